Source: an optimization exercise on an open RTL-to-GDS flow (aim: small area, a short achievable clock period and few clock cycles per item). Production flows keep margins and buffers that such runs may drop. RTL that was checked went through simulation tests only; none was proved equivalent to the original. The runs stand in the order in which they began. Some may have run side by side, so a run need not build on the results above it, and the first need not be the original design. Some runs may be left out. An edit can pass the tests and still lose a function that they never use. The RTL of runs 3, 4, 11, 13, 18 and 19 was laid out without a check of its function. Power is estimated from default activity; no workload was simulated.

## flow/run.sh

```bash
#!/bin/bash
# synth_recipe.tcl (not shown) runs the flow's synth.tcl, then flattens the netlist and writes it again
# the make line also repeats each setting of config.mk as NAME=value (left out here)
make -C /OpenROAD-flow-scripts/flow DESIGN_CONFIG=/design/flow/config.mk WORK_HOME=/design/flow/orfs CLKGATE_MAP_FILE= SYNTH_SCRIPT=/design/flow/synth_recipe.tcl finish
```

## flow/config.mk

```make
export PLATFORM = sky130hd
export DESIGN_NAME = product_gen
export DESIGN_NICKNAME = product_gen
export VERILOG_FILES = /design/flow/design.v
export SDC_FILE = /design/flow/constraint.sdc
export NUM_CORES = 4
export LEC_CHECK = 0
export CAP_MARGIN = 20
export CORE_MARGIN = 2
export CORE_UTILIZATION = 40
export SLEW_MARGIN = 20
```

## flow/constraint.sdc

```tcl
create_clock -name core_clock -period 5.0 [get_ports {clk}]
set_input_delay 1.0000 -clock core_clock [delete_from_list [all_inputs] [get_ports {clk}]]
set_output_delay 1.0000 -clock core_clock [all_outputs]
set_load 0.01 [all_outputs]
```

## flow/design.v

```verilog
module product_gen
#(
parameter WORD_SIZE=29
)
(
  input wire clk,
  output reg[2*WORD_SIZE-1:0] sum1,
  input wire[WORD_SIZE-1:0] min,
  input wire[WORD_SIZE-1:0]q
);
  wire[2*WORD_SIZE-1:0] sum;
  wire [WORD_SIZE-1:0] temp[WORD_SIZE:1];
  wire [WORD_SIZE-1:0] ptemp[WORD_SIZE-1:1];
  row_gen #(.WORD_SIZE(WORD_SIZE)) r_first (clk,ptemp[1], temp[1], sum[0], min, {WORD_SIZE{1'b0}}, q[0]);
  genvar c;
  generate 
    for(c=2;c<=WORD_SIZE-1;c++) begin:row_inst
      row_gen #(.WORD_SIZE(WORD_SIZE)) r_intermediate (clk, ptemp[c], temp[c], sum[c-1], temp[c-1], ptemp[c-1], q[c-1]);
    end
  endgenerate
  row_gen #(.WORD_SIZE(WORD_SIZE)) r_last (clk,sum[2*WORD_SIZE-1:WORD_SIZE], temp[WORD_SIZE], sum[WORD_SIZE-1], temp[WORD_SIZE-1], ptemp[WORD_SIZE-1], q[WORD_SIZE-1]);
always@(posedge clk)
begin
  sum1<=sum;
end
endmodule
module row_gen
#(
parameter WORD_SIZE = 29
)
(
input wire clk,
output reg[WORD_SIZE-1:0] ppo1,
output reg[WORD_SIZE-1:0] mout1,
output reg sum1,
input wire[WORD_SIZE-1:0] min,
input wire[WORD_SIZE-1:0] ppi,
input wire q
);
wire[28:0] ppo;
wire[28:0] mout;
wire sum;
wire c[WORD_SIZE-1:1];
block b_first (clk,sum,c[1],mout[0],min[0],ppi[0],q,1'b0);
genvar d;
  generate 
    for(d=2;d<=WORD_SIZE-1;d++) begin:block_inst
      block  b_intermediate (clk, ppo[d-2], c[d], mout[d-1], min[d-1], ppi[d-1], q, c[d-1]);
    end
endgenerate
block b_last (clk,ppo[WORD_SIZE-2], ppo[WORD_SIZE-1], mout[WORD_SIZE-1], min[WORD_SIZE-1], ppi[WORD_SIZE-1], q, c[WORD_SIZE-1]);
always@(posedge clk)
begin
  ppo1<=ppo;
  mout1<=mout;
  sum1<=sum;
end
endmodule
module block(
input wire clk,
output reg ppo1,  
output reg cout1,  
output reg mout1,  
input wire min,  
input wire ppi,  
input wire q,  
input wire cin  
);
wire ppo;
wire cout;
wire mout;
wire temp;
and(temp,min,q);
full_adder FA(clk,ppo,cout,ppi,temp,cin);
or(mout,min,1'b0);
always@(posedge clk)
begin
  ppo1<=ppo;
  cout1<=cout;
  mout1<=mout; 
end
endmodule
module full_adder(
input wire clk,
output reg sum1,
output reg cout1,
input wire in1,
input wire in2,
input wire cin
);
wire sum;
wire cout;
wire temp1;
wire temp2;
wire temp3;
xor(sum,in1,in2,cin);
and(temp1,in1,in2);
and(temp2,in1,cin);
and(temp3,in2,cin);
or(cout,temp1,temp2,temp3);
always@(posedge clk)
begin
  sum1<=sum;
  cout1<=cout;
end
endmodule
```

==> results of run 1 <==
cells by family after synthesis:
| family | Yosys count |
|---|---|
| adders and majority gates | 812 |
| DFF | 5857 |
| and+or+nand+nor | 841 |
| buffers and inverters | 3219 |
synthesized netlist by cell type:
cell	count	area share, %
sky130_fd_sc_hd__inv_1	3132	7.9
sky130_fd_sc_hd__and2_4	7	0.041
sky130_fd_sc_hd__dfxtp_1	5857	79
sky130_fd_sc_hd__buf_8	1	0.010
sky130_fd_sc_hd__clkbuf_2	1	0.0034
sky130_fd_sc_hd__ha_1	29	0.24
sky130_fd_sc_hd__fa_1	783	11
sky130_fd_sc_hd__buf_4	28	0.14
sky130_fd_sc_hd__and2_1	42	0.18
sky130_fd_sc_hd__and2_2	9	0.045
sky130_fd_sc_hd__nand2_1	783	2.0
sky130_fd_sc_hd__buf_6	29	0.22
sky130_fd_sc_hd__buf_2	28	0.094
layout make-up:
cell class / count / area [sq um]
antenna: 2 / 5.00
clock buffer: 783 / 15700
clock inverter: 157 / 1830
fill: 33000 / 198000
inverter: 3132 / 11800
multi-input combinational: 1653 / 19400
sequential: 5857 / 117000
tap: 4972 / 6220
timing repair buffer: 138 / 1300
flip-flops by register name, summed over array words and instances (netlist names), 28 cells and up:
name / flops
row_inst.r_intermediate.block_inst.b_intermediate.mout1: 729
row_inst.r_intermediate.block_inst.b_intermediate.FA.sum1: 729
r_last.ppo1: 29
r_first.ppo1: 28
sum1: 58
row_inst.r_intermediate.ppo1: 783
row_inst.r_intermediate.block_inst.b_intermediate.FA.cout1: 729
r_first.mout1: 29
row_inst.r_intermediate.mout1: 783
row_inst.r_intermediate.block_inst.b_intermediate.cout1: 729
row_inst.r_intermediate.block_inst.b_intermediate.ppo1: 729
metal layers:
metal / global-route usage (%) / vias to the layer above
li1: - / 30800
met1: 8.44 / 28600
met2: 15.7 / 729
met3: 2.55 / 449
met4: 3.47 / 18
met5: 0 / -
power by group:
part	internal (mW)	switching (mW)	leakage, nW
Clock	23.2	16.3	8.63
Sequential	59.1	2.61	49.0
Combinational	3.53	5.32	22.9
worst max path at each step:
stage,start,end,slack (ns)
detailed placement,q[27],register,2.02
CTS,sum1[22],sum1[22],2.03
finish,sum1[22],sum1[22],2.19
global placement,q[27],register,2.04
global route,sum1[2],sum1[2],2.04
floorplan,q[25],row_inst[26].r_intermediate.b_last.FA.sum1,3.02
metrics by stage:
stage	hold WS (ns)	total power [mW]	instance area (sq um)	setup WS, ns	instances
after floorplan	0.310	69.1	149000	3.02	10700
final	0.296	110	173000	2.19	16700
after global routing	0.285	117	173000	2.04	16700
after detailed placement	0.312	72.3	156000	2.02	15800
after global placement	0.310	71.6	156000	2.04	15800
after CTS	0.287	112	173000	2.03	16700
==> impl_metrics.xml, run 1 <==
<?xml version="1.0" encoding="UTF-8"?>
<metrics>
  <group name="timing">
    <metric name="time_the_final_worst_path_needs_with_i_o_delays_and_setup" unit="ns">2.81</metric>
    <metric name="report.final.slew_viol_count" unit="">0</metric>
    <metric name="worst_slew_pin_slew" unit="ns">0.874</metric>
    <metric name="grt_setup_unrepaired" unit="">no</metric>
    <metric name="finalSetupTns" unit="ns">0</metric>
    <metric name="max_freq" unit="MHz">356</metric>
    <metric name="setup_violations" unit="">0</metric>
    <metric name="report.final.hold_viol_count" unit="">0</metric>
    <metric name="fin_skew" unit="ns">0.0342</metric>
    <metric name="worst_slew_margin_rel" unit="%">41.5</metric>
    <metric name="finalCritPeriodShare" unit="%">56.2</metric>
  </group>
  <group name="clocking">
    <metric name="numCtsBuffers" unit="">542</metric>
    <metric name="clock_tree_from_tritoncts" unit="">done</metric>
    <metric name="post_cts.resized_instances" unit="">0</metric>
    <metric name="count_of_hold_buffers_inserted_by_post_cts_repair" unit="">0</metric>
    <metric name="path_clk_slew" unit="ns">0.06</metric>
    <metric name="ctsRootBufferMaster" unit="">sky130_fd_sc_hd__clkbuf_16</metric>
    <metric name="insertion_delay" unit="ns">0.95</metric>
    <metric name="ctsLongestPathBuffers" unit="">4</metric>
    <metric name="ctsHtreeMaxLevel" unit="">6</metric>
    <metric name="postCtsSetupBuffers" unit="">0</metric>
    <metric name="cts.sink_count" unit="">5857</metric>
  </group>
  <group name="drt">
    <metric name="route.antenna.remaining_nets" unit="">0</metric>
    <metric name="drt_first_pass_iters" unit="">4</metric>
    <metric name="wirelength_met1" unit="um">57800</metric>
    <metric name="met2RoutedLength" unit="um">79500</metric>
    <metric name="dr.max_layer_used" unit="">met5</metric>
    <metric name="drt_iter0_markers" unit="">1791</metric>
    <metric name="final_wirelength" unit="um">151000</metric>
    <metric name="met3RoutedLength" unit="um">8840</metric>
    <metric name="routedWlPerCell" unit="um">9.06</metric>
    <metric name="routed_via_density" unit="">3.63</metric>
    <metric name="route.detailed.drc" unit="">0</metric>
    <metric name="vias_post_dr" unit="">60600</metric>
  </group>
  <group name="worst_setup_path">
    <metric name="crit_path_cell_trace" unit="">clkdlybuf4s50_1</metric>
    <metric name="worst_setup_path_end_kind" unit="">primary output</metric>
    <metric name="cp.buffers_inverters" unit="">1</metric>
    <metric name="worstSetupStartpointType" unit="">register</metric>
    <metric name="critical_path_cell_count" unit="">1</metric>
    <metric name="cpLargestDelayFamily" unit="">buffers and inverters</metric>
    <metric name="required_arrival_time_at_the_worst_endpoint" unit="ns">4.00</metric>
    <metric name="worstSetupPathType" unit="">reg -&gt; out</metric>
    <metric name="critical_path.slowest_cell" unit="">sky130_fd_sc_hd__clkdlybuf4s50_1</metric>
    <metric name="critPathMaxFanout" unit="">1</metric>
    <metric name="rr_startpoint" unit="">row_inst[25].r_intermediate.mout1[9]</metric>
    <metric name="critPathMaxStageDelay" unit="ns">0.57</metric>
    <metric name="r2r_slack" unit="ns">3.85</metric>
    <metric name="arrival" unit="ns">1.81</metric>
    <metric name="worst_r2r_path_depth" unit="">3</metric>
  </group>
  <group name="floorplanning">
    <metric name="fp.dieArea" unit="sq um">378000</metric>
    <metric name="die_x" unit="um">614</metric>
    <metric name="floorplan.die.height" unit="um">614</metric>
    <metric name="io_pins" unit="">117</metric>
    <metric name="effective_utilization_at_floorplan" unit="%">40.1</metric>
    <metric name="core.rowCount" unit="">224</metric>
    <metric name="placeableCoreArea" unit="sq um">372000</metric>
  </group>
  <group name="logic_synthesis">
    <metric name="syn_avg_cell_area" unit="sq um">13.9</metric>
    <metric name="synth_simple_gate_area_share" unit="%">2.23</metric>
    <metric name="synthCells" unit="">10700</metric>
    <metric name="synthXorXnorAreaFrac" unit="%">0</metric>
    <metric name="share_of_the_synthesized_area_in_compound_gates_ao_oa_aoi_oai" unit="%">0</metric>
    <metric name="netlist_area" unit="sq um">149000</metric>
    <metric name="synth_top_family_by_area" unit="">adder cells</metric>
    <metric name="synth.mux.area_fraction" unit="%">0</metric>
    <metric name="synthDistinctLibCells" unit="">13</metric>
    <metric name="register_bit_count_reported_by_yosys" unit="">5857</metric>
    <metric name="yosysSeqAreaShare" unit="%">78.7</metric>
    <metric name="synthesis.yosys.warnings" unit="">4</metric>
    <metric name="arithmetic_cell_share_of_the_synthesized_area_counting_full_adders_half_adders_and_majority_gates" unit="%">10.8</metric>
  </group>
  <group name="power_and_ir_drop">
    <metric name="peakVddDrop" unit="uV">378</metric>
    <metric name="power_per_unit_of_standard_cell_area" unit="nW/um^2">635</metric>
    <metric name="leakage" unit="nW">80.6</metric>
  </group>
  <group name="hold_path">
    <metric name="hold_depth" unit="">0</metric>
    <metric name="timing.hold.worst_endpoint" unit="">row_inst[28].r_intermediate.mout1[25]</metric>
    <metric name="worstHoldPathType" unit="">reg -&gt; reg</metric>
  </group>
  <group name="placed_design">
    <metric name="port_buffers" unit="">116</metric>
    <metric name="place_hpwl" unit="um">92600</metric>
    <metric name="final_weighted_congestion_of_routability_driven_global_placement" unit="">0.671</metric>
  </group>
  <group name="final_layout">
    <metric name="area_growth_syn_to_layout" unit="%">16.3</metric>
    <metric name="finish.utilization" unit="%">46.7</metric>
    <metric name="design.final.nets" unit="">12200</metric>
    <metric name="final_cell_mix" unit="">5,857 x sky130_fd_sc_hd__dfxtp_1, 3,132 x sky130_fd_sc_hd__inv_1, 783 x sky130_fd_sc_hd__nand2_1, 783 x sky130_fd_sc_hd__fa_1, 551 x sky130_fd_sc_hd__clkbuf_16</metric>
    <metric name="drive_gt1_share" unit="%">7.31</metric>
    <metric name="final_common_cell" unit="">sky130_fd_sc_hd__dfxtp_1</metric>
  </group>
  <group name="global_route">
    <metric name="number_of_global_route_vias_before_repair" unit="">62600</metric>
    <metric name="largest_net_degree_at_the_start_of_global_routing" unit="">30</metric>
    <metric name="grt_overflow_total" unit="">0</metric>
    <metric name="aggregate_global_route_resource_usage" unit="%">8.35</metric>
    <metric name="wire_length_of_the_first_global_routing_pass" unit="um">272000</metric>
    <metric name="antenna_violations_before_repair" unit="">13</metric>
  </group>
  <group name="run">
    <metric name="maxCapViolations" unit="">0</metric>
  </group>
  <group name="status">
    <metric name="outcome" unit="">no timing/DRC/antenna violations</metric>
  </group>
</metrics>
Testbench counts, summed over its fixed seeds: cycles 49,955, items 512.
==> inputs of run 2 (changes only) <==
==> flow/design.v (replaced) <==
module product_gen
#(
parameter WORD_SIZE=29
)
(
  input wire clk,
  output wire[2*WORD_SIZE-1:0] sum1,
  input wire[WORD_SIZE-1:0] min,
  input wire[WORD_SIZE-1:0] q
);
  reg r1130;
  reg r1131;
  reg r1132;
  reg r1133;
  reg r1134;
  reg r1135;
  reg r1136;
  reg r1137;
  reg r1138;
  reg r1139;
  reg r1140;
  reg r1141;
  reg r1142;
  reg r1143;
  reg r1144;
  reg r1145;
  reg r1146;
  reg r1147;
  reg r1148;
  reg r1149;
  reg r1150;
  reg r1151;
  reg r1152;
  reg r1153;
  reg r1154;
  reg r1155;
  reg r1156;
  reg r1157;
  reg r1158;
  reg r1159;
  reg r1160;
  reg r1161;
  reg r1162;
  reg r1163;
  reg r1164;
  reg r1165;
  reg r1166;
  reg r1167;
  reg r1168;
  reg r1169;
  reg r1170;
  reg r1171;
  reg r1172;
  reg r1173;
  reg r1174;
  reg r1175;
  reg r1176;
  reg r1177;
  reg r1178;
  reg r1179;
  reg r1180;
  reg r1181;
  reg r1182;
  reg r1183;
  reg r1184;
  reg r1185;
  reg r1186;
  reg r1187;
  reg r1188;
  reg r1189;
  reg r1190;
  reg r1191;
  reg r1192;
  reg r1193;
  reg r1194;
  reg r1195;
  reg r1196;
  reg r1197;
  reg r1198;
  reg r1199;
  reg r1200;
  reg r1201;
  reg r1202;
  reg r1203;
  reg r1204;
  reg r1205;
  reg r1206;
  reg r1207;
  reg r1208;
  reg r1209;
  reg r1210;
  reg r1211;
  reg r1212;
  reg r1213;
  reg r1214;
  reg r1215;
  reg r1216;
  reg r1217;
  reg r1218;
  reg r1219;
  reg r1220;
  reg r1221;
  reg r1222;
  reg r1223;
  reg r1224;
  reg r1225;
  reg r1226;
  reg r1227;
  reg r1228;
  reg r1229;
  reg r1230;
  reg r1231;
  reg r1232;
  reg r1233;
  reg r1234;
  reg r1235;
  reg r1236;
  reg r1237;
  reg r1238;
  reg r1239;
  reg r1240;
  reg r1241;
  reg r1242;
  reg r1243;
  reg r1244;
  reg r1245;
  reg r1246;
  reg r1247;
  reg r1248;
  reg r1249;
  reg r1250;
  reg r1251;
  reg r1252;
  reg r1253;
  reg r1254;
  reg r1255;
  reg r1256;
  reg r1257;
  reg r1258;
  reg r1259;
  reg r1260;
  reg r1261;
  reg r1262;
  reg r1263;
  reg r1264;
  reg r1265;
  reg r1266;
  reg r1267;
  reg r1268;
  reg r1269;
  reg r1270;
  reg r1271;
  reg r1272;
  reg r1273;
  reg r1274;
  reg r1275;
  reg r1276;
  reg r1277;
  reg r1278;
  reg r1279;
  reg r1280;
  reg r1281;
  reg r1282;
  reg r1283;
  reg r1284;
  reg r1285;
  reg r1286;
  reg r1287;
  reg r1288;
  reg r1289;
  reg r1290;
  reg r1291;
  reg r1292;
  reg r1293;
  reg r1294;
  reg r1295;
  reg r1296;
  reg r1297;
  reg r1298;
  reg r1299;
  reg r1300;
  reg r1301;
  reg r1302;
  reg r1303;
  reg r1304;
  reg r1305;
  reg r1306;
  reg r1307;
  reg r1308;
  reg r1309;
  reg r1310;
  reg r1311;
  reg r1312;
  reg r1313;
  reg r1314;
  reg r1315;
  reg r1316;
  reg r1317;
  reg r1318;
  reg r1319;
  reg r1320;
  reg r1321;
  reg r1322;
  reg r1323;
  reg r1324;
  reg r1325;
  reg r1326;
  reg r1327;
  reg r1328;
  reg r1329;
  reg r1330;
  reg r1331;
  reg r1332;
  reg r1333;
  reg r1334;
  reg r1335;
  reg r1336;
  reg r1337;
  reg r1338;
  reg r1339;
  reg r1340;
  reg r1341;
  reg r1342;
  reg r1343;
  reg r1344;
  reg r1345;
  wire bo1 = q[0] ^ 1'b0;
  wire bt2 = (q[1] & ~q[0] & ~1'b0) | (~q[1] & q[0] & 1'b0);
  wire bn3 = q[1] & ~(q[0] & 1'b0);
  wire pp4 = ((bo1 & min[0]) | (bt2 & 1'b0)) ^ bn3;
  wire pp5 = ((bo1 & min[1]) | (bt2 & min[0])) ^ bn3;
  wire pp6 = ((bo1 & min[2]) | (bt2 & min[1])) ^ bn3;
  wire pp7 = ((bo1 & min[3]) | (bt2 & min[2])) ^ bn3;
  wire pp8 = ((bo1 & min[4]) | (bt2 & min[3])) ^ bn3;
  wire pp9 = ((bo1 & min[5]) | (bt2 & min[4])) ^ bn3;
  wire pp10 = ((bo1 & min[6]) | (bt2 & min[5])) ^ bn3;
  wire pp11 = ((bo1 & min[7]) | (bt2 & min[6])) ^ bn3;
  wire pp12 = ((bo1 & min[8]) | (bt2 & min[7])) ^ bn3;
  wire pp13 = ((bo1 & min[9]) | (bt2 & min[8])) ^ bn3;
  wire pp14 = ((bo1 & min[10]) | (bt2 & min[9])) ^ bn3;
  wire pp15 = ((bo1 & min[11]) | (bt2 & min[10])) ^ bn3;
  wire pp16 = ((bo1 & min[12]) | (bt2 & min[11])) ^ bn3;
  wire pp17 = ((bo1 & min[13]) | (bt2 & min[12])) ^ bn3;
  wire pp18 = ((bo1 & min[14]) | (bt2 & min[13])) ^ bn3;
  wire pp19 = ((bo1 & min[15]) | (bt2 & min[14])) ^ bn3;
  wire pp20 = ((bo1 & min[16]) | (bt2 & min[15])) ^ bn3;
  wire pp21 = ((bo1 & min[17]) | (bt2 & min[16])) ^ bn3;
  wire pp22 = ((bo1 & min[18]) | (bt2 & min[17])) ^ bn3;
  wire pp23 = ((bo1 & min[19]) | (bt2 & min[18])) ^ bn3;
  wire pp24 = ((bo1 & min[20]) | (bt2 & min[19])) ^ bn3;
  wire pp25 = ((bo1 & min[21]) | (bt2 & min[20])) ^ bn3;
  wire pp26 = ((bo1 & min[22]) | (bt2 & min[21])) ^ bn3;
  wire pp27 = ((bo1 & min[23]) | (bt2 & min[22])) ^ bn3;
  wire pp28 = ((bo1 & min[24]) | (bt2 & min[23])) ^ bn3;
  wire pp29 = ((bo1 & min[25]) | (bt2 & min[24])) ^ bn3;
  wire pp30 = ((bo1 & min[26]) | (bt2 & min[25])) ^ bn3;
  wire pp31 = ((bo1 & min[27]) | (bt2 & min[26])) ^ bn3;
  wire pp32 = ((bo1 & min[28]) | (bt2 & min[27])) ^ bn3;
  wire pp33 = ((bo1 & 1'b0) | (bt2 & min[28])) ^ bn3;
  wire bs34 = ~bn3;
  wire bo35 = q[2] ^ q[1];
  wire bt36 = (q[3] & ~q[2] & ~q[1]) | (~q[3] & q[2] & q[1]);
  wire bn37 = q[3] & ~(q[2] & q[1]);
  wire pp38 = ((bo35 & min[0]) | (bt36 & 1'b0)) ^ bn37;
  wire pp39 = ((bo35 & min[1]) | (bt36 & min[0])) ^ bn37;
  wire pp40 = ((bo35 & min[2]) | (bt36 & min[1])) ^ bn37;
  wire pp41 = ((bo35 & min[3]) | (bt36 & min[2])) ^ bn37;
  wire pp42 = ((bo35 & min[4]) | (bt36 & min[3])) ^ bn37;
  wire pp43 = ((bo35 & min[5]) | (bt36 & min[4])) ^ bn37;
  wire pp44 = ((bo35 & min[6]) | (bt36 & min[5])) ^ bn37;
  wire pp45 = ((bo35 & min[7]) | (bt36 & min[6])) ^ bn37;
  wire pp46 = ((bo35 & min[8]) | (bt36 & min[7])) ^ bn37;
  wire pp47 = ((bo35 & min[9]) | (bt36 & min[8])) ^ bn37;
  wire pp48 = ((bo35 & min[10]) | (bt36 & min[9])) ^ bn37;
  wire pp49 = ((bo35 & min[11]) | (bt36 & min[10])) ^ bn37;
  wire pp50 = ((bo35 & min[12]) | (bt36 & min[11])) ^ bn37;
  wire pp51 = ((bo35 & min[13]) | (bt36 & min[12])) ^ bn37;
  wire pp52 = ((bo35 & min[14]) | (bt36 & min[13])) ^ bn37;
  wire pp53 = ((bo35 & min[15]) | (bt36 & min[14])) ^ bn37;
  wire pp54 = ((bo35 & min[16]) | (bt36 & min[15])) ^ bn37;
  wire pp55 = ((bo35 & min[17]) | (bt36 & min[16])) ^ bn37;
  wire pp56 = ((bo35 & min[18]) | (bt36 & min[17])) ^ bn37;
  wire pp57 = ((bo35 & min[19]) | (bt36 & min[18])) ^ bn37;
  wire pp58 = ((bo35 & min[20]) | (bt36 & min[19])) ^ bn37;
  wire pp59 = ((bo35 & min[21]) | (bt36 & min[20])) ^ bn37;
  wire pp60 = ((bo35 & min[22]) | (bt36 & min[21])) ^ bn37;
  wire pp61 = ((bo35 & min[23]) | (bt36 & min[22])) ^ bn37;
  wire pp62 = ((bo35 & min[24]) | (bt36 & min[23])) ^ bn37;
  wire pp63 = ((bo35 & min[25]) | (bt36 & min[24])) ^ bn37;
  wire pp64 = ((bo35 & min[26]) | (bt36 & min[25])) ^ bn37;
  wire pp65 = ((bo35 & min[27]) | (bt36 & min[26])) ^ bn37;
  wire pp66 = ((bo35 & min[28]) | (bt36 & min[27])) ^ bn37;
  wire pp67 = ((bo35 & 1'b0) | (bt36 & min[28])) ^ bn37;
  wire bs68 = ~bn37;
  wire bo69 = q[4] ^ q[3];
  wire bt70 = (q[5] & ~q[4] & ~q[3]) | (~q[5] & q[4] & q[3]);
  wire bn71 = q[5] & ~(q[4] & q[3]);
  wire pp72 = ((bo69 & min[0]) | (bt70 & 1'b0)) ^ bn71;
  wire pp73 = ((bo69 & min[1]) | (bt70 & min[0])) ^ bn71;
  wire pp74 = ((bo69 & min[2]) | (bt70 & min[1])) ^ bn71;
  wire pp75 = ((bo69 & min[3]) | (bt70 & min[2])) ^ bn71;
  wire pp76 = ((bo69 & min[4]) | (bt70 & min[3])) ^ bn71;
  wire pp77 = ((bo69 & min[5]) | (bt70 & min[4])) ^ bn71;
  wire pp78 = ((bo69 & min[6]) | (bt70 & min[5])) ^ bn71;
  wire pp79 = ((bo69 & min[7]) | (bt70 & min[6])) ^ bn71;
  wire pp80 = ((bo69 & min[8]) | (bt70 & min[7])) ^ bn71;
  wire pp81 = ((bo69 & min[9]) | (bt70 & min[8])) ^ bn71;
  wire pp82 = ((bo69 & min[10]) | (bt70 & min[9])) ^ bn71;
  wire pp83 = ((bo69 & min[11]) | (bt70 & min[10])) ^ bn71;
  wire pp84 = ((bo69 & min[12]) | (bt70 & min[11])) ^ bn71;
  wire pp85 = ((bo69 & min[13]) | (bt70 & min[12])) ^ bn71;
  wire pp86 = ((bo69 & min[14]) | (bt70 & min[13])) ^ bn71;
  wire pp87 = ((bo69 & min[15]) | (bt70 & min[14])) ^ bn71;
  wire pp88 = ((bo69 & min[16]) | (bt70 & min[15])) ^ bn71;
  wire pp89 = ((bo69 & min[17]) | (bt70 & min[16])) ^ bn71;
  wire pp90 = ((bo69 & min[18]) | (bt70 & min[17])) ^ bn71;
  wire pp91 = ((bo69 & min[19]) | (bt70 & min[18])) ^ bn71;
  wire pp92 = ((bo69 & min[20]) | (bt70 & min[19])) ^ bn71;
  wire pp93 = ((bo69 & min[21]) | (bt70 & min[20])) ^ bn71;
  wire pp94 = ((bo69 & min[22]) | (bt70 & min[21])) ^ bn71;
  wire pp95 = ((bo69 & min[23]) | (bt70 & min[22])) ^ bn71;
  wire pp96 = ((bo69 & min[24]) | (bt70 & min[23])) ^ bn71;
  wire pp97 = ((bo69 & min[25]) | (bt70 & min[24])) ^ bn71;
  wire pp98 = ((bo69 & min[26]) | (bt70 & min[25])) ^ bn71;
  wire pp99 = ((bo69 & min[27]) | (bt70 & min[26])) ^ bn71;
  wire pp100 = ((bo69 & min[28]) | (bt70 & min[27])) ^ bn71;
  wire pp101 = ((bo69 & 1'b0) | (bt70 & min[28])) ^ bn71;
  wire bs102 = ~bn71;
  wire bo103 = q[6] ^ q[5];
  wire bt104 = (q[7] & ~q[6] & ~q[5]) | (~q[7] & q[6] & q[5]);
  wire bn105 = q[7] & ~(q[6] & q[5]);
  wire pp106 = ((bo103 & min[0]) | (bt104 & 1'b0)) ^ bn105;
  wire pp107 = ((bo103 & min[1]) | (bt104 & min[0])) ^ bn105;
  wire pp108 = ((bo103 & min[2]) | (bt104 & min[1])) ^ bn105;
  wire pp109 = ((bo103 & min[3]) | (bt104 & min[2])) ^ bn105;
  wire pp110 = ((bo103 & min[4]) | (bt104 & min[3])) ^ bn105;
  wire pp111 = ((bo103 & min[5]) | (bt104 & min[4])) ^ bn105;
  wire pp112 = ((bo103 & min[6]) | (bt104 & min[5])) ^ bn105;
  wire pp113 = ((bo103 & min[7]) | (bt104 & min[6])) ^ bn105;
  wire pp114 = ((bo103 & min[8]) | (bt104 & min[7])) ^ bn105;
  wire pp115 = ((bo103 & min[9]) | (bt104 & min[8])) ^ bn105;
  wire pp116 = ((bo103 & min[10]) | (bt104 & min[9])) ^ bn105;
  wire pp117 = ((bo103 & min[11]) | (bt104 & min[10])) ^ bn105;
  wire pp118 = ((bo103 & min[12]) | (bt104 & min[11])) ^ bn105;
  wire pp119 = ((bo103 & min[13]) | (bt104 & min[12])) ^ bn105;
  wire pp120 = ((bo103 & min[14]) | (bt104 & min[13])) ^ bn105;
  wire pp121 = ((bo103 & min[15]) | (bt104 & min[14])) ^ bn105;
  wire pp122 = ((bo103 & min[16]) | (bt104 & min[15])) ^ bn105;
  wire pp123 = ((bo103 & min[17]) | (bt104 & min[16])) ^ bn105;
  wire pp124 = ((bo103 & min[18]) | (bt104 & min[17])) ^ bn105;
  wire pp125 = ((bo103 & min[19]) | (bt104 & min[18])) ^ bn105;
  wire pp126 = ((bo103 & min[20]) | (bt104 & min[19])) ^ bn105;
  wire pp127 = ((bo103 & min[21]) | (bt104 & min[20])) ^ bn105;
  wire pp128 = ((bo103 & min[22]) | (bt104 & min[21])) ^ bn105;
  wire pp129 = ((bo103 & min[23]) | (bt104 & min[22])) ^ bn105;
  wire pp130 = ((bo103 & min[24]) | (bt104 & min[23])) ^ bn105;
  wire pp131 = ((bo103 & min[25]) | (bt104 & min[24])) ^ bn105;
  wire pp132 = ((bo103 & min[26]) | (bt104 & min[25])) ^ bn105;
  wire pp133 = ((bo103 & min[27]) | (bt104 & min[26])) ^ bn105;
  wire pp134 = ((bo103 & min[28]) | (bt104 & min[27])) ^ bn105;
  wire pp135 = ((bo103 & 1'b0) | (bt104 & min[28])) ^ bn105;
  wire bs136 = ~bn105;
  wire bo137 = q[8] ^ q[7];
  wire bt138 = (q[9] & ~q[8] & ~q[7]) | (~q[9] & q[8] & q[7]);
  wire bn139 = q[9] & ~(q[8] & q[7]);
  wire pp140 = ((bo137 & min[0]) | (bt138 & 1'b0)) ^ bn139;
  wire pp141 = ((bo137 & min[1]) | (bt138 & min[0])) ^ bn139;
  wire pp142 = ((bo137 & min[2]) | (bt138 & min[1])) ^ bn139;
  wire pp143 = ((bo137 & min[3]) | (bt138 & min[2])) ^ bn139;
  wire pp144 = ((bo137 & min[4]) | (bt138 & min[3])) ^ bn139;
  wire pp145 = ((bo137 & min[5]) | (bt138 & min[4])) ^ bn139;
  wire pp146 = ((bo137 & min[6]) | (bt138 & min[5])) ^ bn139;
  wire pp147 = ((bo137 & min[7]) | (bt138 & min[6])) ^ bn139;
  wire pp148 = ((bo137 & min[8]) | (bt138 & min[7])) ^ bn139;
  wire pp149 = ((bo137 & min[9]) | (bt138 & min[8])) ^ bn139;
  wire pp150 = ((bo137 & min[10]) | (bt138 & min[9])) ^ bn139;
  wire pp151 = ((bo137 & min[11]) | (bt138 & min[10])) ^ bn139;
  wire pp152 = ((bo137 & min[12]) | (bt138 & min[11])) ^ bn139;
  wire pp153 = ((bo137 & min[13]) | (bt138 & min[12])) ^ bn139;
  wire pp154 = ((bo137 & min[14]) | (bt138 & min[13])) ^ bn139;
  wire pp155 = ((bo137 & min[15]) | (bt138 & min[14])) ^ bn139;
  wire pp156 = ((bo137 & min[16]) | (bt138 & min[15])) ^ bn139;
  wire pp157 = ((bo137 & min[17]) | (bt138 & min[16])) ^ bn139;
  wire pp158 = ((bo137 & min[18]) | (bt138 & min[17])) ^ bn139;
  wire pp159 = ((bo137 & min[19]) | (bt138 & min[18])) ^ bn139;
  wire pp160 = ((bo137 & min[20]) | (bt138 & min[19])) ^ bn139;
  wire pp161 = ((bo137 & min[21]) | (bt138 & min[20])) ^ bn139;
  wire pp162 = ((bo137 & min[22]) | (bt138 & min[21])) ^ bn139;
  wire pp163 = ((bo137 & min[23]) | (bt138 & min[22])) ^ bn139;
  wire pp164 = ((bo137 & min[24]) | (bt138 & min[23])) ^ bn139;
  wire pp165 = ((bo137 & min[25]) | (bt138 & min[24])) ^ bn139;
  wire pp166 = ((bo137 & min[26]) | (bt138 & min[25])) ^ bn139;
  wire pp167 = ((bo137 & min[27]) | (bt138 & min[26])) ^ bn139;
  wire pp168 = ((bo137 & min[28]) | (bt138 & min[27])) ^ bn139;
  wire pp169 = ((bo137 & 1'b0) | (bt138 & min[28])) ^ bn139;
  wire bs170 = ~bn139;
  wire bo171 = q[10] ^ q[9];
  wire bt172 = (q[11] & ~q[10] & ~q[9]) | (~q[11] & q[10] & q[9]);
  wire bn173 = q[11] & ~(q[10] & q[9]);
  wire pp174 = ((bo171 & min[0]) | (bt172 & 1'b0)) ^ bn173;
  wire pp175 = ((bo171 & min[1]) | (bt172 & min[0])) ^ bn173;
  wire pp176 = ((bo171 & min[2]) | (bt172 & min[1])) ^ bn173;
  wire pp177 = ((bo171 & min[3]) | (bt172 & min[2])) ^ bn173;
  wire pp178 = ((bo171 & min[4]) | (bt172 & min[3])) ^ bn173;
  wire pp179 = ((bo171 & min[5]) | (bt172 & min[4])) ^ bn173;
  wire pp180 = ((bo171 & min[6]) | (bt172 & min[5])) ^ bn173;
  wire pp181 = ((bo171 & min[7]) | (bt172 & min[6])) ^ bn173;
  wire pp182 = ((bo171 & min[8]) | (bt172 & min[7])) ^ bn173;
  wire pp183 = ((bo171 & min[9]) | (bt172 & min[8])) ^ bn173;
  wire pp184 = ((bo171 & min[10]) | (bt172 & min[9])) ^ bn173;
  wire pp185 = ((bo171 & min[11]) | (bt172 & min[10])) ^ bn173;
  wire pp186 = ((bo171 & min[12]) | (bt172 & min[11])) ^ bn173;
  wire pp187 = ((bo171 & min[13]) | (bt172 & min[12])) ^ bn173;
  wire pp188 = ((bo171 & min[14]) | (bt172 & min[13])) ^ bn173;
  wire pp189 = ((bo171 & min[15]) | (bt172 & min[14])) ^ bn173;
  wire pp190 = ((bo171 & min[16]) | (bt172 & min[15])) ^ bn173;
  wire pp191 = ((bo171 & min[17]) | (bt172 & min[16])) ^ bn173;
  wire pp192 = ((bo171 & min[18]) | (bt172 & min[17])) ^ bn173;
  wire pp193 = ((bo171 & min[19]) | (bt172 & min[18])) ^ bn173;
  wire pp194 = ((bo171 & min[20]) | (bt172 & min[19])) ^ bn173;
  wire pp195 = ((bo171 & min[21]) | (bt172 & min[20])) ^ bn173;
  wire pp196 = ((bo171 & min[22]) | (bt172 & min[21])) ^ bn173;
  wire pp197 = ((bo171 & min[23]) | (bt172 & min[22])) ^ bn173;
  wire pp198 = ((bo171 & min[24]) | (bt172 & min[23])) ^ bn173;
  wire pp199 = ((bo171 & min[25]) | (bt172 & min[24])) ^ bn173;
  wire pp200 = ((bo171 & min[26]) | (bt172 & min[25])) ^ bn173;
  wire pp201 = ((bo171 & min[27]) | (bt172 & min[26])) ^ bn173;
  wire pp202 = ((bo171 & min[28]) | (bt172 & min[27])) ^ bn173;
  wire pp203 = ((bo171 & 1'b0) | (bt172 & min[28])) ^ bn173;
  wire bs204 = ~bn173;
  wire bo205 = q[12] ^ q[11];
  wire bt206 = (q[13] & ~q[12] & ~q[11]) | (~q[13] & q[12] & q[11]);
  wire bn207 = q[13] & ~(q[12] & q[11]);
  wire pp208 = ((bo205 & min[0]) | (bt206 & 1'b0)) ^ bn207;
  wire pp209 = ((bo205 & min[1]) | (bt206 & min[0])) ^ bn207;
  wire pp210 = ((bo205 & min[2]) | (bt206 & min[1])) ^ bn207;
  wire pp211 = ((bo205 & min[3]) | (bt206 & min[2])) ^ bn207;
  wire pp212 = ((bo205 & min[4]) | (bt206 & min[3])) ^ bn207;
  wire pp213 = ((bo205 & min[5]) | (bt206 & min[4])) ^ bn207;
  wire pp214 = ((bo205 & min[6]) | (bt206 & min[5])) ^ bn207;
  wire pp215 = ((bo205 & min[7]) | (bt206 & min[6])) ^ bn207;
  wire pp216 = ((bo205 & min[8]) | (bt206 & min[7])) ^ bn207;
  wire pp217 = ((bo205 & min[9]) | (bt206 & min[8])) ^ bn207;
  wire pp218 = ((bo205 & min[10]) | (bt206 & min[9])) ^ bn207;
  wire pp219 = ((bo205 & min[11]) | (bt206 & min[10])) ^ bn207;
  wire pp220 = ((bo205 & min[12]) | (bt206 & min[11])) ^ bn207;
  wire pp221 = ((bo205 & min[13]) | (bt206 & min[12])) ^ bn207;
  wire pp222 = ((bo205 & min[14]) | (bt206 & min[13])) ^ bn207;
  wire pp223 = ((bo205 & min[15]) | (bt206 & min[14])) ^ bn207;
  wire pp224 = ((bo205 & min[16]) | (bt206 & min[15])) ^ bn207;
  wire pp225 = ((bo205 & min[17]) | (bt206 & min[16])) ^ bn207;
  wire pp226 = ((bo205 & min[18]) | (bt206 & min[17])) ^ bn207;
  wire pp227 = ((bo205 & min[19]) | (bt206 & min[18])) ^ bn207;
  wire pp228 = ((bo205 & min[20]) | (bt206 & min[19])) ^ bn207;
  wire pp229 = ((bo205 & min[21]) | (bt206 & min[20])) ^ bn207;
  wire pp230 = ((bo205 & min[22]) | (bt206 & min[21])) ^ bn207;
  wire pp231 = ((bo205 & min[23]) | (bt206 & min[22])) ^ bn207;
  wire pp232 = ((bo205 & min[24]) | (bt206 & min[23])) ^ bn207;
  wire pp233 = ((bo205 & min[25]) | (bt206 & min[24])) ^ bn207;
  wire pp234 = ((bo205 & min[26]) | (bt206 & min[25])) ^ bn207;
  wire pp235 = ((bo205 & min[27]) | (bt206 & min[26])) ^ bn207;
  wire pp236 = ((bo205 & min[28]) | (bt206 & min[27])) ^ bn207;
  wire pp237 = ((bo205 & 1'b0) | (bt206 & min[28])) ^ bn207;
  wire bs238 = ~bn207;
  wire bo239 = q[14] ^ q[13];
  wire bt240 = (q[15] & ~q[14] & ~q[13]) | (~q[15] & q[14] & q[13]);
  wire bn241 = q[15] & ~(q[14] & q[13]);
  wire pp242 = ((bo239 & min[0]) | (bt240 & 1'b0)) ^ bn241;
  wire pp243 = ((bo239 & min[1]) | (bt240 & min[0])) ^ bn241;
  wire pp244 = ((bo239 & min[2]) | (bt240 & min[1])) ^ bn241;
  wire pp245 = ((bo239 & min[3]) | (bt240 & min[2])) ^ bn241;
  wire pp246 = ((bo239 & min[4]) | (bt240 & min[3])) ^ bn241;
  wire pp247 = ((bo239 & min[5]) | (bt240 & min[4])) ^ bn241;
  wire pp248 = ((bo239 & min[6]) | (bt240 & min[5])) ^ bn241;
  wire pp249 = ((bo239 & min[7]) | (bt240 & min[6])) ^ bn241;
  wire pp250 = ((bo239 & min[8]) | (bt240 & min[7])) ^ bn241;
  wire pp251 = ((bo239 & min[9]) | (bt240 & min[8])) ^ bn241;
  wire pp252 = ((bo239 & min[10]) | (bt240 & min[9])) ^ bn241;
  wire pp253 = ((bo239 & min[11]) | (bt240 & min[10])) ^ bn241;
  wire pp254 = ((bo239 & min[12]) | (bt240 & min[11])) ^ bn241;
  wire pp255 = ((bo239 & min[13]) | (bt240 & min[12])) ^ bn241;
  wire pp256 = ((bo239 & min[14]) | (bt240 & min[13])) ^ bn241;
  wire pp257 = ((bo239 & min[15]) | (bt240 & min[14])) ^ bn241;
  wire pp258 = ((bo239 & min[16]) | (bt240 & min[15])) ^ bn241;
  wire pp259 = ((bo239 & min[17]) | (bt240 & min[16])) ^ bn241;
  wire pp260 = ((bo239 & min[18]) | (bt240 & min[17])) ^ bn241;
  wire pp261 = ((bo239 & min[19]) | (bt240 & min[18])) ^ bn241;
  wire pp262 = ((bo239 & min[20]) | (bt240 & min[19])) ^ bn241;
  wire pp263 = ((bo239 & min[21]) | (bt240 & min[20])) ^ bn241;
  wire pp264 = ((bo239 & min[22]) | (bt240 & min[21])) ^ bn241;
  wire pp265 = ((bo239 & min[23]) | (bt240 & min[22])) ^ bn241;
  wire pp266 = ((bo239 & min[24]) | (bt240 & min[23])) ^ bn241;
  wire pp267 = ((bo239 & min[25]) | (bt240 & min[24])) ^ bn241;
  wire pp268 = ((bo239 & min[26]) | (bt240 & min[25])) ^ bn241;
  wire pp269 = ((bo239 & min[27]) | (bt240 & min[26])) ^ bn241;
  wire pp270 = ((bo239 & min[28]) | (bt240 & min[27])) ^ bn241;
  wire pp271 = ((bo239 & 1'b0) | (bt240 & min[28])) ^ bn241;
  wire bs272 = ~bn241;
  wire bo273 = q[16] ^ q[15];
  wire bt274 = (q[17] & ~q[16] & ~q[15]) | (~q[17] & q[16] & q[15]);
  wire bn275 = q[17] & ~(q[16] & q[15]);
  wire pp276 = ((bo273 & min[0]) | (bt274 & 1'b0)) ^ bn275;
  wire pp277 = ((bo273 & min[1]) | (bt274 & min[0])) ^ bn275;
  wire pp278 = ((bo273 & min[2]) | (bt274 & min[1])) ^ bn275;
  wire pp279 = ((bo273 & min[3]) | (bt274 & min[2])) ^ bn275;
  wire pp280 = ((bo273 & min[4]) | (bt274 & min[3])) ^ bn275;
  wire pp281 = ((bo273 & min[5]) | (bt274 & min[4])) ^ bn275;
  wire pp282 = ((bo273 & min[6]) | (bt274 & min[5])) ^ bn275;
  wire pp283 = ((bo273 & min[7]) | (bt274 & min[6])) ^ bn275;
  wire pp284 = ((bo273 & min[8]) | (bt274 & min[7])) ^ bn275;
  wire pp285 = ((bo273 & min[9]) | (bt274 & min[8])) ^ bn275;
  wire pp286 = ((bo273 & min[10]) | (bt274 & min[9])) ^ bn275;
  wire pp287 = ((bo273 & min[11]) | (bt274 & min[10])) ^ bn275;
  wire pp288 = ((bo273 & min[12]) | (bt274 & min[11])) ^ bn275;
  wire pp289 = ((bo273 & min[13]) | (bt274 & min[12])) ^ bn275;
  wire pp290 = ((bo273 & min[14]) | (bt274 & min[13])) ^ bn275;
  wire pp291 = ((bo273 & min[15]) | (bt274 & min[14])) ^ bn275;
  wire pp292 = ((bo273 & min[16]) | (bt274 & min[15])) ^ bn275;
  wire pp293 = ((bo273 & min[17]) | (bt274 & min[16])) ^ bn275;
  wire pp294 = ((bo273 & min[18]) | (bt274 & min[17])) ^ bn275;
  wire pp295 = ((bo273 & min[19]) | (bt274 & min[18])) ^ bn275;
  wire pp296 = ((bo273 & min[20]) | (bt274 & min[19])) ^ bn275;
  wire pp297 = ((bo273 & min[21]) | (bt274 & min[20])) ^ bn275;
  wire pp298 = ((bo273 & min[22]) | (bt274 & min[21])) ^ bn275;
  wire pp299 = ((bo273 & min[23]) | (bt274 & min[22])) ^ bn275;
  wire pp300 = ((bo273 & min[24]) | (bt274 & min[23])) ^ bn275;
  wire pp301 = ((bo273 & min[25]) | (bt274 & min[24])) ^ bn275;
  wire pp302 = ((bo273 & min[26]) | (bt274 & min[25])) ^ bn275;
  wire pp303 = ((bo273 & min[27]) | (bt274 & min[26])) ^ bn275;
  wire pp304 = ((bo273 & min[28]) | (bt274 & min[27])) ^ bn275;
  wire pp305 = ((bo273 & 1'b0) | (bt274 & min[28])) ^ bn275;
  wire bs306 = ~bn275;
  wire bo307 = q[18] ^ q[17];
  wire bt308 = (q[19] & ~q[18] & ~q[17]) | (~q[19] & q[18] & q[17]);
  wire bn309 = q[19] & ~(q[18] & q[17]);
  wire pp310 = ((bo307 & min[0]) | (bt308 & 1'b0)) ^ bn309;
  wire pp311 = ((bo307 & min[1]) | (bt308 & min[0])) ^ bn309;
  wire pp312 = ((bo307 & min[2]) | (bt308 & min[1])) ^ bn309;
  wire pp313 = ((bo307 & min[3]) | (bt308 & min[2])) ^ bn309;
  wire pp314 = ((bo307 & min[4]) | (bt308 & min[3])) ^ bn309;
  wire pp315 = ((bo307 & min[5]) | (bt308 & min[4])) ^ bn309;
  wire pp316 = ((bo307 & min[6]) | (bt308 & min[5])) ^ bn309;
  wire pp317 = ((bo307 & min[7]) | (bt308 & min[6])) ^ bn309;
  wire pp318 = ((bo307 & min[8]) | (bt308 & min[7])) ^ bn309;
  wire pp319 = ((bo307 & min[9]) | (bt308 & min[8])) ^ bn309;
  wire pp320 = ((bo307 & min[10]) | (bt308 & min[9])) ^ bn309;
  wire pp321 = ((bo307 & min[11]) | (bt308 & min[10])) ^ bn309;
  wire pp322 = ((bo307 & min[12]) | (bt308 & min[11])) ^ bn309;
  wire pp323 = ((bo307 & min[13]) | (bt308 & min[12])) ^ bn309;
  wire pp324 = ((bo307 & min[14]) | (bt308 & min[13])) ^ bn309;
  wire pp325 = ((bo307 & min[15]) | (bt308 & min[14])) ^ bn309;
  wire pp326 = ((bo307 & min[16]) | (bt308 & min[15])) ^ bn309;
  wire pp327 = ((bo307 & min[17]) | (bt308 & min[16])) ^ bn309;
  wire pp328 = ((bo307 & min[18]) | (bt308 & min[17])) ^ bn309;
  wire pp329 = ((bo307 & min[19]) | (bt308 & min[18])) ^ bn309;
  wire pp330 = ((bo307 & min[20]) | (bt308 & min[19])) ^ bn309;
  wire pp331 = ((bo307 & min[21]) | (bt308 & min[20])) ^ bn309;
  wire pp332 = ((bo307 & min[22]) | (bt308 & min[21])) ^ bn309;
  wire pp333 = ((bo307 & min[23]) | (bt308 & min[22])) ^ bn309;
  wire pp334 = ((bo307 & min[24]) | (bt308 & min[23])) ^ bn309;
  wire pp335 = ((bo307 & min[25]) | (bt308 & min[24])) ^ bn309;
  wire pp336 = ((bo307 & min[26]) | (bt308 & min[25])) ^ bn309;
  wire pp337 = ((bo307 & min[27]) | (bt308 & min[26])) ^ bn309;
  wire pp338 = ((bo307 & min[28]) | (bt308 & min[27])) ^ bn309;
  wire pp339 = ((bo307 & 1'b0) | (bt308 & min[28])) ^ bn309;
  wire bs340 = ~bn309;
  wire bo341 = q[20] ^ q[19];
  wire bt342 = (q[21] & ~q[20] & ~q[19]) | (~q[21] & q[20] & q[19]);
  wire bn343 = q[21] & ~(q[20] & q[19]);
  wire pp344 = ((bo341 & min[0]) | (bt342 & 1'b0)) ^ bn343;
  wire pp345 = ((bo341 & min[1]) | (bt342 & min[0])) ^ bn343;
  wire pp346 = ((bo341 & min[2]) | (bt342 & min[1])) ^ bn343;
  wire pp347 = ((bo341 & min[3]) | (bt342 & min[2])) ^ bn343;
  wire pp348 = ((bo341 & min[4]) | (bt342 & min[3])) ^ bn343;
  wire pp349 = ((bo341 & min[5]) | (bt342 & min[4])) ^ bn343;
  wire pp350 = ((bo341 & min[6]) | (bt342 & min[5])) ^ bn343;
  wire pp351 = ((bo341 & min[7]) | (bt342 & min[6])) ^ bn343;
  wire pp352 = ((bo341 & min[8]) | (bt342 & min[7])) ^ bn343;
  wire pp353 = ((bo341 & min[9]) | (bt342 & min[8])) ^ bn343;
  wire pp354 = ((bo341 & min[10]) | (bt342 & min[9])) ^ bn343;
  wire pp355 = ((bo341 & min[11]) | (bt342 & min[10])) ^ bn343;
  wire pp356 = ((bo341 & min[12]) | (bt342 & min[11])) ^ bn343;
  wire pp357 = ((bo341 & min[13]) | (bt342 & min[12])) ^ bn343;
  wire pp358 = ((bo341 & min[14]) | (bt342 & min[13])) ^ bn343;
  wire pp359 = ((bo341 & min[15]) | (bt342 & min[14])) ^ bn343;
  wire pp360 = ((bo341 & min[16]) | (bt342 & min[15])) ^ bn343;
  wire pp361 = ((bo341 & min[17]) | (bt342 & min[16])) ^ bn343;
  wire pp362 = ((bo341 & min[18]) | (bt342 & min[17])) ^ bn343;
  wire pp363 = ((bo341 & min[19]) | (bt342 & min[18])) ^ bn343;
  wire pp364 = ((bo341 & min[20]) | (bt342 & min[19])) ^ bn343;
  wire pp365 = ((bo341 & min[21]) | (bt342 & min[20])) ^ bn343;
  wire pp366 = ((bo341 & min[22]) | (bt342 & min[21])) ^ bn343;
  wire pp367 = ((bo341 & min[23]) | (bt342 & min[22])) ^ bn343;
  wire pp368 = ((bo341 & min[24]) | (bt342 & min[23])) ^ bn343;
  wire pp369 = ((bo341 & min[25]) | (bt342 & min[24])) ^ bn343;
  wire pp370 = ((bo341 & min[26]) | (bt342 & min[25])) ^ bn343;
  wire pp371 = ((bo341 & min[27]) | (bt342 & min[26])) ^ bn343;
  wire pp372 = ((bo341 & min[28]) | (bt342 & min[27])) ^ bn343;
  wire pp373 = ((bo341 & 1'b0) | (bt342 & min[28])) ^ bn343;
  wire bs374 = ~bn343;
  wire bo375 = q[22] ^ q[21];
  wire bt376 = (q[23] & ~q[22] & ~q[21]) | (~q[23] & q[22] & q[21]);
  wire bn377 = q[23] & ~(q[22] & q[21]);
  wire pp378 = ((bo375 & min[0]) | (bt376 & 1'b0)) ^ bn377;
  wire pp379 = ((bo375 & min[1]) | (bt376 & min[0])) ^ bn377;
  wire pp380 = ((bo375 & min[2]) | (bt376 & min[1])) ^ bn377;
  wire pp381 = ((bo375 & min[3]) | (bt376 & min[2])) ^ bn377;
  wire pp382 = ((bo375 & min[4]) | (bt376 & min[3])) ^ bn377;
  wire pp383 = ((bo375 & min[5]) | (bt376 & min[4])) ^ bn377;
  wire pp384 = ((bo375 & min[6]) | (bt376 & min[5])) ^ bn377;
  wire pp385 = ((bo375 & min[7]) | (bt376 & min[6])) ^ bn377;
  wire pp386 = ((bo375 & min[8]) | (bt376 & min[7])) ^ bn377;
  wire pp387 = ((bo375 & min[9]) | (bt376 & min[8])) ^ bn377;
  wire pp388 = ((bo375 & min[10]) | (bt376 & min[9])) ^ bn377;
  wire pp389 = ((bo375 & min[11]) | (bt376 & min[10])) ^ bn377;
  wire pp390 = ((bo375 & min[12]) | (bt376 & min[11])) ^ bn377;
  wire pp391 = ((bo375 & min[13]) | (bt376 & min[12])) ^ bn377;
  wire pp392 = ((bo375 & min[14]) | (bt376 & min[13])) ^ bn377;
  wire pp393 = ((bo375 & min[15]) | (bt376 & min[14])) ^ bn377;
  wire pp394 = ((bo375 & min[16]) | (bt376 & min[15])) ^ bn377;
  wire pp395 = ((bo375 & min[17]) | (bt376 & min[16])) ^ bn377;
  wire pp396 = ((bo375 & min[18]) | (bt376 & min[17])) ^ bn377;
  wire pp397 = ((bo375 & min[19]) | (bt376 & min[18])) ^ bn377;
  wire pp398 = ((bo375 & min[20]) | (bt376 & min[19])) ^ bn377;
  wire pp399 = ((bo375 & min[21]) | (bt376 & min[20])) ^ bn377;
  wire pp400 = ((bo375 & min[22]) | (bt376 & min[21])) ^ bn377;
  wire pp401 = ((bo375 & min[23]) | (bt376 & min[22])) ^ bn377;
  wire pp402 = ((bo375 & min[24]) | (bt376 & min[23])) ^ bn377;
  wire pp403 = ((bo375 & min[25]) | (bt376 & min[24])) ^ bn377;
  wire pp404 = ((bo375 & min[26]) | (bt376 & min[25])) ^ bn377;
  wire pp405 = ((bo375 & min[27]) | (bt376 & min[26])) ^ bn377;
  wire pp406 = ((bo375 & min[28]) | (bt376 & min[27])) ^ bn377;
  wire pp407 = ((bo375 & 1'b0) | (bt376 & min[28])) ^ bn377;
  wire bs408 = ~bn377;
  wire bo409 = q[24] ^ q[23];
  wire bt410 = (q[25] & ~q[24] & ~q[23]) | (~q[25] & q[24] & q[23]);
  wire bn411 = q[25] & ~(q[24] & q[23]);
  wire pp412 = ((bo409 & min[0]) | (bt410 & 1'b0)) ^ bn411;
  wire pp413 = ((bo409 & min[1]) | (bt410 & min[0])) ^ bn411;
  wire pp414 = ((bo409 & min[2]) | (bt410 & min[1])) ^ bn411;
  wire pp415 = ((bo409 & min[3]) | (bt410 & min[2])) ^ bn411;
  wire pp416 = ((bo409 & min[4]) | (bt410 & min[3])) ^ bn411;
  wire pp417 = ((bo409 & min[5]) | (bt410 & min[4])) ^ bn411;
  wire pp418 = ((bo409 & min[6]) | (bt410 & min[5])) ^ bn411;
  wire pp419 = ((bo409 & min[7]) | (bt410 & min[6])) ^ bn411;
  wire pp420 = ((bo409 & min[8]) | (bt410 & min[7])) ^ bn411;
  wire pp421 = ((bo409 & min[9]) | (bt410 & min[8])) ^ bn411;
  wire pp422 = ((bo409 & min[10]) | (bt410 & min[9])) ^ bn411;
  wire pp423 = ((bo409 & min[11]) | (bt410 & min[10])) ^ bn411;
  wire pp424 = ((bo409 & min[12]) | (bt410 & min[11])) ^ bn411;
  wire pp425 = ((bo409 & min[13]) | (bt410 & min[12])) ^ bn411;
  wire pp426 = ((bo409 & min[14]) | (bt410 & min[13])) ^ bn411;
  wire pp427 = ((bo409 & min[15]) | (bt410 & min[14])) ^ bn411;
  wire pp428 = ((bo409 & min[16]) | (bt410 & min[15])) ^ bn411;
  wire pp429 = ((bo409 & min[17]) | (bt410 & min[16])) ^ bn411;
  wire pp430 = ((bo409 & min[18]) | (bt410 & min[17])) ^ bn411;
  wire pp431 = ((bo409 & min[19]) | (bt410 & min[18])) ^ bn411;
  wire pp432 = ((bo409 & min[20]) | (bt410 & min[19])) ^ bn411;
  wire pp433 = ((bo409 & min[21]) | (bt410 & min[20])) ^ bn411;
  wire pp434 = ((bo409 & min[22]) | (bt410 & min[21])) ^ bn411;
  wire pp435 = ((bo409 & min[23]) | (bt410 & min[22])) ^ bn411;
  wire pp436 = ((bo409 & min[24]) | (bt410 & min[23])) ^ bn411;
  wire pp437 = ((bo409 & min[25]) | (bt410 & min[24])) ^ bn411;
  wire pp438 = ((bo409 & min[26]) | (bt410 & min[25])) ^ bn411;
  wire pp439 = ((bo409 & min[27]) | (bt410 & min[26])) ^ bn411;
  wire pp440 = ((bo409 & min[28]) | (bt410 & min[27])) ^ bn411;
  wire pp441 = ((bo409 & 1'b0) | (bt410 & min[28])) ^ bn411;
  wire bs442 = ~bn411;
  wire bo443 = q[26] ^ q[25];
  wire bt444 = (q[27] & ~q[26] & ~q[25]) | (~q[27] & q[26] & q[25]);
  wire bn445 = q[27] & ~(q[26] & q[25]);
  wire pp446 = ((bo443 & min[0]) | (bt444 & 1'b0)) ^ bn445;
  wire pp447 = ((bo443 & min[1]) | (bt444 & min[0])) ^ bn445;
  wire pp448 = ((bo443 & min[2]) | (bt444 & min[1])) ^ bn445;
  wire pp449 = ((bo443 & min[3]) | (bt444 & min[2])) ^ bn445;
  wire pp450 = ((bo443 & min[4]) | (bt444 & min[3])) ^ bn445;
  wire pp451 = ((bo443 & min[5]) | (bt444 & min[4])) ^ bn445;
  wire pp452 = ((bo443 & min[6]) | (bt444 & min[5])) ^ bn445;
  wire pp453 = ((bo443 & min[7]) | (bt444 & min[6])) ^ bn445;
  wire pp454 = ((bo443 & min[8]) | (bt444 & min[7])) ^ bn445;
  wire pp455 = ((bo443 & min[9]) | (bt444 & min[8])) ^ bn445;
  wire pp456 = ((bo443 & min[10]) | (bt444 & min[9])) ^ bn445;
  wire pp457 = ((bo443 & min[11]) | (bt444 & min[10])) ^ bn445;
  wire pp458 = ((bo443 & min[12]) | (bt444 & min[11])) ^ bn445;
  wire pp459 = ((bo443 & min[13]) | (bt444 & min[12])) ^ bn445;
  wire pp460 = ((bo443 & min[14]) | (bt444 & min[13])) ^ bn445;
  wire pp461 = ((bo443 & min[15]) | (bt444 & min[14])) ^ bn445;
  wire pp462 = ((bo443 & min[16]) | (bt444 & min[15])) ^ bn445;
  wire pp463 = ((bo443 & min[17]) | (bt444 & min[16])) ^ bn445;
  wire pp464 = ((bo443 & min[18]) | (bt444 & min[17])) ^ bn445;
  wire pp465 = ((bo443 & min[19]) | (bt444 & min[18])) ^ bn445;
  wire pp466 = ((bo443 & min[20]) | (bt444 & min[19])) ^ bn445;
  wire pp467 = ((bo443 & min[21]) | (bt444 & min[20])) ^ bn445;
  wire pp468 = ((bo443 & min[22]) | (bt444 & min[21])) ^ bn445;
  wire pp469 = ((bo443 & min[23]) | (bt444 & min[22])) ^ bn445;
  wire pp470 = ((bo443 & min[24]) | (bt444 & min[23])) ^ bn445;
  wire pp471 = ((bo443 & min[25]) | (bt444 & min[24])) ^ bn445;
  wire pp472 = ((bo443 & min[26]) | (bt444 & min[25])) ^ bn445;
  wire pp473 = ((bo443 & min[27]) | (bt444 & min[26])) ^ bn445;
  wire pp474 = ((bo443 & min[28]) | (bt444 & min[27])) ^ bn445;
  wire pp475 = ((bo443 & 1'b0) | (bt444 & min[28])) ^ bn445;
  wire bs476 = ~bn445;
  wire bo477 = q[28] ^ q[27];
  wire bt478 = (1'b0 & ~q[28] & ~q[27]) | (~1'b0 & q[28] & q[27]);
  wire bn479 = 1'b0 & ~(q[28] & q[27]);
  wire pp480 = ((bo477 & min[0]) | (bt478 & 1'b0));
  wire pp481 = ((bo477 & min[1]) | (bt478 & min[0]));
  wire pp482 = ((bo477 & min[2]) | (bt478 & min[1]));
  wire pp483 = ((bo477 & min[3]) | (bt478 & min[2]));
  wire pp484 = ((bo477 & min[4]) | (bt478 & min[3]));
  wire pp485 = ((bo477 & min[5]) | (bt478 & min[4]));
  wire pp486 = ((bo477 & min[6]) | (bt478 & min[5]));
  wire pp487 = ((bo477 & min[7]) | (bt478 & min[6]));
  wire pp488 = ((bo477 & min[8]) | (bt478 & min[7]));
  wire pp489 = ((bo477 & min[9]) | (bt478 & min[8]));
  wire pp490 = ((bo477 & min[10]) | (bt478 & min[9]));
  wire pp491 = ((bo477 & min[11]) | (bt478 & min[10]));
  wire pp492 = ((bo477 & min[12]) | (bt478 & min[11]));
  wire pp493 = ((bo477 & min[13]) | (bt478 & min[12]));
  wire pp494 = ((bo477 & min[14]) | (bt478 & min[13]));
  wire pp495 = ((bo477 & min[15]) | (bt478 & min[14]));
  wire pp496 = ((bo477 & min[16]) | (bt478 & min[15]));
  wire pp497 = ((bo477 & min[17]) | (bt478 & min[16]));
  wire pp498 = ((bo477 & min[18]) | (bt478 & min[17]));
  wire pp499 = ((bo477 & min[19]) | (bt478 & min[18]));
  wire pp500 = ((bo477 & min[20]) | (bt478 & min[19]));
  wire pp501 = ((bo477 & min[21]) | (bt478 & min[20]));
  wire pp502 = ((bo477 & min[22]) | (bt478 & min[21]));
  wire pp503 = ((bo477 & min[23]) | (bt478 & min[22]));
  wire pp504 = ((bo477 & min[24]) | (bt478 & min[23]));
  wire pp505 = ((bo477 & min[25]) | (bt478 & min[24]));
  wire pp506 = ((bo477 & min[26]) | (bt478 & min[25]));
  wire pp507 = ((bo477 & min[27]) | (bt478 & min[26]));
  wire pp508 = ((bo477 & min[28]) | (bt478 & min[27]));
  wire pp509 = ((bo477 & 1'b0) | (bt478 & min[28]));
  wire hs510, hc511;
  ha u_hs510 (bn105, pp10, hs510, hc511);
  wire hs512, hc513;
  ha u_hs512 (pp107, pp11, hs512, hc513);
  wire fs514, fc515;
  fa u_fs514 (bn139, pp108, pp12, fs514, fc515);
  wire hs516, hc517;
  ha u_hs516 (pp140, pp44, hs516, hc517);
  wire fs518, fc519;
  fa u_fs518 (pp109, pp13, pp141, fs518, fc519);
  wire hs520, hc521;
  ha u_hs520 (pp45, pp77, hs520, hc521);
  wire fs522, fc523;
  fa u_fs522 (bn173, pp110, pp14, fs522, fc523);
  wire fs524, fc525;
  fa u_fs524 (pp142, pp174, pp46, fs524, fc525);
  wire hs526, hc527;
  ha u_hs526 (pp78, hc521, hs526, hc527);
  wire fs528, fc529;
  fa u_fs528 (pp111, pp143, pp15, fs528, fc529);
  wire fs530, fc531;
  fa u_fs530 (pp175, pp47, pp79, fs530, fc531);
  wire hs532, hc533;
  ha u_hs532 (hc527, fc523, hs532, hc533);
  wire fs534, fc535;
  fa u_fs534 (bn207, pp112, pp144, fs534, fc535);
  wire fs536, fc537;
  fa u_fs536 (pp16, pp176, pp208, fs536, fc537);
  wire fs538, fc539;
  fa u_fs538 (pp48, pp80, fc529, fs538, fc539);
  wire hs540, hc541;
  ha u_hs540 (fc531, fs534, hs540, hc541);
  wire fs542, fc543;
  fa u_fs542 (pp113, pp145, pp17, fs542, fc543);
  wire fs544, fc545;
  fa u_fs544 (pp177, pp209, pp49, fs544, fc545);
  wire fs546, fc547;
  fa u_fs546 (pp81, fc535, fc537, fs546, fc547);
  wire hs548, hc549;
  ha u_hs548 (fs542, fs544, hs548, hc549);
  wire fs550, fc551;
  fa u_fs550 (bn241, pp114, pp146, fs550, fc551);
  wire fs552, fc553;
  fa u_fs552 (pp178, pp18, pp210, fs552, fc553);
  wire fs554, fc555;
  fa u_fs554 (pp242, pp50, pp82, fs554, fc555);
  wire fs556, fc557;
  fa u_fs556 (fc543, fc545, fs550, fs556, fc557);
  wire hs558, hc559;
  ha u_hs558 (fs552, fs554, hs558, hc559);
  wire fs560, fc561;
  fa u_fs560 (pp115, pp147, pp179, fs560, fc561);
  wire fs562, fc563;
  fa u_fs562 (pp19, pp211, pp243, fs562, fc563);
  wire fs564, fc565;
  fa u_fs564 (pp51, pp83, fc551, fs564, fc565);
  wire fs566, fc567;
  fa u_fs566 (fc553, fc555, fs560, fs566, fc567);
  wire hs568, hc569;
  ha u_hs568 (fs562, hc559, hs568, hc569);
  wire fs570, fc571;
  fa u_fs570 (bn275, pp116, pp148, fs570, fc571);
  wire fs572, fc573;
  fa u_fs572 (pp180, pp20, pp212, fs572, fc573);
  wire fs574, fc575;
  fa u_fs574 (pp244, pp276, pp52, fs574, fc575);
  wire fs576, fc577;
  fa u_fs576 (pp84, fc561, fc563, fs576, fc577);
  wire fs578, fc579;
  fa u_fs578 (fs570, fs572, fs574, fs578, fc579);
  wire hs580, hc581;
  ha u_hs580 (hc569, fc565, hs580, hc581);
  wire fs582, fc583;
  fa u_fs582 (pp117, pp149, pp181, fs582, fc583);
  wire fs584, fc585;
  fa u_fs584 (pp21, pp213, pp245, fs584, fc585);
  wire fs586, fc587;
  fa u_fs586 (pp277, pp53, pp85, fs586, fc587);
  wire fs588, fc589;
  fa u_fs588 (fc571, fc573, fc575, fs588, fc589);
  wire fs590, fc591;
  fa u_fs590 (fs582, fs584, fs586, fs590, fc591);
  wire hs592, hc593;
  ha u_hs592 (fc577, fc579, hs592, hc593);
  wire fs594, fc595;
  fa u_fs594 (bn309, pp118, pp150, fs594, fc595);
  wire fs596, fc597;
  fa u_fs596 (pp182, pp214, pp22, fs596, fc597);
  wire fs598, fc599;
  fa u_fs598 (pp246, pp278, pp310, fs598, fc599);
  wire fs600, fc601;
  fa u_fs600 (pp54, pp86, fc583, fs600, fc601);
  wire fs602, fc603;
  fa u_fs602 (fc585, fc587, fs594, fs602, fc603);
  wire fs604, fc605;
  fa u_fs604 (fs596, fs598, fc589, fs604, fc605);
  wire hs606, hc607;
  ha u_hs606 (fc591, fs600, hs606, hc607);
  wire fs608, fc609;
  fa u_fs608 (pp119, pp151, pp183, fs608, fc609);
  wire fs610, fc611;
  fa u_fs610 (pp215, pp23, pp247, fs610, fc611);
  wire fs612, fc613;
  fa u_fs612 (pp279, pp311, pp55, fs612, fc613);
  wire fs614, fc615;
  fa u_fs614 (pp87, fc595, fc597, fs614, fc615);
  wire fs616, fc617;
  fa u_fs616 (fc599, fs608, fs610, fs616, fc617);
  wire fs618, fc619;
  fa u_fs618 (fs612, fc601, fc603, fs618, fc619);
  wire hs620, hc621;
  ha u_hs620 (fs614, fs616, hs620, hc621);
  wire fs622, fc623;
  fa u_fs622 (bn343, pp120, pp152, fs622, fc623);
  wire fs624, fc625;
  fa u_fs624 (pp184, pp216, pp24, fs624, fc625);
  wire fs626, fc627;
  fa u_fs626 (pp248, pp280, pp312, fs626, fc627);
  wire fs628, fc629;
  fa u_fs628 (pp344, pp56, pp88, fs628, fc629);
  wire fs630, fc631;
  fa u_fs630 (fc609, fc611, fc613, fs630, fc631);
  wire fs632, fc633;
  fa u_fs632 (fs622, fs624, fs626, fs632, fc633);
  wire fs634, fc635;
  fa u_fs634 (fs628, fc615, fc617, fs634, fc635);
  wire hs636, hc637;
  ha u_hs636 (fs630, fs632, hs636, hc637);
  wire fs638, fc639;
  fa u_fs638 (pp121, pp153, pp185, fs638, fc639);
  wire fs640, fc641;
  fa u_fs640 (pp217, pp249, pp25, fs640, fc641);
  wire fs642, fc643;
  fa u_fs642 (pp281, pp313, pp345, fs642, fc643);
  wire fs644, fc645;
  fa u_fs644 (pp57, pp89, fc623, fs644, fc645);
  wire fs646, fc647;
  fa u_fs646 (fc625, fc627, fc629, fs646, fc647);
  wire fs648, fc649;
  fa u_fs648 (fs638, fs640, fs642, fs648, fc649);
  wire fs650, fc651;
  fa u_fs650 (fc631, fc633, fs644, fs650, fc651);
  wire hs652, hc653;
  ha u_hs652 (fs646, fs648, hs652, hc653);
  wire fs654, fc655;
  fa u_fs654 (bn377, pp122, pp154, fs654, fc655);
  wire fs656, fc657;
  fa u_fs656 (pp186, pp218, pp250, fs656, fc657);
  wire fs658, fc659;
  fa u_fs658 (pp26, pp282, pp314, fs658, fc659);
  wire fs660, fc661;
  fa u_fs660 (pp346, pp378, pp58, fs660, fc661);
  wire fs662, fc663;
  fa u_fs662 (pp90, fc639, fc641, fs662, fc663);
  wire fs664, fc665;
  fa u_fs664 (fc643, fs654, fs656, fs664, fc665);
  wire fs666, fc667;
  fa u_fs666 (fs658, fs660, fc645, fs666, fc667);
  wire fs668, fc669;
  fa u_fs668 (fc647, fc649, fs662, fs668, fc669);
  wire hs670, hc671;
  ha u_hs670 (fs664, hc653, hs670, hc671);
  wire fs672, fc673;
  fa u_fs672 (pp123, pp155, pp187, fs672, fc673);
  wire fs674, fc675;
  fa u_fs674 (pp219, pp251, pp27, fs674, fc675);
  wire fs676, fc677;
  fa u_fs676 (pp283, pp315, pp347, fs676, fc677);
  wire fs678, fc679;
  fa u_fs678 (pp379, pp59, pp91, fs678, fc679);
  wire fs680, fc681;
  fa u_fs680 (fc655, fc657, fc659, fs680, fc681);
  wire fs682, fc683;
  fa u_fs682 (fc661, fs672, fs674, fs682, fc683);
  wire fs684, fc685;
  fa u_fs684 (fs676, fs678, fc663, fs684, fc685);
  wire fs686, fc687;
  fa u_fs686 (fc665, fs680, fs682, fs686, fc687);
  wire hs688, hc689;
  ha u_hs688 (fc667, hc671, hs688, hc689);
  wire fs690, fc691;
  fa u_fs690 (bn411, pp124, pp156, fs690, fc691);
  wire fs692, fc693;
  fa u_fs692 (pp188, pp220, pp252, fs692, fc693);
  wire fs694, fc695;
  fa u_fs694 (pp28, pp284, pp316, fs694, fc695);
  wire fs696, fc697;
  fa u_fs696 (pp348, pp380, pp412, fs696, fc697);
  wire fs698, fc699;
  fa u_fs698 (pp60, pp92, fc673, fs698, fc699);
  wire fs700, fc701;
  fa u_fs700 (fc675, fc677, fc679, fs700, fc701);
  wire fs702, fc703;
  fa u_fs702 (fs690, fs692, fs694, fs702, fc703);
  wire fs704, fc705;
  fa u_fs704 (fs696, fc681, fc683, fs704, fc705);
  wire fs706, fc707;
  fa u_fs706 (fs698, fs700, fs702, fs706, fc707);
  wire hs708, hc709;
  ha u_hs708 (fc685, fc687, hs708, hc709);
  wire fs710, fc711;
  fa u_fs710 (pp125, pp157, pp189, fs710, fc711);
  wire fs712, fc713;
  fa u_fs712 (pp221, pp253, pp285, fs712, fc713);
  wire fs714, fc715;
  fa u_fs714 (pp29, pp317, pp349, fs714, fc715);
  wire fs716, fc717;
  fa u_fs716 (pp381, pp413, pp61, fs716, fc717);
  wire fs718, fc719;
  fa u_fs718 (pp93, fc691, fc693, fs718, fc719);
  wire fs720, fc721;
  fa u_fs720 (fc695, fc697, fs710, fs720, fc721);
  wire fs722, fc723;
  fa u_fs722 (fs712, fs714, fs716, fs722, fc723);
  wire fs724, fc725;
  fa u_fs724 (fc699, fc701, fc703, fs724, fc725);
  wire fs726, fc727;
  fa u_fs726 (fs718, fs720, fs722, fs726, fc727);
  wire hs728, hc729;
  ha u_hs728 (fc705, fc707, hs728, hc729);
  wire fs730, fc731;
  fa u_fs730 (bn445, pp126, pp158, fs730, fc731);
  wire fs732, fc733;
  fa u_fs732 (pp190, pp222, pp254, fs732, fc733);
  wire fs734, fc735;
  fa u_fs734 (pp286, pp30, pp318, fs734, fc735);
  wire fs736, fc737;
  fa u_fs736 (pp350, pp382, pp414, fs736, fc737);
  wire fs738, fc739;
  fa u_fs738 (pp446, pp62, pp94, fs738, fc739);
  wire fs740, fc741;
  fa u_fs740 (fc711, fc713, fc715, fs740, fc741);
  wire fs742, fc743;
  fa u_fs742 (fc717, fs730, fs732, fs742, fc743);
  wire fs744, fc745;
  fa u_fs744 (fs734, fs736, fs738, fs744, fc745);
  wire fs746, fc747;
  fa u_fs746 (fc719, fc721, fc723, fs746, fc747);
  wire fs748, fc749;
  fa u_fs748 (fs740, fs742, fs744, fs748, fc749);
  wire hs750, hc751;
  ha u_hs750 (fc725, fc727, hs750, hc751);
  wire fs752, fc753;
  fa u_fs752 (pp127, pp159, pp191, fs752, fc753);
  wire fs754, fc755;
  fa u_fs754 (pp223, pp255, pp287, fs754, fc755);
  wire fs756, fc757;
  fa u_fs756 (pp31, pp319, pp351, fs756, fc757);
  wire fs758, fc759;
  fa u_fs758 (pp383, pp415, pp447, fs758, fc759);
  wire fs760, fc761;
  fa u_fs760 (pp63, pp95, fc731, fs760, fc761);
  wire fs762, fc763;
  fa u_fs762 (fc733, fc735, fc737, fs762, fc763);
  wire fs764, fc765;
  fa u_fs764 (fc739, fs752, fs754, fs764, fc765);
  wire fs766, fc767;
  fa u_fs766 (fs756, fs758, fc741, fs766, fc767);
  wire fs768, fc769;
  fa u_fs768 (fc743, fc745, fs760, fs768, fc769);
  wire fs770, fc771;
  fa u_fs770 (fs762, fs764, fc747, fs770, fc771);
  wire hs772, hc773;
  ha u_hs772 (fs766, fc749, hs772, hc773);
  wire fs774, fc775;
  fa u_fs774 (pp128, pp160, pp192, fs774, fc775);
  wire fs776, fc777;
  fa u_fs776 (pp224, pp256, pp288, fs776, fc777);
  wire fs778, fc779;
  fa u_fs778 (pp32, pp320, pp352, fs778, fc779);
  wire fs780, fc781;
  fa u_fs780 (pp384, pp416, pp448, fs780, fc781);
  wire fs782, fc783;
  fa u_fs782 (pp480, pp64, pp96, fs782, fc783);
  wire fs784, fc785;
  fa u_fs784 (fc753, fc755, fc757, fs784, fc785);
  wire fs786, fc787;
  fa u_fs786 (fc759, fs774, fs776, fs786, fc787);
  wire fs788, fc789;
  fa u_fs788 (fs778, fs780, fs782, fs788, fc789);
  wire fs790, fc791;
  fa u_fs790 (fc761, fc763, fc765, fs790, fc791);
  wire fs792, fc793;
  fa u_fs792 (fs784, fs786, fs788, fs792, fc793);
  wire fs794, fc795;
  fa u_fs794 (fc767, fc769, fs790, fs794, fc795);
  wire fs796, fc797;
  fa u_fs796 (pp129, pp161, pp193, fs796, fc797);
  wire fs798, fc799;
  fa u_fs798 (pp225, pp257, pp289, fs798, fc799);
  wire fs800, fc801;
  fa u_fs800 (pp321, pp33, pp353, fs800, fc801);
  wire fs802, fc803;
  fa u_fs802 (pp385, pp417, pp449, fs802, fc803);
  wire fs804, fc805;
  fa u_fs804 (pp481, pp65, pp97, fs804, fc805);
  wire fs806, fc807;
  fa u_fs806 (fc775, fc777, fc779, fs806, fc807);
  wire fs808, fc809;
  fa u_fs808 (fc781, fc783, fs796, fs808, fc809);
  wire fs810, fc811;
  fa u_fs810 (fs798, fs800, fs802, fs810, fc811);
  wire fs812, fc813;
  fa u_fs812 (fs804, fc785, fc787, fs812, fc813);
  wire fs814, fc815;
  fa u_fs814 (fc789, fs806, fs808, fs814, fc815);
  wire fs816, fc817;
  fa u_fs816 (fs810, fc791, fc793, fs816, fc817);
  wire fs818, fc819;
  fa u_fs818 (1'b1, bs34, pp130, fs818, fc819);
  wire fs820, fc821;
  fa u_fs820 (pp162, pp194, pp226, fs820, fc821);
  wire fs822, fc823;
  fa u_fs822 (pp258, pp290, pp322, fs822, fc823);
  wire fs824, fc825;
  fa u_fs824 (pp354, pp386, pp418, fs824, fc825);
  wire fs826, fc827;
  fa u_fs826 (pp450, pp482, pp66, fs826, fc827);
  wire fs828, fc829;
  fa u_fs828 (pp98, fc797, fc799, fs828, fc829);
  wire fs830, fc831;
  fa u_fs830 (fc801, fc803, fc805, fs830, fc831);
  wire fs832, fc833;
  fa u_fs832 (fs818, fs820, fs822, fs832, fc833);
  wire fs834, fc835;
  fa u_fs834 (fs824, fs826, fc807, fs834, fc835);
  wire fs836, fc837;
  fa u_fs836 (fc809, fc811, fs828, fs836, fc837);
  wire fs838, fc839;
  fa u_fs838 (fs830, fs832, fc813, fs838, fc839);
  wire hs840, hc841;
  ha u_hs840 (fs834, fc815, hs840, hc841);
  wire fs842, fc843;
  fa u_fs842 (1'b1, pp131, pp163, fs842, fc843);
  wire fs844, fc845;
  fa u_fs844 (pp195, pp227, pp259, fs844, fc845);
  wire fs846, fc847;
  fa u_fs846 (pp291, pp323, pp355, fs846, fc847);
  wire fs848, fc849;
  fa u_fs848 (pp387, pp419, pp451, fs848, fc849);
  wire fs850, fc851;
  fa u_fs850 (pp483, pp67, pp99, fs850, fc851);
  wire fs852, fc853;
  fa u_fs852 (fc819, fc821, fc823, fs852, fc853);
  wire fs854, fc855;
  fa u_fs854 (fc825, fc827, fs842, fs854, fc855);
  wire fs856, fc857;
  fa u_fs856 (fs844, fs846, fs848, fs856, fc857);
  wire fs858, fc859;
  fa u_fs858 (fs850, fc829, fc831, fs858, fc859);
  wire fs860, fc861;
  fa u_fs860 (fc833, fs852, fs854, fs860, fc861);
  wire fs862, fc863;
  fa u_fs862 (fs856, fc835, fc837, fs862, fc863);
  wire hs864, hc865;
  ha u_hs864 (fs858, fs860, hs864, hc865);
  wire fs866, fc867;
  fa u_fs866 (bs68, pp100, pp132, fs866, fc867);
  wire fs868, fc869;
  fa u_fs868 (pp164, pp196, pp228, fs868, fc869);
  wire fs870, fc871;
  fa u_fs870 (pp260, pp292, pp324, fs870, fc871);
  wire fs872, fc873;
  fa u_fs872 (pp356, pp388, pp420, fs872, fc873);
  wire fs874, fc875;
  fa u_fs874 (pp452, pp484, fc843, fs874, fc875);
  wire fs876, fc877;
  fa u_fs876 (fc845, fc847, fc849, fs876, fc877);
  wire fs878, fc879;
  fa u_fs878 (fc851, fs866, fs868, fs878, fc879);
  wire fs880, fc881;
  fa u_fs880 (fs870, fs872, fc853, fs880, fc881);
  wire fs882, fc883;
  fa u_fs882 (fc855, fc857, fs874, fs882, fc883);
  wire fs884, fc885;
  fa u_fs884 (fs876, fs878, fc859, fs884, fc885);
  wire fs886, fc887;
  fa u_fs886 (fs880, fc861, fs882, fs886, fc887);
  wire fs888, fc889;
  fa u_fs888 (1'b1, pp101, pp133, fs888, fc889);
  wire fs890, fc891;
  fa u_fs890 (pp165, pp197, pp229, fs890, fc891);
  wire fs892, fc893;
  fa u_fs892 (pp261, pp293, pp325, fs892, fc893);
  wire fs894, fc895;
  fa u_fs894 (pp357, pp389, pp421, fs894, fc895);
  wire fs896, fc897;
  fa u_fs896 (pp453, pp485, fc867, fs896, fc897);
  wire fs898, fc899;
  fa u_fs898 (fc869, fc871, fc873, fs898, fc899);
  wire fs900, fc901;
  fa u_fs900 (fs888, fs890, fs892, fs900, fc901);
  wire fs902, fc903;
  fa u_fs902 (fs894, fc875, fc877, fs902, fc903);
  wire fs904, fc905;
  fa u_fs904 (fc879, fs896, fs898, fs904, fc905);
  wire fs906, fc907;
  fa u_fs906 (fs900, fc881, fc883, fs906, fc907);
  wire hs908, hc909;
  ha u_hs908 (fs902, fs904, hs908, hc909);
  wire fs910, fc911;
  fa u_fs910 (bs102, pp134, pp166, fs910, fc911);
  wire fs912, fc913;
  fa u_fs912 (pp198, pp230, pp262, fs912, fc913);
  wire fs914, fc915;
  fa u_fs914 (pp294, pp326, pp358, fs914, fc915);
  wire fs916, fc917;
  fa u_fs916 (pp390, pp422, pp454, fs916, fc917);
  wire fs918, fc919;
  fa u_fs918 (pp486, fc889, fc891, fs918, fc919);
  wire fs920, fc921;
  fa u_fs920 (fc893, fc895, fs910, fs920, fc921);
  wire fs922, fc923;
  fa u_fs922 (fs912, fs914, fs916, fs922, fc923);
  wire fs924, fc925;
  fa u_fs924 (fc897, fc899, fc901, fs924, fc925);
  wire fs926, fc927;
  fa u_fs926 (fs918, fs920, fs922, fs926, fc927);
  wire fs928, fc929;
  fa u_fs928 (fc903, fc905, fs924, fs928, fc929);
  wire fs930, fc931;
  fa u_fs930 (1'b1, pp135, pp167, fs930, fc931);
  wire fs932, fc933;
  fa u_fs932 (pp199, pp231, pp263, fs932, fc933);
  wire fs934, fc935;
  fa u_fs934 (pp295, pp327, pp359, fs934, fc935);
  wire fs936, fc937;
  fa u_fs936 (pp391, pp423, pp455, fs936, fc937);
  wire fs938, fc939;
  fa u_fs938 (pp487, fc911, fc913, fs938, fc939);
  wire fs940, fc941;
  fa u_fs940 (fc915, fc917, fs930, fs940, fc941);
  wire fs942, fc943;
  fa u_fs942 (fs932, fs934, fs936, fs942, fc943);
  wire fs944, fc945;
  fa u_fs944 (fc919, fc921, fc923, fs944, fc945);
  wire fs946, fc947;
  fa u_fs946 (fs938, fs940, fs942, fs946, fc947);
  wire hs948, hc949;
  ha u_hs948 (fc925, fc927, hs948, hc949);
  wire fs950, fc951;
  fa u_fs950 (bs136, pp168, pp200, fs950, fc951);
  wire fs952, fc953;
  fa u_fs952 (pp232, pp264, pp296, fs952, fc953);
  wire fs954, fc955;
  fa u_fs954 (pp328, pp360, pp392, fs954, fc955);
  wire fs956, fc957;
  fa u_fs956 (pp424, pp456, pp488, fs956, fc957);
  wire fs958, fc959;
  fa u_fs958 (fc931, fc933, fc935, fs958, fc959);
  wire fs960, fc961;
  fa u_fs960 (fc937, fs950, fs952, fs960, fc961);
  wire fs962, fc963;
  fa u_fs962 (fs954, fs956, fc939, fs962, fc963);
  wire fs964, fc965;
  fa u_fs964 (fc941, fc943, fs958, fs964, fc965);
  wire fs966, fc967;
  fa u_fs966 (fs960, fc945, fs962, fs966, fc967);
  wire fs968, fc969;
  fa u_fs968 (1'b1, pp169, pp201, fs968, fc969);
  wire fs970, fc971;
  fa u_fs970 (pp233, pp265, pp297, fs970, fc971);
  wire fs972, fc973;
  fa u_fs972 (pp329, pp361, pp393, fs972, fc973);
  wire fs974, fc975;
  fa u_fs974 (pp425, pp457, pp489, fs974, fc975);
  wire fs976, fc977;
  fa u_fs976 (fc951, fc953, fc955, fs976, fc977);
  wire fs978, fc979;
  fa u_fs978 (fc957, fs968, fs970, fs978, fc979);
  wire fs980, fc981;
  fa u_fs980 (fs972, fs974, fc959, fs980, fc981);
  wire fs982, fc983;
  fa u_fs982 (fc961, fs976, fs978, fs982, fc983);
  wire hs984, hc985;
  ha u_hs984 (fc963, fc965, hs984, hc985);
  wire fs986, fc987;
  fa u_fs986 (bs170, pp202, pp234, fs986, fc987);
  wire fs988, fc989;
  fa u_fs988 (pp266, pp298, pp330, fs988, fc989);
  wire fs990, fc991;
  fa u_fs990 (pp362, pp394, pp426, fs990, fc991);
  wire fs992, fc993;
  fa u_fs992 (pp458, pp490, fc969, fs992, fc993);
  wire fs994, fc995;
  fa u_fs994 (fc971, fc973, fc975, fs994, fc995);
  wire fs996, fc997;
  fa u_fs996 (fs986, fs988, fs990, fs996, fc997);
  wire fs998, fc999;
  fa u_fs998 (fc977, fc979, fs992, fs998, fc999);
  wire fs1000, fc1001;
  fa u_fs1000 (fs994, fs996, fc981, fs1000, fc1001);
  wire fs1002, fc1003;
  fa u_fs1002 (1'b1, pp203, pp235, fs1002, fc1003);
  wire fs1004, fc1005;
  fa u_fs1004 (pp267, pp299, pp331, fs1004, fc1005);
  wire fs1006, fc1007;
  fa u_fs1006 (pp363, pp395, pp427, fs1006, fc1007);
  wire fs1008, fc1009;
  fa u_fs1008 (pp459, pp491, fc987, fs1008, fc1009);
  wire fs1010, fc1011;
  fa u_fs1010 (fc989, fc991, fs1002, fs1010, fc1011);
  wire fs1012, fc1013;
  fa u_fs1012 (fs1004, fs1006, fc993, fs1012, fc1013);
  wire fs1014, fc1015;
  fa u_fs1014 (fc995, fc997, fs1008, fs1014, fc1015);
  wire hs1016, hc1017;
  ha u_hs1016 (fs1010, fc999, hs1016, hc1017);
  wire fs1018, fc1019;
  fa u_fs1018 (bs204, pp236, pp268, fs1018, fc1019);
  wire fs1020, fc1021;
  fa u_fs1020 (pp300, pp332, pp364, fs1020, fc1021);
  wire fs1022, fc1023;
  fa u_fs1022 (pp396, pp428, pp460, fs1022, fc1023);
  wire fs1024, fc1025;
  fa u_fs1024 (pp492, fc1003, fc1005, fs1024, fc1025);
  wire fs1026, fc1027;
  fa u_fs1026 (fc1007, fs1018, fs1020, fs1026, fc1027);
  wire fs1028, fc1029;
  fa u_fs1028 (fs1022, fc1009, fc1011, fs1028, fc1029);
  wire fs1030, fc1031;
  fa u_fs1030 (fs1024, fs1026, fc1013, fs1030, fc1031);
  wire fs1032, fc1033;
  fa u_fs1032 (1'b1, pp237, pp269, fs1032, fc1033);
  wire fs1034, fc1035;
  fa u_fs1034 (pp301, pp333, pp365, fs1034, fc1035);
  wire fs1036, fc1037;
  fa u_fs1036 (pp397, pp429, pp461, fs1036, fc1037);
  wire fs1038, fc1039;
  fa u_fs1038 (pp493, fc1019, fc1021, fs1038, fc1039);
  wire fs1040, fc1041;
  fa u_fs1040 (fc1023, fs1032, fs1034, fs1040, fc1041);
  wire fs1042, fc1043;
  fa u_fs1042 (fs1036, fc1025, fc1027, fs1042, fc1043);
  wire hs1044, hc1045;
  ha u_hs1044 (fs1038, fs1040, hs1044, hc1045);
  wire fs1046, fc1047;
  fa u_fs1046 (bs238, pp270, pp302, fs1046, fc1047);
  wire fs1048, fc1049;
  fa u_fs1048 (pp334, pp366, pp398, fs1048, fc1049);
  wire fs1050, fc1051;
  fa u_fs1050 (pp430, pp462, pp494, fs1050, fc1051);
  wire fs1052, fc1053;
  fa u_fs1052 (fc1033, fc1035, fc1037, fs1052, fc1053);
  wire fs1054, fc1055;
  fa u_fs1054 (fs1046, fs1048, fs1050, fs1054, fc1055);
  wire fs1056, fc1057;
  fa u_fs1056 (fc1039, fc1041, fs1052, fs1056, fc1057);
  wire fs1058, fc1059;
  fa u_fs1058 (1'b1, pp271, pp303, fs1058, fc1059);
  wire fs1060, fc1061;
  fa u_fs1060 (pp335, pp367, pp399, fs1060, fc1061);
  wire fs1062, fc1063;
  fa u_fs1062 (pp431, pp463, pp495, fs1062, fc1063);
  wire fs1064, fc1065;
  fa u_fs1064 (fc1047, fc1049, fc1051, fs1064, fc1065);
  wire fs1066, fc1067;
  fa u_fs1066 (fs1058, fs1060, fs1062, fs1066, fc1067);
  wire hs1068, hc1069;
  ha u_hs1068 (fc1053, fc1055, hs1068, hc1069);
  wire fs1070, fc1071;
  fa u_fs1070 (bs272, pp304, pp336, fs1070, fc1071);
  wire fs1072, fc1073;
  fa u_fs1072 (pp368, pp400, pp432, fs1072, fc1073);
  wire fs1074, fc1075;
  fa u_fs1074 (pp464, pp496, fc1059, fs1074, fc1075);
  wire fs1076, fc1077;
  fa u_fs1076 (fc1061, fc1063, fs1070, fs1076, fc1077);
  wire fs1078, fc1079;
  fa u_fs1078 (fs1072, fc1065, fc1067, fs1078, fc1079);
  wire fs1080, fc1081;
  fa u_fs1080 (1'b1, pp305, pp337, fs1080, fc1081);
  wire fs1082, fc1083;
  fa u_fs1082 (pp369, pp401, pp433, fs1082, fc1083);
  wire fs1084, fc1085;
  fa u_fs1084 (pp465, pp497, fc1071, fs1084, fc1085);
  wire fs1086, fc1087;
  fa u_fs1086 (fc1073, fs1080, fs1082, fs1086, fc1087);
  wire hs1088, hc1089;
  ha u_hs1088 (fc1075, fc1077, hs1088, hc1089);
  wire fs1090, fc1091;
  fa u_fs1090 (bs306, pp338, pp370, fs1090, fc1091);
  wire fs1092, fc1093;
  fa u_fs1092 (pp402, pp434, pp466, fs1092, fc1093);
  wire fs1094, fc1095;
  fa u_fs1094 (pp498, fc1081, fc1083, fs1094, fc1095);
  wire fs1096, fc1097;
  fa u_fs1096 (fs1090, fs1092, fc1085, fs1096, fc1097);
  wire fs1098, fc1099;
  fa u_fs1098 (1'b1, pp339, pp371, fs1098, fc1099);
  wire fs1100, fc1101;
  fa u_fs1100 (pp403, pp435, pp467, fs1100, fc1101);
  wire fs1102, fc1103;
  fa u_fs1102 (pp499, fc1091, fc1093, fs1102, fc1103);
  wire hs1104, hc1105;
  ha u_hs1104 (fs1098, fs1100, hs1104, hc1105);
  wire fs1106, fc1107;
  fa u_fs1106 (bs340, pp372, pp404, fs1106, fc1107);
  wire fs1108, fc1109;
  fa u_fs1108 (pp436, pp468, pp500, fs1108, fc1109);
  wire fs1110, fc1111;
  fa u_fs1110 (fc1099, fc1101, fs1106, fs1110, fc1111);
  wire fs1112, fc1113;
  fa u_fs1112 (1'b1, pp373, pp405, fs1112, fc1113);
  wire fs1114, fc1115;
  fa u_fs1114 (pp437, pp469, pp501, fs1114, fc1115);
  wire hs1116, hc1117;
  ha u_hs1116 (fc1107, fc1109, hs1116, hc1117);
  wire fs1118, fc1119;
  fa u_fs1118 (bs374, pp406, pp438, fs1118, fc1119);
  wire fs1120, fc1121;
  fa u_fs1120 (pp470, pp502, fc1113, fs1120, fc1121);
  wire fs1122, fc1123;
  fa u_fs1122 (1'b1, pp407, pp439, fs1122, fc1123);
  wire hs1124, hc1125;
  ha u_hs1124 (pp471, pp503, hs1124, hc1125);
  wire fs1126, fc1127;
  fa u_fs1126 (bs408, pp440, pp472, fs1126, fc1127);
  wire hs1128, hc1129;
  ha u_hs1128 (1'b1, pp441, hs1128, hc1129);
  wire hs1346, hc1347;
  ha u_hs1346 (r1133, r1134, hs1346, hc1347);
  wire hs1348, hc1349;
  ha u_hs1348 (r1136, r1137, hs1348, hc1349);
  wire fs1350, fc1351;
  fa u_fs1350 (r1138, r1139, r1140, fs1350, fc1351);
  wire hs1352, hc1353;
  ha u_hs1352 (r1141, hc1349, hs1352, hc1353);
  wire fs1354, fc1355;
  fa u_fs1354 (r1142, r1143, r1144, fs1354, fc1355);
  wire hs1356, hc1357;
  ha u_hs1356 (hc1353, fc1351, hs1356, hc1357);
  wire fs1358, fc1359;
  fa u_fs1358 (r1145, r1146, r1147, fs1358, fc1359);
  wire fs1360, fc1361;
  fa u_fs1360 (r1148, fc1355, fs1358, fs1360, fc1361);
  wire fs1362, fc1363;
  fa u_fs1362 (r1149, r1150, r1151, fs1362, fc1363);
  wire fs1364, fc1365;
  fa u_fs1364 (r1152, fc1359, fs1362, fs1364, fc1365);
  wire fs1366, fc1367;
  fa u_fs1366 (r1153, r1154, r1155, fs1366, fc1367);
  wire fs1368, fc1369;
  fa u_fs1368 (r1156, fc1363, fs1366, fs1368, fc1369);
  wire fs1370, fc1371;
  fa u_fs1370 (r1157, r1158, r1159, fs1370, fc1371);
  wire fs1372, fc1373;
  fa u_fs1372 (r1160, fc1367, fs1370, fs1372, fc1373);
  wire fs1374, fc1375;
  fa u_fs1374 (r1161, r1162, r1163, fs1374, fc1375);
  wire fs1376, fc1377;
  fa u_fs1376 (r1164, fc1371, fs1374, fs1376, fc1377);
  wire fs1378, fc1379;
  fa u_fs1378 (r1165, r1166, r1167, fs1378, fc1379);
  wire fs1380, fc1381;
  fa u_fs1380 (r1168, fc1375, fs1378, fs1380, fc1381);
  wire fs1382, fc1383;
  fa u_fs1382 (r1169, r1170, r1171, fs1382, fc1383);
  wire fs1384, fc1385;
  fa u_fs1384 (r1172, fc1379, fs1382, fs1384, fc1385);
  wire fs1386, fc1387;
  fa u_fs1386 (r1173, r1174, r1175, fs1386, fc1387);
  wire fs1388, fc1389;
  fa u_fs1388 (r1176, fc1383, fs1386, fs1388, fc1389);
  wire fs1390, fc1391;
  fa u_fs1390 (r1177, r1178, r1179, fs1390, fc1391);
  wire fs1392, fc1393;
  fa u_fs1392 (r1180, fc1387, fs1390, fs1392, fc1393);
  wire fs1394, fc1395;
  fa u_fs1394 (r1181, r1182, r1183, fs1394, fc1395);
  wire fs1396, fc1397;
  fa u_fs1396 (r1184, fc1391, fs1394, fs1396, fc1397);
  wire fs1398, fc1399;
  fa u_fs1398 (r1185, r1186, r1187, fs1398, fc1399);
  wire fs1400, fc1401;
  fa u_fs1400 (r1188, fc1395, fs1398, fs1400, fc1401);
  wire fs1402, fc1403;
  fa u_fs1402 (r1189, r1190, r1191, fs1402, fc1403);
  wire fs1404, fc1405;
  fa u_fs1404 (r1192, fc1399, fs1402, fs1404, fc1405);
  wire fs1406, fc1407;
  fa u_fs1406 (r1193, r1194, r1195, fs1406, fc1407);
  wire fs1408, fc1409;
  fa u_fs1408 (r1196, fc1403, fs1406, fs1408, fc1409);
  wire fs1410, fc1411;
  fa u_fs1410 (r1197, r1198, r1199, fs1410, fc1411);
  wire fs1412, fc1413;
  fa u_fs1412 (r1200, fc1407, fs1410, fs1412, fc1413);
  wire fs1414, fc1415;
  fa u_fs1414 (r1201, r1202, r1203, fs1414, fc1415);
  wire fs1416, fc1417;
  fa u_fs1416 (r1204, fc1411, fs1414, fs1416, fc1417);
  wire fs1418, fc1419;
  fa u_fs1418 (r1205, r1206, r1207, fs1418, fc1419);
  wire fs1420, fc1421;
  fa u_fs1420 (r1208, fc1415, fs1418, fs1420, fc1421);
  wire fs1422, fc1423;
  fa u_fs1422 (r1209, r1210, r1211, fs1422, fc1423);
  wire fs1424, fc1425;
  fa u_fs1424 (r1212, fc1419, fs1422, fs1424, fc1425);
  wire fs1426, fc1427;
  fa u_fs1426 (r1213, r1214, r1215, fs1426, fc1427);
  wire fs1428, fc1429;
  fa u_fs1428 (r1216, fc1423, fs1426, fs1428, fc1429);
  wire fs1430, fc1431;
  fa u_fs1430 (r1217, r1218, r1219, fs1430, fc1431);
  wire fs1432, fc1433;
  fa u_fs1432 (r1220, fc1427, fs1430, fs1432, fc1433);
  wire fs1434, fc1435;
  fa u_fs1434 (r1221, r1222, r1223, fs1434, fc1435);
  wire fs1436, fc1437;
  fa u_fs1436 (r1224, fc1431, fs1434, fs1436, fc1437);
  wire fs1438, fc1439;
  fa u_fs1438 (r1225, r1226, r1227, fs1438, fc1439);
  wire fs1440, fc1441;
  fa u_fs1440 (r1228, fc1435, fs1438, fs1440, fc1441);
  wire fs1442, fc1443;
  fa u_fs1442 (r1229, r1230, r1231, fs1442, fc1443);
  wire fs1444, fc1445;
  fa u_fs1444 (r1232, fc1439, fs1442, fs1444, fc1445);
  wire fs1446, fc1447;
  fa u_fs1446 (r1233, r1234, r1235, fs1446, fc1447);
  wire fs1448, fc1449;
  fa u_fs1448 (r1236, fc1443, fs1446, fs1448, fc1449);
  wire fs1450, fc1451;
  fa u_fs1450 (r1237, r1238, r1239, fs1450, fc1451);
  wire fs1452, fc1453;
  fa u_fs1452 (r1240, fc1447, fs1450, fs1452, fc1453);
  wire fs1454, fc1455;
  fa u_fs1454 (r1241, r1242, r1243, fs1454, fc1455);
  wire fs1456, fc1457;
  fa u_fs1456 (r1244, fc1451, fs1454, fs1456, fc1457);
  wire fs1458, fc1459;
  fa u_fs1458 (r1245, r1246, r1247, fs1458, fc1459);
  wire fs1460, fc1461;
  fa u_fs1460 (r1248, fc1455, fs1458, fs1460, fc1461);
  wire fs1462, fc1463;
  fa u_fs1462 (r1249, r1250, r1251, fs1462, fc1463);
  wire fs1464, fc1465;
  fa u_fs1464 (r1252, fc1459, fs1462, fs1464, fc1465);
  wire fs1466, fc1467;
  fa u_fs1466 (r1253, r1254, r1255, fs1466, fc1467);
  wire fs1468, fc1469;
  fa u_fs1468 (r1256, fc1463, fs1466, fs1468, fc1469);
  wire fs1470, fc1471;
  fa u_fs1470 (r1257, r1258, r1259, fs1470, fc1471);
  wire fs1472, fc1473;
  fa u_fs1472 (r1260, fc1467, fs1470, fs1472, fc1473);
  wire fs1474, fc1475;
  fa u_fs1474 (r1261, r1262, r1263, fs1474, fc1475);
  wire fs1476, fc1477;
  fa u_fs1476 (r1264, fc1471, fs1474, fs1476, fc1477);
  wire fs1478, fc1479;
  fa u_fs1478 (r1265, r1266, r1267, fs1478, fc1479);
  wire fs1480, fc1481;
  fa u_fs1480 (r1268, fc1475, fs1478, fs1480, fc1481);
  wire fs1482, fc1483;
  fa u_fs1482 (r1269, r1270, r1271, fs1482, fc1483);
  wire fs1484, fc1485;
  fa u_fs1484 (r1272, fc1479, fs1482, fs1484, fc1485);
  wire fs1486, fc1487;
  fa u_fs1486 (r1273, r1274, r1275, fs1486, fc1487);
  wire fs1488, fc1489;
  fa u_fs1488 (r1276, fc1483, fs1486, fs1488, fc1489);
  wire fs1490, fc1491;
  fa u_fs1490 (r1277, r1278, r1279, fs1490, fc1491);
  wire fs1492, fc1493;
  fa u_fs1492 (r1280, fc1487, fs1490, fs1492, fc1493);
  wire fs1494, fc1495;
  fa u_fs1494 (r1281, r1282, r1283, fs1494, fc1495);
  wire fs1496, fc1497;
  fa u_fs1496 (r1284, fc1491, fs1494, fs1496, fc1497);
  wire fs1498, fc1499;
  fa u_fs1498 (r1285, r1286, r1287, fs1498, fc1499);
  wire fs1500, fc1501;
  fa u_fs1500 (r1288, fc1495, fs1498, fs1500, fc1501);
  wire fs1502, fc1503;
  fa u_fs1502 (r1289, r1290, r1291, fs1502, fc1503);
  wire fs1504, fc1505;
  fa u_fs1504 (r1292, fc1499, fs1502, fs1504, fc1505);
  wire fs1506, fc1507;
  fa u_fs1506 (r1293, r1294, r1295, fs1506, fc1507);
  wire fs1508, fc1509;
  fa u_fs1508 (r1296, fc1503, fs1506, fs1508, fc1509);
  wire fs1510, fc1511;
  fa u_fs1510 (r1297, r1298, r1299, fs1510, fc1511);
  wire fs1512, fc1513;
  fa u_fs1512 (r1300, fc1507, fs1510, fs1512, fc1513);
  wire fs1514, fc1515;
  fa u_fs1514 (r1301, r1302, r1303, fs1514, fc1515);
  wire fs1516, fc1517;
  fa u_fs1516 (r1304, fc1511, fs1514, fs1516, fc1517);
  wire fs1518, fc1519;
  fa u_fs1518 (r1305, r1306, r1307, fs1518, fc1519);
  wire fs1520, fc1521;
  fa u_fs1520 (r1308, fc1515, fs1518, fs1520, fc1521);
  wire fs1522, fc1523;
  fa u_fs1522 (r1309, r1310, r1311, fs1522, fc1523);
  wire fs1524, fc1525;
  fa u_fs1524 (r1312, fc1519, fs1522, fs1524, fc1525);
  wire fs1526, fc1527;
  fa u_fs1526 (r1313, r1314, r1315, fs1526, fc1527);
  wire fs1528, fc1529;
  fa u_fs1528 (r1316, fc1523, fs1526, fs1528, fc1529);
  wire fs1530, fc1531;
  fa u_fs1530 (r1317, r1318, r1319, fs1530, fc1531);
  wire fs1532, fc1533;
  fa u_fs1532 (r1320, fc1527, fs1530, fs1532, fc1533);
  wire fs1534, fc1535;
  fa u_fs1534 (r1321, r1322, r1323, fs1534, fc1535);
  wire fs1536, fc1537;
  fa u_fs1536 (r1324, fc1531, fs1534, fs1536, fc1537);
  wire fs1538, fc1539;
  fa u_fs1538 (r1325, r1326, r1327, fs1538, fc1539);
  wire fs1540, fc1541;
  fa u_fs1540 (r1328, fc1535, fs1538, fs1540, fc1541);
  wire fs1542, fc1543;
  fa u_fs1542 (r1329, r1330, r1331, fs1542, fc1543);
  wire fs1544, fc1545;
  fa u_fs1544 (r1332, fc1539, fs1542, fs1544, fc1545);
  wire fs1546, fc1547;
  fa u_fs1546 (r1333, r1334, r1335, fs1546, fc1547);
  wire fs1548, fc1549;
  fa u_fs1548 (r1336, fc1543, fs1546, fs1548, fc1549);
  wire fs1550, fc1551;
  fa u_fs1550 (r1337, r1338, r1339, fs1550, fc1551);
  wire fs1552, fc1553;
  fa u_fs1552 (r1340, fc1547, fs1550, fs1552, fc1553);
  wire fs1554, fc1555;
  fa u_fs1554 (1'b1, r1341, r1342, fs1554, fc1555);
  wire hs1556, hc1557;
  ha u_hs1556 (fc1551, fs1554, hs1556, hc1557);
  wire fs1558, fc1559;
  fa u_fs1558 (r1343, r1344, fc1555, fs1558, fc1559);
  wire hs1560, hc1561;
  ha u_hs1560 (1'b1, r1345, hs1560, hc1561);
  wire [57:0] fa_x = {hs1560, hc1557, hs1556, fc1549, fc1545, fc1541, fc1537, fc1533, fc1529, fc1525, fc1521, fc1517, fc1513, fc1509, fc1505, fc1501, fc1497, fc1493, fc1489, fc1485, fc1481, fc1477, fc1473, fc1469, fc1465, fc1461, fc1457, fc1453, fc1449, fc1445, fc1441, fc1437, fc1433, fc1429, fc1425, fc1421, fc1417, fc1413, fc1409, fc1405, fc1401, fc1397, fc1393, fc1389, fc1385, fc1381, fc1377, fc1373, fc1369, fc1365, fc1361, hc1357, fs1354, fs1350, hc1347, r1135, r1132, r1130};
  wire [57:0] fa_y = {fc1559, fs1558, fc1553, fs1552, fs1548, fs1544, fs1540, fs1536, fs1532, fs1528, fs1524, fs1520, fs1516, fs1512, fs1508, fs1504, fs1500, fs1496, fs1492, fs1488, fs1484, fs1480, fs1476, fs1472, fs1468, fs1464, fs1460, fs1456, fs1452, fs1448, fs1444, fs1440, fs1436, fs1432, fs1428, fs1424, fs1420, fs1416, fs1412, fs1408, fs1404, fs1400, fs1396, fs1392, fs1388, fs1384, fs1380, fs1376, fs1372, fs1368, fs1364, fs1360, hs1356, hs1352, hs1348, hs1346, 1'b0, r1131};
  assign sum1 = fa_x + fa_y;
  always @(posedge clk) begin
    r1130 <= bn3;
    r1131 <= pp4;
    r1132 <= pp5;
    r1133 <= bn37;
    r1134 <= pp38;
    r1135 <= pp6;
    r1136 <= pp39;
    r1137 <= pp7;
    r1138 <= bn71;
    r1139 <= pp40;
    r1140 <= pp72;
    r1141 <= pp8;
    r1142 <= pp41;
    r1143 <= pp73;
    r1144 <= pp9;
    r1145 <= pp106;
    r1146 <= pp42;
    r1147 <= pp74;
    r1148 <= hs510;
    r1149 <= pp43;
    r1150 <= pp75;
    r1151 <= hc511;
    r1152 <= hs512;
    r1153 <= pp76;
    r1154 <= hc513;
    r1155 <= hs516;
    r1156 <= fs514;
    r1157 <= hc517;
    r1158 <= hs520;
    r1159 <= fc515;
    r1160 <= fs518;
    r1161 <= fc519;
    r1162 <= fs522;
    r1163 <= fs524;
    r1164 <= hs526;
    r1165 <= fc525;
    r1166 <= fs528;
    r1167 <= fs530;
    r1168 <= hs532;
    r1169 <= fs536;
    r1170 <= hc533;
    r1171 <= hs540;
    r1172 <= fs538;
    r1173 <= hc541;
    r1174 <= hs548;
    r1175 <= fc539;
    r1176 <= fs546;
    r1177 <= hc549;
    r1178 <= hs558;
    r1179 <= fc547;
    r1180 <= fs556;
    r1181 <= fc557;
    r1182 <= fs564;
    r1183 <= fs566;
    r1184 <= hs568;
    r1185 <= fc567;
    r1186 <= fs576;
    r1187 <= fs578;
    r1188 <= hs580;
    r1189 <= fs588;
    r1190 <= fs590;
    r1191 <= hc581;
    r1192 <= hs592;
    r1193 <= fs602;
    r1194 <= hc593;
    r1195 <= hs606;
    r1196 <= fs604;
    r1197 <= hc607;
    r1198 <= hs620;
    r1199 <= fc605;
    r1200 <= fs618;
    r1201 <= hc621;
    r1202 <= hs636;
    r1203 <= fc619;
    r1204 <= fs634;
    r1205 <= hc637;
    r1206 <= hs652;
    r1207 <= fc635;
    r1208 <= fs650;
    r1209 <= fc651;
    r1210 <= fs666;
    r1211 <= fs668;
    r1212 <= hs670;
    r1213 <= fc669;
    r1214 <= fs684;
    r1215 <= fs686;
    r1216 <= hs688;
    r1217 <= fs704;
    r1218 <= fs706;
    r1219 <= hc689;
    r1220 <= hs708;
    r1221 <= fs724;
    r1222 <= fs726;
    r1223 <= hc709;
    r1224 <= hs728;
    r1225 <= fs746;
    r1226 <= fs748;
    r1227 <= hc729;
    r1228 <= hs750;
    r1229 <= fs768;
    r1230 <= hc751;
    r1231 <= hs772;
    r1232 <= fs770;
    r1233 <= fs792;
    r1234 <= hc773;
    r1235 <= fc771;
    r1236 <= fs794;
    r1237 <= fs812;
    r1238 <= fs814;
    r1239 <= fc795;
    r1240 <= fs816;
    r1241 <= fs836;
    r1242 <= hs840;
    r1243 <= fc817;
    r1244 <= fs838;
    r1245 <= hc841;
    r1246 <= hs864;
    r1247 <= fc839;
    r1248 <= fs862;
    r1249 <= hc865;
    r1250 <= fc863;
    r1251 <= fs884;
    r1252 <= fs886;
    r1253 <= hs908;
    r1254 <= fc885;
    r1255 <= fc887;
    r1256 <= fs906;
    r1257 <= fs926;
    r1258 <= hc909;
    r1259 <= fc907;
    r1260 <= fs928;
    r1261 <= fs944;
    r1262 <= fs946;
    r1263 <= hs948;
    r1264 <= fc929;
    r1265 <= fc947;
    r1266 <= fs964;
    r1267 <= hc949;
    r1268 <= fs966;
    r1269 <= fs980;
    r1270 <= fs982;
    r1271 <= hs984;
    r1272 <= fc967;
    r1273 <= fc983;
    r1274 <= fs998;
    r1275 <= hc985;
    r1276 <= fs1000;
    r1277 <= fs1012;
    r1278 <= fs1014;
    r1279 <= hs1016;
    r1280 <= fc1001;
    r1281 <= fc1015;
    r1282 <= fs1028;
    r1283 <= hc1017;
    r1284 <= fs1030;
    r1285 <= hs1044;
    r1286 <= fc1029;
    r1287 <= fs1042;
    r1288 <= fc1031;
    r1289 <= fs1054;
    r1290 <= hc1045;
    r1291 <= fc1043;
    r1292 <= fs1056;
    r1293 <= fs1064;
    r1294 <= fs1066;
    r1295 <= hs1068;
    r1296 <= fc1057;
    r1297 <= fs1074;
    r1298 <= fs1076;
    r1299 <= hc1069;
    r1300 <= fs1078;
    r1301 <= fs1084;
    r1302 <= fs1086;
    r1303 <= hs1088;
    r1304 <= fc1079;
    r1305 <= fc1087;
    r1306 <= fs1094;
    r1307 <= hc1089;
    r1308 <= fs1096;
    r1309 <= hs1104;
    r1310 <= fc1095;
    r1311 <= fs1102;
    r1312 <= fc1097;
    r1313 <= fs1108;
    r1314 <= hc1105;
    r1315 <= fc1103;
    r1316 <= fs1110;
    r1317 <= fs1112;
    r1318 <= fs1114;
    r1319 <= hs1116;
    r1320 <= fc1111;
    r1321 <= fc1115;
    r1322 <= fs1118;
    r1323 <= hc1117;
    r1324 <= fs1120;
    r1325 <= hs1124;
    r1326 <= fc1119;
    r1327 <= fs1122;
    r1328 <= fc1121;
    r1329 <= pp504;
    r1330 <= hc1125;
    r1331 <= fc1123;
    r1332 <= fs1126;
    r1333 <= pp473;
    r1334 <= pp505;
    r1335 <= hs1128;
    r1336 <= fc1127;
    r1337 <= bs442;
    r1338 <= pp474;
    r1339 <= pp506;
    r1340 <= hc1129;
    r1341 <= pp475;
    r1342 <= pp507;
    r1343 <= bs476;
    r1344 <= pp508;
    r1345 <= pp509;
  end
endmodule
module fa(input wire a, input wire b, input wire c, output wire s, output wire co);
  assign s = a ^ b ^ c;
  assign co = (a & b) | (a & c) | (b & c);
endmodule
module ha(input wire a, input wire b, output wire s, output wire co);
  assign s = a ^ b;
  assign co = a & b;
endmodule
--- a/flow/config.mk
+++ b/flow/config.mk
@@ -9,3 +9,5 @@
 export CORE_MARGIN = 2
 export CORE_UTILIZATION = 40
 export SLEW_MARGIN = 20
+export SYNTH_HIERARCHICAL = 1
+export SYNTH_MINIMUM_KEEP_SIZE = 0
==> run 2 against run 1 <==
- now fails the layout checks on setup timing
- via count fell by 67%
- non-clock buffer count rose by 272
- global-route usage rose by 19 points
- critical path type unchanged
==> impl_metrics.xml, run 2 <==
<?xml version="1.0" encoding="UTF-8"?>
<metrics>
  <group name="status">
    <metric name="outcome" unit="">failed layout checks</metric>
    <metric name="so_faults" unit="">setup timing</metric>
  </group>
  <group name="worst_setup_path">
    <metric name="worstSetupStartpointType" unit="">register</metric>
    <metric name="critPathMaxFanout" unit="">4</metric>
    <metric name="worst_setup_path_end_kind" unit="">primary output</metric>
    <metric name="required_arrival_time_at_the_worst_endpoint" unit="ns">4.00</metric>
    <metric name="arrival" unit="ns">4.23</metric>
    <metric name="worstSetupPathType" unit="">reg -&gt; out</metric>
  </group>
  <group name="hold_path">
    <metric name="timing.hold.worst_endpoint" unit="">r1131</metric>
    <metric name="hold_path_startpoint" unit="">q[1]</metric>
    <metric name="hold_depth" unit="">2</metric>
    <metric name="worstHoldPathType" unit="">in -&gt; reg</metric>
  </group>
  <group name="global_route">
    <metric name="wire_length_of_the_first_global_routing_pass" unit="um">130000</metric>
    <metric name="largest_net_degree_at_the_start_of_global_routing" unit="">59</metric>
    <metric name="antenna_violations_before_repair" unit="">3</metric>
    <metric name="aggregate_global_route_resource_usage" unit="%">27.4</metric>
    <metric name="grt_overflow_total" unit="">0</metric>
    <metric name="number_of_global_route_vias_before_repair" unit="">20000</metric>
  </group>
  <group name="final_layout">
    <metric name="final_common_cell" unit="">sky130_fd_sc_hd__xnor2_1</metric>
    <metric name="design.final.nets" unit="">3090</metric>
    <metric name="area_growth_syn_to_layout" unit="%">22.0</metric>
    <metric name="finish.utilization" unit="%">49.3</metric>
    <metric name="design_area" unit="sq um">29700</metric>
    <metric name="final_cell_mix" unit="">402 x sky130_fd_sc_hd__xnor2_1, 375 x sky130_fd_sc_hd__fa_1, 364 x sky130_fd_sc_hd__a22oi_1, 251 x sky130_fd_sc_hd__buf_4, 208 x sky130_fd_sc_hd__dfxtp_1</metric>
    <metric name="drive_gt1_share" unit="%">20.9</metric>
  </group>
  <group name="drt">
    <metric name="vias_post_dr" unit="">19900</metric>
    <metric name="drt_first_pass_iters" unit="">6</metric>
    <metric name="routed_via_density" unit="">5.96</metric>
    <metric name="route.detailed.drc" unit="">0</metric>
    <metric name="routedWlPerCell" unit="um">26.3</metric>
    <metric name="final_wirelength" unit="um">88000</metric>
    <metric name="route.antenna.remaining_nets" unit="">0</metric>
    <metric name="drt_iter0_markers" unit="">2401</metric>
  </group>
  <group name="logic_synthesis">
    <metric name="synth-async-reset-ratio" unit="%">0</metric>
    <metric name="share_of_the_synthesized_area_in_compound_gates_ao_oa_aoi_oai" unit="%">18.7</metric>
    <metric name="yosysMostFrequentCell" unit="">sky130_fd_sc_hd__xnor2_1</metric>
    <metric name="synth.mux.area_fraction" unit="%">0</metric>
    <metric name="register_bit_count_reported_by_yosys" unit="">216</metric>
    <metric name="synthXorXnorAreaFrac" unit="%">16.1</metric>
    <metric name="synthesis.yosys.warnings" unit="">7</metric>
    <metric name="yosys-top-cells-area" unit="">sky130_fd_sc_hd__fa_1 31%, sky130_fd_sc_hd__dfxtp_1 18%, sky130_fd_sc_hd__xnor2_1 15%</metric>
    <metric name="yosysSeqAreaShare" unit="%">17.8</metric>
    <metric name="synth_top_family_by_area" unit="">adder cells</metric>
    <metric name="synthDistinctLibCells" unit="">76</metric>
    <metric name="synthCells" unit="">2343</metric>
    <metric name="synth_largest_type_area_fraction" unit="%">31.0</metric>
    <metric name="ys.flop_type" unit="">sky130_fd_sc_hd__dfxtp_1</metric>
    <metric name="arithmetic_cell_share_of_the_synthesized_area_counting_full_adders_half_adders_and_majority_gates" unit="%">36.7</metric>
    <metric name="syn_avg_cell_area" unit="sq um">10.4</metric>
    <metric name="synth_edf_count" unit="">0</metric>
    <metric name="synth_simple_gate_area_share" unit="%">5.88</metric>
    <metric name="synth_top_cells_by_count" unit="">414 x sky130_fd_sc_hd__xnor2_1, 377 x sky130_fd_sc_hd__fa_1, 364 x sky130_fd_sc_hd__a22oi_1</metric>
    <metric name="netlist_area" unit="sq um">24400</metric>
    <metric name="post-synth-top-area-cell" unit="">sky130_fd_sc_hd__fa_1</metric>
  </group>
  <group name="clocking">
    <metric name="cts.sink_count" unit="">216</metric>
    <metric name="ctsLongestPathBuffers" unit="">3</metric>
    <metric name="ctsHtreeMaxLevel" unit="">1</metric>
    <metric name="clock_tree_from_tritoncts" unit="">done</metric>
    <metric name="count_of_hold_buffers_inserted_by_post_cts_repair" unit="">0</metric>
    <metric name="ctsRootBufferMaster" unit="">sky130_fd_sc_hd__clkbuf_16</metric>
    <metric name="path_clk_slew" unit="ns">0.06</metric>
    <metric name="numCtsBuffers" unit="">24</metric>
  </group>
  <group name="placed_design">
    <metric name="port_buffers" unit="">116</metric>
    <metric name="detailed_place.area" unit="sq um">27600</metric>
    <metric name="final_weighted_congestion_of_routability_driven_global_placement" unit="">0.958</metric>
    <metric name="place_hpwl" unit="um">67900</metric>
  </group>
  <group name="floorplanning">
    <metric name="effective_utilization_at_floorplan" unit="%">40.4</metric>
    <metric name="core.rowCount" unit="">90</metric>
    <metric name="floorplan.die.height" unit="um">251</metric>
    <metric name="fp.dieArea" unit="sq um">62900</metric>
    <metric name="io_pins" unit="">117</metric>
    <metric name="die_x" unit="um">251</metric>
    <metric name="placeableCoreArea" unit="sq um">60200</metric>
  </group>
  <group name="timing">
    <metric name="finalSetupTns" unit="ns">-2.24</metric>
    <metric name="time_the_final_worst_path_needs_with_i_o_delays_and_setup" unit="ns">5.23</metric>
    <metric name="finalCritPeriodShare" unit="%">105</metric>
    <metric name="worst_slew_pin_slew" unit="ns">0.920</metric>
    <metric name="report.final.hold_viol_count" unit="">0</metric>
    <metric name="max_freq" unit="MHz">191</metric>
    <metric name="report.final.slew_viol_count" unit="">0</metric>
    <metric name="setup_violations" unit="">23</metric>
    <metric name="worst_slew_margin_rel" unit="%">38.3</metric>
    <metric name="min_setup_slack_post_route" unit="ns">-0.234</metric>
    <metric name="grt_setup_unrepaired" unit="">yes</metric>
  </group>
  <group name="run">
    <metric name="maxCapViolations" unit="">0</metric>
  </group>
</metrics>
[run 2: cell types whose count changed in the layout (fill, tap and decap cells not counted), sizes merged, moves of 83 or more]
| cell | change |
|---|---|
| fa | -406 |
| ha | +83 |
| buf | +298 |
| nand2 | -656 |
| dfxtp | -5641 |
| a22oi | +364 |
| xnor2 | +414 |
| inv | -3146 |
| clkbuf | -750 |
[run 2: modules after synthesis (local to each module, per instance)]
| module | cells | flops+latches | cell area [sq um] | times used |
|---|---|---|---|---|
| product_gen | 1925 | 216 | 16300 | 1 |
| fa | 1 | 0 | 20.0 | 377 |
| ha | 1 | 0 | 12.5 | 41 |
[run 2: area by class of cell]
cell class / instances / area (sq um)
fill: 5349 / 30500
multi-input combinational: 1863 / 20000
sequential: 216 / 4330
timing repair buffer: 410 / 3500
tap: 782 / 978
clock buffer: 30 / 694
clock inverter: 14 / 120
inverter: 27 / 104
antenna: 2 / 5.00
[run 2: stage by stage]
stage	setup slack, ns	instances	hold WS, ns
finish	-0.234	3344	0.744
global route	-0.326	3342	0.736
CTS	-0.299	3328	0.716
detailed placement	-0.474	3264	1.28
global placement	-0.462	3264	1.27
floorplan	0.609	2357	1.03
[run 2: worst max-delay path by stage]
stage,startpoint,end,slack [ns]
after CTS,r1181,sum1[56],-0.30
after floorplan,r1229,sum1[55],0.61
after global placement,r1153,sum1[56],-0.46
final,r1158,sum1[55],-0.23
after global routing,r1158,sum1[55],-0.33
after detailed placement,r1153,sum1[56],-0.47
[run 2: cell families after synthesis]
| logic type | Yosys count |
|---|---|
| AO/OA/AOI/OAI | 624 |
| adder cells (fa/ha/maj) | 489 |
| XOR/XNOR | 448 |
| AND/OR/NAND/NOR | 287 |
| buffers and inverters | 278 |
| flip-flops | 216 |
| other | 1 |
[run 2: timing repair]
action | CTS | global route
setup buffers | 26 | 18
resized for setup | 250 | 105
endpoints found under the setup margin | 43 | 37
pin swaps | 61 | 60
[run 2: worst max-delay path, stage by stage, from the launching register on]
cell	delay, ns
sky130_fd_sc_hd__dfxtp_2	0.32
sky130_fd_sc_hd__fa_1	0.55
sky130_fd_sc_hd__fa_1	0.45
sky130_fd_sc_hd__ha_4	0.31
sky130_fd_sc_hd__buf_6	0.13
sky130_fd_sc_hd__inv_4	0.04
sky130_fd_sc_hd__o221ai_4	0.21
sky130_fd_sc_hd__a21oi_4	0.11
sky130_fd_sc_hd__buf_6	0.13
sky130_fd_sc_hd__o21ai_4	0.19
sky130_fd_sc_hd__a21oi_4	0.11
sky130_fd_sc_hd__o41ai_4	0.34
sky130_fd_sc_hd__a31oi_4	0.17
sky130_fd_sc_hd__o31ai_2	0.27
sky130_fd_sc_hd__xor2_1	0.22
sky130_fd_sc_hd__buf_2	0.17
[run 2: routing by layer]
layer / part of all wire, % / track usage [%] / vias to the layer above
met5: 0.015 / 0 / -
met4: 2.9 / 7.17 / 2
met3: 11 / 5.53 / 141
met2: 42 / 39.7 / 1179
met1: 44 / 41.3 / 10100
li1: - / - / 8503
Testbench counts for the RTL of run 2, summed over its fixed seeds: cycles 512, items 512.
Power of run 2 is not shown: default switching activity piles up to over one toggle a cycle in this logic, so the estimate is an artifact.
--- run 3: outline of the changes from run 2 ---
flow/design.v: 1801 -> 2065 lines; modules unchanged: 2
  product_gen: edited, 1793 -> 2052 lines, shown in part
  benc: new, 5 lines
==> module product_gen as of run 3, first 135 of 2052 lines <==
module product_gen
#(
parameter WORD_SIZE=29
)
(
  input wire clk,
  output wire[2*WORD_SIZE-1:0] sum1,
  input wire[WORD_SIZE-1:0] min,
  input wire[WORD_SIZE-1:0] q
);
  reg r1324;
  reg r1325;
  reg r1326;
  reg r1327;
  reg r1328;
  reg r1329;
  reg r1330;
  reg r1331;
  reg r1332;
  reg r1333;
  reg r1334;
  reg r1335;
  reg r1336;
  reg r1337;
  reg r1338;
  reg r1339;
  reg r1340;
  reg r1341;
  reg r1342;
  reg r1343;
  reg r1344;
  reg r1345;
  reg r1346;
  reg r1347;
  reg r1348;
  reg r1349;
  reg r1350;
  reg r1351;
  reg r1352;
  reg r1353;
  reg r1354;
  reg r1355;
  reg r1356;
  reg r1357;
  reg r1358;
  reg r1359;
  reg r1360;
  reg r1361;
  reg r1362;
  reg r1363;
  reg r1364;
  reg r1365;
  reg r1366;
  reg r1367;
  reg r1368;
  reg r1369;
  reg r1370;
  reg r1371;
  reg r1372;
  reg r1373;
  reg r1374;
  reg r1375;
  reg r1376;
  reg r1377;
  reg r1378;
  reg r1379;
  reg r1380;
  reg r1381;
  reg r1382;
  reg r1383;
  reg r1384;
  reg r1385;
  reg r1386;
  reg r1387;
  reg r1388;
  reg r1389;
  reg r1390;
  reg r1391;
  reg r1392;
  reg r1393;
  reg r1394;
  reg r1395;
  reg r1396;
  reg r1397;
  reg r1398;
  reg r1399;
  reg r1400;
  reg r1401;
  reg r1402;
  reg r1403;
  reg r1404;
  reg r1405;
  reg r1406;
  reg r1407;
  reg r1408;
  reg r1409;
  reg r1410;
  reg r1411;
  reg r1412;
  reg r1413;
  reg r1414;
  reg r1415;
  reg r1416;
  reg r1417;
  reg r1418;
  reg r1419;
  reg r1420;
  reg r1421;
  reg r1422;
  reg r1423;
  reg r1424;
  reg r1425;
  reg r1426;
  reg r1427;
  reg r1428;
  reg r1429;
  reg r1430;
  reg r1431;
  reg r1432;
  reg r1433;
  reg r1434;
  reg r1435;
  reg r1436;
  reg r1437;
  reg r1438;
  reg r1439;
  reg r1440;
  reg r1441;
  reg r1442;
  reg r1443;
  reg r1444;
  reg r1445;
  reg r1446;
  reg r1447;
  reg r1448;
==> module benc as of run 3 <==
module benc(input wire x2, input wire x1, input wire x0, output wire one, output wire two, output wire neg);
  assign one = x1 ^ x0;
  assign two = (x2 & ~x1 & ~x0) | (~x2 & x1 & x0);
  assign neg = x2 & ~(x1 & x0);
endmodule
--- a/flow/config.mk
+++ b/flow/config.mk
@@ -7,7 +7,7 @@
 export LEC_CHECK = 0
 export CAP_MARGIN = 20
 export CORE_MARGIN = 2
-export CORE_UTILIZATION = 40
+export CORE_UTILIZATION = 60
 export SLEW_MARGIN = 20
 export SYNTH_HIERARCHICAL = 1
 export SYNTH_MINIMUM_KEEP_SIZE = 0
==> run 3 against run 2 <==
- synthesized cell count fell by 5.5%
- clock-buffer cell count fell by 11
- via count fell by 7.4%
- the run now finishes clean
- maximum frequency increased by 5.2%
- routed wire length shrank 17%
- final cell count is 12% lower
==> impl_metrics.xml, run 3 <==
<?xml version="1.0" encoding="UTF-8"?>
<metrics>
  <group name="worst_setup_path">
    <metric name="cpLargestDelayFamily" unit="">compound AO/OA/AOI/OAI gates</metric>
    <metric name="worst_path_most_repeated_cell" unit="">sky130_fd_sc_hd__fa_1</metric>
    <metric name="critPathMaxStageDelay" unit="ns">0.56</metric>
    <metric name="worstSetupStartpointType" unit="">register</metric>
    <metric name="crit_path_cell_trace" unit="">fa_1 -&gt; fa_1 -&gt; ha_4 -&gt; a21oi_4 -&gt; o21ai_4 -&gt; a211oi_2 -&gt; nand2_4 -&gt; buf_6 -&gt; o21a_4 -&gt; o21a_1 -&gt; a31o_1 -&gt; a21oi_2 -&gt; xnor2_1 -&gt; buf_2</metric>
    <metric name="critical_path.slowest_cell" unit="">sky130_fd_sc_hd__fa_1</metric>
    <metric name="critPathMaxFanout" unit="">3</metric>
    <metric name="worstSetupPathType" unit="">reg -&gt; out</metric>
    <metric name="cp.buffers_inverters" unit="">2</metric>
    <metric name="required_arrival_time_at_the_worst_endpoint" unit="ns">4.00</metric>
    <metric name="arrival" unit="ns">3.97</metric>
    <metric name="worst_setup_path_end_kind" unit="">primary output</metric>
  </group>
  <group name="floorplanning">
    <metric name="die_x" unit="um">201</metric>
    <metric name="effective_utilization_at_floorplan" unit="%">60.5</metric>
    <metric name="core.rowCount" unit="">72</metric>
    <metric name="io_pins" unit="">117</metric>
    <metric name="fp.dieArea" unit="sq um">40400</metric>
    <metric name="placeableCoreArea" unit="sq um">38500</metric>
    <metric name="floorplan.die.height" unit="um">201</metric>
  </group>
  <group name="timing">
    <metric name="setup_violations" unit="">0</metric>
    <metric name="grt_setup_unrepaired" unit="">yes</metric>
    <metric name="time_the_final_worst_path_needs_with_i_o_delays_and_setup" unit="ns">4.97</metric>
    <metric name="report.final.hold_viol_count" unit="">0</metric>
    <metric name="worst_slew_pin_slew" unit="ns">1.16</metric>
    <metric name="finalCritPeriodShare" unit="%">99.5</metric>
    <metric name="max_freq" unit="MHz">201</metric>
    <metric name="worst_slew_margin_rel" unit="%">22.8</metric>
    <metric name="report.final.slew_viol_count" unit="">0</metric>
    <metric name="min_setup_slack_post_route" unit="ns">0.0252</metric>
  </group>
  <group name="global_route">
    <metric name="grt_overflow_total" unit="">0</metric>
    <metric name="largest_net_degree_at_the_start_of_global_routing" unit="">31</metric>
    <metric name="antenna_violations_before_repair" unit="">1</metric>
    <metric name="number_of_global_route_vias_before_repair" unit="">19200</metric>
    <metric name="wire_length_of_the_first_global_routing_pass" unit="um">112000</metric>
    <metric name="aggregate_global_route_resource_usage" unit="%">36.8</metric>
  </group>
  <group name="placed_design">
    <metric name="detailedPlace.worstSlack" unit="ns">-0.206</metric>
    <metric name="port_buffers" unit="">116</metric>
    <metric name="post-place-cells" unit="">2900</metric>
    <metric name="place_hpwl" unit="um">58500</metric>
    <metric name="final_weighted_congestion_of_routability_driven_global_placement" unit="">0.995</metric>
  </group>
  <group name="hold_path">
    <metric name="hold_depth" unit="">4</metric>
    <metric name="timing.hold.worst_endpoint" unit="">r1325</metric>
    <metric name="worstHoldPathType" unit="">in -&gt; reg</metric>
    <metric name="hold_path_startpoint" unit="">min[0]</metric>
  </group>
  <group name="logic_synthesis">
    <metric name="synthesis.yosys.warnings" unit="">7</metric>
    <metric name="syn_avg_cell_area" unit="sq um">10.5</metric>
    <metric name="synthCells" unit="">2215</metric>
    <metric name="netlist_area" unit="sq um">23300</metric>
  </group>
  <group name="drt">
    <metric name="routedWlPerCell" unit="um">24.9</metric>
    <metric name="route.detailed.drc" unit="">0</metric>
    <metric name="drt_iter0_markers" unit="">1865</metric>
    <metric name="routed_via_density" unit="">6.28</metric>
    <metric name="drt_first_pass_iters" unit="">6</metric>
    <metric name="route.antenna.remaining_nets" unit="">0</metric>
    <metric name="final_wirelength" unit="um">73200</metric>
    <metric name="vias_post_dr" unit="">18400</metric>
  </group>
  <group name="clocking">
    <metric name="path_clk_slew" unit="ns">0.07</metric>
    <metric name="ctsRootBufferMaster" unit="">sky130_fd_sc_hd__clkbuf_16</metric>
    <metric name="ctsLongestPathBuffers" unit="">2</metric>
    <metric name="numCtsBuffers" unit="">17</metric>
    <metric name="ctsHtreeMaxLevel" unit="">4</metric>
    <metric name="cts.sink_count" unit="">149</metric>
    <metric name="clock_tree_from_tritoncts" unit="">done</metric>
    <metric name="count_of_hold_buffers_inserted_by_post_cts_repair" unit="">0</metric>
  </group>
  <group name="final_layout">
    <metric name="drive_gt1_share" unit="%">16.9</metric>
    <metric name="area_growth_syn_to_layout" unit="%">17.7</metric>
    <metric name="final_cell_mix" unit="">446 x sky130_fd_sc_hd__xnor2_1, 392 x sky130_fd_sc_hd__a22oi_1, 380 x sky130_fd_sc_hd__fa_1, 222 x sky130_fd_sc_hd__buf_4, 145 x sky130_fd_sc_hd__dfxtp_1</metric>
    <metric name="final_common_cell" unit="">sky130_fd_sc_hd__xnor2_1</metric>
    <metric name="stdcell_count" unit="">2938</metric>
    <metric name="design.final.nets" unit="">3000</metric>
  </group>
  <group name="status">
    <metric name="outcome" unit="">no timing/DRC/antenna violations</metric>
  </group>
  <group name="run">
    <metric name="maxCapViolations" unit="">0</metric>
  </group>
</metrics>
run 3: layout make-up:
| class | instances | area (sq um) |
|---|---|---|
| Sequential cell | 149 | 2990 |
| Timing Repair Buffer | 363 | 3220 |
| Clock inverter | 13 | 159 |
| Inverter | 40 | 150 |
| Tap cell | 518 | 648 |
| Clock buffer | 19 | 433 |
| Antenna cell | 1 | 2.50 |
| Fill cell | 2977 | 11100 |
| Multi-Input combinational cell | 1835 | 19800 |
run 3: layer usage:
layer  up-vias  routed length, um  global-route usage [%]
li1       8011                  -                       -
met3       166               7920                    12.2
met2       985              32800                    55.9
met5         -                  0                       0
met4         0               2610                    13.4
met1      9278              29900                    49.2
run 3: worst max-delay path by stage:
stage | startpoint | end | slack (ns) | cells after the start
4_1_cts | r1358 | sum1[47] | -0.10 | 16
5_1_grt | r1402 | sum1[57] | -0.13 | 15
2_1_floorplan | q[5] | r1434 | 0.73 | 9
6_report | r1397 | sum1[52] | 0.03 | 14
3_3_place_gp | q[4] | r1404 | -0.43 | 9
3_5_place_dp | q[11] | r1404 | -0.21 | 10
run 3: through the flow:
step	hold slack, ns	utilization (%)	instance area [sq um]	setup TNS, ns
final	1.35	71.3	27400	0
after global routing	1.38	71.3	27400	-0.966
after CTS	1.35	70.6	27200	-0.242
after detailed placement	1.86	68.8	26500	-1.52
after global placement	1.84	68.8	26500	-6.19
after floorplan	1.20	-	23400	0
run 3: what timing repair did:
action | in CTS | in global routing
pin swaps | 12 | 43
cloned | 0 | 0
buffers inserted | 4 | 1
resized for setup | 83 | 67
endpoints found under the setup margin | 31 | 33
Power of run 3 is not shown: the default activity estimate is doubtful for this run.
==> inputs of run 4 (changes only) <==
--- a/flow/config.mk
+++ b/flow/config.mk
@@ -8,6 +8,7 @@
 export CAP_MARGIN = 20
 export CORE_MARGIN = 2
 export CORE_UTILIZATION = 60
+export SETUP_SLACK_MARGIN = 0.5
 export SLEW_MARGIN = 20
 export SYNTH_HIERARCHICAL = 1
 export SYNTH_MINIMUM_KEEP_SIZE = 0
==> run 4 against run 3 <==
- final cell count rose by 0.82%
- sequential cell count did not move
- clock-buffer cell count did not move
- global-route usage rose by 0.50 points
- utilization rose by 1.2 points
- synthesized cell count did not move
- critical path depth rose by 1
==> impl_metrics.xml, run 4 <==
<?xml version="1.0" encoding="UTF-8"?>
<metrics>
  <group name="status">
    <metric name="outcome" unit="">no timing/DRC/antenna violations</metric>
  </group>
  <group name="global_route">
    <metric name="grt_overflow_total" unit="">0</metric>
    <metric name="grt_use_met1" unit="%">50.2</metric>
    <metric name="largest_net_degree_at_the_start_of_global_routing" unit="">31</metric>
    <metric name="grtUsageMet2" unit="%">57.3</metric>
    <metric name="groute.layer.met3.usage" unit="%">11.2</metric>
    <metric name="gr-max-usage-layer" unit="">met2</metric>
    <metric name="aggregate_global_route_resource_usage" unit="%">37.3</metric>
    <metric name="number_of_global_route_vias_before_repair" unit="">19400</metric>
    <metric name="antenna_violations_before_repair" unit="">1</metric>
    <metric name="wire_length_of_the_first_global_routing_pass" unit="um">113000</metric>
  </group>
  <group name="timing">
    <metric name="finalSetupTns" unit="ns">0</metric>
    <metric name="max_freq" unit="MHz">204</metric>
    <metric name="finalCritPeriodShare" unit="%">98.2</metric>
    <metric name="grt_setup_unrepaired" unit="">yes</metric>
    <metric name="worst_slew_margin_rel" unit="%">44.8</metric>
    <metric name="worst_slew_pin_slew" unit="ns">0.824</metric>
    <metric name="report.final.hold_viol_count" unit="">0</metric>
    <metric name="setup_violations" unit="">0</metric>
    <metric name="time_the_final_worst_path_needs_with_i_o_delays_and_setup" unit="ns">4.91</metric>
    <metric name="report.final.slew_viol_count" unit="">0</metric>
  </group>
  <group name="logic_synthesis">
    <metric name="syn_avg_cell_area" unit="sq um">10.5</metric>
    <metric name="synthCells" unit="">2215</metric>
    <metric name="netlist_area" unit="sq um">23300</metric>
    <metric name="synthesis.yosys.warnings" unit="">7</metric>
  </group>
  <group name="final_layout">
    <metric name="design.final.nets" unit="">3024</metric>
    <metric name="area_growth_syn_to_layout" unit="%">19.7</metric>
    <metric name="final_common_cell" unit="">sky130_fd_sc_hd__xnor2_1</metric>
    <metric name="final_cell_mix" unit="">442 x sky130_fd_sc_hd__xnor2_1, 392 x sky130_fd_sc_hd__a22oi_1, 376 x sky130_fd_sc_hd__fa_1, 234 x sky130_fd_sc_hd__buf_4, 143 x sky130_fd_sc_hd__dfxtp_1</metric>
    <metric name="register_area" unit="sq um">2990</metric>
    <metric name="drive_gt1_share" unit="%">20.1</metric>
    <metric name="multiInputGateArea" unit="sq um">20100</metric>
    <metric name="fillerInstances" unit="">2895</metric>
  </group>
  <group name="floorplanning">
    <metric name="floorplan.die.height" unit="um">201</metric>
    <metric name="die_x" unit="um">201</metric>
    <metric name="fp.dieArea" unit="sq um">40400</metric>
    <metric name="io_pins" unit="">117</metric>
    <metric name="effective_utilization_at_floorplan" unit="%">60.5</metric>
    <metric name="placeableCoreArea" unit="sq um">38500</metric>
    <metric name="core.rowCount" unit="">72</metric>
  </group>
  <group name="clocking">
    <metric name="numCtsBuffers" unit="">17</metric>
    <metric name="path_clk_slew" unit="ns">0.07</metric>
    <metric name="count_of_hold_buffers_inserted_by_post_cts_repair" unit="">0</metric>
    <metric name="ctsRootBufferMaster" unit="">sky130_fd_sc_hd__clkbuf_16</metric>
    <metric name="ctsLongestPathBuffers" unit="">2</metric>
    <metric name="cts.sink_count" unit="">149</metric>
    <metric name="clock_tree_from_tritoncts" unit="">done</metric>
    <metric name="ctsHtreeMaxLevel" unit="">4</metric>
  </group>
  <group name="worst_setup_path">
    <metric name="worst_setup_path_end_kind" unit="">primary output</metric>
    <metric name="arrival" unit="ns">3.91</metric>
    <metric name="critPathMaxFanout" unit="">3</metric>
    <metric name="required_arrival_time_at_the_worst_endpoint" unit="ns">4.00</metric>
    <metric name="worstSetupStartpointType" unit="">register</metric>
    <metric name="worstSetupPathType" unit="">reg -&gt; out</metric>
  </group>
  <group name="placed_design">
    <metric name="port_buffers" unit="">116</metric>
    <metric name="final_weighted_congestion_of_routability_driven_global_placement" unit="">0.995</metric>
    <metric name="place_hpwl" unit="um">58500</metric>
  </group>
  <group name="drt">
    <metric name="route.antenna.remaining_nets" unit="">0</metric>
    <metric name="route.detailed.drc" unit="">0</metric>
    <metric name="routed_via_density" unit="">6.31</metric>
    <metric name="final_wirelength" unit="um">74900</metric>
    <metric name="vias_post_dr" unit="">18700</metric>
    <metric name="drt_first_pass_iters" unit="">6</metric>
    <metric name="routedWlPerCell" unit="um">25.3</metric>
    <metric name="drt_iter0_markers" unit="">1939</metric>
  </group>
  <group name="run">
    <metric name="maxCapViolations" unit="">0</metric>
  </group>
  <group name="hold_path">
    <metric name="worstHoldPathType" unit="">in -&gt; reg</metric>
  </group>
</metrics>
## run 4: cell count changes in the layout (fill, tap and decap cells not counted), moves of 8 or more
| cell | before | now |
|---|---|---|
| sky130_fd_sc_hd__ha_4 | 10 | 18 |
| sky130_fd_sc_hd__buf_2 | 11 | 31 |
| sky130_fd_sc_hd__ha_1 | 143 | 134 |
| sky130_fd_sc_hd__buf_6 | 3 | 15 |
| sky130_fd_sc_hd__clkdlybuf4s50_1 | 85 | 76 |
| sky130_fd_sc_hd__buf_4 | 222 | 234 |
## run 4: final timing paths
| check | depth (start not counted) | startpoint | slack [ns] | endpoint |
|---|---|---|---|---|
| hold / removal | 4 | min[0] | 1.36 | r1325 |
| setup / recovery | 15 | r1367 | 0.09 | sum1[52] |
## run 4: layout make-up
class / count / area share [%]
multi-input cells: 1835 / 72.2
repair buffers: 387 / 12.0
flip-flops and latches: 149 / 10.7
well taps: 518 / 2.33
clock buffers: 19 / 1.55
clock inverters: 13 / 0.570
inverters: 40 / 0.548
diodes: 1 / 0.00898
## run 4: metrics by stage
step	utilization, %	hold slack [ns]	area, sq um	setup slack [ns]	cells
after floorplan	-	1.20	23400	0.729	2243
after global placement	68.8	1.84	26500	-0.435	2900
after detailed placement	68.8	1.86	26500	-0.206	2900
after CTS	71.3	1.35	27400	0.0963	2943
after global routing	72.4	1.38	27900	-0.0560	2962
final	72.4	1.36	27900	0.0885	2962
## run 4: per-layer routing
metal	routed length (um)	part of all wire, %
met3	7350	9.8
met5	0	0
met4	2620	3.5
met1	31100	42
met2	33800	45
## run 4: timing repair
action / 4_1_cts / 5_1_grt
buffers inserted: 11 / 18
setup endpoints to repair: 47 / 61
resized for setup: 197 / 91
pin swaps: 56 / 58
## run 4: worst max-delay path, stage by stage, from the launching register on
cell	delay [ns]
sky130_fd_sc_hd__dfxtp_2	0.33
sky130_fd_sc_hd__fa_1	0.60
sky130_fd_sc_hd__ha_4	0.23
sky130_fd_sc_hd__ha_4	0.24
sky130_fd_sc_hd__nand4_1	0.14
sky130_fd_sc_hd__nor3_2	0.07
sky130_fd_sc_hd__buf_4	0.14
sky130_fd_sc_hd__buf_4	0.13
sky130_fd_sc_hd__a211oi_4	0.25
sky130_fd_sc_hd__nand2_4	0.13
sky130_fd_sc_hd__o21a_4	0.28
sky130_fd_sc_hd__o21a_1	0.20
sky130_fd_sc_hd__a31o_1	0.23
sky130_fd_sc_hd__a21oi_2	0.16
sky130_fd_sc_hd__xnor2_1	0.14
sky130_fd_sc_hd__buf_2	0.16
Power of run 4 is not shown: the default activity estimate is doubtful for this run.
==> run 5: too many edits to list; what changed since run 4 <==
flow/design.v: 2065 -> 2025 lines; modules unchanged: 3
  product_gen: edited, 2052 -> 2012 lines, shown in part
==> module product_gen, changes in run 5, first 121 of 2297 lines <==
@@ -8,72 +8,6 @@
   input wire[WORD_SIZE-1:0] min,
   input wire[WORD_SIZE-1:0] q
 );
-  reg r1324;
-  reg r1325;
-  reg r1326;
-  reg r1327;
-  reg r1328;
-  reg r1329;
-  reg r1330;
-  reg r1331;
-  reg r1332;
-  reg r1333;
-  reg r1334;
-  reg r1335;
-  reg r1336;
-  reg r1337;
-  reg r1338;
-  reg r1339;
-  reg r1340;
-  reg r1341;
-  reg r1342;
-  reg r1343;
-  reg r1344;
-  reg r1345;
-  reg r1346;
-  reg r1347;
-  reg r1348;
-  reg r1349;
-  reg r1350;
-  reg r1351;
-  reg r1352;
-  reg r1353;
-  reg r1354;
-  reg r1355;
-  reg r1356;
-  reg r1357;
-  reg r1358;
-  reg r1359;
-  reg r1360;
-  reg r1361;
-  reg r1362;
-  reg r1363;
-  reg r1364;
-  reg r1365;
-  reg r1366;
-  reg r1367;
-  reg r1368;
-  reg r1369;
-  reg r1370;
-  reg r1371;
-  reg r1372;
-  reg r1373;
-  reg r1374;
-  reg r1375;
-  reg r1376;
-  reg r1377;
-  reg r1378;
-  reg r1379;
-  reg r1380;
-  reg r1381;
-  reg r1382;
-  reg r1383;
-  reg r1384;
-  reg r1385;
-  reg r1386;
-  reg r1387;
-  reg r1388;
-  reg r1389;
   reg r1390;
   reg r1391;
   reg r1392;
@@ -157,6 +91,46 @@
   reg r1470;
   reg r1471;
   reg r1472;
+  reg r1473;
+  reg r1474;
+  reg r1475;
+  reg r1476;
+  reg r1477;
+  reg r1478;
+  reg r1479;
+  reg r1480;
+  reg r1481;
+  reg r1482;
+  reg r1483;
+  reg r1484;
+  reg r1485;
+  reg r1486;
+  reg r1487;
+  reg r1488;
+  reg r1489;
+  reg r1490;
+  reg r1491;
+  reg r1492;
+  reg r1493;
+  reg r1494;
+  reg r1495;
+  reg r1496;
+  reg r1497;
+  reg r1498;
+  reg r1499;
+  reg r1500;
+  reg r1501;
+  reg r1502;
+  reg r1503;
+  reg r1504;
+  reg r1505;
+  reg r1506;
+  reg r1507;
+  reg r1508;
+  reg r1509;
+  reg r1510;
+  reg r1511;
+  reg r1512;
   wire bo1, bt2, bn3;
   benc u_bo1 (q[1], q[0], 1'b0, bo1, bt2, bn3);
   wire bo4, bt5, bn6;
@@ -793,1260 +767,1246 @@
==> run 5 against run 4 <==
- still clean on timing, DRC and antenna
- non-clock buffer count is 108 higher
- setup slack improved by 0.28 ns
- clock-buffer cell count is 2 higher
- routed wire length increased by 3.7%
- sequential cell count shrank 26
- sequential share of layout area down 2.2 points
- largest cell class unchanged
==> impl_metrics.xml, run 5 <==
<?xml version="1.0" encoding="UTF-8"?>
<metrics>
  <group name="floorplanning">
    <metric name="placeableCoreArea" unit="sq um">37600</metric>
    <metric name="fp.dieArea" unit="sq um">39600</metric>
    <metric name="io_pins" unit="">117</metric>
    <metric name="effective_utilization_at_floorplan" unit="%">60.7</metric>
    <metric name="die_x" unit="um">199</metric>
    <metric name="floorplan.die.height" unit="um">199</metric>
    <metric name="core.rowCount" unit="">71</metric>
  </group>
  <group name="clocking">
    <metric name="clock_tree_from_tritoncts" unit="">done</metric>
    <metric name="cts.sink_count" unit="">123</metric>
    <metric name="ctsRootBufferMaster" unit="">sky130_fd_sc_hd__clkbuf_16</metric>
    <metric name="numCtsBuffers" unit="">17</metric>
    <metric name="path_clk_slew" unit="ns">0.08</metric>
    <metric name="ctsHtreeMaxLevel" unit="">4</metric>
    <metric name="ctsLongestPathBuffers" unit="">2</metric>
  </group>
  <group name="run">
    <metric name="maxCapViolations" unit="">0</metric>
  </group>
  <group name="timing">
    <metric name="report.final.slew_viol_count" unit="">0</metric>
    <metric name="min_setup_slack_post_route" unit="ns">0.372</metric>
    <metric name="max_freq" unit="MHz">216</metric>
    <metric name="grt_setup_unrepaired" unit="">yes</metric>
    <metric name="worst_slew_pin_slew" unit="ns">0.646</metric>
    <metric name="report.final.hold_viol_count" unit="">0</metric>
    <metric name="setup_violations" unit="">0</metric>
    <metric name="time_the_final_worst_path_needs_with_i_o_delays_and_setup" unit="ns">4.63</metric>
    <metric name="finalCritPeriodShare" unit="%">92.6</metric>
    <metric name="worst_slew_margin_rel" unit="%">56.6</metric>
  </group>
  <group name="final_layout">
    <metric name="drive_gt1_share" unit="%">26.5</metric>
    <metric name="finish.utilization" unit="%">77.2</metric>
    <metric name="multiInputGateArea" unit="sq um">20600</metric>
    <metric name="stdcell_count" unit="">3050</metric>
    <metric name="fillerInstances" unit="">2514</metric>
    <metric name="final_common_cell" unit="">sky130_fd_sc_hd__xnor2_1</metric>
    <metric name="register_area" unit="sq um">2470</metric>
    <metric name="final_cell_mix" unit="">427 x sky130_fd_sc_hd__xnor2_1, 371 x sky130_fd_sc_hd__a22oi_1, 339 x sky130_fd_sc_hd__fa_1, 297 x sky130_fd_sc_hd__buf_4, 116 x sky130_fd_sc_hd__ha_1</metric>
    <metric name="area_growth_syn_to_layout" unit="%">27.3</metric>
    <metric name="design.final.nets" unit="">3123</metric>
  </group>
  <group name="logic_synthesis">
    <metric name="netlist_area" unit="sq um">22800</metric>
    <metric name="synthCells" unit="">2200</metric>
    <metric name="syn_avg_cell_area" unit="sq um">10.4</metric>
    <metric name="synthesis.yosys.warnings" unit="">7</metric>
  </group>
  <group name="placed_design">
    <metric name="detailedPlace.worstSlack" unit="ns">-0.269</metric>
    <metric name="place_hpwl" unit="um">60900</metric>
    <metric name="final_weighted_congestion_of_routability_driven_global_placement" unit="">0.979</metric>
    <metric name="port_buffers" unit="">116</metric>
    <metric name="post-place-cells" unit="">2976</metric>
  </group>
  <group name="worst_setup_path">
    <metric name="required_arrival_time_at_the_worst_endpoint" unit="ns">4.00</metric>
    <metric name="worst_setup_path_end_kind" unit="">primary output</metric>
    <metric name="worstSetupPathType" unit="">reg -&gt; out</metric>
    <metric name="critPathMaxFanout" unit="">3</metric>
    <metric name="crit_start" unit="">r1478</metric>
    <metric name="worstSetupEndpoint" unit="">sum1[57]</metric>
    <metric name="worstSetupStartpointType" unit="">register</metric>
    <metric name="arrival" unit="ns">3.63</metric>
  </group>
  <group name="status">
    <metric name="outcome" unit="">no timing/DRC/antenna violations</metric>
  </group>
  <group name="global_route">
    <metric name="grt_overflow_total" unit="">0</metric>
    <metric name="wire_length_of_the_first_global_routing_pass" unit="um">116000</metric>
    <metric name="aggregate_global_route_resource_usage" unit="%">39.8</metric>
    <metric name="largest_net_degree_at_the_start_of_global_routing" unit="">31</metric>
    <metric name="antenna_violations_before_repair" unit="">4</metric>
    <metric name="number_of_global_route_vias_before_repair" unit="">19800</metric>
  </group>
  <group name="drt">
    <metric name="routedWlPerCell" unit="um">25.5</metric>
    <metric name="drt_first_pass_iters" unit="">7</metric>
    <metric name="final_wirelength" unit="um">77700</metric>
    <metric name="routed_via_density" unit="">6.32</metric>
    <metric name="route.detailed.drc" unit="">0</metric>
    <metric name="route.antenna.remaining_nets" unit="">0</metric>
    <metric name="vias_post_dr" unit="">19300</metric>
    <metric name="drt_iter0_markers" unit="">2086</metric>
  </group>
  <group name="hold_path">
    <metric name="hold_path_startpoint" unit="">min[0]</metric>
    <metric name="worstHoldPathType" unit="">in -&gt; reg</metric>
  </group>
</metrics>
-- run 5: how the worst min path moves through the flow --
stage | endpoint | slack (ns) | cells after the start
global route | r1393 | 1.33 | 4
CTS | r1393 | 1.31 | 4
detailed placement | r1393 | 1.84 | 4
floorplan | r1390 | 1.20 | 1
global placement | r1391 | 1.83 | 4
finish | r1393 | 1.33 | 4
-- run 5: layer usage --
layer  GRT usage [%]  part of all wire [%]  up-vias
li1                -                     -     8258
met4            15.1                   3.9        0
met5               0                     0        -
met1            53.0                    40     9698
met3            10.2                    10      184
met2            62.7                    46     1134
-- run 5: critical path, stage by stage (launching register included) --
cell,delay [ns]
sky130_fd_sc_hd__dfxtp_2,0.33
sky130_fd_sc_hd__fa_2,0.50
sky130_fd_sc_hd__ha_4,0.29
sky130_fd_sc_hd__nand4_1,0.09
sky130_fd_sc_hd__buf_6,0.17
sky130_fd_sc_hd__or3_4,0.39
sky130_fd_sc_hd__nor3_2,0.15
sky130_fd_sc_hd__o21a_1,0.20
sky130_fd_sc_hd__buf_12,0.14
sky130_fd_sc_hd__o21ai_4,0.08
sky130_fd_sc_hd__o211ai_1,0.25
sky130_fd_sc_hd__buf_4,0.17
sky130_fd_sc_hd__a31oi_4,0.08
sky130_fd_sc_hd__xnor2_2,0.15
sky130_fd_sc_hd__buf_2,0.16
-- run 5: what timing repair did --
item	CTS	global route
resized for setup	242	150
cloned	1	1
pin swaps	73	84
hold buffers	0	0
endpoints found under the setup margin	104	86
buffers inserted	14	23
-- run 5: final cells by class --
cell class	count	share of cell area, %
Clock inverter	11	0.384
Inverter	42	0.543
Multi-Input combinational cell	1844	71.1
Sequential cell	123	8.52
Antenna cell	3	0.0259
Clock buffer	21	1.62
Tap cell	511	2.20
Timing Repair Buffer	495	15.6
-- run 5: through the flow --
step	hold slack [ns]	instance area, sq um	setup TNS [ns]
after floorplan	1.20	22900	0
after global placement	1.83	26800	-4.51
after detailed placement	1.84	26800	-7.02
after CTS	1.31	28300	0
after global routing	1.33	29000	0
final	1.33	29000	0
Testbench counts for the RTL of run 5, summed over its fixed seeds: cycles 512, items 512.
Power of run 5 is not shown: the default activity estimate is doubtful for this run.
==> run 6: too many edits to list; what changed since run 5 <==
flow/design.v: 2025 -> 1975 lines; modules unchanged: 2
  product_gen: edited, 2012 -> 1967 lines, shown in part
  removed: benc
==> module product_gen, changes in run 6, first 125 of 3576 lines <==
@@ -8,6 +8,96 @@
   input wire[WORD_SIZE-1:0] min,
   input wire[WORD_SIZE-1:0] q
 );
+  reg r1300;
+  reg r1301;
+  reg r1302;
+  reg r1303;
+  reg r1304;
+  reg r1305;
+  reg r1306;
+  reg r1307;
+  reg r1308;
+  reg r1309;
+  reg r1310;
+  reg r1311;
+  reg r1312;
+  reg r1313;
+  reg r1314;
+  reg r1315;
+  reg r1316;
+  reg r1317;
+  reg r1318;
+  reg r1319;
+  reg r1320;
+  reg r1321;
+  reg r1322;
+  reg r1323;
+  reg r1324;
+  reg r1325;
+  reg r1326;
+  reg r1327;
+  reg r1328;
+  reg r1329;
+  reg r1330;
+  reg r1331;
+  reg r1332;
+  reg r1333;
+  reg r1334;
+  reg r1335;
+  reg r1336;
+  reg r1337;
+  reg r1338;
+  reg r1339;
+  reg r1340;
+  reg r1341;
+  reg r1342;
+  reg r1343;
+  reg r1344;
+  reg r1345;
+  reg r1346;
+  reg r1347;
+  reg r1348;
+  reg r1349;
+  reg r1350;
+  reg r1351;
+  reg r1352;
+  reg r1353;
+  reg r1354;
+  reg r1355;
+  reg r1356;
+  reg r1357;
+  reg r1358;
+  reg r1359;
+  reg r1360;
+  reg r1361;
+  reg r1362;
+  reg r1363;
+  reg r1364;
+  reg r1365;
+  reg r1366;
+  reg r1367;
+  reg r1368;
+  reg r1369;
+  reg r1370;
+  reg r1371;
+  reg r1372;
+  reg r1373;
+  reg r1374;
+  reg r1375;
+  reg r1376;
+  reg r1377;
+  reg r1378;
+  reg r1379;
+  reg r1380;
+  reg r1381;
+  reg r1382;
+  reg r1383;
+  reg r1384;
+  reg r1385;
+  reg r1386;
+  reg r1387;
+  reg r1388;
+  reg r1389;
   reg r1390;
   reg r1391;
   reg r1392;
@@ -41,1972 +131,1837 @@
   reg r1420;
   reg r1421;
   reg r1422;
-  reg r1423;
-  reg r1424;
-  reg r1425;
-  reg r1426;
-  reg r1427;
-  reg r1428;
-  reg r1429;
-  reg r1430;
-  reg r1431;
-  reg r1432;
-  reg r1433;
-  reg r1434;
-  reg r1435;
-  reg r1436;
-  reg r1437;
-  reg r1438;
-  reg r1439;
-  reg r1440;
-  reg r1441;
-  reg r1442;
-  reg r1443;
-  reg r1444;
-  reg r1445;
-  reg r1446;
==> run 6 against run 5 <==
- sequential cell count stayed put
- utilization is 1.9 points lower
- non-clock buffer count is 88 lower
- via count is 3.9% lower
- critical endpoint is now r1375
- routed wire length is 3.0% lower
==> impl_metrics.xml, run 6 <==
<?xml version="1.0" encoding="UTF-8"?>
<metrics>
  <group name="worst_setup_path">
    <metric name="crit_path_cell_trace" unit="">clkdlybuf4s50_1 -&gt; buf_12 -&gt; a22oi_1 -&gt; xnor2_1 -&gt; fa_1 -&gt; fa_1 -&gt; fa_1 -&gt; fa_1 -&gt; fa_1</metric>
    <metric name="critPathMaxStageDelay" unit="ns">0.78</metric>
    <metric name="required_arrival_time_at_the_worst_endpoint" unit="ns">5.33</metric>
    <metric name="critPathMaxFanout" unit="">25</metric>
    <metric name="critical_path.slowest_cell" unit="">sky130_fd_sc_hd__clkdlybuf4s50_1</metric>
    <metric name="cp.buffers_inverters" unit="">2</metric>
    <metric name="worstSetupStartpointType" unit="">input pin</metric>
    <metric name="crit_start" unit="">min[19]</metric>
    <metric name="arrival" unit="ns">4.80</metric>
    <metric name="worst_path_most_repeated_cell" unit="">sky130_fd_sc_hd__fa_1</metric>
    <metric name="worst_setup_path_end_kind" unit="">register</metric>
    <metric name="worstSetupPathType" unit="">in -&gt; reg</metric>
    <metric name="cpLargestDelayFamily" unit="">adder cells</metric>
  </group>
  <group name="logic_synthesis">
    <metric name="synth_edf_count" unit="">0</metric>
    <metric name="synth_largest_type_area_fraction" unit="%">35.1</metric>
    <metric name="synth-async-reset-ratio" unit="%">0</metric>
    <metric name="synth_top_cells_by_count" unit="">432 x sky130_fd_sc_hd__xnor2_1, 381 x sky130_fd_sc_hd__fa_1, 364 x sky130_fd_sc_hd__a22oi_1</metric>
    <metric name="synthDistinctLibCells" unit="">70</metric>
    <metric name="register_bit_count_reported_by_yosys" unit="">123</metric>
    <metric name="synthCells" unit="">2095</metric>
    <metric name="netlist_area" unit="sq um">21700</metric>
    <metric name="synthesis.yosys.warnings" unit="">7</metric>
    <metric name="syn_avg_cell_area" unit="sq um">10.4</metric>
    <metric name="post-synth-top-area-cell" unit="">sky130_fd_sc_hd__fa_1</metric>
    <metric name="yosysMostFrequentCell" unit="">sky130_fd_sc_hd__xnor2_1</metric>
    <metric name="yosysSeqAreaShare" unit="%">11.3</metric>
    <metric name="ys.flop_type" unit="">sky130_fd_sc_hd__dfxtp_1</metric>
    <metric name="yosys-top-cells-area" unit="">sky130_fd_sc_hd__fa_1 35%, sky130_fd_sc_hd__xnor2_1 17%, sky130_fd_sc_hd__a22oi_1 13%</metric>
  </group>
  <group name="drt">
    <metric name="routed_via_density" unit="">6.64</metric>
    <metric name="route.detailed.drc" unit="">0</metric>
    <metric name="drt_iter0_markers" unit="">2682</metric>
    <metric name="drt_first_pass_iters" unit="">24</metric>
    <metric name="routedWlPerCell" unit="um">27.0</metric>
    <metric name="final_wirelength" unit="um">75400</metric>
    <metric name="route.antenna.remaining_nets" unit="">0</metric>
    <metric name="vias_post_dr" unit="">18500</metric>
  </group>
  <group name="timing">
    <metric name="min_setup_slack_post_route" unit="ns">0.530</metric>
    <metric name="grt_setup_unrepaired" unit="">yes</metric>
    <metric name="report.final.slew_viol_count" unit="">0</metric>
    <metric name="time_the_final_worst_path_needs_with_i_o_delays_and_setup" unit="ns">4.47</metric>
    <metric name="max_freq" unit="MHz">224</metric>
    <metric name="setup_violations" unit="">0</metric>
    <metric name="report.final.hold_viol_count" unit="">0</metric>
    <metric name="finalCritPeriodShare" unit="%">89.4</metric>
  </group>
  <group name="final_layout">
    <metric name="design.final.nets" unit="">2883</metric>
    <metric name="area_growth_syn_to_layout" unit="%">23.5</metric>
    <metric name="final_common_cell" unit="">sky130_fd_sc_hd__xnor2_1</metric>
    <metric name="final_cell_mix" unit="">417 x sky130_fd_sc_hd__xnor2_1, 352 x sky130_fd_sc_hd__fa_1, 345 x sky130_fd_sc_hd__a22oi_1, 227 x sky130_fd_sc_hd__buf_4, 123 x sky130_fd_sc_hd__dfxtp_1</metric>
    <metric name="drive_gt1_share" unit="%">21.9</metric>
  </group>
  <group name="global_route">
    <metric name="aggregate_global_route_resource_usage" unit="%">40.3</metric>
    <metric name="grt_overflow_total" unit="">0</metric>
    <metric name="largest_net_degree_at_the_start_of_global_routing" unit="">31</metric>
    <metric name="groute.layer.met3.usage" unit="%">13.0</metric>
    <metric name="gr-max-usage-layer" unit="">met2</metric>
    <metric name="grtUsageMet2" unit="%">60.6</metric>
    <metric name="grt_use_met1" unit="%">54.5</metric>
    <metric name="wire_length_of_the_first_global_routing_pass" unit="um">114000</metric>
    <metric name="antenna_violations_before_repair" unit="">1</metric>
    <metric name="number_of_global_route_vias_before_repair" unit="">19300</metric>
  </group>
  <group name="clocking">
    <metric name="ctsHtreeMaxLevel" unit="">4</metric>
    <metric name="path_clk_slew" unit="ns">0.05</metric>
    <metric name="cts.sink_count" unit="">123</metric>
    <metric name="ctsLongestPathBuffers" unit="">2</metric>
    <metric name="numCtsBuffers" unit="">17</metric>
    <metric name="ctsRootBufferMaster" unit="">sky130_fd_sc_hd__clkbuf_16</metric>
    <metric name="count_of_hold_buffers_inserted_by_post_cts_repair" unit="">0</metric>
    <metric name="clock_tree_from_tritoncts" unit="">done</metric>
  </group>
  <group name="status">
    <metric name="outcome" unit="">no timing/DRC/antenna violations</metric>
  </group>
  <group name="run">
    <metric name="maxCapViolations" unit="">0</metric>
  </group>
  <group name="floorplanning">
    <metric name="effective_utilization_at_floorplan" unit="%">61.0</metric>
    <metric name="core.rowCount" unit="">69</metric>
    <metric name="io_pins" unit="">117</metric>
    <metric name="die_x" unit="um">194</metric>
    <metric name="fp.dieArea" unit="sq um">37800</metric>
    <metric name="floorplan.die.height" unit="um">194</metric>
    <metric name="placeableCoreArea" unit="sq um">35700</metric>
  </group>
  <group name="placed_design">
    <metric name="place_hpwl" unit="um">57100</metric>
    <metric name="port_buffers" unit="">116</metric>
    <metric name="detailedPlace.worstSlack" unit="ns">-0.261</metric>
    <metric name="final_weighted_congestion_of_routability_driven_global_placement" unit="">0.974</metric>
  </group>
  <group name="power_and_ir_drop">
    <metric name="leakage" unit="nW">10.5</metric>
    <metric name="power" unit="mW">20.1</metric>
    <metric name="peakVddDrop" unit="uV">1080</metric>
    <metric name="power_per_unit_of_standard_cell_area" unit="nW/um^2">748</metric>
  </group>
  <group name="hold_path">
    <metric name="hold_path_startpoint" unit="">q[1]</metric>
    <metric name="worstHoldPathType" unit="">in -&gt; reg</metric>
  </group>
</metrics>
==> run 6: cells by family (layout without fill, tap and decap cells) <==
group / after synthesis / after routing / synth area share, %
muxes: 1 / 1 / 0.0461
AOI/OAI and AO/OA: 548 / 549 / 18.6
DFF: 123 / 123 / 11.3
xor gates and xnor gates: 456 / 456 / 18.4
buffers and inverters: 268 / 485 / 4.65
and+or+nand+nor: 188 / 188 / 4.47
other: 1 / 16 / 0.0173
adders and majority gates: 510 / 510 / 42.5
==> run 6: area by class of cell <==
| type | count | area, sq um |
|---|---|---|
| sequential | 123 | 2460 |
| tap | 461 | 577 |
| inverter | 46 | 184 |
| clock buffer | 20 | 457 |
| fill | 2513 | 8810 |
| multi-input combinational | 1719 | 19200 |
| timing repair buffer | 407 | 3820 |
| clock inverter | 12 | 186 |
| antenna | 1 | 2.50 |
==> run 6: power breakdown <==
part           total, mW  internal, mW  switching [mW]  leakage, nW
combinational       16.7          7.96            8.79         9.18
clock               1.38         0.865           0.519        0.304
sequential          1.94          1.73           0.215         1.04
==> run 6: timing repair <==
item / 4_1_cts / 5_1_grt
setup buffers: 12 / 17
setup endpoints to repair: 98 / 84
pin swaps: 29 / 42
gates resized for setup: 150 / 138
gates cloned: 2 / 1
==> run 6: routing by layer <==
metal / wire length, um / up-vias
li1: - / 7706
met1: 28900 / 9279
met2: 33300 / 1361
met3: 10300 / 178
met4: 2750 / 2
met5: 49 / -
==> run 6: through the flow <==
stage | utilization, % | setup TNS (ns) | instance area (sq um) | std cells | hold slack (ns)
2_1_floorplan | - | 0 | 21900 | 2109 | 1.03
3_3_place_gp | 70.4 | -6.11 | 25100 | 2724 | 1.54
3_5_place_dp | 70.4 | -7.71 | 25100 | 2724 | 1.54
4_1_cts | 73.7 | 0 | 26300 | 2770 | 1.06
5_1_grt | 75.3 | 0 | 26800 | 2789 | 1.09
6_report | 75.3 | 0 | 26800 | 2789 | 1.09
==> run 6: worst paths after layout <==
kind                  cells after the start  endpoint  slack [ns]
worst min-delay path                      2     r1300        1.09
worst max-delay path                      9     r1375        0.53
==> run 6: modules after synthesis, one instance, submodules excluded <==
module | flops+latches | cells inside | cell area, sq um | times used
product_gen | 123 | 1661 | 13500 | 1
ha | 0 | 1 | 12.5 | 58
fa | 0 | 1 | 20.0 | 376
Testbench counts for the RTL of run 6, summed over its fixed seeds: cycles 512, items 512.
==> inputs of run 7 (changes only) <==
--- a/flow/config.mk
+++ b/flow/config.mk
@@ -7,8 +7,8 @@
 export LEC_CHECK = 0
 export CAP_MARGIN = 20
 export CORE_MARGIN = 2
-export CORE_UTILIZATION = 60
-export SETUP_SLACK_MARGIN = 0.5
+export CORE_UTILIZATION = 55
+export SETUP_SLACK_MARGIN = 1.0
 export SLEW_MARGIN = 20
 export SYNTH_HIERARCHICAL = 1
 export SYNTH_MINIMUM_KEEP_SIZE = 0
==> run 7 against run 6 <==
- clock-buffer cell count fell by 2
- global-route usage rose by 4.2 points
- routed wire length grew 26%
- first-iteration DRC count grew 17%
- non-clock buffer count is 124 higher
- critical endpoint is now sum1[39]
==> impl_metrics.xml, run 7 <==
<?xml version="1.0" encoding="UTF-8"?>
<metrics>
  <group name="timing">
    <metric name="time_the_final_worst_path_needs_with_i_o_delays_and_setup" unit="ns">4.40</metric>
    <metric name="report.final.slew_viol_count" unit="">0</metric>
    <metric name="report.final.hold_viol_count" unit="">0</metric>
    <metric name="finalCritPeriodShare" unit="%">87.9</metric>
    <metric name="grt_setup_unrepaired" unit="">yes</metric>
    <metric name="min_setup_slack_post_route" unit="ns">0.604</metric>
    <metric name="max_freq" unit="MHz">227</metric>
    <metric name="final.hold.worst_slack" unit="ns">1.05</metric>
    <metric name="setup_violations" unit="">0</metric>
    <metric name="worst_slew_pin_slew" unit="ns">0.521</metric>
    <metric name="worst_slew_margin_rel" unit="%">65.1</metric>
    <metric name="finalSetupTns" unit="ns">0</metric>
  </group>
  <group name="placed_design">
    <metric name="port_buffers" unit="">116</metric>
    <metric name="place_hpwl" unit="um">55100</metric>
    <metric name="final_weighted_congestion_of_routability_driven_global_placement" unit="">0.944</metric>
    <metric name="detailedPlace.worstSlack" unit="ns">-0.132</metric>
    <metric name="detailed_place.area" unit="sq um">26000</metric>
  </group>
  <group name="drt">
    <metric name="drt_iter0_markers" unit="">3149</metric>
    <metric name="route.antenna.remaining_nets" unit="">0</metric>
    <metric name="final_wirelength" unit="um">95000</metric>
    <metric name="routed_via_density" unit="">6.89</metric>
    <metric name="route.detailed.drc" unit="">0</metric>
    <metric name="routedWlPerCell" unit="um">32.0</metric>
    <metric name="vias_post_dr" unit="">20500</metric>
    <metric name="drt_first_pass_iters" unit="">8</metric>
  </group>
  <group name="final_layout">
    <metric name="design_area" unit="sq um">32000</metric>
    <metric name="multiInputGateArea" unit="sq um">21600</metric>
    <metric name="register_area" unit="sq um">2490</metric>
    <metric name="final_common_cell" unit="">sky130_fd_sc_hd__xnor2_1</metric>
    <metric name="drive_gt1_share" unit="%">46.4</metric>
    <metric name="fillerInstances" unit="">2151</metric>
    <metric name="area_growth_syn_to_layout" unit="%">47.0</metric>
    <metric name="final_cell_mix" unit="">352 x sky130_fd_sc_hd__xnor2_1, 241 x sky130_fd_sc_hd__a22oi_1, 201 x sky130_fd_sc_hd__fa_2, 200 x sky130_fd_sc_hd__buf_4, 180 x sky130_fd_sc_hd__fa_1</metric>
    <metric name="design.final.nets" unit="">3006</metric>
  </group>
  <group name="worst_setup_path">
    <metric name="cp.buffers_inverters" unit="">5</metric>
    <metric name="worst_setup_path_end_kind" unit="">primary output</metric>
    <metric name="worstSetupStartpointType" unit="">register</metric>
    <metric name="critPathMaxFanout" unit="">5</metric>
    <metric name="critPathMaxStageDelay" unit="ns">0.57</metric>
    <metric name="required_arrival_time_at_the_worst_endpoint" unit="ns">4.00</metric>
    <metric name="worstSetupPathType" unit="">reg -&gt; out</metric>
    <metric name="arrival" unit="ns">3.40</metric>
    <metric name="crit_path_cell_trace" unit="">fa_1 -&gt; ha_4 -&gt; a21oi_2 -&gt; o21ai_2 -&gt; nor2_2 -&gt; nand2_4 -&gt; buf_8 -&gt; o21ai_4 -&gt; buf_6 -&gt; a21boi_2 -&gt; buf_4 -&gt; buf_6 -&gt; o21ai_4 -&gt; o311ai_4 -&gt; buf_2</metric>
    <metric name="cpLargestDelayFamily" unit="">compound AO/OA/AOI/OAI gates</metric>
    <metric name="critical_path.slowest_cell" unit="">sky130_fd_sc_hd__fa_1</metric>
  </group>
  <group name="logic_synthesis">
    <metric name="synthCells" unit="">2095</metric>
    <metric name="netlist_area" unit="sq um">21700</metric>
    <metric name="synth_edf_count" unit="">0</metric>
    <metric name="synthDistinctLibCells" unit="">70</metric>
    <metric name="post-synth-top-area-cell" unit="">sky130_fd_sc_hd__fa_1</metric>
    <metric name="syn_avg_cell_area" unit="sq um">10.4</metric>
    <metric name="ys.flop_type" unit="">sky130_fd_sc_hd__dfxtp_1</metric>
    <metric name="synth-async-reset-ratio" unit="%">0</metric>
    <metric name="synthesis.yosys.warnings" unit="">7</metric>
    <metric name="synth_largest_type_area_fraction" unit="%">35.1</metric>
    <metric name="register_bit_count_reported_by_yosys" unit="">123</metric>
    <metric name="synth_top_cells_by_count" unit="">432 x sky130_fd_sc_hd__xnor2_1, 381 x sky130_fd_sc_hd__fa_1, 364 x sky130_fd_sc_hd__a22oi_1</metric>
    <metric name="yosys-top-cells-area" unit="">sky130_fd_sc_hd__fa_1 35%, sky130_fd_sc_hd__xnor2_1 17%, sky130_fd_sc_hd__a22oi_1 13%</metric>
    <metric name="yosysSeqAreaShare" unit="%">11.3</metric>
    <metric name="yosysMostFrequentCell" unit="">sky130_fd_sc_hd__xnor2_1</metric>
  </group>
  <group name="floorplanning">
    <metric name="floorplan.die.height" unit="um">203</metric>
    <metric name="die_x" unit="um">203</metric>
    <metric name="effective_utilization_at_floorplan" unit="%">56.0</metric>
    <metric name="core.rowCount" unit="">72</metric>
    <metric name="placeableCoreArea" unit="sq um">38800</metric>
    <metric name="fp.dieArea" unit="sq um">41100</metric>
    <metric name="io_pins" unit="">117</metric>
  </group>
  <group name="clocking">
    <metric name="clock_tree_from_tritoncts" unit="">done</metric>
    <metric name="ctsHtreeMaxLevel" unit="">4</metric>
    <metric name="numCtsBuffers" unit="">17</metric>
    <metric name="ctsRootBufferMaster" unit="">sky130_fd_sc_hd__clkbuf_16</metric>
    <metric name="path_clk_slew" unit="ns">0.06</metric>
    <metric name="cts.sink_count" unit="">123</metric>
    <metric name="ctsLongestPathBuffers" unit="">2</metric>
  </group>
  <group name="global_route">
    <metric name="aggregate_global_route_resource_usage" unit="%">44.4</metric>
    <metric name="grt_use_met1" unit="%">58.1</metric>
    <metric name="antenna_violations_before_repair" unit="">3</metric>
    <metric name="number_of_global_route_vias_before_repair" unit="">20400</metric>
    <metric name="grt_overflow_total" unit="">0</metric>
    <metric name="grtUsageMet2" unit="%">62.8</metric>
    <metric name="groute.layer.met3.usage" unit="%">18.3</metric>
    <metric name="gr-max-usage-layer" unit="">met2</metric>
    <metric name="largest_net_degree_at_the_start_of_global_routing" unit="">31</metric>
    <metric name="wire_length_of_the_first_global_routing_pass" unit="um">133000</metric>
  </group>
  <group name="hold_path">
    <metric name="hold_path_startpoint" unit="">q[1]</metric>
    <metric name="hold_depth" unit="">2</metric>
    <metric name="worstHoldPathType" unit="">in -&gt; reg</metric>
    <metric name="timing.hold.worst_endpoint" unit="">r1300</metric>
  </group>
  <group name="status">
    <metric name="outcome" unit="">no timing/DRC/antenna violations</metric>
  </group>
  <group name="run">
    <metric name="maxCapViolations" unit="">0</metric>
  </group>
</metrics>
run 7: cell counts after synthesis:
No cell type changed its count.
run 7: per-stage QoR:
| step | std cells | util (%) |
|---|---|---|
| 2_1_floorplan | 2109 | - |
| 3_3_place_gp | 2713 | 66.9 |
| 3_5_place_dp | 2713 | 66.9 |
| 4_1_cts | 2913 | 77.7 |
| 5_1_grt | 2968 | 82.3 |
| 6_report | 2969 | 82.3 |
run 7: worst max-delay path by stage:
stage / from / to / slack, ns / cells after the start
2_1_floorplan: q[20] / r1365 / 0.72 / 12
3_3_place_gp: q[17] / r1353 / -0.09 / 11
3_5_place_dp: q[11] / r1375 / -0.13 / 12
4_1_cts: r1300 / sum1[15] / 0.60 / 12
5_1_grt: r1359 / sum1[39] / 0.52 / 15
6_report: r1359 / sum1[39] / 0.60 / 15
run 7: final cells by class:
cell class	count	share of cell area (%)
clock inverters	14	0.388
diodes	1	0.00783
well taps	518	2.03
multi-input cells	1718	67.5
repair buffers	531	20.3
inverters	46	0.595
clock buffers	18	1.37
flip-flops and latches	123	7.79
run 7: logic make-up after synthesis:
family,after synthesis,synth area share [%]
AOI/OAI and AO/OA,548,18.6
adders and majority gates,510,42.5
xor gates and xnor gates,456,18.4
buffers and inverters,268,4.65
and+or+nand+nor,188,4.47
DFF,123,11.3
other,1,0.0173
muxes,1,0.0461
run 7: layer usage:
| layer | wire [um] | vias up |
|---|---|---|
| li1 | - | 7989 |
| met1 | 33800 | 10100 |
| met2 | 39500 | 1885 |
| met3 | 15300 | 495 |
| met4 | 6470 | 2 |
| met5 | 13 | - |
run 7: timing repair:
item                                    in CTS  in global routing
gates resized for setup                    563                312
setup buffers                              130                 51
cloned                                      38                  4
endpoints found under the setup margin     135                118
pin swaps                                  187                213
hold buffers                                 0                  0
run 7: modules after synthesis (local to each module, per instance):
module,copies in the design,flip-flops and latches,cells inside
ha,58,0,1
fa,376,0,1
product_gen,1,123,1661
Power of run 7 is not shown: the default activity estimate is doubtful for this run.
==> inputs of run 8 (changes only) <==
==> flow/flow/run.sh (new file) <==
#!/bin/bash
set -uo pipefail
export BUFFER_PORTS_ARGS="-buffer_cell sky130_fd_sc_hd__buf_4"
export RECOVER_POWER=100
bash standard.sh > standard.log 2>&1
==> flow/standard.sh (new file) <==
#!/bin/bash
# synth_recipe.tcl (not shown) runs the flow's synth.tcl, then flattens the netlist and writes it again
# the make line also repeats each setting of config.mk as NAME=value (left out here)
make -C /OpenROAD-flow-scripts/flow DESIGN_CONFIG=/design/flow/config.mk WORK_HOME=/design/flow/orfs CLKGATE_MAP_FILE= SYNTH_SCRIPT=/design/flow/synth_recipe.tcl "${@:-finish}"
--- a/flow/config.mk
+++ b/flow/config.mk
@@ -7,8 +7,8 @@
 export LEC_CHECK = 0
 export CAP_MARGIN = 20
 export CORE_MARGIN = 2
-export CORE_UTILIZATION = 55
-export SETUP_SLACK_MARGIN = 1.0
+export CORE_UTILIZATION = 60
+export SETUP_SLACK_MARGIN = 0.5
 export SLEW_MARGIN = 20
 export SYNTH_HIERARCHICAL = 1
 export SYNTH_MINIMUM_KEEP_SIZE = 0
removed: flow/run.sh
==> run 8 against run 7 <==
- hold slack lost 0.21 ns
- clock-buffer cell count is the same
- sequential share of layout area is 2.3 points higher
- sequential cell count unchanged
- setup slack got worse by 0.26 ns
- final cell count down 11%
==> impl_metrics.xml, run 8 <==
<?xml version="1.0" encoding="UTF-8"?>
<metrics>
  <group name="worst_setup_path">
    <metric name="worst_setup_path_end_kind" unit="">register</metric>
    <metric name="required_arrival_time_at_the_worst_endpoint" unit="ns">5.33</metric>
    <metric name="arrival" unit="ns">4.99</metric>
    <metric name="worstSetupStartpointType" unit="">input pin</metric>
    <metric name="worstSetupPathType" unit="">in -&gt; reg</metric>
    <metric name="critPathMaxFanout" unit="">12</metric>
  </group>
  <group name="clocking">
    <metric name="ctsRootBufferMaster" unit="">sky130_fd_sc_hd__clkbuf_16</metric>
    <metric name="count_of_hold_buffers_inserted_by_post_cts_repair" unit="">0</metric>
    <metric name="ctsHtreeMaxLevel" unit="">4</metric>
    <metric name="path_clk_slew" unit="ns">0.06</metric>
    <metric name="cts.sink_count" unit="">123</metric>
    <metric name="clock_tree_from_tritoncts" unit="">done</metric>
    <metric name="numCtsBuffers" unit="">17</metric>
    <metric name="ctsLongestPathBuffers" unit="">2</metric>
  </group>
  <group name="drt">
    <metric name="routed_via_density" unit="">6.75</metric>
    <metric name="vias_post_dr" unit="">17900</metric>
    <metric name="route.antenna.remaining_nets" unit="">0</metric>
    <metric name="final_wirelength" unit="um">72800</metric>
    <metric name="route.detailed.drc" unit="">0</metric>
    <metric name="drt_iter0_markers" unit="">2477</metric>
    <metric name="routedWlPerCell" unit="um">27.5</metric>
    <metric name="drt_first_pass_iters" unit="">23</metric>
  </group>
  <group name="logic_synthesis">
    <metric name="synthXorXnorAreaFrac" unit="%">18.4</metric>
    <metric name="synthesis.yosys.warnings" unit="">7</metric>
    <metric name="share_of_the_synthesized_area_in_compound_gates_ao_oa_aoi_oai" unit="%">18.6</metric>
    <metric name="post-synth-top-area-cell" unit="">sky130_fd_sc_hd__fa_1</metric>
    <metric name="synthDistinctLibCells" unit="">70</metric>
    <metric name="synth.mux.area_fraction" unit="%">0.0461</metric>
    <metric name="yosys-top-cells-area" unit="">sky130_fd_sc_hd__fa_1 35%, sky130_fd_sc_hd__xnor2_1 17%, sky130_fd_sc_hd__a22oi_1 13%</metric>
    <metric name="yosysSeqAreaShare" unit="%">11.3</metric>
    <metric name="synthCells" unit="">2095</metric>
    <metric name="synth_top_cells_by_count" unit="">432 x sky130_fd_sc_hd__xnor2_1, 381 x sky130_fd_sc_hd__fa_1, 364 x sky130_fd_sc_hd__a22oi_1</metric>
    <metric name="arithmetic_cell_share_of_the_synthesized_area_counting_full_adders_half_adders_and_majority_gates" unit="%">42.5</metric>
    <metric name="yosysMostFrequentCell" unit="">sky130_fd_sc_hd__xnor2_1</metric>
    <metric name="synth_largest_type_area_fraction" unit="%">35.1</metric>
    <metric name="ys.flop_type" unit="">sky130_fd_sc_hd__dfxtp_1</metric>
    <metric name="synth-async-reset-ratio" unit="%">0</metric>
    <metric name="register_bit_count_reported_by_yosys" unit="">123</metric>
    <metric name="synth_simple_gate_area_share" unit="%">4.47</metric>
    <metric name="syn_avg_cell_area" unit="sq um">10.4</metric>
    <metric name="synth_edf_count" unit="">0</metric>
    <metric name="synth_top_family_by_area" unit="">adder cells</metric>
    <metric name="netlist_area" unit="sq um">21700</metric>
  </group>
  <group name="timing">
    <metric name="report.final.hold_viol_count" unit="">0</metric>
    <metric name="grt_setup_unrepaired" unit="">yes</metric>
    <metric name="max_freq" unit="MHz">215</metric>
    <metric name="report.final.slew_viol_count" unit="">0</metric>
    <metric name="worst_slew_margin_rel" unit="%">40.7</metric>
    <metric name="worst_slew_pin_slew" unit="ns">0.889</metric>
    <metric name="finalCritPeriodShare" unit="%">93.2</metric>
    <metric name="time_the_final_worst_path_needs_with_i_o_delays_and_setup" unit="ns">4.66</metric>
    <metric name="setup_violations" unit="">0</metric>
    <metric name="final.hold.worst_slack" unit="ns">0.839</metric>
  </group>
  <group name="floorplanning">
    <metric name="core.rowCount" unit="">69</metric>
    <metric name="io_pins" unit="">117</metric>
    <metric name="floorplan.die.height" unit="um">194</metric>
    <metric name="effective_utilization_at_floorplan" unit="%">61.0</metric>
    <metric name="fp.dieArea" unit="sq um">37800</metric>
    <metric name="placeableCoreArea" unit="sq um">35700</metric>
    <metric name="die_x" unit="um">194</metric>
  </group>
  <group name="status">
    <metric name="outcome" unit="">no timing/DRC/antenna violations</metric>
  </group>
  <group name="global_route">
    <metric name="number_of_global_route_vias_before_repair" unit="">18400</metric>
    <metric name="aggregate_global_route_resource_usage" unit="%">39.5</metric>
    <metric name="largest_net_degree_at_the_start_of_global_routing" unit="">31</metric>
    <metric name="antenna_violations_before_repair" unit="">1</metric>
    <metric name="wire_length_of_the_first_global_routing_pass" unit="um">111000</metric>
    <metric name="grt_overflow_total" unit="">0</metric>
  </group>
  <group name="final_layout">
    <metric name="final_common_cell" unit="">sky130_fd_sc_hd__xnor2_1</metric>
    <metric name="design.final.nets" unit="">2741</metric>
    <metric name="final_cell_mix" unit="">428 x sky130_fd_sc_hd__xnor2_1, 378 x sky130_fd_sc_hd__fa_1, 360 x sky130_fd_sc_hd__a22oi_1, 208 x sky130_fd_sc_hd__buf_4, 123 x sky130_fd_sc_hd__dfxtp_1</metric>
    <metric name="area_growth_syn_to_layout" unit="%">12.6</metric>
    <metric name="insertedDiodeCount" unit="">0</metric>
    <metric name="drive_gt1_share" unit="%">15.0</metric>
  </group>
  <group name="hold_path">
    <metric name="worstHoldPathType" unit="">in -&gt; reg</metric>
    <metric name="hold_depth" unit="">3</metric>
  </group>
  <group name="placed_design">
    <metric name="port_buffers" unit="">116</metric>
    <metric name="place_hpwl" unit="um">53500</metric>
    <metric name="final_weighted_congestion_of_routability_driven_global_placement" unit="">0.939</metric>
  </group>
  <group name="run">
    <metric name="maxCapViolations" unit="">0</metric>
  </group>
</metrics>
==> run 8: cell types whose count changed in the layout (fill, tap and decap cells not counted), moves of 42 or more <==
cell                      previous run  this run
sky130_fd_sc_hd__a22oi_1           241       360
sky130_fd_sc_hd__a22oi_2           123         4
sky130_fd_sc_hd__buf_12             89        15
sky130_fd_sc_hd__buf_2              46         0
sky130_fd_sc_hd__buf_6              85         1
sky130_fd_sc_hd__fa_1              180       378
sky130_fd_sc_hd__fa_2              201         3
sky130_fd_sc_hd__ha_1               77       119
sky130_fd_sc_hd__xnor2_1           352       428
sky130_fd_sc_hd__xnor2_2            79         4
==> run 8: modules after synthesis, one instance, submodules excluded <==
module       cell area (sq um)  cells  flops+latches
product_gen              13500   1661            123
ha                        12.5      1              0
fa                        20.0      1              0
==> run 8: cells by family (layout without fill, tap and decap cells) <==
logic type      count (synthesis)  after routing
mux                             1              1
simple gates                  188            188
xor+xnor                      456            456
buf+inv                       268            344
fa+ha+maj                     510            510
other cells                     1             15
flops                         123            123
compound gates                548            548
==> run 8: per-layer routing <==
layer | share of wire, % | GRT usage (%) | vias to the layer above
li1 | - | - | 7409
met1 | 39 | 53.6 | 8919
met2 | 43 | 58.1 | 1300
met3 | 14 | 13.5 | 230
met4 | 4.2 | 16.2 | 0
met5 | 0 | 0 | -
==> run 8: critical path: stages <==
cell and delay (ns):
sky130_fd_sc_hd__buf_4 0.17, sky130_fd_sc_hd__ha_1 0.15, sky130_fd_sc_hd__nand2b_1 0.18, sky130_fd_sc_hd__clkinvlp_2 0.40, sky130_fd_sc_hd__buf_4 0.37, sky130_fd_sc_hd__xnor2_1 0.24
sky130_fd_sc_hd__fa_1 0.52, sky130_fd_sc_hd__fa_1 0.46, sky130_fd_sc_hd__fa_1 0.53, sky130_fd_sc_hd__fa_1 0.54, sky130_fd_sc_hd__fa_1 0.41
==> run 8: final timing paths <==
kind | slack, ns | from | endpoint
max | 0.34 | q[11] | r1365
min | 0.84 | q[0] | r1301
==> run 8: repair_timing <==
| item | CTS | global route |
|---|---|---|
| setup buffers | 6 | 10 |
| cloned | 0 | 0 |
| endpoints found under the hold margin | 0 | 0 |
| gates resized for setup | 12 | 40 |
| pin swaps | 3 | 7 |
| endpoints found under the setup margin | 33 | 33 |
==> run 8: per-stage QoR <==
step / setup slack [ns] / instances / cell area (sq um) / TNS (ns) / util, %
global route: 0.230 / 2646 / 24500 / 0 / 68.7
global placement: -0.157 / 2598 / 23600 / -0.648 / 66.2
finish: 0.340 / 2646 / 24500 / 0 / 68.7
CTS: 0.469 / 2636 / 24400 / 0 / 68.4
floorplan: 0.452 / 2109 / 21900 / 0 / -
detailed placement: -0.228 / 2598 / 23600 / -1.43 / 66.2
==> run 8: final cells by class <==
class                   instances  area [sq um]
fillers                      2851         11200
flip-flops and latches        123          2460
repair buffers                266          2030
well taps                     461           577
clock buffers                  18           439
inverters                      46           186
clock inverters                14           195
multi-input cells            1718         18600
Power of run 8 is not shown: the default activity estimate is doubtful for this run.
==> inputs of run 9 (changes only) <==
==> flow/flow/run.sh (replaced) <==
#!/bin/bash
set -uo pipefail
export BUFFER_PORTS_ARGS="-buffer_cell sky130_fd_sc_hd__buf_4"
bash standard.sh > standard.log 2>&1
==> run 9 against run 8 <==
- critical endpoint unchanged
- routed wire length barely moved
- global-route usage did not move
- non-clock buffer count did not move
==> impl_metrics.xml, run 9 <==
<?xml version="1.0" encoding="UTF-8"?>
<metrics>
  <group name="worst_setup_path">
    <metric name="required_arrival_time_at_the_worst_endpoint" unit="ns">5.33</metric>
    <metric name="critPathMaxStageDelay" unit="ns">0.54</metric>
    <metric name="worstSetupStartpointType" unit="">input pin</metric>
    <metric name="worst_setup_path_end_kind" unit="">register</metric>
    <metric name="critical_path.slowest_cell" unit="">sky130_fd_sc_hd__fa_1</metric>
    <metric name="critPathMaxFanout" unit="">12</metric>
    <metric name="cpLargestDelayFamily" unit="">adder cells</metric>
    <metric name="cp.buffers_inverters" unit="">3</metric>
    <metric name="arrival" unit="ns">4.82</metric>
    <metric name="worstSetupPathType" unit="">in -&gt; reg</metric>
    <metric name="worst_path_most_repeated_cell" unit="">sky130_fd_sc_hd__fa_1</metric>
    <metric name="crit_path_cell_trace" unit="">buf_4 -&gt; ha_1 -&gt; nand2b_1 -&gt; clkinvlp_4 -&gt; buf_4 -&gt; xnor2_1 -&gt; fa_1 -&gt; fa_1 -&gt; fa_1 -&gt; fa_1 -&gt; fa_1</metric>
  </group>
  <group name="logic_synthesis">
    <metric name="synthCells" unit="">2095</metric>
    <metric name="synth_top_cells_by_count" unit="">432 x sky130_fd_sc_hd__xnor2_1, 381 x sky130_fd_sc_hd__fa_1, 364 x sky130_fd_sc_hd__a22oi_1</metric>
    <metric name="syn_avg_cell_area" unit="sq um">10.4</metric>
    <metric name="yosysMostFrequentCell" unit="">sky130_fd_sc_hd__xnor2_1</metric>
    <metric name="yosysSeqAreaShare" unit="%">11.3</metric>
    <metric name="ys.flop_type" unit="">sky130_fd_sc_hd__dfxtp_1</metric>
    <metric name="synthDistinctLibCells" unit="">70</metric>
    <metric name="synth_edf_count" unit="">0</metric>
    <metric name="synth_largest_type_area_fraction" unit="%">35.1</metric>
    <metric name="yosys-top-cells-area" unit="">sky130_fd_sc_hd__fa_1 35%, sky130_fd_sc_hd__xnor2_1 17%, sky130_fd_sc_hd__a22oi_1 13%</metric>
    <metric name="netlist_area" unit="sq um">21700</metric>
    <metric name="register_bit_count_reported_by_yosys" unit="">123</metric>
    <metric name="synthesis.yosys.warnings" unit="">7</metric>
    <metric name="synth-async-reset-ratio" unit="%">0</metric>
    <metric name="post-synth-top-area-cell" unit="">sky130_fd_sc_hd__fa_1</metric>
  </group>
  <group name="hold_path">
    <metric name="worstHoldPathType" unit="">in -&gt; reg</metric>
  </group>
  <group name="timing">
    <metric name="worst_slew_pin_slew" unit="ns">0.598</metric>
    <metric name="worst_slew_margin_rel" unit="%">60.1</metric>
    <metric name="grt_setup_unrepaired" unit="">yes</metric>
    <metric name="report.final.hold_viol_count" unit="">0</metric>
    <metric name="setup_violations" unit="">0</metric>
    <metric name="final.hold.worst_slack" unit="ns">0.733</metric>
    <metric name="finalCritPeriodShare" unit="%">89.8</metric>
    <metric name="max_freq" unit="MHz">223</metric>
    <metric name="report.final.slew_viol_count" unit="">0</metric>
    <metric name="time_the_final_worst_path_needs_with_i_o_delays_and_setup" unit="ns">4.49</metric>
  </group>
  <group name="placed_design">
    <metric name="detailed_place.area" unit="sq um">23600</metric>
    <metric name="port_buffers" unit="">116</metric>
    <metric name="final_weighted_congestion_of_routability_driven_global_placement" unit="">0.939</metric>
    <metric name="place_hpwl" unit="um">53500</metric>
  </group>
  <group name="floorplanning">
    <metric name="placeableCoreArea" unit="sq um">35700</metric>
    <metric name="fp.dieArea" unit="sq um">37800</metric>
    <metric name="io_pins" unit="">117</metric>
    <metric name="core.rowCount" unit="">69</metric>
    <metric name="die_x" unit="um">194</metric>
    <metric name="floorplan.die.height" unit="um">194</metric>
    <metric name="effective_utilization_at_floorplan" unit="%">61.0</metric>
  </group>
  <group name="final_layout">
    <metric name="design.final.nets" unit="">2741</metric>
    <metric name="final_cell_mix" unit="">428 x sky130_fd_sc_hd__xnor2_1, 377 x sky130_fd_sc_hd__fa_1, 360 x sky130_fd_sc_hd__a22oi_1, 250 x sky130_fd_sc_hd__buf_4, 123 x sky130_fd_sc_hd__dfxtp_1</metric>
    <metric name="area_growth_syn_to_layout" unit="%">13.5</metric>
    <metric name="drive_gt1_share" unit="%">17.3</metric>
    <metric name="insertedDiodeCount" unit="">0</metric>
    <metric name="final_common_cell" unit="">sky130_fd_sc_hd__xnor2_1</metric>
    <metric name="design_area" unit="sq um">24700</metric>
  </group>
  <group name="drt">
    <metric name="route.antenna.remaining_nets" unit="">0</metric>
    <metric name="drt_iter0_markers" unit="">2453</metric>
    <metric name="route.detailed.drc" unit="">0</metric>
    <metric name="vias_post_dr" unit="">17900</metric>
    <metric name="routedWlPerCell" unit="um">27.5</metric>
    <metric name="final_wirelength" unit="um">72800</metric>
    <metric name="drt_first_pass_iters" unit="">23</metric>
    <metric name="routed_via_density" unit="">6.75</metric>
  </group>
  <group name="clocking">
    <metric name="ctsLongestPathBuffers" unit="">2</metric>
    <metric name="ctsHtreeMaxLevel" unit="">4</metric>
    <metric name="path_clk_slew" unit="ns">0.06</metric>
    <metric name="cts.sink_count" unit="">123</metric>
    <metric name="clock_tree_from_tritoncts" unit="">done</metric>
    <metric name="ctsRootBufferMaster" unit="">sky130_fd_sc_hd__clkbuf_16</metric>
    <metric name="numCtsBuffers" unit="">17</metric>
  </group>
  <group name="global_route">
    <metric name="largest_net_degree_at_the_start_of_global_routing" unit="">31</metric>
    <metric name="grt_overflow_total" unit="">0</metric>
    <metric name="wire_length_of_the_first_global_routing_pass" unit="um">111000</metric>
    <metric name="aggregate_global_route_resource_usage" unit="%">39.5</metric>
    <metric name="number_of_global_route_vias_before_repair" unit="">18400</metric>
    <metric name="antenna_violations_before_repair" unit="">1</metric>
  </group>
  <group name="run">
    <metric name="maxCapViolations" unit="">0</metric>
  </group>
  <group name="status">
    <metric name="outcome" unit="">no timing/DRC/antenna violations</metric>
  </group>
</metrics>
[run 9: cell families (layout without fill, tap and decap cells)]
family	Yosys count	after routing	share of synthesized area, %
compound gates	548	548	18.6
fa+ha+maj	510	510	42.5
xor+xnor	456	456	18.4
buf+inv	268	344	4.65
simple gates	188	188	4.47
flops	123	123	11.3
other cells	1	15	0.0173
mux	1	1	0.0461
[run 9: per-module statistics from Yosys (local to each module, per instance)]
| module | cells | times used | area, sq um | flops+latches |
|---|---|---|---|---|
| ha | 1 | 58 | 12.5 | 0 |
| product_gen | 1661 | 1 | 13500 | 123 |
| fa | 1 | 376 | 20.0 | 0 |
[run 9: stage by stage]
stage                     util [%]  std cells  setup WS, ns  TNS, ns
after floorplan                  -       2109         0.452        0
after CTS                     68.4       2636         0.469        0
after global placement        66.2       2598        -0.157   -0.648
after global routing          69.2       2646         0.411        0
after detailed placement      66.2       2598        -0.228    -1.43
final                         69.2       2646         0.510        0
[run 9: metal layers]
metal  GRT usage, %  routed length [um]  up-vias  part of all wire [%]
li1               -                   -     7410                     -
met4           16.2                3030        0                   4.2
met5              0                   0        -                     0
met2           58.1               31400     1311                    43
met3           13.5                9910      230                    14
met1           53.6               28500     8912                    39
[run 9: what timing repair did]
action                     4_1_cts  5_1_grt
hold buffers                     0        0
resized for setup               12       40
hold endpoints to repair         0        0
setup endpoints to repair       33       33
pin swaps                        3        7
setup buffers                    6       10
[run 9: final timing paths]
check             startpoint     to  depth (start not counted)
setup / recovery       q[11]  r1365                         11
hold / removal          q[1]  r1300                          1
[run 9: layout make-up]
cell class                      instances  area, sq um
Clock buffer                           18          439
Inverter                               46          189
Clock inverter                         14          195
Tap cell                              461          577
Timing Repair Buffer                  266         2190
Multi-Input combinational cell       1718        18600
Fill cell                            2804        11000
Sequential cell                       123         2460
Power of run 9 is not shown: the default activity estimate is doubtful for this run.
==> inputs of run 10 (changes only) <==
--- a/flow/config.mk
+++ b/flow/config.mk
@@ -8,7 +8,7 @@
 export CAP_MARGIN = 20
 export CORE_MARGIN = 2
 export CORE_UTILIZATION = 60
-export SETUP_SLACK_MARGIN = 0.5
+export SETUP_SLACK_MARGIN = 0.7
 export SLEW_MARGIN = 20
 export SYNTH_HIERARCHICAL = 1
 export SYNTH_MINIMUM_KEEP_SIZE = 0
==> run 10 against run 9 <==
- maximum frequency grew 3.0%
- routed wire length grew 1.9%
- global-route usage shrank 0.20 points
- sequential share of layout area shrank 0.45 points
- setup slack gained 0.13 ns
- clock-buffer cell count shrank 1
- final cell count grew 0.79%
- largest cell class unchanged
==> impl_metrics.xml, run 10 <==
<?xml version="1.0" encoding="UTF-8"?>
<metrics>
  <group name="drt">
    <metric name="route.antenna.remaining_nets" unit="">0</metric>
    <metric name="final_wirelength" unit="um">74200</metric>
    <metric name="route.detailed.drc" unit="">0</metric>
    <metric name="drt_iter0_markers" unit="">2246</metric>
    <metric name="vias_post_dr" unit="">18000</metric>
    <metric name="routedWlPerCell" unit="um">27.8</metric>
    <metric name="routed_via_density" unit="">6.77</metric>
    <metric name="drt_first_pass_iters" unit="">26</metric>
  </group>
  <group name="logic_synthesis">
    <metric name="synth_largest_type_area_fraction" unit="%">35.1</metric>
    <metric name="synth_simple_gate_area_share" unit="%">4.47</metric>
    <metric name="synthesis.yosys.warnings" unit="">7</metric>
    <metric name="synthCells" unit="">2095</metric>
    <metric name="post-synth-top-area-cell" unit="">sky130_fd_sc_hd__fa_1</metric>
    <metric name="share_of_the_synthesized_area_in_compound_gates_ao_oa_aoi_oai" unit="%">18.6</metric>
    <metric name="syn_avg_cell_area" unit="sq um">10.4</metric>
    <metric name="synth_top_family_by_area" unit="">adder cells</metric>
    <metric name="yosysSeqAreaShare" unit="%">11.3</metric>
    <metric name="synthXorXnorAreaFrac" unit="%">18.4</metric>
    <metric name="synth_edf_count" unit="">0</metric>
    <metric name="synth_top_cells_by_count" unit="">432 x sky130_fd_sc_hd__xnor2_1, 381 x sky130_fd_sc_hd__fa_1, 364 x sky130_fd_sc_hd__a22oi_1</metric>
    <metric name="netlist_area" unit="sq um">21700</metric>
    <metric name="arithmetic_cell_share_of_the_synthesized_area_counting_full_adders_half_adders_and_majority_gates" unit="%">42.5</metric>
    <metric name="synth-async-reset-ratio" unit="%">0</metric>
    <metric name="yosys-top-cells-area" unit="">sky130_fd_sc_hd__fa_1 35%, sky130_fd_sc_hd__xnor2_1 17%, sky130_fd_sc_hd__a22oi_1 13%</metric>
    <metric name="ys.flop_type" unit="">sky130_fd_sc_hd__dfxtp_1</metric>
    <metric name="register_bit_count_reported_by_yosys" unit="">123</metric>
    <metric name="synthDistinctLibCells" unit="">70</metric>
    <metric name="synth.mux.area_fraction" unit="%">0.0461</metric>
    <metric name="yosysMostFrequentCell" unit="">sky130_fd_sc_hd__xnor2_1</metric>
  </group>
  <group name="worst_setup_path">
    <metric name="required_arrival_time_at_the_worst_endpoint" unit="ns">4.00</metric>
    <metric name="cp.buffers_inverters" unit="">2</metric>
    <metric name="critical_path.slowest_cell" unit="">sky130_fd_sc_hd__fa_1</metric>
    <metric name="arrival" unit="ns">3.36</metric>
    <metric name="crit_path_cell_trace" unit="">fa_1 -&gt; ha_1 -&gt; nand4_1 -&gt; nor3_2 -&gt; buf_4 -&gt; and3_4 -&gt; o2111ai_2 -&gt; nand3b_1 -&gt; a21oi_2 -&gt; xnor2_2 -&gt; buf_4</metric>
    <metric name="worst_path_most_repeated_cell" unit="">sky130_fd_sc_hd__buf_4</metric>
    <metric name="cpLargestDelayFamily" unit="">simple AND/OR/NAND/NOR gates</metric>
    <metric name="worstSetupPathType" unit="">reg -&gt; out</metric>
    <metric name="critPathMaxFanout" unit="">3</metric>
    <metric name="critPathMaxStageDelay" unit="ns">0.53</metric>
    <metric name="worst_setup_path_end_kind" unit="">primary output</metric>
    <metric name="worstSetupStartpointType" unit="">register</metric>
  </group>
  <group name="clocking">
    <metric name="ctsRootBufferMaster" unit="">sky130_fd_sc_hd__clkbuf_16</metric>
    <metric name="cts.sink_count" unit="">123</metric>
    <metric name="numCtsBuffers" unit="">17</metric>
    <metric name="ctsHtreeMaxLevel" unit="">4</metric>
    <metric name="count_of_hold_buffers_inserted_by_post_cts_repair" unit="">0</metric>
    <metric name="ctsLongestPathBuffers" unit="">2</metric>
    <metric name="path_clk_slew" unit="ns">0.06</metric>
    <metric name="clock_tree_from_tritoncts" unit="">done</metric>
  </group>
  <group name="final_layout">
    <metric name="final_cell_mix" unit="">422 x sky130_fd_sc_hd__xnor2_1, 350 x sky130_fd_sc_hd__fa_1, 346 x sky130_fd_sc_hd__a22oi_1, 234 x sky130_fd_sc_hd__buf_4, 117 x sky130_fd_sc_hd__dfxtp_1</metric>
    <metric name="insertedDiodeCount" unit="">0</metric>
    <metric name="area_growth_syn_to_layout" unit="%">19.2</metric>
    <metric name="final_common_cell" unit="">sky130_fd_sc_hd__xnor2_1</metric>
    <metric name="design.final.nets" unit="">2762</metric>
    <metric name="drive_gt1_share" unit="%">23.1</metric>
    <metric name="design_area" unit="sq um">25900</metric>
  </group>
  <group name="placed_design">
    <metric name="place_hpwl" unit="um">51200</metric>
    <metric name="detailed_place.area" unit="sq um">23800</metric>
    <metric name="detailedPlace.worstSlack" unit="ns">-0.149</metric>
    <metric name="final_weighted_congestion_of_routability_driven_global_placement" unit="">0.973</metric>
    <metric name="port_buffers" unit="">116</metric>
  </group>
  <group name="floorplanning">
    <metric name="core.rowCount" unit="">69</metric>
    <metric name="fp.dieArea" unit="sq um">37800</metric>
    <metric name="die_x" unit="um">194</metric>
    <metric name="floorplan.die.height" unit="um">194</metric>
    <metric name="io_pins" unit="">117</metric>
    <metric name="effective_utilization_at_floorplan" unit="%">61.0</metric>
    <metric name="placeableCoreArea" unit="sq um">35700</metric>
  </group>
  <group name="timing">
    <metric name="max_freq" unit="MHz">230</metric>
    <metric name="worst_slew_pin_slew" unit="ns">0.639</metric>
    <metric name="report.final.hold_viol_count" unit="">0</metric>
    <metric name="worst_slew_margin_rel" unit="%">57.4</metric>
    <metric name="time_the_final_worst_path_needs_with_i_o_delays_and_setup" unit="ns">4.36</metric>
    <metric name="min_setup_slack_post_route" unit="ns">0.643</metric>
    <metric name="report.final.slew_viol_count" unit="">0</metric>
    <metric name="finalCritPeriodShare" unit="%">87.1</metric>
    <metric name="final.hold.worst_slack" unit="ns">0.710</metric>
    <metric name="setup_violations" unit="">0</metric>
    <metric name="grt_setup_unrepaired" unit="">yes</metric>
  </group>
  <group name="global_route">
    <metric name="grt_overflow_total" unit="">0</metric>
    <metric name="aggregate_global_route_resource_usage" unit="%">39.3</metric>
    <metric name="number_of_global_route_vias_before_repair" unit="">18500</metric>
    <metric name="antenna_violations_before_repair" unit="">0</metric>
    <metric name="wire_length_of_the_first_global_routing_pass" unit="um">111000</metric>
    <metric name="largest_net_degree_at_the_start_of_global_routing" unit="">31</metric>
  </group>
  <group name="hold_path">
    <metric name="worstHoldPathType" unit="">in -&gt; reg</metric>
  </group>
  <group name="status">
    <metric name="outcome" unit="">no timing/DRC/antenna violations</metric>
  </group>
  <group name="run">
    <metric name="maxCapViolations" unit="">0</metric>
  </group>
</metrics>
run 10: cell counts after synthesis:
Identical to the previous run, type by type.
run 10: layer usage:
metal	share of wire (%)	routed length [um]	up-vias	GRT usage, %
met3	12	9250	219	9.37
met4	3.9	2910	0	16.0
met2	45	33300	1335	59.9
met1	39	28700	9029	54.4
li1	-	-	7460	-
met5	0	0	-	0
run 10: metrics by stage:
step	instances	utilization, %	TNS (ns)
6_report	2667	72.7	0
5_1_grt	2667	72.7	0
4_1_cts	2631	70.2	0
3_5_place_dp	2576	66.6	-1.52
3_3_place_gp	2576	66.6	-0.703
2_1_floorplan	2109	-	0
run 10: final cells by class:
class / count / area [sq um]
clock buffer: 17 / 425
clock inverter: 15 / 214
fill: 2653 / 9740
inverter: 46 / 188
multi-input combinational: 1719 / 19300
sequential: 123 / 2470
tap: 461 / 577
timing repair buffer: 286 / 2740
run 10: worst paths after layout:
check,startpoint,to,cells after the start
worst max-delay path,r1368,sum1[50],11
worst min-delay path,q[1],r1300,1
run 10: logic make-up (layout without fill, tap and decap cells):
family,Yosys count,in the layout
AOI/OAI and AO/OA,548,549
adders and majority gates,510,510
xor gates and xnor gates,456,456
buffers and inverters,268,364
and+or+nand+nor,188,188
DFF,123,123
other,1,15
muxes,1,1
run 10: Yosys stat by module, one instance, submodules excluded:
module / cell area, sq um / copies in the design / cells inside / flops+latches
fa: 20.0 / 376 / 1 / 0
product_gen: 13500 / 1 / 1661 / 123
ha: 12.5 / 58 / 1 / 0
run 10: what timing repair did:
item / CTS / global route
buffers inserted: 19 / 31
gates resized for setup: 59 / 108
setup endpoints to repair: 97 / 52
pin swaps: 26 / 51
gates cloned: 4 / 5
Power of run 10 is not shown: the default activity estimate is doubtful for this run.
==> run 11: too many edits to list; what changed since run 10 <==
flow/design.v: 1975 -> 1991 lines; modules unchanged: 2
  product_gen: edited, 1967 -> 1983 lines, shown in part
==> module product_gen, changes in run 11, first 71 of 2045 lines <==
@@ -8,20 +8,6 @@
   input wire[WORD_SIZE-1:0] min,
   input wire[WORD_SIZE-1:0] q
 );
-  reg r1300;
-  reg r1301;
-  reg r1302;
-  reg r1303;
-  reg r1304;
-  reg r1305;
-  reg r1306;
-  reg r1307;
-  reg r1308;
-  reg r1309;
-  reg r1310;
-  reg r1311;
-  reg r1312;
-  reg r1313;
   reg r1314;
   reg r1315;
   reg r1316;
@@ -131,6 +117,22 @@
   reg r1420;
   reg r1421;
   reg r1422;
+  reg r1423;
+  reg r1424;
+  reg r1425;
+  reg r1426;
+  reg r1427;
+  reg r1428;
+  reg r1429;
+  reg r1430;
+  reg r1431;
+  reg r1432;
+  reg r1433;
+  reg r1434;
+  reg r1435;
+  reg r1436;
+  reg r1437;
+  reg r1438;
   wire bo1 = q[0] ^ 1'b0;
   wire bt2 = (q[1] & ~q[0] & ~1'b0) | (~q[1] & q[0] & 1'b0);
   wire bn3 = q[1] & ~(q[0] & 1'b0);
@@ -818,1150 +820,1164 @@
   fa u_fs684 (fs678, fs680, fc665, fs684, fc685);
   wire fs686, fc687;
   fa u_fs686 (fs682, fc667, fs684, fs686, fc687);
-  wire fs688, fc689;
-  fa u_fs688 (bn343, pp120, pp152, fs688, fc689);
+  wire hs688, hc689;
+  ha u_hs688 (fc669, fs686, hs688, hc689);
   wire fs690, fc691;
-  fa u_fs690 (pp184, pp216, pp24, fs690, fc691);
+  fa u_fs690 (bn343, pp120, pp152, fs690, fc691);
   wire fs692, fc693;
-  fa u_fs692 (pp248, pp280, pp312, fs692, fc693);
+  fa u_fs692 (pp184, pp216, pp24, fs692, fc693);
   wire fs694, fc695;
-  fa u_fs694 (pp344, pp56, pp88, fs694, fc695);
+  fa u_fs694 (pp248, pp280, pp312, fs694, fc695);
   wire fs696, fc697;
-  fa u_fs696 (fc673, fc675, fc677, fs696, fc697);
+  fa u_fs696 (pp344, pp56, pp88, fs696, fc697);
   wire fs698, fc699;
-  fa u_fs698 (fs688, fs690, fs692, fs698, fc699);
+  fa u_fs698 (fc673, fc675, fc677, fs698, fc699);
   wire fs700, fc701;
-  fa u_fs700 (fs694, fc679, fc681, fs700, fc701);
+  fa u_fs700 (fs690, fs692, fs694, fs700, fc701);
   wire fs702, fc703;
--- a/flow/config.mk
+++ b/flow/config.mk
@@ -8,7 +8,7 @@
 export CAP_MARGIN = 20
 export CORE_MARGIN = 2
 export CORE_UTILIZATION = 60
-export SETUP_SLACK_MARGIN = 0.7
+export SETUP_SLACK_MARGIN = 0.3
 export SLEW_MARGIN = 20
 export SYNTH_HIERARCHICAL = 1
 export SYNTH_MINIMUM_KEEP_SIZE = 0
==> run 11 against run 10 <==
- still clean
- critical path depth increased by 3
- sequential share of layout area increased by 0.54 points
- global-route usage increased by 0.49 points
- setup slack got worse by 0.28 ns
- hold slack improved by 0.12 ns
- maximum frequency decreased by 6.0%
==> impl_metrics.xml, run 11 <==
<?xml version="1.0" encoding="UTF-8"?>
<metrics>
  <group name="worst_setup_path">
    <metric name="crit_path_cell_trace" unit="">ha_4 -&gt; ha_4 -&gt; fa_2 -&gt; ha_4 -&gt; a21o_1 -&gt; a31o_2 -&gt; a221oi_2 -&gt; buf_4 -&gt; a21oi_2 -&gt; nand2_2 -&gt; a21oi_2 -&gt; or2_1 -&gt; a311oi_2 -&gt; buf_4</metric>
    <metric name="worstSetupStartpointType" unit="">register</metric>
    <metric name="worstSetupPathType" unit="">reg -&gt; out</metric>
    <metric name="worst_path_most_repeated_cell" unit="">sky130_fd_sc_hd__ha_4</metric>
    <metric name="critPathMaxStageDelay" unit="ns">0.57</metric>
    <metric name="arrival" unit="ns">3.63</metric>
    <metric name="cpLargestDelayFamily" unit="">adder cells</metric>
    <metric name="critical_path.slowest_cell" unit="">sky130_fd_sc_hd__fa_2</metric>
    <metric name="required_arrival_time_at_the_worst_endpoint" unit="ns">4.00</metric>
    <metric name="critPathMaxFanout" unit="">4</metric>
    <metric name="worst_setup_path_end_kind" unit="">primary output</metric>
    <metric name="cp.buffers_inverters" unit="">2</metric>
  </group>
  <group name="global_route">
    <metric name="aggregate_global_route_resource_usage" unit="%">39.8</metric>
    <metric name="gr-max-usage-layer" unit="">met2</metric>
    <metric name="wire_length_of_the_first_global_routing_pass" unit="um">114000</metric>
    <metric name="groute.layer.met3.usage" unit="%">8.90</metric>
    <metric name="grt_use_met1" unit="%">54.4</metric>
    <metric name="largest_net_degree_at_the_start_of_global_routing" unit="">31</metric>
    <metric name="number_of_global_route_vias_before_repair" unit="">18900</metric>
    <metric name="grt_overflow_total" unit="">0</metric>
    <metric name="antenna_violations_before_repair" unit="">1</metric>
    <metric name="grtUsageMet2" unit="%">60.3</metric>
  </group>
  <group name="timing">
    <metric name="report.final.slew_viol_count" unit="">0</metric>
    <metric name="finalCritPeriodShare" unit="%">92.7</metric>
    <metric name="time_the_final_worst_path_needs_with_i_o_delays_and_setup" unit="ns">4.63</metric>
    <metric name="worst_slew_margin_rel" unit="%">58.9</metric>
    <metric name="setup_violations" unit="">0</metric>
    <metric name="max_freq" unit="MHz">216</metric>
    <metric name="grt_setup_unrepaired" unit="">yes</metric>
    <metric name="report.final.hold_viol_count" unit="">0</metric>
    <metric name="worst_slew_pin_slew" unit="ns">0.614</metric>
  </group>
  <group name="final_layout">
    <metric name="drive_gt1_share" unit="%">15.6</metric>
    <metric name="design.final.nets" unit="">2728</metric>
    <metric name="stdcell_count" unit="">2627</metric>
    <metric name="area_growth_syn_to_layout" unit="%">13.9</metric>
    <metric name="final_common_cell" unit="">sky130_fd_sc_hd__xnor2_1</metric>
    <metric name="final_cell_mix" unit="">432 x sky130_fd_sc_hd__xnor2_1, 376 x sky130_fd_sc_hd__fa_1, 364 x sky130_fd_sc_hd__a22oi_1, 202 x sky130_fd_sc_hd__buf_4, 124 x sky130_fd_sc_hd__ha_1</metric>
    <metric name="insertedDiodeCount" unit="">0</metric>
    <metric name="design_area" unit="sq um">24900</metric>
  </group>
  <group name="clocking">
    <metric name="numCtsBuffers" unit="">17</metric>
    <metric name="cts.sink_count" unit="">125</metric>
    <metric name="clock_tree_from_tritoncts" unit="">done</metric>
    <metric name="ctsRootBufferMaster" unit="">sky130_fd_sc_hd__clkbuf_16</metric>
    <metric name="ctsLongestPathBuffers" unit="">2</metric>
    <metric name="ctsHtreeMaxLevel" unit="">4</metric>
    <metric name="path_clk_slew" unit="ns">0.06</metric>
  </group>
  <group name="logic_synthesis">
    <metric name="syn_avg_cell_area" unit="sq um">10.4</metric>
    <metric name="register_bit_count_reported_by_yosys" unit="">125</metric>
    <metric name="post-synth-top-area-cell" unit="">sky130_fd_sc_hd__fa_1</metric>
    <metric name="netlist_area" unit="sq um">21900</metric>
    <metric name="ys.flop_type" unit="">sky130_fd_sc_hd__dfxtp_1</metric>
    <metric name="synth_edf_count" unit="">0</metric>
    <metric name="synth_top_cells_by_count" unit="">432 x sky130_fd_sc_hd__xnor2_1, 381 x sky130_fd_sc_hd__fa_1, 364 x sky130_fd_sc_hd__a22oi_1</metric>
    <metric name="yosysSeqAreaShare" unit="%">11.5</metric>
    <metric name="synthesis.yosys.warnings" unit="">7</metric>
    <metric name="yosys-top-cells-area" unit="">sky130_fd_sc_hd__fa_1 35%, sky130_fd_sc_hd__xnor2_1 17%, sky130_fd_sc_hd__a22oi_1 13%</metric>
    <metric name="yosysMostFrequentCell" unit="">sky130_fd_sc_hd__xnor2_1</metric>
    <metric name="synthDistinctLibCells" unit="">70</metric>
    <metric name="synth-async-reset-ratio" unit="%">0</metric>
    <metric name="synth_largest_type_area_fraction" unit="%">34.9</metric>
    <metric name="synthCells" unit="">2103</metric>
  </group>
  <group name="floorplanning">
    <metric name="io_pins" unit="">117</metric>
    <metric name="die_x" unit="um">195</metric>
    <metric name="fp.dieArea" unit="sq um">38000</metric>
    <metric name="effective_utilization_at_floorplan" unit="%">61.1</metric>
    <metric name="placeableCoreArea" unit="sq um">35700</metric>
    <metric name="floorplan.die.height" unit="um">195</metric>
    <metric name="core.rowCount" unit="">69</metric>
  </group>
  <group name="placed_design">
    <metric name="place_hpwl" unit="um">52000</metric>
    <metric name="post-place-cells" unit="">2583</metric>
    <metric name="final_weighted_congestion_of_routability_driven_global_placement" unit="">0.976</metric>
    <metric name="detailed_place.area" unit="sq um">23800</metric>
    <metric name="port_buffers" unit="">116</metric>
  </group>
  <group name="drt">
    <metric name="route.detailed.drc" unit="">0</metric>
    <metric name="final_wirelength" unit="um">73600</metric>
    <metric name="routed_via_density" unit="">6.86</metric>
    <metric name="route.antenna.remaining_nets" unit="">0</metric>
    <metric name="vias_post_dr" unit="">18000</metric>
    <metric name="drt_iter0_markers" unit="">2203</metric>
    <metric name="routedWlPerCell" unit="um">28.0</metric>
    <metric name="drt_first_pass_iters" unit="">7</metric>
  </group>
  <group name="status">
    <metric name="outcome" unit="">no timing/DRC/antenna violations</metric>
  </group>
  <group name="run">
    <metric name="maxCapViolations" unit="">0</metric>
  </group>
  <group name="hold_path">
    <metric name="worstHoldPathType" unit="">in -&gt; reg</metric>
  </group>
</metrics>
==> run 11: changes by cell type in the layout (fill, tap and decap cells not counted), sizes merged, moves of 2 or more <==
cell	change
dfxtp	+2
inv	-7
buf	-40
bufinv	+4
bufbuf	-3
ha	+6
==> run 11: routing by layer <==
| metal | share of wire [%] | vias to the layer above |
|---|---|---|
| met1 | 39 | 9095 |
| met4 | 5.1 | 2 |
| met5 | 0.016 | - |
| met2 | 45 | 1255 |
| met3 | 11 | 270 |
| li1 | - | 7407 |
==> run 11: kinds of logic (layout without fill, tap and decap cells) <==
logic type	after synthesis	in the layout	share of synthesized area (%)
AND/OR/NAND/NOR	188	188	4.44
XOR/XNOR	456	456	18.3
buffers and inverters	268	317	4.63
AO/OA/AOI/OAI	548	548	18.5
multiplexers	1	1	0.0458
flip-flops	125	125	11.5
other	1	15	0.0172
adder cells (fa/ha/maj)	516	516	42.6
==> run 11: stage by stage <==
| step | hold WS (ns) | util [%] | worst slack, ns | setup TNS, ns |
|---|---|---|---|---|
| after floorplan | 1.03 | - | 0.295 | 0 |
| after global placement | 1.29 | 66.6 | -0.0650 | -0.110 |
| after detailed placement | 1.30 | 66.6 | -0.117 | -0.337 |
| after CTS | 0.825 | 69.1 | 0.234 | 0 |
| after global routing | 0.827 | 69.6 | 0.239 | 0 |
| final | 0.835 | 69.6 | 0.366 | 0 |
==> run 11: cell type report <==
type | count | area (sq um)
multi-input combinational | 1724 | 18700
fill | 2762 | 10900
sequential | 125 | 2500
timing repair buffer | 239 | 2240
tap | 461 | 577
clock buffer | 22 | 474
clock inverter | 10 | 256
inverter | 46 | 173
==> run 11: worst paths after layout <==
| path | start | end | slack, ns | cells past startpoint |
|---|---|---|---|---|
| max | r1404 | sum1[57] | 0.37 | 14 |
| min | q[0] | r1315 | 0.84 | 3 |
==> run 11: Yosys stat by module, one instance, submodules excluded <==
module	copies in the design	flops+latches
fa	376	0
ha	64	0
product_gen	1	125
==> run 11: timing repair <==
action / CTS / global route
resized for setup: 20 / 26
hold buffers: 0 / 0
pin swaps: 7 / 21
setup buffers: 5 / 7
endpoints found under the setup margin: 21 / 22
Power of run 11 is not shown: the default activity estimate is doubtful for this run.
==> inputs of run 12 (changes only) <==
==> flow/design.v: back to that of run 6 <==
==> run 12 against run 11 <==
- sequential share of layout area is 0.096 points higher
- final cell count increased by 0.61%
- maximum frequency rose by 2.1%
- die area fell by 0.52%
- synthesized cell count down 0.38%
- sequential cell count decreased by 2
- first-iteration DRC count is 5.6% higher
- utilization fell by 1.7 points
- largest cell class unchanged
==> impl_metrics.xml, run 12 <==
<?xml version="1.0" encoding="UTF-8"?>
<metrics>
  <group name="logic_synthesis">
    <metric name="synth-async-reset-ratio" unit="%">0</metric>
    <metric name="netlist_area" unit="sq um">21700</metric>
    <metric name="synth_edf_count" unit="">0</metric>
    <metric name="post-synth-top-area-cell" unit="">sky130_fd_sc_hd__fa_1</metric>
    <metric name="ys.flop_type" unit="">sky130_fd_sc_hd__dfxtp_1</metric>
    <metric name="syn_avg_cell_area" unit="sq um">10.4</metric>
    <metric name="yosysMostFrequentCell" unit="">sky130_fd_sc_hd__xnor2_1</metric>
    <metric name="synth_largest_type_area_fraction" unit="%">35.1</metric>
    <metric name="yosys-top-cells-area" unit="">sky130_fd_sc_hd__fa_1 35%, sky130_fd_sc_hd__xnor2_1 17%, sky130_fd_sc_hd__a22oi_1 13%</metric>
    <metric name="yosysSeqAreaShare" unit="%">11.3</metric>
    <metric name="synth_top_cells_by_count" unit="">432 x sky130_fd_sc_hd__xnor2_1, 381 x sky130_fd_sc_hd__fa_1, 364 x sky130_fd_sc_hd__a22oi_1</metric>
    <metric name="synthesis.yosys.warnings" unit="">7</metric>
    <metric name="register_bit_count_reported_by_yosys" unit="">123</metric>
    <metric name="synthCells" unit="">2095</metric>
    <metric name="synthDistinctLibCells" unit="">70</metric>
  </group>
  <group name="drt">
    <metric name="routedWlPerCell" unit="um">27.5</metric>
    <metric name="drt_first_pass_iters" unit="">25</metric>
    <metric name="routed_via_density" unit="">6.68</metric>
    <metric name="route.detailed.drc" unit="">0</metric>
    <metric name="drt_iter0_markers" unit="">2327</metric>
    <metric name="vias_post_dr" unit="">17700</metric>
    <metric name="final_wirelength" unit="um">72800</metric>
    <metric name="route.antenna.remaining_nets" unit="">0</metric>
  </group>
  <group name="global_route">
    <metric name="grt_overflow_total" unit="">0</metric>
    <metric name="number_of_global_route_vias_before_repair" unit="">18200</metric>
    <metric name="largest_net_degree_at_the_start_of_global_routing" unit="">31</metric>
    <metric name="wire_length_of_the_first_global_routing_pass" unit="um">112000</metric>
    <metric name="aggregate_global_route_resource_usage" unit="%">39.6</metric>
    <metric name="antenna_violations_before_repair" unit="">0</metric>
  </group>
  <group name="worst_setup_path">
    <metric name="critical_path.slowest_cell" unit="">sky130_fd_sc_hd__or4_2</metric>
    <metric name="cpLargestDelayFamily" unit="">simple AND/OR/NAND/NOR gates</metric>
    <metric name="crit_start" unit="">r1346</metric>
    <metric name="critPathMaxFanout" unit="">5</metric>
    <metric name="arrival" unit="ns">3.54</metric>
    <metric name="critPathMaxStageDelay" unit="ns">0.53</metric>
    <metric name="worstSetupPathType" unit="">reg -&gt; out</metric>
    <metric name="worstSetupEndpoint" unit="">sum1[41]</metric>
    <metric name="worst_setup_path_end_kind" unit="">primary output</metric>
    <metric name="required_arrival_time_at_the_worst_endpoint" unit="ns">4.00</metric>
    <metric name="worst_path_most_repeated_cell" unit="">sky130_fd_sc_hd__buf_4</metric>
    <metric name="cp.buffers_inverters" unit="">3</metric>
    <metric name="critical_path_cell_count" unit="">12</metric>
    <metric name="worstSetupStartpointType" unit="">register</metric>
    <metric name="crit_path_cell_trace" unit="">ha_1 -&gt; ha_1 -&gt; and4_1 -&gt; a221oi_2 -&gt; buf_4 -&gt; nand2_1 -&gt; buf_4 -&gt; o21ai_4 -&gt; a21oi_2 -&gt; or4_2 -&gt; o311ai_1 -&gt; buf_4</metric>
  </group>
  <group name="hold_path">
    <metric name="hold_depth" unit="">1</metric>
    <metric name="worstHoldPathType" unit="">in -&gt; reg</metric>
  </group>
  <group name="final_layout">
    <metric name="drive_gt1_share" unit="%">15.5</metric>
    <metric name="insertedDiodeCount" unit="">0</metric>
    <metric name="area_growth_syn_to_layout" unit="%">11.5</metric>
    <metric name="finish.utilization" unit="%">67.9</metric>
    <metric name="design.final.nets" unit="">2738</metric>
    <metric name="multiInputGateArea" unit="sq um">18400</metric>
    <metric name="design_area" unit="sq um">24200</metric>
    <metric name="fillerInstances" unit="">2874</metric>
    <metric name="register_area" unit="sq um">2460</metric>
    <metric name="final_cell_mix" unit="">432 x sky130_fd_sc_hd__xnor2_1, 381 x sky130_fd_sc_hd__fa_1, 364 x sky130_fd_sc_hd__a22oi_1, 258 x sky130_fd_sc_hd__buf_4, 127 x sky130_fd_sc_hd__ha_1</metric>
    <metric name="final_common_cell" unit="">sky130_fd_sc_hd__xnor2_1</metric>
  </group>
  <group name="floorplanning">
    <metric name="placeableCoreArea" unit="sq um">35700</metric>
    <metric name="die_x" unit="um">194</metric>
    <metric name="effective_utilization_at_floorplan" unit="%">61.0</metric>
    <metric name="fp.dieArea" unit="sq um">37800</metric>
    <metric name="io_pins" unit="">117</metric>
    <metric name="core.rowCount" unit="">69</metric>
    <metric name="floorplan.die.height" unit="um">194</metric>
  </group>
  <group name="clocking">
    <metric name="ctsHtreeMaxLevel" unit="">4</metric>
    <metric name="clock_tree_from_tritoncts" unit="">done</metric>
    <metric name="cts.sink_count" unit="">123</metric>
    <metric name="path_clk_slew" unit="ns">0.07</metric>
    <metric name="ctsLongestPathBuffers" unit="">2</metric>
    <metric name="numCtsBuffers" unit="">17</metric>
    <metric name="ctsRootBufferMaster" unit="">sky130_fd_sc_hd__clkbuf_16</metric>
    <metric name="count_of_hold_buffers_inserted_by_post_cts_repair" unit="">0</metric>
  </group>
  <group name="timing">
    <metric name="worst_slew_pin_slew" unit="ns">0.799</metric>
    <metric name="max_freq" unit="MHz">220</metric>
    <metric name="grt_setup_unrepaired" unit="">yes</metric>
    <metric name="worst_slew_margin_rel" unit="%">46.3</metric>
    <metric name="report.final.slew_viol_count" unit="">0</metric>
    <metric name="finalCritPeriodShare" unit="%">90.8</metric>
    <metric name="time_the_final_worst_path_needs_with_i_o_delays_and_setup" unit="ns">4.54</metric>
    <metric name="report.final.hold_viol_count" unit="">0</metric>
    <metric name="setup_violations" unit="">0</metric>
  </group>
  <group name="placed_design">
    <metric name="port_buffers" unit="">116</metric>
    <metric name="place_hpwl" unit="um">54900</metric>
    <metric name="detailed_place.area" unit="sq um">23600</metric>
    <metric name="final_weighted_congestion_of_routability_driven_global_placement" unit="">0.977</metric>
  </group>
  <group name="run">
    <metric name="maxCapViolations" unit="">0</metric>
  </group>
  <group name="status">
    <metric name="outcome" unit="">no timing/DRC/antenna violations</metric>
  </group>
</metrics>
## run 12: cell types whose count changed after synthesis
cell	change
sky130_fd_sc_hd__ha_1	-6
sky130_fd_sc_hd__clkbuf_1	+3
sky130_fd_sc_hd__buf_1	-3
sky130_fd_sc_hd__dfxtp_1	-2
## run 12: cells by family after synthesis
| kind of cell | after synthesis | synth area share (%) |
|---|---|---|
| buffers and inverters | 268 | 4.65 |
| AOI/OAI and AO/OA | 548 | 18.6 |
| adders and majority gates | 510 | 42.5 |
| DFF | 123 | 11.3 |
| and+or+nand+nor | 188 | 4.47 |
| xor gates and xnor gates | 456 | 18.4 |
| other | 1 | 0.0173 |
| muxes | 1 | 0.0461 |
## run 12: layout make-up
class	count	share of cell area, %
sequential	123	10.2
timing repair buffer	263	8.41
clock buffer	17	1.76
inverter	46	0.728
multi-input combinational	1718	75.9
clock inverter	15	0.677
tap	461	2.38
## run 12: stage by stage
| step | worst slack (ns) | hold slack, ns | TNS, ns | instances |
|---|---|---|---|---|
| floorplan | 0.302 | 1.03 | 0 | 2109 |
| global placement | -0.0351 | 1.20 | -0.0493 | 2606 |
| detailed placement | -0.0777 | 1.20 | -0.260 | 2606 |
| CTS | 0.391 | 0.721 | 0 | 2639 |
| global route | 0.285 | 0.734 | 0 | 2643 |
| finish | 0.459 | 0.744 | 0 | 2643 |
## run 12: modules after synthesis, one instance, submodules excluded
| module | cell area, sq um | flops+latches |
|---|---|---|
| product_gen | 13500 | 123 |
| fa | 20.0 | 0 |
| ha | 12.5 | 0 |
## run 12: worst min path at each step
stage	to	start
finish	r1300	q[1]
floorplan	r1300	q[1]
CTS	r1300	q[1]
detailed placement	r1300	q[1]
global placement	r1300	q[1]
global route	r1300	q[1]
## run 12: timing repair
action	CTS	global route
setup buffers	1	4
endpoints found under the setup margin	2	7
hold endpoints to repair	0	0
resized for setup	1	6
pin swaps	1	2
cloned	0	0
## run 12: per-layer routing
layer	wire length, um	vias up	track usage (%)
li1	-	7401	-
met1	29300	8830	55.9
met2	31300	1245	57.5
met3	9820	174	12.7
met4	2360	0	13.8
met5	0	-	0
Testbench counts for the RTL of run 12, summed over its fixed seeds: cycles 512, items 512.
Power of run 12 is not shown: the default activity estimate is doubtful for this run.
## Run 13: large edit since run 12, in outline
flow/design.v: 1975 -> 1983 lines; modules unchanged: 2
  product_gen: edited, 1967 -> 1975 lines, shown in part
==> module product_gen, changes in run 13, first 83 of 2036 lines <==
@@ -8,32 +8,6 @@
   input wire[WORD_SIZE-1:0] min,
   input wire[WORD_SIZE-1:0] q
 );
-  reg r1300;
-  reg r1301;
-  reg r1302;
-  reg r1303;
-  reg r1304;
-  reg r1305;
-  reg r1306;
-  reg r1307;
-  reg r1308;
-  reg r1309;
-  reg r1310;
-  reg r1311;
-  reg r1312;
-  reg r1313;
-  reg r1314;
-  reg r1315;
-  reg r1316;
-  reg r1317;
-  reg r1318;
-  reg r1319;
-  reg r1320;
-  reg r1321;
-  reg r1322;
-  reg r1323;
-  reg r1324;
-  reg r1325;
   reg r1326;
   reg r1327;
   reg r1328;
@@ -131,6 +105,28 @@
   reg r1420;
   reg r1421;
   reg r1422;
+  reg r1423;
+  reg r1424;
+  reg r1425;
+  reg r1426;
+  reg r1427;
+  reg r1428;
+  reg r1429;
+  reg r1430;
+  reg r1431;
+  reg r1432;
+  reg r1433;
+  reg r1434;
+  reg r1435;
+  reg r1436;
+  reg r1437;
+  reg r1438;
+  reg r1439;
+  reg r1440;
+  reg r1441;
+  reg r1442;
+  reg r1443;
+  reg r1444;
   wire bo1 = q[0] ^ 1'b0;
   wire bt2 = (q[1] & ~q[0] & ~1'b0) | (~q[1] & q[0] & 1'b0);
   wire bn3 = q[1] & ~(q[0] & 1'b0);
@@ -818,1150 +814,1162 @@
   fa u_fs684 (fs678, fs680, fc665, fs684, fc685);
   wire fs686, fc687;
   fa u_fs686 (fs682, fc667, fs684, fs686, fc687);
-  wire fs688, fc689;
-  fa u_fs688 (bn343, pp120, pp152, fs688, fc689);
+  wire hs688, hc689;
+  ha u_hs688 (fc669, fs686, hs688, hc689);
   wire fs690, fc691;
-  fa u_fs690 (pp184, pp216, pp24, fs690, fc691);
+  fa u_fs690 (bn343, pp120, pp152, fs690, fc691);
   wire fs692, fc693;
-  fa u_fs692 (pp248, pp280, pp312, fs692, fc693);
+  fa u_fs692 (pp184, pp216, pp24, fs692, fc693);
   wire fs694, fc695;
-  fa u_fs694 (pp344, pp56, pp88, fs694, fc695);
+  fa u_fs694 (pp248, pp280, pp312, fs694, fc695);
   wire fs696, fc697;
-  fa u_fs696 (fc673, fc675, fc677, fs696, fc697);
+  fa u_fs696 (pp344, pp56, pp88, fs696, fc697);
   wire fs698, fc699;
==> run 13 against run 12 <==
- area after synthesis about the same
- critical path depth decreased by 2
- maximum frequency is 1.0% lower
- cell area grew 1.1%
- synthesized cell count is 0.19% higher
- routed wire length down 2.7%
- setup slack got worse by 0.048 ns
- utilization increased by 0.74 points
- sequential share of layout area decreased by 0.44 points
- highest routed layer unchanged
==> impl_metrics.xml, run 13 <==
<?xml version="1.0" encoding="UTF-8"?>
<metrics>
  <group name="status">
    <metric name="outcome" unit="">no timing/DRC/antenna violations</metric>
  </group>
  <group name="logic_synthesis">
    <metric name="synth_edf_count" unit="">0</metric>
    <metric name="ys.flop_type" unit="">sky130_fd_sc_hd__dfxtp_1</metric>
    <metric name="synth_largest_type_area_fraction" unit="%">35.1</metric>
    <metric name="synth-async-reset-ratio" unit="%">0</metric>
    <metric name="synthCells" unit="">2099</metric>
    <metric name="yosysSeqAreaShare" unit="%">11.0</metric>
    <metric name="register_bit_count_reported_by_yosys" unit="">119</metric>
    <metric name="synth_top_cells_by_count" unit="">432 x sky130_fd_sc_hd__xnor2_1, 381 x sky130_fd_sc_hd__fa_1, 364 x sky130_fd_sc_hd__a22oi_1</metric>
    <metric name="synthDistinctLibCells" unit="">70</metric>
    <metric name="yosysMostFrequentCell" unit="">sky130_fd_sc_hd__xnor2_1</metric>
    <metric name="netlist_area" unit="sq um">21800</metric>
    <metric name="synthesis.yosys.warnings" unit="">7</metric>
    <metric name="yosys-top-cells-area" unit="">sky130_fd_sc_hd__fa_1 35%, sky130_fd_sc_hd__xnor2_1 17%, sky130_fd_sc_hd__a22oi_1 13%</metric>
    <metric name="syn_avg_cell_area" unit="sq um">10.4</metric>
    <metric name="post-synth-top-area-cell" unit="">sky130_fd_sc_hd__fa_1</metric>
  </group>
  <group name="worst_setup_path">
    <metric name="worst_setup_path_end_kind" unit="">register</metric>
    <metric name="required_arrival_time_at_the_worst_endpoint" unit="ns">5.32</metric>
    <metric name="critPathMaxFanout" unit="">8</metric>
    <metric name="arrival" unit="ns">4.91</metric>
    <metric name="worstSetupPathType" unit="">in -&gt; reg</metric>
    <metric name="worstSetupStartpointType" unit="">input pin</metric>
  </group>
  <group name="timing">
    <metric name="worst_slew_margin_rel" unit="%">62.3</metric>
    <metric name="finalCritPeriodShare" unit="%">91.8</metric>
    <metric name="time_the_final_worst_path_needs_with_i_o_delays_and_setup" unit="ns">4.59</metric>
    <metric name="report.final.hold_viol_count" unit="">0</metric>
    <metric name="max_freq" unit="MHz">218</metric>
    <metric name="worst_slew_pin_slew" unit="ns">0.566</metric>
    <metric name="setup_violations" unit="">0</metric>
    <metric name="grt_setup_unrepaired" unit="">no</metric>
    <metric name="report.final.slew_viol_count" unit="">0</metric>
    <metric name="finalSetupTns" unit="ns">0</metric>
  </group>
  <group name="global_route">
    <metric name="grt_overflow_total" unit="">0</metric>
    <metric name="largest_net_degree_at_the_start_of_global_routing" unit="">31</metric>
    <metric name="number_of_global_route_vias_before_repair" unit="">18000</metric>
    <metric name="aggregate_global_route_resource_usage" unit="%">38.3</metric>
    <metric name="antenna_violations_before_repair" unit="">0</metric>
    <metric name="wire_length_of_the_first_global_routing_pass" unit="um">109000</metric>
  </group>
  <group name="clocking">
    <metric name="cts.sink_count" unit="">119</metric>
    <metric name="ctsLongestPathBuffers" unit="">2</metric>
    <metric name="ctsRootBufferMaster" unit="">sky130_fd_sc_hd__clkbuf_16</metric>
    <metric name="ctsHtreeMaxLevel" unit="">4</metric>
    <metric name="numCtsBuffers" unit="">17</metric>
    <metric name="postCtsSetupBuffers" unit="">0</metric>
    <metric name="clock_tree_from_tritoncts" unit="">done</metric>
    <metric name="path_clk_slew" unit="ns">0.06</metric>
  </group>
  <group name="final_layout">
    <metric name="drive_gt1_share" unit="%">14.5</metric>
    <metric name="insertedDiodeCount" unit="">0</metric>
    <metric name="design.final.nets" unit="">2731</metric>
    <metric name="final_common_cell" unit="">sky130_fd_sc_hd__xnor2_1</metric>
    <metric name="final_cell_mix" unit="">432 x sky130_fd_sc_hd__xnor2_1, 381 x sky130_fd_sc_hd__fa_1, 364 x sky130_fd_sc_hd__a22oi_1, 209 x sky130_fd_sc_hd__buf_4, 137 x sky130_fd_sc_hd__ha_1</metric>
    <metric name="fillerInstances" unit="">2801</metric>
    <metric name="finish.utilization" unit="%">68.7</metric>
    <metric name="area_growth_syn_to_layout" unit="%">12.6</metric>
  </group>
  <group name="floorplanning">
    <metric name="placeableCoreArea" unit="sq um">35700</metric>
    <metric name="floorplan.die.height" unit="um">194</metric>
    <metric name="fp.dieArea" unit="sq um">37800</metric>
    <metric name="core.rowCount" unit="">69</metric>
    <metric name="die_x" unit="um">194</metric>
    <metric name="io_pins" unit="">117</metric>
    <metric name="effective_utilization_at_floorplan" unit="%">61.0</metric>
  </group>
  <group name="drt">
    <metric name="route.antenna.remaining_nets" unit="">0</metric>
    <metric name="drt_first_pass_iters" unit="">24</metric>
    <metric name="route.detailed.drc" unit="">0</metric>
    <metric name="routedWlPerCell" unit="um">26.9</metric>
    <metric name="drt_iter0_markers" unit="">2465</metric>
    <metric name="routed_via_density" unit="">6.70</metric>
    <metric name="vias_post_dr" unit="">17600</metric>
    <metric name="final_wirelength" unit="um">70800</metric>
  </group>
  <group name="run">
    <metric name="maxCapViolations" unit="">0</metric>
  </group>
  <group name="placed_design">
    <metric name="port_buffers" unit="">116</metric>
    <metric name="place_hpwl" unit="um">51900</metric>
    <metric name="final_weighted_congestion_of_routability_driven_global_placement" unit="">0.976</metric>
  </group>
  <group name="hold_path">
    <metric name="worstHoldPathType" unit="">in -&gt; reg</metric>
  </group>
</metrics>
==> run 13: critical path, cell delays in order <==
cell	delay (ns)
sky130_fd_sc_hd__buf_4	0.12
sky130_fd_sc_hd__ha_1	0.53
sky130_fd_sc_hd__a22oi_1	0.18
sky130_fd_sc_hd__xnor2_1	0.34
sky130_fd_sc_hd__fa_1	0.51
sky130_fd_sc_hd__fa_1	0.41
sky130_fd_sc_hd__fa_1	0.47
sky130_fd_sc_hd__fa_1	0.49
sky130_fd_sc_hd__fa_1	0.41
sky130_fd_sc_hd__fa_1	0.45
==> run 13: per-stage QoR <==
| step | instance area, sq um | std cells | hold slack [ns] | worst slack [ns] |
|---|---|---|---|---|
| 3_5_place_dp | 23900 | 2596 | 1.24 | 0.00706 |
| 5_1_grt | 24500 | 2628 | 0.781 | 0.303 |
| 2_1_floorplan | 21900 | 2113 | 1.03 | 0.248 |
| 4_1_cts | 24500 | 2628 | 0.768 | 0.433 |
| 6_report | 24500 | 2628 | 0.785 | 0.411 |
| 3_3_place_gp | 23900 | 2596 | 1.23 | 0.0462 |
==> run 13: logic make-up (layout without fill, tap and decap cells) <==
| family | Yosys count | count (layout) | share of synthesized area, % |
|---|---|---|---|
| compound gates | 548 | 548 | 18.6 |
| mux | 1 | 1 | 0.0460 |
| simple gates | 188 | 188 | 4.46 |
| xor+xnor | 456 | 456 | 18.4 |
| fa+ha+maj | 518 | 518 | 42.9 |
| buf+inv | 268 | 322 | 4.65 |
| flops | 119 | 119 | 11.0 |
| other cells | 1 | 15 | 0.0172 |
==> run 13: metal layers <==
layer / GRT usage, % / vias up / wire length [um]
li1: - / 7390 / -
met1: 54.0 / 8789 / 28800
met2: 56.9 / 1259 / 30500
met3: 11.8 / 169 / 9410
met4: 11.5 / 0 / 2070
met5: 0 / - / 0
==> run 13: Yosys stat by module (local to each module, per instance) <==
module	cells inside	copies in the design	flops+latches
fa	1	376	0
ha	1	66	0
product_gen	1657	1	119
==> run 13: path summary, 6_finish.rpt <==
kind | startpoint | to | slack (ns) | cells past startpoint
max | q[24] | r1385 | 0.41 | 10
min | q[1] | r1326 | 0.78 | 1
==> run 13: what timing repair did <==
| item | 4_1_cts | 5_1_grt |
|---|---|---|
| endpoints found under the setup margin | 0 | 1 |
| gates resized for setup | 0 | 1 |
| hold buffers | 0 | 0 |
==> run 13: area by class of cell <==
cell class	instances	area (sq um)	share of cell area (%)
Timing Repair Buffer	244	2270	9.27
Multi-Input combinational cell	1726	18500	75.4
Tap cell	461	577	2.36
Clock inverter	13	171	0.700
Inverter	46	173	0.705
Clock buffer	19	453	1.85
Sequential cell	119	2380	9.73
Power of run 13 is not shown: the default activity estimate is doubtful for this run.
==> inputs of run 14 (changes only) <==
==> flow/design.v: back to that of run 6 <==
--- a/flow/config.mk
+++ b/flow/config.mk
@@ -8,7 +8,6 @@
 export CAP_MARGIN = 20
 export CORE_MARGIN = 2
 export CORE_UTILIZATION = 60
-export SETUP_SLACK_MARGIN = 0.3
 export SLEW_MARGIN = 20
 export SYNTH_HIERARCHICAL = 1
 export SYNTH_MINIMUM_KEEP_SIZE = 0
==> run 14 against run 13 <==
- still clean on timing, DRC and antenna
- maximum frequency is essentially flat
- area after synthesis is essentially flat
- die area is essentially flat
- highest routed layer is now met5
==> impl_metrics.xml, run 14 <==
<?xml version="1.0" encoding="UTF-8"?>
<metrics>
  <group name="final_layout">
    <metric name="insertedDiodeCount" unit="">0</metric>
    <metric name="design_area" unit="sq um">24100</metric>
    <metric name="final_cell_mix" unit="">432 x sky130_fd_sc_hd__xnor2_1, 381 x sky130_fd_sc_hd__fa_1, 364 x sky130_fd_sc_hd__a22oi_1, 237 x sky130_fd_sc_hd__buf_4, 129 x sky130_fd_sc_hd__ha_1</metric>
    <metric name="design.final.nets" unit="">2721</metric>
    <metric name="area_growth_syn_to_layout" unit="%">10.9</metric>
    <metric name="drive_gt1_share" unit="%">14.6</metric>
    <metric name="final_common_cell" unit="">sky130_fd_sc_hd__xnor2_1</metric>
    <metric name="fillerInstances" unit="">2873</metric>
  </group>
  <group name="placed_design">
    <metric name="place_hpwl" unit="um">54600</metric>
    <metric name="port_buffers" unit="">116</metric>
    <metric name="detailed_place.area" unit="sq um">23500</metric>
    <metric name="final_weighted_congestion_of_routability_driven_global_placement" unit="">0.995</metric>
  </group>
  <group name="global_route">
    <metric name="grt_overflow_total" unit="">0</metric>
    <metric name="number_of_global_route_vias_before_repair" unit="">18000</metric>
    <metric name="antenna_violations_before_repair" unit="">1</metric>
    <metric name="aggregate_global_route_resource_usage" unit="%">38.9</metric>
    <metric name="largest_net_degree_at_the_start_of_global_routing" unit="">31</metric>
    <metric name="wire_length_of_the_first_global_routing_pass" unit="um">110000</metric>
  </group>
  <group name="logic_synthesis">
    <metric name="synth_edf_count" unit="">0</metric>
    <metric name="yosysSeqAreaShare" unit="%">11.3</metric>
    <metric name="synthesis.yosys.warnings" unit="">7</metric>
    <metric name="synth-async-reset-ratio" unit="%">0</metric>
    <metric name="yosys-top-cells-area" unit="">sky130_fd_sc_hd__fa_1 35%, sky130_fd_sc_hd__xnor2_1 17%, sky130_fd_sc_hd__a22oi_1 13%</metric>
    <metric name="yosysMostFrequentCell" unit="">sky130_fd_sc_hd__xnor2_1</metric>
    <metric name="synthDistinctLibCells" unit="">70</metric>
    <metric name="register_bit_count_reported_by_yosys" unit="">123</metric>
    <metric name="synth_largest_type_area_fraction" unit="%">35.1</metric>
    <metric name="syn_avg_cell_area" unit="sq um">10.4</metric>
    <metric name="synthCells" unit="">2095</metric>
    <metric name="post-synth-top-area-cell" unit="">sky130_fd_sc_hd__fa_1</metric>
    <metric name="ys.flop_type" unit="">sky130_fd_sc_hd__dfxtp_1</metric>
    <metric name="netlist_area" unit="sq um">21700</metric>
    <metric name="synth_top_cells_by_count" unit="">432 x sky130_fd_sc_hd__xnor2_1, 381 x sky130_fd_sc_hd__fa_1, 364 x sky130_fd_sc_hd__a22oi_1</metric>
  </group>
  <group name="clocking">
    <metric name="clock_tree_from_tritoncts" unit="">done</metric>
    <metric name="ctsHtreeMaxLevel" unit="">4</metric>
    <metric name="post_cts.resized_instances" unit="">0</metric>
    <metric name="cts.sink_count" unit="">123</metric>
    <metric name="numCtsBuffers" unit="">17</metric>
    <metric name="count_of_hold_buffers_inserted_by_post_cts_repair" unit="">0</metric>
    <metric name="ctsRootBufferMaster" unit="">sky130_fd_sc_hd__clkbuf_16</metric>
    <metric name="path_clk_slew" unit="ns">0.06</metric>
    <metric name="postCtsSetupBuffers" unit="">0</metric>
    <metric name="ctsLongestPathBuffers" unit="">2</metric>
  </group>
  <group name="floorplanning">
    <metric name="io_pins" unit="">117</metric>
    <metric name="die_x" unit="um">194</metric>
    <metric name="floorplan.die.height" unit="um">194</metric>
    <metric name="effective_utilization_at_floorplan" unit="%">61.0</metric>
    <metric name="core.rowCount" unit="">69</metric>
    <metric name="placeableCoreArea" unit="sq um">35700</metric>
    <metric name="fp.dieArea" unit="sq um">37800</metric>
  </group>
  <group name="worst_setup_path">
    <metric name="crit_path_cell_trace" unit="">ha_1 -&gt; ha_1 -&gt; and4_1 -&gt; a221oi_2 -&gt; buf_4 -&gt; nand2_1 -&gt; buf_4 -&gt; o21ai_2 -&gt; a21oi_2 -&gt; or4_2 -&gt; o311ai_1 -&gt; buf_4</metric>
    <metric name="worstSetupPathType" unit="">reg -&gt; out</metric>
    <metric name="critPathMaxFanout" unit="">5</metric>
    <metric name="worst_setup_path_end_kind" unit="">primary output</metric>
    <metric name="critPathMaxStageDelay" unit="ns">0.54</metric>
    <metric name="critical_path.slowest_cell" unit="">sky130_fd_sc_hd__or4_2</metric>
    <metric name="arrival" unit="ns">3.59</metric>
    <metric name="worstSetupStartpointType" unit="">register</metric>
    <metric name="cpLargestDelayFamily" unit="">simple AND/OR/NAND/NOR gates</metric>
    <metric name="worst_path_most_repeated_cell" unit="">sky130_fd_sc_hd__buf_4</metric>
    <metric name="required_arrival_time_at_the_worst_endpoint" unit="ns">4.00</metric>
    <metric name="cp.buffers_inverters" unit="">3</metric>
  </group>
  <group name="timing">
    <metric name="finalCritPeriodShare" unit="%">91.8</metric>
    <metric name="finalSetupTns" unit="ns">0</metric>
    <metric name="report.final.hold_viol_count" unit="">0</metric>
    <metric name="worst_slew_margin_rel" unit="%">54.7</metric>
    <metric name="time_the_final_worst_path_needs_with_i_o_delays_and_setup" unit="ns">4.59</metric>
    <metric name="grt_setup_unrepaired" unit="">no</metric>
    <metric name="max_freq" unit="MHz">218</metric>
    <metric name="worst_slew_pin_slew" unit="ns">0.672</metric>
    <metric name="report.final.slew_viol_count" unit="">0</metric>
    <metric name="setup_violations" unit="">0</metric>
  </group>
  <group name="drt">
    <metric name="drt_iter0_markers" unit="">2396</metric>
    <metric name="route.detailed.drc" unit="">0</metric>
    <metric name="routedWlPerCell" unit="um">27.4</metric>
    <metric name="final_wirelength" unit="um">71900</metric>
    <metric name="drt_first_pass_iters" unit="">25</metric>
    <metric name="routed_via_density" unit="">6.82</metric>
    <metric name="vias_post_dr" unit="">17900</metric>
    <metric name="route.antenna.remaining_nets" unit="">0</metric>
  </group>
  <group name="hold_path">
    <metric name="worstHoldPathType" unit="">in -&gt; reg</metric>
  </group>
  <group name="run">
    <metric name="maxCapViolations" unit="">0</metric>
  </group>
  <group name="status">
    <metric name="outcome" unit="">no timing/DRC/antenna violations</metric>
  </group>
</metrics>
[run 14: cell count changes after synthesis, sizes merged]
cell / delta
dfxtp: +4
ha: -8
[run 14: per-stage QoR]
step                      utilization (%)  hold slack, ns  worst slack (ns)  cells
final                                67.6           0.787             0.412   2626
after global routing                 67.6           0.776             0.191   2626
after CTS                            67.6           0.763             0.386   2626
after detailed placement             66.0            1.24             0.153   2594
after global placement               66.0            1.24             0.244   2594
after floorplan                         -            1.03             0.194   2109
[run 14: path summary, 6_finish.rpt]
check	start	end	slack (ns)	depth (start not counted)
worst max-delay path	r1346	sum1[41]	0.41	12
worst min-delay path	q[1]	r1300	0.79	1
[run 14: modules after synthesis, one instance, submodules excluded]
module	flops+latches	copies in the design
ha	0	58
product_gen	123	1
fa	0	376
[run 14: kinds of logic (layout without fill, tap and decap cells)]
group / after synthesis / after routing / synth area share [%]
muxes: 1 / 1 / 0.0461
adders and majority gates: 510 / 510 / 42.5
AOI/OAI and AO/OA: 548 / 548 / 18.6
buffers and inverters: 268 / 324 / 4.65
DFF: 123 / 123 / 11.3
and+or+nand+nor: 188 / 188 / 4.47
other: 1 / 15 / 0.0173
xor gates and xnor gates: 456 / 456 / 18.4
[run 14: final cells by class]
class                      instances  area (sq um)  area share [%]
timing repair buffer             246          1960            8.13
inverter                          46           173           0.717
clock inverter                    14           124           0.514
sequential                       123          2460            10.2
clock buffer                      18           439            1.82
tap                              461           577            2.39
multi-input combinational       1718         18400            76.2
[run 14: metal layers]
layer | global-route usage, % | share of wire [%] | vias to the layer above | wire length (um)
met3 | 12.4 | 14 | 193 | 9720
met4 | 13.1 | 3.3 | 2 | 2400
met5 | 0 | 0.019 | - | 14
met2 | 55.6 | 42 | 1296 | 30400
li1 | - | - | 7384 | -
met1 | 55.9 | 41 | 9028 | 29400
Testbench counts for the RTL of run 14, summed over its fixed seeds: cycles 512, items 512.
Power of run 14 is not shown: the default activity estimate is doubtful for this run.
==> inputs of run 15 (changes only) <==
==> flow/flow/run.sh (replaced) <==
#!/bin/bash
set -uo pipefail
export BUFFER_PORTS_ARGS="-buffer_cell sky130_fd_sc_hd__buf_2"
bash standard.sh > standard.log 2>&1
--- a/flow/config.mk
+++ b/flow/config.mk
@@ -8,6 +8,7 @@
 export CAP_MARGIN = 20
 export CORE_MARGIN = 2
 export CORE_UTILIZATION = 60
+export SETUP_SLACK_MARGIN = 0.3
 export SLEW_MARGIN = 20
 export SYNTH_HIERARCHICAL = 1
 export SYNTH_MINIMUM_KEEP_SIZE = 0
==> run 15 against run 14 <==
- first-iteration DRC count is 13% lower
- cell area is 0.33% higher
- clock-buffer cell count is 1 lower
- maximum frequency is 0.71% higher
- sequential share of layout area hardly changed
- critical path type unchanged
- utilization is 0.22 points higher
- final cell count is 1.5% higher
- die area stayed put
- routed wire length is 0.85% higher
- largest cell class unchanged
==> impl_metrics.xml, run 15 <==
<?xml version="1.0" encoding="UTF-8"?>
<metrics>
  <group name="status">
    <metric name="outcome" unit="">no timing/DRC/antenna violations</metric>
  </group>
  <group name="worst_setup_path">
    <metric name="critical_path.slowest_cell" unit="">sky130_fd_sc_hd__fa_1</metric>
    <metric name="worstSetupStartpointType" unit="">register</metric>
    <metric name="critPathMaxStageDelay" unit="ns">0.62</metric>
    <metric name="crit_path_cell_trace" unit="">fa_1 -&gt; ha_2 -&gt; and3_1 -&gt; and2_1 -&gt; a221oi_4 -&gt; buf_4 -&gt; a21oi_2 -&gt; nand2_2 -&gt; a21oi_2 -&gt; or2_1 -&gt; a311oi_2 -&gt; buf_2</metric>
    <metric name="cp.buffers_inverters" unit="">2</metric>
    <metric name="worst_setup_path_end_kind" unit="">primary output</metric>
    <metric name="critPathMaxFanout" unit="">7</metric>
    <metric name="cpLargestDelayFamily" unit="">adder cells</metric>
    <metric name="required_arrival_time_at_the_worst_endpoint" unit="ns">4.00</metric>
    <metric name="worstSetupPathType" unit="">reg -&gt; out</metric>
    <metric name="worst_path_most_repeated_cell" unit="">sky130_fd_sc_hd__a21oi_2</metric>
    <metric name="arrival" unit="ns">3.56</metric>
  </group>
  <group name="logic_synthesis">
    <metric name="register_bit_count_reported_by_yosys" unit="">123</metric>
    <metric name="yosysMostFrequentCell" unit="">sky130_fd_sc_hd__xnor2_1</metric>
    <metric name="synthCells" unit="">2095</metric>
    <metric name="synthDistinctLibCells" unit="">70</metric>
    <metric name="ys.flop_type" unit="">sky130_fd_sc_hd__dfxtp_1</metric>
    <metric name="synth_top_cells_by_count" unit="">432 x sky130_fd_sc_hd__xnor2_1, 381 x sky130_fd_sc_hd__fa_1, 364 x sky130_fd_sc_hd__a22oi_1</metric>
    <metric name="synth-async-reset-ratio" unit="%">0</metric>
    <metric name="synth_edf_count" unit="">0</metric>
    <metric name="post-synth-top-area-cell" unit="">sky130_fd_sc_hd__fa_1</metric>
    <metric name="synth_largest_type_area_fraction" unit="%">35.1</metric>
    <metric name="yosysSeqAreaShare" unit="%">11.3</metric>
    <metric name="yosys-top-cells-area" unit="">sky130_fd_sc_hd__fa_1 35%, sky130_fd_sc_hd__xnor2_1 17%, sky130_fd_sc_hd__a22oi_1 13%</metric>
    <metric name="syn_avg_cell_area" unit="sq um">10.4</metric>
    <metric name="netlist_area" unit="sq um">21700</metric>
    <metric name="synthesis.yosys.warnings" unit="">7</metric>
  </group>
  <group name="final_layout">
    <metric name="design.final.nets" unit="">2760</metric>
    <metric name="stdcell_count" unit="">2666</metric>
    <metric name="finish.utilization" unit="%">67.8</metric>
    <metric name="final_cell_mix" unit="">432 x sky130_fd_sc_hd__xnor2_1, 381 x sky130_fd_sc_hd__fa_1, 364 x sky130_fd_sc_hd__a22oi_1, 160 x sky130_fd_sc_hd__buf_4, 127 x sky130_fd_sc_hd__ha_1</metric>
    <metric name="final_common_cell" unit="">sky130_fd_sc_hd__xnor2_1</metric>
    <metric name="drive_gt1_share" unit="%">16.3</metric>
    <metric name="area_growth_syn_to_layout" unit="%">11.2</metric>
  </group>
  <group name="timing">
    <metric name="worst_slew_margin_rel" unit="%">43.3</metric>
    <metric name="setup_violations" unit="">0</metric>
    <metric name="time_the_final_worst_path_needs_with_i_o_delays_and_setup" unit="ns">4.56</metric>
    <metric name="finalSetupTns" unit="ns">0</metric>
    <metric name="report.final.slew_viol_count" unit="">0</metric>
    <metric name="report.final.hold_viol_count" unit="">0</metric>
    <metric name="max_freq" unit="MHz">220</metric>
    <metric name="grt_setup_unrepaired" unit="">yes</metric>
    <metric name="min_setup_slack_post_route" unit="ns">0.444</metric>
    <metric name="worst_slew_pin_slew" unit="ns">0.845</metric>
    <metric name="finalCritPeriodShare" unit="%">91.1</metric>
  </group>
  <group name="floorplanning">
    <metric name="core.rowCount" unit="">69</metric>
    <metric name="fp.dieArea" unit="sq um">37800</metric>
    <metric name="die_x" unit="um">194</metric>
    <metric name="floorplan.die.height" unit="um">194</metric>
    <metric name="placeableCoreArea" unit="sq um">35700</metric>
    <metric name="io_pins" unit="">117</metric>
    <metric name="effective_utilization_at_floorplan" unit="%">61.0</metric>
  </group>
  <group name="placed_design">
    <metric name="post-place-cells" unit="">2629</metric>
    <metric name="detailedPlace.worstSlack" unit="ns">0.0200</metric>
    <metric name="port_buffers" unit="">116</metric>
    <metric name="place_hpwl" unit="um">56300</metric>
    <metric name="final_weighted_congestion_of_routability_driven_global_placement" unit="">1.00</metric>
  </group>
  <group name="global_route">
    <metric name="grt_overflow_total" unit="">0</metric>
    <metric name="number_of_global_route_vias_before_repair" unit="">17900</metric>
    <metric name="antenna_violations_before_repair" unit="">1</metric>
    <metric name="largest_net_degree_at_the_start_of_global_routing" unit="">30</metric>
    <metric name="wire_length_of_the_first_global_routing_pass" unit="um">111000</metric>
    <metric name="aggregate_global_route_resource_usage" unit="%">39.4</metric>
  </group>
  <group name="drt">
    <metric name="drt_first_pass_iters" unit="">23</metric>
    <metric name="routedWlPerCell" unit="um">27.2</metric>
    <metric name="route.detailed.drc" unit="">0</metric>
    <metric name="vias_post_dr" unit="">17800</metric>
    <metric name="routed_via_density" unit="">6.66</metric>
    <metric name="final_wirelength" unit="um">72500</metric>
    <metric name="drt_iter0_markers" unit="">2088</metric>
    <metric name="route.antenna.remaining_nets" unit="">0</metric>
  </group>
  <group name="clocking">
    <metric name="ctsLongestPathBuffers" unit="">2</metric>
    <metric name="numCtsBuffers" unit="">17</metric>
    <metric name="cts.sink_count" unit="">123</metric>
    <metric name="ctsRootBufferMaster" unit="">sky130_fd_sc_hd__clkbuf_16</metric>
    <metric name="clock_tree_from_tritoncts" unit="">done</metric>
    <metric name="ctsHtreeMaxLevel" unit="">4</metric>
    <metric name="path_clk_slew" unit="ns">0.06</metric>
  </group>
  <group name="hold_path">
    <metric name="worstHoldPathType" unit="">in -&gt; reg</metric>
  </group>
  <group name="run">
    <metric name="maxCapViolations" unit="">0</metric>
  </group>
</metrics>
run 15: cell types whose count changed in the layout (fill, tap and decap cells not counted), sizes merged:
cell	delta
buf	+39
inv	-4
bufinv	+3
clkinv	+2
clkbuf	-1
diode	+1
run 15: metrics by stage:
step / instance area (sq um) / hold WS [ns]
CTS: 24100 / 0.817
global route: 24200 / 0.831
detailed placement: 23500 / 1.30
finish: 24200 / 0.840
floorplan: 21800 / 1.03
global placement: 23500 / 1.29
run 15: cell families after synthesis:
family	after synthesis	synth area share, %
AOI/OAI and AO/OA	548	18.6
muxes	1	0.0461
other	1	0.0173
xor gates and xnor gates	456	18.4
and+or+nand+nor	188	4.47
DFF	123	11.3
buffers and inverters	268	4.65
adders and majority gates	510	42.5
run 15: metal layers:
layer  share of wire (%)  track usage (%)  wire, um  vias to the layer above
li1                    -                -         -                     7463
met1                  41             56.4     29600                     8839
met2                  43             56.8     30900                     1277
met3                  13             12.8      9600                      176
met4                 3.3             13.0      2400                        2
met5               0.025                0        18                        -
run 15: final timing paths:
path | depth (start not counted) | slack (ns) | to | startpoint
max | 12 | 0.44 | sum1[57] | r1386
min | 3 | 0.84 | r1301 | q[0]
run 15: final cells by class:
class                   instances  area (sq um)
multi-input cells            1718         18400
fillers                      2820         11500
flip-flops and latches        123          2460
repair buffers                285          1950
well taps                     461           577
clock buffers                  17           425
clock inverters                15           190
inverters                      46           173
diodes                          1          2.50
run 15: worst min-delay path: stages:
cell                      delay (ns)
sky130_fd_sc_hd__buf_2          0.11
sky130_fd_sc_hd__nand2_1        0.07
sky130_fd_sc_hd__xnor2_1        0.06
run 15: timing repair:
action / in CTS / in global routing
hold buffers: 0 / 0
cloned: 0 / 0
pin swaps: 0 / 4
setup buffers: 0 / 4
resized for setup: 2 / 7
setup endpoints to repair: 2 / 9
run 15: per-module statistics from Yosys (local to each module, per instance):
module,cells,times used,flops+latches
fa,1,376,0
ha,1,58,0
product_gen,1661,1,123
Power of run 15 is not shown: the default activity estimate is doubtful for this run.
==> inputs of run 16 (changes only) <==
==> flow/flow/run.sh (replaced) <==
#!/bin/bash
set -uo pipefail
export BUFFER_PORTS_ARGS="-buffer_cell sky130_fd_sc_hd__buf_4"
bash standard.sh > standard.log 2>&1
--- a/flow/config.mk
+++ b/flow/config.mk
@@ -8,6 +8,8 @@
 export CAP_MARGIN = 20
 export CORE_MARGIN = 2
 export CORE_UTILIZATION = 60
+export CTS_BUF_LIST = sky130_fd_sc_hd__clkbuf_8
+export CTS_CLUSTER_SIZE = 30
 export SETUP_SLACK_MARGIN = 0.3
 export SLEW_MARGIN = 20
 export SYNTH_HIERARCHICAL = 1
==> run 16 against run 15 <==
- still clean
- maximum frequency decreased by 1.3%
- utilization decreased by 0.23 points
- sequential cell count unchanged
- via count increased by 0.31%
- critical path depth decreased by 1
- critical endpoint is now r1380
- highest routed layer is now met4
==> impl_metrics.xml, run 16 <==
<?xml version="1.0" encoding="UTF-8"?>
<metrics>
  <group name="status">
    <metric name="outcome" unit="">no timing/DRC/antenna violations</metric>
  </group>
  <group name="final_layout">
    <metric name="finish.utilization" unit="%">67.6</metric>
    <metric name="area_growth_syn_to_layout" unit="%">10.9</metric>
    <metric name="fillerInstances" unit="">2898</metric>
    <metric name="final_common_cell" unit="">sky130_fd_sc_hd__xnor2_1</metric>
    <metric name="design.final.nets" unit="">2739</metric>
    <metric name="insertedDiodeCount" unit="">0</metric>
    <metric name="final_cell_mix" unit="">432 x sky130_fd_sc_hd__xnor2_1, 381 x sky130_fd_sc_hd__fa_1, 364 x sky130_fd_sc_hd__a22oi_1, 258 x sky130_fd_sc_hd__buf_4, 123 x sky130_fd_sc_hd__dfxtp_1</metric>
    <metric name="drive_gt1_share" unit="%">15.9</metric>
  </group>
  <group name="floorplanning">
    <metric name="floorplan.die.height" unit="um">194</metric>
    <metric name="placeableCoreArea" unit="sq um">35700</metric>
    <metric name="die_x" unit="um">194</metric>
    <metric name="core.rowCount" unit="">69</metric>
    <metric name="effective_utilization_at_floorplan" unit="%">61.0</metric>
    <metric name="io_pins" unit="">117</metric>
    <metric name="fp.dieArea" unit="sq um">37800</metric>
  </group>
  <group name="clocking">
    <metric name="ctsHtreeMaxLevel" unit="">4</metric>
    <metric name="ctsRootBufferMaster" unit="">sky130_fd_sc_hd__clkbuf_8</metric>
    <metric name="path_clk_slew" unit="ns">0.08</metric>
    <metric name="count_of_hold_buffers_inserted_by_post_cts_repair" unit="">0</metric>
    <metric name="ctsLongestPathBuffers" unit="">2</metric>
    <metric name="clock_tree_from_tritoncts" unit="">done</metric>
    <metric name="numCtsBuffers" unit="">17</metric>
    <metric name="cts.sink_count" unit="">123</metric>
  </group>
  <group name="logic_synthesis">
    <metric name="yosysMostFrequentCell" unit="">sky130_fd_sc_hd__xnor2_1</metric>
    <metric name="ys.flop_type" unit="">sky130_fd_sc_hd__dfxtp_1</metric>
    <metric name="synth_top_cells_by_count" unit="">432 x sky130_fd_sc_hd__xnor2_1, 381 x sky130_fd_sc_hd__fa_1, 364 x sky130_fd_sc_hd__a22oi_1</metric>
    <metric name="synthCells" unit="">2095</metric>
    <metric name="post-synth-top-area-cell" unit="">sky130_fd_sc_hd__fa_1</metric>
    <metric name="synth-async-reset-ratio" unit="%">0</metric>
    <metric name="synth_largest_type_area_fraction" unit="%">35.1</metric>
    <metric name="synth_edf_count" unit="">0</metric>
    <metric name="synthesis.yosys.warnings" unit="">7</metric>
    <metric name="register_bit_count_reported_by_yosys" unit="">123</metric>
    <metric name="syn_avg_cell_area" unit="sq um">10.4</metric>
    <metric name="synthDistinctLibCells" unit="">70</metric>
    <metric name="yosysSeqAreaShare" unit="%">11.3</metric>
    <metric name="netlist_area" unit="sq um">21700</metric>
    <metric name="yosys-top-cells-area" unit="">sky130_fd_sc_hd__fa_1 35%, sky130_fd_sc_hd__xnor2_1 17%, sky130_fd_sc_hd__a22oi_1 13%</metric>
  </group>
  <group name="worst_setup_path">
    <metric name="arrival" unit="ns">4.98</metric>
    <metric name="worstSetupPathType" unit="">in -&gt; reg</metric>
    <metric name="critPathMaxFanout" unit="">12</metric>
    <metric name="worst_setup_path_end_kind" unit="">register</metric>
    <metric name="required_arrival_time_at_the_worst_endpoint" unit="ns">5.37</metric>
    <metric name="crit_start" unit="">q[19]</metric>
    <metric name="worstSetupStartpointType" unit="">input pin</metric>
  </group>
  <group name="timing">
    <metric name="max_freq" unit="MHz">217</metric>
    <metric name="setup_violations" unit="">0</metric>
    <metric name="finalCritPeriodShare" unit="%">92.3</metric>
    <metric name="worst_slew_pin_slew" unit="ns">0.788</metric>
    <metric name="grt_setup_unrepaired" unit="">no</metric>
    <metric name="time_the_final_worst_path_needs_with_i_o_delays_and_setup" unit="ns">4.62</metric>
    <metric name="final.hold.worst_slack" unit="ns">0.702</metric>
    <metric name="report.final.hold_viol_count" unit="">0</metric>
    <metric name="report.final.slew_viol_count" unit="">0</metric>
    <metric name="worst_slew_margin_rel" unit="%">47.1</metric>
  </group>
  <group name="hold_path">
    <metric name="worstHoldPathType" unit="">in -&gt; reg</metric>
    <metric name="hold_path_startpoint" unit="">q[1]</metric>
  </group>
  <group name="drt">
    <metric name="routedWlPerCell" unit="um">27.5</metric>
    <metric name="routed_via_density" unit="">6.74</metric>
    <metric name="drt_first_pass_iters" unit="">25</metric>
    <metric name="final_wirelength" unit="um">72800</metric>
    <metric name="route.detailed.drc" unit="">0</metric>
    <metric name="route.antenna.remaining_nets" unit="">0</metric>
    <metric name="vias_post_dr" unit="">17800</metric>
    <metric name="drt_iter0_markers" unit="">2345</metric>
  </group>
  <group name="placed_design">
    <metric name="place_hpwl" unit="um">54900</metric>
    <metric name="final_weighted_congestion_of_routability_driven_global_placement" unit="">0.977</metric>
    <metric name="port_buffers" unit="">116</metric>
  </group>
  <group name="global_route">
    <metric name="wire_length_of_the_first_global_routing_pass" unit="um">112000</metric>
    <metric name="grt_use_met1" unit="%">56.3</metric>
    <metric name="gr-max-usage-layer" unit="">met2</metric>
    <metric name="grt_overflow_total" unit="">0</metric>
    <metric name="groute.layer.met3.usage" unit="%">12.2</metric>
    <metric name="number_of_global_route_vias_before_repair" unit="">18200</metric>
    <metric name="aggregate_global_route_resource_usage" unit="%">39.5</metric>
    <metric name="largest_net_degree_at_the_start_of_global_routing" unit="">31</metric>
    <metric name="grtUsageMet2" unit="%">57.5</metric>
    <metric name="antenna_violations_before_repair" unit="">0</metric>
  </group>
  <group name="run">
    <metric name="maxCapViolations" unit="">0</metric>
  </group>
</metrics>
==> run 16: what timing repair did <==
action / CTS / global route
pin swaps: 1 / 5
buffers inserted: 1 / 5
gates resized for setup: 1 / 14
setup endpoints to repair: 6 / 10
==> run 16: cells by family after synthesis <==
family / count (synthesis) / synth area share, %
XOR/XNOR: 456 / 18.4
other: 1 / 0.0173
buffers and inverters: 268 / 4.65
AO/OA/AOI/OAI: 548 / 18.6
flip-flops: 123 / 11.3
adder cells (fa/ha/maj): 510 / 42.5
multiplexers: 1 / 0.0461
AND/OR/NAND/NOR: 188 / 4.47
==> run 16: final timing paths <==
| check | slack, ns | end | cells after the start |
|---|---|---|---|
| worst max-delay path | 0.38 | r1380 | 11 |
| worst min-delay path | 0.70 | r1300 | 1 |
==> run 16: final cells by class <==
cell class                 count  area [sq um]  area share, %
clock buffer                  17           234          0.971
clock inverter                15           164          0.680
inverter                      46           173          0.717
multi-input combinational   1718         18400           76.5
sequential                   123          2460           10.2
tap                          461           577           2.39
timing repair buffer         264          2060           8.54
==> run 16: modules after synthesis, one instance, submodules excluded <==
module | cell area (sq um) | copies in the design
ha | 12.5 | 58
product_gen | 13500 | 1
fa | 20.0 | 376
==> run 16: routing by layer <==
metal / vias to the layer above / part of all wire, % / routed length [um]
met5: - / 0 / 0
met1: 8910 / 40 / 29400
li1: 7408 / - / -
met3: 195 / 13 / 9620
met2: 1299 / 43 / 31200
met4: 0 / 3.5 / 2570
==> run 16: per-stage QoR <==
step / TNS, ns / worst slack, ns / area, sq um / instances
detailed placement: -0.260 / -0.0777 / 23600 / 2606
global placement: -0.0493 / -0.0351 / 23600 / 2606
global route: 0 / 0.295 / 24100 / 2644
CTS: 0 / 0.323 / 24000 / 2639
floorplan: 0 / 0.302 / 21800 / 2109
finish: 0 / 0.384 / 24100 / 2644
==> run 16: worst max-delay path, cell delays in order <==
cell                       delay, ns
sky130_fd_sc_hd__buf_4          0.11
sky130_fd_sc_hd__ha_1           0.15
sky130_fd_sc_hd__nand2b_1       0.15
sky130_fd_sc_hd__clkinv_1       0.56
sky130_fd_sc_hd__buf_4          0.46
sky130_fd_sc_hd__xnor2_1        0.25
sky130_fd_sc_hd__fa_1           0.51
sky130_fd_sc_hd__fa_1           0.45
sky130_fd_sc_hd__fa_1           0.42
sky130_fd_sc_hd__fa_1           0.51
sky130_fd_sc_hd__fa_1           0.41
Power of run 16 is not shown: the default activity estimate is doubtful for this run.
==> inputs of run 17 (changes only) <==
--- a/flow/config.mk
+++ b/flow/config.mk
@@ -7,9 +7,7 @@
 export LEC_CHECK = 0
 export CAP_MARGIN = 20
 export CORE_MARGIN = 2
-export CORE_UTILIZATION = 60
-export CTS_BUF_LIST = sky130_fd_sc_hd__clkbuf_8
-export CTS_CLUSTER_SIZE = 30
+export CORE_UTILIZATION = 50
 export SETUP_SLACK_MARGIN = 0.3
 export SLEW_MARGIN = 20
 export SYNTH_HIERARCHICAL = 1
==> run 17 against run 16 <==
- still clean
- non-clock buffer count is 23 higher
- die area is 20% higher
- maximum frequency is 1.8% higher
- setup slack better by 0.080 ns
- final cell count is 5.4% higher
- critical path depth is 2 higher
==> impl_metrics.xml, run 17 <==
<?xml version="1.0" encoding="UTF-8"?>
<metrics>
  <group name="final_layout">
    <metric name="insertedDiodeCount" unit="">0</metric>
    <metric name="final_cell_mix" unit="">432 x sky130_fd_sc_hd__xnor2_1, 381 x sky130_fd_sc_hd__fa_1, 364 x sky130_fd_sc_hd__a22oi_1, 273 x sky130_fd_sc_hd__buf_4, 124 x sky130_fd_sc_hd__ha_1</metric>
    <metric name="drive_gt1_share" unit="%">16.3</metric>
    <metric name="fillerInstances" unit="">3757</metric>
    <metric name="design.final.nets" unit="">2762</metric>
    <metric name="stdcell_count" unit="">2787</metric>
    <metric name="finish.utilization" unit="%">57.4</metric>
    <metric name="area_growth_syn_to_layout" unit="%">13.5</metric>
    <metric name="final_common_cell" unit="">sky130_fd_sc_hd__xnor2_1</metric>
  </group>
  <group name="worst_setup_path">
    <metric name="worst_path_most_repeated_cell" unit="">sky130_fd_sc_hd__buf_4</metric>
    <metric name="critPathMaxStageDelay" unit="ns">0.54</metric>
    <metric name="worstSetupStartpointType" unit="">register</metric>
    <metric name="critical_path.slowest_cell" unit="">sky130_fd_sc_hd__or4_2</metric>
    <metric name="critPathMaxFanout" unit="">6</metric>
    <metric name="cp.buffers_inverters" unit="">3</metric>
    <metric name="required_arrival_time_at_the_worst_endpoint" unit="ns">4.00</metric>
    <metric name="crit_path_cell_trace" unit="">ha_1 -&gt; ha_1 -&gt; nand3_1 -&gt; nand3b_1 -&gt; a221oi_2 -&gt; buf_4 -&gt; nand2_1 -&gt; buf_4 -&gt; o21ai_4 -&gt; a21oi_2 -&gt; or4_2 -&gt; o311ai_1 -&gt; buf_4</metric>
    <metric name="worstSetupPathType" unit="">reg -&gt; out</metric>
    <metric name="cpLargestDelayFamily" unit="">simple AND/OR/NAND/NOR gates</metric>
    <metric name="arrival" unit="ns">3.54</metric>
    <metric name="crit_start" unit="">r1342</metric>
    <metric name="worst_setup_path_end_kind" unit="">primary output</metric>
  </group>
  <group name="floorplanning">
    <metric name="floorplan.die.height" unit="um">213</metric>
    <metric name="placeableCoreArea" unit="sq um">43000</metric>
    <metric name="io_pins" unit="">117</metric>
    <metric name="fp.dieArea" unit="sq um">45200</metric>
    <metric name="effective_utilization_at_floorplan" unit="%">50.6</metric>
    <metric name="core.rowCount" unit="">76</metric>
    <metric name="die_x" unit="um">213</metric>
  </group>
  <group name="global_route">
    <metric name="largest_net_degree_at_the_start_of_global_routing" unit="">31</metric>
    <metric name="grt_overflow_total" unit="">0</metric>
    <metric name="wire_length_of_the_first_global_routing_pass" unit="um">111000</metric>
    <metric name="number_of_global_route_vias_before_repair" unit="">17800</metric>
    <metric name="aggregate_global_route_resource_usage" unit="%">33.5</metric>
    <metric name="antenna_violations_before_repair" unit="">0</metric>
  </group>
  <group name="timing">
    <metric name="time_the_final_worst_path_needs_with_i_o_delays_and_setup" unit="ns">4.54</metric>
    <metric name="worst_slew_pin_slew" unit="ns">0.676</metric>
    <metric name="min_setup_slack_post_route" unit="ns">0.465</metric>
    <metric name="report.final.hold_viol_count" unit="">0</metric>
    <metric name="finalCritPeriodShare" unit="%">90.7</metric>
    <metric name="report.final.slew_viol_count" unit="">0</metric>
    <metric name="finalSetupTns" unit="ns">0</metric>
    <metric name="worst_slew_margin_rel" unit="%">54.9</metric>
    <metric name="grt_setup_unrepaired" unit="">no</metric>
    <metric name="setup_violations" unit="">0</metric>
    <metric name="max_freq" unit="MHz">220</metric>
  </group>
  <group name="clocking">
    <metric name="clock_tree_from_tritoncts" unit="">done</metric>
    <metric name="ctsHtreeMaxLevel" unit="">4</metric>
    <metric name="cts.sink_count" unit="">123</metric>
    <metric name="numCtsBuffers" unit="">17</metric>
    <metric name="path_clk_slew" unit="ns">0.07</metric>
    <metric name="ctsRootBufferMaster" unit="">sky130_fd_sc_hd__clkbuf_16</metric>
    <metric name="ctsLongestPathBuffers" unit="">2</metric>
  </group>
  <group name="logic_synthesis">
    <metric name="ys.flop_type" unit="">sky130_fd_sc_hd__dfxtp_1</metric>
    <metric name="netlist_area" unit="sq um">21700</metric>
    <metric name="yosys-top-cells-area" unit="">sky130_fd_sc_hd__fa_1 35%, sky130_fd_sc_hd__xnor2_1 17%, sky130_fd_sc_hd__a22oi_1 13%</metric>
    <metric name="yosysMostFrequentCell" unit="">sky130_fd_sc_hd__xnor2_1</metric>
    <metric name="synthCells" unit="">2095</metric>
    <metric name="synth_top_cells_by_count" unit="">432 x sky130_fd_sc_hd__xnor2_1, 381 x sky130_fd_sc_hd__fa_1, 364 x sky130_fd_sc_hd__a22oi_1</metric>
    <metric name="syn_avg_cell_area" unit="sq um">10.4</metric>
    <metric name="synthesis.yosys.warnings" unit="">7</metric>
    <metric name="register_bit_count_reported_by_yosys" unit="">123</metric>
    <metric name="synth_edf_count" unit="">0</metric>
    <metric name="synthDistinctLibCells" unit="">70</metric>
    <metric name="synth-async-reset-ratio" unit="%">0</metric>
    <metric name="yosysSeqAreaShare" unit="%">11.3</metric>
    <metric name="post-synth-top-area-cell" unit="">sky130_fd_sc_hd__fa_1</metric>
    <metric name="synth_largest_type_area_fraction" unit="%">35.1</metric>
  </group>
  <group name="hold_path">
    <metric name="hold_path_startpoint" unit="">q[1]</metric>
    <metric name="worstHoldPathType" unit="">in -&gt; reg</metric>
  </group>
  <group name="placed_design">
    <metric name="post-place-cells" unit="">2752</metric>
    <metric name="detailedPlace.worstSlack" unit="ns">0.148</metric>
    <metric name="place_hpwl" unit="um">56400</metric>
    <metric name="port_buffers" unit="">116</metric>
    <metric name="final_weighted_congestion_of_routability_driven_global_placement" unit="">0.977</metric>
  </group>
  <group name="drt">
    <metric name="final_wirelength" unit="um">72800</metric>
    <metric name="route.antenna.remaining_nets" unit="">0</metric>
    <metric name="drt_iter0_markers" unit="">1888</metric>
    <metric name="routedWlPerCell" unit="um">26.1</metric>
    <metric name="routed_via_density" unit="">6.25</metric>
    <metric name="vias_post_dr" unit="">17400</metric>
    <metric name="route.detailed.drc" unit="">0</metric>
    <metric name="drt_first_pass_iters" unit="">6</metric>
  </group>
  <group name="status">
    <metric name="outcome" unit="">no timing/DRC/antenna violations</metric>
  </group>
  <group name="run">
    <metric name="maxCapViolations" unit="">0</metric>
  </group>
</metrics>
-- run 17: cell counts after synthesis --
No cell type changed its count.
-- run 17: per-module statistics from Yosys, one instance, submodules excluded --
module       times used  flops+latches
fa                  376              0
product_gen           1            123
ha                   58              0
-- run 17: final cells by class --
type / instances / area [sq um] / area share [%]
clock buffer: 20 / 447 / 1.81
clock inverter: 8 / 123 / 0.497
inverter: 46 / 173 / 0.700
multi-input combinational: 1718 / 18400 / 74.6
sequential: 123 / 2460 / 9.98
tap: 585 / 732 / 2.97
timing repair buffer: 287 / 2330 / 9.44
-- run 17: metal layers --
| metal | global-route usage (%) | vias to the layer above | part of all wire [%] |
|---|---|---|---|
| met5 | 0 | - | 0 |
| met4 | 9.28 | 0 | 2.2 |
| met3 | 9.38 | 87 | 11 |
| met2 | 48.1 | 1066 | 43 |
| met1 | 49.4 | 8808 | 44 |
| li1 | - | 7451 | - |
-- run 17: kinds of logic (layout without fill, tap and decap cells) --
logic type / Yosys count / count (layout) / synth area share (%)
buffers and inverters: 268 / 361 / 4.65
adders and majority gates: 510 / 510 / 42.5
muxes: 1 / 1 / 0.0461
AOI/OAI and AO/OA: 548 / 548 / 18.6
xor gates and xnor gates: 456 / 456 / 18.4
other: 1 / 15 / 0.0173
and+or+nand+nor: 188 / 188 / 4.47
DFF: 123 / 123 / 11.3
-- run 17: path summary, 6_finish.rpt --
kind       end  slack [ns]  cells past startpoint
max   sum1[41]        0.46                     13
min      r1300        0.71                      1
-- run 17: timing repair --
| action | 4_1_cts | 5_1_grt |
|---|---|---|
| pin swaps | 2 | 3 |
| gates cloned | 0 | 0 |
| gates resized for setup | 1 | 10 |
| endpoints found under the setup margin | 3 | 5 |
| buffers inserted | 3 | 4 |
| hold buffers | 0 | 0 |
-- run 17: stage by stage --
| step | area (sq um) | hold WS [ns] |
|---|---|---|
| after detailed placement | 24000 | 1.20 |
| final | 24700 | 0.712 |
| after global placement | 24000 | 1.20 |
| after global routing | 24700 | 0.691 |
| after floorplan | 21800 | 1.03 |
| after CTS | 24600 | 0.677 |
Power of run 17 is not shown: the default activity estimate is doubtful for this run.
==> inputs of run 18 (changes only) <==
--- a/flow/design.v
+++ b/flow/design.v
@@ -1513,332 +1513,576 @@
   wire [57:0] ag = fa_x & fa_y;
   wire [57:0] ap = fa_x ^ fa_y;
   wire pg1501 = ag[1] | (ap[1] & ag[0]);
-  wire pg1502 = ag[3] | (ap[3] & ag[2]);
-  wire pp_1503 = ap[3] & ap[2];
-  wire pg1504 = ag[5] | (ap[5] & ag[4]);
-  wire pp_1505 = ap[5] & ap[4];
-  wire pg1506 = ag[7] | (ap[7] & ag[6]);
-  wire pp_1507 = ap[7] & ap[6];
-  wire pg1508 = ag[9] | (ap[9] & ag[8]);
-  wire pp_1509 = ap[9] & ap[8];
-  wire pg1510 = ag[11] | (ap[11] & ag[10]);
-  wire pp_1511 = ap[11] & ap[10];
-  wire pg1512 = ag[13] | (ap[13] & ag[12]);
-  wire pp_1513 = ap[13] & ap[12];
-  wire pg1514 = ag[15] | (ap[15] & ag[14]);
-  wire pp_1515 = ap[15] & ap[14];
-  wire pg1516 = ag[17] | (ap[17] & ag[16]);
-  wire pp_1517 = ap[17] & ap[16];
-  wire pg1518 = ag[19] | (ap[19] & ag[18]);
-  wire pp_1519 = ap[19] & ap[18];
-  wire pg1520 = ag[21] | (ap[21] & ag[20]);
-  wire pp_1521 = ap[21] & ap[20];
-  wire pg1522 = ag[23] | (ap[23] & ag[22]);
-  wire pp_1523 = ap[23] & ap[22];
-  wire pg1524 = ag[25] | (ap[25] & ag[24]);
-  wire pp_1525 = ap[25] & ap[24];
-  wire pg1526 = ag[27] | (ap[27] & ag[26]);
-  wire pp_1527 = ap[27] & ap[26];
-  wire pg1528 = ag[29] | (ap[29] & ag[28]);
-  wire pp_1529 = ap[29] & ap[28];
-  wire pg1530 = ag[31] | (ap[31] & ag[30]);
-  wire pp_1531 = ap[31] & ap[30];
-  wire pg1532 = ag[33] | (ap[33] & ag[32]);
-  wire pp_1533 = ap[33] & ap[32];
-  wire pg1534 = ag[35] | (ap[35] & ag[34]);
-  wire pp_1535 = ap[35] & ap[34];
-  wire pg1536 = ag[37] | (ap[37] & ag[36]);
-  wire pp_1537 = ap[37] & ap[36];
-  wire pg1538 = ag[39] | (ap[39] & ag[38]);
-  wire pp_1539 = ap[39] & ap[38];
-  wire pg1540 = ag[41] | (ap[41] & ag[40]);
-  wire pp_1541 = ap[41] & ap[40];
-  wire pg1542 = ag[43] | (ap[43] & ag[42]);
-  wire pp_1543 = ap[43] & ap[42];
-  wire pg1544 = ag[45] | (ap[45] & ag[44]);
-  wire pp_1545 = ap[45] & ap[44];
-  wire pg1546 = ag[47] | (ap[47] & ag[46]);
-  wire pp_1547 = ap[47] & ap[46];
-  wire pg1548 = ag[49] | (ap[49] & ag[48]);
-  wire pp_1549 = ap[49] & ap[48];
-  wire pg1550 = ag[51] | (ap[51] & ag[50]);
-  wire pp_1551 = ap[51] & ap[50];
-  wire pg1552 = ag[53] | (ap[53] & ag[52]);
-  wire pp_1553 = ap[53] & ap[52];
-  wire pg1554 = ag[55] | (ap[55] & ag[54]);
-  wire pp_1555 = ap[55] & ap[54];
-  wire pg1556 = ag[57] | (ap[57] & ag[56]);
-  wire pp_1557 = ap[57] & ap[56];
-  wire pg1558 = ag[2] | (ap[2] & pg1501);
-  wire pg1559 = pg1502 | (pp_1503 & pg1501);
-  wire pg1560 = ag[6] | (ap[6] & pg1504);
-  wire pp_1561 = ap[6] & pp_1505;
-  wire pg1562 = pg1506 | (pp_1507 & pg1504);
-  wire pp_1563 = pp_1507 & pp_1505;
-  wire pg1564 = ag[10] | (ap[10] & pg1508);
-  wire pp_1565 = ap[10] & pp_1509;
-  wire pg1566 = pg1510 | (pp_1511 & pg1508);
-  wire pp_1567 = pp_1511 & pp_1509;
-  wire pg1568 = ag[14] | (ap[14] & pg1512);
-  wire pp_1569 = ap[14] & pp_1513;
-  wire pg1570 = pg1514 | (pp_1515 & pg1512);
-  wire pp_1571 = pp_1515 & pp_1513;
-  wire pg1572 = ag[18] | (ap[18] & pg1516);
-  wire pp_1573 = ap[18] & pp_1517;
-  wire pg1574 = pg1518 | (pp_1519 & pg1516);
-  wire pp_1575 = pp_1519 & pp_1517;
-  wire pg1576 = ag[22] | (ap[22] & pg1520);
-  wire pp_1577 = ap[22] & pp_1521;
-  wire pg1578 = pg1522 | (pp_1523 & pg1520);
-  wire pp_1579 = pp_1523 & pp_1521;
-  wire pg1580 = ag[26] | (ap[26] & pg1524);
-  wire pp_1581 = ap[26] & pp_1525;
-  wire pg1582 = pg1526 | (pp_1527 & pg1524);
-  wire pp_1583 = pp_1527 & pp_1525;
-  wire pg1584 = ag[30] | (ap[30] & pg1528);
-  wire pp_1585 = ap[30] & pp_1529;
-  wire pg1586 = pg1530 | (pp_1531 & pg1528);
-  wire pp_1587 = pp_1531 & pp_1529;
-  wire pg1588 = ag[34] | (ap[34] & pg1532);
-  wire pp_1589 = ap[34] & pp_1533;
-  wire pg1590 = pg1534 | (pp_1535 & pg1532);
-  wire pp_1591 = pp_1535 & pp_1533;
-  wire pg1592 = ag[38] | (ap[38] & pg1536);
-  wire pp_1593 = ap[38] & pp_1537;
-  wire pg1594 = pg1538 | (pp_1539 & pg1536);
-  wire pp_1595 = pp_1539 & pp_1537;
-  wire pg1596 = ag[42] | (ap[42] & pg1540);
-  wire pp_1597 = ap[42] & pp_1541;
-  wire pg1598 = pg1542 | (pp_1543 & pg1540);
-  wire pp_1599 = pp_1543 & pp_1541;
-  wire pg1600 = ag[46] | (ap[46] & pg1544);
-  wire pp_1601 = ap[46] & pp_1545;
-  wire pg1602 = pg1546 | (pp_1547 & pg1544);
-  wire pp_1603 = pp_1547 & pp_1545;
-  wire pg1604 = ag[50] | (ap[50] & pg1548);
-  wire pp_1605 = ap[50] & pp_1549;
-  wire pg1606 = pg1550 | (pp_1551 & pg1548);
-  wire pp_1607 = pp_1551 & pp_1549;
-  wire pg1608 = ag[54] | (ap[54] & pg1552);
-  wire pp_1609 = ap[54] & pp_1553;
-  wire pg1610 = pg1554 | (pp_1555 & pg1552);
-  wire pp_1611 = pp_1555 & pp_1553;
-  wire pg1612 = ag[4] | (ap[4] & pg1559);
-  wire pg1613 = pg1504 | (pp_1505 & pg1559);
-  wire pg1614 = pg1560 | (pp_1561 & pg1559);
-  wire pg1615 = pg1562 | (pp_1563 & pg1559);
-  wire pg1616 = ag[12] | (ap[12] & pg1566);
-  wire pp_1617 = ap[12] & pp_1567;
-  wire pg1618 = pg1512 | (pp_1513 & pg1566);
-  wire pp_1619 = pp_1513 & pp_1567;
-  wire pg1620 = pg1568 | (pp_1569 & pg1566);
-  wire pp_1621 = pp_1569 & pp_1567;
-  wire pg1622 = pg1570 | (pp_1571 & pg1566);
-  wire pp_1623 = pp_1571 & pp_1567;
-  wire pg1624 = ag[20] | (ap[20] & pg1574);
-  wire pp_1625 = ap[20] & pp_1575;
-  wire pg1626 = pg1520 | (pp_1521 & pg1574);
-  wire pp_1627 = pp_1521 & pp_1575;
-  wire pg1628 = pg1576 | (pp_1577 & pg1574);
-  wire pp_1629 = pp_1577 & pp_1575;
-  wire pg1630 = pg1578 | (pp_1579 & pg1574);
-  wire pp_1631 = pp_1579 & pp_1575;
-  wire pg1632 = ag[28] | (ap[28] & pg1582);
-  wire pp_1633 = ap[28] & pp_1583;
-  wire pg1634 = pg1528 | (pp_1529 & pg1582);
-  wire pp_1635 = pp_1529 & pp_1583;
-  wire pg1636 = pg1584 | (pp_1585 & pg1582);
-  wire pp_1637 = pp_1585 & pp_1583;
-  wire pg1638 = pg1586 | (pp_1587 & pg1582);
-  wire pp_1639 = pp_1587 & pp_1583;
-  wire pg1640 = ag[36] | (ap[36] & pg1590);
-  wire pp_1641 = ap[36] & pp_1591;
-  wire pg1642 = pg1536 | (pp_1537 & pg1590);
-  wire pp_1643 = pp_1537 & pp_1591;
-  wire pg1644 = pg1592 | (pp_1593 & pg1590);
-  wire pp_1645 = pp_1593 & pp_1591;
-  wire pg1646 = pg1594 | (pp_1595 & pg1590);
-  wire pp_1647 = pp_1595 & pp_1591;
-  wire pg1648 = ag[44] | (ap[44] & pg1598);
-  wire pp_1649 = ap[44] & pp_1599;
-  wire pg1650 = pg1544 | (pp_1545 & pg1598);
-  wire pp_1651 = pp_1545 & pp_1599;
-  wire pg1652 = pg1600 | (pp_1601 & pg1598);
-  wire pp_1653 = pp_1601 & pp_1599;
-  wire pg1654 = pg1602 | (pp_1603 & pg1598);
-  wire pp_1655 = pp_1603 & pp_1599;
-  wire pg1656 = ag[52] | (ap[52] & pg1606);
-  wire pp_1657 = ap[52] & pp_1607;
-  wire pg1658 = pg1552 | (pp_1553 & pg1606);
-  wire pp_1659 = pp_1553 & pp_1607;
-  wire pg1660 = pg1608 | (pp_1609 & pg1606);
-  wire pp_1661 = pp_1609 & pp_1607;
-  wire pg1662 = pg1610 | (pp_1611 & pg1606);
-  wire pp_1663 = pp_1611 & pp_1607;
-  wire pg1664 = ag[8] | (ap[8] & pg1615);
-  wire pg1665 = pg1508 | (pp_1509 & pg1615);
-  wire pg1666 = pg1564 | (pp_1565 & pg1615);
-  wire pg1667 = pg1566 | (pp_1567 & pg1615);
-  wire pg1668 = pg1616 | (pp_1617 & pg1615);
-  wire pg1669 = pg1618 | (pp_1619 & pg1615);
-  wire pg1670 = pg1620 | (pp_1621 & pg1615);
-  wire pg1671 = pg1622 | (pp_1623 & pg1615);
-  wire pg1672 = ag[24] | (ap[24] & pg1630);
-  wire pp_1673 = ap[24] & pp_1631;
-  wire pg1674 = pg1524 | (pp_1525 & pg1630);
-  wire pp_1675 = pp_1525 & pp_1631;
-  wire pg1676 = pg1580 | (pp_1581 & pg1630);
-  wire pp_1677 = pp_1581 & pp_1631;
-  wire pg1678 = pg1582 | (pp_1583 & pg1630);
-  wire pp_1679 = pp_1583 & pp_1631;
-  wire pg1680 = pg1632 | (pp_1633 & pg1630);
-  wire pp_1681 = pp_1633 & pp_1631;
-  wire pg1682 = pg1634 | (pp_1635 & pg1630);
-  wire pp_1683 = pp_1635 & pp_1631;
-  wire pg1684 = pg1636 | (pp_1637 & pg1630);
-  wire pp_1685 = pp_1637 & pp_1631;
-  wire pg1686 = pg1638 | (pp_1639 & pg1630);
-  wire pp_1687 = pp_1639 & pp_1631;
-  wire pg1688 = ag[40] | (ap[40] & pg1646);
-  wire pp_1689 = ap[40] & pp_1647;
-  wire pg1690 = pg1540 | (pp_1541 & pg1646);
-  wire pp_1691 = pp_1541 & pp_1647;
-  wire pg1692 = pg1596 | (pp_1597 & pg1646);
-  wire pp_1693 = pp_1597 & pp_1647;
-  wire pg1694 = pg1598 | (pp_1599 & pg1646);
-  wire pp_1695 = pp_1599 & pp_1647;
-  wire pg1696 = pg1648 | (pp_1649 & pg1646);
-  wire pp_1697 = pp_1649 & pp_1647;
-  wire pg1698 = pg1650 | (pp_1651 & pg1646);
-  wire pp_1699 = pp_1651 & pp_1647;
-  wire pg1700 = pg1652 | (pp_1653 & pg1646);
-  wire pp_1701 = pp_1653 & pp_1647;
-  wire pg1702 = pg1654 | (pp_1655 & pg1646);
-  wire pp_1703 = pp_1655 & pp_1647;
-  wire pg1704 = ag[56] | (ap[56] & pg1662);
-  wire pp_1705 = ap[56] & pp_1663;
-  wire pg1706 = pg1556 | (pp_1557 & pg1662);
-  wire pp_1707 = pp_1557 & pp_1663;
-  wire pg1708 = ag[16] | (ap[16] & pg1671);
-  wire pg1709 = pg1516 | (pp_1517 & pg1671);
-  wire pg1710 = pg1572 | (pp_1573 & pg1671);
-  wire pg1711 = pg1574 | (pp_1575 & pg1671);
-  wire pg1712 = pg1624 | (pp_1625 & pg1671);
-  wire pg1713 = pg1626 | (pp_1627 & pg1671);
-  wire pg1714 = pg1628 | (pp_1629 & pg1671);
-  wire pg1715 = pg1630 | (pp_1631 & pg1671);
-  wire pg1716 = pg1672 | (pp_1673 & pg1671);
-  wire pg1717 = pg1674 | (pp_1675 & pg1671);
-  wire pg1718 = pg1676 | (pp_1677 & pg1671);
-  wire pg1719 = pg1678 | (pp_1679 & pg1671);
-  wire pg1720 = pg1680 | (pp_1681 & pg1671);
-  wire pg1721 = pg1682 | (pp_1683 & pg1671);
-  wire pg1722 = pg1684 | (pp_1685 & pg1671);
-  wire pg1723 = pg1686 | (pp_1687 & pg1671);
-  wire pg1724 = ag[48] | (ap[48] & pg1702);
-  wire pp_1725 = ap[48] & pp_1703;
-  wire pg1726 = pg1548 | (pp_1549 & pg1702);
-  wire pp_1727 = pp_1549 & pp_1703;
-  wire pg1728 = pg1604 | (pp_1605 & pg1702);
-  wire pp_1729 = pp_1605 & pp_1703;
-  wire pg1730 = pg1606 | (pp_1607 & pg1702);
-  wire pp_1731 = pp_1607 & pp_1703;
-  wire pg1732 = pg1656 | (pp_1657 & pg1702);
-  wire pp_1733 = pp_1657 & pp_1703;
-  wire pg1734 = pg1658 | (pp_1659 & pg1702);
-  wire pp_1735 = pp_1659 & pp_1703;
-  wire pg1736 = pg1660 | (pp_1661 & pg1702);
-  wire pp_1737 = pp_1661 & pp_1703;
-  wire pg1738 = pg1662 | (pp_1663 & pg1702);
-  wire pp_1739 = pp_1663 & pp_1703;
-  wire pg1740 = pg1704 | (pp_1705 & pg1702);
-  wire pp_1741 = pp_1705 & pp_1703;
-  wire pg1742 = pg1706 | (pp_1707 & pg1702);
-  wire pp_1743 = pp_1707 & pp_1703;
-  wire pg1744 = ag[32] | (ap[32] & pg1723);
-  wire pg1745 = pg1532 | (pp_1533 & pg1723);
-  wire pg1746 = pg1588 | (pp_1589 & pg1723);
-  wire pg1747 = pg1590 | (pp_1591 & pg1723);
-  wire pg1748 = pg1640 | (pp_1641 & pg1723);
-  wire pg1749 = pg1642 | (pp_1643 & pg1723);
-  wire pg1750 = pg1644 | (pp_1645 & pg1723);
-  wire pg1751 = pg1646 | (pp_1647 & pg1723);
-  wire pg1752 = pg1688 | (pp_1689 & pg1723);
-  wire pg1753 = pg1690 | (pp_1691 & pg1723);
-  wire pg1754 = pg1692 | (pp_1693 & pg1723);
-  wire pg1755 = pg1694 | (pp_1695 & pg1723);
-  wire pg1756 = pg1696 | (pp_1697 & pg1723);
-  wire pg1757 = pg1698 | (pp_1699 & pg1723);
-  wire pg1758 = pg1700 | (pp_1701 & pg1723);
-  wire pg1759 = pg1702 | (pp_1703 & pg1723);
-  wire pg1760 = pg1724 | (pp_1725 & pg1723);
-  wire pg1761 = pg1726 | (pp_1727 & pg1723);
-  wire pg1762 = pg1728 | (pp_1729 & pg1723);
-  wire pg1763 = pg1730 | (pp_1731 & pg1723);
-  wire pg1764 = pg1732 | (pp_1733 & pg1723);
-  wire pg1765 = pg1734 | (pp_1735 & pg1723);
-  wire pg1766 = pg1736 | (pp_1737 & pg1723);
-  wire pg1767 = pg1738 | (pp_1739 & pg1723);
-  wire pg1768 = pg1740 | (pp_1741 & pg1723);
-  wire pg1769 = pg1742 | (pp_1743 & pg1723);
+  wire pg1502 = ag[2] | (ap[2] & ag[1]);
+  wire pp_1503 = ap[2] & ap[1];
+  wire pg1504 = ag[3] | (ap[3] & ag[2]);
+  wire pp_1505 = ap[3] & ap[2];
+  wire pg1506 = ag[4] | (ap[4] & ag[3]);
+  wire pp_1507 = ap[4] & ap[3];
+  wire pg1508 = ag[5] | (ap[5] & ag[4]);
+  wire pp_1509 = ap[5] & ap[4];
+  wire pg1510 = ag[6] | (ap[6] & ag[5]);
+  wire pp_1511 = ap[6] & ap[5];
+  wire pg1512 = ag[7] | (ap[7] & ag[6]);
+  wire pp_1513 = ap[7] & ap[6];
+  wire pg1514 = ag[8] | (ap[8] & ag[7]);
+  wire pp_1515 = ap[8] & ap[7];
+  wire pg1516 = ag[9] | (ap[9] & ag[8]);
+  wire pp_1517 = ap[9] & ap[8];
+  wire pg1518 = ag[10] | (ap[10] & ag[9]);
+  wire pp_1519 = ap[10] & ap[9];
+  wire pg1520 = ag[11] | (ap[11] & ag[10]);
+  wire pp_1521 = ap[11] & ap[10];
+  wire pg1522 = ag[12] | (ap[12] & ag[11]);
+  wire pp_1523 = ap[12] & ap[11];
+  wire pg1524 = ag[13] | (ap[13] & ag[12]);
+  wire pp_1525 = ap[13] & ap[12];
+  wire pg1526 = ag[14] | (ap[14] & ag[13]);
+  wire pp_1527 = ap[14] & ap[13];
+  wire pg1528 = ag[15] | (ap[15] & ag[14]);
+  wire pp_1529 = ap[15] & ap[14];
+  wire pg1530 = ag[16] | (ap[16] & ag[15]);
+  wire pp_1531 = ap[16] & ap[15];
+  wire pg1532 = ag[17] | (ap[17] & ag[16]);
+  wire pp_1533 = ap[17] & ap[16];
+  wire pg1534 = ag[18] | (ap[18] & ag[17]);
+  wire pp_1535 = ap[18] & ap[17];
+  wire pg1536 = ag[19] | (ap[19] & ag[18]);
+  wire pp_1537 = ap[19] & ap[18];
+  wire pg1538 = ag[20] | (ap[20] & ag[19]);
+  wire pp_1539 = ap[20] & ap[19];
+  wire pg1540 = ag[21] | (ap[21] & ag[20]);
+  wire pp_1541 = ap[21] & ap[20];
+  wire pg1542 = ag[22] | (ap[22] & ag[21]);
+  wire pp_1543 = ap[22] & ap[21];
+  wire pg1544 = ag[23] | (ap[23] & ag[22]);
+  wire pp_1545 = ap[23] & ap[22];
+  wire pg1546 = ag[24] | (ap[24] & ag[23]);
+  wire pp_1547 = ap[24] & ap[23];
+  wire pg1548 = ag[25] | (ap[25] & ag[24]);
+  wire pp_1549 = ap[25] & ap[24];
+  wire pg1550 = ag[26] | (ap[26] & ag[25]);
+  wire pp_1551 = ap[26] & ap[25];
+  wire pg1552 = ag[27] | (ap[27] & ag[26]);
+  wire pp_1553 = ap[27] & ap[26];
+  wire pg1554 = ag[28] | (ap[28] & ag[27]);
+  wire pp_1555 = ap[28] & ap[27];
+  wire pg1556 = ag[29] | (ap[29] & ag[28]);
+  wire pp_1557 = ap[29] & ap[28];
+  wire pg1558 = ag[30] | (ap[30] & ag[29]);
+  wire pp_1559 = ap[30] & ap[29];
+  wire pg1560 = ag[31] | (ap[31] & ag[30]);
+  wire pp_1561 = ap[31] & ap[30];
+  wire pg1562 = ag[32] | (ap[32] & ag[31]);
+  wire pp_1563 = ap[32] & ap[31];
+  wire pg1564 = ag[33] | (ap[33] & ag[32]);
+  wire pp_1565 = ap[33] & ap[32];
+  wire pg1566 = ag[34] | (ap[34] & ag[33]);
+  wire pp_1567 = ap[34] & ap[33];
+  wire pg1568 = ag[35] | (ap[35] & ag[34]);
+  wire pp_1569 = ap[35] & ap[34];
+  wire pg1570 = ag[36] | (ap[36] & ag[35]);
+  wire pp_1571 = ap[36] & ap[35];
+  wire pg1572 = ag[37] | (ap[37] & ag[36]);
+  wire pp_1573 = ap[37] & ap[36];
+  wire pg1574 = ag[38] | (ap[38] & ag[37]);
+  wire pp_1575 = ap[38] & ap[37];
+  wire pg1576 = ag[39] | (ap[39] & ag[38]);
+  wire pp_1577 = ap[39] & ap[38];
+  wire pg1578 = ag[40] | (ap[40] & ag[39]);
+  wire pp_1579 = ap[40] & ap[39];
+  wire pg1580 = ag[41] | (ap[41] & ag[40]);
+  wire pp_1581 = ap[41] & ap[40];
+  wire pg1582 = ag[42] | (ap[42] & ag[41]);
+  wire pp_1583 = ap[42] & ap[41];
+  wire pg1584 = ag[43] | (ap[43] & ag[42]);
+  wire pp_1585 = ap[43] & ap[42];
+  wire pg1586 = ag[44] | (ap[44] & ag[43]);
+  wire pp_1587 = ap[44] & ap[43];
+  wire pg1588 = ag[45] | (ap[45] & ag[44]);
+  wire pp_1589 = ap[45] & ap[44];
+  wire pg1590 = ag[46] | (ap[46] & ag[45]);
+  wire pp_1591 = ap[46] & ap[45];
+  wire pg1592 = ag[47] | (ap[47] & ag[46]);
+  wire pp_1593 = ap[47] & ap[46];
+  wire pg1594 = ag[48] | (ap[48] & ag[47]);
+  wire pp_1595 = ap[48] & ap[47];
+  wire pg1596 = ag[49] | (ap[49] & ag[48]);
+  wire pp_1597 = ap[49] & ap[48];
+  wire pg1598 = ag[50] | (ap[50] & ag[49]);
+  wire pp_1599 = ap[50] & ap[49];
+  wire pg1600 = ag[51] | (ap[51] & ag[50]);
+  wire pp_1601 = ap[51] & ap[50];
+  wire pg1602 = ag[52] | (ap[52] & ag[51]);
+  wire pp_1603 = ap[52] & ap[51];
+  wire pg1604 = ag[53] | (ap[53] & ag[52]);
+  wire pp_1605 = ap[53] & ap[52];
+  wire pg1606 = ag[54] | (ap[54] & ag[53]);
+  wire pp_1607 = ap[54] & ap[53];
+  wire pg1608 = ag[55] | (ap[55] & ag[54]);
+  wire pp_1609 = ap[55] & ap[54];
+  wire pg1610 = ag[56] | (ap[56] & ag[55]);
+  wire pp_1611 = ap[56] & ap[55];
+  wire pg1612 = ag[57] | (ap[57] & ag[56]);
+  wire pp_1613 = ap[57] & ap[56];
+  wire pg1614 = pg1502 | (pp_1503 & ag[0]);
+  wire pg1615 = pg1504 | (pp_1505 & pg1501);
+  wire pg1616 = pg1506 | (pp_1507 & pg1502);
+  wire pp_1617 = pp_1507 & pp_1503;
+  wire pg1618 = pg1508 | (pp_1509 & pg1504);
+  wire pp_1619 = pp_1509 & pp_1505;
+  wire pg1620 = pg1510 | (pp_1511 & pg1506);
+  wire pp_1621 = pp_1511 & pp_1507;
+  wire pg1622 = pg1512 | (pp_1513 & pg1508);
+  wire pp_1623 = pp_1513 & pp_1509;
+  wire pg1624 = pg1514 | (pp_1515 & pg1510);
+  wire pp_1625 = pp_1515 & pp_1511;
+  wire pg1626 = pg1516 | (pp_1517 & pg1512);
+  wire pp_1627 = pp_1517 & pp_1513;
+  wire pg1628 = pg1518 | (pp_1519 & pg1514);
+  wire pp_1629 = pp_1519 & pp_1515;
+  wire pg1630 = pg1520 | (pp_1521 & pg1516);
+  wire pp_1631 = pp_1521 & pp_1517;
+  wire pg1632 = pg1522 | (pp_1523 & pg1518);
+  wire pp_1633 = pp_1523 & pp_1519;
+  wire pg1634 = pg1524 | (pp_1525 & pg1520);
+  wire pp_1635 = pp_1525 & pp_1521;
+  wire pg1636 = pg1526 | (pp_1527 & pg1522);
+  wire pp_1637 = pp_1527 & pp_1523;
+  wire pg1638 = pg1528 | (pp_1529 & pg1524);
+  wire pp_1639 = pp_1529 & pp_1525;
+  wire pg1640 = pg1530 | (pp_1531 & pg1526);
+  wire pp_1641 = pp_1531 & pp_1527;
+  wire pg1642 = pg1532 | (pp_1533 & pg1528);
+  wire pp_1643 = pp_1533 & pp_1529;
+  wire pg1644 = pg1534 | (pp_1535 & pg1530);
+  wire pp_1645 = pp_1535 & pp_1531;
+  wire pg1646 = pg1536 | (pp_1537 & pg1532);
+  wire pp_1647 = pp_1537 & pp_1533;
+  wire pg1648 = pg1538 | (pp_1539 & pg1534);
+  wire pp_1649 = pp_1539 & pp_1535;
+  wire pg1650 = pg1540 | (pp_1541 & pg1536);
+  wire pp_1651 = pp_1541 & pp_1537;
+  wire pg1652 = pg1542 | (pp_1543 & pg1538);
+  wire pp_1653 = pp_1543 & pp_1539;
+  wire pg1654 = pg1544 | (pp_1545 & pg1540);
+  wire pp_1655 = pp_1545 & pp_1541;
+  wire pg1656 = pg1546 | (pp_1547 & pg1542);
+  wire pp_1657 = pp_1547 & pp_1543;
+  wire pg1658 = pg1548 | (pp_1549 & pg1544);
+  wire pp_1659 = pp_1549 & pp_1545;
+  wire pg1660 = pg1550 | (pp_1551 & pg1546);
+  wire pp_1661 = pp_1551 & pp_1547;
+  wire pg1662 = pg1552 | (pp_1553 & pg1548);
+  wire pp_1663 = pp_1553 & pp_1549;
+  wire pg1664 = pg1554 | (pp_1555 & pg1550);
+  wire pp_1665 = pp_1555 & pp_1551;
+  wire pg1666 = pg1556 | (pp_1557 & pg1552);
+  wire pp_1667 = pp_1557 & pp_1553;
+  wire pg1668 = pg1558 | (pp_1559 & pg1554);
+  wire pp_1669 = pp_1559 & pp_1555;
+  wire pg1670 = pg1560 | (pp_1561 & pg1556);
+  wire pp_1671 = pp_1561 & pp_1557;
+  wire pg1672 = pg1562 | (pp_1563 & pg1558);
+  wire pp_1673 = pp_1563 & pp_1559;
+  wire pg1674 = pg1564 | (pp_1565 & pg1560);
+  wire pp_1675 = pp_1565 & pp_1561;
+  wire pg1676 = pg1566 | (pp_1567 & pg1562);
+  wire pp_1677 = pp_1567 & pp_1563;
+  wire pg1678 = pg1568 | (pp_1569 & pg1564);
+  wire pp_1679 = pp_1569 & pp_1565;
+  wire pg1680 = pg1570 | (pp_1571 & pg1566);
+  wire pp_1681 = pp_1571 & pp_1567;
+  wire pg1682 = pg1572 | (pp_1573 & pg1568);
+  wire pp_1683 = pp_1573 & pp_1569;
+  wire pg1684 = pg1574 | (pp_1575 & pg1570);
+  wire pp_1685 = pp_1575 & pp_1571;
+  wire pg1686 = pg1576 | (pp_1577 & pg1572);
+  wire pp_1687 = pp_1577 & pp_1573;
+  wire pg1688 = pg1578 | (pp_1579 & pg1574);
+  wire pp_1689 = pp_1579 & pp_1575;
+  wire pg1690 = pg1580 | (pp_1581 & pg1576);
+  wire pp_1691 = pp_1581 & pp_1577;
+  wire pg1692 = pg1582 | (pp_1583 & pg1578);
+  wire pp_1693 = pp_1583 & pp_1579;
+  wire pg1694 = pg1584 | (pp_1585 & pg1580);
+  wire pp_1695 = pp_1585 & pp_1581;
+  wire pg1696 = pg1586 | (pp_1587 & pg1582);
+  wire pp_1697 = pp_1587 & pp_1583;
+  wire pg1698 = pg1588 | (pp_1589 & pg1584);
+  wire pp_1699 = pp_1589 & pp_1585;
+  wire pg1700 = pg1590 | (pp_1591 & pg1586);
+  wire pp_1701 = pp_1591 & pp_1587;
+  wire pg1702 = pg1592 | (pp_1593 & pg1588);
+  wire pp_1703 = pp_1593 & pp_1589;
+  wire pg1704 = pg1594 | (pp_1595 & pg1590);
+  wire pp_1705 = pp_1595 & pp_1591;
+  wire pg1706 = pg1596 | (pp_1597 & pg1592);
+  wire pp_1707 = pp_1597 & pp_1593;
+  wire pg1708 = pg1598 | (pp_1599 & pg1594);
+  wire pp_1709 = pp_1599 & pp_1595;
+  wire pg1710 = pg1600 | (pp_1601 & pg1596);
+  wire pp_1711 = pp_1601 & pp_1597;
+  wire pg1712 = pg1602 | (pp_1603 & pg1598);
+  wire pp_1713 = pp_1603 & pp_1599;
+  wire pg1714 = pg1604 | (pp_1605 & pg1600);
+  wire pp_1715 = pp_1605 & pp_1601;
+  wire pg1716 = pg1606 | (pp_1607 & pg1602);
+  wire pp_1717 = pp_1607 & pp_1603;
+  wire pg1718 = pg1608 | (pp_1609 & pg1604);
+  wire pp_1719 = pp_1609 & pp_1605;
+  wire pg1720 = pg1610 | (pp_1611 & pg1606);
+  wire pp_1721 = pp_1611 & pp_1607;
+  wire pg1722 = pg1612 | (pp_1613 & pg1608);
+  wire pp_1723 = pp_1613 & pp_1609;
+  wire pg1724 = pg1616 | (pp_1617 & ag[0]);
+  wire pg1725 = pg1618 | (pp_1619 & pg1501);
+  wire pg1726 = pg1620 | (pp_1621 & pg1614);
+  wire pg1727 = pg1622 | (pp_1623 & pg1615);
+  wire pg1728 = pg1624 | (pp_1625 & pg1616);
+  wire pp_1729 = pp_1625 & pp_1617;
+  wire pg1730 = pg1626 | (pp_1627 & pg1618);
+  wire pp_1731 = pp_1627 & pp_1619;
+  wire pg1732 = pg1628 | (pp_1629 & pg1620);
+  wire pp_1733 = pp_1629 & pp_1621;
+  wire pg1734 = pg1630 | (pp_1631 & pg1622);
+  wire pp_1735 = pp_1631 & pp_1623;
+  wire pg1736 = pg1632 | (pp_1633 & pg1624);
+  wire pp_1737 = pp_1633 & pp_1625;
+  wire pg1738 = pg1634 | (pp_1635 & pg1626);
+  wire pp_1739 = pp_1635 & pp_1627;
+  wire pg1740 = pg1636 | (pp_1637 & pg1628);
+  wire pp_1741 = pp_1637 & pp_1629;
+  wire pg1742 = pg1638 | (pp_1639 & pg1630);
+  wire pp_1743 = pp_1639 & pp_1631;
+  wire pg1744 = pg1640 | (pp_1641 & pg1632);
+  wire pp_1745 = pp_1641 & pp_1633;
+  wire pg1746 = pg1642 | (pp_1643 & pg1634);
+  wire pp_1747 = pp_1643 & pp_1635;
+  wire pg1748 = pg1644 | (pp_1645 & pg1636);
+  wire pp_1749 = pp_1645 & pp_1637;
+  wire pg1750 = pg1646 | (pp_1647 & pg1638);
+  wire pp_1751 = pp_1647 & pp_1639;
+  wire pg1752 = pg1648 | (pp_1649 & pg1640);
+  wire pp_1753 = pp_1649 & pp_1641;
+  wire pg1754 = pg1650 | (pp_1651 & pg1642);
+  wire pp_1755 = pp_1651 & pp_1643;
+  wire pg1756 = pg1652 | (pp_1653 & pg1644);
+  wire pp_1757 = pp_1653 & pp_1645;
+  wire pg1758 = pg1654 | (pp_1655 & pg1646);
+  wire pp_1759 = pp_1655 & pp_1647;
+  wire pg1760 = pg1656 | (pp_1657 & pg1648);
+  wire pp_1761 = pp_1657 & pp_1649;
+  wire pg1762 = pg1658 | (pp_1659 & pg1650);
+  wire pp_1763 = pp_1659 & pp_1651;
+  wire pg1764 = pg1660 | (pp_1661 & pg1652);
+  wire pp_1765 = pp_1661 & pp_1653;
+  wire pg1766 = pg1662 | (pp_1663 & pg1654);
+  wire pp_1767 = pp_1663 & pp_1655;
+  wire pg1768 = pg1664 | (pp_1665 & pg1656);
+  wire pp_1769 = pp_1665 & pp_1657;
+  wire pg1770 = pg1666 | (pp_1667 & pg1658);
+  wire pp_1771 = pp_1667 & pp_1659;
+  wire pg1772 = pg1668 | (pp_1669 & pg1660);
+  wire pp_1773 = pp_1669 & pp_1661;
+  wire pg1774 = pg1670 | (pp_1671 & pg1662);
+  wire pp_1775 = pp_1671 & pp_1663;
+  wire pg1776 = pg1672 | (pp_1673 & pg1664);
+  wire pp_1777 = pp_1673 & pp_1665;
+  wire pg1778 = pg1674 | (pp_1675 & pg1666);
+  wire pp_1779 = pp_1675 & pp_1667;
+  wire pg1780 = pg1676 | (pp_1677 & pg1668);
+  wire pp_1781 = pp_1677 & pp_1669;
+  wire pg1782 = pg1678 | (pp_1679 & pg1670);
+  wire pp_1783 = pp_1679 & pp_1671;
+  wire pg1784 = pg1680 | (pp_1681 & pg1672);
+  wire pp_1785 = pp_1681 & pp_1673;
+  wire pg1786 = pg1682 | (pp_1683 & pg1674);
+  wire pp_1787 = pp_1683 & pp_1675;
+  wire pg1788 = pg1684 | (pp_1685 & pg1676);
+  wire pp_1789 = pp_1685 & pp_1677;
+  wire pg1790 = pg1686 | (pp_1687 & pg1678);
+  wire pp_1791 = pp_1687 & pp_1679;
+  wire pg1792 = pg1688 | (pp_1689 & pg1680);
+  wire pp_1793 = pp_1689 & pp_1681;
+  wire pg1794 = pg1690 | (pp_1691 & pg1682);
+  wire pp_1795 = pp_1691 & pp_1683;
+  wire pg1796 = pg1692 | (pp_1693 & pg1684);
+  wire pp_1797 = pp_1693 & pp_1685;
+  wire pg1798 = pg1694 | (pp_1695 & pg1686);
+  wire pp_1799 = pp_1695 & pp_1687;
+  wire pg1800 = pg1696 | (pp_1697 & pg1688);
+  wire pp_1801 = pp_1697 & pp_1689;
+  wire pg1802 = pg1698 | (pp_1699 & pg1690);
+  wire pp_1803 = pp_1699 & pp_1691;
+  wire pg1804 = pg1700 | (pp_1701 & pg1692);
+  wire pp_1805 = pp_1701 & pp_1693;
+  wire pg1806 = pg1702 | (pp_1703 & pg1694);
+  wire pp_1807 = pp_1703 & pp_1695;
+  wire pg1808 = pg1704 | (pp_1705 & pg1696);
+  wire pp_1809 = pp_1705 & pp_1697;
+  wire pg1810 = pg1706 | (pp_1707 & pg1698);
+  wire pp_1811 = pp_1707 & pp_1699;
+  wire pg1812 = pg1708 | (pp_1709 & pg1700);
+  wire pp_1813 = pp_1709 & pp_1701;
+  wire pg1814 = pg1710 | (pp_1711 & pg1702);
+  wire pp_1815 = pp_1711 & pp_1703;
+  wire pg1816 = pg1712 | (pp_1713 & pg1704);
+  wire pp_1817 = pp_1713 & pp_1705;
+  wire pg1818 = pg1714 | (pp_1715 & pg1706);
+  wire pp_1819 = pp_1715 & pp_1707;
+  wire pg1820 = pg1716 | (pp_1717 & pg1708);
+  wire pp_1821 = pp_1717 & pp_1709;
+  wire pg1822 = pg1718 | (pp_1719 & pg1710);
+  wire pp_1823 = pp_1719 & pp_1711;
+  wire pg1824 = pg1720 | (pp_1721 & pg1712);
+  wire pp_1825 = pp_1721 & pp_1713;
+  wire pg1826 = pg1722 | (pp_1723 & pg1714);
+  wire pp_1827 = pp_1723 & pp_1715;
+  wire pg1828 = pg1728 | (pp_1729 & ag[0]);
+  wire pg1829 = pg1730 | (pp_1731 & pg1501);
+  wire pg1830 = pg1732 | (pp_1733 & pg1614);
+  wire pg1831 = pg1734 | (pp_1735 & pg1615);
+  wire pg1832 = pg1736 | (pp_1737 & pg1724);
+  wire pg1833 = pg1738 | (pp_1739 & pg1725);
+  wire pg1834 = pg1740 | (pp_1741 & pg1726);
+  wire pg1835 = pg1742 | (pp_1743 & pg1727);
+  wire pg1836 = pg1744 | (pp_1745 & pg1728);
+  wire pp_1837 = pp_1745 & pp_1729;
+  wire pg1838 = pg1746 | (pp_1747 & pg1730);
+  wire pp_1839 = pp_1747 & pp_1731;
+  wire pg1840 = pg1748 | (pp_1749 & pg1732);
+  wire pp_1841 = pp_1749 & pp_1733;
+  wire pg1842 = pg1750 | (pp_1751 & pg1734);
+  wire pp_1843 = pp_1751 & pp_1735;
+  wire pg1844 = pg1752 | (pp_1753 & pg1736);
+  wire pp_1845 = pp_1753 & pp_1737;
+  wire pg1846 = pg1754 | (pp_1755 & pg1738);
+  wire pp_1847 = pp_1755 & pp_1739;
+  wire pg1848 = pg1756 | (pp_1757 & pg1740);
+  wire pp_1849 = pp_1757 & pp_1741;
+  wire pg1850 = pg1758 | (pp_1759 & pg1742);
+  wire pp_1851 = pp_1759 & pp_1743;
+  wire pg1852 = pg1760 | (pp_1761 & pg1744);
+  wire pp_1853 = pp_1761 & pp_1745;
+  wire pg1854 = pg1762 | (pp_1763 & pg1746);
+  wire pp_1855 = pp_1763 & pp_1747;
+  wire pg1856 = pg1764 | (pp_1765 & pg1748);
+  wire pp_1857 = pp_1765 & pp_1749;
+  wire pg1858 = pg1766 | (pp_1767 & pg1750);
+  wire pp_1859 = pp_1767 & pp_1751;
+  wire pg1860 = pg1768 | (pp_1769 & pg1752);
+  wire pp_1861 = pp_1769 & pp_1753;
+  wire pg1862 = pg1770 | (pp_1771 & pg1754);
+  wire pp_1863 = pp_1771 & pp_1755;
+  wire pg1864 = pg1772 | (pp_1773 & pg1756);
+  wire pp_1865 = pp_1773 & pp_1757;
+  wire pg1866 = pg1774 | (pp_1775 & pg1758);
+  wire pp_1867 = pp_1775 & pp_1759;
+  wire pg1868 = pg1776 | (pp_1777 & pg1760);
+  wire pp_1869 = pp_1777 & pp_1761;
+  wire pg1870 = pg1778 | (pp_1779 & pg1762);
+  wire pp_1871 = pp_1779 & pp_1763;
+  wire pg1872 = pg1780 | (pp_1781 & pg1764);
+  wire pp_1873 = pp_1781 & pp_1765;
+  wire pg1874 = pg1782 | (pp_1783 & pg1766);
+  wire pp_1875 = pp_1783 & pp_1767;
+  wire pg1876 = pg1784 | (pp_1785 & pg1768);
+  wire pp_1877 = pp_1785 & pp_1769;
+  wire pg1878 = pg1786 | (pp_1787 & pg1770);
+  wire pp_1879 = pp_1787 & pp_1771;
+  wire pg1880 = pg1788 | (pp_1789 & pg1772);
+  wire pp_1881 = pp_1789 & pp_1773;
+  wire pg1882 = pg1790 | (pp_1791 & pg1774);
+  wire pp_1883 = pp_1791 & pp_1775;
+  wire pg1884 = pg1792 | (pp_1793 & pg1776);
+  wire pp_1885 = pp_1793 & pp_1777;
+  wire pg1886 = pg1794 | (pp_1795 & pg1778);
+  wire pp_1887 = pp_1795 & pp_1779;
+  wire pg1888 = pg1796 | (pp_1797 & pg1780);
+  wire pp_1889 = pp_1797 & pp_1781;
+  wire pg1890 = pg1798 | (pp_1799 & pg1782);
+  wire pp_1891 = pp_1799 & pp_1783;
+  wire pg1892 = pg1800 | (pp_1801 & pg1784);
+  wire pp_1893 = pp_1801 & pp_1785;
+  wire pg1894 = pg1802 | (pp_1803 & pg1786);
+  wire pp_1895 = pp_1803 & pp_1787;
+  wire pg1896 = pg1804 | (pp_1805 & pg1788);
+  wire pp_1897 = pp_1805 & pp_1789;
+  wire pg1898 = pg1806 | (pp_1807 & pg1790);
+  wire pp_1899 = pp_1807 & pp_1791;
+  wire pg1900 = pg1808 | (pp_1809 & pg1792);
+  wire pp_1901 = pp_1809 & pp_1793;
+  wire pg1902 = pg1810 | (pp_1811 & pg1794);
+  wire pp_1903 = pp_1811 & pp_1795;
+  wire pg1904 = pg1812 | (pp_1813 & pg1796);
+  wire pp_1905 = pp_1813 & pp_1797;
+  wire pg1906 = pg1814 | (pp_1815 & pg1798);
+  wire pp_1907 = pp_1815 & pp_1799;
+  wire pg1908 = pg1816 | (pp_1817 & pg1800);
+  wire pp_1909 = pp_1817 & pp_1801;
+  wire pg1910 = pg1818 | (pp_1819 & pg1802);
+  wire pp_1911 = pp_1819 & pp_1803;
+  wire pg1912 = pg1820 | (pp_1821 & pg1804);
+  wire pp_1913 = pp_1821 & pp_1805;
+  wire pg1914 = pg1822 | (pp_1823 & pg1806);
+  wire pp_1915 = pp_1823 & pp_1807;
+  wire pg1916 = pg1824 | (pp_1825 & pg1808);
+  wire pp_1917 = pp_1825 & pp_1809;
+  wire pg1918 = pg1826 | (pp_1827 & pg1810);
+  wire pp_1919 = pp_1827 & pp_1811;
+  wire pg1920 = pg1836 | (pp_1837 & ag[0]);
+  wire pg1921 = pg1838 | (pp_1839 & pg1501);
+  wire pg1922 = pg1840 | (pp_1841 & pg1614);
+  wire pg1923 = pg1842 | (pp_1843 & pg1615);
+  wire pg1924 = pg1844 | (pp_1845 & pg1724);
+  wire pg1925 = pg1846 | (pp_1847 & pg1725);
+  wire pg1926 = pg1848 | (pp_1849 & pg1726);
+  wire pg1927 = pg1850 | (pp_1851 & pg1727);
+  wire pg1928 = pg1852 | (pp_1853 & pg1828);
+  wire pg1929 = pg1854 | (pp_1855 & pg1829);
+  wire pg1930 = pg1856 | (pp_1857 & pg1830);
+  wire pg1931 = pg1858 | (pp_1859 & pg1831);
+  wire pg1932 = pg1860 | (pp_1861 & pg1832);
+  wire pg1933 = pg1862 | (pp_1863 & pg1833);
+  wire pg1934 = pg1864 | (pp_1865 & pg1834);
+  wire pg1935 = pg1866 | (pp_1867 & pg1835);
+  wire pg1936 = pg1868 | (pp_1869 & pg1836);
+  wire pp_1937 = pp_1869 & pp_1837;
+  wire pg1938 = pg1870 | (pp_1871 & pg1838);
+  wire pp_1939 = pp_1871 & pp_1839;
+  wire pg1940 = pg1872 | (pp_1873 & pg1840);
+  wire pp_1941 = pp_1873 & pp_1841;
+  wire pg1942 = pg1874 | (pp_1875 & pg1842);
+  wire pp_1943 = pp_1875 & pp_1843;
+  wire pg1944 = pg1876 | (pp_1877 & pg1844);
+  wire pp_1945 = pp_1877 & pp_1845;
+  wire pg1946 = pg1878 | (pp_1879 & pg1846);
+  wire pp_1947 = pp_1879 & pp_1847;
+  wire pg1948 = pg1880 | (pp_1881 & pg1848);
+  wire pp_1949 = pp_1881 & pp_1849;
+  wire pg1950 = pg1882 | (pp_1883 & pg1850);
+  wire pp_1951 = pp_1883 & pp_1851;
+  wire pg1952 = pg1884 | (pp_1885 & pg1852);
+  wire pp_1953 = pp_1885 & pp_1853;
+  wire pg1954 = pg1886 | (pp_1887 & pg1854);
+  wire pp_1955 = pp_1887 & pp_1855;
+  wire pg1956 = pg1888 | (pp_1889 & pg1856);
+  wire pp_1957 = pp_1889 & pp_1857;
+  wire pg1958 = pg1890 | (pp_1891 & pg1858);
+  wire pp_1959 = pp_1891 & pp_1859;
+  wire pg1960 = pg1892 | (pp_1893 & pg1860);
+  wire pp_1961 = pp_1893 & pp_1861;
+  wire pg1962 = pg1894 | (pp_1895 & pg1862);
+  wire pp_1963 = pp_1895 & pp_1863;
+  wire pg1964 = pg1896 | (pp_1897 & pg1864);
+  wire pp_1965 = pp_1897 & pp_1865;
+  wire pg1966 = pg1898 | (pp_1899 & pg1866);
+  wire pp_1967 = pp_1899 & pp_1867;
+  wire pg1968 = pg1900 | (pp_1901 & pg1868);
+  wire pp_1969 = pp_1901 & pp_1869;
+  wire pg1970 = pg1902 | (pp_1903 & pg1870);
+  wire pp_1971 = pp_1903 & pp_1871;
+  wire pg1972 = pg1904 | (pp_1905 & pg1872);
+  wire pp_1973 = pp_1905 & pp_1873;
+  wire pg1974 = pg1906 | (pp_1907 & pg1874);
+  wire pp_1975 = pp_1907 & pp_1875;
+  wire pg1976 = pg1908 | (pp_1909 & pg1876);
+  wire pp_1977 = pp_1909 & pp_1877;
+  wire pg1978 = pg1910 | (pp_1911 & pg1878);
+  wire pp_1979 = pp_1911 & pp_1879;
+  wire pg1980 = pg1912 | (pp_1913 & pg1880);
+  wire pp_1981 = pp_1913 & pp_1881;
+  wire pg1982 = pg1914 | (pp_1915 & pg1882);
+  wire pp_1983 = pp_1915 & pp_1883;
+  wire pg1984 = pg1916 | (pp_1917 & pg1884);
+  wire pp_1985 = pp_1917 & pp_1885;
+  wire pg1986 = pg1918 | (pp_1919 & pg1886);
+  wire pp_1987 = pp_1919 & pp_1887;
+  wire pg1988 = pg1936 | (pp_1937 & ag[0]);
+  wire pg1989 = pg1938 | (pp_1939 & pg1501);
+  wire pg1990 = pg1940 | (pp_1941 & pg1614);
+  wire pg1991 = pg1942 | (pp_1943 & pg1615);
+  wire pg1992 = pg1944 | (pp_1945 & pg1724);
+  wire pg1993 = pg1946 | (pp_1947 & pg1725);
+  wire pg1994 = pg1948 | (pp_1949 & pg1726);
+  wire pg1995 = pg1950 | (pp_1951 & pg1727);
+  wire pg1996 = pg1952 | (pp_1953 & pg1828);
+  wire pg1997 = pg1954 | (pp_1955 & pg1829);
+  wire pg1998 = pg1956 | (pp_1957 & pg1830);
+  wire pg1999 = pg1958 | (pp_1959 & pg1831);
+  wire pg2000 = pg1960 | (pp_1961 & pg1832);
+  wire pg2001 = pg1962 | (pp_1963 & pg1833);
+  wire pg2002 = pg1964 | (pp_1965 & pg1834);
+  wire pg2003 = pg1966 | (pp_1967 & pg1835);
+  wire pg2004 = pg1968 | (pp_1969 & pg1920);
+  wire pg2005 = pg1970 | (pp_1971 & pg1921);
+  wire pg2006 = pg1972 | (pp_1973 & pg1922);
+  wire pg2007 = pg1974 | (pp_1975 & pg1923);
+  wire pg2008 = pg1976 | (pp_1977 & pg1924);
+  wire pg2009 = pg1978 | (pp_1979 & pg1925);
+  wire pg2010 = pg1980 | (pp_1981 & pg1926);
+  wire pg2011 = pg1982 | (pp_1983 & pg1927);
+  wire pg2012 = pg1984 | (pp_1985 & pg1928);
+  wire pg2013 = pg1986 | (pp_1987 & pg1929);
   assign sum1[0] = ap[0];
   assign sum1[1] = ap[1] ^ ag[0];
   assign sum1[2] = ap[2] ^ pg1501;
-  assign sum1[3] = ap[3] ^ pg1558;
-  assign sum1[4] = ap[4] ^ pg1559;
-  assign sum1[5] = ap[5] ^ pg1612;
-  assign sum1[6] = ap[6] ^ pg1613;
-  assign sum1[7] = ap[7] ^ pg1614;
-  assign sum1[8] = ap[8] ^ pg1615;
-  assign sum1[9] = ap[9] ^ pg1664;
-  assign sum1[10] = ap[10] ^ pg1665;
-  assign sum1[11] = ap[11] ^ pg1666;
-  assign sum1[12] = ap[12] ^ pg1667;
-  assign sum1[13] = ap[13] ^ pg1668;
-  assign sum1[14] = ap[14] ^ pg1669;
-  assign sum1[15] = ap[15] ^ pg1670;
-  assign sum1[16] = ap[16] ^ pg1671;
-  assign sum1[17] = ap[17] ^ pg1708;
-  assign sum1[18] = ap[18] ^ pg1709;
-  assign sum1[19] = ap[19] ^ pg1710;
-  assign sum1[20] = ap[20] ^ pg1711;
-  assign sum1[21] = ap[21] ^ pg1712;
-  assign sum1[22] = ap[22] ^ pg1713;
-  assign sum1[23] = ap[23] ^ pg1714;
-  assign sum1[24] = ap[24] ^ pg1715;
-  assign sum1[25] = ap[25] ^ pg1716;
-  assign sum1[26] = ap[26] ^ pg1717;
-  assign sum1[27] = ap[27] ^ pg1718;
-  assign sum1[28] = ap[28] ^ pg1719;
-  assign sum1[29] = ap[29] ^ pg1720;
-  assign sum1[30] = ap[30] ^ pg1721;
-  assign sum1[31] = ap[31] ^ pg1722;
-  assign sum1[32] = ap[32] ^ pg1723;
-  assign sum1[33] = ap[33] ^ pg1744;
-  assign sum1[34] = ap[34] ^ pg1745;
-  assign sum1[35] = ap[35] ^ pg1746;
-  assign sum1[36] = ap[36] ^ pg1747;
-  assign sum1[37] = ap[37] ^ pg1748;
-  assign sum1[38] = ap[38] ^ pg1749;
-  assign sum1[39] = ap[39] ^ pg1750;
-  assign sum1[40] = ap[40] ^ pg1751;
-  assign sum1[41] = ap[41] ^ pg1752;
-  assign sum1[42] = ap[42] ^ pg1753;
-  assign sum1[43] = ap[43] ^ pg1754;
-  assign sum1[44] = ap[44] ^ pg1755;
-  assign sum1[45] = ap[45] ^ pg1756;
-  assign sum1[46] = ap[46] ^ pg1757;
-  assign sum1[47] = ap[47] ^ pg1758;
-  assign sum1[48] = ap[48] ^ pg1759;
-  assign sum1[49] = ap[49] ^ pg1760;
-  assign sum1[50] = ap[50] ^ pg1761;
-  assign sum1[51] = ap[51] ^ pg1762;
-  assign sum1[52] = ap[52] ^ pg1763;
-  assign sum1[53] = ap[53] ^ pg1764;
-  assign sum1[54] = ap[54] ^ pg1765;
-  assign sum1[55] = ap[55] ^ pg1766;
-  assign sum1[56] = ap[56] ^ pg1767;
-  assign sum1[57] = ap[57] ^ pg1768;
+  assign sum1[3] = ap[3] ^ pg1614;
+  assign sum1[4] = ap[4] ^ pg1615;
+  assign sum1[5] = ap[5] ^ pg1724;
+  assign sum1[6] = ap[6] ^ pg1725;
+  assign sum1[7] = ap[7] ^ pg1726;
+  assign sum1[8] = ap[8] ^ pg1727;
+  assign sum1[9] = ap[9] ^ pg1828;
+  assign sum1[10] = ap[10] ^ pg1829;
+  assign sum1[11] = ap[11] ^ pg1830;
+  assign sum1[12] = ap[12] ^ pg1831;
+  assign sum1[13] = ap[13] ^ pg1832;
+  assign sum1[14] = ap[14] ^ pg1833;
+  assign sum1[15] = ap[15] ^ pg1834;
+  assign sum1[16] = ap[16] ^ pg1835;
+  assign sum1[17] = ap[17] ^ pg1920;
+  assign sum1[18] = ap[18] ^ pg1921;
+  assign sum1[19] = ap[19] ^ pg1922;
+  assign sum1[20] = ap[20] ^ pg1923;
+  assign sum1[21] = ap[21] ^ pg1924;
+  assign sum1[22] = ap[22] ^ pg1925;
+  assign sum1[23] = ap[23] ^ pg1926;
+  assign sum1[24] = ap[24] ^ pg1927;
+  assign sum1[25] = ap[25] ^ pg1928;
+  assign sum1[26] = ap[26] ^ pg1929;
+  assign sum1[27] = ap[27] ^ pg1930;
+  assign sum1[28] = ap[28] ^ pg1931;
+  assign sum1[29] = ap[29] ^ pg1932;
+  assign sum1[30] = ap[30] ^ pg1933;
+  assign sum1[31] = ap[31] ^ pg1934;
+  assign sum1[32] = ap[32] ^ pg1935;
+  assign sum1[33] = ap[33] ^ pg1988;
+  assign sum1[34] = ap[34] ^ pg1989;
+  assign sum1[35] = ap[35] ^ pg1990;
+  assign sum1[36] = ap[36] ^ pg1991;
+  assign sum1[37] = ap[37] ^ pg1992;
+  assign sum1[38] = ap[38] ^ pg1993;
+  assign sum1[39] = ap[39] ^ pg1994;
+  assign sum1[40] = ap[40] ^ pg1995;
+  assign sum1[41] = ap[41] ^ pg1996;
+  assign sum1[42] = ap[42] ^ pg1997;
+  assign sum1[43] = ap[43] ^ pg1998;
+  assign sum1[44] = ap[44] ^ pg1999;
+  assign sum1[45] = ap[45] ^ pg2000;
+  assign sum1[46] = ap[46] ^ pg2001;
+  assign sum1[47] = ap[47] ^ pg2002;
+  assign sum1[48] = ap[48] ^ pg2003;
+  assign sum1[49] = ap[49] ^ pg2004;
+  assign sum1[50] = ap[50] ^ pg2005;
+  assign sum1[51] = ap[51] ^ pg2006;
+  assign sum1[52] = ap[52] ^ pg2007;
+  assign sum1[53] = ap[53] ^ pg2008;
+  assign sum1[54] = ap[54] ^ pg2009;
+  assign sum1[55] = ap[55] ^ pg2010;
+  assign sum1[56] = ap[56] ^ pg2011;
+  assign sum1[57] = ap[57] ^ pg2012;
   always @(posedge clk) begin
     r1300 <= bn3;
     r1301 <= pp4;
--- a/flow/config.mk
+++ b/flow/config.mk
@@ -7,7 +7,7 @@
 export LEC_CHECK = 0
 export CAP_MARGIN = 20
 export CORE_MARGIN = 2
-export CORE_UTILIZATION = 50
+export CORE_UTILIZATION = 60
 export SETUP_SLACK_MARGIN = 0.3
 export SLEW_MARGIN = 20
 export SYNTH_HIERARCHICAL = 1
==> run 18 against run 17 <==
- still clean on timing, DRC and antenna
- via count is 5.4% higher
- sequential cell count is the same
- first-iteration DRC count up 20%
- global-route usage rose by 6.0 points
- utilization increased by 10 points
- sequential share of layout area is essentially flat
- hold slack better by 0.15 ns
- critical path depth stayed put
- highest routed layer is now met5
==> impl_metrics.xml, run 18 <==
<?xml version="1.0" encoding="UTF-8"?>
<metrics>
  <group name="timing">
    <metric name="report.final.slew_viol_count" unit="">0</metric>
    <metric name="worst_slew_margin_rel" unit="%">59.5</metric>
    <metric name="max_freq" unit="MHz">214</metric>
    <metric name="time_the_final_worst_path_needs_with_i_o_delays_and_setup" unit="ns">4.67</metric>
    <metric name="finalSetupTns" unit="ns">0</metric>
    <metric name="grt_setup_unrepaired" unit="">yes</metric>
    <metric name="setup_violations" unit="">0</metric>
    <metric name="worst_slew_pin_slew" unit="ns">0.602</metric>
    <metric name="report.final.hold_viol_count" unit="">0</metric>
    <metric name="finalCritPeriodShare" unit="%">93.4</metric>
  </group>
  <group name="hold_path">
    <metric name="hold_depth" unit="">3</metric>
    <metric name="worstHoldPathType" unit="">in -&gt; reg</metric>
  </group>
  <group name="final_layout">
    <metric name="area_growth_syn_to_layout" unit="%">11.5</metric>
    <metric name="final_cell_mix" unit="">442 x sky130_fd_sc_hd__xnor2_1, 374 x sky130_fd_sc_hd__fa_1, 365 x sky130_fd_sc_hd__a22oi_1, 250 x sky130_fd_sc_hd__buf_4, 125 x sky130_fd_sc_hd__ha_1</metric>
    <metric name="fillerInstances" unit="">2964</metric>
    <metric name="stdcell_count" unit="">2717</metric>
    <metric name="final_common_cell" unit="">sky130_fd_sc_hd__xnor2_1</metric>
    <metric name="drive_gt1_share" unit="%">15.0</metric>
    <metric name="design.final.nets" unit="">2798</metric>
    <metric name="multiInputGateArea" unit="sq um">18900</metric>
    <metric name="register_area" unit="sq um">2460</metric>
  </group>
  <group name="worst_setup_path">
    <metric name="critPathMaxFanout" unit="">6</metric>
    <metric name="worstSetupStartpointType" unit="">register</metric>
    <metric name="worst_setup_path_end_kind" unit="">primary output</metric>
    <metric name="arrival" unit="ns">3.67</metric>
    <metric name="worstSetupPathType" unit="">reg -&gt; out</metric>
    <metric name="required_arrival_time_at_the_worst_endpoint" unit="ns">4.00</metric>
  </group>
  <group name="global_route">
    <metric name="wire_length_of_the_first_global_routing_pass" unit="um">113000</metric>
    <metric name="largest_net_degree_at_the_start_of_global_routing" unit="">31</metric>
    <metric name="grt_overflow_total" unit="">0</metric>
    <metric name="aggregate_global_route_resource_usage" unit="%">39.6</metric>
    <metric name="antenna_violations_before_repair" unit="">6</metric>
    <metric name="number_of_global_route_vias_before_repair" unit="">18400</metric>
  </group>
  <group name="clocking">
    <metric name="path_clk_slew" unit="ns">0.06</metric>
    <metric name="ctsLongestPathBuffers" unit="">2</metric>
    <metric name="cts.sink_count" unit="">123</metric>
    <metric name="ctsHtreeMaxLevel" unit="">4</metric>
    <metric name="ctsRootBufferMaster" unit="">sky130_fd_sc_hd__clkbuf_16</metric>
    <metric name="clock_tree_from_tritoncts" unit="">done</metric>
    <metric name="count_of_hold_buffers_inserted_by_post_cts_repair" unit="">0</metric>
    <metric name="numCtsBuffers" unit="">17</metric>
  </group>
  <group name="logic_synthesis">
    <metric name="synthDistinctLibCells" unit="">56</metric>
    <metric name="post-synth-top-area-cell" unit="">sky130_fd_sc_hd__fa_1</metric>
    <metric name="yosysSeqAreaShare" unit="%">11.1</metric>
    <metric name="syn_avg_cell_area" unit="sq um">10.2</metric>
    <metric name="synthesis.yosys.warnings" unit="">7</metric>
    <metric name="synthCells" unit="">2174</metric>
    <metric name="synth-async-reset-ratio" unit="%">0</metric>
    <metric name="synth_edf_count" unit="">0</metric>
    <metric name="synth_largest_type_area_fraction" unit="%">34.0</metric>
    <metric name="register_bit_count_reported_by_yosys" unit="">123</metric>
    <metric name="synth_top_cells_by_count" unit="">442 x sky130_fd_sc_hd__xnor2_1, 376 x sky130_fd_sc_hd__fa_1, 365 x sky130_fd_sc_hd__a22oi_1</metric>
    <metric name="yosys-top-cells-area" unit="">sky130_fd_sc_hd__fa_1 34%, sky130_fd_sc_hd__xnor2_1 17%, sky130_fd_sc_hd__a22oi_1 12%</metric>
    <metric name="netlist_area" unit="sq um">22100</metric>
    <metric name="ys.flop_type" unit="">sky130_fd_sc_hd__dfxtp_1</metric>
    <metric name="yosysMostFrequentCell" unit="">sky130_fd_sc_hd__xnor2_1</metric>
  </group>
  <group name="placed_design">
    <metric name="final_weighted_congestion_of_routability_driven_global_placement" unit="">0.975</metric>
    <metric name="port_buffers" unit="">116</metric>
    <metric name="post-place-cells" unit="">2674</metric>
    <metric name="place_hpwl" unit="um">57500</metric>
  </group>
  <group name="floorplanning">
    <metric name="effective_utilization_at_floorplan" unit="%">60.8</metric>
    <metric name="core.rowCount" unit="">70</metric>
    <metric name="fp.dieArea" unit="sq um">38500</metric>
    <metric name="placeableCoreArea" unit="sq um">36400</metric>
    <metric name="io_pins" unit="">117</metric>
    <metric name="die_x" unit="um">196</metric>
    <metric name="floorplan.die.height" unit="um">196</metric>
  </group>
  <group name="drt">
    <metric name="drt_iter0_markers" unit="">2260</metric>
    <metric name="route.antenna.remaining_nets" unit="">0</metric>
    <metric name="route.detailed.drc" unit="">0</metric>
    <metric name="final_wirelength" unit="um">75000</metric>
    <metric name="routed_via_density" unit="">6.76</metric>
    <metric name="vias_post_dr" unit="">18400</metric>
    <metric name="drt_first_pass_iters" unit="">7</metric>
    <metric name="routedWlPerCell" unit="um">27.6</metric>
  </group>
  <group name="run">
    <metric name="maxCapViolations" unit="">0</metric>
  </group>
  <group name="status">
    <metric name="outcome" unit="">no timing/DRC/antenna violations</metric>
  </group>
</metrics>
[run 18: changes by cell type after synthesis, sizes merged, moves of 7 or more]
cell,change
xor2,+8
nand2,+31
inv,-18
a21o,+19
nor2,-7
o21ai,+11
a21oi,+26
xnor2,+10
[run 18: metrics by stage]
step / utilization [%] / setup slack (ns) / hold WS, ns / instance area [sq um]
after floorplan: - / 0.307 / 1.03 / 22200
after global placement: 65.7 / 0.176 / 1.31 / 23900
after detailed placement: 65.7 / 0.124 / 1.31 / 23900
after CTS: 67.4 / 0.297 / 0.838 / 24600
after global routing: 67.7 / 0.158 / 0.865 / 24700
final: 67.7 / 0.332 / 0.861 / 24700
[run 18: final cells by class]
type / instances / area share, %
diodes: 2 / 0.0203
clock buffers: 17 / 1.72
multi-input cells: 1806 / 76.7
inverters: 28 / 0.426
repair buffers: 258 / 8.25
clock inverters: 15 / 0.542
well taps: 468 / 2.37
flip-flops and latches: 123 / 9.98
[run 18: critical path, cell delays in order (launching register included)]
cell                       delay (ns)
sky130_fd_sc_hd__dfxtp_1         0.31
sky130_fd_sc_hd__fa_1            0.54
sky130_fd_sc_hd__ha_2            0.32
sky130_fd_sc_hd__a21oi_4         0.18
sky130_fd_sc_hd__o21ai_0         0.15
sky130_fd_sc_hd__a211oi_1        0.30
sky130_fd_sc_hd__a21oi_1         0.15
sky130_fd_sc_hd__a21oi_2         0.25
sky130_fd_sc_hd__o21ai_4         0.13
sky130_fd_sc_hd__a21oi_2         0.19
sky130_fd_sc_hd__o21ai_2         0.12
sky130_fd_sc_hd__a221oi_2        0.27
sky130_fd_sc_hd__xnor2_1         0.16
sky130_fd_sc_hd__buf_4           0.15
[run 18: per-layer routing]
metal  part of all wire (%)  up-vias  GRT usage (%)
li1                       -     7724              -
met1                     40     9110           55.3
met2                     42     1323           56.9
met3                     15      197           14.5
met4                    3.6        6           13.6
met5                  0.049        -              0
[run 18: final timing paths]
kind  endpoint  start  slack (ns)
min      r1301   q[0]        0.86
max   sum1[57]  r1356        0.33
[run 18: what timing repair did]
action	4_1_cts	5_1_grt
endpoints found under the setup margin	12	17
pin swaps	2	7
gates resized for setup	9	16
setup buffers	3	6
endpoints found under the hold margin	0	0
[run 18: logic make-up after synthesis]
group           Yosys count  synth area share (%)
compound gates          617                  20.1
xor+xnor                474                  18.7
buf+inv                 259                  4.39
flops                   123                  11.1
fa+ha+maj               505                  41.3
simple gates            195                  4.32
other cells               1                0.0169
[run 18: Yosys stat by module, one instance, submodules excluded]
module,flip-flops and latches,area (sq um),cells
product_gen,123,13900,1740
fa,0,20.0,1
ha,0,12.5,1
Power of run 18 is not shown: the default activity estimate is doubtful for this run.
## Run 19: large edit since run 18, in outline
flow/design.v: 2219 -> 2235 lines; modules unchanged: 2
  product_gen: edited, 2211 -> 2227 lines, shown in part
==> module product_gen, changes in run 19, first 71 of 1985 lines <==
@@ -8,20 +8,6 @@
   input wire[WORD_SIZE-1:0] min,
   input wire[WORD_SIZE-1:0] q
 );
-  reg r1300;
-  reg r1301;
-  reg r1302;
-  reg r1303;
-  reg r1304;
-  reg r1305;
-  reg r1306;
-  reg r1307;
-  reg r1308;
-  reg r1309;
-  reg r1310;
-  reg r1311;
-  reg r1312;
-  reg r1313;
   reg r1314;
   reg r1315;
   reg r1316;
@@ -131,6 +117,22 @@
   reg r1420;
   reg r1421;
   reg r1422;
+  reg r1423;
+  reg r1424;
+  reg r1425;
+  reg r1426;
+  reg r1427;
+  reg r1428;
+  reg r1429;
+  reg r1430;
+  reg r1431;
+  reg r1432;
+  reg r1433;
+  reg r1434;
+  reg r1435;
+  reg r1436;
+  reg r1437;
+  reg r1438;
   wire bo1 = q[0] ^ 1'b0;
   wire bt2 = (q[1] & ~q[0] & ~1'b0) | (~q[1] & q[0] & 1'b0);
   wire bn3 = q[1] & ~(q[0] & 1'b0);
@@ -818,829 +820,827 @@
   fa u_fs684 (fs678, fs680, fc665, fs684, fc685);
   wire fs686, fc687;
   fa u_fs686 (fs682, fc667, fs684, fs686, fc687);
-  wire fs688, fc689;
-  fa u_fs688 (bn343, pp120, pp152, fs688, fc689);
+  wire hs688, hc689;
+  ha u_hs688 (fc669, fs686, hs688, hc689);
   wire fs690, fc691;
-  fa u_fs690 (pp184, pp216, pp24, fs690, fc691);
+  fa u_fs690 (bn343, pp120, pp152, fs690, fc691);
   wire fs692, fc693;
-  fa u_fs692 (pp248, pp280, pp312, fs692, fc693);
+  fa u_fs692 (pp184, pp216, pp24, fs692, fc693);
   wire fs694, fc695;
-  fa u_fs694 (pp344, pp56, pp88, fs694, fc695);
+  fa u_fs694 (pp248, pp280, pp312, fs694, fc695);
   wire fs696, fc697;
-  fa u_fs696 (fc673, fc675, fc677, fs696, fc697);
+  fa u_fs696 (pp344, pp56, pp88, fs696, fc697);
   wire fs698, fc699;
-  fa u_fs698 (fs688, fs690, fs692, fs698, fc699);
+  fa u_fs698 (fc673, fc675, fc677, fs698, fc699);
   wire fs700, fc701;
-  fa u_fs700 (fs694, fc679, fc681, fs700, fc701);
+  fa u_fs700 (fs690, fs692, fs694, fs700, fc701);
   wire fs702, fc703;
==> run 19 against run 18 <==
- first-iteration DRC count rose by 15%
- final cell count rose by 3.8%
- synthesized cell count rose by 5.1%
- maximum frequency rose by 0.87%
- sequential share of layout area fell by 0.16 points
- global-route usage rose by 1.5 points
- utilization rose by 0.11 points
- area after synthesis rose by 3.0%
- cell area rose by 3.3%
- non-clock buffer count fell by 37
- setup slack improved by 0.040 ns
- critical path depth fell by 2
- critical endpoint is now sum1[55]
==> impl_metrics.xml, run 19 <==
<?xml version="1.0" encoding="UTF-8"?>
<metrics>
  <group name="status">
    <metric name="outcome" unit="">no timing/DRC/antenna violations</metric>
  </group>
  <group name="floorplanning">
    <metric name="floorplan.die.height" unit="um">199</metric>
    <metric name="io_pins" unit="">117</metric>
    <metric name="die_x" unit="um">199</metric>
    <metric name="core.rowCount" unit="">71</metric>
    <metric name="effective_utilization_at_floorplan" unit="%">60.7</metric>
    <metric name="fp.dieArea" unit="sq um">39600</metric>
    <metric name="placeableCoreArea" unit="sq um">37600</metric>
  </group>
  <group name="logic_synthesis">
    <metric name="netlist_area" unit="sq um">22800</metric>
    <metric name="post-synth-top-area-cell" unit="">sky130_fd_sc_hd__fa_1</metric>
    <metric name="synthDistinctLibCells" unit="">72</metric>
    <metric name="syn_avg_cell_area" unit="sq um">9.98</metric>
    <metric name="synth.mux.area_fraction" unit="%">0.0494</metric>
    <metric name="register_bit_count_reported_by_yosys" unit="">125</metric>
    <metric name="synth_edf_count" unit="">0</metric>
    <metric name="synthesis.yosys.warnings" unit="">7</metric>
    <metric name="synth_largest_type_area_fraction" unit="%">33.0</metric>
    <metric name="yosysMostFrequentCell" unit="">sky130_fd_sc_hd__xnor2_1</metric>
    <metric name="synth_simple_gate_area_share" unit="%">5.30</metric>
    <metric name="yosysSeqAreaShare" unit="%">11.0</metric>
    <metric name="share_of_the_synthesized_area_in_compound_gates_ao_oa_aoi_oai" unit="%">20.5</metric>
    <metric name="synth-async-reset-ratio" unit="%">0</metric>
    <metric name="yosys-top-cells-area" unit="">sky130_fd_sc_hd__fa_1 33%, sky130_fd_sc_hd__xnor2_1 17%, sky130_fd_sc_hd__a22oi_1 12%</metric>
    <metric name="synth_top_cells_by_count" unit="">435 x sky130_fd_sc_hd__xnor2_1, 376 x sky130_fd_sc_hd__fa_1, 366 x sky130_fd_sc_hd__a22oi_1</metric>
    <metric name="ys.flop_type" unit="">sky130_fd_sc_hd__dfxtp_1</metric>
    <metric name="synthCells" unit="">2285</metric>
    <metric name="synthXorXnorAreaFrac" unit="%">18.0</metric>
    <metric name="synth_top_family_by_area" unit="">adder cells</metric>
    <metric name="arithmetic_cell_share_of_the_synthesized_area_counting_full_adders_half_adders_and_majority_gates" unit="%">40.4</metric>
  </group>
  <group name="timing">
    <metric name="report.final.slew_viol_count" unit="">0</metric>
    <metric name="max_freq" unit="MHz">216</metric>
    <metric name="finalSetupTns" unit="ns">0</metric>
    <metric name="worst_slew_margin_rel" unit="%">49.3</metric>
    <metric name="final.hold.worst_slack" unit="ns">0.857</metric>
    <metric name="report.final.hold_viol_count" unit="">0</metric>
    <metric name="worst_slew_pin_slew" unit="ns">0.760</metric>
    <metric name="finalCritPeriodShare" unit="%">92.6</metric>
    <metric name="grt_setup_unrepaired" unit="">yes</metric>
    <metric name="setup_violations" unit="">0</metric>
    <metric name="time_the_final_worst_path_needs_with_i_o_delays_and_setup" unit="ns">4.63</metric>
  </group>
  <group name="global_route">
    <metric name="number_of_global_route_vias_before_repair" unit="">19800</metric>
    <metric name="grt_overflow_total" unit="">0</metric>
    <metric name="antenna_violations_before_repair" unit="">0</metric>
    <metric name="largest_net_degree_at_the_start_of_global_routing" unit="">31</metric>
    <metric name="wire_length_of_the_first_global_routing_pass" unit="um">120000</metric>
    <metric name="aggregate_global_route_resource_usage" unit="%">41.1</metric>
  </group>
  <group name="drt">
    <metric name="dr.max_layer_used" unit="">met4</metric>
    <metric name="route.detailed.drc" unit="">0</metric>
    <metric name="drt_first_pass_iters" unit="">9</metric>
    <metric name="drt_iter0_markers" unit="">2599</metric>
    <metric name="routedWlPerCell" unit="um">28.3</metric>
    <metric name="routed_via_density" unit="">6.90</metric>
    <metric name="route.antenna.remaining_nets" unit="">0</metric>
    <metric name="met3RoutedLength" unit="um">12200</metric>
    <metric name="wirelength_met1" unit="um">30300</metric>
    <metric name="final_wirelength" unit="um">79700</metric>
    <metric name="vias_post_dr" unit="">19400</metric>
    <metric name="met2RoutedLength" unit="um">33700</metric>
  </group>
  <group name="placed_design">
    <metric name="place_hpwl" unit="um">57300</metric>
    <metric name="final_weighted_congestion_of_routability_driven_global_placement" unit="">0.985</metric>
    <metric name="detailed_place.area" unit="sq um">24600</metric>
    <metric name="port_buffers" unit="">116</metric>
  </group>
  <group name="worst_setup_path">
    <metric name="worst_setup_path_end_kind" unit="">primary output</metric>
    <metric name="crit_path_cell_trace" unit="">fa_2 -&gt; ha_4 -&gt; a21o_1 -&gt; o21bai_2 -&gt; a21o_1 -&gt; a21oi_2 -&gt; o211ai_1 -&gt; a21oi_2 -&gt; mux2_2 -&gt; a311oi_2 -&gt; buf_4</metric>
    <metric name="required_arrival_time_at_the_worst_endpoint" unit="ns">4.00</metric>
    <metric name="arrival" unit="ns">3.63</metric>
    <metric name="critPathMaxStageDelay" unit="ns">0.70</metric>
    <metric name="worstSetupStartpointType" unit="">register</metric>
    <metric name="critical_path.slowest_cell" unit="">sky130_fd_sc_hd__fa_2</metric>
    <metric name="worstSetupPathType" unit="">reg -&gt; out</metric>
    <metric name="critPathMaxFanout" unit="">6</metric>
  </group>
  <group name="clocking">
    <metric name="path_clk_slew" unit="ns">0.07</metric>
    <metric name="ctsRootBufferMaster" unit="">sky130_fd_sc_hd__clkbuf_16</metric>
    <metric name="clock_tree_from_tritoncts" unit="">done</metric>
    <metric name="cts.sink_count" unit="">125</metric>
    <metric name="ctsHtreeMaxLevel" unit="">4</metric>
    <metric name="numCtsBuffers" unit="">17</metric>
    <metric name="ctsLongestPathBuffers" unit="">2</metric>
  </group>
  <group name="final_layout">
    <metric name="drive_gt1_share" unit="%">14.0</metric>
    <metric name="design.final.nets" unit="">2866</metric>
    <metric name="final_cell_mix" unit="">435 x sky130_fd_sc_hd__xnor2_1, 374 x sky130_fd_sc_hd__fa_1, 366 x sky130_fd_sc_hd__a22oi_1, 190 x sky130_fd_sc_hd__buf_4, 128 x sky130_fd_sc_hd__ha_1</metric>
    <metric name="fillerInstances" unit="">2988</metric>
    <metric name="insertedDiodeCount" unit="">0</metric>
    <metric name="area_growth_syn_to_layout" unit="%">11.8</metric>
    <metric name="final_common_cell" unit="">sky130_fd_sc_hd__xnor2_1</metric>
    <metric name="design_area" unit="sq um">25500</metric>
  </group>
  <group name="hold_path">
    <metric name="worstHoldPathType" unit="">in -&gt; reg</metric>
  </group>
  <group name="run">
    <metric name="maxCapViolations" unit="">0</metric>
  </group>
</metrics>
[run 19: cell count changes in the layout (fill, tap and decap cells not counted), sizes merged, moves of 7 or more]
cell	change
o21ai	+8
nor2	+19
a21oi	+15
nand3	+11
nand4	+10
buf	-37
nor3	+9
a21o	-8
xnor2	-7
[run 19: worst paths after layout]
path / endpoint / start / slack, ns / cells past startpoint
max: sum1[55] / r1407 / 0.37 / 11
min: r1315 / q[0] / 0.86 / 3
[run 19: timing repair]
item	4_1_cts	5_1_grt
pin swaps	5	12
buffers inserted	3	5
gates resized for setup	16	35
hold buffers	0	0
endpoints found under the setup margin	10	16
[run 19: cell type report]
class / count / area, sq um / share of cell area, %
inverter: 40 / 150 / 0.589
multi-input combinational: 1891 / 19600 / 76.7
tap: 511 / 639 / 2.51
sequential: 125 / 2500 / 9.81
clock inverter: 13 / 164 / 0.643
timing repair buffer: 221 / 2050 / 8.03
clock buffer: 19 / 443 / 1.74
[run 19: kinds of logic (layout without fill, tap and decap cells)]
| logic type | Yosys count | count (layout) |
|---|---|---|
| xor gates and xnor gates | 469 | 469 |
| and+or+nand+nor | 243 | 243 |
| buffers and inverters | 283 | 293 |
| muxes | 1 | 1 |
| AOI/OAI and AO/OA | 652 | 652 |
| other | 1 | 15 |
| adders and majority gates | 511 | 511 |
| DFF | 125 | 125 |
[run 19: layer usage]
| metal | track usage, % | vias to the layer above |
|---|---|---|
| met2 | 59.3 | 1513 |
| met4 | 17.7 | 0 |
| met5 | 0 | - |
| met3 | 16.6 | 291 |
| li1 | - | 8037 |
| met1 | 54.5 | 9604 |
[run 19: Yosys stat by module, one instance, submodules excluded]
module	cells	flip-flops and latches	times used	area, sq um
fa	1	0	376	20.0
ha	1	0	64	12.5
product_gen	1845	125	1	14500
[run 19: through the flow]
step / std cells / utilization, % / setup WS (ns)
5_1_grt: 2820 / 67.9 / 0.270
2_1_floorplan: 2299 / - / 0.295
4_1_cts: 2815 / 67.3 / 0.275
3_5_place_dp: 2780 / 65.4 / 0.0950
3_3_place_gp: 2780 / 65.4 / 0.179
6_report: 2820 / 67.9 / 0.372
[run 19: worst max-delay path, delay by kind of cell (launching register included)]
family / cells / cell delay [ns]
compound gates: 7 / 1.37
flops: 1 / 0.33
buf+inv: 1 / 0.16
fa+ha+maj: 2 / 0.96
mux: 1 / 0.36
Power of run 19 is not shown: the default activity estimate is doubtful for this run.

==> static timing again, ports no longer ideal <==
The results above use ideal ports. As a check the final layouts listed here were re-extracted and re-timed, cells and wires unchanged. Step 1 assumes that a clkbuf_16 drives the clock port and a buf_2 every other input. Step 2 adds t to the input delays and takes it off the output delays; t is the mean of the earliest and latest rising clock arrival at the registers after step 1. Input paths then give back, and output paths get back, about the clock's delay inside the block. Three values: ideal ports, drivers, drivers and shift; two values: the first two.
| run | t (ns) | slack for setup (ns) | hold slack, ns | worst setup path at the end | worst data-port slew with drivers (ns) |
|---|---|---|---|---|---|
| run 1 | 1.024 | 2.192 / 2.101 / 1.976 | 0.296 / 0.296 / 0.296 | input to register | 0.15 |
| run 2 | 0.580 | -0.234 / -0.294 / -0.195 | 0.744 / 0.711 / 1.291 | input to register | 0.07 |
| run 3 | 0.528 | 0.025 / -0.031 / -0.248 | 1.355 / 1.320 / 1.770 | input to register | 0.09 |
| run 4 | 0.528 | 0.089 / 0.033 / 0.050 | 1.361 / 1.327 / 1.767 | input to register | 0.09 |
| run 5 | 0.528 | 0.372 / 0.313 / 0.008 | 1.329 / 1.295 / 1.783 | input to register | 0.09 |
| run 6 | 0.510 | 0.530 / 0.499 / 0.056 | 1.089 / 1.060 / 1.570 | input to register | 0.05 |
| run 7 | 0.530 | 0.604 / 0.542 / 0.238 | 1.046 / 1.006 / 1.536 | input to register | 0.06 |
| run 8 | 0.514 | 0.340 / 0.345 / -0.139 | 0.839 / 0.809 / 1.323 | input to register | 0.06 |
| run 9 | 0.514 | 0.510 / 0.491 / 0.033 | 0.733 / 0.703 / 1.217 | input to register | 0.06 |
| run 10 | 0.514 | 0.643 / 0.586 / 0.239 | 0.710 / 0.686 / 1.201 | input to register | 0.05 |
| run 11 | 0.508 | 0.366 / 0.308 / 0.025 | 0.835 / 0.798 / 1.306 | input to register | 0.08 |
| run 12 | 0.507 | 0.459 / 0.404 / 0.000 | 0.744 / 0.717 / 1.224 | input to register | 0.05 |
| run 13 | 0.507 | 0.411 / 0.408 / -0.065 | 0.785 / 0.752 / 1.259 | input to register | 0.06 |
| run 14 | 0.504 | 0.412 / 0.355 / 0.087 | 0.787 / 0.755 / 1.258 | input to register | 0.05 |
| run 15 | 0.512 | 0.444 / 0.387 / -0.026 | 0.840 / 0.801 / 1.313 | input to register | 0.04 |
| run 16 | 0.545 | 0.384 / 0.411 / -0.134 | 0.702 / 0.677 / 1.222 | input to register | 0.05 |
| run 17 | 0.544 | 0.465 / 0.405 / 0.065 | 0.712 / 0.677 / 1.221 | input to register | 0.05 |
| run 18 | 0.493 | 0.332 / 0.273 / -0.002 | 0.861 / 0.825 / 1.318 | input to register | 0.05 |
| run 19 | 0.485 | 0.372 / 0.320 / 0.016 | 0.857 / 0.827 / 1.312 | input to register | 0.05 |
Met with ideal ports but missed after step 2: setup timing in 6 of these runs. The setup slack of run 16, which loses most, moves by +0.027 ns with the drivers and by -0.518 ns with both steps.
